Context: an optimization exercise on an open-source flow, tuned for small area, a short achievable clock period and few clock cycles per item. The choices shown serve that exercise and are no tape-out recipe.
Where RTL was checked, it was by simulation tests only, not by an equivalence proof against the original.
Order is by start time. A run may have started before the one above it ended, and the first run may already hold edits.
The series may have gaps, and a smaller design here may also do less where the tests do not look.
Function not checked in runs 1, 4, 6 to 16, 22 to 25, 29 to 33, 42, 43, 57 and 58: the RTL went through the layout flow alone.
Power is estimated from default activity; no workload was simulated.

`design/flow/run.sh`:
```
#!/bin/bash
# synth_recipe.tcl (not shown) runs the flow's synth.tcl, then flattens the netlist and writes it again
# the make line also repeats each setting of config.mk as NAME=value (left out here)
make -C /OpenROAD-flow-scripts/flow DESIGN_CONFIG=/design/flow/config.mk WORK_HOME=/design/flow/orfs CLKGATE_MAP_FILE= SYNTH_SCRIPT=/design/flow/synth_recipe.tcl finish
```
`design/flow/config.mk`:
```
export PLATFORM = sky130hd
export DESIGN_NAME = FP16_div
export DESIGN_NICKNAME = FP16_div
export VERILOG_FILES = /design/flow/design.v
export SDC_FILE = /design/flow/constraint.sdc
export NUM_CORES = 4
export LEC_CHECK = 0
export CAP_MARGIN = 20
export CORE_MARGIN = 2
export CORE_UTILIZATION = 40
export SLEW_MARGIN = 20
```
`design/flow/constraint.sdc`:
```
create_clock -name core_clock -period 5.0 [get_ports {clk}]
set_input_delay 1.0000 -clock core_clock [delete_from_list [all_inputs] [get_ports {clk}]]
set_output_delay 1.0000 -clock core_clock [all_outputs]
set_load 0.01 [all_outputs]
```
`design/flow/design.v`:
```
`timescale 1ns / 1ps
module FP16_div(
    input [15:0]data_dividend,
    input [15:0]data_divisor,
    input input_valid,
    input clk,
    input rst,
    output reg [15:0]data_q,
    output reg output_update,
    output reg idle
    );
    reg [2:0]state;
    reg overflow;
    reg sign_x;
    reg sign_d;
    reg sign_q;
    reg signed [6:0]exp_x;
    reg signed [6:0]exp_d;
    reg signed [6:0]exp_q;
    reg [44:0]rm_x;
    wire [44:0]rm_x_cache1;
    wire [44:0]rm_x_cache2;
    reg [43:0]rm_d;
    reg [11:0]rm_q;
    reg [11:0]rm_q_cache;
    reg round_flag;
    reg [5:0]n;
    reg debug;
    assign rm_x_cache1 = rm_x << 1;
    assign rm_x_cache2 = rm_x[44] ? rm_x_cache1 + rm_d : rm_x_cache1 - rm_d;
    always@(posedge clk or posedge rst) begin        
        if(rst) begin
            state <= 3'd0;
        end
        else    begin
            case (state)
                3'd0 : begin                
                    if(input_valid)
                        state <= 1;
                    else
                        state <= 0;
                end
                3'd1 : begin                
                    if(overflow)
                        state <= 6;
                    else
                        state <= 2;
                end
                3'd2 : begin                
                    if(n == 0)
                        state <= 3;
                    else
                        state <= 2;
                end
                3'd3 : state <= 4;          
                3'd4 : state <= 5;          
                3'd5 : state <= 6;          
                3'd6 : state <= 0;          
            endcase
        end
    end
    always@(posedge clk)    begin
      if(rst)   begin
        output_update <= 1'b0;
        idle <= 1'b0;
        data_q <= 16'h0000;
        overflow <= 1'b0;
        sign_x <= 1'b0;
        sign_d <= 1'b0;
        exp_x <= 0;
        exp_d <= 0;
        rm_d <= 44'd0;
        rm_x <= 45'd0;
        round_flag <= 1'b0;
        n <= 6'd32;
      end
      else  begin
        case(state)
            3'd0 : begin
                output_update <= 1'b0;
                if(input_valid) begin
                    idle <= 1'b0;
                    sign_x <= data_dividend[15];
                    rm_x <= data_dividend[9:0];
                    if(data_dividend[14:10] == 5'd0)    begin
                        if(data_dividend[9:0] == 10'd0) begin    
                            exp_x <= data_dividend[14:10];
                            rm_x[10] <= 1'b0;
                        end
                        else    begin                            
                            exp_x <= 7'd1;
                            rm_x[10] <= 1'b0;
                        end
                    end
                    else    begin                                
                        exp_x <= data_dividend[14:10];
                        rm_x[10] <= 1'b1;
                    end
                    sign_d <= data_divisor[15];
                    rm_d  <= data_divisor[9:0];
                    if(data_divisor[14:10] == 5'd0)    begin
                        if(data_divisor[9:0] == 10'd0) begin    
                            exp_d <= data_divisor[14:10];
                            rm_d[10] <= 1'b0;
                            overflow <= 1'b1;
                        end
                        else    begin                            
                            exp_d <= 7'd1;
                            rm_d[10] <= 1'b0;
                            overflow <= 1'b0;
                        end
                    end
                    else    begin                                
                        exp_d <= data_divisor[14:10];
                        rm_d[10] <= 1'b1;
                        overflow <= 1'b0;
                    end
                end
                else    begin
                    idle <= 1'b1;
                    sign_x <= sign_x;
                    exp_x <= exp_x;
                    rm_x <= rm_x;
                    sign_d <= sign_d;
                    exp_d <= exp_d;
                    rm_d <= rm_d;
                    overflow <= overflow;
                end
            end
            3'd1 : begin
                exp_q <= exp_x - exp_d + 15;
                sign_q <= sign_x ^ sign_d;
                rm_x <= rm_x << 22;
                rm_d <= rm_d << 33;
                n <= 6'd32;
            end
            3'd2 : begin
                rm_x[44:1] <= rm_x_cache2[44:1];
                rm_x[0] <= ~rm_x_cache2[44];
                n <= n - 1;
            end
            3'd3 : begin
                casex(rm_x[32:0])
                    33'b1_xxxx_xxxx_xxxx_xxxx_xxxx_xxxx_xxxx_xxxx :begin
                        rm_q <= rm_x[32:22];
                        round_flag <= rm_x[21];
                        exp_q <= exp_q + 10;
                    end
                    33'b0_1xxx_xxxx_xxxx_xxxx_xxxx_xxxx_xxxx_xxxx :begin
                        rm_q <= rm_x[31:21];
                        round_flag <= rm_x[20];
                        exp_q <= exp_q + 9;
                    end
                    33'b0_01xx_xxxx_xxxx_xxxx_xxxx_xxxx_xxxx_xxxx :begin
                        rm_q <= rm_x[30:20];
                        round_flag <= rm_x[19];
                        exp_q <= exp_q + 8;
                    end
                    33'b0_001x_xxxx_xxxx_xxxx_xxxx_xxxx_xxxx_xxxx :begin
                        rm_q <= rm_x[29:19];
                        round_flag <= rm_x[18];
                        exp_q <= exp_q + 7;
                    end
                    33'b0_0001_xxxx_xxxx_xxxx_xxxx_xxxx_xxxx_xxxx :begin
                        rm_q <= rm_x[28:18];
                        round_flag <= rm_x[17];
                        exp_q <= exp_q + 6;
                    end
                    33'b0_0000_1xxx_xxxx_xxxx_xxxx_xxxx_xxxx_xxxx :begin
                        rm_q <= rm_x[27:17];
                        round_flag <= rm_x[16];
                        exp_q <= exp_q + 5;
                    end
                    33'b0_0000_01xx_xxxx_xxxx_xxxx_xxxx_xxxx_xxxx :begin
                        rm_q <= rm_x[26:16];
                        round_flag <= rm_x[15];
                        exp_q <= exp_q + 4;
                    end
                    33'b0_0000_001x_xxxx_xxxx_xxxx_xxxx_xxxx_xxxx :begin
                        rm_q <= rm_x[25:15];
                        round_flag <= rm_x[14];
                        exp_q <= exp_q + 3;
                    end
                    33'b0_0000_0001_xxxx_xxxx_xxxx_xxxx_xxxx_xxxx :begin
                        rm_q <= rm_x[24:14];
                        round_flag <= rm_x[13];
                        exp_q <= exp_q + 2;
                    end
                    33'b0_0000_0000_1xxx_xxxx_xxxx_xxxx_xxxx_xxxx :begin
                        rm_q <= rm_x[23:13];
                        round_flag <= rm_x[12];
                        exp_q <= exp_q + 1;
                    end
                    33'b0_0000_0000_01xx_xxxx_xxxx_xxxx_xxxx_xxxx :begin
                        rm_q <= rm_x[22:12];
                        round_flag <= rm_x[11];
                        exp_q <= exp_q;
                    end
                    33'b0_0000_0000_001x_xxxx_xxxx_xxxx_xxxx_xxxx :begin
                        rm_q <= rm_x[21:11];
                        round_flag <= rm_x[10];
                        exp_q <= exp_q - 1;
                    end
                    33'b0_0000_0000_0001_xxxx_xxxx_xxxx_xxxx_xxxx :begin
                        rm_q <= rm_x[20:10];
                        round_flag <= rm_x[9];
                        exp_q <= exp_q - 2;
                    end
                    33'b0_0000_0000_0000_1xxx_xxxx_xxxx_xxxx_xxxx :begin
                        rm_q <= rm_x[19:9];
                        round_flag <= rm_x[8];
                        exp_q <= exp_q - 3;
                    end
                    33'b0_0000_0000_0000_01xx_xxxx_xxxx_xxxx_xxxx :begin
                        rm_q <= rm_x[18:8];
                        round_flag <= rm_x[7];
                        exp_q <= exp_q - 4;
                    end
                    33'b0_0000_0000_0000_001x_xxxx_xxxx_xxxx_xxxx :begin
                        rm_q <= rm_x[17:7];
                        round_flag <= rm_x[6];
                        exp_q <= exp_q - 5;
                    end
                    33'b0_0000_0000_0000_0001_xxxx_xxxx_xxxx_xxxx :begin
                        rm_q <= rm_x[16:6];
                        round_flag <= rm_x[5];
                        exp_q <= exp_q - 6;
                    end
                    33'b0_0000_0000_0000_0000_1xxx_xxxx_xxxx_xxxx :begin
                        rm_q <= rm_x[15:5];
                        round_flag <= rm_x[4];
                        exp_q <= exp_q - 7;
                    end
                    33'b0_0000_0000_0000_0000_01xx_xxxx_xxxx_xxxx :begin
                        rm_q <= rm_x[14:4];
                        round_flag <= rm_x[3];
                        exp_q <= exp_q - 8;
                    end
                    33'b0_0000_0000_0000_0000_001x_xxxx_xxxx_xxxx :begin
                        rm_q <= rm_x[13:3];
                        round_flag <= rm_x[2];
                        exp_q <= exp_q - 9;
                    end
                    33'b0_0000_0000_0000_0000_0001_xxxx_xxxx_xxxx :begin
                        rm_q <= rm_x[12:2];
                        round_flag <= rm_x[1];
                        exp_q <= exp_q - 10;
                    end
                    33'b0_0000_0000_0000_0000_0000_1xxx_xxxx_xxxx :begin
                        rm_q <= rm_x[11:1];
                        round_flag <= rm_x[0];
                        exp_q <= exp_q - 11;
                    end
                    default : begin
                        rm_q <= 12'd0;
                        round_flag <= 1'b0;
                        exp_q <= 0;
                    end
                endcase
            end
            3'd4 : begin
                if(exp_q < 1)   begin
                    case(exp_q) 
                        0 : begin
                            round_flag <= rm_q[0];
                            rm_q <= rm_q >> 1;
                        end
                        -1 : begin
                            round_flag <= rm_q[1];
                            rm_q <= rm_q >> 2;
                        end
                        -2 : begin
                            round_flag <= rm_q[2];
                            rm_q <= rm_q >> 3;
                        end
                        -3 : begin
                            round_flag <= rm_q[3];
                            rm_q <= rm_q >> 4;
                        end
                        -4 : begin
                            round_flag <= rm_q[4];
                            rm_q <= rm_q >> 5;
                        end
                        -5 : begin
                            round_flag <= rm_q[5];
                            rm_q <= rm_q >> 6;
                        end
                        -6 : begin
                            round_flag <= rm_q[6];
                            rm_q <= rm_q >> 7;
                        end
                        -7 : begin
                            round_flag <= rm_q[7];
                            rm_q <= rm_q >> 8;
                        end
                        -8 : begin
                            round_flag <= rm_q[8];
                            rm_q <= rm_q >> 9;
                        end
                        -9 : begin
                            round_flag <= rm_q[9];
                            rm_q <= rm_q >> 10;
                        end
                        -10 : begin
                            round_flag <= rm_q[10];
                            rm_q <= rm_q >> 11;
                        end
                        default : begin
                            round_flag <= 1'b0;
                            rm_q <= 12'd0;
                        end
                    endcase
                    exp_q <= 0;
                end
                else    begin
                    exp_q <= exp_q;
                    rm_q <= rm_q;
                    round_flag <= round_flag;
                end
            end
            3'd5 : begin
                rm_q_cache = rm_q + round_flag;
                if(exp_q == 0)  begin
                    rm_q <= rm_q_cache;
                    if(rm_q_cache[10])    
                        exp_q <= 1;
                    else
                        exp_q <= exp_q;
                end
                else    begin
                    if(rm_q_cache[11])  begin    
                        exp_q <= exp_q + 1;
                        rm_q <= rm_q_cache >> 1;
                    end
                    else    begin
                        exp_q <= exp_q;
                        rm_q <= rm_q_cache;
                    end
                end
            end
            3'd6 : begin
                if((exp_q > 30) || overflow)
                    data_q <= {sign_q,15'h7bff};
                else if(rm_q == 12'd0)
                    data_q <= 16'h0000;
                else
                    data_q <= {sign_q,exp_q[4:0],rm_q[9:0]};
                output_update <= 1'b1;
                idle <= 1'b1;
            end
        endcase
      end
    end
endmodule
```
==> results.txt, run 1 <==
Hold path
The worst hold path belongs to the class reg -> reg. The hold path startpoint is exp_d[3].

Worst setup path
STA classifies the critical path startpoint as a register. STA classifies the critical path endpoint as a register. Data on the critical path arrives at its endpoint at 4770 ps. The startpoint of the worst setup timing path is rm_x[17].

The critical path is of the reg -> reg type. The required time of the critical path is roughly 5200 ps. The critical register-to-register path startpoint is rm_x[17].

The largest fanout on the critical path is 14.

Placed design
The HPWL reported at the end of detailed placement is around 33000 um. Timing analysis after detailed placement gives a worst setup slack of approximately 90 ps. The number of buffer cells added on primary ports is 52. Routability-driven placement finished with a final weighted congestion of between 0.9 and 1.

Timing
The count of final max-slew check failures is 0. The post-route clock period utilization is just over 90%. Headroom to the max-slew limit came out at 39.4%. The final-report hold violation count came to 0. The transition time at the pin with the least slew margin is 909 ps.

The worst-case clock skew is roughly 32 ps. The highest attainable clock frequency is 0.219 GHz. Setup repair after global routing left no endpoint under its margin. The final period demand of the worst path is 4570 ps. Setup slack closes at between 400 and 500 ps. Setup violations remaining at the end of the flow were counted as 0. The setup total negative slack is 0 ps.

Logic synthesis
After synthesis the netlist holds a flip-flop and latch count of between 100 and 150. The proportion of synthesized chip area in sequential cells is between 20% and 30%. The number of nets handed over by synthesis was 1755. The most common flop cell mapped by yosys is dfxtp_1. The combined area of all synthesized cells is between 10000 and 15000 um2. The count of flip-flops with a built-in enable after synthesis is 20. The count of distinct cell types in the synthesized netlist is 90. The average cell area after synthesis is between 7 and 8 um2. The synthesized instance count is around 1600. The total number of yosys warnings is 1. In the synthesized netlist the async set-or-reset flop fraction comes to ~2.3%.

Clock network
The tree is rooted in a clkbuf_16. Clock tree synthesis inserted a total of 17 buffers. The clock edge transition at the registers on the reported setup and hold paths is ~70 ps.

The clock reaches the later pin of the worst-skew pair after about 450 ps. The deepest level of the CTS H-tree is 4. TritonCTS built the clock tree.

The longest clock path from root to sink contains 2 buffers. CTS saw 128 sinks.

Drt
The first TritonRoute pass finished after 9 iterations. The number of vias after detailed routing is between 10000 and 15000. Dividing the detail-routed wire length by the instance count gives about 23 um. After detailed routing, the number of remaining DRC violations is 0. Using the TritonRoute via totals, the vias-per-cell ratio works out to about 6.6. The final antenna-violating net count is 0. The routed design has about 46000 um of wire.

The count of routing violations after the opening detailed-route iteration is 1808.

Finish
The library cell used most frequently in the layout, excluding fill and tap cells, is nand2_1. In the final layout, the share of cells above drive strength 1 is roughly 8.7%. The library cells used most frequently in the layout, excluding fill and tap cells, are nand2_1 (170), nor2_1 (134), a21oi_1 (119). The utilization of the core after routing is a little under half.

For this run, the post-layout net count is about 1700. Compared with the post-synthesis result, the final layout area differs by 12.0%.

Job
The count of maximum capacitance violations is 0.

Global routing
The global router's overall resource usage is between 20% and 30%. The maximum number of pins on one net before global-route repair is 76. The via count of the first global-routing pass is approximately 12000. The first global-routing pass estimated between 70000 and 80000 um of wire. The initial antenna violation count is 1.

The total congestion overflow after global routing is 0.

Floorplanning
The area of the die is approximately 32000 um2. The die span in x is 179 um. The number of ports placed on the die boundary is 53.

The height of the chip is ~180 um. The core footprint is between 20000 and 30000 um2. The floorplan has between 60 and 70 rows. For this configuration, the core starts out at a cell density of 40.9%.

Status
The run finished with no timing, DRC or antenna violations.
## stage by stage
step / hold slack (ps) / cells / area, um2
after CTS: 463 / 2017 / 13600
after global routing: 489 / 2020 / 13700
final: 461 / 2021 / 13700
after detailed placement: 454 / 1985 / 13000
after global placement: 445 / 1985 / 13000
after floorplan: 436 / 1645 / 12200
## per-layer routing
| metal | wire length (um) | part of all wire (%) | global-route usage (%) | vias to the layer above |
|---|---|---|---|---|
| li1 | - | - | - | 6119 |
| met1 | 19900 | 44 | 40.2 | 6340 |
| met4 | 1070 | 2.3 | 9.25 | 0 |
| met5 | 0 | 0 | 0 | - |
| met2 | 20500 | 45 | 43.6 | 760 |
| met3 | 4190 | 9.2 | 5.69 | 83 |
## cell usage after synthesis, drive strengths merged (18+ instances only)
master | number | share of area [%]
nand2 | 171 | 5.3
nor2 | 137 | 4.2
clkbuf | 126 | 3.9
a21oi | 120 | 5.0
dfxtp | 105 | 17
o21ai | 87 | 3.6
inv | 71 | 2.2
ha | 68 | 7.0
a22oi | 61 | 3.8
nand3 | 53 | 2.2
xnor2 | 50 | 3.6
nor3 | 40 | 1.8
a221oi | 35 | 2.5
o22ai | 34 | 1.7
a222oi | 33 | 2.7
nor4 | 33 | 1.9
buf | 31 | 1.2
xor2 | 24 | 1.7
nand2b | 21 | 1.1
edfxtp | 20 | 4.9
a21o | 19 | 1.2
nand4 | 18 | 0.92
## worst max-delay path, cell delays in order (launching register included)
cell and delay [ps]:
dfxtp_1 310, buf_4 190, nor4_1 560, nand2_1 260, nor4_2 360, nand2b_1 220, nor4_1 120, nor4_1 560
ha_1 350, a21o_1 150, a21oi_1 230, o21bai_1 150, nor3_2 200, inv_1 100, a311oi_1 290, nor2_1 90
a31o_1 210
## sequential cells by signal, indices dropped and copies added (netlist names), 3 cells and up
name	cells
rm_x	45
exp_d	5
exp_q	7
data_q	16
exp_x	5
n	6
rm_d	22
state	3
rm_q	12
## cell families (layout without fill, tap and decap cells)
kind of cell | after synthesis | after routing | synth area share, %
AND/OR/NAND/NOR | 579 | 579 | 23.7
AO/OA/AOI/OAI | 549 | 549 | 31.9
buffers and inverters | 229 | 214 | 7.31
flip-flops | 128 | 128 | 22.8
adder cells (fa/ha/maj) | 75 | 75 | 8.13
XOR/XNOR | 74 | 74 | 5.31
multiplexers | 11 | 11 | 0.913
other | 0 | 1 | 0
## timing repair
item / 4_1_cts / 5_1_grt
buffers inserted: 0 / 3
hold buffers: 0 / 0
setup endpoints to repair: 0 / 2
gates resized for setup: 0 / 1
## area by class of cell
class / instances / area, um2
Multi-Input combinational cell: 1288 / 8550
Clock inverter: 12 / 129
Timing Repair Buffer: 110 / 951
Fill cell: 3022 / 16100
Antenna cell: 1 / 2.50
Clock buffer: 20 / 489
Inverter: 72 / 270
Sequential cell: 128 / 2780
Tap cell: 390 / 488
## final timing paths
| kind | end | slack [ps] | depth (start not counted) |
|---|---|---|---|
| worst max-delay path | exp_q[5] | 430 | 16 |
| worst min-delay path | exp_d[3] | 460 | 2 |
| worst max register to register | exp_q[5] | 430 | 16 |
| worst min register to register | exp_d[3] | 460 | 2 |
| max in group asynchronous | state[1] | 4100 | 3 |
| min in group asynchronous | state[0] | 660 | 3 |
Power of run 1 is not shown: the default activity estimate is doubtful for this run.
==> run 2, diff against run 1 <==
==> design/flow/design.v (replaced) <==
`timescale 1ns / 1ps
module FP16_div(
    input [15:0]data_dividend,
    input [15:0]data_divisor,
    input input_valid,
    input clk,
    input rst,
    output [15:0]data_q,
    output reg output_update,
    output idle
    );
    reg busy;
    reg first;
    reg s;
    reg rnd;
    reg [11:0] X;            
    reg [10:0] D;            
    reg [6:0] E;             
    reg [9:0] M;             
    reg [3:0] K;             
    assign idle = ~busy;
    wire load = input_valid & ~busy;
    wire [4:0] ea = data_dividend[14:10];
    wire [4:0] eb = data_divisor[14:10];
    wire ea_nz = |ea;
    wire eb_nz = |eb;
    wire [6:0] E_in = {2'b00, ea[4:1], ea[0] | ~ea_nz} - {2'b00, eb[4:1], eb[0] | ~eb_nz} + 7'd15;
    wire [12:0] A = {1'b0, X} - {2'b00, D};                    
    wire [13:0] B = {1'b0, X, 1'b0} - {3'b000, D};             
    wire [13:0] C = {1'b0, X, 1'b0} - {3'b000, D} - {2'b00, D, 1'b0};  
    wire h = ~A[12];
    wire l = h ? ~C[13] : ~B[13];
    reg [10:0] P;            
    always @(*) begin
        case ({h, l})
            2'b00: P = {X[9:0], 1'b0};
            2'b01: P = B[10:0];
            2'b10: P = {A[9:0], 1'b0};
            default: P = C[10:0];
        endcase
    end
    wire Xz = ~|X;
    wire Dz = ~|D;
    wire norm = X[10] & D[10];
    wire signed [6:0] Es = E;
    wire e_ge2 = Es >= 2;
    wire e_eq1 = E == 7'd1;
    wire ovf = (Es >= 32) | ((E == 7'd31) & h);
    wire [6:0] t = E + 7'd10;                         
    wire [3:0] K0 = e_ge2 ? (4'd12 - {3'b000, h}) : t[3:0];
    wire K0_last = Es <= -9;                          
    wire K0_neg = Es <= -11;                          
    wire [6:0] Em1 = E - 7'd1;
    wire [4:0] Ef = e_ge2 ? (h ? E[4:0] : Em1[4:0]) : {4'b0000, e_eq1 & h};
    wire [3:0] Kc = first ? K0 : K;
    wire last = first ? K0_last : (K[3:1] == 3'd0);
    always @(posedge clk) begin
        if (rst) begin
            busy <= 1'b0;
            output_update <= 1'b0;
        end else if (load) begin
            busy <= 1'b1;
            output_update <= 1'b0;
        end else if (busy) begin
            if (first ? (Dz | Xz | (norm & (ovf | last))) : last) begin
                busy <= 1'b0;
                output_update <= 1'b1;
            end
        end else begin
            output_update <= 1'b0;
        end
    end
    always @(posedge clk) begin
        if (load) begin
            first <= 1'b1;
            s <= data_dividend[15] ^ data_divisor[15];
            X <= {1'b0, ea_nz, data_dividend[9:0]};
            D <= {eb_nz, data_divisor[9:0]};
            E <= E_in;
            M <= 10'd0;
            rnd <= 1'b0;
        end else if (busy) begin
            if (first & Dz) begin
                E <= 7'd30;
                M <= 10'h3ff;
            end else if (first & Xz) begin
                E <= 7'd0;
            end else if (first & ~norm) begin
                if (~X[10]) X <= {X[10:0], 1'b0};
                if (~D[10]) D <= {D[9:0], 1'b0};
                E <= E + {{6{~X[10] & D[10]}}, X[10] ^ D[10]};
            end else begin
                first <= 1'b0;
                if (first) E <= {2'b00, Ef};
                if (first & ovf) begin
                    E <= 7'd30;
                    M <= 10'h3ff;
                end else if (~last) begin
                    X <= {P, 1'b0};
                    M <= {M[7:0], h, l};
                    K <= Kc - 4'd2;
                end else if (~K0_neg | ~first) begin
                    if (Kc[0]) begin
                        M <= {M[8:0], h};
                        rnd <= l;
                    end else begin
                        rnd <= h;
                    end
                end
            end
        end
    end
    wire [14:0] EM = {E[4:0], M};
    wire sat = &{~E[0], E[4:1], M};                   
    wire [14:0] V = EM + {14'd0, rnd & ~sat};
    wire zero = ~|{E[4:0], M, rnd};
    assign data_q = {s & ~zero, V};
endmodule
--- a/design/flow/config.mk
+++ b/design/flow/config.mk
@@ -6,4 +6,5 @@
 export NUM_CORES = 4
 export LEC_CHECK = 0
+export ABC_CLOCK_PERIOD_IN_PS = 1500
 export CAP_MARGIN = 20
 export CORE_MARGIN = 2
==> results.txt, run 2 <==
Timing
The post-route clock period utilization came to 88.2% (-3.2 points). The final-report hold violation count is 0 (unchanged). The count of final max-slew check failures came to 0 (unchanged). The highest attainable clock frequency is 0.227 GHz (+3.7%). The remaining max-slew budget at the tightest pin was 46.1% (+6.7 points). The final period demand of the worst path is 4410 ps (-161 ps).

Placed design
The number of placed cells counting well taps is 857 (-57%). The routability congestion estimate came to 0.871 (-9.4%). The number of buffer cells added on primary ports is 52 (unchanged). The HPWL reported at the end of detailed placement is 12200 um (-63%).

Floorplanning
The die span in x is 121 um (-32%). The total number of placement rows came to 42 (-33%). The area of the die is 14800 um2 (-54%). The number of ports placed on the die boundary is 53 (unchanged). The core footprint is 13300 um2 (-55%).

The height of the chip came to 121 um (-32%). The initial core utilization is 41.3% (+0.42 points).

Logic synthesis
The total number of yosys warnings came to 1 (unchanged). The synthesized instance count is 648 (-61%). The synthesized flop and latch total was 49 (-62%). The count of distinct cell types in the synthesized netlist is 83 (-7.8%).

The count of flip-flops with a built-in enable after synthesis is 34 (+70%). The async set or reset register ratio after synthesis is 0% (-2.3 points). The most used flip-flop cell after synthesis is edfxtp_1. The net count of the mapped netlist came to 746 (-57%). The most common cell in the netlist is nand2_1.

The share of the synthesized area in the top cell type is 18.5% (+1.3 points). The proportion of synthesized chip area in sequential cells is 23.9% (+1.2 points). Ranked by instance count, the synthesized netlist is headed by nand2_1 (62), ha_1 (58), nor2_1 (52).

Worst setup path
The data arrival time of the worst path is 4630 ps (-140 ps). Traced cell by cell, the critical path runs through inv_1 -> fa_1 -> a211oi_2 -> o21ai_2 -> a211oi_1 -> o31ai_1 -> xnor2_1 -> ha_1 -> a21o_1 -> a21oi_1 -> nand2_1 -> nand4bb_1 -> nand2_4 -> xor2_4 -> or4b_1 -> a32oi_1. The critical path launch point type is a register. The kind of cell with the highest combined delay along the critical path is compound AO/OA/AOI/OAI gates. The required time of the critical path is 5220 ps (+20 ps). The delay of the slowest critical-path stage is 550 ps (about the same). The type of the worst setup path is reg -> reg. The number of buffers and inverters on the critical path was 1 (-1).

Clock network
The buffer count from post-CTS setup fixing is 0 (unchanged). The deepest level of the CTS H-tree is 2 (-2). The CTS tree is built. The clock edge transition at the registers on the reported setup and hold paths is 80 ps (about the same). The root buffer selected by CTS is clkbuf_16. The number of buffers inserted for hold repair after clock tree synthesis is 0 (unchanged). The CTS buffer count is 5 (-12). The clock latency at the later pin of the worst-skew pair was 300 ps (-150 ps).

Drt
The routed via count divided by cell count is 5.89 (-11%). The wire length on met1 is 7180 um (-64%). The post-route DRC violation count came to 0 (unchanged). The number of vias after detailed routing is 5091 (-62%). The sum of met3 wire segment lengths after detailed routing is 702 um (-83%). The final antenna-violating net count is 0 (unchanged). The routed wire length is 15600 um (-66%). The average detailed-routed wire length per instance is 18.0 um (-20%). The number of iterations in the first detailed-routing pass is 4 (-5).

Finish
Counting flops per register, the top entry is X. The count of filler cells inserted in the layout is 1298 (-57%). The number of nets at the end of the flow is 786 (-54%). The number of flip-flops under the largest register name is 12 (-73%). The number of antenna repair diodes is 0 (-1). The post-layout instance count excluding filler cells came to 865 (-57%).

The layout-stage area growth over the synthesis result is 14.6%. Leaving out fill and tap cells, the most frequent cell in the layout is nand2_1. The library cells used most frequently in the layout, excluding fill and tap cells, are nand2_1 (62), ha_1 (58), nor2_1 (52), clkdlybuf4s50_1 (52), a21oi_1 (43).

The fraction of final layout cells with drive strength greater than 1 is 7.26% (-1.4 points).

Hold path
The min-delay analysis places its worst path in the category reg -> reg.

Global routing
The maximum number of pins on one net before global-route repair is 46 (-39%). The initial antenna violation count is 0 (-1). The first-pass GRT wire length came to 25700 um (-64%). The total congestion overflow after global routing was 0 (unchanged).

Status
The flow ran to the end and the layout has no timing, DRC or antenna violations.

Job
The count of maximum capacitance violations is 0 (unchanged).
-- run 2: cell types whose count changed in the layout (fill, tap and decap cells not counted), sizes merged, moves of 34 or more --
| cell | before | now |
|---|---|---|
| dfxtp | 105 | 15 |
| a21oi | 120 | 45 |
| nand3 | 53 | 17 |
| buf | 59 | 6 |
| nand2 | 171 | 63 |
| inv | 80 | 43 |
| a22oi | 61 | 2 |
| a221oi | 35 | 1 |
| nor2 | 137 | 53 |
| o21ai | 87 | 37 |
-- run 2: routing by layer --
layer | up-vias | global-route usage (%)
met5 | - | 0
met4 | 0 | 5.75
met3 | 21 | 2.21
met2 | 146 | 36.4
met1 | 2454 | 29.9
li1 | 2470 | -
-- run 2: cell families after synthesis --
family,Yosys count,share of synthesized area (%)
AOI/OAI and AO/OA,187,24.9
xor gates and xnor gates,53,9.09
adders and majority gates,63,15.0
buffers and inverters,66,5.24
DFF,49,23.9
muxes,10,1.93
and+or+nand+nor,220,19.9
-- run 2: layout make-up --
cell class                 count  area, um2  area share [%]
multi-input combinational    533       3910            61.8
tap                          176        220            3.48
clock inverter                 3       28.8           0.455
inverter                      41        154            2.43
timing repair buffer          58        566            8.94
sequential                    49       1320            20.9
clock buffer                   5        125            1.98
-- run 2: per-stage QoR --
stage / area (um2) / hold WS [ps] / util, % / worst slack, ps
3_3_place_gp: 6170 / 551 / 46.2 / 746
3_5_place_dp: 6170 / 558 / 46.2 / 626
5_1_grt: 6320 / 600 / 47.4 / 197
6_report: 6320 / 577 / 47.4 / 590
4_1_cts: 6320 / 571 / 47.4 / 600
2_1_floorplan: 5520 / 478 / - / 1080
-- run 2: worst paths after layout --
kind / from / to / slack (ps) / cells after the start
min reg2reg: X[11] / X[11] / 580 / 2
max reg2reg: D[0] / X[11] / 590 / 16
max: D[0] / X[11] / 590 / 16
min: X[11] / X[11] / 580 / 2
Testbench counts for the RTL of run 2, summed over its fixed seeds: cycles 51,532, items 8,000.
Power of run 2 is not shown: the default activity estimate is doubtful for this run.
==> run 3, diff against run 2 <==
--- a/design/flow/config.mk
+++ b/design/flow/config.mk
@@ -10,3 +10,4 @@
 export CORE_MARGIN = 2
 export CORE_UTILIZATION = 40
+export SETUP_SLACK_MARGIN = 2.8
 export SLEW_MARGIN = 20
==> results.txt, run 3 <==
Global routing
The via count of the first global-routing pass came to 5570. The first-pass GRT wire length was 28300 um (+10%). The met1 usage is 30.0% (+0.12 points). The initial antenna violation count is 0 (unchanged). The met2 usage in global routing was 44.6% (+8.1 points).

The total congestion overflow after global routing is 0 (unchanged). The maximum number of pins on one net before global-route repair is 46 (unchanged). The met3 usage in global routing is 2.40% (+0.19 points).

Finish
The number of flip-flops under the largest register name is 12 (unchanged). The utilization of the core after routing is 59.4% (+12 points). The fraction of final layout cells with drive strength greater than 1 is 36.0% (+29 points). The number of nets at the end of the flow is 870 (+11%). Relative to the synthesized area, the layout overhead comes to 43.6%. The number of antenna repair diodes is 0 (unchanged). The top cell types in the final layout, fill and taps aside, are buf_4 (61), nand2_1 (55), nor2_1 (48). The leading cell type in the layout, fill and taps excluded is buf_4.

The register with the most flip-flops is X.

Floorplanning
The height of the chip is 121 um (unchanged). The initial core utilization is 41.3% (unchanged). The die span in x is 121 um (unchanged). The total number of placement rows is 42 (unchanged).

The core footprint came to 13300 um2 (unchanged). The area of the die was 14800 um2 (unchanged). The number of ports placed on the die boundary came to 53 (unchanged).

Timing
The worst hold-check slack is 555 ps (-22.7 ps). The count of final max-slew check failures was 0 (unchanged). The final period demand of the worst path is 4040 ps (-368 ps). The post-route clock period utilization was 80.8% (-7.4 points).

The worst-case clock skew is 8.90 ps. The remaining max-slew budget at the tightest pin is 42.5% (-3.5 points). The final-report hold violation count is 0 (unchanged). The highest attainable clock frequency is 0.247 GHz (+9.1%).

Drt
The post-route DRC violation count came to 0 (unchanged). The final antenna-violating net count came to 0 (unchanged). The routed via count divided by cell count is 5.84 (-0.85%). The sum of met3 wire segment lengths after detailed routing was 886 um (+26%). The wire length on met1 was 7440 um (+3.6%). The routed wire length is 18200 um (+17%). The number of iterations in the first detailed-routing pass is 4 (unchanged).

The highest metal layer carrying signal wires in the routed design is met4. The average detailed-routed wire length per instance is 19.2 um (+6.4%). The number of vias after detailed routing was 5538 (+8.8%).

Logic synthesis
The synthesized flop and latch total was 49 (unchanged). The most common flop cell mapped by yosys is edfxtp_1. The total number of yosys warnings is 1 (unchanged). The proportion of synthesized chip area in sequential cells was 23.9% (unchanged).

The count of flip-flops with a built-in enable after synthesis came to 34 (unchanged). The share of the synthesized area in the top cell type was 18.5% (unchanged). The most common cell in the netlist is nand2_1.

The count of distinct cell types in the synthesized netlist is 83 (unchanged). By count the netlist is led by nand2_1 (62), ha_1 (58), nor2_1 (52). The net count of the mapped netlist is 746 (unchanged). The async set or reset register ratio after synthesis is 0% (unchanged). The synthesized instance count was 648 (unchanged).

Clock network
The CTS buffer count is 5 (unchanged). The deepest level of the CTS H-tree is 2 (unchanged). The CTS tree is built. The number of buffers inserted for hold repair after clock tree synthesis is 0 (unchanged). The clock latency at the later pin of the worst-skew pair was 300 ps (about the same). The clock edge transition at the registers on the reported setup and hold paths is 80 ps (about the same). The root buffer selected by CTS is clkbuf_16.

Worst setup path
The type of the worst setup path is reg -> reg. The data arrival time of the worst path is 4200 ps (-430 ps). The worst setup path is launched from a register. The required time of the critical path is 5160 ps (-60 ps).

Placed design
The routability congestion estimate is 0.851 (-2.3%). The number of buffer cells added on primary ports is 52 (unchanged). The HPWL reported at the end of detailed placement is 12200 um (+0.31%).

Job
The count of maximum capacitance violations is 0 (unchanged).

Hold path
In this run the worst hold path is classified as reg -> reg.

Status
The flow ran to the end and the layout has no timing, DRC or antenna violations.
==> run 3: changes by cell type in the layout (fill, tap and decap cells not counted), moves of 11 or more <==
cell and delta:
clkdlybuf4s50_1 -28, dfxtp_1 -11, xnor2_1 -13, buf_4 +55
ha_1 -12, xnor2_2 +12, buf_2 +15, inv_1 -11
buf_6 +21
==> run 3: logic make-up (layout without fill, tap and decap cells) <==
group	after synthesis	in the layout	synth area share, %
buffers and inverters	66	188	5.24
adders and majority gates	63	63	15.0
xor gates and xnor gates	53	54	9.09
AOI/OAI and AO/OA	187	188	24.9
and+or+nand+nor	220	221	19.9
DFF	49	49	23.9
muxes	10	10	1.93
==> run 3: worst max-delay path: stages (launching register included) <==
cell,delay [ps]
edfxtp_1,480
fa_2,450
a211oi_4,260
o21ai_2,100
a211oi_2,240
o31ai_2,120
xnor2_1,170
ha_1,330
buf_6,110
o2111ai_2,140
nor2_2,160
o21ai_4,100
o2111ai_4,130
nand2_8,120
xnor2_4,350
buf_4,190
mux2_4,290
o21ai_1,130
==> run 3: what timing repair did <==
action / 4_1_cts / 5_1_grt
pin swaps: 49 / 44
buffers inserted: 61 / 20
cloned: 3 / 1
gates resized for setup: 177 / 41
endpoints found under the setup margin: 98 / 88
==> run 3: worst paths after layout <==
| path | start | to | slack [ps] | depth (start not counted) |
|---|---|---|---|---|
| max | X[0] | X[3] | 960 | 17 |
| max reg2reg | X[0] | X[3] | 960 | 17 |
| min reg2reg | M[9] | M[9] | 550 | 2 |
| min | M[9] | M[9] | 550 | 2 |
==> run 3: layout make-up <==
cell class / count / area (um2)
inverters: 41 / 176
clock inverters: 2 / 17.5
repair buffers: 139 / 1270
multi-input cells: 536 / 4740
clock buffers: 6 / 150
well taps: 176 / 220
fillers: 1127 / 5420
flip-flops and latches: 49 / 1350
==> run 3: stage by stage <==
step | setup WS, ps | instances | instance area, um2
detailed placement | 917 | 856 | 6550
global route | 851 | 949 | 7920
floorplan | 1350 | 648 | 5960
finish | 958 | 949 | 7920
CTS | 1150 | 928 | 7580
global placement | 964 | 856 | 6550
Power of run 3 is not shown: the default activity estimate is doubtful for this run.
==> run 4, diff against run 3 <==
--- a/design/flow/design.v
+++ b/design/flow/design.v
@@ -27,17 +27,6 @@
     wire [6:0] E_in = {2'b00, ea[4:1], ea[0] | ~ea_nz} - {2'b00, eb[4:1], eb[0] | ~eb_nz} + 7'd15;
     wire [12:0] A = {1'b0, X} - {2'b00, D};                    
-    wire [13:0] B = {1'b0, X, 1'b0} - {3'b000, D};             
-    wire [13:0] C = {1'b0, X, 1'b0} - {3'b000, D} - {2'b00, D, 1'b0};  
-    wire h = ~A[12];
-    wire l = h ? ~C[13] : ~B[13];
-    reg [10:0] P;            
-    always @(*) begin
-        case ({h, l})
-            2'b00: P = {X[9:0], 1'b0};
-            2'b01: P = B[10:0];
-            2'b10: P = {A[9:0], 1'b0};
-            default: P = C[10:0];
-        endcase
-    end
+    wire h = ~A[12];                                           
+    wire [10:0] P = h ? A[10:0] : X[10:0];                     
     wire Xz = ~|X;
     wire Dz = ~|D;
@@ -49,10 +38,10 @@
     wire [6:0] t = E + 7'd10;                         
     wire [3:0] K0 = e_ge2 ? (4'd12 - {3'b000, h}) : t[3:0];
-    wire K0_last = Es <= -9;                          
+    wire K0_last = Es <= -10;                         
     wire K0_neg = Es <= -11;                          
     wire [6:0] Em1 = E - 7'd1;
     wire [4:0] Ef = e_ge2 ? (h ? E[4:0] : Em1[4:0]) : {4'b0000, e_eq1 & h};
     wire [3:0] Kc = first ? K0 : K;
-    wire last = first ? K0_last : (K[3:1] == 3'd0);
+    wire last = first ? K0_last : (K == 4'd0);
     always @(posedge clk) begin
         if (rst) begin
@@ -98,13 +87,8 @@
                 end else if (~last) begin
                     X <= {P, 1'b0};
-                    M <= {M[7:0], h, l};
-                    K <= Kc - 4'd2;
+                    M <= {M[8:0], h};
+                    K <= Kc - 4'd1;
                 end else if (~K0_neg | ~first) begin
-                    if (Kc[0]) begin
-                        M <= {M[8:0], h};
-                        rnd <= l;
-                    end else begin
-                        rnd <= h;
-                    end
+                    rnd <= h;
                 end
             end
--- a/design/flow/config.mk
+++ b/design/flow/config.mk
@@ -6,8 +6,6 @@
 export NUM_CORES = 4
 export LEC_CHECK = 0
-export ABC_CLOCK_PERIOD_IN_PS = 1500
 export CAP_MARGIN = 20
 export CORE_MARGIN = 2
 export CORE_UTILIZATION = 40
-export SETUP_SLACK_MARGIN = 2.8
 export SLEW_MARGIN = 20
==> results.txt, run 4 <==
Status
The run finished with no timing, DRC or antenna violations.

Finish
The register with the most flip-flops is X. Relative to the synthesized area, the layout overhead comes to 17.2%. The post-layout instance count excluding filler cells is 641 (-32%).

The number of antenna repair diodes is 0 (unchanged). The library cell used most frequently in the layout, excluding fill and tap cells, is clkdlybuf4s50_1.

Clock network
The clock latency at the later pin of the worst-skew pair was 320 ps (+20 ps). The number of buffers inserted for hold repair after clock tree synthesis came to 0 (unchanged). The buffer count from post-CTS setup fixing is 0 (-100%). The number of gates resized after cts came to 0 (-100%). The CTS buffer count is 5 (unchanged).

TritonCTS built the clock tree. The root buffer selected by CTS is clkbuf_8.

Logic synthesis
The net count of the mapped netlist came to 535 (-28%). The share of the synthesized area in the top cell type is 24.3% (+5.8 points). The fraction of synthesized area in multiplexers is 0.238% (-1.7 points). The simple-gate area share of the yosys netlist is 21.6% (+1.7 points). The xor and xnor fraction of the mapped netlist area came to 6.88% (-2.2 points). The async set or reset register ratio after synthesis is 0% (unchanged). The most common flop cell mapped by yosys is edfxtp_1. The synthesized instance count is 460 (-29%).

The total number of yosys warnings is 1 (unchanged). The proportion of synthesized chip area in sequential cells is 31.4% (+7.5 points). The post-synthesis adder-cell area fraction is 12.4% (-2.5 points).

The count of distinct cell types in the synthesized netlist came to 72 (-13%). The synthesized flop and latch total is 49 (unchanged). The count of flip-flops with a built-in enable after synthesis was 34 (unchanged). The fraction of the mapped netlist area in compound gates is 21.9% (-3.0 points).

The commonest cells after synthesis are ha_1 (37), nand2_1 (37), edfxtp_1 (34).

Floorplanning
The die span in x is 106 um (-12%). The total number of placement rows was 37 (-12%). The core footprint was 10300 um2 (-23%). The height of the chip was 106 um (-12%).

Drt
The routed via count divided by cell count was 5.80 (-0.63%). The final antenna-violating net count was 0 (unchanged). The number of iterations in the first detailed-routing pass was 5 (+1).

The number of vias after detailed routing came to 3717 (-33%). The average detailed-routed wire length per instance is 17.1 um (-11%). The routed wire length is 11000 um (-40%). The post-route DRC violation count is 0 (unchanged).

Worst setup path
The required time of the critical path came to 4000 ps (-1160 ps). Walking the worst path, the cells encountered are inv_1 -> ha_1 -> nand3_1 -> o31a_1 -> ha_1 -> ha_1 -> nand2_1 -> nor2_1 -> nand4_1 -> xnor2_1 -> clkdlybuf4s50_1. The count of cells along the worst register-to-register path is 8 (-9). The data arrival time of the worst path is 3240 ps (-960 ps). The master of the slowest instance on the critical path is edfxtp_1. The worst setup path is launched from a register.

The setup slack of the most critical reg-to-reg path is 1780 ps (+820 ps). The type of the worst setup path is reg -> out. The delay of the slowest critical-path stage is 600 ps (+120 ps). The endpoint identified for the worst register-to-register timing path is E[0].

The kind of cell adding the most delay to the critical path is buffers and inverters. Tracing the worst setup path back leads to its startpoint at E[0]. The termination of the worst setup path is data_q[14]. The number of cells on the critical path was 11 (-6).

The critical register-to-register path startpoint is D[0].

Global routing
The maximum number of pins on one net before global-route repair is 31 (-33%). The first-pass GRT wire length is 17900 um (-37%). The initial antenna violation count was 0 (unchanged).

The total congestion overflow after global routing was 0 (unchanged).

Placed design
The routability congestion estimate is 0.882 (+3.7%). The HPWL reported at the end of detailed placement is 8360 um (-32%). The number of buffer cells added on primary ports is 52 (unchanged).

Job
The count of maximum capacitance violations came to 0 (unchanged).

Timing
The final period demand of the worst path came to 4240 ps (+199 ps). The final-report hold violation count was 0 (unchanged). The remaining max-slew budget at the tightest pin was 50.1% (+7.6 points).

The post-route clock period utilization is 84.8% (+4.0 points). The count of final max-slew check failures came to 0 (unchanged). The highest attainable clock frequency is 0.236 GHz (-4.7%). The worst-case clock skew is 7.64 ps (-1.26 ps).

Hold path
In this run the worst hold path is classified as reg -> reg.
-- run 4: worst min-delay path by stage --
stage | endpoint | slack (ps) | cells after the start
after floorplan | rnd | 490 | 2
after global placement | rnd | 520 | 2
after detailed placement | rnd | 520 | 2
after CTS | rnd | 540 | 2
after global routing | rnd | 560 | 2
final | rnd | 540 | 2
-- run 4: power by group --
| part | switching, mW | internal (mW) |
|---|---|---|
| clock network | 0.168 | 0.105 |
| registers | 0.236 | 0.628 |
| logic | 0.919 | 0.757 |
-- run 4: metal layers --
layer | part of all wire [%] | up-vias | wire, um | global-route usage (%)
li1 | - | 1818 | - | -
met1 | 47 | 1779 | 5190 | 26.8
met2 | 47 | 115 | 5160 | 33.2
met3 | 5.1 | 5 | 554 | 2.70
met4 | 0.52 | 0 | 57 | 3.90
met5 | 0 | - | 0 | 0
-- run 4: logic make-up after synthesis --
kind of cell / count (synthesis)
compound gates: 122
buf+inv: 53
xor+xnor: 33
mux: 1
flops: 49
fa+ha+maj: 40
simple gates: 162
-- run 4: per-stage QoR --
| step | utilization [%] | hold WS, ps | setup slack (ps) |
|---|---|---|---|
| global route | 47.9 | 564 | 543 |
| finish | 47.9 | 535 | 759 |
| CTS | 47.8 | 537 | 756 |
| floorplan | - | 491 | 1760 |
| global placement | 46.9 | 521 | 1210 |
| detailed placement | 46.9 | 520 | 1110 |
-- run 4: final cells by class --
cell class | instances | area (um2)
Clock buffer | 5 | 68.8
Clock inverter | 3 | 28.8
Fill cell | 990 | 5350
Inverter | 33 | 124
Multi-Input combinational cell | 358 | 2650
Sequential cell | 49 | 1320
Tap cell | 136 | 170
Timing Repair Buffer | 57 | 558
-- run 4: tightest hold or removal path, stage by stage (launching register included) --
cell	delay, ps
dfxtp_1	350
nor2_1	100
a211oi_1	50
==> run 5, diff against run 4 <==
--- a/design/flow/design.v
+++ b/design/flow/design.v
@@ -27,6 +27,17 @@
     wire [6:0] E_in = {2'b00, ea[4:1], ea[0] | ~ea_nz} - {2'b00, eb[4:1], eb[0] | ~eb_nz} + 7'd15;
     wire [12:0] A = {1'b0, X} - {2'b00, D};                    
-    wire h = ~A[12];                                           
-    wire [10:0] P = h ? A[10:0] : X[10:0];                     
+    wire [13:0] B = {1'b0, X, 1'b0} - {3'b000, D};             
+    wire [13:0] C = {1'b0, X, 1'b0} - {3'b000, D} - {2'b00, D, 1'b0};  
+    wire h = ~A[12];
+    wire l = h ? ~C[13] : ~B[13];
+    reg [10:0] P;            
+    always @(*) begin
+        case ({h, l})
+            2'b00: P = {X[9:0], 1'b0};
+            2'b01: P = B[10:0];
+            2'b10: P = {A[9:0], 1'b0};
+            default: P = C[10:0];
+        endcase
+    end
     wire Xz = ~|X;
     wire Dz = ~|D;
@@ -38,10 +49,10 @@
     wire [6:0] t = E + 7'd10;                         
     wire [3:0] K0 = e_ge2 ? (4'd12 - {3'b000, h}) : t[3:0];
-    wire K0_last = Es <= -10;                         
+    wire K0_last = Es <= -9;                          
     wire K0_neg = Es <= -11;                          
     wire [6:0] Em1 = E - 7'd1;
     wire [4:0] Ef = e_ge2 ? (h ? E[4:0] : Em1[4:0]) : {4'b0000, e_eq1 & h};
     wire [3:0] Kc = first ? K0 : K;
-    wire last = first ? K0_last : (K == 4'd0);
+    wire last = first ? K0_last : (K[3:1] == 3'd0);
     always @(posedge clk) begin
         if (rst) begin
@@ -87,8 +98,13 @@
                 end else if (~last) begin
                     X <= {P, 1'b0};
-                    M <= {M[8:0], h};
-                    K <= Kc - 4'd1;
+                    M <= {M[7:0], h, l};
+                    K <= Kc - 4'd2;
                 end else if (~K0_neg | ~first) begin
-                    rnd <= h;
+                    if (Kc[0]) begin
+                        M <= {M[8:0], h};
+                        rnd <= l;
+                    end else begin
+                        rnd <= h;
+                    end
                 end
             end
==> results.txt, run 5 <==
Worst setup path
The required time of the critical path is 5220 ps (+1220 ps). The data arrival time of the worst path is 4630 ps (+1390 ps). The type of the worst setup path is reg -> reg.

The master of the slowest instance on the critical path is or4b_1. The signal on the critical path passes through inv_1 -> fa_1 -> a211oi_2 -> o21ai_2 -> a211oi_1 -> o31ai_1 -> xnor2_1 -> ha_1 -> a21o_1 -> a21oi_1 -> nand2_1 -> nand4bb_1 -> nand2_4 -> xor2_4 -> or4b_1 -> a32oi_1. The worst setup path is launched from a register. Grouping stages by cell kind, the critical path spends the most delay in compound AO/OA/AOI/OAI gates. The delay of the slowest critical-path stage is 550 ps (-50 ps).

Logic synthesis
The proportion of synthesized chip area in sequential cells is 23.9% (-7.5 points). The net count of the mapped netlist is 746 (+39%). Among all cell types in the netlist, the one instantiated most often is nand2_1. Among all flip-flop cells after synthesis, the most frequent one is edfxtp_1.

The count of distinct cell types in the synthesized netlist came to 83 (+15%). The synthesized flop and latch total is 49 (unchanged). The async set or reset register ratio after synthesis is 0% (unchanged). Dividing the synthesized area by the synthesized cell count gives 8.52 um2.

The total number of yosys warnings came to 1 (unchanged). The share of the synthesized area in the top cell type was 18.5% (-5.8 points). The library cell occupying the most area in the post-synthesis netlist is edfxtp_1. The cell area that synthesis handed to floorplanning was 5520 um2.

The synthesized instance count is 648 (+41%). The count of flip-flops with a built-in enable after synthesis is 34 (unchanged). The commonest cells after synthesis are nand2_1 (62), ha_1 (58), nor2_1 (52).

Global routing
The first-pass GRT wire length is 25700 um (+43%). The maximum number of pins on one net before global-route repair is 46 (+48%). The initial antenna violation count came to 0 (unchanged). The total congestion overflow after global routing is 0 (unchanged).

Finish
The post-route netlist has around 7.3% of its cells at a drive strength greater than 1. From synthesis to final layout, the design area changed by 14.6%. The register with the most flip-flops is X. In the layout the commonest cells are nand2_1 (62), ha_1 (58), nor2_1 (52), clkdlybuf4s50_1 (52), a21oi_1 (43). The leading cell type in the layout, fill and taps excluded is nand2_1. The number of antenna repair diodes was 0 (unchanged). The post-layout instance count excluding filler cells was 865 (+35%).

Floorplanning
The die span in x is 121 um (+14%). 53 I/O pins were placed. The height of the chip is 121 um (+14%). The core footprint came to 13300 um2 (+30%). The area of the die is 14800 um2. The total number of placement rows came to 42 (+14%).

Hold path
The path class of the tightest hold or removal check is reg -> reg.

Placed design
The HPWL reported at the end of detailed placement is 12200 um (+46%). The number of buffer cells added on primary ports was 52 (unchanged). The setup slack at placement is 626 ps (-480 ps). The routability congestion estimate is 0.871 (-1.3%).

Timing
The final-report hold violation count is 0 (unchanged). The final period demand of the worst path is 4410 ps (+169 ps). The highest attainable clock frequency was 0.227 GHz (-3.8%).

The post-route clock period utilization came to 88.2% (+3.4 points). The remaining max-slew budget at the tightest pin is 46.1% (-4.0 points). The setup slack of the critical path after layout is 590 ps (-169 ps). The transition time at the pin with the least slew margin is approximately 800 ps. Setup repair after global routing left no endpoint under its margin. The worst-case clock skew is 12.0 ps (+4.36 ps). The count of final max-slew check failures is 0 (unchanged).

Clock network
The number of buffers inserted for hold repair after clock tree synthesis came to 0 (unchanged). The clock latency at the later pin of the worst-skew pair was 300 ps (-20 ps). The CTS tree is built. In this run the clock root is driven by a clkbuf_16.

The number of gates resized after cts came to 0 (unchanged). The CTS buffer count came to 5 (unchanged). The buffer count from post-CTS setup fixing is 0 (unchanged).

Drt
The routed wire length is 15600 um (+42%). The number of iterations in the first detailed-routing pass is 4 (-1). The post-route DRC violation count is 0 (unchanged). The routed via count divided by cell count came to 5.89 (+1.5%). The average detailed-routed wire length per instance was 18.0 um (+5.4%).

The number of vias after detailed routing is 5091 (+37%). The final antenna-violating net count is 0 (unchanged).

Job
The count of maximum capacitance violations is 0 (unchanged).

Status
The flow ran to the end and the layout has no timing, DRC or antenna violations.
run 5: cell types whose count changed in the layout (fill, tap and decap cells not counted), sizes merged, moves of 10 or more:
| cell | delta |
|---|---|
| ha | +21 |
| o221a | -10 |
| a21o | +12 |
| o21ai | +17 |
| xnor2 | +12 |
| a21oi | +20 |
| nand2 | +25 |
| nor2 | +22 |
| and3 | +12 |
run 5: logic make-up after synthesis:
kind of cell / Yosys count / share of synthesized area (%)
AOI/OAI and AO/OA: 187 / 24.9
xor gates and xnor gates: 53 / 9.09
adders and majority gates: 63 / 15.0
buffers and inverters: 66 / 5.24
DFF: 49 / 23.9
muxes: 10 / 1.93
and+or+nand+nor: 220 / 19.9
run 5: area by class of cell:
| cell class | instances | area [um2] |
|---|---|---|
| clock inverters | 3 | 28.8 |
| fillers | 1298 | 7020 |
| repair buffers | 58 | 566 |
| clock buffers | 5 | 125 |
| flip-flops and latches | 49 | 1320 |
| multi-input cells | 533 | 3910 |
| inverters | 41 | 154 |
| well taps | 176 | 220 |
run 5: path summary, 6_finish.rpt:
| path | depth (start not counted) | slack (ps) | from | to |
|---|---|---|---|---|
| setup / recovery | 16 | 590 | D[0] | X[11] |
| hold / removal | 2 | 580 | X[11] | X[11] |
| hold reg to reg | 2 | 580 | X[11] | X[11] |
| setup reg to reg | 16 | 590 | D[0] | X[11] |
run 5: routing by layer:
metal | track usage, % | up-vias | routed length, um
met5 | 0 | - | 0
met4 | 5.75 | 0 | 276
met3 | 2.21 | 21 | 702
met2 | 36.4 | 146 | 7430
met1 | 29.9 | 2454 | 7180
li1 | - | 2470 | -
run 5: stage by stage:
step           area [um2]  utilization [%]  hold WS, ps
2_1_floorplan        5520                -          478
5_1_grt              6320             47.4          600
3_3_place_gp         6170             46.2          551
3_5_place_dp         6170             46.2          558
4_1_cts              6320             47.4          571
6_report             6320             47.4          577
Testbench counts for the RTL of run 5, summed over its fixed seeds: cycles 51,532, items 8,000.
Power of run 5 is not shown: the default activity estimate is doubtful for this run.
==> run 6, diff against run 5 <==
==> design/flow/design.v (replaced) <==
`timescale 1ns / 1ps
module FP16_div(
    input [15:0]data_dividend,
    input [15:0]data_divisor,
    input input_valid,
    input clk,
    input rst,
    output [15:0]data_q,
    output reg output_update,
    output reg idle
    );
    reg found;               
    reg s;                   
    reg [12:0] X;            
    reg [10:0] D;            
    reg [6:0] E;             
    reg [10:0] M;            
    assign data_q = {s, E[4:0], M[9:0]};
    wire busy = ~idle;
    wire load = input_valid & idle;
    wire [4:0] ea = data_dividend[14:10];
    wire [4:0] eb = data_divisor[14:10];
    wire ea_nz = |ea;
    wire eb_nz = |eb;
    wire [12:0] X_in = ea_nz ? {2'b00, 1'b1, data_dividend[9:0]} : {2'b00, data_dividend[9:0], 1'b0};
    wire [10:0] D_in = eb_nz ? {1'b1, data_divisor[9:0]} : {data_divisor[9:0], 1'b0};
    wire [6:0] E_in = {2'b00, ea} + {2'b11, ~eb} + 7'd16;    
    wire sub = ~X[12];
    wire [12:0] T = X + ({2'b00, D} ^ {13{sub}}) + {12'd0, sub};
    wire q = ~T[12];
    wire Dz = ~|D;
    wire dn = ~D[10];
    wire last = found & M[10];
    wire e_ovf = ~E[6] & E[5];                            
    wire e_m10 = E == 7'b1110110;                         
    wire e_zero = E[6] & ~(E[5] & E[4] & (E[3] | (E[2] & E[1])));   
    wire e_den = (E[6] | (E == 7'd0)) & ~e_zero;          
    wire e_one = E == 7'd1;
    wire e_31 = E == 7'd31;
    wire [3:0] mk = 4'd1 - E[3:0];                        
    wire [10:0] marker = (~found & e_den & ~e_m10) ? (11'd1 << mk) : 11'd0;
    wire ovf = Dz | (~dn & ~found & (e_ovf | (e_31 & q)));
    wire done = ovf | (~dn & (found ? M[10] : (e_zero | e_m10)));
    wire dec = ~dn & ~found;
    wire [6:0] Epm = E + (dec ? 7'h7f : 7'h01);
    wire m_ones = &M[9:0];
    wire sat = m_ones & (E[4:0] == 5'd30);
    wire rnd = q & ~sat;
    wire [9:0] M_inc = M[9:0] + 10'd1;
    wire em_zero = ~|{E[4:0], M[9:0]};
    always @(posedge clk) begin
        if (rst) begin
            idle <= 1'b1;
            output_update <= 1'b0;
        end else if (load) begin
            idle <= 1'b0;
            output_update <= 1'b0;
        end else begin
            idle <= idle | done;
            output_update <= busy & done;
        end
    end
    always @(posedge clk) begin
        if (load) begin
            s <= data_dividend[15] ^ data_divisor[15];
            X <= X_in;
            D <= D_in;
            E <= E_in;
            M <= 11'd0;
            found <= 1'b0;
        end else if (ovf) begin
            E <= 7'd30;
            M <= 11'h3ff;
        end else if (dn) begin
            D <= {D[9:0], 1'b0};
            E <= Epm;
        end else begin
            X <= {T[11:0], 1'b0};
            if (last) begin
                if (rnd) begin
                    M[9:0] <= M_inc;
                    if (m_ones) E <= Epm;
                end
                if (em_zero & ~q) s <= 1'b0;
            end else begin
                M <= {M[9:0], found ? q : ((q | e_one) & ~e_zero)} | marker;
            end
            if (~found) begin
                found <= 1'b1;
                if (e_zero) begin
                    s <= 1'b0;
                    E <= 7'd0;
                end else if (e_den) begin
                    E <= 7'd0;
                    if (e_m10) s <= s & q;
                end else if (e_one) begin
                    E <= {6'd0, q};
                end else if (~q) begin
                    found <= 1'b0;
                    E <= Epm;
                end
            end
        end
    end
endmodule
==> results.txt, run 6 <==
Status
The flow ran to the end and the layout has no timing, DRC or antenna violations.

Job
The count of maximum capacitance violations is 0 (unchanged).

Logic synthesis
The count of distinct cell types in the synthesized netlist came to 64 (-23%). The async set or reset register ratio after synthesis is 0% (unchanged). The total number of yosys warnings is 1 (unchanged).

The average cell area after synthesis was 8.32 um2 (-2.3%). The fraction of synthesized area in multiplexers was 3.81% (+1.9 points). The xor and xnor fraction of the mapped netlist area is 6.40% (-2.7 points). The synthesized instance count came to 477 (-26%). The commonest cells after synthesis are nand2_1 (41), a21oi_1 (34), nor2_1 (33).

The share of the synthesized area in the top cell type came to 18.9% (+0.41 points). Yosys instantiated no cell more often than nand2_1. The count of flip-flops with a built-in enable after synthesis was 25 (-26%).

The post-synthesis adder-cell area fraction is 8.57% (-6.4 points). The proportion of synthesized chip area in sequential cells is 29.5% (+5.6 points). The synthesized flop and latch total is 46 (-6.1%). The library cell occupying the most area in the post-synthesis netlist is edfxtp_1. The simple-gate area share of the yosys netlist was 19.9% (+0.045 points).

The main combinational cell family by area after synthesis is compound AO/OA/AOI/OAI gates. The fraction of the mapped netlist area in compound gates is 24.4% (-0.54 points). The net count of the mapped netlist came to 538 (-28%).

Drt
The routed wire length came to 10300 um (-34%). The average detailed-routed wire length per instance was 16.3 um (-9.3%). The number of iterations in the first detailed-routing pass is 5 (+1).

The post-route DRC violation count was 0 (unchanged). The final antenna-violating net count is 0 (unchanged). The number of vias after detailed routing came to 3599 (-29%). The routed via count divided by cell count was 5.69 (-3.2%).

Finish
The layout-stage area growth over the synthesis result is 15.3%. The leading cell type in the layout, fill and taps excluded is clkdlybuf4s50_1. The register with the most flip-flops is X. The fraction of final layout cells with drive strength greater than 1 was 4.81% (-2.4 points).

In the layout the commonest cells are clkdlybuf4s50_1 (52), nand2_1 (41), a21oi_1 (34). The number of antenna repair diodes was 0 (unchanged).

Placed design
The number of buffer cells added on primary ports came to 52 (unchanged). The setup slack at placement was 1510 ps (+881 ps). The routability congestion estimate is 0.837 (-3.9%).

Worst setup path
In this run the critical register-to-register path is launched from X[12]. The capturing point of the worst reg2reg path is M[4]. The setup slack of the most critical reg-to-reg path is 1680 ps (+1090 ps).

The count of cells along the worst register-to-register path was 10 (-6). By startpoint and endpoint, the worst setup path is classified as reg -> reg. STA classifies the critical path startpoint as a register.

The data arrival time of the worst path is 3540 ps (-1090 ps).

Clock network
The tree is rooted in a clkbuf_8. The number of gates resized after cts is 0 (unchanged). The CTS tree is built. The buffer count from post-CTS setup fixing is 0 (unchanged). The number of buffers inserted for hold repair after clock tree synthesis is 0 (unchanged).

Timing
The post-route clock period utilization is 66.4% (-22 points). The final period demand of the worst path is 3320 ps (-1090 ps). The final-report hold violation count is 0 (unchanged). The setup slack of the critical path after layout is 1680 ps (+1090 ps). The remaining max-slew budget at the tightest pin came to 27.6% (-19 points). The highest attainable clock frequency is 0.301 GHz (+33%).

The transition time at the pin with the least slew margin came to 1090 ps (+281 ps). The worst-case clock skew was 6.94 ps (-5.06 ps). The count of final max-slew check failures was 0 (unchanged). Setup repair after global routing left no endpoint under its margin.

Hold path
The tightest min-delay check is of the reg -> reg type. In this run the most critical hold path is launched from M[8]. The end point of the most critical hold path is M[8]. The instance count along the most critical hold path is 2 (unchanged).

Floorplanning
The core footprint is 9680 um2 (-27%). The number of ports placed on the die boundary is 53 (unchanged). The total number of placement rows is 36 (-14%).

The height of the chip is 104 um (-15%).

Global routing
The first-pass GRT wire length was 17200 um (-33%). The total congestion overflow after global routing is 0 (unchanged). The initial antenna violation count is 0 (unchanged). The maximum number of pins on one net before global-route repair is 35 (-24%).
==> run 6: area by class of cell <==
type / count / area [um2]
fill: 970 / 5100
multi-input combinational: 371 / 2510
tap: 133 / 166
clock inverter: 2 / 37.5
sequential: 46 / 1170
timing repair buffer: 58 / 566
inverter: 16 / 60.1
clock buffer: 6 / 72.6
==> run 6: worst max-delay path by stage <==
stage                           start  endpoint  slack (ps)  depth (start not counted)
floorplan                       X[12]      X[0]        1220                          9
global placement    data_dividend[11]      X[2]        1540                          6
detailed placement  data_dividend[11]      X[2]        1510                          6
CTS                             X[12]      M[4]        1660                         10
global route                    X[12]      M[0]        1280                         10
finish                          X[12]      M[4]        1680                         10
==> run 6: power groups by stage <==
stage / registers, mW / clock network [mW] / logic, mW
2_1_floorplan: 0.684 / 0 / 1.54
3_3_place_gp: 0.837 / 0 / 1.78
3_5_place_dp: 0.839 / 0 / 1.80
4_1_cts: 0.833 / 0.296 / 1.81
5_1_grt: 0.865 / 0.309 / 2.02
6_report: 0.832 / 0.282 / 1.82
==> run 6: worst max-delay path, stage by stage, from the launching register on <==
cell	delay, ps
edfxtp_1	620
xnor2_1	300
inv_1	80
fa_1	400
nand2b_1	190
a21o_1	200
a211o_1	340
nand2_2	180
o21bai_1	320
or3_1	460
a31oi_1	150
==> run 6: per-layer routing <==
layer | part of all wire (%) | global-route usage, % | wire length, um | vias to the layer above
met5 | 0 | 0 | 0 | -
li1 | - | - | - | 1813
met1 | 47 | 26.2 | 4820 | 1666
met4 | 1.5 | 5.31 | 153 | 0
met3 | 4.5 | 3.08 | 460 | 19
met2 | 47 | 32.6 | 4890 | 101
==> run 6: through the flow <==
step / total power, mW / area [um2] / hold slack, ps / cells / util [%]
6_report: 2.93 / 4580 / 582 / 632 / 47.3
5_1_grt: 3.19 / 4580 / 619 / 632 / 47.3
4_1_cts: 2.94 / 4580 / 582 / 632 / 47.3
3_5_place_dp: 2.64 / 4470 / 566 / 624 / 46.1
3_3_place_gp: 2.62 / 4470 / 555 / 624 / 46.1
2_1_floorplan: 2.22 / 3970 / 507 / 477 / -
==> run 7, diff against run 6 <==
--- a/design/flow/config.mk
+++ b/design/flow/config.mk
@@ -9,3 +9,4 @@
 export CORE_MARGIN = 2
 export CORE_UTILIZATION = 40
+export SETUP_SLACK_MARGIN = 2.5
 export SLEW_MARGIN = 20
==> results.txt, run 7 <==
Status
The run finished with no timing, DRC or antenna violations.

Logic synthesis
The synthesized flop and latch total was 46 (unchanged). The proportion of synthesized chip area in sequential cells is 29.5% (unchanged). The most common flop cell mapped by yosys is edfxtp_1. The most common cell in the netlist is nand2_1. The share of the synthesized area in the top cell type is 18.9% (unchanged). By count the netlist is led by nand2_1 (41), a21oi_1 (34), nor2_1 (33). The total number of yosys warnings was 1 (unchanged). The count of flip-flops with a built-in enable after synthesis was 25 (unchanged). The synthesized instance count is 477 (unchanged).

The library cell occupying the most area in the post-synthesis netlist is edfxtp_1. The count of distinct cell types in the synthesized netlist is 64 (unchanged). The average cell area after synthesis is 8.32 um2 (unchanged).

Timing
The highest attainable clock frequency is 0.337 GHz (+12%). The count of final max-slew check failures came to 0 (unchanged). The final-report hold violation count is 0 (unchanged). The remaining max-slew budget at the tightest pin came to 46.1% (+19 points).

The worst hold-check slack is 555 ps (-26.7 ps). The transition time at the pin with the least slew margin is 802 ps (-285 ps). The setup slack of the critical path after layout is 2030 ps (+349 ps).

The post-route clock period utilization is 59.4% (-7.0 points). The setup total negative slack is 0 ps. Setup repair after global routing could not meet its margin everywhere. The final period demand of the worst path is 2970 ps (-349 ps). The worst-case clock skew is 6.92 ps (-0.0207 ps).

Job
The count of maximum capacitance violations is 0 (unchanged).

Worst setup path
The count of cells along the worst register-to-register path is 11 (+1). The worst register-to-register path ends at E[6]. The critical path launch point type is a register. The data arrival time of the worst path is 3230 ps (-310 ps).

The type of the worst setup path is reg -> reg. The critical register-to-register path startpoint is X[12]. The setup slack of the most critical reg-to-reg path is 2030 ps (+350 ps).

Drt
The routed via count divided by cell count is 5.85 (+2.7%). The average detailed-routed wire length per instance is 17.2 um (+5.3%). The final antenna-violating net count was 0 (unchanged). The number of vias after detailed routing is 3937 (+9.4%).

The routed wire length is 11600 um (+12%). The post-route DRC violation count came to 0 (unchanged). The number of iterations in the first detailed-routing pass is 4 (-1).

Global routing
The initial antenna violation count is 0 (unchanged). The global router's overall resource usage is between 20% and 30%. The maximum number of pins on one net before global-route repair was 37 (+5.7%). The total congestion overflow after global routing is 0 (unchanged). The first-pass GRT wire length was 19100 um (+11%).

Placed design
The area after detailed placement is 4520 um2 (+1.1%). The number of placed cells counting well taps is 622 (-0.32%). The number of buffer cells added on primary ports is 52 (unchanged). The routability congestion estimate came to 0.867 (+3.6%). The setup slack at placement was 1410 ps (-99.3 ps).

Finish
The final standard cell area without fillers is 5380 um2 (+17%). The library cells used most frequently in the layout, excluding fill and tap cells, are clkdlybuf4s50_1 (44), nand2_1 (39), buf_4 (31). X holds more flip-flops than any other register. Leaving out fill and tap cells, the most frequent cell in the layout is clkdlybuf4s50_1. The utilization of the core after routing is 55.6% (+8.3 points). The fraction of final layout cells with drive strength greater than 1 is 22.4% (+18 points). Compared with the post-synthesis result, the final layout area differs by 35.5%. The number of antenna repair diodes is 0 (unchanged). The post-layout instance count excluding filler cells is 673 (+6.5%).

Hold path
The path class of the lowest-slack min-delay path is reg -> reg. The end point of the most critical hold path is M[1]. The instance count along the most critical hold path came to 2 (unchanged). The startpoint identified for the worst hold timing path is M[1].

Clock network
TritonCTS built the clock tree. The tree built by TritonCTS fans out to 46 sinks. The root buffer selected by CTS is clkbuf_8.

Floorplanning
The number of ports placed on the die boundary is 53 (unchanged). The total number of placement rows is 36 (unchanged). The core footprint is 9680 um2 (unchanged).

Power
VDD sags by at most about 0.25 mV. The power consumption is 3.67 mW (+25%).
==> run 7: kinds of logic after synthesis <==
kind of cell    share of synthesized area, %
xor+xnor                                6.40
mux                                     3.81
flops                                   29.5
buf+inv                                 7.37
compound gates                          24.4
simple gates                            19.9
fa+ha+maj                               8.57
==> run 7: layer usage <==
| metal | global-route usage [%] | up-vias | routed length, um |
|---|---|---|---|
| li1 | - | 1899 | - |
| met2 | 36.5 | 126 | 5610 |
| met4 | 5.60 | 0 | 166 |
| met5 | 0 | - | 0 |
| met3 | 2.45 | 13 | 499 |
| met1 | 29.2 | 1899 | 5300 |
==> run 7: worst max path at each step <==
| stage | start | endpoint | cells after the start |
|---|---|---|---|
| 3_3_place_gp | data_dividend[11] | X[6] | 6 |
| 4_1_cts | X[12] | E[6] | 11 |
| 5_1_grt | X[12] | E[5] | 12 |
| 3_5_place_dp | data_dividend[11] | X[6] | 6 |
| 2_1_floorplan | X[12] | X[0] | 9 |
| 6_report | X[12] | E[6] | 11 |
==> run 7: what timing repair did <==
action                     CTS  global route
hold buffers                 0             0
gates resized for setup     69            20
pin swaps                   32            20
setup buffers               37             4
cloned                       2             0
setup endpoints to repair   74            54
==> run 7: area by class of cell <==
class | instances | area [um2]
clock buffer | 5 | 68.8
clock inverter | 3 | 47.5
fill | 877 | 4300
inverter | 16 | 60.1
multi-input combinational | 371 | 2880
sequential | 46 | 1180
tap | 133 | 166
timing repair buffer | 99 | 977
==> run 7: worst max-delay path, cell delays in order (launching register included) <==
cell and delay [ps]:
edfxtp_1 470, buf_4 170, nor2_2 120, a21oi_2 80, fa_2 370, nand2b_4 150
a21o_1 180, a211o_4 360, a21oi_4 250, a211oi_4 130, or4_1 550, nand3_1 80
==> run 7: report_power, final <==
group	internal, mW	switching, mW	leakage, nW
clock network	0.153	0.152	0.0591
logic	1.25	1.29	1.52
registers	0.593	0.237	0.431
total	1.99	1.68	2.01
==> run 8, diff against run 7 <==
--- a/design/flow/config.mk
+++ b/design/flow/config.mk
@@ -9,4 +9,4 @@
 export CORE_MARGIN = 2
 export CORE_UTILIZATION = 40
-export SETUP_SLACK_MARGIN = 2.5
+export SETUP_SLACK_MARGIN = 1.5
 export SLEW_MARGIN = 20
==> results.txt, run 8 <==
Global routing
The maximum number of pins on one net before global-route repair is 50 (+35%). The first-pass GRT wire length was 18000 um (-5.9%). The global router's overall resource usage came to 20.0% (-1.5 points). The initial antenna violation count is 0 (unchanged).

Worst setup path
The critical path launch point type is a register. The critical path in this run is classified as reg -> reg. The critical register-to-register path startpoint is X[12]. The data arrival time of the worst path came to 3400 ps (+170 ps). STA classifies the critical path endpoint as a register.

The startpoint of the worst setup timing path is X[12].

Logic synthesis
The most common flop cell mapped by yosys is edfxtp_1. By instance count, the leading cell after synthesis is nand2_1. In the synthesized netlist, the cells that appear most often are nand2_1 (41), a21oi_1 (34), nor2_1 (33).

The fraction of synthesized area in multiplexers came to 3.81% (unchanged). The synthesized flop and latch total is 46 (unchanged). The total number of yosys warnings came to 1 (unchanged). The fraction of the mapped netlist area in compound gates is 24.4% (unchanged). The average cell area after synthesis is 8.32 um2 (unchanged). The synthesized instance count is 477 (unchanged). The count of distinct cell types in the synthesized netlist was 64 (unchanged). The share of the synthesized area in the top cell type is 18.9% (unchanged). By area, the combinational part of the netlist is dominated by compound AO/OA/AOI/OAI gates. The post-synthesis adder-cell area fraction came to 8.57% (unchanged). The proportion of synthesized chip area in sequential cells came to 29.5% (unchanged).

Clock network
The number of gates resized after cts is 0 (-100%). The root buffer selected by CTS is clkbuf_8. The clock sink count is 46 (unchanged).

Drt
The final antenna-violating net count is 0 (unchanged). The routed via count divided by cell count is 5.82 (-0.45%). The post-route DRC violation count was 0 (unchanged). The average detailed-routed wire length per instance is 16.8 um (-2.1%). The number of vias after detailed routing is 3692 (-6.2%).

Timing
Setup repair after global routing left no endpoint under its margin. The final-report hold violation count is 0 (unchanged). The transition time at the pin with the least slew margin was 966 ps (+165 ps).

The highest attainable clock frequency is 0.313 GHz (-7.2%). The setup slack of the critical path after layout was 1800 ps (-229 ps). The worst hold-check slack was 522 ps (-33.3 ps). The remaining max-slew budget at the tightest pin came to 35.3% (-11 points).

The worst-case clock skew came to 8.01 ps (+1.09 ps). The post-route clock period utilization is 64.0% (+4.6 points). The setup total negative slack was 0 ps (unchanged).

The count of final max-slew check failures is 0 (unchanged).

Placed design
Detailed placement ended at an HPWL of around 7800 um. The routability congestion estimate was 0.828 (-4.5%). The setup slack at placement is 1550 ps (+143 ps). The number of placed cells counting well taps is 625 (+0.48%). The number of buffer cells added on primary ports was 52 (unchanged).

Finish
The sequential standard cell area came to 1170 um2 (-0.85%). The fraction of final layout cells with drive strength greater than 1 is 5.19% (-17 points). The register with the most flip-flops is X. The library cell used most frequently in the layout, excluding fill and tap cells, is clkdlybuf4s50_1. The post-layout instance count excluding filler cells was 634 (-5.8%).

In the layout the commonest cells are clkdlybuf4s50_1 (52), nand2_1 (41), a21oi_1 (34). The count of filler cells inserted in the layout is 970 (+11%). The number of antenna repair diodes is 0 (unchanged). Relative to the synthesized area, the layout overhead comes to 15.4%.

Status
The run finished with no timing, DRC or antenna violations.

Power
The cell-internal power was 1.54 mW (-23%). The power consumption is 2.94 mW (-20%). The share of power burned in registers came to 28.1% (+5.5 points).

The share of total power in the clock network is 8.2% (about the same). The worst IR drop on VDD is 0.245 mV (-2.9%). The fraction of power consumed by combinational cells is 63.7% (-5.4 points). The net switching fraction of the power came to 47.7% (+2.0 points).

Hold path
In this run the most critical hold path is launched from idle. The path class of the lowest-slack min-delay path is reg -> reg.

Job
The count of maximum capacitance violations is 0 (unchanged).

Floorplanning
The core footprint is 9680 um2 (unchanged). The total number of placement rows is 36 (unchanged). The number of ports placed on the die boundary came to 53 (unchanged).
[run 8: cell type report]
type,count,area share [%]
tap,133,3.63
sequential,46,25.6
clock buffer,6,1.58
inverter,16,1.31
timing repair buffer,60,12.9
clock inverter,2,0.300
multi-input combinational,371,54.7
[run 8: timing repair]
action / CTS / global route
endpoints found under the setup margin: 0 / 25
hold buffers: 0 / 0
buffers inserted: 0 / 1
[run 8: path summary, 6_finish.rpt]
check | endpoint | slack (ps) | cells after the start
max | E[1] | 1800 | 11
min | output_update | 520 | 1
max reg2reg | E[1] | 1800 | 11
min reg2reg | output_update | 520 | 1
[run 8: critical path: stages, from the launching register on]
cell      delay, ps
edfxtp_1        480
buf_12          190
xnor2_1         200
ha_1            310
a21o_1          220
o21ai_1         220
a211o_1         250
nand2_2         150
a221oi_2        240
buf_4           260
nand2_1         180
o32a_1          390
[run 8: metrics by stage]
stage	cell area, um2	utilization, %
3_3_place_gp	4480	46.2
2_1_floorplan	3970	-
3_5_place_dp	4480	46.2
5_1_grt	4580	47.3
6_report	4580	47.3
4_1_cts	4560	47.1
[run 8: power by group through the flow]
stage	logic (mW)	registers, mW	clock network [mW]
6_report	1.87	0.827	0.240
5_1_grt	2.08	0.854	0.256
4_1_cts	1.84	0.837	0.241
3_5_place_dp	1.83	0.843	0
3_3_place_gp	1.81	0.841	0
2_1_floorplan	1.54	0.683	0
[run 8: kinds of logic (layout without fill, tap and decap cells)]
kind of cell             Yosys count  after routing
AO/OA/AOI/OAI                    144            144
XOR/XNOR                          29             29
adder cells (fa/ha/maj)           26             26
buffers and inverters             60             84
flip-flops                        46             46
multiplexers                      15             15
AND/OR/NAND/NOR                  157            157
[run 8: per-layer routing]
layer / track usage, % / wire length [um]
met2: 34.9 / 5430
met1: 27.2 / 4810
met4: 3.38 / 34
met3: 2.27 / 397
met5: 0 / 0
==> run 9, diff against run 8 <==
==> design/flow/design.v (replaced) <==
`timescale 1ns / 1ps
module FP16_div(
    input [15:0]data_dividend,
    input [15:0]data_divisor,
    input input_valid,
    input clk,
    input rst,
    output [15:0]data_q,
    output reg output_update,
    output reg idle
    );
    reg found;               
    reg s;                   
    reg [12:0] X;            
    reg [10:0] D;            
    reg [6:0] F;             
    reg [10:0] M;            
    assign data_q = {s, F[4:0], M[9:0]};
    wire busy = ~idle;
    wire load = input_valid & idle;
    wire [4:0] ea = data_dividend[14:10];
    wire [4:0] eb = data_divisor[14:10];
    wire ea_nz = |ea;
    wire eb_nz = |eb;
    wire [12:0] X_in = ea_nz ? {2'b00, 1'b1, data_dividend[9:0]} : {2'b00, data_dividend[9:0], 1'b0};
    wire [10:0] D_in = eb_nz ? {1'b1, data_divisor[9:0]} : {data_divisor[9:0], 1'b0};
    wire [6:0] F_in = {2'b00, ea} + {2'b00, ~eb} + 7'b1110001;    
    wire sub = ~X[12];
    wire [11:0] T = X[11:0] + ({1'b0, D} ^ {12{sub}}) + {11'd0, sub};
    wire q = ~T[11];
    wire Dz = ~|D;
    wire dn = ~D[10];
    wire last = found & M[10];
    wire f_ovf = ~F[6] & F[5] & (|F[4:0]);                
    wire f_32 = F == 7'd32;                               
    wire f_zero = $signed(F) <= -10;
    wire f_m9 = F == 7'b1110111;                          
    wire f_den = ($signed(F) >= -8) & ($signed(F) <= 1);
    wire f_two = F == 7'd2;
    wire [3:0] mk = 4'd2 - F[3:0];                        
    wire [10:0] marker = (~found & f_den) ? (11'd1 << mk) : 11'd0;
    wire ovf = Dz | (~dn & ~found & (f_ovf | (f_32 & q)));
    wire done = ovf | (~dn & (found ? M[10] : (f_zero | f_m9)));
    wire [6:0] Fpm = F + ((found | dn) ? 7'h01 : 7'h7f);
    wire m_ones = &M[9:0];
    wire sat = m_ones & (F[4:0] == 5'd30);
    wire [9:0] M_inc = M[9:0] + 10'd1;
    wire em_zero = ~|{F[4:0], M[9:0]};
    always @(posedge clk) begin
        if (rst) begin
            idle <= 1'b1;
            output_update <= 1'b0;
        end else if (load) begin
            idle <= 1'b0;
            output_update <= 1'b0;
        end else begin
            idle <= idle | done;
            output_update <= busy & done;
        end
    end
    always @(posedge clk) begin
        if (load) begin
            s <= data_dividend[15] ^ data_divisor[15];
            X <= X_in;
            D <= D_in;
            F <= F_in;
            M <= 11'd0;
            found <= 1'b0;
        end else if (ovf) begin
            F <= 7'd30;
            M <= 11'h3ff;
        end else if (dn) begin
            D <= {D[9:0], 1'b0};
            F <= Fpm;
        end else begin
            X <= {T, 1'b0};
            if (found) begin
                if (M[10]) begin
                    if (q & ~sat) begin
                        M[9:0] <= M_inc;
                        if (m_ones) F <= Fpm;
                    end
                    if (em_zero & ~q) s <= 1'b0;
                end else begin
                    M <= {M[9:0], q};
                end
            end else begin
                M <= {10'd0, (q | f_two) & ~f_zero} | marker;
                found <= q | f_two | f_den | f_zero | f_m9;      
                if (f_zero) s <= 1'b0;
                if (f_m9) s <= s & q;
                if (f_zero | f_m9 | f_den) F <= 7'd0;
                else if (f_two) F <= {6'd0, q};
                else F <= Fpm;
            end
        end
    end
endmodule
==> results.txt, run 9 <==
Finish
The register with the most flip-flops is X. The post-layout instance count excluding filler cells is 611 (-3.6%). The count of filler cells inserted in the layout is 997 (+2.8%). The library cell used most frequently in the layout, excluding fill and tap cells, is clkdlybuf4s50_1.

The sequential standard cell area is 1240 um2 (+6.0%). The number of antenna repair diodes is 0 (unchanged). The utilization of the core after routing is 47.5% (+0.14 points). The fraction of final layout cells with drive strength greater than 1 is 6.28% (+1.1 points). In the layout the commonest cells are clkdlybuf4s50_1 (52), nand2_1 (38), o21ai_0 (36). The final standard cell area without fillers was 4580 um2 (-0.16%). The layout-stage area growth over the synthesis result is 17.0%.

Drt
The number of vias after detailed routing is 3329 (-9.8%). The routed via count divided by cell count is 5.45 (-6.4%). The average detailed-routed wire length per instance is 16.1 um (-4.4%). The routed wire length is between 9000 and 10000 um. The final antenna-violating net count came to 0 (unchanged). The post-route DRC violation count is 0 (unchanged).

Timing
The final-report hold violation count is 0 (unchanged). The transition time at the pin with the least slew margin is 878 ps (-88.4 ps). The setup total negative slack is 0 ps (unchanged). Setup repair after global routing left no endpoint under its margin. The post-route clock period utilization came to 64.0% (about the same).

The count of final max-slew check failures was 0 (unchanged). The remaining max-slew budget at the tightest pin is 41.2% (+5.9 points). The worst-case clock skew was 13.7 ps (+5.68 ps). The setup slack of the critical path after layout is 1800 ps (-2.69 ps). The worst hold-check slack came to 618 ps (+95.6 ps). The highest attainable clock frequency was 0.312 GHz (about the same).

Logic synthesis
The synthesized instance count is 449 (-5.9%). The share of the synthesized area in the top cell type is 24.6% (+5.7 points). The total number of yosys warnings is 1 (unchanged).

After synthesis, the share of flip-flops with an asynchronous set or reset is 0%. The average cell area after synthesis is 8.71 um2 (+4.6%). The count of distinct cell types in the synthesized netlist was 56 (-13%). The most common flop cell mapped by yosys is edfxtp_1.

nand2_1 is the most common cell in the netlist. The synthesized flop and latch total is 46 (unchanged). The proportion of synthesized chip area in sequential cells is 31.7% (+2.2 points). Ranked by total cell area, the synthesized netlist is headed by edfxtp_1 (25%), ha_1 (8.0%), dfxtp_1 (7.2%), mux2i_1 (6.4%), o21ai_0 (4.6%). The commonest cells after synthesis are nand2_1 (39), o21ai_0 (36), a21oi_1 (33).

Placed design
The number of buffer cells added on primary ports is 52 (unchanged). The area after detailed placement is 4420 um2 (-1.3%). The setup slack at placement came to 1410 ps (-142 ps). The number of placed cells counting well taps is 598 (-4.3%). The routability congestion estimate came to 0.812 (-2.0%). The HPWL reported at the end of detailed placement is 7320 um (-6.2%).

Hold path
The path class of the lowest-slack min-delay path is reg -> reg. In this run the most critical hold path is launched from idle.

Job
The count of maximum capacitance violations was 0 (unchanged).

Status
The run finished with no timing, DRC or antenna violations.

Worst setup path
The setup slack of the most critical reg-to-reg path is 1800 ps (about the same). The critical path starts at X[12]. In this run the critical register-to-register path is launched from X[12]. The type of the worst setup path is reg -> reg. The kind of end point of the critical path is a register.

The critical path launch point type is a register. The data arrival time of the worst path is 3270 ps (-130 ps).

Global routing
The initial antenna violation count is 0 (unchanged). The first-pass GRT wire length is 16100 um (-10%). The global router's overall resource usage was 19.2% (-0.83 points). The maximum number of pins on one net before global-route repair is 27 (-46%).

Power
The worst IR drop on VDD is 0.358 mV (+46%). The power consumption was 2.95 mW (+0.40%).

Floorplanning
The total number of placement rows is 36 (unchanged). The number of ports placed on the die boundary came to 53 (unchanged). The floorplan step set the die height to between 100 and 150 um.

The core footprint was 9640 um2 (-0.47%). The initial core utilization is between 40 and 50%.

Clock network
The number of buffers inserted for hold repair after clock tree synthesis is 0 (unchanged). The clock sink count was 46 (unchanged). The root buffer selected by CTS is clkbuf_8.
-- run 9: cell types whose count changed in the layout (fill, tap and decap cells not counted), moves of 7 or more --
cell,before,now
nand3b_1,0,11
mux2i_1,14,25
nor2_1,33,24
o21ai_0,26,36
dfxtp_1,21,14
edfxtp_1,25,32
a31oi_1,16,7
nand3_1,22,12
-- run 9: power breakdown --
| group | total, mW | internal [mW] | switching [mW] |
|---|---|---|---|
| logic | 1.81 | 0.849 | 0.958 |
| registers | 0.860 | 0.627 | 0.233 |
| clock network | 0.283 | 0.149 | 0.133 |
-- run 9: routing by layer --
metal	wire [um]	part of all wire, %	GRT usage (%)	vias to the layer above
li1	-	-	-	1688
met1	4540	46	24.7	1555
met2	4840	49	34.4	80
met3	387	3.9	2.92	6
met4	64	0.65	3.64	0
met5	0	0	0	-
-- run 9: kinds of logic after synthesis --
group	Yosys count	share of synthesized area, %
AND/OR/NAND/NOR	139	18.2
multiplexers	25	6.40
buffers and inverters	61	7.58
AO/OA/AOI/OAI	125	20.7
XOR/XNOR	25	5.79
flip-flops	46	31.7
adder cells (fa/ha/maj)	28	9.54
-- run 9: critical path, cell delays in order (launching register included) --
cell and delay (ps):
edfxtp_1 370, buf_4 190, buf_4 140, xnor2_1 200, ha_1 300, a21oi_1 140
o21ai_0 120, a21oi_1 170, o41ai_2 110, xnor2_2 440, o22ai_4 240, buf_4 250
or2_2 290
-- run 9: layout make-up --
| type | instances | share of cell area, % |
|---|---|---|
| multi-input cells | 342 | 52.1 |
| flip-flops and latches | 46 | 27.1 |
| repair buffers | 63 | 13.2 |
| well taps | 133 | 3.64 |
| clock buffers | 6 | 1.59 |
| inverters | 19 | 1.56 |
| clock inverters | 2 | 0.820 |
-- run 9: what timing repair did --
item	CTS	global route
setup buffers	0	5
resized for setup	1	2
endpoints found under the setup margin	13	35
-- run 9: worst paths after layout --
kind / cells after the start / endpoint
setup reg to reg: 12 / D[10]
hold reg to reg: 2 / output_update
hold / removal: 2 / output_update
setup / recovery: 12 / D[10]
==> run 10, diff against run 9 <==
--- a/design/flow/config.mk
+++ b/design/flow/config.mk
@@ -9,4 +9,4 @@
 export CORE_MARGIN = 2
 export CORE_UTILIZATION = 40
-export SETUP_SLACK_MARGIN = 1.5
+export SETUP_SLACK_MARGIN = 2.5
 export SLEW_MARGIN = 20
==> results.txt, run 10 <==
Status
The run finished with no timing, DRC or antenna violations.

Worst setup path
The critical path launch point type is a register. In this run the worst setup path begins at X[12]. The kind of end point of the critical path is a register.

The largest individual stage delay along the critical path comes from the cell edfxtp_1. The critical register-to-register path startpoint is X[12]. The setup path with the least slack is of type reg -> reg. The number of buffers and inverters on the critical path was 2 (-1).

Broken down by cell family, the worst path's largest delay share belongs to compound AO/OA/AOI/OAI gates. The signal on the critical path passes through buf_6 -> xnor2_4 -> ha_1 -> nand2_2 -> o31ai_4 -> nand3_2 -> o41ai_4 -> xnor2_4 -> o22ai_4 -> buf_8 -> nand2_8 -> nand2_8. The data arrival time of the worst path is 2960 ps (-310 ps).

The delay of the slowest critical-path stage came to 530 ps (+90 ps).

Floorplanning
The height of the chip is 103 um (unchanged). The total number of placement rows is 36 (unchanged). The core footprint is 9640 um2 (unchanged). The initial core utilization is 40.6% (unchanged). The number of ports placed on the die boundary is 53 (unchanged). The area of the die is between 10000 and 15000 um2.

Global routing
The maximum number of pins on one net before global-route repair was 39 (+44%). The first-pass GRT wire length is 17200 um (+6.3%). The initial antenna violation count is 0 (unchanged).

The global router's overall resource usage is 20.7% (+1.5 points).

Power
The total net switching power is 1.66 mW (+25%). The share of total power in the clock network is 9.0% (-0.6 points). The power consumption is 3.80 mW (+29%). The share of power burned in registers was 22.6% (-6.5 points). The net switching fraction of the power is 43.7% (-1.2 points). The worst IR drop on VDD is 0.319 mV (-11%). The fraction of power consumed by combinational cells is 68.5% (+7.2 points).

Drt
The number of vias after detailed routing is 3562 (+7.0%). The average detailed-routed wire length per instance is 16.9 um (+5.0%). The routed via count divided by cell count is 5.54 (+1.7%). The post-route DRC violation count is 0 (unchanged). The routed wire length is 10900 um (+10%).

Finish
The utilization of the core after routing is 56.0% (+8.6 points). Relative to the synthesized area, the layout overhead comes to 38.1%. The fraction of final layout cells with drive strength greater than 1 was 24.9% (+19 points).

The final standard cell area without fillers is 5400 um2 (+18%). The top cell types in the final layout, fill and taps aside, are clkdlybuf4s50_1 (45), edfxtp_1 (32), nand2_1 (31). The number of antenna repair diodes is 0 (unchanged).

The register with the most flip-flops in the final layout is X. The post-layout instance count excluding filler cells is 643 (+5.2%).

Timing
The count of final max-slew check failures is 0 (unchanged). The setup slack of the critical path after layout is 2070 ps (+268 ps). The worst hold-check slack is 626 ps (+8.52 ps). The final-report hold violation count was 0 (unchanged). The highest attainable clock frequency came to 0.341 GHz (+9.1%). The remaining max-slew budget at the tightest pin is 43.3% (+2.0 points).

The post-route clock period utilization was 58.7% (-5.4 points). The transition time at the pin with the least slew margin is 851 ps (-27.0 ps). The worst-case clock skew is 13.6 ps (-0.129 ps). The setup total negative slack was 0 ps (unchanged).

Logic synthesis
The total number of yosys warnings came to 1 (unchanged). Sorting the synthesized cells by area gives the leading types as edfxtp_1 (25%), ha_1 (8.0%), dfxtp_1 (7.2%), mux2i_1 (6.4%), o21ai_0 (4.6%). The average cell area after synthesis is 8.71 um2 (unchanged). The count of distinct cell types in the synthesized netlist was 56 (unchanged). The async set or reset register ratio after synthesis is 0% (unchanged). The most common cell in the synthesized netlist is nand2_1.

The synthesized instance count is 449 (unchanged). The proportion of synthesized chip area in sequential cells is 31.7% (unchanged). The commonest cells after synthesis are nand2_1 (39), o21ai_0 (36), a21oi_1 (33).

Placed design
The routability congestion estimate came to 0.859 (+5.8%). The setup slack at placement is 1450 ps (+43.0 ps). The area after detailed placement was 4470 um2 (+1.1%). The HPWL reported at the end of detailed placement was 7290 um (-0.44%).

Hold path
The hold path startpoint is idle. The path class of the tightest hold or removal check is reg -> reg.

Job
The count of maximum capacitance violations is 0 (unchanged).

Clock network
The root buffer selected by CTS is clkbuf_8. The clock sink count is 46 (unchanged). The number of buffers inserted for hold repair after clock tree synthesis came to 0 (unchanged).
run 10: cell families after synthesis:
group	Yosys count	share of synthesized area (%)
AND/OR/NAND/NOR	139	18.2
flip-flops	46	31.7
AO/OA/AOI/OAI	125	20.7
buffers and inverters	61	7.58
adder cells (fa/ha/maj)	28	9.54
XOR/XNOR	25	5.79
multiplexers	25	6.40
run 10: what timing repair did:
action / in CTS / in global routing
resized for setup: 67 / 41
endpoints found under the setup margin: 70 / 70
cloned: 2 / 1
pin swaps: 30 / 19
setup buffers: 23 / 11
run 10: area by class of cell:
cell class | instances | area, um2 | area share [%]
clock buffer | 5 | 68.8 | 1.27
clock inverter | 3 | 68.8 | 1.27
inverter | 19 | 75.1 | 1.39
multi-input combinational | 343 | 2850 | 52.8
sequential | 46 | 1250 | 23.1
tap | 133 | 166 | 3.08
timing repair buffer | 94 | 926 | 17.1
run 10: power by group through the flow:
stage,Combinational [mW],Clock (mW),Sequential (mW)
floorplan,1.55,0,0.734
global placement,1.78,0,0.883
detailed placement,1.81,0,0.883
CTS,2.24,0.347,0.841
global route,2.84,0.357,0.883
finish,2.60,0.341,0.858
run 10: per-layer routing:
metal / wire length [um] / vias to the layer above / GRT usage (%)
li1: - / 1757 / -
met1: 4950 / 1715 / 29.4
met2: 5420 / 80 / 33.9
met3: 392 / 10 / 2.51
met4: 105 / 0 / 4.96
met5: 0 / - / 0
run 10: final timing paths:
path | endpoint | slack, ps | depth (start not counted)
max | X[11] | 2070 | 12
min | idle | 630 | 2
max reg2reg | X[11] | 2070 | 12
min reg2reg | idle | 630 | 2
run 10: worst register-to-register path, delay by kind of cell, from the launching register on:
family                   cells  cell delay [ps]
buffers and inverters        2              370
adder cells (fa/ha/maj)      1              300
AO/OA/AOI/OAI                3              760
XOR/XNOR                     2              280
flip-flops                   1              530
AND/OR/NAND/NOR              4              400
==> run 11, diff against run 10 <==
--- a/design/flow/design.v
+++ b/design/flow/design.v
@@ -61,7 +61,15 @@
     always @(posedge clk) begin
         if (load) begin
-            s <= data_dividend[15] ^ data_divisor[15];
             X <= X_in;
             D <= D_in;
+        end else if (dn) begin
+            D <= {D[9:0], 1'b0};
+        end else begin
+            X <= {T, 1'b0};
+        end
+    end
+    always @(posedge clk) begin
+        if (load) begin
+            s <= data_dividend[15] ^ data_divisor[15];
             F <= F_in;
             M <= 11'd0;
@@ -71,27 +79,23 @@
             M <= 11'h3ff;
         end else if (dn) begin
-            D <= {D[9:0], 1'b0};
             F <= Fpm;
+        end else if (found) begin
+            if (M[10]) begin
+                if (q & ~sat) begin
+                    M[9:0] <= M_inc;
+                    if (m_ones) F <= Fpm;
+                end
+                if (em_zero & ~q) s <= 1'b0;
+            end else begin
+                M <= {M[9:0], q};
+            end
         end else begin
-            X <= {T, 1'b0};
-            if (found) begin
-                if (M[10]) begin
-                    if (q & ~sat) begin
-                        M[9:0] <= M_inc;
-                        if (m_ones) F <= Fpm;
-                    end
-                    if (em_zero & ~q) s <= 1'b0;
-                end else begin
-                    M <= {M[9:0], q};
-                end
-            end else begin
-                M <= {10'd0, (q | f_two) & ~f_zero} | marker;
-                found <= q | f_two | f_den | f_zero | f_m9;      
-                if (f_zero) s <= 1'b0;
-                if (f_m9) s <= s & q;
-                if (f_zero | f_m9 | f_den) F <= 7'd0;
-                else if (f_two) F <= {6'd0, q};
-                else F <= Fpm;
-            end
+            M <= {10'd0, (q | f_two) & ~f_zero} | marker;
+            found <= q | f_two | f_den | f_zero | f_m9;      
+            if (f_zero) s <= 1'b0;
+            if (f_m9) s <= s & q;
+            if (f_zero | f_m9 | f_den) F <= 7'd0;
+            else if (f_two) F <= {6'd0, q};
+            else F <= Fpm;
         end
     end
==> design/flow/flow/run.sh (new file) <==
#!/bin/bash
# Standard layout, with the port buffers made from buf_2 cells.
set -euo pipefail
export BUFFER_PORTS_ARGS="-buffer_cell sky130_fd_sc_hd__buf_2"
bash standard.sh > standard.log 2>&1
==> design/flow/standard.sh (new file) <==
#!/bin/bash
# synth_recipe.tcl (not shown) runs the flow's synth.tcl, then flattens the netlist and writes it again
# the make line also repeats each setting of config.mk as NAME=value (left out here)
make -C /OpenROAD-flow-scripts/flow DESIGN_CONFIG=/design/flow/config.mk WORK_HOME=/design/flow/orfs CLKGATE_MAP_FILE= SYNTH_SCRIPT=/design/flow/synth_recipe.tcl "${@:-finish}"
--- a/design/flow/config.mk
+++ b/design/flow/config.mk
@@ -9,4 +9,4 @@
 export CORE_MARGIN = 2
 export CORE_UTILIZATION = 40
-export SETUP_SLACK_MARGIN = 2.5
+export SETUP_SLACK_MARGIN = 1.5
 export SLEW_MARGIN = 20
removed: design/flow/run.sh
==> results.txt, run 11 <==
Timing
The highest attainable clock frequency was 0.306 GHz (-10%). The worst-case clock skew came to 11.0 ps (-2.52 ps). The count of final max-slew check failures is 0 (unchanged). The remaining max-slew budget at the tightest pin is 34.0% (-9.3 points). The setup slack of the critical path after layout is 1740 ps (-330 ps). The setup total negative slack was 0 ps (unchanged). The worst hold-check slack is 503 ps (-123 ps). The final-report hold violation count is 0 (unchanged). The transition time at the pin with the least slew margin is 986 ps (+135 ps). The post-route clock period utilization is 65.3% (+6.6 points).

Clock network
TritonCTS built the clock tree. The later pin in the worst-skew pair is clocked with a latency of 310 ps. Clock tree synthesis inserted a total of 5 buffers. The clock sink count was 46 (unchanged).

Logic synthesis
The async set or reset register ratio after synthesis is 0% (unchanged). The average cell area after synthesis came to 8.75 um2 (+0.48%). The commonest cells after synthesis are a21oi_1 (32), nor2_1 (32), o21ai_0 (32). In the post-synthesis netlist, the biggest area contributors are edfxtp_1 (24%), ha_1 (7.9%), dfxtp_1 (7.6%), xnor2_1 (4.7%), mux2i_1 (4.6%). The count of distinct cell types in the synthesized netlist was 59 (+5.4%). The synthesized instance count is 452 (+0.67%). The proportion of synthesized chip area in sequential cells is 31.1% (-0.61 points). After synthesis, the largest area contributor takes up a little under a quarter of total cell area.

Floorplanning
The total number of placement rows was 36 (unchanged). The area of the die came to 10700 um2 (+1.1%). The initial core utilization is 40.8% (+0.28 points). The height of the chip is 103 um (+0.55%). The number of ports placed on the die boundary is 53 (unchanged).

The core footprint came to 9680 um2 (+0.47%).

Power
The fraction of power consumed by combinational cells came to 61.6% (-6.9 points). The net switching fraction of the power is 46.7% (+3.1 points). The share of total power in the clock network is 8.5% (-0.5 points). The worst IR drop on VDD was 0.223 mV (-30%).

The share of power burned in registers is 29.9% (+7.3 points).

Worst setup path
The type of the worst setup path is reg -> reg. The data arrival time of the worst path is 3470 ps (+510 ps). The delay of the slowest critical-path stage is 500 ps (-30 ps).

STA classifies the critical path endpoint as a register. The setup slack of the most critical reg-to-reg path was 1740 ps (-330 ps). The startpoint identified for the worst register-to-register timing path is X[12]. STA classifies the critical path startpoint as a register. The slowest stage of the critical path belongs to the cell a31oi_2. In this run the critical register-to-register path is captured at M[2]. Traced cell by cell, the critical path runs through buf_12 -> xnor2_1 -> ha_1 -> a21o_1 -> a21oi_1 -> a21bo_1 -> a31oi_1 -> or4_1 -> a31oi_2 -> o2111ai_1 -> o311a_1. The count of cells along the worst register-to-register path came to 11 (-1).

Job
The count of maximum capacitance violations is 0 (unchanged).

Finish
After the last flow step, the layout net total stands at around 540. The number of antenna repair diodes is 0 (unchanged). The layout-stage area growth over the synthesis result is 9.05%.

The utilization of the core after routing is 44.5% (-11 points). In the layout the commonest cells are buf_2 (52), nor2_1 (32), o21ai_0 (32), a21oi_1 (32), edfxtp_1 (31). The final standard cell area without fillers is 4310 um2 (-20%). The fraction of final layout cells with drive strength greater than 1 is 16.9% (-8.0 points). X holds more flip-flops than any other register.

Hold path
The instance count along the most critical hold path is 1 (-1). The worst hold path terminates at output_update. In this run the most critical hold path is launched from idle. The path class of the lowest-slack min-delay path is reg -> reg.

Placed design
The HPWL reported at the end of detailed placement came to 7000 um (-4.0%). The routability congestion estimate is 0.837 (-2.5%). The area after detailed placement is 4180 um2 (-6.3%). The setup slack at placement came to 1220 ps (-235 ps).

Status
The run finished with no timing, DRC or antenna violations.

Drt
The average detailed-routed wire length per instance was 15.8 um (-6.6%). The post-route DRC violation count is 0 (unchanged). The routed via count divided by cell count came to 5.68 (+2.5%).

The routed wire length is 9580 um (-12%). The number of vias after detailed routing is 3448 (-3.2%).

Global routing
The global router's overall resource usage came to 18.8% (-2.0 points). The initial antenna violation count is 0 (unchanged). The first-pass GRT wire length is 15900 um (-7.2%). The maximum number of pins on one net before global-route repair is 39 (unchanged).
-- run 11: how the worst max path moves through the flow --
stage / start / to / slack, ps
floorplan: X[12] / F[3] / 1640
global placement: X[12] / M[2] / 1330
detailed placement: X[12] / M[2] / 1220
CTS: X[12] / F[1] / 1690
global route: X[12] / M[2] / 1550
finish: X[12] / M[2] / 1740
-- run 11: per-layer routing --
layer  global-route usage, %  part of all wire (%)  up-vias
met4                    6.07                   1.6        0
met1                    26.8                    47     1612
li1                        -                     -     1708
met5                       0                     0        -
met3                    2.08                   5.4       11
met2                    29.7                    46      117
-- run 11: repair_timing --
action / CTS / global route
hold buffers: 0 / 0
buffers inserted: 2 / 0
gates resized for setup: 1 / 1
gates cloned: 0 / 0
setup endpoints to repair: 18 / 7
-- run 11: per-stage QoR --
stage          std cells  power, mW
6_report             607       2.82
5_1_grt              607       3.08
4_1_cts              607       2.80
3_5_place_dp         597       2.52
3_3_place_gp         597       2.48
2_1_floorplan        452       2.19
-- run 11: kinds of logic after synthesis --
family	Yosys count	share of synthesized area, %
AOI/OAI and AO/OA	124	21.0
xor gates and xnor gates	32	7.09
adders and majority gates	28	9.43
buffers and inverters	62	7.66
DFF	46	31.1
muxes	18	4.56
and+or+nand+nor	142	19.1
-- run 11: final cells by class --
type,instances,area (um2)
clock buffer,6,73.8
clock inverter,2,13.8
fill,970,5370
inverter,16,60.1
multi-input combinational,344,2430
sequential,46,1230
tap,133,166
timing repair buffer,60,333
-- run 11: power groups by stage --
stage | combinational (mW) | clock (mW) | sequential [mW]
2_1_floorplan | 1.48 | 0 | 0.712
3_3_place_gp | 1.62 | 0 | 0.866
3_5_place_dp | 1.65 | 0 | 0.871
4_1_cts | 1.71 | 0.244 | 0.844
5_1_grt | 1.95 | 0.255 | 0.874
6_report | 1.74 | 0.239 | 0.845
-- run 11: critical path, delay by kind of cell (launching register included) --
kind / cells / cell delay [ps]
DFF: 1 / 430
xor gates and xnor gates: 1 / 170
and+or+nand+nor: 1 / 490
AOI/OAI and AO/OA: 7 / 1600
adders and majority gates: 1 / 300
buffers and inverters: 1 / 170
==> run 12, diff against run 11 <==
==> design/flow/run.sh (new file) <==
#!/bin/bash
# synth_recipe.tcl (not shown) runs the flow's synth.tcl, then flattens the netlist and writes it again
# the make line also repeats each setting of config.mk as NAME=value (left out here)
make -C /OpenROAD-flow-scripts/flow DESIGN_CONFIG=/design/flow/config.mk WORK_HOME=/design/flow/orfs CLKGATE_MAP_FILE= SYNTH_SCRIPT=/design/flow/synth_recipe.tcl finish
removed: design/flow/flow/run.sh
removed: design/flow/standard.sh
==> results.txt, run 12 <==
Clock network
The clock sink count was 46 (unchanged). The CTS tree is built. The clock latency at the later pin of the worst-skew pair was 310 ps (about the same).

The CTS buffer count is 5 (unchanged). The number of buffers between clock root and the deepest sink is 2.

Finish
The multi-input logic area is 2430 um2 (unchanged). The sequential standard cell area came to 1230 um2 (unchanged). The count of filler cells inserted in the layout is 965 (-0.52%). The number of antenna repair diodes is 0 (unchanged). The fraction of final layout cells with drive strength greater than 1 came to 5.08% (-12 points).

The layout-stage area growth over the synthesis result is 15.1%. In the layout the commonest cells are clkdlybuf4s50_1 (52), nor2_1 (32), o21ai_0 (32), a21oi_1 (32), edfxtp_1 (31). The register with the most flip-flops is X. The number of nets at the end of the flow is 534 (-0.37%). The utilization of the core after routing came to 47.0% (+2.5 points). The post-layout instance count excluding filler cells was 605 (-0.33%).

Worst setup path
The delay of the slowest critical-path stage is 810 ps (+310 ps). Traced cell by cell, the critical path runs through clkdlybuf4s50_1 -> or4_1 -> nor2_1 -> inv_1 -> o211ai_1 -> o31ai_1. Grouping stages by cell kind, the critical path spends the most delay in simple AND/OR/NAND/NOR gates. The master of the slowest instance on the critical path is nor2_1. The type of the worst setup path is in -> reg. The worst setup path is captured at a register. STA classifies the critical path startpoint as an input pin.

The count of cells along the worst register-to-register path is 11 (unchanged). The data arrival time of the worst path was 3330 ps (-140 ps). The setup slack of the most critical reg-to-reg path is 1730 ps (about the same). At the worst endpoint, the required time is a little over 5000 ps. The startpoint identified for the worst register-to-register timing path is X[12].

The capturing point of the worst reg2reg path is M[2]. The number of buffers and inverters on the critical path was 2 (+1).

Floorplanning
The total number of placement rows is 36 (unchanged). The initial core utilization came to 40.8% (unchanged). The core footprint is 9680 um2 (unchanged). The area of the die is 10700 um2 (unchanged).

The height of the chip is 103 um (unchanged). The number of ports placed on the die boundary is 53 (unchanged).

Drt
The routed via count divided by cell count was 5.57 (-1.9%). The post-route DRC violation count came to 0 (unchanged). The routed wire length is 9480 um (-1.1%). The number of vias after detailed routing was 3370 (-2.3%).

The average detailed-routed wire length per instance was 15.7 um (-0.74%).

Timing
The worst-case clock skew is 7.66 ps (-3.39 ps). The count of final max-slew check failures was 0 (unchanged). The setup total negative slack is 0 ps (unchanged). The final-report hold violation count is 0 (unchanged). The highest attainable clock frequency is 0.306 GHz (-0.18%). The post-route clock period utilization is 65.4% (+0.12 points). The remaining max-slew budget at the tightest pin is 28.8% (-5.2 points). The transition time at the pin with the least slew margin was 1060 ps (+77.2 ps).

Placed design
The routability congestion estimate is 0.887 (+6.0%). The number of placed cells counting well taps was 596 (-0.17%). The HPWL reported at the end of detailed placement was 6990 um (-0.14%).

Logic synthesis
The share of the synthesized area in the top cell type came to 23.5% (unchanged). The average cell area after synthesis is 8.75 um2 (unchanged). The async set or reset register ratio after synthesis is 0% (unchanged).

The proportion of synthesized chip area in sequential cells is 31.1% (unchanged). The commonest cells after synthesis are a21oi_1 (32), nor2_1 (32), o21ai_0 (32). After synthesis, the cell types taking the most area are edfxtp_1 (24%), ha_1 (7.9%), dfxtp_1 (7.6%), xnor2_1 (4.7%), mux2i_1 (4.6%).

The count of distinct cell types in the synthesized netlist is 59 (unchanged). The synthesized instance count is 452 (unchanged).

Hold path
The end point of the most critical hold path is output_update. The tightest min-delay check is of the reg -> reg type. The hold path startpoint is idle.

The instance count along the most critical hold path is 1 (unchanged).

Global routing
The initial antenna violation count is 0 (unchanged). The first-pass GRT wire length came to 16000 um (+0.43%). The maximum number of pins on one net before global-route repair is 30 (-23%). The global router's overall resource usage is 18.8% (+0.080 points).

Status
The flow ran to the end and the layout has no timing, DRC or antenna violations.

Job
The count of maximum capacitance violations is 0 (unchanged).

Power
The worst IR drop on VDD was 0.184 mV (-17%).
[run 12: cell counts after synthesis]
No cell type changed its count.
[run 12: cell families (layout without fill, tap and decap cells)]
kind of cell | count (synthesis) | in the layout | share of synthesized area [%]
AOI/OAI and AO/OA | 124 | 124 | 21.0
xor gates and xnor gates | 32 | 32 | 7.09
adders and majority gates | 28 | 28 | 9.43
buffers and inverters | 62 | 82 | 7.66
DFF | 46 | 46 | 31.1
muxes | 18 | 18 | 4.56
and+or+nand+nor | 142 | 142 | 19.1
[run 12: cell type report]
cell class	count	area share (%)
clock buffers	6	1.59
clock inverters	2	0.192
inverters	16	1.32
multi-input cells	344	53.5
flip-flops and latches	46	27.0
well taps	133	3.66
repair buffers	58	12.7
[run 12: worst max path at each step]
stage	cells after the start	start	to	slack (ps)
after global placement	10	X[12]	M[2]	1340
after global routing	11	X[12]	found	1510
final	6	data_dividend[11]	X[5]	1730
after floorplan	13	X[12]	F[3]	1640
after CTS	11	X[12]	F[1]	1560
after detailed placement	10	X[12]	M[2]	1240
[run 12: per-stage QoR]
stage               cell area [um2]  power [mW]  hold slack, ps  worst slack, ps
floorplan                      3960        2.19             518             1640
global placement               4440        2.55             498             1340
detailed placement             4440        2.58             499             1240
CTS                            4540        2.84             523             1560
global route                   4550        3.13             558             1510
finish                         4550        2.85             521             1730
[run 12: per-layer routing]
layer	track usage (%)	vias to the layer above	part of all wire, %
met5	0	-	0
met4	5.26	0	1.3
met3	2.42	10	4.6
met2	29.4	92	46
met1	27.5	1561	48
li1	-	1707	-
[run 12: repair_timing]
item,in CTS,in global routing
buffers inserted,1,0
pin swaps,0,0
endpoints found under the setup margin,18,7
gates resized for setup,1,1
hold buffers,0,0
cloned,0,0
[run 12: report_power, final]
part	leakage, nW	switching (mW)	internal [mW]	total (mW)
registers	0.442	0.227	0.612	0.839
clock network	0.0426	0.136	0.0966	0.233
logic	1.16	0.928	0.850	1.78
total	1.64	1.29	1.56	2.85
==> run 13, diff against run 12 <==
==> design/flow/flow/run.sh (new file) <==
#!/bin/bash
# Standard layout, with the port buffers made from buf_2 cells.
set -euo pipefail
export BUFFER_PORTS_ARGS="-buffer_cell sky130_fd_sc_hd__buf_2"
bash standard.sh > standard.log 2>&1
==> design/flow/standard.sh (new file) <==
#!/bin/bash
# synth_recipe.tcl (not shown) runs the flow's synth.tcl, then flattens the netlist and writes it again
# the make line also repeats each setting of config.mk as NAME=value (left out here)
make -C /OpenROAD-flow-scripts/flow DESIGN_CONFIG=/design/flow/config.mk WORK_HOME=/design/flow/orfs CLKGATE_MAP_FILE= SYNTH_SCRIPT=/design/flow/synth_recipe.tcl "${@:-finish}"
--- a/design/flow/config.mk
+++ b/design/flow/config.mk
@@ -9,4 +9,4 @@
 export CORE_MARGIN = 2
 export CORE_UTILIZATION = 40
-export SETUP_SLACK_MARGIN = 1.5
+export SETUP_SLACK_MARGIN = 2.0
 export SLEW_MARGIN = 20
removed: design/flow/run.sh
==> results.txt, run 13 <==
Clock network
The clock latency at the later pin of the worst-skew pair is 300 ps (about the same). The CTS buffer count is 5 (unchanged). The number of buffers between clock root and the deepest sink was 2 (unchanged). The number of buffers inserted for hold repair after clock tree synthesis is 0 (unchanged). The clock edge transition at the registers on the reported setup and hold paths is roughly 90 ps. The CTS tree is built.

Finish
The count of filler cells inserted in the layout is 918 (-4.9%). The register with the most flip-flops in the final layout is X. The number of antenna repair diodes is 0 (unchanged). The layout-stage area growth over the synthesis result is 17.2%.

The number of nets at the end of the flow is 556 (+4.1%). The top cell types in the final layout, fill and taps aside, are buf_2 (52), edfxtp_1 (31), nor2_1 (31), o21ai_0 (31), a21oi_1 (29). The fraction of final layout cells with drive strength greater than 1 is 24.1% (+19 points).

Floorplanning
The initial core utilization came to 40.8% (unchanged). The area of the die was 10700 um2 (unchanged).

Power
The power in combinational cells came to 2.13 mW (+20%). The power consumption was 3.22 mW (+13%). The power group with the highest consumption is combinational logic. The cell-internal power is 1.77 mW (+14%). The sequential cell power is 853 uW (+2%). The total net switching power is 1.45 mW (+12%). The share of total power in the clock network came to 7.2% (-1.0 points).

The share of power burned in registers is 26.5% (-2.9 points). The fraction of power consumed by combinational cells is 66.3% (+3.9 points). The worst IR drop on VDD is 0.231 mV (+25%). The clock-net power was 233 uW (about the same).

Logic synthesis
The share of the synthesized area in the top cell type is 23.5% (unchanged). The count of distinct cell types in the synthesized netlist is 59 (unchanged). The proportion of synthesized chip area in sequential cells is 31.1% (unchanged). The commonest cells after synthesis are a21oi_1 (32), nor2_1 (32), o21ai_0 (32). The async set or reset register ratio after synthesis is 0% (unchanged).

Timing
The worst hold-check slack is 496 ps (-25.3 ps). The count of final max-slew check failures is 0 (unchanged). The worst-case clock skew is 14.4 ps (+6.70 ps). The highest attainable clock frequency is 0.323 GHz (+5.7%).

The transition time at the pin with the least slew margin came to 1070 ps (+8.23 ps). The post-route clock period utilization was 61.9% (-3.5 points). The remaining max-slew budget at the tightest pin came to 28.3% (-0.55 points).

Placed design
During placement, the flow inserted port buffers numbering 52. The routability congestion estimate was 0.867 (-2.3%). The HPWL reported at the end of detailed placement is 7090 um (+1.5%).

Worst setup path
The critical path goes through buf_12 -> xnor2_1 -> ha_1 -> o21a_1 -> o211a_1 -> o21ai_2 -> a31oi_2 -> or4_4 -> a31o_4 -> or3_1 -> o22ai_1. The data arrival time of the worst path is 3230 ps (-100 ps). The count of cells along the worst register-to-register path was 11 (unchanged). The setup slack of the most critical reg-to-reg path is 1910 ps (+180 ps). The type of the worst setup path is reg -> reg. In this run the worst path has a maximum fanout of 11. The worst setup path is launched from a register.

The required time of the critical path is 5140 ps (+80 ps).

Drt
In this run the top signal layer used is met4. The routed via count divided by cell count is 5.62 (+0.84%). The wire length on met1 is 4580 um (-0.37%).

The average detailed-routed wire length per instance was 16.3 um (+3.8%). The sum of met3 wire segment lengths after detailed routing came to 624 um (+44%). The routed length on met2 is 4840 um (+12%). The number of vias after detailed routing is 3522 (+4.5%). The routed wire length is 10200 um (+7.6%). The post-route DRC violation count is 0 (unchanged).

Global routing
The met1 usage is 27.4% (-0.065 points). The routing layer with the top usage in global route is met2. The first-pass GRT wire length is 16900 um (+5.6%). The maximum number of pins on one net before global-route repair is 31 (+3.3%). The via count of the first global-routing pass is 3414. The met3 usage in global routing is 2.76% (+0.34 points). The met2 usage in global routing came to 32.4% (+3.0 points). The initial antenna violation count is 0 (unchanged).

The global router's overall resource usage is 19.9% (+1.1 points).

Hold path
The path class of the lowest-slack min-delay path is reg -> reg. The instance count along the most critical hold path is 1 (unchanged).

Job
The count of maximum capacitance violations is 0 (unchanged).

Status
The flow ran to the end and the layout has no timing, DRC or antenna violations.
[run 13: changes by cell type in the layout (fill, tap and decap cells not counted), moves of 3 or more]
cell	change
buf_2	+52
clkdlybuf4s50_1	-52
buf_4	+20
nor3_1	-4
nor3_2	+4
xnor2_1	-4
a21oi_1	-3
ha_1	-3
ha_4	+3
[run 13: layout make-up]
cell class / count / area (um2) / share of cell area, %
multi-input combinational: 345 / 2610 / 56.4
tap: 133 / 166 / 3.59
sequential: 46 / 1230 / 26.6
inverter: 16 / 60.1 / 1.30
timing repair buffer: 79 / 479 / 10.3
clock buffer: 7 / 76.3 / 1.65
clock inverter: 1 / 7.51 / 0.162
[run 13: through the flow]
step	util (%)	std cells	cell area (um2)	worst slack, ps
detailed placement	43.2	597	4180	1170
global route	47.9	627	4630	1780
floorplan	-	452	3960	2000
global placement	43.2	597	4180	1340
finish	47.9	627	4630	1910
CTS	45.8	616	4430	1960
[run 13: logic make-up (layout without fill, tap and decap cells)]
logic type               count (synthesis)  count (layout)  share of synthesized area, %
multiplexers                            18              18                          4.56
adder cells (fa/ha/maj)                 28              28                          9.43
flip-flops                              46              46                          31.1
buffers and inverters                   62             103                          7.66
XOR/XNOR                                32              32                          7.09
AND/OR/NAND/NOR                        142             142                          19.1
AO/OA/AOI/OAI                          124             125                          21.0
[run 13: repair_timing]
item | in CTS | in global routing
buffers inserted | 10 | 11
pin swaps | 5 | 14
resized for setup | 12 | 18
endpoints found under the setup margin | 31 | 29
gates cloned | 1 | 0
[run 13: path summary, 6_finish.rpt]
| kind | startpoint | end |
|---|---|---|
| setup / recovery | X[12] | F[0] |
| hold / removal | idle | output_update |
| setup reg to reg | X[12] | F[0] |
| hold reg to reg | idle | output_update |
[run 13: worst max-delay path: cells and delay by family (launching register included)]
| family | cells | cell delay, ps |
|---|---|---|
| AND/OR/NAND/NOR | 2 | 890 |
| XOR/XNOR | 1 | 130 |
| AO/OA/AOI/OAI | 6 | 1010 |
| adder cells (fa/ha/maj) | 1 | 310 |
| buffers and inverters | 1 | 180 |
| flip-flops | 1 | 420 |
==> run 14, diff against run 13 <==
==> design/flow/design.v (replaced) <==
`timescale 1ns / 1ps
module FP16_div(
    input [15:0]data_dividend,
    input [15:0]data_divisor,
    input input_valid,
    input clk,
    input rst,
    output [15:0]data_q,
    output reg output_update,
    output reg idle
    );
    reg found;               
    reg s;                   
    reg [12:0] X;            
    reg [10:0] D;            
    reg [6:0] E;             
    reg [10:0] M;            
    assign data_q = {s, E[4:0], M[9:0]};
    wire busy = ~idle;
    wire load = input_valid & idle;
    wire [4:0] ea = data_dividend[14:10];
    wire [4:0] eb = data_divisor[14:10];
    wire ea_nz = |ea;
    wire eb_nz = |eb;
    wire [12:0] X_in = ea_nz ? {2'b00, 1'b1, data_dividend[9:0]} : {2'b00, data_dividend[9:0], 1'b0};
    wire [10:0] D_in = eb_nz ? {1'b1, data_divisor[9:0]} : {data_divisor[9:0], 1'b0};
    wire [6:0] E_in = {2'b00, ea} + {2'b00, ~eb} + 7'b1110000;    
    wire sub = ~X[12];
    wire [11:0] Dm = {1'b0, D} ^ {12{sub}};                    
    wire [11:0] D2m = {D, 1'b0} ^ {12{sub}};                   
    wire [11:0] T1 = X[11:0] + Dm + {11'd0, sub};              
    wire [11:0] A = {X[10:0], 1'b0} + Dm + {11'd0, sub};       
    wire [11:0] B = {X[10:0], 1'b0} + Dm + D2m + {10'd0, sub, 1'b0};   
    wire q1 = ~T1[11];
    wire [11:0] T2 = (q1 == sub) ? B : A;
    wire q2 = ~T2[11];
    wire Dz = ~|D;
    wire dn = ~D[10];
    wire signed [6:0] Es = E;
    wire e_ovf = Es >= 32;
    wire e31 = E == 7'd31;
    wire e_big = (Es >= 3) & (Es <= 31);
    wire e2 = E == 7'd2;
    wire e1 = E == 7'd1;
    wire e_den = (Es >= -8) & (Es <= 0);
    wire e_m9 = Es == -9;
    wire e_m10 = Es == -10;
    wire e_zero = Es <= -11;
    wire [3:0] mk = 4'd2 - E[3:0];                       
    wire [10:0] marker = 11'd1 << mk;
    wire [6:0] Ep1 = E + 7'd1;
    wire [6:0] Em1 = E - 7'd1;
    wire [6:0] Em2 = E - 7'd2;
    wire [9:0] M_inc = M[9:0] + 10'd1;
    wire ones9 = &M[8:0];
    wire ones10 = ones9 & M[9];
    wire e30 = E[4:0] == 5'd30;
    wire zero9 = ~|{E[4:0], M[8:0]};
    wire inc9 = q1 & q2 & ~(e30 & ones9);                 
    wire inc10 = q1 & ~(e30 & ones10);                    
    wire ovf = Dz | (~dn & ~found & (e_ovf | (e31 & q1)));
    wire done = ovf | (~dn & (found ? (M[10] | M[9]) : (e_zero | e_m10 | e_m9)));
    always @(posedge clk) begin
        if (rst) begin
            idle <= 1'b1;
            output_update <= 1'b0;
        end else if (load) begin
            idle <= 1'b0;
            output_update <= 1'b0;
        end else begin
            idle <= idle | done;
            output_update <= busy & done;
        end
    end
    always @(posedge clk) begin
        if (load) begin
            X <= X_in;
            D <= D_in;
        end else if (dn) begin
            D <= {D[9:0], 1'b0};
        end else begin
            X <= {T2, 1'b0};
        end
    end
    always @(posedge clk) begin
        if (load) begin
            s <= data_dividend[15] ^ data_divisor[15];
            E <= E_in;
            M <= 11'd0;
            found <= 1'b0;
        end else if (ovf) begin
            E <= 7'd30;
            M <= 11'h3ff;
        end else if (dn) begin
            E <= Ep1;
        end else if (found) begin
            if (M[10]) begin
                if (inc10) begin
                    M[9:0] <= M_inc;
                    if (ones10) E <= Ep1;
                end
                if (zero9 & ~M[9] & ~q1) s <= 1'b0;
            end else if (M[9]) begin
                M[9:0] <= inc9 ? {M_inc[8:0], 1'b0} : {M[8:0], q1 | q2};
                if (inc9 & ones9) E <= Ep1;
                if (zero9 & ~q1 & ~q2) s <= 1'b0;
            end else begin
                M <= {M[8:0], q1, q2};
            end
        end else begin
            found <= 1'b1;
            if (e_zero) begin
                s <= 1'b0;
                E <= 7'd0;
            end else if (e_m10) begin
                s <= s & q1;
                E <= 7'd0;
                M <= {10'd0, q1};
            end else if (e_m9) begin
                s <= s & (q1 | q2);
                E <= 7'd0;
                M <= {9'd0, q1 & q2, q1 ^ q2};
            end else if (e_den) begin
                E <= 7'd0;
                M <= marker | {9'd0, q1, q2};
            end else if (e1) begin
                E <= {6'd0, q1};
                M <= {9'd0, 1'b1, q2};
            end else if (e2) begin
                E <= q1 ? 7'd2 : {6'd0, q2};
                M <= {9'd0, q1, q1 ? q2 : 1'b1};
            end else begin
                if (q1) begin
                    M <= {9'd0, 1'b1, q2};
                end else if (q2) begin
                    E <= Em1;
                    M <= 11'd1;
                end else begin
                    E <= Em2;
                    found <= 1'b0;
                end
            end
        end
    end
endmodule
--- a/design/flow/config.mk
+++ b/design/flow/config.mk
@@ -9,4 +9,4 @@
 export CORE_MARGIN = 2
 export CORE_UTILIZATION = 40
-export SETUP_SLACK_MARGIN = 2.0
+export SETUP_SLACK_MARGIN = 1.5
 export SLEW_MARGIN = 20
==> results.txt, run 14 <==
Status
The flow ran to the end and the layout has no timing, DRC or antenna violations.

Logic synthesis
After synthesis, the mean cell area works out to around 8.4 um2. Yosys attributes the largest share of cell area to edfxtp_1 (16%), ha_1 (15%), dfxtp_1 (5.2%), mux2i_1 (5.2%), xnor2_1 (4.5%). The async set or reset register ratio after synthesis is 0% (unchanged). The net count of the mapped netlist is 804. The commonest cells after synthesis are ha_1 (69), nand2_1 (56), a21oi_1 (48). The count of distinct cell types in the synthesized netlist is 78 (+32%).

The share of the synthesized area in the top cell type is 16.0% (-7.6 points). The most common flop cell mapped by yosys is edfxtp_1. The most common cell in the netlist is ha_1. The proportion of synthesized chip area in sequential cells was 21.1% (-10 points). The synthesized flop and latch total is between 40 and 50.

Hold path
In this run the most critical hold path is launched from idle. The tightest min-delay check is of the reg -> reg type. The instance count along the most critical hold path is 2 (+1).

Placed design
The number of placed cells counting well taps was 904 (+51%). The setup slack at placement came to -63.4 ps (-1240 ps). The HPWL reported at the end of detailed placement is 13000 um (+83%). The routability congestion estimate is 0.863 (-0.45%). The number of buffer cells added on primary ports was 52 (unchanged).

Finish
Relative to the synthesized area, the layout overhead comes to 32.1%. More flip-flops sit in one register than any other, and that register is X. The number of antenna repair diodes came to 0 (unchanged). The number of nets at the end of the flow came to 886 (+59%).

The utilization of the core after routing was 53.6% (+5.7 points). The fraction of final layout cells with drive strength greater than 1 is 31.7% (+7.6 points). The post-layout instance count excluding filler cells is 964 (+54%). The top cell types in the final layout, fill and taps aside, are buf_4 (56), nand2_1 (55), buf_2 (52).

Drt
The sum of met3 wire segment lengths after detailed routing was 808 um (+29%). The post-route DRC violation count was 0 (unchanged). The routed via count divided by cell count is 5.99 (+6.7%).

The wire length on met1 is 7960 um (+74%). The routed wire length was 18300 um (+79%). The routed length on met2 is 9020 um (+87%). The average detailed-routed wire length per instance is 18.9 um (+16%). The number of vias after detailed routing is 5779 (+64%). The topmost layer with routed signal wires is met4.

Floorplanning
The die is ~120 um tall. The initial core utilization came to 40.6% (-0.27 points). The area of the die came to 15600 um2 (+45%).

Global routing
The global router's overall resource usage was 23.1% (+3.1 points). The maximum number of pins on one net before global-route repair is 42 (+35%). The met1 usage is 29.4% (+2.0 points). The initial antenna violation count was 0 (unchanged). The via count of the first global-routing pass was 5791 (+70%). The first-pass GRT wire length is 29400 um (+74%). The routing layer with the top usage in global route is met2.

The met3 usage in global routing was 2.96% (+0.21 points). The met2 usage in global routing was 40.4% (+8.1 points).

Clock network
The CTS buffer count came to 5 (unchanged). The clock edge transition at the registers on the reported setup and hold paths is 70 ps (-20 ps). TritonCTS built the clock tree. The clock latency at the later pin of the worst-skew pair is 300 ps (about the same).

Worst setup path
In this run the critical register-to-register path is captured at E[6]. The worst setup path is launched from a register. The data arrival time of the worst path is 4730 ps (+1500 ps).

The startpoint of the worst setup timing path is X[12]. The critical register-to-register path startpoint is X[12]. The setup slack of the most critical reg-to-reg path is 320 ps (-1590 ps).

The required time of the critical path is 5050 ps (-90 ps). The count of cells along the worst register-to-register path was 21 (+10). The largest fanout on the critical path is 7 (-4).

The worst setup path is of the reg -> reg kind.

Timing
The transition time at the pin with the least slew margin is 1100 ps (+31.5 ps). The remaining max-slew budget at the tightest pin was 26.2% (-2.1 points). The highest attainable clock frequency is 0.214 GHz (-34%).

The setup slack of the critical path after layout was 317 ps (-1590 ps). The post-route clock period utilization is 93.7% (+32 points). The worst-case clock skew came to 8.45 ps (-5.91 ps). The count of final max-slew check failures is 0 (unchanged).

Job
The count of maximum capacitance violations came to 0 (unchanged).
[run 14: changes by cell type after synthesis, sizes merged, moves of 12 or more]
cell | before | now
o21ai | 33 | 47
nand2 | 26 | 56
nand3 | 10 | 23
ha | 25 | 69
mux2i | 18 | 30
inv | 16 | 28
a21oi | 32 | 48
[run 14: how the worst max path moves through the flow]
stage | endpoint | slack, ps | cells after the start
6_report | E[6] | 320 | 21
5_1_grt | E[1] | 150 | 20
4_1_cts | E[6] | 330 | 23
3_5_place_dp | E[6] | -60 | 22
3_3_place_gp | E[6] | 40 | 22
2_1_floorplan | E[6] | 230 | 22
[run 14: repair_timing]
action	CTS	global route
hold buffers	0	0
gates resized for setup	93	35
pin swaps	37	19
buffers inserted	35	16
endpoints found under the setup margin	39	38
cloned	1	0
[run 14: cells by family after synthesis]
kind of cell	share of synthesized area (%)
flops	21.1
simple gates	20.0
mux	5.54
xor+xnor	7.90
fa+ha+maj	15.8
buf+inv	6.72
compound gates	22.9
[run 14: metrics by stage]
stage | area [um2] | hold WS, ps | TNS (ps)
after global routing | 7700 | 619 | 0
after detailed placement | 6370 | 568 | -169
after floorplan | 6010 | 539 | 0
final | 7700 | 566 | 0
after CTS | 7350 | 585 | 0
after global placement | 6370 | 542 | 0
[run 14: area by class of cell]
cell class / instances / area [um2]
clock buffer: 7 / 133
clock inverter: 1 / 7.51
fill: 1266 / 6670
inverter: 28 / 108
multi-input combinational: 572 / 5060
sequential: 46 / 1230
tap: 184 / 230
timing repair buffer: 126 / 936
[run 14: worst max-delay path: stages (launching register included)]
cell and delay [ps]:
edfxtp_1 460, buf_12 190, xnor2_4 230, ha_4 240, a21o_1 170, a31o_1 230
a221o_1 360, nor3_4 160, inv_2 70, ha_4 240, ha_4 230, a21oi_2 150
o21ai_2 80, a31oi_4 150, a21o_1 150, nand2_1 60, mux2i_2 200, xor2_2 230
buf_12 170, mux2_4 310, a311oi_2 240, o21ai_1 80
Power of run 14 is not shown: default switching activity piles up to over one toggle a cycle in this logic, so the estimate is an artifact.
==> run 15, diff against run 14 <==
==> design/flow/design.v (replaced) <==
`timescale 1ns / 1ps
module FP16_div(
    input [15:0]data_dividend,
    input [15:0]data_divisor,
    input input_valid,
    input clk,
    input rst,
    output [15:0]data_q,
    output reg output_update,
    output reg idle
    );
    reg found;               
    reg st;                  
    reg qr;                  
    reg s;                   
    reg [12:0] X;            
    reg [10:0] D;            
    reg [6:0] E;             
    reg [9:0] M;             
    assign data_q = {s, E[4:0], M[9:0]};
    wire busy = ~idle;
    wire load = input_valid & idle;
    wire [4:0] ea = data_dividend[14:10];
    wire [4:0] eb = data_divisor[14:10];
    wire ea_nz = |ea;
    wire eb_nz = |eb;
    wire [12:0] X_in = ea_nz ? {2'b00, 1'b1, data_dividend[9:0]} : {2'b00, data_dividend[9:0], 1'b0};
    wire [10:0] D_in = eb_nz ? {1'b1, data_divisor[9:0]} : {data_divisor[9:0], 1'b0};
    wire [6:0] E_in = {2'b00, ea} + {2'b00, ~eb} + 7'b1110000;    
    wire sub = ~X[12];
    wire [11:0] T = X[11:0] + ({1'b0, D} ^ {12{sub}}) + {11'd0, sub};
    wire q = ~T[11];
    wire Dz = ~|D;
    wire dn = ~D[10];
    wire signed [6:0] Es = E;
    wire e_ovf = Es >= 32;
    wire e31 = E == 7'd31;
    wire e_zero = Es <= -11;
    wire e_m10 = Es == -10;
    wire e_m9 = Es == -9;
    wire e_den = (Es >= -8) & (Es <= 0);
    wire e1 = E == 7'd1;
    wire [3:0] mk = 4'd1 - E[3:0];                    
    wire [9:0] marker = 10'd1 << mk;
    wire [6:0] Ep1 = E + 7'd1;
    wire [6:0] Em1 = E - 7'd1;
    wire [13:0] EM9 = {E[4:0], M[8:0]};
    wire [13:0] EM9_inc = EM9 + 14'd1;
    wire sat = (EM9 == {5'd30, 9'h1ff}) & qr;
    wire [14:0] rounded = (q & ~sat) ? (qr ? {EM9_inc, 1'b0} : {EM9, 1'b1}) : {EM9, qr};
    wire em_zero = ~|{EM9, qr};
    wire rnd_now = st & found & M[9];
    wire ovf = Dz | (~dn & ((~st & e_ovf) | (st & ~found & e31 & qr)));
    wire done = ovf | (~dn & (st ? (found ? M[9] : e_m9) : (e_zero | e_m10)));
    always @(posedge clk) begin
        if (rst) begin
            idle <= 1'b1;
            output_update <= 1'b0;
        end else if (load) begin
            idle <= 1'b0;
            output_update <= 1'b0;
        end else begin
            idle <= idle | done;
            output_update <= busy & done;
        end
    end
    always @(posedge clk) begin
        if (load) begin
            X <= X_in;
            D <= D_in;
            st <= 1'b0;
        end else if (dn) begin
            D <= {D[9:0], 1'b0};
        end else begin
            X <= {T, 1'b0};
            st <= 1'b1;
        end
        qr <= q;
    end
    always @(posedge clk) begin
        if (load) begin
            s <= data_dividend[15] ^ data_divisor[15];
            E <= E_in;
            M <= 10'd0;
            found <= 1'b0;
        end else if (ovf) begin
            E <= 7'd30;
            M <= 10'h3ff;
        end else if (dn) begin
            E <= Ep1;
        end else if (~st) begin
            if (e_zero) begin
                E <= 7'd0;
                s <= 1'b0;
            end else if (e_m10) begin
                E <= 7'd0;
                M <= {9'd0, q};
                s <= s & q;
            end
        end else if (found) begin
            if (M[9]) begin
                {E[4:0], M} <= rounded;
                if (em_zero & ~q) s <= 1'b0;
            end else begin
                M <= {M[8:0], qr};
            end
        end else begin
            found <= 1'b1;
            if (e_m9) begin
                E <= 7'd0;
                M <= {8'd0, qr & q, qr ^ q};
                s <= s & (qr | q);
            end else if (e_den) begin
                E <= 7'd0;
                M <= marker | {9'd0, qr};
            end else if (e1) begin
                E <= {6'd0, qr};
                M <= 10'd1;
            end else if (qr) begin
                M <= 10'd1;
            end else begin
                found <= 1'b0;
                E <= Em1;
            end
        end
    end
endmodule
==> results.txt, run 15 <==
Status
The flow ran to the end and the layout has no timing, DRC or antenna violations.

Drt
The first routing iteration left around 360 violations. The routed via count divided by cell count came to 6.03 (+0.54%). The post-route DRC violation count is 0 (unchanged). The average detailed-routed wire length per instance was 18.2 um (-3.8%). The number of vias after detailed routing is 4237 (-27%). The routed wire length is 12800 um (-30%).

Logic synthesis
For this run, the number of Yosys warnings is 1. The proportion of synthesized chip area in sequential cells came to 28.8% (+7.7 points). The most common cell in the netlist is nor2_1. The average cell area after synthesis is 8.22 um2 (-1.7%). The synthesized flop and latch total is 47 (+2.2%).

The async set or reset register ratio after synthesis is 0% (unchanged). Synthesis handed over a netlist of around 530 instances. The most common flop cell mapped by yosys is edfxtp_1.

The net count of the mapped netlist is 595 (-26%). After synthesis, the most frequently instantiated cells are nor2_1 (45), nand2_1 (43), o21ai_0 (38). By area the synthesized netlist is led by edfxtp_1 (21%), ha_1 (8.7%), dfxtp_1 (7.4%), xnor2_1 (5.4%), o21ai_0 (4.4%).

The share of the synthesized area in the top cell type is 21.5% (+5.5 points). The count of distinct cell types in the synthesized netlist is 68 (-13%).

Worst setup path
The critical path launch point type is a register. The number of buffers and inverters on the critical path is 3 (unchanged). The largest fanout on the critical path is 12 (+5). The slowest stage of the critical path belongs to the cell edfxtp_1. The kind of cell adding the most delay to the critical path is compound AO/OA/AOI/OAI gates. The worst setup path is of the reg -> reg kind.

The data arrival time of the worst path is 3320 ps (-1410 ps). Walking the worst path, the cells encountered are buf_4 -> xnor2_1 -> ha_1 -> a21oi_1 -> o21ai_0 -> or3_1 -> o21a_4 -> xnor2_4 -> inv_4 -> nor2_4 -> nor3_1 -> a211oi_2 -> buf_4. The dominant cell type by count on the critical path is buf_4.

The required time of the critical path was 5010 ps (-40 ps). STA classifies the critical path endpoint as a register. The delay of the slowest critical-path stage is 480 ps (+20 ps).

Finish
The number of antenna repair diodes came to 0 (unchanged). The fraction of final layout cells with drive strength greater than 1 was 14.7% (-17 points). The largest registers in the layout are X (13), D (11), M (10). Leaving out fill and tap cells, the most frequent cells in the layout are buf_2 (52), nor2_1 (44), nand2_1 (43). The register with the most flip-flops is X. The number of nets at the end of the flow is 629 (-29%). The count of filler cells inserted in the layout is 1099 (-13%).

The layout-stage area growth over the synthesis result is 11.7%.

Timing
The transition time at the pin with the least slew margin is 1110 ps (+5.04 ps). The count of final max-slew check failures is 0 (unchanged). The post-route clock period utilization is 66.2% (-27 points). The setup total negative slack came to 0 ps (unchanged).

The setup slack of the critical path after layout is 1690 ps (+1370 ps). The remaining max-slew budget at the tightest pin is 25.9% (-0.34 points). The worst-case clock skew is 12.3 ps (+3.81 ps).

Setup repair after global routing left no endpoint under its margin. The highest attainable clock frequency came to 0.302 GHz (+41%).

Placed design
The number of buffer cells added on primary ports is 52 (unchanged). The setup slack at placement is 1190 ps (+1260 ps). The HPWL reported at the end of detailed placement is 9570 um (-26%). The routability congestion estimate is 0.949 (+10%).

Clock network
CTS placed an instance of clkbuf_8 at the clock tree root. The CTS buffer count came to 5 (unchanged). TritonCTS built the clock tree. The number of buffers inserted for hold repair after clock tree synthesis is 0 (unchanged). The clock latency at the later pin of the worst-skew pair came to 300 ps (about the same). In this run the deepest clock path goes through 2 buffers. The clock edge transition at the registers on the reported setup and hold paths is 100 ps (+30 ps).

Job
The count of maximum capacitance violations is 0 (unchanged).

Global routing
The via count of the first global-routing pass is 4032 (-30%). The initial antenna violation count is 0 (unchanged). The maximum number of pins on one net before global-route repair is 25 (-40%). The global router's overall resource usage is 22.0% (-1.0 points). The first-pass GRT wire length is 20300 um (-31%).

Floorplanning
The height of the chip came to 108 um (-13%). The area of the die is 11700 um2 (-25%). The initial core utilization is 40.6% (about the same).

Hold path
The worst hold path belongs to the class reg -> reg.

Power
The share of total power in the clock network is roughly 10%.
==> run 15: logic make-up (layout without fill, tap and decap cells) <==
| kind of cell | Yosys count | count (layout) | synth area share, % |
|---|---|---|---|
| xor gates and xnor gates | 39 | 39 | 8.30 |
| adders and majority gates | 32 | 32 | 9.57 |
| and+or+nand+nor | 195 | 195 | 22.3 |
| AOI/OAI and AO/OA | 139 | 139 | 20.8 |
| DFF | 47 | 47 | 28.8 |
| buffers and inverters | 57 | 92 | 5.77 |
| muxes | 19 | 19 | 4.41 |
==> run 15: final timing paths <==
| check | startpoint | to | slack, ps | depth (start not counted) |
|---|---|---|---|---|
| worst max-delay path | X[12] | E[0] | 1690 | 13 |
| worst min-delay path | idle | output_update | 540 | 1 |
| worst max register to register | X[12] | E[0] | 1690 | 13 |
| worst min register to register | idle | output_update | 540 | 1 |
==> run 15: stage by stage <==
step | power (mW) | hold slack, ps | instance area (um2) | instances | utilization [%]
6_report | 3.31 | 537 | 4850 | 703 | 45.3
5_1_grt | 3.57 | 572 | 4850 | 703 | 45.3
4_1_cts | 3.18 | 532 | 4800 | 700 | 44.9
3_5_place_dp | 2.79 | 516 | 4640 | 688 | 43.4
3_3_place_gp | 2.74 | 497 | 4640 | 688 | 43.4
2_1_floorplan | 2.37 | 510 | 4350 | 528 | -
==> run 15: what timing repair did <==
action / in CTS / in global routing
gates resized for setup: 1 / 5
setup endpoints to repair: 7 / 10
pin swaps: 1 / 4
buffers inserted: 4 / 3
==> run 15: layout make-up <==
cell class	count	area, um2	area share [%]
multi-input cells	424	2870	59.1
flip-flops and latches	47	1250	25.8
repair buffers	63	343	7.07
well taps	140	175	3.61
inverters	21	81.3	1.68
clock buffers	6	72.6	1.50
clock inverters	2	60.1	1.24
==> run 15: layer usage <==
metal / track usage, % / vias to the layer above / routed length, um
met5: 0 / - / 0
met4: 7.88 / 0 / 295
met3: 2.95 / 38 / 844
met2: 37.2 / 166 / 6140
met1: 28.8 / 2023 / 5530
li1: - / 2010 / -
==> run 16, diff against run 15 <==
==> design/flow/design.v: back to that of run 11 <==
--- a/design/flow/config.mk
+++ b/design/flow/config.mk
@@ -8,5 +8,5 @@
 export CAP_MARGIN = 20
 export CORE_MARGIN = 2
-export CORE_UTILIZATION = 40
+export CORE_UTILIZATION = 65
 export SETUP_SLACK_MARGIN = 1.5
 export SLEW_MARGIN = 20
==> results.txt, run 16 <==
Status
The run finished with no timing, DRC or antenna violations.

Clock network
The number of buffers inserted for hold repair after clock tree synthesis came to 0 (unchanged). The clock latency at the later pin of the worst-skew pair was 310 ps (about the same). The clock edge transition at the registers on the reported setup and hold paths is 100 ps (about the same). The CTS tree is built. The CTS buffer count is 5 (unchanged). The number of buffers between clock root and the deepest sink is 2 (unchanged). The root buffer cell chosen for the clock tree is clkbuf_8.

Finish
The library cell used most frequently in the layout, excluding fill and tap cells, is buf_2. Ranked by flip-flop count, first place goes to X. The count of filler cells inserted in the layout is 478 (-57%). The number of nets at the end of the flow is 537 (-15%). The multi-input logic area is 2440 um2 (-15%). The layout-stage area growth over the synthesis result is 7.28%. The fraction of final layout cells with drive strength greater than 1 was 16.8% (+2.1 points).

The library cells used most frequently in the layout, excluding fill and tap cells, are buf_2 (52), nor2_1 (32), o21ai_0 (32), a21oi_1 (32), edfxtp_1 (31). The sequential standard cell area came to 1230 um2 (-1.6%). In the final layout, the registers with the most flip-flops are X (13), D (11), M (11).

Logic synthesis
The synthesized flop and latch total is 46 (-2.1%). The total number of yosys warnings is 1 (unchanged). The average cell area after synthesis is 8.75 um2 (+6.5%).

The async set or reset register ratio after synthesis came to 0% (unchanged). The net count of the mapped netlist came to 515 (-13%). The synthesized instance count is 452 (-14%).

The share of the synthesized area in the top cell type is 23.5% (+2.1 points). The count of distinct cell types in the synthesized netlist was 59 (-13%). The most common flop cell mapped by yosys is edfxtp_1. The proportion of synthesized chip area in sequential cells was 31.1% (+2.3 points).

Drt
The routed wire length is 9140 um (-29%). The post-route DRC violation count is 0 (unchanged). The average detailed-routed wire length per instance is 16.6 um (-8.9%). The routed via count divided by cell count came to 6.25 (+3.7%). The number of vias after detailed routing is 3437 (-19%).

The count of routing violations after the opening detailed-route iteration came to 253 (-30%).

Timing
Setup violations remaining at the end of the flow were counted as 0. The setup slack of the critical path after layout is 1670 ps (-22.0 ps). The highest attainable clock frequency is 0.300 GHz (-0.66%).

The setup total negative slack was 0 ps (unchanged). Setup repair after global routing left no endpoint under its margin. The worst-case clock skew is 15.5 ps (+3.24 ps). The count of final max-slew check failures is 0 (unchanged). The transition time at the pin with the least slew margin is 1060 ps (-52.3 ps). The post-route clock period utilization is 66.7% (+0.44 points). The remaining max-slew budget at the tightest pin came to 29.4% (+3.5 points).

Worst setup path
The type of the worst setup path is reg -> reg. The number of buffers and inverters on the critical path is 1 (-2). On the critical path the largest part of the delay comes from compound AO/OA/AOI/OAI gates.

The worst setup path is launched from a register. The data arrival time of the worst path is 3480 ps (+160 ps). The largest fanout on the critical path came to 17 (+5).

The required time of the critical path was 5140 ps (+130 ps). The signal on the critical path passes through buf_4 -> xnor2_1 -> ha_1 -> o21a_1 -> o211a_1 -> o21ai_0 -> a31oi_1 -> or4_1 -> a31o_4 -> or3_1 -> o22ai_1. The kind of end point of the critical path is a register. The master of the slowest instance on the critical path is or4_1.

Floorplanning
The initial core utilization is 67.2% (+27 points). The area of the die is 6720 um2 (-43%). The height of the chip is 82.0 um (-24%).

Placed design
The setup slack at placement came to 1210 ps (+16.8 ps). The HPWL reported at the end of detailed placement is 6630 um (-31%). The routability congestion estimate is 0.888 (-6.5%). The number of buffer cells added on primary ports is 52 (unchanged).

Global routing
The total congestion overflow after global routing is 0. The via count of the first global-routing pass is 3058 (-24%). The initial antenna violation count is 0 (unchanged). The maximum number of pins on one net before global-route repair was 35 (+40%). The first-pass GRT wire length is 14400 um (-29%).

Power
The share of total power in the clock network came to 8.4% (-1.8 points). The power consumption is 2.81 mW (-15%). The fraction of power consumed by combinational cells is between 60% and 70%.

Hold path
The tightest min-delay check is of the reg -> reg type.

Job
The count of maximum capacitance violations is 0 (unchanged).
==> run 16: cell types whose count changed in the layout (fill, tap and decap cells not counted), moves of 7 or more <==
cell,previous run,this run
nand2_1,43,26
nor2_1,44,32
nand3_1,25,10
nor4_1,13,6
nand3b_1,1,10
==> run 16: timing repair <==
| action | CTS | global route |
|---|---|---|
| gates cloned | 0 | 0 |
| setup endpoints to repair | 18 | 9 |
| buffers inserted | 3 | 0 |
| gates resized for setup | 1 | 2 |
| pin swaps | 0 | 0 |
==> run 16: final timing paths <==
| kind | cells after the start | startpoint | slack [ps] | end |
|---|---|---|---|---|
| setup / recovery | 11 | X[12] | 1670 | F[0] |
| hold reg to reg | 1 | idle | 510 | output_update |
| hold / removal | 1 | idle | 510 | output_update |
| setup reg to reg | 11 | X[12] | 1670 | F[0] |
==> run 16: layout make-up <==
| cell class | count | share of cell area [%] |
|---|---|---|
| timing repair buffer | 61 | 7.73 |
| multi-input combinational | 344 | 57.6 |
| clock buffer | 6 | 1.71 |
| inverter | 16 | 1.42 |
| tap | 75 | 2.21 |
| sequential | 46 | 29.0 |
| clock inverter | 2 | 0.324 |
==> run 16: logic make-up (layout without fill, tap and decap cells) <==
logic type      Yosys count  count (layout)  share of synthesized area [%]
fa+ha+maj                28              28                           9.43
flops                    46              46                           31.1
mux                      18              18                           4.56
buf+inv                  62              85                           7.66
compound gates          124             124                           21.0
simple gates            142             142                           19.1
xor+xnor                 32              32                           7.09
==> run 16: routing by layer <==
metal	track usage (%)	wire length (um)
met5	0	0
met4	3.83	58
met3	3.96	506
met2	45.0	4220
met1	39.2	4350
==> run 16: per-stage QoR <==
step / std cells / hold slack [ps] / cell area (um2) / utilization [%]
after floorplan: 452 / 518 / 3960 / -
after global routing: 550 / 528 / 4240 / 72.1
after global placement: 539 / 488 / 4110 / 69.9
final: 550 / 510 / 4240 / 72.1
after CTS: 550 / 511 / 4230 / 71.8
after detailed placement: 539 / 495 / 4110 / 69.9
==> run 17, diff against run 16 <==
==> design/flow/design.v (replaced) <==
`timescale 1ns / 1ps
module FP16_div(
    input [15:0]data_dividend,
    input [15:0]data_divisor,
    input input_valid,
    input clk,
    input rst,
    output [15:0]data_q,
    output reg output_update,
    output reg idle
    );
    reg found;               
    reg st;                  
    reg qr1, qr2;            
    reg s;                   
    reg rnd;                 
    reg [12:0] X;            
    reg [10:0] D;            
    reg [12:0] D3;           
    reg [6:0] E;             
    reg [9:0] M;             
    wire busy = ~idle;
    wire load = input_valid & idle;
    wire [4:0] ea = data_dividend[14:10];
    wire [4:0] eb = data_divisor[14:10];
    wire ea_nz = |ea;
    wire eb_nz = |eb;
    wire [12:0] X_in = {2'b00, ea_nz, data_dividend[9:0]};
    wire [10:0] D_in = {eb_nz, data_divisor[9:0]};
    wire [12:0] D3_in = {2'b00, D_in} + {1'b0, D_in, 1'b0};
    wire [6:0] E_in = {2'b00, ea} + {2'b00, ~eb} + {6'd0, ~ea_nz} + {6'd0, eb_nz} + 7'b1101111;    
    wire sub = ~X[12];
    wire [11:0] Dm = {1'b0, D} ^ {12{sub}};                    
    wire [11:0] D3m = D3[11:0] ^ {12{sub}};                    
    wire [11:0] T1 = X[11:0] + Dm + {11'd0, sub};              
    wire [11:0] A = {X[10:0], 1'b0} + Dm + {11'd0, sub};       
    wire [11:0] B = {X[10:0], 1'b0} + D3m + {11'd0, sub};      
    wire q1 = ~T1[11];
    wire [11:0] T2 = (q1 == sub) ? B : A;
    wire q2 = ~T2[11];
    wire Dz = ~|D;
    wire dn = ~D[10];
    wire signed [6:0] Es = E;
    wire e_ovf = Es >= 32;
    wire e31 = E == 7'd31;
    wire e_zero = Es <= -11;
    wire e_m10 = Es == -10;
    wire e_m9 = Es == -9;
    wire e_den = (Es >= -8) & (Es <= 0);
    wire e1 = E == 7'd1;
    wire e2 = E == 7'd2;
    wire [3:0] mk = 4'd2 - E[3:0];                    
    wire [10:0] marker = 11'd1 << mk;
    wire [6:0] Ep1 = E + 7'd1;
    wire [6:0] Em1 = E - 7'd1;
    wire [6:0] Em2 = E - 7'd2;
    reg f2;
    reg [6:0] E2;
    reg [10:0] M2;
    always @(*) begin
        f2 = 1'b1;
        E2 = E;
        M2 = {M[8:0], qr1, qr2};
        if (~found) begin
            if (e_den) begin
                E2 = 7'd0;
                M2 = marker | {9'd0, qr1, qr2};
            end else if (e1) begin
                E2 = {6'd0, qr1};
                M2 = {9'd0, 1'b1, qr2};
            end else if (e2) begin
                E2 = qr1 ? 7'd2 : {6'd0, qr2};
                M2 = {9'd0, qr1, qr1 ? qr2 : 1'b1};
            end else if (qr1) begin
                M2 = {9'd0, 1'b1, qr2};
            end else if (qr2) begin
                E2 = Em1;
                M2 = 11'd1;
            end else begin
                E2 = Em2;
                M2 = 11'd0;
                f2 = 1'b0;
            end
        end
    end
    wire ovf = Dz | (~dn & (st ? (~found & e31 & qr1) : e_ovf));
    wire zero = ~dn & ~st & e_zero;
    wire fin_b = ~dn & (st ? M2[10] : e_m10);         
    wire fin_a = ~dn & (st ? (M2[9] & ~M2[10]) : e_m9);          
    wire done = ovf | zero | fin_a | fin_b;
    always @(posedge clk) begin
        if (rst) begin
            idle <= 1'b1;
            output_update <= 1'b0;
        end else if (load) begin
            idle <= 1'b0;
            output_update <= 1'b0;
        end else begin
            idle <= idle | done;
            output_update <= busy & done;
        end
    end
    always @(posedge clk) begin
        if (load) begin
            X <= X_in;
            D <= D_in;
            D3 <= D3_in;
            st <= 1'b0;
        end else if (dn) begin
            D <= {D[9:0], 1'b0};
            D3 <= {D3[11:0], 1'b0};
        end else begin
            X <= {T2, 1'b0};
            st <= 1'b1;
        end
        qr1 <= q1;
        qr2 <= q2;
        rnd <= (fin_b & q1) | (fin_a & q2);
    end
    always @(posedge clk) begin
        if (load) begin
            s <= data_dividend[15] ^ data_divisor[15];
            E <= E_in;
            M <= 10'd0;
            found <= 1'b0;
        end else if (ovf) begin
            E <= 7'd30;
            M <= 10'h3ff;
        end else if (dn) begin
            E <= Ep1;
        end else if (~st) begin
            if (zero | fin_a | fin_b) begin
                E <= 7'd0;
                M <= {9'd0, fin_a & q1};
            end
        end else begin
            E <= E2;
            found <= f2;
            M <= fin_a ? {M2[8:0], q1} : M2[9:0];
        end
    end
    wire [14:0] EM = {E[4:0], M};
    wire sat = EM == 15'h7bff;
    wire [14:0] V = EM + {14'd0, rnd & ~sat};
    wire rzero = ~|{EM, rnd};
    assign data_q = {s & ~rzero, V};
endmodule
--- a/design/flow/config.mk
+++ b/design/flow/config.mk
@@ -8,5 +8,5 @@
 export CAP_MARGIN = 20
 export CORE_MARGIN = 2
-export CORE_UTILIZATION = 65
-export SETUP_SLACK_MARGIN = 1.5
+export CORE_UTILIZATION = 40
+export SETUP_SLACK_MARGIN = 2.5
 export SLEW_MARGIN = 20
==> results.txt, run 17 <==
Floorplanning
The initial core utilization came to 40.9% (-26 points). The area of the die was 16500 um2 (+150%). The height of the chip was 128 um (+57%).

Finish
The number of nets at the end of the flow is 943 (+76%). The fraction of final layout cells with drive strength greater than 1 was 35.3% (+18 points). The post-layout instance count excluding filler cells was 1029 (+87%). The layout-stage area growth over the synthesis result is 37.0%. Leaving out fill and tap cells, the most frequent cells in the layout are nand2_1 (72), buf_4 (59), ha_1 (50). The register with the most flip-flops in the layout has 13 of them. Leaving out fill and tap cells, the most frequent cell in the layout is nand2_1. The register with the most flip-flops is X.

In the final layout, the registers with the most flip-flops are X (13), D3 (12), D (11).

Logic synthesis
In the synthesized netlist the dominant register cell turns out to be edfxtp_1. The async set or reset register ratio after synthesis was 0% (unchanged). After synthesis the cells add up to slightly above 6000 um2. The synthesized instance count is 732 (+62%). The share of the synthesized area in the top cell type is 19.9% (-3.7 points). The count of distinct cell types in the synthesized netlist is 77 (+31%).

The net count of the mapped netlist is 839 (+63%). The synthesized flop and latch total was 61 (+33%). The total number of yosys warnings is 1 (unchanged).

Worst setup path
On the critical path, the stage with the largest delay is an instance of or3_4. The type of the worst setup path is reg -> out. STA classifies the critical path startpoint as a register. Traced cell by cell, the critical path runs through and3_4 -> and3_4 -> nand2_2 -> o31a_1 -> ha_4 -> ha_4 -> nand3_4 -> or3_4 -> xnor2_2 -> buf_2. The kind of cell adding the most delay to the critical path is simple AND/OR/NAND/NOR gates. The required time of the critical path came to 4000 ps (-1140 ps). The kind of end point of the critical path is an output port. The largest fanout on the critical path is 4 (-13). The data arrival time of the worst path is 2360 ps (-1120 ps).

The number of buffers and inverters on the critical path is 1 (unchanged).

Job
The count of maximum capacitance violations is 0 (unchanged).

Timing
The worst hold-check slack was 551 ps (+40.5 ps). The number of failing setup endpoints in the final timing report is 0 (unchanged). The setup slack of the critical path after layout came to 1640 ps (-30.1 ps). The highest attainable clock frequency is 0.297 GHz (-0.90%). The setup total negative slack is 0 ps (unchanged). The post-route clock period utilization is 67.3% (+0.60 points). The transition time at the pin with the least slew margin came to 728 ps (-328 ps). The count of final max-slew check failures is 0 (unchanged). The worst-case clock skew came to 7.52 ps (-7.98 ps). The remaining max-slew budget at the tightest pin is 51.4% (+22 points). Setup repair after global routing could not meet its margin everywhere.

Drt
The routed length on met2 came to 8560 um (+100%). The post-route DRC violation count is 0 (unchanged). The number of vias after detailed routing came to 5977 (+74%). The routed via count divided by cell count was 5.81 (-7.0%).

The sum of met3 wire segment lengths after detailed routing is 1320 um (+160%). The count of nets left with antenna violations once routing finished came out at 0. The topmost layer with routed signal wires is met5. The wire length on met1 is 8170 um (+88%). The count of routing violations after the opening detailed-route iteration is 486 (+92%).

The average detailed-routed wire length per instance was 17.8 um (+7.3%). The routed wire length is 18300 um (+100%).

Placed design
The number of buffer cells added on primary ports was 52 (unchanged). The setup slack at placement was 1490 ps (+284 ps). The HPWL reported at the end of detailed placement came to 12500 um (+89%). The routability congestion estimate is 0.954 (+7.5%).

Global routing
The via count of the first global-routing pass is 5663 (+85%). The maximum number of pins on one net before global-route repair is 42 (+20%). The first-pass GRT wire length is 28700 um (+100%).

The total congestion overflow after global routing is 0 (unchanged). The initial antenna violation count is 1 (+1).

Clock network
The root buffer selected by CTS is clkbuf_16. The number of buffers between clock root and the deepest sink came to 2 (unchanged). The clock latency at the later pin of the worst-skew pair came to 330 ps (+20 ps). The CTS buffer count is 9 (+4).

The clock edge transition at the registers on the reported setup and hold paths is 60 ps (-40 ps).

Status
The run finished with no timing, DRC or antenna violations.

Hold path
The tightest min-delay check is of the reg -> reg type.

Power
The power consumption is 5.81 mW (+110%).
-- run 17: cell types whose count changed after synthesis, sizes merged, moves of 11 or more --
cell | previous run | this run
a21oi | 32 | 43
xnor2 | 21 | 57
o21ai | 33 | 46
inv | 16 | 37
nand2 | 26 | 83
nor2 | 33 | 49
nand3 | 10 | 30
buf | 23 | 11
ha | 25 | 66
-- run 17: layout make-up --
class | count | area, um2
sequential | 61 | 1650
tap | 188 | 235
clock buffer | 10 | 239
fill | 1282 | 6650
inverter | 37 | 154
timing repair buffer | 123 | 933
clock inverter | 6 | 70.1
multi-input combinational | 604 | 5210
-- run 17: cells by family after synthesis --
kind of cell             count (synthesis)  synth area share [%]
buffers and inverters                   67                  4.42
AND/OR/NAND/NOR                        268                  22.0
flip-flops                              61                  26.3
AO/OA/AOI/OAI                          177                  19.1
multiplexers                            17                  2.99
adder cells (fa/ha/maj)                 72                  15.3
XOR/XNOR                                70                  9.89
-- run 17: path summary, 6_finish.rpt --
kind | startpoint | end | slack (ps) | cells past startpoint
min reg2reg | X[11] | X[11] | 550 | 2
min | X[11] | X[11] | 550 | 2
max reg2reg | E[1] | M[5] | 2100 | 14
max | M[4] | data_q[14] | 1640 | 10
-- run 17: repair_timing --
item / CTS / global route
gates resized for setup: 89 / 86
hold buffers: 0 / 0
setup buffers: 30 / 36
cloned: 0 / 1
pin swaps: 36 / 48
setup endpoints to repair: 61 / 63
-- run 17: per-layer routing --
layer	global-route usage, %	vias to the layer above
li1	-	2874
met1	30.4	2843
met5	0	-
met2	35.0	225
met4	4.91	2
met3	3.45	33
-- run 17: power breakdown --
part | switching [mW] | internal, mW | total (mW)
Sequential | 0.275 | 0.769 | 1.04
Combinational | 2.18 | 1.93 | 4.11
Clock | 0.258 | 0.404 | 0.662
Total | 2.71 | 3.10 | 5.81
-- run 17: stage by stage --
stage	cell area (um2)	util, %
finish	8490	56.1
global route	8490	56.1
CTS	7760	51.2
detailed placement	6840	45.2
global placement	6840	45.2
floorplan	6500	-
Testbench counts for the RTL of run 17, summed over its fixed seeds: cycles 51,570, items 8,000.
==> run 18, diff against run 17 <==
--- a/design/flow/config.mk
+++ b/design/flow/config.mk
@@ -9,4 +9,4 @@
 export CORE_MARGIN = 2
 export CORE_UTILIZATION = 40
-export SETUP_SLACK_MARGIN = 2.5
+export SETUP_SLACK_MARGIN = 2.0
 export SLEW_MARGIN = 20
==> results.txt, run 18 <==
Global routing
The first-pass GRT wire length was 27500 um (-4.1%). The via count of the first global-routing pass came to 5485 (-3.1%). The total congestion overflow after global routing is 0 (unchanged). The initial antenna violation count was 0 (-1). The maximum number of pins on one net before global-route repair is 59 (+40%).

Logic synthesis
The async set or reset register ratio after synthesis is 0% (unchanged). The share of the synthesized area in the top cell type is 19.9% (unchanged). The most common flop cell mapped by yosys is edfxtp_1. The net count of the mapped netlist is 839 (unchanged).

The total number of yosys warnings is 1 (unchanged). The synthesized flop and latch total is 61 (unchanged). The count of distinct cell types in the synthesized netlist is 77 (unchanged). The combined area of all synthesized cells came to 6200 um2 (unchanged). The synthesized instance count came to 732 (unchanged).

Drt
The number of vias after detailed routing was 5680 (-5.0%). The count of routing violations after the opening detailed-route iteration is 477 (-1.9%). The post-route DRC violation count was 0 (unchanged). The routed wire length is 16800 um (-8.2%).

The routed via count divided by cell count is 5.78 (-0.42%). The average detailed-routed wire length per instance is 17.1 um (-3.8%). The final antenna-violating net count is 0 (unchanged).

Worst setup path
The largest fanout on the critical path is 3 (-1). The required time of the critical path is 4000 ps (about the same). The signal on the critical path passes through inv_4 -> ha_4 -> nand4_1 -> o31a_1 -> ha_2 -> and4_4 -> and3_4 -> nand2_2 -> xnor2_1 -> buf_2.

The type of the worst setup path is reg -> out. The data arrival time of the worst path is 2350 ps (about the same). For this design, the slowest cell found on the critical path is edfxtp_1. The worst setup path is captured at an output port.

The critical path launch point type is a register.

Placed design
The area after detailed placement is 6640 um2 (-2.9%). The number of buffer cells added on primary ports is 52 (unchanged). The setup slack at placement is 1250 ps (-242 ps). The routability congestion estimate is 0.918 (-3.7%). The HPWL reported at the end of detailed placement is 12300 um (-1.4%).

Finish
The final standard cell area without fillers is 7360 um2 (-13%). Counting flops per register, the top entry is X. In the layout the commonest cells are nand2_1 (75), ha_1 (61), xnor2_1 (50). The post-layout instance count excluding filler cells is 982 (-4.6%). The number of nets at the end of the flow came to 896 (-5.0%). Relative to the synthesized area, the layout overhead comes to 18.7%.

The count of filler cells inserted in the layout is 1416 (+10%). The leading cell type in the layout, fill and taps excluded is nand2_1. The utilization of the core after routing is 48.6% (-7.5 points). The fraction of final layout cells with drive strength greater than 1 is 20.4% (-15 points). In the final layout, the registers with the most flip-flops are X (13), D3 (12), D (11).

The number of flip-flops under the largest register name is 13 (unchanged).

Status
The run finished with no timing, DRC or antenna violations.

Timing
The highest attainable clock frequency was 0.299 GHz (+0.45%). The transition time at the pin with the least slew margin came to 690 ps (-37.8 ps). The remaining max-slew budget at the tightest pin was 53.9% (+2.5 points). The count of final max-slew check failures was 0 (unchanged). The setup total negative slack came to 0 ps (unchanged).

The worst hold-check slack is 496 ps (-55.0 ps). The number of failing setup endpoints in the final timing report came to 0 (unchanged). Setup repair after global routing could not meet its margin everywhere. The setup slack of the critical path after layout was 1650 ps (+15.0 ps). The worst-case clock skew was 12.3 ps (+4.80 ps). The post-route clock period utilization was 67.0% (-0.30 points).

Clock network
The root buffer selected by CTS is clkbuf_16. The CTS buffer count is 9 (unchanged). The clock latency at the later pin of the worst-skew pair is 340 ps (about the same). The clock sink count is between 60 and 70. The number of buffers between clock root and the deepest sink is 2 (unchanged). The clock edge transition at the registers on the reported setup and hold paths is 50 ps (about the same).

Floorplanning
The height of the chip is 128 um (unchanged). The initial core utilization is 40.9% (unchanged). The area of the die is 16500 um2 (unchanged).

Job
The count of maximum capacitance violations was 0 (unchanged).

Power
The power consumption is 4.92 mW (-15%). The analysis attributes to cell leakage a power of between 3 and 4 nW.

Hold path
The path class of the tightest hold or removal check is reg -> reg.
## run 18: repair_timing
item | in CTS | in global routing
setup buffers | 18 | 2
resized for setup | 31 | 36
hold buffers | 0 | 0
endpoints found under the setup margin | 50 | 47
pin swaps | 12 | 14
## run 18: cell type report
class / count / area (um2) / area share, %
Clock buffer: 9 / 225 / 3.06
Sequential cell: 61 / 1650 / 22.4
Tap cell: 188 / 235 / 3.20
Timing Repair Buffer: 76 / 474 / 6.45
Inverter: 37 / 145 / 1.97
Clock inverter: 7 / 66.3 / 0.901
Multi-Input combinational cell: 604 / 4560 / 62.0
## run 18: path summary, 6_finish.rpt
kind	start	endpoint	slack (ps)	cells past startpoint
worst max-delay path	E[0]	data_q[11]	1650	10
worst min-delay path	X[11]	X[11]	500	2
worst max register to register	E[2]	M[8]	2090	11
worst min register to register	X[11]	X[11]	500	2
## run 18: logic make-up (layout without fill, tap and decap cells)
group                      Yosys count  in the layout  synth area share [%]
AOI/OAI and AO/OA                  177            177                  19.1
xor gates and xnor gates            70             70                  9.89
adders and majority gates           72             72                  15.3
buffers and inverters               67            129                  4.42
DFF                                 61             61                  26.3
muxes                               17             17                  2.99
and+or+nand+nor                    268            268                  22.0
## run 18: layer usage
| metal | track usage, % | wire length, um | share of wire, % | vias to the layer above |
|---|---|---|---|---|
| met5 | 0 | 0 | 0 | - |
| met4 | 6.33 | 249 | 1.5 | 0 |
| met3 | 2.41 | 843 | 5.0 | 21 |
| met2 | 33.3 | 7650 | 45 | 170 |
| met1 | 29.2 | 8090 | 48 | 2719 |
| li1 | - | - | - | 2770 |
## run 18: worst max-delay path, delay by kind of cell, from the launching register on
kind / cells / cell delay (ps)
AOI/OAI and AO/OA: 1 / 310
xor gates and xnor gates: 1 / 130
adders and majority gates: 2 / 330
buffers and inverters: 2 / 260
DFF: 1 / 460
and+or+nand+nor: 4 / 540
## run 18: power breakdown
group / internal [mW] / switching (mW)
clock: 0.383 / 0.241
sequential: 0.769 / 0.261
combinational: 1.44 / 1.83
total: 2.59 / 2.33
==> run 19, diff against run 18 <==
--- a/design/flow/config.mk
+++ b/design/flow/config.mk
@@ -9,4 +9,4 @@
 export CORE_MARGIN = 2
 export CORE_UTILIZATION = 40
-export SETUP_SLACK_MARGIN = 2.0
+export SETUP_SLACK_MARGIN = 1.0
 export SLEW_MARGIN = 20
==> results.txt, run 19 <==
Status
The flow ran to the end and the layout has no timing, DRC or antenna violations.

Floorplanning
The floorplan has 45 rows. The area of the die is 16500 um2 (unchanged). The height of the chip was 128 um (unchanged). The initial core utilization came to 40.9% (unchanged).

Drt
The routed via count divided by cell count is 5.67 (-1.9%). The average detailed-routed wire length per instance came to 16.8 um (-2.0%). The post-route DRC violation count is 0 (unchanged). The number of vias after detailed routing is 5497 (-3.2%).

The routed wire length is 16300 um (-3.3%).

Timing
Setup repair after global routing could not meet its margin everywhere. The worst-case clock skew was 8.91 ps (-3.42 ps). The worst hold-check slack is 498 ps (+1.77 ps). The number of failing setup endpoints in the final timing report is 0 (unchanged). The setup total negative slack is 0 ps (unchanged).

The transition time at the pin with the least slew margin is 983 ps (+293 ps). The setup slack of the critical path after layout came to 1160 ps (-491 ps). The remaining max-slew budget at the tightest pin is 34.1% (-20 points). The count of final max-slew check failures was 0 (unchanged). The highest attainable clock frequency is 0.260 GHz (-13%).

Worst setup path
The worst setup path is launched from a register. The critical register-to-register path startpoint is X[12]. The count of cells along the worst register-to-register path is 11 (unchanged).

The capturing point of the worst reg2reg path is X[11]. The setup slack of the most critical reg-to-reg path is 1620 ps (-470 ps). The data arrival time of the worst path is 2840 ps (+490 ps). The largest fanout on the critical path came to 10 (+7). The termination of the worst setup path is data_q[14]. The kind of end point of the critical path is an output port. The worst setup path is of the reg -> out kind.

Clock network
The number of buffers inserted for hold repair after clock tree synthesis is 0 (unchanged). The clock edge transition at the registers on the reported setup and hold paths is 50 ps (about the same). The clock sink count is 61 (unchanged). The tree is rooted in a clkbuf_16. The number of buffers between clock root and the deepest sink came to 2 (unchanged).

The CTS buffer count is 9 (unchanged).

Global routing
The maximum number of pins on one net before global-route repair is 42 (-29%). The met1 usage is 29.1% (-0.10 points). The initial antenna violation count is 0 (unchanged). The total congestion overflow after global routing is 0 (unchanged). The met3 usage in global routing came to 2.99% (+0.58 points). The routing layer with the top usage in global route is met2. The via count of the first global-routing pass is 5354 (-2.4%). The met2 usage in global routing is 31.2% (-2.1 points). The first-pass GRT wire length came to 26700 um (-3.0%).

Finish
The final standard cell area without fillers was 6900 um2 (-6.2%). The fraction of final layout cells with drive strength greater than 1 is 12.0% (-8.4 points). The number of flip-flops under the largest register name was 13 (unchanged). In the final layout, the registers with the most flip-flops are X (13), D3 (12), D (11). The count of filler cells inserted in the layout is 1475 (+4.2%). Leaving out fill and tap cells, the most frequent cell in the layout is nand2_1. The number of nets at the end of the flow is 883 (-1.5%).

The sequential standard cell area is 1630 um2 (-1.1%).

Hold path
The instance count along the most critical hold path is 2 (unchanged). The path class of the lowest-slack min-delay path is reg -> reg.

Logic synthesis
The async set or reset register ratio after synthesis came to 0% (unchanged). The synthesized instance count is 732 (unchanged). The count of distinct cell types in the synthesized netlist is 77 (unchanged).

The total number of yosys warnings was 1 (unchanged). The most common flop cell mapped by yosys is edfxtp_1. The net count of the mapped netlist is 839 (unchanged). The synthesized flop and latch total is 61 (unchanged). The share of the synthesized area in the top cell type is 19.9% (unchanged). The combined area of all synthesized cells is 6200 um2 (unchanged).

Power
The leakage dissipation is 2.98 nW (-5.7%). The power consumption is 4.67 mW (-5.2%).

Placed design
The setup slack at placement is 1250 ps (-3.38 ps). The area after detailed placement came to 6590 um2 (-0.79%). The routability congestion estimate is 0.886 (-3.5%). The number of buffer cells added on primary ports is 52 (unchanged). The HPWL reported at the end of detailed placement is 12500 um (+1.5%).
==> run 19: cell type report <==
| class | instances | share of cell area [%] |
|---|---|---|
| clock buffers | 10 | 3.32 |
| multi-input cells | 604 | 62.2 |
| inverters | 37 | 2.01 |
| well taps | 188 | 3.41 |
| repair buffers | 63 | 4.97 |
| flip-flops and latches | 61 | 23.6 |
| clock inverters | 6 | 0.435 |
==> run 19: metal layers <==
layer  wire length (um)  part of all wire (%)
met1               7950                    49
met2               7360                    45
met3                708                   4.3
met4                258                   1.6
met5                  0                     0
==> run 19: worst min-delay path by stage <==
stage / slack (ps) / from / end
finish: 500 / X[11] / X[11]
global route: 510 / X[11] / X[11]
CTS: 500 / X[11] / X[11]
detailed placement: 490 / X[11] / X[11]
global placement: 470 / X[11] / X[11]
floorplan: 460 / X[11] / X[11]
==> run 19: timing repair <==
| action | CTS | global route |
|---|---|---|
| setup endpoints to repair | 0 | 7 |
| buffers inserted | 0 | 7 |
| resized for setup | 0 | 0 |
==> run 19: stage by stage <==
step                      std cells  utilization (%)
final                           969             45.6
after global placement          946             43.5
after detailed placement        946             43.5
after floorplan                 732                -
after CTS                       962             45.2
after global routing            969             45.6
==> run 19: worst max-delay path: stages (launching register included) <==
cell and delay [ps]:
edfxtp_1 540, inv_1 180, ha_1 260, nand4_1 100
o31a_1 150, ha_1 180, ha_1 190, nand3_1 200
or3_1 390, xnor2_1 160, buf_2 150
==> run 19: kinds of logic (layout without fill, tap and decap cells) <==
kind of cell	count (synthesis)	after routing	synth area share [%]
compound gates	177	177	19.1
xor+xnor	70	70	9.89
fa+ha+maj	72	72	15.3
buf+inv	67	116	4.42
flops	61	61	26.3
mux	17	17	2.99
simple gates	268	268	22.0
==> run 19: power by group <==
group | switching, mW | leakage, nW | internal, mW
Sequential | 0.317 | 0.580 | 0.764
Combinational | 1.67 | 2.27 | 1.36
Clock | 0.229 | 0.127 | 0.329
Total | 2.22 | 2.98 | 2.45
==> run 20, diff against run 19 <==
--- a/design/flow/config.mk
+++ b/design/flow/config.mk
@@ -9,4 +9,4 @@
 export CORE_MARGIN = 2
 export CORE_UTILIZATION = 40
-export SETUP_SLACK_MARGIN = 1.0
+export SETUP_SLACK_MARGIN = 1.5
 export SLEW_MARGIN = 20
==> results.txt, run 20 <==
Status
The flow ran to the end and the layout has no timing, DRC or antenna violations.

Hold path
The path class of the tightest hold or removal check is reg -> reg. The end point of the most critical hold path is X[11]. The worst hold path begins at X[11].

The instance count along the most critical hold path is 2 (unchanged).

Timing
The number of failing setup endpoints in the final timing report is 0 (unchanged). The highest attainable clock frequency came to 0.287 GHz (+10%). The worst hold-check slack is 498 ps (+0.210 ps). The remaining max-slew budget at the tightest pin came to 33.4% (-0.69 points). The count of final max-slew check failures came to 0 (unchanged).

The worst-case clock skew is 10.2 ps (+1.30 ps). The transition time at the pin with the least slew margin is 993 ps (+10.3 ps). The setup slack of the critical path after layout was 1510 ps (+352 ps). Setup repair after global routing could not meet its margin everywhere.

Worst setup path
The worst setup path is captured at an output port. The critical path launch point type is a register. The largest fanout on the critical path is 5 (-5). The count of cells along the worst register-to-register path is 9 (-2). Data on the critical path is required at its endpoint by ~4000 ps. The type of the worst setup path is reg -> out. In this run the critical register-to-register path is captured at M[5]. In this run the critical register-to-register path is launched from E[0]. The data arrival time of the worst path came to 2490 ps (-350 ps). The setup slack of the most critical reg-to-reg path is 1720 ps (+100 ps).

Clock network
The root buffer selected by CTS is clkbuf_16. CTS built an H-tree with a depth of 3. The number of buffers between clock root and the deepest sink is 2 (unchanged). The CTS buffer count came to 9 (unchanged). The clock edge transition at the registers on the reported setup and hold paths was 60 ps (about the same).

Finish
Leaving out fill and tap cells, the most frequent cell in the layout is nand2_1. The count of filler cells inserted in the layout came to 1459 (-1.1%). The number of flip-flops under the largest register name is 13 (unchanged). The fraction of final layout cells with drive strength greater than 1 is 15.3% (+3.3 points).

The utilization of the core after routing came to 46.5% (+0.88 points). In the final layout, the registers with the most flip-flops are X (13), D3 (12), D (11). The number of nets at the end of the flow is 893 (+1.1%). The post-layout instance count excluding filler cells was 979 (+1.0%).

The final standard cell area without fillers is 7040 um2 (+1.9%). The number of antenna repair diodes is 0.

Drt
The number of vias after detailed routing is 5574 (+1.4%). The average detailed-routed wire length per instance is 16.9 um (+0.88%). The routed wire length is 16600 um (+1.9%). The post-route DRC violation count is 0 (unchanged). The routed via count divided by cell count is 5.69 (+0.37%).

Floorplanning
The height of the chip is 128 um (unchanged). Pin placement for this block handled between 50 and 60 I/O pins. The initial core utilization is 40.9% (unchanged).

The total number of placement rows was 45 (unchanged). The area of the die is 16500 um2 (unchanged).

Logic synthesis
The count of distinct cell types in the synthesized netlist is 77 (unchanged). The async set or reset register ratio after synthesis was 0% (unchanged). The most common flop cell mapped by yosys is edfxtp_1. The total number of yosys warnings was 1 (unchanged).

The share of the synthesized area in the top cell type is 19.9% (unchanged). The net count of the mapped netlist is 839 (unchanged). The synthesized instance count is 732 (unchanged).

The synthesized flop and latch total is 61 (unchanged). The combined area of all synthesized cells is 6200 um2 (unchanged).

Placed design
The number of placed cells counting well taps is 946 (unchanged). The setup slack at placement is 1250 ps (unchanged). The number of buffer cells added on primary ports is 52 (unchanged). The routability congestion estimate is 0.886 (unchanged). The HPWL reported at the end of detailed placement is 12500 um (unchanged). The area after detailed placement is 6590 um2 (unchanged).

Global routing
The total congestion overflow after global routing came to 0 (unchanged). The first-pass GRT wire length is 27000 um (+1.1%). The via count of the first global-routing pass is 5402 (+0.90%). The maximum number of pins on one net before global-route repair came to 42 (unchanged).

The initial antenna violation count is 0 (unchanged).

Power
The leakage dissipation came to 3.02 nW (+1.4%). The power consumption was 4.72 mW (+1.1%).
==> run 20: cell counts after synthesis <==
Identical to the previous run, type by type.
==> run 20: final cells by class <==
cell class,instances,area [um2],share of cell area (%)
Clock buffer,10,229,3.25
Clock inverter,6,30.0,0.427
Inverter,37,139,1.97
Multi-Input combinational cell,604,4340,61.7
Sequential cell,61,1650,23.4
Tap cell,188,235,3.34
Timing Repair Buffer,73,418,5.94
==> run 20: timing repair <==
item	CTS	global route
setup buffers	6	11
hold buffers	0	0
endpoints found under the setup margin	27	10
pin swaps	0	1
resized for setup	11	10
==> run 20: worst max-delay path, stage by stage (launching register included) <==
cell and delay [ps]:
dfxtp_4 350, and3_4 180, and3_4 190, nand2_2 90
o31a_1 150, ha_2 190, ha_2 220, nand3_4 110
or3_1 360, xnor2_1 170, buf_2 150
==> run 20: layer usage <==
metal	wire [um]	up-vias	GRT usage (%)	share of wire, %
met5	0	-	0	0
met4	198	0	6.59	1.2
met3	807	12	3.08	4.9
met2	7530	154	31.8	45
met1	8050	2642	29.3	49
li1	-	2766	-	-
==> run 20: worst max path at each step <==
stage,start,endpoint,slack [ps],cells after the start
finish,M[6],data_q[14],1510,10
global route,M[6],data_q[14],1390,10
CTS,M[6],data_q[14],1470,10
detailed placement,X[12],X[11],1250,10
global placement,X[12],X[11],1520,10
floorplan,E[0],data_q[14],1800,10
==> run 20: logic make-up after synthesis <==
logic type | Yosys count | synth area share, %
adder cells (fa/ha/maj) | 72 | 15.3
AO/OA/AOI/OAI | 177 | 19.1
AND/OR/NAND/NOR | 268 | 22.0
flip-flops | 61 | 26.3
XOR/XNOR | 70 | 9.89
multiplexers | 17 | 2.99
buffers and inverters | 67 | 4.42
==> run 20: where the power goes <==
| part | switching, mW | internal [mW] | total [mW] |
|---|---|---|---|
| clock network | 0.231 | 0.329 | 0.560 |
| logic | 1.74 | 1.38 | 3.13 |
| registers | 0.265 | 0.769 | 1.03 |
| total | 2.24 | 2.48 | 4.72 |
==> run 21, diff against run 20 <==
--- a/design/flow/config.mk
+++ b/design/flow/config.mk
@@ -6,7 +6,7 @@
 export NUM_CORES = 4
 export LEC_CHECK = 0
-export CAP_MARGIN = 20
+export CAP_MARGIN = 0
 export CORE_MARGIN = 2
 export CORE_UTILIZATION = 40
 export SETUP_SLACK_MARGIN = 1.5
-export SLEW_MARGIN = 20
+export SLEW_MARGIN = 0
==> results.txt, run 21 <==
Logic synthesis
The total number of yosys warnings was 1 (unchanged). The most common flop cell mapped by yosys is edfxtp_1. The synthesized instance count is 732 (unchanged).

The synthesized flop and latch total came to 61 (unchanged). The most common cell in the netlist is nand2_1. The net count of the mapped netlist came to 839 (unchanged). The async set or reset register ratio after synthesis is 0% (unchanged). The share of the synthesized area in the top cell type is 19.9% (unchanged).

Yosys attributes the largest share of cell area to edfxtp_1 (20%), ha_1 (13%), xnor2_1 (8.1%), dfxtp_1 (6.5%), nand2_1 (5.0%). The count of distinct cell types in the synthesized netlist was 77 (unchanged).

Clock network
The tree built by TritonCTS fans out to slightly above 60 sinks. The number of buffers inserted for hold repair after clock tree synthesis was 0 (unchanged). The clock edge transition at the registers on the reported setup and hold paths is 60 ps (about the same).

The deepest level of the CTS H-tree came to 3 (unchanged). The CTS buffer count is 9 (unchanged). The root buffer selected by CTS is clkbuf_16. The number of buffers between clock root and the deepest sink is 2 (unchanged).

Floorplanning
The area of the die was 16500 um2 (unchanged). The initial core utilization is 40.9% (unchanged). The total number of placement rows is 45 (unchanged). The number of ports placed on the die boundary came to 53 (unchanged).

Timing
The transition time at the pin with the least slew margin was 993 ps (unchanged). The count of final max-slew check failures is 0 (unchanged). Setup repair after global routing could not meet its margin everywhere. The worst hold-check slack came to 498 ps (unchanged). The setup slack of the critical path after layout is 1510 ps (unchanged). The remaining max-slew budget at the tightest pin is 33.4% (unchanged). The number of failing setup endpoints in the final timing report is 0 (unchanged). The worst-case clock skew is 10.2 ps (unchanged). The highest attainable clock frequency was 0.287 GHz (unchanged).

Hold path
The instance count along the most critical hold path is 2 (unchanged). The path class of the lowest-slack min-delay path is reg -> reg.

Drt
The routed wire length is 16600 um (unchanged). The routed via count divided by cell count came to 5.69 (unchanged). The average detailed-routed wire length per instance is 16.9 um (unchanged). The post-route DRC violation count was 0 (unchanged).

Power
The leakage dissipation is 3.02 nW (unchanged). The power consumption is 4.72 mW (unchanged). The power per cell area is 671 nW/um2.

Status
The run finished with no timing, DRC or antenna violations.

Finish
The fraction of final layout cells with drive strength greater than 1 was 15.3% (unchanged). The library cell used most frequently in the layout, excluding fill and tap cells, is nand2_1. The utilization of the core after routing was 46.5% (unchanged). The count of filler cells inserted in the layout is 1459 (unchanged). The number of nets at the end of the flow is 893 (unchanged). The final standard cell area without fillers is 7040 um2 (unchanged).

The largest registers in the layout are X (13), D3 (12), D (11). The post-layout instance count excluding filler cells is 979 (unchanged). The number of flip-flops under the largest register name was 13 (unchanged).

Worst setup path
The critical path goes through and3_4 -> and3_4 -> nand2_2 -> o31a_1 -> ha_2 -> ha_2 -> nand3_4 -> or3_1 -> xnor2_1 -> buf_2. The kind of end point of the critical path is an output port. The required time of the critical path is 4000 ps (about the same).

The type of the worst setup path is reg -> out. The delay of the slowest critical-path stage came to 360 ps (about the same). The master of the slowest instance on the critical path is or3_1. The number of cells on the critical path is 10 (unchanged).

The cell family contributing the most delay on the critical path is simple AND/OR/NAND/NOR gates. The number of buffers and inverters on the critical path is 1 (unchanged). The critical path launch point type is a register. The data arrival time of the worst path came to 2490 ps (about the same).

Global routing
The via count of the first global-routing pass is 5402 (unchanged). The first-pass GRT wire length is 27000 um (unchanged). The total congestion overflow after global routing was 0 (unchanged). The maximum number of pins on one net before global-route repair is 42 (unchanged). The initial antenna violation count is 0 (unchanged).

Placed design
The number of placed cells counting well taps is 946 (unchanged). The setup slack at placement came to 1250 ps (unchanged). The area after detailed placement came to 6590 um2 (unchanged). The number of buffer cells added on primary ports is 52 (unchanged). The routability congestion estimate is 0.886 (unchanged).

The HPWL reported at the end of detailed placement was 12500 um (unchanged).
-- run 21: timing repair --
item,4_1_cts,5_1_grt
resized for setup,11,10
pin swaps,0,1
endpoints found under the setup margin,27,10
setup buffers,6,11
-- run 21: final timing paths --
check             startpoint         end  slack (ps)
hold / removal         X[11]       X[11]         500
hold reg to reg        X[11]       X[11]         500
setup / recovery        M[6]  data_q[14]        1510
setup reg to reg        E[0]        M[5]        1720
-- run 21: worst register-to-register path, delay by kind of cell (launching register included) --
kind                     cells  cell delay (ps)
flip-flops                   1              380
adder cells (fa/ha/maj)      1              380
AO/OA/AOI/OAI                5             1810
AND/OR/NAND/NOR              2              420
buffers and inverters        1              220
-- run 21: logic make-up after synthesis --
logic type,Yosys count,synth area share [%]
muxes,17,2.99
xor gates and xnor gates,70,9.89
AOI/OAI and AO/OA,177,19.1
DFF,61,26.3
buffers and inverters,67,4.42
adders and majority gates,72,15.3
and+or+nand+nor,268,22.0
-- run 21: cell type report --
class | count | area [um2] | share of cell area [%]
Clock inverter | 6 | 30.0 | 0.427
Tap cell | 188 | 235 | 3.34
Inverter | 37 | 139 | 1.97
Multi-Input combinational cell | 604 | 4340 | 61.7
Clock buffer | 10 | 229 | 3.25
Sequential cell | 61 | 1650 | 23.4
Timing Repair Buffer | 73 | 418 | 5.94
-- run 21: report_power, final --
part           switching [mW]  total (mW)  internal, mW
logic                    1.74        3.13          1.38
clock network           0.231       0.560         0.329
registers               0.265        1.03         0.769
-- run 21: per-layer routing --
metal	vias up	part of all wire, %	global-route usage (%)
met3	12	4.9	3.08
met5	-	0	0
li1	2766	-	-
met4	0	1.2	6.59
met1	2642	49	29.3
met2	154	45	31.8
==> run 22, diff against run 21 <==
--- a/design/flow/design.v
+++ b/design/flow/design.v
@@ -17,5 +17,4 @@
     reg [12:0] X;            
     reg [10:0] D;            
-    reg [12:0] D3;           
     reg [6:0] E;             
     reg [9:0] M;             
@@ -28,12 +27,14 @@
     wire [12:0] X_in = {2'b00, ea_nz, data_dividend[9:0]};
     wire [10:0] D_in = {eb_nz, data_divisor[9:0]};
-    wire [12:0] D3_in = {2'b00, D_in} + {1'b0, D_in, 1'b0};
     wire [6:0] E_in = {2'b00, ea} + {2'b00, ~eb} + {6'd0, ~ea_nz} + {6'd0, eb_nz} + 7'b1101111;    
     wire sub = ~X[12];
     wire [11:0] Dm = {1'b0, D} ^ {12{sub}};                    
-    wire [11:0] D3m = D3[11:0] ^ {12{sub}};                    
+    wire [11:0] D2m = {D, 1'b0} ^ {12{sub}};                   
+    wire [11:0] X2 = {X[10:0], 1'b0};
+    wire [11:0] cs_s = X2 ^ Dm ^ D2m;
+    wire [11:0] cs_c = (X2 & Dm) | (X2 & D2m) | (Dm & D2m);
     wire [11:0] T1 = X[11:0] + Dm + {11'd0, sub};              
     wire [11:0] A = {X[10:0], 1'b0} + Dm + {11'd0, sub};       
-    wire [11:0] B = {X[10:0], 1'b0} + D3m + {11'd0, sub};      
+    wire [11:0] B = cs_s + {cs_c[10:0], 1'b0} + {10'd0, sub, 1'b0};   
     wire q1 = ~T1[11];
     wire [11:0] T2 = (q1 == sub) ? B : A;
@@ -105,9 +106,7 @@
             X <= X_in;
             D <= D_in;
-            D3 <= D3_in;
             st <= 1'b0;
         end else if (dn) begin
             D <= {D[9:0], 1'b0};
-            D3 <= {D3[11:0], 1'b0};
         end else begin
             X <= {T2, 1'b0};
--- a/design/flow/config.mk
+++ b/design/flow/config.mk
@@ -6,7 +6,7 @@
 export NUM_CORES = 4
 export LEC_CHECK = 0
-export CAP_MARGIN = 0
+export CAP_MARGIN = 20
 export CORE_MARGIN = 2
 export CORE_UTILIZATION = 40
 export SETUP_SLACK_MARGIN = 1.5
-export SLEW_MARGIN = 0
+export SLEW_MARGIN = 20
==> results.txt, run 22 <==
Status
The flow ran to the end and the layout has no timing, DRC or antenna violations.

Clock network
Clock tree synthesis selected as its root buffer the cell clkbuf_16. The CTS buffer count was 5 (-4). The clock edge transition at the registers on the reported setup and hold paths was 80 ps (+20 ps).

The clock sink count is 49 (-20%). The later pin in the worst-skew pair is clocked with a latency of approximately 310 ps. The number of buffers inserted for hold repair after clock tree synthesis is 0 (unchanged). The number of buffers between clock root and the deepest sink is 2 (unchanged). The deepest level of the CTS H-tree is 2 (-1).

Finish
Leaving out fill and tap cells, the most frequent cell in the layout is nand2_1. From synthesis to final layout, the design area changed by 18.6%. 0 antenna diodes ended up in the layout. In the layout the commonest cells are nand2_1 (66), ha_1 (54), buf_2 (52). The number of nets at the end of the flow is 824 (-7.7%). The final standard cell area without fillers is 6450 um2 (-8.3%). The number of flip-flops under the largest register name was 13 (unchanged). The fraction of final layout cells with drive strength greater than 1 is 19.1% (+3.8 points).

The largest registers in the layout are X (13), D (11), M (10).

Timing
Setup repair after global routing could not meet its margin everywhere. The number of failing setup endpoints in the final timing report came to 0 (unchanged). The worst-case clock skew is 12.6 ps (+2.42 ps).

The transition time at the pin with the least slew margin is 887 ps (-106 ps). The highest attainable clock frequency was 0.290 GHz (+1.3%). The remaining max-slew budget at the tightest pin is 40.3% (+7.0 points). The final period demand of the worst path is about 3400 ps.

The count of final max-slew check failures was 0 (unchanged).

Drt
In this run the remaining antenna-violating nets after routing total 0. The number of iterations in the first detailed-routing pass is 5. The average detailed-routed wire length per instance was 16.7 um (-1.3%). The routed wire length is 14900 um (-10%).

The routed via count divided by cell count came to 5.66 (-0.64%). The post-route DRC violation count is 0 (unchanged).

Logic synthesis
The count of distinct cell types in the synthesized netlist is 69 (-10%). The most common flop cell mapped by yosys is edfxtp_1. The async set or reset register ratio after synthesis is 0% (unchanged). The share of the synthesized area in the top cell type came to 16.0% (-3.9 points). Among all cell types in the netlist, the one instantiated most often is nand2_1.

Each instance of the synthesized netlist takes up on average 8.23 um2. The synthesized flop and latch total is 49 (-20%). The net count of the mapped netlist is 770 (-8.2%).

The synthesized instance count is 661 (-9.7%). The total number of yosys warnings is 1 (unchanged). By area the synthesized netlist is led by edfxtp_1 (16%), ha_1 (14%), dfxtp_1 (7.4%), xnor2_1 (6.8%), nand2_1 (4.7%).

Floorplanning
The initial core utilization was 41.1% (+0.17 points). The total number of placement rows is 42 (-6.7%). The core region is ~13000 um2.

The number of ports placed on the die boundary was 53 (unchanged). The area of the die is 14600 um2 (-12%).

Global routing
The via count of the first global-routing pass is 4792 (-11%). The first-pass GRT wire length came to 24100 um (-11%). The total congestion overflow after global routing is 0 (unchanged).

The maximum number of pins on one net before global-route repair is 27 (-36%). The initial antenna violation count was 0 (unchanged).

Worst setup path
The delay of the slowest critical-path stage is 410 ps (+50 ps). The setup path with the least slack is of type reg -> reg. Tracing the worst setup path back leads to its startpoint at X[12].

The worst register-to-register path begins at X[12]. The critical path launch point type is a register. The kind of end point of the critical path is a register. The master of the slowest instance on the critical path is dfxtp_4. The setup slack of the most critical reg-to-reg path was 1560 ps (-160 ps). The data arrival time of the worst path is 3580 ps (+1090 ps). The required time of the critical path came to 5140 ps (+1140 ps). Walking the worst path, the cells encountered are buf_6 -> xor2_4 -> inv_1 -> ha_1 -> inv_1 -> xnor2_1 -> ha_1 -> ha_4 -> a211oi_2 -> o21ai_1 -> a2111o_1 -> o211ai_1 -> o22a_1 -> o211ai_1.

Placed design
The number of buffer cells added on primary ports is 52 (unchanged). The HPWL reported at the end of detailed placement was 11000 um (-12%). The routability congestion estimate is 0.942 (+6.3%). The area after detailed placement is 5860 um2 (-11%).

Hold path
The worst hold path begins at idle. In this run the worst hold path is classified as reg -> reg.

Job
Across the run, the number of max-cap violations was 0.
[run 22: changes by cell type after synthesis, moves of 11 or more]
| cell | change |
|---|---|
| xnor2_1 | -15 |
| nand2_1 | -14 |
| edfxtp_1 | -12 |
| a31oi_1 | +11 |
| inv_1 | +18 |
| o21ai_0 | -15 |
[run 22: per-layer routing]
| metal | GRT usage [%] | vias up | part of all wire, % |
|---|---|---|---|
| met4 | 4.43 | 0 | 0.97 |
| li1 | - | 2479 | - |
| met5 | 0 | - | 0 |
| met3 | 3.07 | 15 | 5.2 |
| met2 | 33.1 | 151 | 47 |
| met1 | 29.4 | 2401 | 47 |
[run 22: worst max-delay path, delay by kind of cell (launching register included)]
family | cells | cell delay (ps)
compound gates | 6 | 1290
flops | 1 | 410
buf+inv | 3 | 350
xor+xnor | 2 | 320
fa+ha+maj | 3 | 920
[run 22: cell type report]
cell class                      instances  area (um2)
Tap cell                              176         220
Inverter                               55         210
Clock buffer                            5         125
Fill cell                            1322        6790
Sequential cell                        49        1280
Timing Repair Buffer                   78         459
Clock inverter                          3        28.8
Multi-Input combinational cell        526        4130
[run 22: path summary, 6_finish.rpt]
path | endpoint | cells past startpoint
max | rnd | 14
min | output_update | 1
max reg2reg | rnd | 14
min reg2reg | output_update | 1
[run 22: logic make-up (layout without fill, tap and decap cells)]
family	Yosys count	count (layout)	synth area share, %
fa+ha+maj	76	76	19.0
buf+inv	86	141	6.11
simple gates	225	225	20.3
xor+xnor	62	62	10.2
flops	49	49	23.4
mux	8	8	1.47
compound gates	155	155	19.5
[run 22: what timing repair did]
action	CTS	global route
endpoints found under the setup margin	35	28
buffers inserted	10	8
endpoints found under the hold margin	0	0
pin swaps	3	11
resized for setup	17	38
[run 22: stage by stage]
step	hold WS (ps)	util (%)	std cells	setup slack (ps)
floorplan	519	-	661	1500
global route	567	48.7	892	1400
global placement	496	44.3	866	793
finish	520	48.7	892	1560
CTS	519	46.7	884	1420
detailed placement	509	44.3	866	852
Power of run 22 is not shown: default switching activity piles up to over one toggle a cycle in this logic, so the estimate is an artifact.
==> run 23, diff against run 22 <==
--- a/design/flow/config.mk
+++ b/design/flow/config.mk
@@ -9,4 +9,4 @@
 export CORE_MARGIN = 2
 export CORE_UTILIZATION = 40
-export SETUP_SLACK_MARGIN = 1.5
+export SETUP_SLACK_MARGIN = 2.0
 export SLEW_MARGIN = 20
==> results.txt, run 23 <==
Timing
The transition time at the pin with the least slew margin came to 927 ps (+39.9 ps). The highest attainable clock frequency was 0.294 GHz (+1.1%). Setup repair after global routing could not meet its margin everywhere. The final period demand of the worst path was 3410 ps (-35.8 ps). The number of failing setup endpoints in the final timing report is 0 (unchanged). The worst-case clock skew came to 13.1 ps (+0.512 ps). The remaining max-slew budget at the tightest pin was 38.1% (-2.2 points). The count of final max-slew check failures is 0 (unchanged).

Hold path
The instance count along the most critical hold path came to 1 (unchanged). The worst hold path begins at idle. In this run the worst hold path is classified as reg -> reg.

The end point of the most critical hold path is output_update.

Worst setup path
The capturing point of the worst reg2reg path is X[12]. The slowest stage of the critical path is the edfxtp_1 cell. The critical path launch point type is a register. The worst register-to-register path begins at X[12]. The kind of end point of the critical path is an output port. The delay of the slowest critical-path stage is 510 ps (+100 ps).

The setup slack of the most critical reg-to-reg path is 1650 ps (+90 ps). The data arrival time of the worst path is 2410 ps (-1170 ps). Traced cell by cell, the critical path runs through inv_8 -> ha_4 -> nand2_2 -> nor2_2 -> nand3_1 -> o31a_1 -> ha_4 -> ha_4 -> buf_4 -> nand3_2 -> xnor2_1 -> buf_2.

The startpoint of the worst setup timing path is E[0]. The count of cells along the worst register-to-register path is 15 (+1).

Logic synthesis
The main combinational cell family by area after synthesis is simple AND/OR/NAND/NOR gates. After synthesis, the cell types taking the most area are edfxtp_1 (16%), ha_1 (14%), dfxtp_1 (7.4%), xnor2_1 (6.8%), nand2_1 (4.7%). The most used flip-flop cell after synthesis is edfxtp_1. The synthesized flop and latch total was 49 (unchanged). The count of distinct cell types in the synthesized netlist is 69 (unchanged). The fraction of the mapped netlist area in compound gates is 19.5% (unchanged). The xor and xnor fraction of the mapped netlist area is 10.2% (unchanged). The average cell area after synthesis is 8.23 um2 (unchanged). The post-synthesis adder-cell area fraction is 19.0% (unchanged). The combined area of all synthesized cells is ~5400 um2. The fraction of synthesized area in multiplexers came to 1.47% (unchanged).

The share of the synthesized area in the top cell type is 16.0% (unchanged). nand2_1 is the most common cell in the netlist. The simple-gate area share of the yosys netlist is 20.3% (unchanged). The total number of yosys warnings came to 1 (unchanged).

The async set or reset register ratio after synthesis is 0% (unchanged).

Drt
The routed wire length is 17000 um (+14%). The number of iterations in the first detailed-routing pass is 6 (+1). The final antenna-violating net count came to 0 (unchanged). The post-route DRC violation count is 0 (unchanged). The average detailed-routed wire length per instance was 17.8 um (+6.7%).

Clock network
The clock edge transition at the registers on the reported setup and hold paths is 70 ps (about the same). The deepest level of the CTS H-tree is 2 (unchanged). The tree is rooted in a clkbuf_16. The CTS buffer count is 5 (unchanged). The clock sink count came to 49 (unchanged).

The number of buffers between clock root and the deepest sink is 2 (unchanged).

Finish
The fraction of final layout cells with drive strength greater than 1 is 35.4% (+16 points). The sequential standard cell area is 1280 um2 (about the same). The count of filler cells inserted in the layout is 1189 (-10%). The number of antenna repair diodes is 0 (unchanged). The number of flip-flops under the largest register name is 13 (unchanged). The multi-input logic area is 4650 um2 (+12%). The top cell types in the final layout, fill and taps aside, are buf_4 (72), nand2_1 (60), buf_2 (50).

The number of nets at the end of the flow is 883 (+7.2%). The area growth from synthesis to layout is 38.0%.

Global routing
The total congestion overflow after global routing is 0 (unchanged). The first-pass GRT wire length is 26400 um (+9.6%). The via count of the first global-routing pass came to 5125 (+6.9%).

Floorplanning
The number of ports placed on the die boundary came to 53 (unchanged). The initial core utilization is 41.1% (unchanged). The area of the die is 14600 um2 (unchanged). The total number of placement rows is 42 (unchanged). The core footprint is 13200 um2 (unchanged).

Placed design
The number of buffer cells added on primary ports is 52 (unchanged). The routability congestion estimate is 0.908 (-3.5%).

Status
The run finished with no timing, DRC or antenna violations.

Job
The count of maximum capacitance violations is 0 (unchanged).
-- run 23: cell types whose count changed in the layout (fill, tap and decap cells not counted), moves of 7 or more --
cell     before  now
buf_4        25   72
buf_6         1   11
ha_1         54   41
ha_4          6   19
inv_1        50   38
inv_2         4   12
xnor2_1      33   26
-- run 23: cell families after synthesis --
| logic type | after synthesis |
|---|---|
| AO/OA/AOI/OAI | 155 |
| XOR/XNOR | 62 |
| adder cells (fa/ha/maj) | 76 |
| buffers and inverters | 86 |
| flip-flops | 49 |
| multiplexers | 8 |
| AND/OR/NAND/NOR | 225 |
-- run 23: repair_timing --
action / 4_1_cts / 5_1_grt
hold buffers: 0 / 0
endpoints found under the hold margin: 0 / 0
setup buffers: 54 / 27
pin swaps: 44 / 44
resized for setup: 99 / 46
endpoints found under the setup margin: 48 / 39
-- run 23: cell type report --
class                   count  area share (%)
multi-input cells         526            61.9
flip-flops and latches     49            17.0
repair buffers            137            13.1
inverters                  55            3.11
well taps                 176            2.93
clock buffers               5            1.67
clock inverters             3           0.283
-- run 23: through the flow --
step	worst slack, ps	utilization (%)	instance area, um2	std cells	hold slack [ps]
after floorplan	1740	-	5710	661	521
after global placement	1370	45.7	6050	862	551
after detailed placement	1260	45.7	6050	862	533
after CTS	1620	53.4	7080	924	552
after global routing	1500	56.7	7510	951	601
final	1590	56.7	7510	951	577
-- run 23: metal layers --
layer  part of all wire [%]  vias up  track usage (%)
met1                     45     2606             32.4
met4                    2.3        0             5.45
li1                       -     2602                -
met3                    6.0       38             3.07
met2                     46      197             36.4
met5                      0        -                0
-- run 23: worst max path at each step --
stage                            to  slack [ps]  cells past startpoint
final                     data_q[4]        1590                     12
after global routing      data_q[8]        1500                     13
after CTS                 data_q[8]        1620                     13
after detailed placement        rnd        1260                     13
after global placement         X[9]        1370                     14
after floorplan               X[12]        1740                     13
Power of run 23 is left out for the same reason.
==> run 24, diff against run 23 <==
--- a/design/flow/design.v
+++ b/design/flow/design.v
@@ -30,8 +30,12 @@
     wire sub = ~X[12];
     wire [11:0] Dm = {1'b0, D} ^ {12{sub}};                    
-    wire [11:0] D2m = {D, 1'b0} ^ {12{sub}};                   
     wire [11:0] X2 = {X[10:0], 1'b0};
-    wire [11:0] cs_s = X2 ^ Dm ^ D2m;
-    wire [11:0] cs_c = (X2 & Dm) | (X2 & D2m) | (Dm & D2m);
+    wire [11:0] Dd = {1'b0, D};
+    wire [11:0] D2 = {D, 1'b0};
+    wire [11:0] K = Dd ^ D2;
+    wire [11:0] Pp = sub ? ~(Dd & D2) : (Dd | D2);
+    wire [11:0] Gg = sub ? ~(Dd | D2) : (Dd & D2);
+    wire [11:0] cs_s = X2 ^ K;
+    wire [11:0] cs_c = (X2 & Pp) | Gg;
     wire [11:0] T1 = X[11:0] + Dm + {11'd0, sub};              
     wire [11:0] A = {X[10:0], 1'b0} + Dm + {11'd0, sub};       
--- a/design/flow/config.mk
+++ b/design/flow/config.mk
@@ -9,4 +9,4 @@
 export CORE_MARGIN = 2
 export CORE_UTILIZATION = 40
-export SETUP_SLACK_MARGIN = 2.0
+export SETUP_SLACK_MARGIN = 1.5
 export SLEW_MARGIN = 20
==> results.txt, run 24 <==
Status
The run finished with no timing, DRC or antenna violations.

Global routing
The met2 usage in global routing came to 33.5% (-2.9 points). The met1 usage is 28.6% (-3.8 points). The via count of the first global-routing pass came to 4959 (-3.2%). The total congestion overflow after global routing is 0 (unchanged). The first-pass GRT wire length is 24600 um (-7.0%). Entering global routing, the biggest net connects 35 pins.

The routing layer with the top usage in global route is met2.

Logic synthesis
The synthesized design contains 29 enable-type register cells. The share of the synthesized area in the top cell type is 19.1% (+3.1 points). The synthesized flop and latch total is 49 (unchanged).

The combined area of all synthesized cells is 5700 um2 (+4.8%). The total number of yosys warnings is 1 (unchanged). The count of distinct cell types in the synthesized netlist is 65 (-5.8%). The most common cell in the synthesized netlist is ha_1. Yosys attributes the largest share of cell area to ha_1 (19%), edfxtp_1 (15%), dfxtp_1 (7.0%), xnor2_1 (6.6%), xor2_1 (4.3%). The async set or reset register ratio after synthesis is 0% (unchanged). The average cell area after synthesis is 8.44 um2 (+2.5%).

The synthesized design spends more area on one cell type than any other, namely ha_1.

Drt
The average detailed-routed wire length per instance is 17.1 um (-4.0%). The sum of met3 wire segment lengths after detailed routing came to 710 um (-30%). The post-route DRC violation count is 0 (unchanged). The routed length on met2 is 7320 um (-7.2%). The final antenna-violating net count came to 0 (unchanged). The number of iterations in the first detailed-routing pass is 6 (unchanged).

The routed wire length is 15600 um (-8.1%). The wire length on met1 is 7380 um (-4.0%). The number of vias after detailed routing is 5216.

Hold path
The startpoint identified for the worst hold timing path is X[11]. The worst hold path belongs to the class reg -> reg.

Finish
The post-layout instance count excluding filler cells is 911 (-4.2%). The fraction of final layout cells with drive strength greater than 1 is 15.9% (-19 points). The area growth from synthesis to layout is 14.5%. The number of antenna repair diodes is 0 (unchanged). The library cells used most frequently in the layout, excluding fill and tap cells, are ha_1 (84), buf_2 (52), inv_1 (49). The count of filler cells inserted in the layout came to 1351 (+14%). The number of nets at the end of the flow is 857 (-2.9%). The number of flip-flops under the largest register name is 13 (unchanged). The utilization of the core after routing is 47.1% (-9.7 points). The largest registers in the layout are X (13), D (11), M (10).

Worst setup path
The critical path launch point type is a register. The delay of the slowest critical-path stage was 500 ps (about the same). The signal on the critical path passes through ha_4 -> nand4_1 -> o41a_1 -> ha_2 -> and3_1 -> nand3_4 -> or3_1 -> xnor2_1 -> buf_2. The critical register-to-register path startpoint is E[1].

The worst setup path is captured at an output port. The data arrival time of the worst path is 2440 ps (+30 ps). The critical path starts at E[1]. For this design, the slowest cell found on the critical path is edfxtp_1.

Clock network
The number of buffers inserted for hold repair after clock tree synthesis is 0 (unchanged). The number of buffers between clock root and the deepest sink is 2 (unchanged). The clock edge transition at the registers on the reported setup and hold paths is 70 ps (about the same). The clock sink count is 49 (unchanged). The CTS buffer count is 5 (unchanged). The deepest level of the CTS H-tree is 2 (unchanged).

Timing
The final period demand of the worst path is 3440 ps (+35.4 ps). The highest attainable clock frequency came to 0.291 GHz (-1.0%). The count of final max-slew check failures came to 0 (unchanged). The number of failing setup endpoints in the final timing report is 0 (unchanged). The remaining max-slew budget at the tightest pin is 52.5% (+14 points). The transition time at the pin with the least slew margin is 711 ps (-216 ps). The worst-case clock skew is 6.37 ps (-6.78 ps). The worst hold-check slack came to 567 ps (-9.98 ps).

Placed design
The number of placed cells counting well taps was 883 (+2.4%). The number of buffer cells added on primary ports came to 52 (unchanged). The routability congestion estimate is 0.900 (-0.88%).

Floorplanning
The initial core utilization is 41.1% (about the same). The area of the die is 15200 um2 (+4.6%). The number of ports placed on the die boundary was 53 (unchanged). The total number of placement rows is 43 (+2.4%). The core footprint came to 13900 um2 (+4.8%).

Job
The count of maximum capacitance violations is 0 (unchanged).
[run 24: cell count changes after synthesis, sizes merged, moves of 9 or more]
| cell | previous run | this run |
|---|---|---|
| ha | 62 | 87 |
| nand2 | 68 | 45 |
| nand3 | 32 | 15 |
| nor2 | 43 | 34 |
| o31ai | 2 | 14 |
| xor2 | 19 | 28 |
[run 24: layout make-up]
cell class                      count  area, um2  share of cell area, %
Tap cell                          180        225                   3.45
Clock inverter                      1       6.26                 0.0957
Timing Repair Buffer               75        437                   6.68
Clock buffer                        7        164                   2.51
Inverter                           54        206                   3.16
Timing Repair inverter              2       12.5                  0.191
Multi-Input combinational cell    543       4200                   64.3
Sequential cell                    49       1280                   19.6
[run 24: final timing paths]
path                endpoint  slack (ps)  depth (start not counted)
setup / recovery  data_q[11]        1560                          9
hold / removal         X[11]         570                          2
setup reg to reg        E[3]        1630                          8
hold reg to reg        X[11]         570                          2
[run 24: what timing repair did]
action	in CTS	in global routing
pin swaps	1	2
gates cloned	1	1
endpoints found under the setup margin	25	22
resized for setup	9	16
buffers inserted	7	11
[run 24: critical path: cells and delay by family, from the launching register on]
family / cells / cell delay [ps]
AND/OR/NAND/NOR: 4 / 830
flip-flops: 1 / 500
adder cells (fa/ha/maj): 2 / 410
buffers and inverters: 1 / 140
AO/OA/AOI/OAI: 1 / 130
XOR/XNOR: 1 / 130
[run 24: per-stage QoR]
stage | setup slack, ps | cell area (um2)
6_report | 1560 | 6530
5_1_grt | 1410 | 6530
4_1_cts | 1500 | 6360
3_5_place_dp | 1190 | 6110
3_3_place_gp | 1270 | 6110
2_1_floorplan | 1560 | 5700
[run 24: cell families (layout without fill, tap and decap cells)]
| family | after synthesis | count (layout) | share of synthesized area [%] |
|---|---|---|---|
| flops | 49 | 49 | 22.3 |
| compound gates | 173 | 173 | 20.3 |
| xor+xnor | 71 | 71 | 10.9 |
| mux | 12 | 12 | 2.13 |
| simple gates | 195 | 195 | 17.9 |
| buf+inv | 84 | 139 | 5.68 |
| fa+ha+maj | 92 | 92 | 20.8 |
Power of run 24 is not shown: the default activity estimate is doubtful for this run.
==> run 25, diff against run 24 <==
--- a/design/flow/config.mk
+++ b/design/flow/config.mk
@@ -9,4 +9,4 @@
 export CORE_MARGIN = 2
 export CORE_UTILIZATION = 40
-export SETUP_SLACK_MARGIN = 1.5
+export SETUP_SLACK_MARGIN = 2.0
 export SLEW_MARGIN = 20
==> results.txt, run 25 <==
Drt
The post-route DRC violation count is 0 (unchanged). The average detailed-routed wire length per instance is 18.2 um (+6.3%). The number of iterations in the first detailed-routing pass is 4 (-2). After detailed routing, the number of vias per cell comes to around 5.7.

The routed wire length is 17700 um (+13%). The final antenna-violating net count is 0 (unchanged). The number of vias after detailed routing is 5531 (+6.0%).

Timing
The transition time at the pin with the least slew margin is 759 ps (+48.1 ps). The final period demand of the worst path was 3410 ps (-30.4 ps). The worst-case clock skew was 10.8 ps (+4.40 ps). The remaining max-slew budget at the tightest pin came to 49.3% (-3.2 points).

The number of failing setup endpoints in the final timing report is 0 (unchanged). The count of final max-slew check failures is 0 (unchanged). Setup repair after global routing could not meet its margin everywhere. The highest attainable clock frequency is 0.293 GHz (+0.89%).

Clock network
The cell sitting at the root of the clock tree is a clkbuf_16. The deepest level of the CTS H-tree came to 2 (unchanged). The number of buffers between clock root and the deepest sink came to 2 (unchanged). The clock edge transition at the registers on the reported setup and hold paths is 70 ps (about the same). The number of buffers inserted for hold repair after clock tree synthesis is 0 (unchanged). The CTS buffer count is 5 (unchanged). The clock sink count came to 49 (unchanged).

Global routing
The maximum number of pins on one net before global-route repair came to 34 (-2.9%). For this run, the total global-route usage over all layers was measured as approximately 22%. The via count of the first global-routing pass is 5280 (+6.5%).

The first-pass GRT wire length is 26700 um (+8.9%). The total congestion overflow after global routing is 0 (unchanged).

Worst setup path
The critical path launch point type is a register. The kind of end point of the critical path is an output port. The setup slack of the most critical reg-to-reg path was 1650 ps (+20 ps). The master of the slowest instance on the critical path is edfxtp_1. The data arrival time of the worst path is 2410 ps (-30 ps). The type of the worst setup path is reg -> out. The count of cells along the worst register-to-register path was 11 (+3). The delay of the slowest critical-path stage is 490 ps (about the same). The critical path goes through ha_4 -> nand4_1 -> o41a_1 -> ha_2 -> and3_4 -> nand3_4 -> or3_4 -> xnor2_2 -> buf_2. The required time of the critical path is around 4000 ps.

Finish
The top cell types in the final layout, fill and taps aside, are ha_1 (71), buf_4 (64), buf_2 (52). The multi-input logic area is 4760 um2 (+13%). The number of antenna repair diodes is 0 (unchanged). The number of flip-flops under the largest register name is 13 (unchanged). The count of filler cells inserted in the layout is 1217 (-9.9%).

The sequential standard cell area is 1290 um2 (+0.78%). The fraction of final layout cells with drive strength greater than 1 is 34.3% (+18 points). The layout-stage area growth over the synthesis result is 33.7%.

The number of nets at the end of the flow was 916 (+6.9%). The largest registers in the layout are X (13), D (11), M (10).

Logic synthesis
In the synthesized netlist, the cells that appear most often are ha_1 (87), inv_1 (52), nand2_1 (45). The net count of the mapped netlist is approximately 800. The count of distinct cell types in the synthesized netlist was 65 (unchanged). The combined area of all synthesized cells was 5700 um2 (unchanged). By area the synthesized netlist is led by ha_1 (19%), edfxtp_1 (15%), dfxtp_1 (7.0%), xnor2_1 (6.6%), xor2_1 (4.3%). The share of the synthesized area in the top cell type is 19.1% (unchanged). Yosys instantiated no cell more often than ha_1. The library cell occupying the most area in the post-synthesis netlist is ha_1.

The count of flip-flops with a built-in enable after synthesis came to 29 (unchanged). The total number of yosys warnings was 1 (unchanged). The average cell area after synthesis is 8.44 um2 (unchanged). The async set or reset register ratio after synthesis is 0% (unchanged). The synthesized flop and latch total was 49 (unchanged).

Job
The count of maximum capacitance violations was 0 (unchanged).

Floorplanning
The number of ports placed on the die boundary was 53 (unchanged). The initial core utilization is 41.1% (unchanged). The total number of placement rows is 43 (unchanged).

The core footprint came to 13900 um2 (unchanged). The area of the die is 15200 um2 (unchanged).

Status
The flow ran to the end and the layout has no timing, DRC or antenna violations.

Hold path
The instance count along the most critical hold path came to 1 (-1). The path class of the lowest-slack min-delay path is reg -> reg.

Placed design
The number of buffer cells added on primary ports came to 52 (unchanged). The routability congestion estimate came to 0.910 (+1.0%).
-- run 25: final timing paths --
path	from	endpoint
setup / recovery	E[1]	data_q[11]
hold / removal	idle	output_update
setup reg to reg	E[1]	E[1]
hold reg to reg	idle	output_update
-- run 25: cell families after synthesis --
kind of cell	share of synthesized area, %
flip-flops	22.3
AO/OA/AOI/OAI	20.3
XOR/XNOR	10.9
adder cells (fa/ha/maj)	20.8
buffers and inverters	5.68
AND/OR/NAND/NOR	17.9
multiplexers	2.13
-- run 25: metal layers --
metal	vias to the layer above	global-route usage, %	routed length (um)
li1	2684	-	-
met5	-	0	0
met3	19	3.37	866
met1	2693	31.5	8130
met2	135	36.1	8370
met4	0	5.61	284
-- run 25: worst max-delay path, delay by kind of cell, from the launching register on --
kind,cells,cell delay [ps]
buffers and inverters,1,130
DFF,1,490
xor gates and xnor gates,1,130
AOI/OAI and AO/OA,1,140
adders and majority gates,2,410
and+or+nand+nor,4,810
-- run 25: repair_timing --
item                                    4_1_cts  5_1_grt
setup buffers                                58       19
cloned                                        2        0
endpoints found under the setup margin       47       49
pin swaps                                    42       49
gates resized for setup                      95       65
-- run 25: layout make-up --
type,instances,share of cell area [%]
Clock inverter,3,0.213
Clock buffer,5,1.64
Sequential cell,49,16.9
Tap cell,180,2.95
Inverter,54,2.87
Timing Repair Buffer,135,12.9
Multi-Input combinational cell,543,62.4
Timing Repair inverter,1,0.0656
-- run 25: through the flow --
stage / util, % / hold WS (ps) / cell area, um2 / cells / setup slack (ps)
6_report: 55.0 / 553 / 7630 / 970 / 1590
5_1_grt: 55.0 / 596 / 7630 / 970 / 1510
4_1_cts: 51.7 / 561 / 7170 / 951 / 1640
3_5_place_dp: 44.8 / 524 / 6210 / 883 / 1410
3_3_place_gp: 44.8 / 534 / 6210 / 883 / 1440
2_1_floorplan: - / 513 / 5820 / 676 / 1890
Power of run 25 is not shown: the default activity estimate is doubtful for this run.
==> run 26, diff against run 25 <==
--- a/design/flow/design.v
+++ b/design/flow/design.v
@@ -57,7 +57,5 @@
     wire [3:0] mk = 4'd2 - E[3:0];                    
     wire [10:0] marker = 11'd1 << mk;
-    wire [6:0] Ep1 = E + 7'd1;
-    wire [6:0] Em1 = E - 7'd1;
-    wire [6:0] Em2 = E - 7'd2;
+    wire [6:0] Eadj = E + (dn ? 7'd1 : {6'b111111, qr2});
     reg f2;
     reg [6:0] E2;
@@ -80,8 +78,8 @@
                 M2 = {9'd0, 1'b1, qr2};
             end else if (qr2) begin
-                E2 = Em1;
+                E2 = Eadj;
                 M2 = 11'd1;
             end else begin
-                E2 = Em2;
+                E2 = Eadj;
                 M2 = 11'd0;
                 f2 = 1'b0;
@@ -131,5 +129,5 @@
             M <= 10'h3ff;
         end else if (dn) begin
-            E <= Ep1;
+            E <= Eadj;
         end else if (~st) begin
             if (zero | fin_a | fin_b) begin
--- a/design/flow/config.mk
+++ b/design/flow/config.mk
@@ -9,4 +9,4 @@
 export CORE_MARGIN = 2
 export CORE_UTILIZATION = 40
-export SETUP_SLACK_MARGIN = 2.0
+export SETUP_SLACK_MARGIN = 1.25
 export SLEW_MARGIN = 20
==> results.txt, run 26 <==
Worst setup path
The required time of the critical path was 5170 ps (+1170 ps). The worst setup path is of the reg -> reg kind. The data arrival time of the worst path was 3760 ps (+1350 ps). The kind of end point of the critical path is a register. The critical path launch point type is a register.

Global routing
The met3 usage in global routing is 3.09% (-0.28 points). The total congestion overflow after global routing came to 0 (unchanged). The maximum number of pins on one net before global-route repair is 34 (unchanged). The via count of the first global-routing pass is 4534 (-14%). The global router's overall resource usage came to 19.4% (-3.1 points). met2 is the most crowded layer. The met2 usage in global routing is 33.0% (-3.1 points). The met1 usage is 25.1% (-6.4 points).

The first-pass GRT wire length is 22700 um (-15%).

Timing
The transition time at the pin with the least slew margin is 861 ps (+102 ps). The final period demand of the worst path is 3590 ps (+182 ps). The highest attainable clock frequency was 0.278 GHz (-5.1%). The count of final max-slew check failures is 0 (unchanged).

The worst-case clock skew came to 11.3 ps (+0.556 ps). Setup repair after global routing could not meet its margin everywhere. Adding up every negative setup slack in the final design gives 0 ps. The number of failing setup endpoints in the final timing report is 0 (unchanged). The remaining max-slew budget at the tightest pin came to 42.6% (-6.7 points).

Drt
The routed wire length is 14400 um (-18%). The wire length on met1 is 6660 um (-18%). The number of vias after detailed routing is 4910 (-11%). The post-route DRC violation count is 0 (unchanged). The number of iterations in the first detailed-routing pass is 5 (+1). The final antenna-violating net count is 0 (unchanged). The average detailed-routed wire length per instance came to 16.5 um (-9.6%).

The sum of met3 wire segment lengths after detailed routing is 483 um (-44%). The topmost layer with routed signal wires is met4. The routed length on met2 is 6910 um (-17%). The routed via count divided by cell count came to 5.61 (-1.6%).

Logic synthesis
The share of the synthesized area in the top cell type was 18.0% (-1.1 points). The count of flip-flops with a built-in enable after synthesis is 29 (unchanged). The most common cell in the netlist is ha_1. The synthesized flop and latch total is 49 (unchanged). The commonest cells after synthesis are ha_1 (80), nand2_1 (55), inv_1 (49). The biggest area contributor in the post-synthesis netlist is ha_1.

The combined area of all synthesized cells is 5560 um2 (-2.6%). The total number of yosys warnings is 1 (unchanged). The async set or reset register ratio after synthesis is 0% (unchanged). After synthesis, the cell types taking the most area are ha_1 (18%), edfxtp_1 (16%), dfxtp_1 (7.2%), xnor2_1 (6.5%), xor2_1 (3.8%). The net count of the mapped netlist is 775 (-3.5%). The count of distinct cell types in the synthesized netlist is 73 (+12%).

Floorplanning
The initial core utilization is 40.5% (-0.59 points). The total number of placement rows is 43 (unchanged). The core footprint is 13700 um2 (-1.2%). The area of the die is 14800 um2 (-2.5%).

The number of ports placed on the die boundary is 53 (unchanged).

Hold path
The path class of the tightest hold or removal check is reg -> reg.

Clock network
The number of buffers between clock root and the deepest sink is 2 (unchanged). The clock sink count is 49 (unchanged). The number of buffers inserted for hold repair after clock tree synthesis is 0 (unchanged). The clock edge transition at the registers on the reported setup and hold paths is 80 ps (about the same). The cell sitting at the root of the clock tree is a clkbuf_16. The deepest level of the CTS H-tree is 2 (unchanged).

The CTS buffer count is 5 (unchanged).

Placed design
The number of buffer cells added on primary ports is 52 (unchanged). The routability congestion estimate was 0.896 (-1.4%).

Finish
The number of nets at the end of the flow was 815 (-11%). The layout-stage area growth over the synthesis result is 10.3%. The top cell types in the final layout, fill and taps aside, are ha_1 (80), nand2_1 (55), buf_2 (52).

The leading cell type in the layout, fill and taps excluded is ha_1. The count of filler cells inserted in the layout is 1369 (+12%). The largest registers in the layout are X (13), D (11), M (10). The number of antenna repair diodes is 0 (unchanged).

The fraction of final layout cells with drive strength greater than 1 was 12.4% (-22 points).

Job
The count of maximum capacitance violations is 0 (unchanged).

Status
The flow ran to the end and the layout has no timing, DRC or antenna violations.
-- run 26: changes by cell type after synthesis, sizes merged, moves of 4 or more --
cell	change
or3	-8
clkbuf	-7
nor3	-7
nand2	+10
a211oi	+6
ha	-7
or4	+4
xor2	-4
a31oi	+7
a221oi	-4
inv	-4
o21ai	-4
nor2b	-4
buf	+5
-- run 26: metrics by stage --
step           utilization (%)  worst slack (ps)  instances  instance area [um2]  hold WS [ps]
2_1_floorplan                -              1700        654                 5560           529
3_3_place_gp              43.5              1070        865                 5960           496
3_5_place_dp              43.5               964        865                 5960           506
4_1_cts                   44.6              1330        873                 6110           522
5_1_grt                   44.7              1220        875                 6130           577
6_report                  44.7              1410        875                 6130           520
-- run 26: area by class of cell --
type                       count  area [um2]  share of cell area (%)
timing repair buffer          60         320                    5.23
inverter                      50         191                    3.12
clock inverter                 3        20.0                   0.327
tap                          180         225                    3.67
timing repair inverter         1        5.00                  0.0817
multi-input combinational    527        3970                    64.8
clock buffer                   5         125                    2.04
sequential                    49        1270                    20.8
-- run 26: logic make-up (layout without fill, tap and decap cells) --
family                   count (synthesis)  count (layout)  synth area share, %
AO/OA/AOI/OAI                          178             178                 21.9
XOR/XNOR                                65              65                 10.2
adder cells (fa/ha/maj)                 86              86                 20.2
buffers and inverters                   78             119                 5.74
flip-flops                              49              49                 22.9
multiplexers                            11              11                 2.09
AND/OR/NAND/NOR                        187             187                 17.0
-- run 26: path summary, 6_finish.rpt --
path,start,endpoint,slack (ps),cells after the start
setup / recovery,X[12],X[4],1410,10
hold / removal,idle,output_update,520,1
setup reg to reg,X[12],X[4],1410,10
hold reg to reg,idle,output_update,520,1
-- run 26: what timing repair did --
item	CTS	global route
cloned	0	1
gates resized for setup	2	1
setup endpoints to repair	10	5
buffers inserted	0	1
-- run 26: worst max-delay path, cell delays in order (launching register included) --
cell and delay (ps):
dfxtp_2 640, xnor2_1 190, ha_1 320, a21o_1 190, a21oi_1 170, o21ai_0 160
o211a_1 280, a2111oi_4 620, buf_4 340, mux2_2 360, a21oi_1 150
Testbench counts for the RTL of run 26, summed over its fixed seeds: cycles 51,570, items 8,000.
Power of run 26 is not shown: the default activity estimate is doubtful for this run.
==> run 27, diff against run 26 <==
--- a/design/flow/config.mk
+++ b/design/flow/config.mk
@@ -9,4 +9,4 @@
 export CORE_MARGIN = 2
 export CORE_UTILIZATION = 40
-export SETUP_SLACK_MARGIN = 1.25
+export SETUP_SLACK_MARGIN = 1.5
 export SLEW_MARGIN = 20
==> results.txt, run 27 <==
Status
The run finished with no timing, DRC or antenna violations.

Finish
The register with the most flip-flops in the layout has 13 of them. Leaving out fill and tap cells, the most frequent cells in the layout are ha_1 (79), nand2_1 (55), buf_2 (52). From synthesis to final layout, the design area changed by 11.1%.

The count of filler cells inserted in the layout is 1370 (+0.073%). Leaving out fill and tap cells, the most frequent cell in the layout is ha_1. The number of antenna repair diodes was 0 (unchanged). The fraction of final layout cells with drive strength greater than 1 is 13.9% (+1.5 points).

The register with the most flip-flops is X. In the final layout, the registers with the most flip-flops are X (13), D (11), M (10). The multi-input logic area is 3980 um2 (+0.32%). The number of nets at the end of the flow is 818 (+0.37%). The sequential standard cell area was 1280 um2 (+0.98%).

Logic synthesis
The net count of the mapped netlist is 775 (unchanged). The count of distinct cell types in the synthesized netlist came to 73 (unchanged). The share of the synthesized area in the top cell type is 18.0% (unchanged).

The combined area of all synthesized cells came to 5560 um2 (unchanged). The most common flop cell mapped by yosys is edfxtp_1. The share of the Yosys chip area taken by registers is between 20% and 30%. The async set or reset register ratio after synthesis is 0% (unchanged). Each instance of the synthesized netlist takes up on average 8.50 um2.

ha_1 is the most common cell in the netlist. The library cell occupying the most area in the post-synthesis netlist is ha_1. By area the synthesized netlist is led by ha_1 (18%), edfxtp_1 (16%), dfxtp_1 (7.2%), xnor2_1 (6.5%), xor2_1 (3.8%).

The synthesized instance count is ~650. The commonest cells after synthesis are ha_1 (80), nand2_1 (55), inv_1 (49). The count of flip-flops with a built-in enable after synthesis is 29 (unchanged). The synthesized flop and latch total is 49 (unchanged). The total number of yosys warnings came to 1 (unchanged).

Global routing
The first-pass GRT wire length is 22900 um (+0.64%). The maximum number of pins on one net before global-route repair is 34 (unchanged). The total congestion overflow after global routing is 0 (unchanged). The initial antenna violation count is 0. The via count of the first global-routing pass is 4563 (+0.64%). The global router's overall resource usage was 19.5% (+0.14 points).

Hold path
The path class of the lowest-slack min-delay path is reg -> reg.

Timing
The remaining max-slew budget at the tightest pin was 43.8% (+1.2 points). The final period demand of the worst path was 3340 ps (-253 ps). The final-report hold violation count came to 0. The worst-case clock skew came to 11.0 ps (-0.312 ps). The transition time at the pin with the least slew margin is 844 ps (-17.3 ps).

The setup slack of the critical path after layout is 1660 ps (+253 ps). The count of final max-slew check failures came to 0 (unchanged). The setup total negative slack is 0 ps (unchanged).

The number of failing setup endpoints in the final timing report came to 0 (unchanged). The highest attainable clock frequency is 0.299 GHz (+7.6%). In the finished design, the share of the clock period the worst path needs comes to about two thirds.

Setup repair after global routing could not meet its margin everywhere.

Worst setup path
STA classifies the critical path endpoint as a register. The worst setup path is launched from a register. The largest fanout on the critical path is 4. The critical path is of the reg -> reg type.

The required time of the critical path is 5070 ps (-100 ps). The data arrival time of the worst path is 3410 ps (-350 ps).

Floorplanning
The core footprint is 13700 um2 (unchanged). The area of the die is 14800 um2 (unchanged). From left edge to right edge, the die measures approximately 120 um. The total number of placement rows is 43 (unchanged). The die is roughly 120 um tall. The number of ports placed on the die boundary is 53 (unchanged). The initial core utilization is 40.5% (unchanged).

Clock network
The deepest level of the CTS H-tree is 2 (unchanged). The clock edge transition at the registers on the reported setup and hold paths was 80 ps (about the same). The clock latency at the later pin of the worst-skew pair is approximately 310 ps. The number of buffers between clock root and the deepest sink was 2 (unchanged).

The clock sink count is 49 (unchanged). The CTS tree is built. The CTS buffer count is 5 (unchanged).

The tree is rooted in a clkbuf_16.

Drt
The number of iterations in the first detailed-routing pass is 5 (unchanged). The count of routing violations after the opening detailed-route iteration is between 300 and 400. The post-route DRC violation count is 0 (unchanged). The number of vias after detailed routing is 4917 (+0.14%). The routed wire length is 14400 um (about the same). The topmost layer with routed signal wires is met4. The sum of met3 wire segment lengths after detailed routing is 469 um (-2.9%). The routed length on met2 came to 6940 um (+0.36%).

The average detailed-routed wire length per instance is 16.4 um (-0.40%). The final antenna-violating net count is 0 (unchanged). The wire length on met1 was 6640 um (-0.39%). The routed via count divided by cell count is 5.60 (-0.20%).

Placed design
The setup slack at placement is 964 ps (unchanged). The number of buffer cells added on primary ports was 52 (unchanged). The HPWL reported at the end of detailed placement is around 11000 um. The routability congestion estimate is 0.896 (unchanged).

Job
The count of maximum capacitance violations is 0 (unchanged).
## run 27: cell counts after synthesis
No cell type changed its count.
## run 27: kinds of logic after synthesis
group                    count (synthesis)  share of synthesized area [%]
multiplexers                            11                           2.09
AO/OA/AOI/OAI                          178                           21.9
AND/OR/NAND/NOR                        187                           17.0
adder cells (fa/ha/maj)                 86                           20.2
XOR/XNOR                                65                           10.2
flip-flops                              49                           22.9
buffers and inverters                   78                           5.74
## run 27: layout make-up
class / instances / area share [%]
inverter: 50 / 3.10
timing repair buffer: 63 / 5.55
sequential: 49 / 20.8
multi-input combinational: 527 / 64.5
timing repair inverter: 1 / 0.0810
tap: 180 / 3.65
clock buffer: 5 / 2.03
clock inverter: 3 / 0.324
## run 27: final timing paths
path,start,endpoint,slack (ps),cells after the start
setup reg to reg,D[1],X[9],1660,16
setup / recovery,D[1],X[9],1660,16
hold reg to reg,idle,output_update,520,1
hold / removal,idle,output_update,520,1
## run 27: metrics by stage
step	std cells	hold WS, ps	area (um2)	util, %
6_report	878	521	6180	45.0
3_5_place_dp	865	506	5960	43.5
5_1_grt	878	577	6180	45.0
4_1_cts	876	522	6140	44.8
3_3_place_gp	865	496	5960	43.5
2_1_floorplan	654	529	5560	-
## run 27: layer usage
metal	up-vias	track usage (%)
li1	2473	-
met1	2318	25.3
met2	99	33.1
met3	27	3.09
met4	0	6.39
met5	-	0
## run 27: what timing repair did
action / 4_1_cts / 5_1_grt
pin swaps: 0 / 2
hold buffers: 0 / 0
endpoints found under the setup margin: 25 / 8
setup buffers: 2 / 2
gates cloned: 1 / 0
resized for setup: 7 / 8
## run 27: critical path, cell delays in order, from the launching register on
cell	delay [ps]
edfxtp_1	460
inv_1	170
ha_1	230
inv_1	70
a211oi_1	230
a31oi_1	70
ha_1	280
ha_1	190
inv_1	60
fa_1	410
nor2b_1	120
o21ai_0	100
a21boi_1	220
o21a_1	170
o21a_1	110
nor3_1	50
o22a_1	170
Power of run 27 is not shown: the default activity estimate is doubtful for this run.
==> run 28, diff against run 27 <==
--- a/design/flow/config.mk
+++ b/design/flow/config.mk
@@ -9,4 +9,4 @@
 export CORE_MARGIN = 2
 export CORE_UTILIZATION = 40
-export SETUP_SLACK_MARGIN = 1.5
+export SETUP_SLACK_MARGIN = 1.75
 export SLEW_MARGIN = 20
==> results.txt, run 28 <==
Status
The run finished with no timing, DRC or antenna violations.

Timing
The worst hold-check slack is 523 ps (+1.91 ps). The setup total negative slack is 0 ps (unchanged). The post-route clock period utilization is 65.0% (-1.8 points). The number of failing setup endpoints in the final timing report is 0 (unchanged). Setup repair after global routing could not meet its margin everywhere. The transition time at the pin with the least slew margin is 685 ps (-159 ps). The worst-case clock skew is 14.8 ps (+3.82 ps). The remaining max-slew budget at the tightest pin came to 54.0% (+10 points). The count of final max-slew check failures was 0 (unchanged).

Worst setup path
The worst setup path is captured at a register. The number of buffers and inverters on the critical path is 2 (-1). The worst setup path is of the reg -> reg kind.

The delay of the slowest critical-path stage was 420 ps (-40 ps). STA classifies the critical path startpoint as a register. The critical path goes through buf_4 -> ha_1 -> a211oi_2 -> a31oi_1 -> ha_1 -> ha_2 -> inv_1 -> fa_2 -> nor2b_1 -> o21ai_1 -> a21boi_2 -> o21a_1 -> o21a_1 -> nor3_1 -> o22a_1. The required time of the critical path was 5050 ps (-20 ps). The largest fanout on the critical path is 5 (+1).

Broken down by cell family, the worst path's largest delay share belongs to compound AO/OA/AOI/OAI gates.

Floorplanning
The area of the die is 14800 um2 (unchanged). The height of the chip is 122 um (unchanged). The number of ports placed on the die boundary was 53 (unchanged). The core footprint is 13700 um2 (unchanged).

The total number of placement rows is 43 (unchanged). The initial core utilization is 40.5% (unchanged). The die span in x is 122 um (unchanged).

Placed design
The routability congestion estimate was 0.895 (-0.11%). The number of buffer cells added on primary ports came to 52 (unchanged). The area after detailed placement was 5970 um2 (+0.13%). The HPWL reported at the end of detailed placement is 11300 um (+1.4%).

The number of placed cells counting well taps is 866 (+0.12%).

Logic synthesis
The net count of the mapped netlist was 775 (unchanged). Of all cell types, the one taking the most synthesized area is ha_1. Sorting the synthesized cells by how often they occur yields ha_1 (80), nand2_1 (55), inv_1 (49). The proportion of synthesized chip area in sequential cells is 22.9% (unchanged). The total number of yosys warnings is 1 (unchanged). The count of flip-flops with a built-in enable after synthesis is 29 (unchanged). For this run, the leading register cell type out of synthesis is edfxtp_1. The count of distinct cell types in the synthesized netlist is 73 (unchanged). The combined area of all synthesized cells came to 5560 um2 (unchanged). The synthesized instance count was 654 (unchanged). Yosys attributes the largest share of cell area to ha_1 (18%), edfxtp_1 (16%), dfxtp_1 (7.2%), xnor2_1 (6.5%), xor2_1 (3.8%). The async set or reset register ratio after synthesis came to 0% (unchanged). The share of the synthesized area in the top cell type is 18.0% (unchanged).

Drt
The average detailed-routed wire length per instance is 16.7 um (+2.1%). The post-route DRC violation count is 0 (unchanged). The routed wire length is 15200 um (+5.9%). The routed via count divided by cell count is 5.59 (-0.26%). The number of iterations in the first detailed-routing pass is 5 (unchanged). The count of routing violations after the opening detailed-route iteration is 257 (-34%).

Clock network
The clock latency at the later pin of the worst-skew pair is 310 ps (about the same). TritonCTS built the clock tree. The clock edge transition at the registers on the reported setup and hold paths is 70 ps (about the same).

The root buffer selected by CTS is clkbuf_16. The deepest level of the CTS H-tree is 2 (unchanged). The CTS buffer count is 5 (unchanged).

The number of buffers between clock root and the deepest sink came to 2 (unchanged).

Finish
Leaving out fill and tap cells, the most frequent cell in the layout is ha_1. The layout-stage area growth over the synthesis result is 17.0%. The number of flip-flops under the largest register name is 13 (unchanged).

In the layout the commonest cells are ha_1 (76), nand2_1 (54), buf_2 (52). The final standard cell area without fillers is 6500 um2 (+5.3%). X holds more flip-flops than any other register.

The largest registers in the layout are X (13), D (11), M (10). The number of antenna repair diodes is 0 (unchanged).

Hold path
The path class of the lowest-slack min-delay path is reg -> reg.

Global routing
The maximum number of pins on one net before global-route repair is 34 (unchanged). The via count of the first global-routing pass is 4646 (+1.8%). The total congestion overflow after global routing was 0 (unchanged). The first-pass GRT wire length is 23600 um (+3.5%).

Job
The count of maximum capacitance violations is 0 (unchanged).
==> run 28: cell counts after synthesis <==
No cell type changed its count.
==> run 28: per-layer routing <==
| metal | vias up | wire length, um | GRT usage, % |
|---|---|---|---|
| li1 | 2532 | - | - |
| met1 | 2400 | 6940 | 26.7 |
| met2 | 134 | 7450 | 34.1 |
| met3 | 17 | 603 | 3.09 |
| met4 | 0 | 249 | 5.32 |
| met5 | - | 0 | 0 |
==> run 28: cell families after synthesis <==
kind of cell | Yosys count | share of synthesized area (%)
simple gates | 187 | 17.0
compound gates | 178 | 21.9
fa+ha+maj | 86 | 20.2
buf+inv | 78 | 5.74
xor+xnor | 65 | 10.2
flops | 49 | 22.9
mux | 11 | 2.09
==> run 28: worst paths after layout <==
path / endpoint / slack [ps] / startpoint / depth (start not counted)
setup / recovery: X[9] / 1750 / D[0] / 15
hold / removal: output_update / 520 / idle / 1
setup reg to reg: X[9] / 1750 / D[0] / 15
hold reg to reg: output_update / 520 / idle / 1
==> run 28: per-stage QoR <==
step | utilization [%] | setup slack, ps
after global placement | 43.5 | 1060
after CTS | 45.5 | 1680
after floorplan | - | 1830
after detailed placement | 43.5 | 976
after global routing | 47.4 | 1600
final | 47.4 | 1750
==> run 28: layout make-up <==
cell class,instances,area [um2]
Fill cell,1338,7220
Multi-Input combinational cell,527,4060
Sequential cell,49,1290
Timing Repair Buffer,95,583
Tap cell,180,225
Inverter,50,191
Clock buffer,6,129
Clock inverter,2,13.8
Timing Repair inverter,1,7.51
==> run 28: repair_timing <==
item,4_1_cts,5_1_grt
gates cloned,1,0
resized for setup,21,24
setup endpoints to repair,29,29
buffers inserted,9,26
hold buffers,0,0
hold endpoints to repair,0,0
pin swaps,2,3
Power of run 28 is not shown: the default activity estimate is doubtful for this run.
==> run 29, diff against run 28 <==
--- a/design/flow/design.v
+++ b/design/flow/design.v
@@ -28,7 +28,30 @@
     wire [10:0] D_in = {eb_nz, data_divisor[9:0]};
     wire [6:0] E_in = {2'b00, ea} + {2'b00, ~eb} + {6'd0, ~ea_nz} + {6'd0, eb_nz} + 7'b1101111;    
+    function [11:0] add12;
+        input [11:0] a, b;
+        input c;
+        reg [11:0] g, p, G, P;
+        reg [12:0] cy;
+        integer i;
+        begin
+            g = a & b;
+            p = a ^ b;
+            G = g; P = p;
+            G[0] = g[0] | (p[0] & c);
+            P[0] = 1'b0;
+            for (i = 1; i < 12; i = i + 2) begin G[i] = G[i] | (P[i] & G[i-1]); P[i] = P[i] & P[i-1]; end
+            for (i = 3; i < 12; i = i + 4) begin G[i] = G[i] | (P[i] & G[i-2]); P[i] = P[i] & P[i-2]; end
+            G[7] = G[7] | (P[7] & G[3]); P[7] = P[7] & P[3];
+            G[11] = G[11] | (P[11] & G[7]);
+            G[5] = G[5] | (P[5] & G[3]);
+            G[9] = G[9] | (P[9] & G[7]);
+            for (i = 2; i < 12; i = i + 2) begin G[i] = G[i] | (P[i] & G[i-1]); end
+            cy = {G, c};
+            add12 = p ^ cy[11:0];
+        end
+    endfunction
     wire sub = ~X[12];
     wire [11:0] Dm = {1'b0, D} ^ {12{sub}};                    
-    wire [11:0] X2 = {X[10:0], 1'b0};
+    wire [11:0] X2 = {X[10:0], sub};                   
     wire [11:0] Dd = {1'b0, D};
     wire [11:0] D2 = {D, 1'b0};
@@ -38,7 +61,7 @@
     wire [11:0] cs_s = X2 ^ K;
     wire [11:0] cs_c = (X2 & Pp) | Gg;
-    wire [11:0] T1 = X[11:0] + Dm + {11'd0, sub};              
-    wire [11:0] A = {X[10:0], 1'b0} + Dm + {11'd0, sub};       
-    wire [11:0] B = cs_s + {cs_c[10:0], 1'b0} + {10'd0, sub, 1'b0};   
+    wire [11:0] T1 = add12(X[11:0], Dm, sub);              
+    wire [11:0] A = add12({X[10:0], 1'b0}, Dm, sub);       
+    wire [11:0] B = add12(cs_s, {cs_c[10:0], 1'b0}, sub);   
     wire q1 = ~T1[11];
     wire [11:0] T2 = (q1 == sub) ? B : A;
--- a/design/flow/config.mk
+++ b/design/flow/config.mk
@@ -9,4 +9,4 @@
 export CORE_MARGIN = 2
 export CORE_UTILIZATION = 40
-export SETUP_SLACK_MARGIN = 1.75
+export SETUP_SLACK_MARGIN = 1.5
 export SLEW_MARGIN = 20
==> results.txt, run 29 <==
Status
The flow ran to the end and the layout has no timing, DRC or antenna violations.

Worst setup path
The critical path launch point type is a register. STA classifies the critical path endpoint as a register. The required time of the critical path is 5200 ps (+150 ps).

The largest fanout on the critical path was 3 (-2). In this run the worst setup path begins at D[1]. The type of the worst setup path is reg -> reg. The delay of the slowest critical-path stage was 430 ps (about the same). The critical path goes through buf_4 -> ha_1 -> a211oi_1 -> a31oi_1 -> ha_1 -> o21ai_1 -> nand2b_1 -> a21o_1 -> a21oi_4 -> o21ai_2 -> a31o_2 -> fa_2 -> xnor2_2 -> xnor2_2 -> xnor2_2 -> o22ai_1 -> a21o_1.

Timing
Setup repair after global routing could not meet its margin everywhere. The remaining max-slew budget at the tightest pin came to 44.3% (-9.7 points). The count of final max-slew check failures is 0 (unchanged).

The setup total negative slack is 0 ps (unchanged). The worst-case clock skew is 7.88 ps (-6.95 ps). The post-route clock period utilization is 71.8% (+6.8 points). The transition time at the pin with the least slew margin is 834 ps (+149 ps).

Global routing
The total congestion overflow after global routing came to 0 (unchanged). The maximum number of pins on one net before global-route repair came to 31 (-8.8%). The met1 usage was 26.5% (-0.20 points). The via count of the first global-routing pass was 4673 (+0.58%). In this run the most used layer during global routing was met2. The met2 usage in global routing is 35.3% (+1.1 points).

Global routing used 20.8% of the available tracks across all layers. The first-pass GRT wire length is 23600 um (-0.20%).

Clock network
The clock edge transition at the registers on the reported setup and hold paths is 80 ps (about the same). The CTS buffer count is 5 (unchanged). The number of buffers between clock root and the deepest sink came to 2 (unchanged). The root buffer cell chosen for the clock tree is clkbuf_16.

The deepest level of the CTS H-tree was 2 (unchanged). The clock latency at the later pin of the worst-skew pair came to 310 ps (about the same).

Drt
The number of iterations in the first detailed-routing pass is 5 (unchanged). The wire length on met1 was 6650 um (-4.2%). The count of routing violations after the opening detailed-route iteration is 290 (+13%). The sum of met3 wire segment lengths after detailed routing is 528 um (-12%). The routed length on met2 is 7070 um (-5.1%). The routed wire length is 14600 um (-4.1%).

The routed via count divided by cell count was 5.51 (-1.3%). The post-route DRC violation count is 0 (unchanged). The topmost layer with routed signal wires is met4.

Floorplanning
The area of the die came to 14300 um2 (-3.6%). The total number of placement rows came to 42 (-2.3%). The height of the chip is 120 um (-1.8%).

The die span in x was 120 um (-1.8%). The initial core utilization was 40.7% (+0.21 points). The core footprint is 13100 um2 (-4.2%).

Logic synthesis
The synthesized instance count is 627 (-4.1%). The share of the synthesized area in the top cell type was 16.3% (-1.7 points). The async set or reset register ratio after synthesis is 0% (unchanged). The combined area of all synthesized cells is 5350 um2 (-3.7%). The count of flip-flops with a built-in enable after synthesis is 29 (unchanged).

The most used flip-flop cell after synthesis is edfxtp_1. The total number of yosys warnings is 1 (unchanged). Of all cell types, the one taking the most synthesized area is edfxtp_1. The count of distinct cell types in the synthesized netlist was 66 (-9.6%). By area the synthesized netlist is led by edfxtp_1 (16%), ha_1 (15%), dfxtp_1 (7.5%), xnor2_1 (6.2%), fa_1 (6.0%). By count the netlist is led by ha_1 (66), inv_1 (60), nand2_1 (51). The net count of the mapped netlist is 744 (-4.0%).

Hold path
The path class of the lowest-slack min-delay path is reg -> reg. The startpoint identified for the worst hold timing path is X[11].

Finish
The library cell used most frequently in the layout, excluding fill and tap cells, is ha_1. Ranked by flip-flop count, first place goes to X. The layout-stage area growth over the synthesis result is 16.7%. The number of flip-flops under the largest register name came to 13 (unchanged). The count of filler cells inserted in the layout was 1295 (-3.2%).

The number of antenna repair diodes was 0 (unchanged). In the final layout, the registers with the most flip-flops are X (13), D (11), M (10). The top cell types in the final layout, fill and taps aside, are ha_1 (61), inv_1 (56), buf_2 (52). The multi-input logic area is 3850 um2 (-5.1%).

Placed design
The routability congestion estimate is 0.883 (-1.4%). The number of buffer cells added on primary ports is 52 (unchanged).

Job
The count of maximum capacitance violations is 0 (unchanged).
-- run 29: cell count changes after synthesis, moves of 7 or more --
| cell | delta |
|---|---|
| ha_1 | -14 |
| nand3_1 | -7 |
| fa_1 | +10 |
| o21ai_0 | -11 |
| clkbuf_1 | +7 |
| inv_1 | +11 |
| a21oi_1 | +9 |
-- run 29: logic make-up (layout without fill, tap and decap cells) --
logic type,after synthesis,after routing,share of synthesized area (%)
flip-flops,49,49,23.8
AO/OA/AOI/OAI,170,170,21.4
adder cells (fa/ha/maj),82,82,21.4
buffers and inverters,94,155,7.09
XOR/XNOR,60,60,9.82
AND/OR/NAND/NOR,165,165,15.1
multiplexers,7,7,1.38
-- run 29: path summary, 6_finish.rpt --
| check | to | slack, ps | depth (start not counted) |
|---|---|---|---|
| setup reg to reg | rnd | 1410 | 17 |
| hold reg to reg | X[11] | 580 | 2 |
| setup / recovery | rnd | 1410 | 17 |
| hold / removal | X[11] | 580 | 2 |
-- run 29: worst max-delay path: cells and delay by family, from the launching register on --
kind | cells | cell delay (ps)
flip-flops | 1 | 430
adder cells (fa/ha/maj) | 3 | 870
XOR/XNOR | 3 | 560
AO/OA/AOI/OAI | 9 | 1360
buffers and inverters | 1 | 170
AND/OR/NAND/NOR | 1 | 90
-- run 29: layout make-up --
cell class / instances / share of cell area, %
clock buffers: 6 / 2.06
clock inverters: 2 / 0.200
inverters: 62 / 3.81
multi-input cells: 484 / 61.7
flip-flops and latches: 49 / 20.4
well taps: 176 / 3.53
repair buffers: 85 / 8.26
-- run 29: what timing repair did --
action                     CTS  global route
buffers inserted            18            10
hold buffers                 0             0
pin swaps                   10            19
resized for setup           14            23
setup endpoints to repair   17            20
-- run 29: stage by stage --
step	worst slack (ps)	util, %	instances	hold WS, ps	instance area, um2
finish	1410	47.5	864	579	6240
global route	1180	47.5	864	593	6240
global placement	1270	43.6	828	539	5730
floorplan	1510	-	627	515	5370
CTS	1400	46.2	854	579	6060
detailed placement	1150	43.6	828	567	5730
Power of run 29 is not shown: the default activity estimate is doubtful for this run.
==> run 30, diff against run 29 <==
--- a/design/flow/design.v
+++ b/design/flow/design.v
@@ -15,5 +15,5 @@
     reg s;                   
     reg rnd;                 
-    reg [12:0] X;            
+    reg [11:0] X;            
     reg [10:0] D;            
     reg [6:0] E;             
@@ -25,46 +25,28 @@
     wire ea_nz = |ea;
     wire eb_nz = |eb;
-    wire [12:0] X_in = {2'b00, ea_nz, data_dividend[9:0]};
+    wire [11:0] X_in = {1'b0, ea_nz, data_dividend[9:0]};
     wire [10:0] D_in = {eb_nz, data_divisor[9:0]};
     wire [6:0] E_in = {2'b00, ea} + {2'b00, ~eb} + {6'd0, ~ea_nz} + {6'd0, eb_nz} + 7'b1101111;    
-    function [11:0] add12;
-        input [11:0] a, b;
-        input c;
-        reg [11:0] g, p, G, P;
-        reg [12:0] cy;
-        integer i;
-        begin
-            g = a & b;
-            p = a ^ b;
-            G = g; P = p;
-            G[0] = g[0] | (p[0] & c);
-            P[0] = 1'b0;
-            for (i = 1; i < 12; i = i + 2) begin G[i] = G[i] | (P[i] & G[i-1]); P[i] = P[i] & P[i-1]; end
-            for (i = 3; i < 12; i = i + 4) begin G[i] = G[i] | (P[i] & G[i-2]); P[i] = P[i] & P[i-2]; end
-            G[7] = G[7] | (P[7] & G[3]); P[7] = P[7] & P[3];
-            G[11] = G[11] | (P[11] & G[7]);
-            G[5] = G[5] | (P[5] & G[3]);
-            G[9] = G[9] | (P[9] & G[7]);
-            for (i = 2; i < 12; i = i + 2) begin G[i] = G[i] | (P[i] & G[i-1]); end
-            cy = {G, c};
-            add12 = p ^ cy[11:0];
-        end
-    endfunction
-    wire sub = ~X[12];
-    wire [11:0] Dm = {1'b0, D} ^ {12{sub}};                    
-    wire [11:0] X2 = {X[10:0], sub};                   
+    wire [11:0] nD = ~{1'b0, D};
+    wire [11:0] X2 = {X[10:0], 1'b0};
+    wire [11:0] A = X[11:0] + nD + 12'd1;                      
+    wire [11:0] B = X2 + nD + 12'd1;                           
+    wire [11:0] D2 = {D, 1'b0};
     wire [11:0] Dd = {1'b0, D};
-    wire [11:0] D2 = {D, 1'b0};
-    wire [11:0] K = Dd ^ D2;
-    wire [11:0] Pp = sub ? ~(Dd & D2) : (Dd | D2);
-    wire [11:0] Gg = sub ? ~(Dd | D2) : (Dd & D2);
-    wire [11:0] cs_s = X2 ^ K;
-    wire [11:0] cs_c = (X2 & Pp) | Gg;
-    wire [11:0] T1 = add12(X[11:0], Dm, sub);              
-    wire [11:0] A = add12({X[10:0], 1'b0}, Dm, sub);       
-    wire [11:0] B = add12(cs_s, {cs_c[10:0], 1'b0}, sub);   
-    wire q1 = ~T1[11];
-    wire [11:0] T2 = (q1 == sub) ? B : A;
-    wire q2 = ~T2[11];
+    wire [11:0] X2c = {X[10:0], 1'b1};
+    wire [11:0] cs_s = X2c ^ Dd ^ D2;
+    wire [11:0] cs_c = (X2c & ~(Dd & D2)) | ~(Dd | D2);
+    wire [11:0] C = cs_s + {cs_c[10:0], 1'b0} + 12'd1;         
+    wire q1 = ~A[11];
+    wire q2 = q1 ? ~C[11] : ~B[11];
+    reg [10:0] P;            
+    always @(*) begin
+        case ({q1, q2})
+            2'b00: P = {X[9:0], 1'b0};
+            2'b01: P = B[10:0];
+            2'b10: P = {A[9:0], 1'b0};
+            default: P = C[10:0];
+        endcase
+    end
     wire Dz = ~|D;
     wire dn = ~D[10];
@@ -135,5 +117,5 @@
             D <= {D[9:0], 1'b0};
         end else begin
-            X <= {T2, 1'b0};
+            X <= {P, 1'b0};
             st <= 1'b1;
         end
--- a/design/flow/config.mk
+++ b/design/flow/config.mk
@@ -9,4 +9,4 @@
 export CORE_MARGIN = 2
 export CORE_UTILIZATION = 40
-export SETUP_SLACK_MARGIN = 1.5
+export SETUP_SLACK_MARGIN = 1.75
 export SLEW_MARGIN = 20
==> results.txt, run 30 <==
Floorplanning
The height of the chip is 118 um (-1.1%). The core footprint is 12700 um2 (-3.6%). The total number of placement rows is 41 (-2.4%).

The area of the die is 14000 um2 (-2.1%). The die span in x is 118 um (-1.1%).

Finish
The area growth from synthesis to layout is 19.7%. The fraction of final layout cells with drive strength greater than 1 is between 20% and 30%. The largest registers in the layout are X (12), D (11), M (10).

The number of antenna repair diodes was 0 (unchanged). More flip-flops sit in one register than any other, and that register is X. The number of flip-flops under the largest register name is 12 (-1).

In the layout the commonest cells are nand2_1 (66), buf_2 (52), nor2_1 (46). The utilization of the core after routing is 49.4% (+1.9 points). The library cell used most frequently in the layout, excluding fill and tap cells, is nand2_1.

Hold path
The instance count along the most critical hold path came to 1 (-1). The path class of the lowest-slack min-delay path is reg -> reg.

Job
The count of maximum capacitance violations is 0 (unchanged).

Worst setup path
The critical path launch point type is a register. The required time of the critical path is 5060 ps (-140 ps). The kind of end point of the critical path is a register. The critical path is of the reg -> reg type. The signal on the critical path passes through inv_2 -> fa_1 -> ha_4 -> a21bo_4 -> a211oi_4 -> o2111ai_2 -> a31oi_4 -> xnor2_4 -> buf_12 -> buf_6 -> mux2_4 -> nand3_2 -> nand2_1. The largest fanout on the critical path is 6 (+3). The count of cells along the worst register-to-register path is 13 (-4). The delay of the slowest critical-path stage is 470 ps (+40 ps).

Logic synthesis
The total number of yosys warnings was 1 (unchanged). The synthesized instance count came to 621 (-0.96%). The share of the synthesized area in the top cell type is 16.6% (+0.37 points). The combined area of all synthesized cells is 5230 um2 (-2.2%). The async set or reset register ratio after synthesis is 0% (unchanged). The synthesized design spends more area on one cell type than any other, namely edfxtp_1. The most common flop cell mapped by yosys is edfxtp_1. After synthesis, the most frequently instantiated cells are nand2_1 (66), ha_1 (48), nor2_1 (46). The count of flip-flops with a built-in enable after synthesis is 29 (unchanged). The count of distinct cell types in the synthesized netlist is 75 (+14%). The net count of the mapped netlist came to 719 (-3.4%). By area the synthesized netlist is led by edfxtp_1 (17%), ha_1 (11%), dfxtp_1 (7.3%), fa_1 (5.7%), xnor2_1 (5.4%). The average cell area after synthesis is about 8.4 um2.

Timing
The transition time at the pin with the least slew margin is 948 ps (+114 ps). The setup total negative slack came to 0 ps (unchanged). Setup repair after global routing could not meet its margin everywhere.

The setup slack of the critical path after layout came to 1750 ps (+341 ps). The remaining max-slew budget at the tightest pin is 36.7% (-7.7 points). The post-route clock period utilization is 65.0% (-6.8 points). The count of final max-slew check failures is 0 (unchanged). The worst-case clock skew is 8.92 ps (+1.03 ps).

Drt
The routed length on met2 is 7370 um (+4.1%). The count of routing violations after the opening detailed-route iteration is 338 (+17%). The post-route DRC violation count was 0 (unchanged).

The wire length on met1 is 6830 um (+2.7%). The topmost layer with routed signal wires is met4. The routed wire length came to 15300 um (+4.7%). The routed via count divided by cell count was 5.85 (+6.2%). The number of iterations in the first detailed-routing pass is 5 (unchanged). The sum of met3 wire segment lengths after detailed routing is 726 um (+38%).

Clock network
The clock latency at the later pin of the worst-skew pair is 300 ps (about the same). The number of buffers inserted for hold repair after clock tree synthesis is 0 (unchanged). The CTS buffer count is 5 (unchanged). The number of buffers between clock root and the deepest sink is 2 (unchanged).

The root buffer selected by CTS is clkbuf_16. The deepest level of the CTS H-tree is 2 (unchanged). The clock edge transition at the registers on the reported setup and hold paths is 80 ps (about the same).

Global routing
The first-pass GRT wire length was 24400 um (+3.4%). The maximum number of pins on one net before global-route repair is 47 (+52%). The via count of the first global-routing pass is 4865 (+4.1%). The total congestion overflow after global routing is 0 (unchanged). The global router's overall resource usage is 21.4% (+0.63 points).

Placed design
The setup slack at placement was 1100 ps (-48.1 ps). The number of buffer cells added on primary ports was 52 (unchanged). The routability congestion estimate was 0.884 (+0.20%).

Status
The flow ran to the end and the layout has no timing, DRC or antenna violations.
## run 30: final cells by class
cell class / instances / area (um2)
inverter: 35 / 134
sequential: 48 / 1260
fill: 1236 / 6410
timing repair buffer: 85 / 528
tap: 172 / 215
multi-input combinational: 513 / 3970
clock inverter: 3 / 26.3
clock buffer: 5 / 125
## run 30: kinds of logic after synthesis
| family | share of synthesized area, % |
|---|---|
| DFF | 23.9 |
| adders and majority gates | 17.2 |
| muxes | 2.15 |
| AOI/OAI and AO/OA | 22.8 |
| buffers and inverters | 5.07 |
| and+or+nand+nor | 20.2 |
| xor gates and xnor gates | 8.68 |
## run 30: worst max-delay path, delay by kind of cell (launching register included)
kind	cells	cell delay [ps]
adders and majority gates	2	770
AOI/OAI and AO/OA	4	930
and+or+nand+nor	2	130
xor gates and xnor gates	1	100
buffers and inverters	3	400
DFF	1	410
muxes	1	270
## run 30: worst paths after layout
kind                                      end  start  slack (ps)
worst max-delay path                     X[1]   D[2]        1750
worst min-delay path            output_update   idle         510
worst max register to register           X[1]   D[2]        1750
worst min register to register  output_update   idle         510
## run 30: per-layer routing
layer,track usage [%],vias to the layer above
met3,2.41,32
met5,0,-
met1,28.2,2427
met4,7.98,0
li1,-,2409
met2,35.9,169
## run 30: what timing repair did
action	CTS	global route
cloned	1	2
pin swaps	14	12
buffers inserted	24	5
endpoints found under the setup margin	27	17
endpoints found under the hold margin	0	0
gates resized for setup	33	27
## run 30: per-stage QoR
stage          area [um2]  cells  hold WS [ps]
2_1_floorplan        5230    621           495
3_3_place_gp         5600    821           486
3_5_place_dp         5600    821           505
4_1_cts              6080    854           510
5_1_grt              6260    861           547
6_report             6260    861           506
Power of run 30 is not shown: the default activity estimate is doubtful for this run.
==> run 31, diff against run 30 <==
--- a/design/flow/config.mk
+++ b/design/flow/config.mk
@@ -9,4 +9,4 @@
 export CORE_MARGIN = 2
 export CORE_UTILIZATION = 40
-export SETUP_SLACK_MARGIN = 1.75
+export SETUP_SLACK_MARGIN = 1.5
 export SLEW_MARGIN = 20
==> results.txt, run 31 <==
Global routing
The via count of the first global-routing pass is 4773 (-1.9%). The total congestion overflow after global routing is 0 (unchanged). The global router's overall resource usage was 21.0% (-0.44 points). The maximum number of pins on one net before global-route repair was 47 (unchanged).

The first-pass GRT wire length came to 23700 um (-2.7%).

Clock network
The number of buffers inserted for hold repair after clock tree synthesis is 0 (unchanged). The root buffer selected by CTS is clkbuf_16. The number of buffers between clock root and the deepest sink is 2 (unchanged). The CTS buffer count is 5 (unchanged). The clock latency at the later pin of the worst-skew pair was 300 ps (about the same). The clock edge transition at the registers on the reported setup and hold paths came to 70 ps (about the same). The deepest level of the CTS H-tree is 2 (unchanged).

Logic synthesis
The count of distinct cell types in the synthesized netlist is 75 (unchanged). The average cell area after synthesis is 8.42 um2 (unchanged). The biggest area contributor in the post-synthesis netlist is edfxtp_1. The main combinational cell family by area after synthesis is compound AO/OA/AOI/OAI gates. In the synthesized netlist, the cells that appear most often are nand2_1 (66), ha_1 (48), nor2_1 (46). The fraction of synthesized area in multiplexers is 2.15% (unchanged). The post-synthesis adder-cell area fraction is 17.2% (unchanged). The fraction of the mapped netlist area in compound gates is 22.8% (unchanged). The share of the synthesized area in the top cell type is 16.6% (unchanged). The xor and xnor fraction of the mapped netlist area came to 8.68% (unchanged). The async set or reset register ratio after synthesis came to 0% (unchanged). The total number of yosys warnings was 1 (unchanged).

The net count of the mapped netlist is 719 (unchanged). Summing the sequential cell areas from Yosys gives a little under a quarter of the chip area. The simple-gate area share of the yosys netlist came to 20.2% (unchanged). The count of flip-flops with a built-in enable after synthesis was 29 (unchanged). By area the synthesized netlist is led by edfxtp_1 (17%), ha_1 (11%), dfxtp_1 (7.3%), fa_1 (5.7%), xnor2_1 (5.4%). nand2_1 is the most common cell in the netlist.

The synthesized instance count is 621 (unchanged). The most used flip-flop cell after synthesis is edfxtp_1.

Placed design
The number of buffer cells added on primary ports is 52 (unchanged). The routability congestion estimate is 0.890 (+0.67%). The number of placed cells counting well taps was 821 (unchanged).

Timing
Setup repair after global routing left no endpoint under its margin. The post-route clock period utilization is 68.1% (+3.1 points). The remaining max-slew budget at the tightest pin is 37.1% (+0.40 points). The worst-case clock skew is 5.23 ps (-3.69 ps). The transition time at the pin with the least slew margin was 937 ps (-10.4 ps). The setup total negative slack is 0 ps (unchanged).

The count of final max-slew check failures is 0 (unchanged).

Hold path
The path class of the lowest-slack min-delay path is reg -> reg.

Finish
The layout-stage area growth over the synthesis result is 14.9%. In the final layout, the registers with the most flip-flops are X (12), D (11), M (10). The number of antenna repair diodes came to 0 (unchanged). The number of flip-flops under the largest register name is 12 (unchanged). The fraction of final layout cells with drive strength greater than 1 is 17.3% (-4.5 points).

The leading cell type in the layout, fill and taps excluded is nand2_1. In the layout the commonest cells are nand2_1 (66), buf_2 (52), ha_1 (48). The utilization of the core after routing is 47.4% (-2.0 points). The post-layout instance count excluding filler cells is 849 (-1.4%). Ranked by flip-flop count, first place goes to X.

Floorplanning
The die span in x is 118 um (unchanged). The initial core utilization is roughly two fifths. The core footprint is 12700 um2 (unchanged). The height of the chip is 118 um (unchanged). The area of the die is 14000 um2 (unchanged). The total number of placement rows is 41 (unchanged).

Worst setup path
The type of the worst setup path is reg -> reg. The delay of the slowest critical-path stage is 450 ps (-20 ps). The worst setup path is launched from a register. Walking the worst path, the cells encountered are inv_4 -> fa_1 -> ha_1 -> a21bo_1 -> a211oi_4 -> o2111ai_2 -> a31oi_4 -> buf_12 -> xnor2_4 -> buf_12 -> mux2i_1 -> and2_0 -> o31ai_1.

The dominant cell type by count on the critical path is buf_12. The largest fanout on the critical path is 5 (-1).

Drt
The routed via count divided by cell count came to 5.72 (-2.3%). The routed wire length is 15000 um (-2.1%). The count of routing violations after the opening detailed-route iteration came to 297 (-12%). The post-route DRC violation count is 0 (unchanged).

Status
The run finished with no timing, DRC or antenna violations.

Job
The count of maximum capacitance violations was 0 (unchanged).
-- run 31: cell types whose count changed in the layout (fill, tap and decap cells not counted), sizes merged --
cell / change
clkinvlp: +2
inv: -2
or3: -2
buf: -10
-- run 31: worst paths after layout --
path                         to  depth (start not counted)  start  slack (ps)
setup / recovery           X[3]                         13   D[2]        1600
hold / removal    output_update                          1   idle         510
setup reg to reg           X[3]                         13   D[2]        1600
hold reg to reg   output_update                          1   idle         510
-- run 31: what timing repair did --
| action | 4_1_cts | 5_1_grt |
|---|---|---|
| pin swaps | 2 | 2 |
| cloned | 1 | 0 |
| resized for setup | 7 | 16 |
| setup buffers | 8 | 11 |
| setup endpoints to repair | 23 | 17 |
-- run 31: cells by family (layout without fill, tap and decap cells) --
| group | after synthesis | count (layout) |
|---|---|---|
| compound gates | 168 | 168 |
| xor+xnor | 51 | 52 |
| fa+ha+maj | 63 | 63 |
| buf+inv | 63 | 118 |
| flops | 48 | 48 |
| mux | 11 | 11 |
| simple gates | 217 | 217 |
-- run 31: area by class of cell --
type	count	area [um2]
flip-flops and latches	48	1260
inverters	35	134
fillers	1269	6660
repair buffers	75	458
multi-input cells	511	3800
well taps	172	215
clock inverters	3	18.8
clock buffers	5	125
-- run 31: routing by layer --
metal	part of all wire [%]	track usage, %
met5	0	0
met4	1.5	5.95
met3	5.3	2.32
met2	49	37.5
met1	44	26.5
-- run 31: per-stage QoR --
step | cell area (um2) | hold slack, ps | setup WS (ps)
after global routing | 6010 | 549 | 1470
after detailed placement | 5600 | 504 | 1110
after global placement | 5600 | 486 | 1260
after CTS | 5870 | 511 | 1500
after floorplan | 5230 | 495 | 1740
final | 6010 | 505 | 1600
-- run 31: worst max-delay path: cells and delay by family (launching register included) --
family                     cells  cell delay, ps
AOI/OAI and AO/OA              5             990
adders and majority gates      2             780
DFF                            1             450
buffers and inverters          3             430
xor gates and xnor gates       1             170
muxes                          1             170
and+or+nand+nor                1             140
Power of run 31 is not shown: the default activity estimate is doubtful for this run.
==> run 32, diff against run 31 <==
--- a/design/flow/design.v
+++ b/design/flow/design.v
@@ -57,7 +57,8 @@
     wire e_m10 = Es == -10;
     wire e_m9 = Es == -9;
-    wire e_den = (Es >= -8) & (Es <= 0);
+    wire e_den = (Es >= -8) & (Es <= 1);
     wire e1 = E == 7'd1;
-    wire e2 = E == 7'd2;
+    wire e_m8 = Es == -8;
+    wire e_m7 = Es == -7;
     wire [3:0] mk = 4'd2 - E[3:0];                    
     wire [10:0] marker = 11'd1 << mk;
@@ -72,12 +73,6 @@
         if (~found) begin
             if (e_den) begin
-                E2 = 7'd0;
+                E2 = {6'd0, e1 & qr1};
                 M2 = marker | {9'd0, qr1, qr2};
-            end else if (e1) begin
-                E2 = {6'd0, qr1};
-                M2 = {9'd0, 1'b1, qr2};
-            end else if (e2) begin
-                E2 = qr1 ? 7'd2 : {6'd0, qr2};
-                M2 = {9'd0, qr1, qr1 ? qr2 : 1'b1};
             end else if (qr1) begin
                 M2 = {9'd0, 1'b1, qr2};
@@ -94,6 +89,6 @@
     wire ovf = Dz | (~dn & (st ? (~found & e31 & qr1) : e_ovf));
     wire zero = ~dn & ~st & e_zero;
-    wire fin_b = ~dn & (st ? M2[10] : e_m10);         
-    wire fin_a = ~dn & (st ? (M2[9] & ~M2[10]) : e_m9);          
+    wire fin_b = ~dn & (st ? (found ? M[8] : e_m8) : e_m10);               
+    wire fin_a = ~dn & (st ? (found ? (M[7] & ~M[8]) : e_m7) : e_m9);     
     wire done = ovf | zero | fin_a | fin_b;
     always @(posedge clk) begin
==> results.txt, run 32 <==
Status
The flow ran to the end and the layout has no timing, DRC or antenna violations.

Worst setup path
The kind of end point of the critical path is a register. The count of cells along the worst register-to-register path is 11 (-2). The capturing point of the worst reg2reg path is X[6]. The setup slack of the most critical reg-to-reg path is 1640 ps (+50 ps). STA classifies the critical path startpoint as a register. The critical register-to-register path startpoint is D[3]. At the worst endpoint, the required time is 5050 ps. The largest fanout on the critical path came to 5 (unchanged).

The type of the worst setup path is reg -> reg. The data arrival time of the worst path is about 3400 ps.

Hold path
The hold path startpoint is idle. The instance count along the most critical hold path came to 1 (unchanged). For hold timing, the worst endpoint is output_update. The path class of the tightest hold or removal check is reg -> reg.

Drt
The post-route DRC violation count was 0 (unchanged). The routed wire length is 14700 um (-1.7%). The routed via count divided by cell count was 5.82 (+1.9%). The average detailed-routed wire length per instance is approximately 18 um.

The count of routing violations after the opening detailed-route iteration came to 364 (+23%). The detail route stage leaves a number of antenna-violating nets equal to 0. Summing over every cut layer, the via total after detailed routing is a little under 5000. The number of iterations in the first detailed-routing pass is 5.

Clock network
The clock sink count is 48. The clock edge transition at the registers on the reported setup and hold paths is 70 ps (about the same). The number of buffers between clock root and the deepest sink is 2 (unchanged). The root buffer selected by CTS is clkbuf_16. The CTS buffer count is 5 (unchanged). TritonCTS built the clock tree. The deepest level of the CTS H-tree is 2 (unchanged). The clock latency at the later pin of the worst-skew pair is 300 ps (about the same).

Finish
The number of flip-flops under the largest register name came to 12 (unchanged). In the layout the commonest cells are nand2_1 (56), nor2_1 (54), buf_2 (52). The fraction of final layout cells with drive strength greater than 1 is 16.8% (-0.44 points).

In the final layout, the registers with the most flip-flops are X (12), D (11), M (10). The final standard cell area without fillers was 5790 um2 (-3.6%). The area growth from synthesis to layout is 12.3%. The number of antenna repair diodes came to 0 (unchanged). The library cell used most frequently in the layout, excluding fill and tap cells, is nand2_1. Ranked by flip-flop count, first place goes to X. After the last flow step, the layout net total stands at between 700 and 800.

Logic synthesis
Ranked by total cell area, the synthesized netlist is headed by edfxtp_1 (17%), ha_1 (12%), dfxtp_1 (7.4%), xnor2_1 (5.9%), fa_1 (5.8%). The commonest cells after synthesis are nand2_1 (56), nor2_1 (54), ha_1 (48). The average cell area after synthesis was 8.50 um2 (+0.86%). The combined area of all synthesized cells is around 5200 um2. The most common cell in the synthesized netlist is nand2_1.

The async set or reset register ratio after synthesis is 0% (unchanged). The total number of yosys warnings is 1 (unchanged). The net count of the mapped netlist is 705 (-1.9%). The share of the synthesized area in the top cell type is 16.9% (+0.24 points). The proportion of synthesized chip area in sequential cells is 24.3% (+0.34 points).

Of all cell types, the one taking the most synthesized area is edfxtp_1. The synthesized design contains between 40 and 50 register bits. The synthesized instance count is 607 (-2.3%). The count of flip-flops with a built-in enable after synthesis is 29 (unchanged).

The count of distinct cell types in the synthesized netlist was 72 (-4.0%). For this run, the leading register cell type out of synthesis is edfxtp_1.

Timing
The post-route clock period utilization is 67.1% (-0.93 points). The transition time at the pin with the least slew margin is 862 ps (-75.2 ps). The count of final max-slew check failures is 0 (unchanged). The remaining max-slew budget at the tightest pin was 42.5% (+5.4 points).

Setup repair after global routing left no endpoint under its margin. The worst-case clock skew is 9.86 ps (+4.63 ps). Derived from the worst setup path, the maximum achievable clock frequency is slightly below 0.3 GHz. The final-report hold violation count is 0. The setup total negative slack is 0 ps (unchanged). The number of failing setup endpoints in the final timing report is 0. The final period demand of the worst path is 3360 ps.

Floorplanning
The die span in x is 118 um (-0.68%). The area of the die is 13800 um2 (-1.4%). For this design the top-level I/O count stands at between 50 and 60. The core footprint is 12600 um2 (-0.40%). The total number of placement rows is 41 (unchanged). The height of the chip is 118 um (-0.68%). The initial core utilization came to 40.9% (-0.42 points).

Global routing
The initial antenna violation count is 0. The maximum number of pins on one net before global-route repair was 26 (-45%). The via count of the first global-routing pass was 4717 (-1.2%). The first-pass GRT wire length is 24300 um (+2.2%). The total congestion overflow after global routing is 0 (unchanged). The global router's overall resource usage is 21.4% (+0.41 points).

Job
The count of maximum capacitance violations is 0 (unchanged).

Placed design
The number of buffer cells added on primary ports was 52 (unchanged). Detailed placement ended at an HPWL of around 11000 um. The area after detailed placement is 5540 um2 (-1.2%).

The routability congestion estimate was 1.01 (+13%).
==> run 32: logic make-up after synthesis <==
| logic type | share of synthesized area, % |
|---|---|
| compound gates | 23.9 |
| xor+xnor | 8.85 |
| fa+ha+maj | 17.5 |
| buf+inv | 5.39 |
| flops | 24.3 |
| mux | 0.801 |
| simple gates | 19.3 |
==> run 32: area by class of cell <==
| class | count | area, um2 |
|---|---|---|
| fill | 1264 | 6830 |
| sequential | 48 | 1260 |
| clock buffer | 5 | 125 |
| multi-input combinational | 492 | 3670 |
| clock inverter | 3 | 22.5 |
| inverter | 42 | 158 |
| timing repair buffer | 63 | 343 |
| tap | 172 | 215 |
==> run 32: repair_timing <==
item,in CTS,in global routing
pin swaps,1,2
buffers inserted,6,2
gates resized for setup,6,14
setup endpoints to repair,16,12
hold buffers,0,0
==> run 32: routing by layer <==
layer	GRT usage, %	wire length [um]	vias to the layer above
met3	4.12	1000	19
met2	34.7	6830	182
li1	-	-	2338
met4	5.05	227	0
met1	29.4	6660	2265
met5	0	0	-
==> run 32: worst max path at each step <==
| stage | slack (ps) | to | startpoint |
|---|---|---|---|
| floorplan | 1830 | X[2] | D[3] |
| global placement | 1060 | X[6] | D[3] |
| detailed placement | 950 | X[6] | D[3] |
| CTS | 1530 | X[6] | D[1] |
| global route | 1500 | X[6] | D[3] |
| finish | 1640 | X[6] | D[3] |
==> run 32: worst max-delay path: stages (launching register included) <==
cell	delay, ps
edfxtp_1	420
inv_2	160
fa_1	440
ha_1	360
a21o_1	180
a31o_2	230
o211ai_1	240
o21ai_1	150
xnor2_2	180
and3_2	280
a22o_1	220
a221o_1	260
==> run 32: stage by stage <==
stage	hold WS (ps)	setup slack, ps	cells	utilization [%]
2_1_floorplan	514	1830	607	-
3_3_place_gp	502	1060	809	43.9
3_5_place_dp	519	946	809	43.9
4_1_cts	531	1530	823	45.5
5_1_grt	576	1500	825	45.9
6_report	531	1640	825	45.9
Power of run 32 is not shown: the default activity estimate is doubtful for this run.
==> run 33, diff against run 32 <==
--- a/design/flow/config.mk
+++ b/design/flow/config.mk
@@ -9,4 +9,4 @@
 export CORE_MARGIN = 2
 export CORE_UTILIZATION = 40
-export SETUP_SLACK_MARGIN = 1.5
+export SETUP_SLACK_MARGIN = 1.75
 export SLEW_MARGIN = 20
==> results.txt, run 33 <==
Worst setup path
The largest fanout on the critical path was 5 (unchanged). The critical path launch point type is a register. The critical path is of the reg -> reg type. The master of the slowest instance on the critical path is fa_1. In this run the critical register-to-register path is captured at X[6]. The delay of the slowest critical-path stage is 480 ps (+40 ps).

The signal on the critical path passes through inv_2 -> fa_1 -> ha_4 -> a21o_1 -> a31o_4 -> o211ai_1 -> o21ai_2 -> xnor2_2 -> and3_4 -> a22o_1 -> a221o_1. The most critical setup path has its startpoint at D[2]. The critical register-to-register path startpoint is D[2].

Global routing
The maximum number of pins on one net before global-route repair was 26 (unchanged). The via count of the first global-routing pass is 4761 (+0.93%). The total congestion overflow after global routing is 0 (unchanged). The met1 usage is 30.0% (+0.54 points). The routing layer with the top usage in global route is met2. The met2 usage in global routing is 35.6% (+0.95 points). The initial antenna violation count is 0 (unchanged). The first-pass GRT wire length came to 24600 um (+1.6%). The global router's overall resource usage is 21.7% (+0.36 points).

Timing
The worst-case clock skew is 12.9 ps (+3.00 ps). The final period demand of the worst path was 3220 ps (-140 ps). The worst hold-check slack came to 534 ps (+2.63 ps). Setup repair after global routing could not meet its margin everywhere.

The number of failing setup endpoints in the final timing report was 0 (unchanged). The remaining max-slew budget at the tightest pin is 36.6% (-5.8 points). The final-report hold violation count is 0 (unchanged).

Logic synthesis
The proportion of synthesized chip area in sequential cells is 24.3% (unchanged). In the synthesized netlist the dominant register cell turns out to be edfxtp_1. The async set or reset register ratio after synthesis was 0% (unchanged). The synthesized instance count was 607 (unchanged).

Sorting the synthesized cells by area gives the leading types as edfxtp_1 (17%), ha_1 (12%), dfxtp_1 (7.4%), xnor2_1 (5.9%), fa_1 (5.8%). The synthesized flop and latch total was 48 (unchanged). The count of flip-flops with a built-in enable after synthesis came to 29 (unchanged).

The net count of the mapped netlist is 705 (unchanged). The share of the synthesized area in the top cell type was 16.9% (unchanged). In the synthesized netlist, the cells that appear most often are nand2_1 (56), nor2_1 (54), ha_1 (48).

The most common cell in the netlist is nand2_1. The combined area of all synthesized cells was 5160 um2 (unchanged).

Finish
In the final layout, the registers with the most flip-flops are X (12), D (11), M (10). The number of nets at the end of the flow came to 772 (+2.9%). The fraction of final layout cells with drive strength greater than 1 is 23.4% (+6.6 points). The register with the most flip-flops is X.

Leaving out fill and tap cells, the most frequent cells in the layout are nand2_1 (54), buf_2 (52), nor2_1 (50). The count of filler cells inserted in the layout is 1238 (-2.1%). The number of antenna repair diodes is 0 (unchanged). Leaving out fill and tap cells, the most frequent cell in the layout is nand2_1.

Placed design
The routability congestion estimate is 1.01 (unchanged). The area after detailed placement is 5540 um2 (unchanged). The number of buffer cells added on primary ports was 52 (unchanged).

Drt
The routed wire length is 15100 um (+2.9%). The count of routing violations after the opening detailed-route iteration is 385 (+5.8%). The number of iterations in the first detailed-routing pass came to 5 (unchanged). The post-route DRC violation count is 0 (unchanged). The routed via count divided by cell count is 5.77 (-0.87%).

Hold path
The instance count along the most critical hold path came to 1 (unchanged). The hold path startpoint is idle.

Floorplanning
The number of ports placed on the die boundary came to 53 (unchanged). The die span in x is 118 um (unchanged). The area of the die is 13800 um2 (unchanged). The height of the chip came to 118 um (unchanged). The core footprint was 12600 um2 (unchanged). The total number of placement rows is 41 (unchanged).

Clock network
The clock sink count is 48 (unchanged). The root buffer selected by CTS is clkbuf_16. The number of buffers inserted for hold repair after clock tree synthesis came to 0 (unchanged).

The number of buffers between clock root and the deepest sink is 2 (unchanged). The CTS buffer count came to 5 (unchanged). The clock latency at the later pin of the worst-skew pair is 300 ps (about the same).

The clock edge transition at the registers on the reported setup and hold paths is 80 ps (about the same). The deepest level of the CTS H-tree is 2 (unchanged).

Job
The count of maximum capacitance violations is 0 (unchanged).

Status
The flow ran to the end and the layout has no timing, DRC or antenna violations.
-- run 33: cell counts after synthesis --
No cell type changed its count.
-- run 33: worst max-delay path by stage --
stage,end,cells past startpoint
floorplan,X[2],12
global placement,X[6],11
detailed placement,X[6],11
CTS,data_q[14],10
global route,X[8],12
finish,X[6],11
-- run 33: cell type report --
type	instances	area, um2	area share [%]
Clock buffer	5	125	2.04
Tap cell	172	215	3.51
Inverter	42	158	2.57
Multi-Input combinational cell	492	3820	62.4
Clock inverter	3	22.5	0.367
Sequential cell	48	1270	20.8
Timing Repair Buffer	85	512	8.35
-- run 33: critical path, delay by kind of cell, from the launching register on --
family	cells	cell delay, ps
adder cells (fa/ha/maj)	2	770
AND/OR/NAND/NOR	1	230
XOR/XNOR	1	190
flip-flops	1	410
buffers and inverters	1	140
AO/OA/AOI/OAI	6	1240
-- run 33: kinds of logic after synthesis --
group / count (synthesis) / share of synthesized area [%]
adder cells (fa/ha/maj): 63 / 17.5
AND/OR/NAND/NOR: 203 / 19.3
AO/OA/AOI/OAI: 172 / 23.9
buffers and inverters: 67 / 5.39
flip-flops: 48 / 24.3
XOR/XNOR: 50 / 8.85
multiplexers: 4 / 0.801
-- run 33: metal layers --
metal  share of wire [%]  up-vias  wire (um)
li1                    -     2373          -
met1                  45     2309       6760
met2                  47      186       7060
met3                 7.0       21       1060
met4                 1.8        0        272
met5                   0        -          0
-- run 33: what timing repair did --
action	in CTS	in global routing
resized for setup	23	40
endpoints found under the setup margin	26	15
pin swaps	4	25
buffers inserted	12	18
-- run 33: per-stage QoR --
stage | setup WS [ps] | std cells
floorplan | 1830 | 607
global placement | 1060 | 809
detailed placement | 946 | 809
CTS | 1760 | 829
global route | 1640 | 847
finish | 1780 | 847
Power of run 33 is not shown: the default activity estimate is doubtful for this run.
==> run 34, diff against run 33 <==
--- a/design/flow/design.v
+++ b/design/flow/design.v
@@ -123,21 +123,27 @@
             s <= data_dividend[15] ^ data_divisor[15];
             E <= E_in;
-            M <= 10'd0;
             found <= 1'b0;
         end else if (ovf) begin
             E <= 7'd30;
-            M <= 10'h3ff;
         end else if (dn) begin
             E <= Eadj;
         end else if (~st) begin
-            if (zero | fin_a | fin_b) begin
-                E <= 7'd0;
-                M <= {9'd0, fin_a & q1};
-            end
+            if (zero | fin_a | fin_b) E <= 7'd0;
         end else begin
             E <= E2;
             found <= f2;
+        end
+    end
+    always @(posedge clk) begin
+        if (load)
+            M <= 10'd0;
+        else if (ovf)
+            M <= 10'h3ff;
+        else if (dn)
+            M <= 10'd0;
+        else if (~st)
+            M <= {9'd0, fin_a & q1};
+        else
             M <= fin_a ? {M2[8:0], q1} : M2[9:0];
-        end
     end
     wire [14:0] EM = {E[4:0], M};
==> results.txt, run 34 <==
Clock network
The number of buffers inserted for hold repair after clock tree synthesis is 0 (unchanged). The deepest level of the CTS H-tree is 2 (unchanged). The number of buffers between clock root and the deepest sink is 2 (unchanged). The clock latency at the later pin of the worst-skew pair is 290 ps (about the same).

The root buffer selected by CTS is clkbuf_16. The CTS buffer count came to 5 (unchanged). The clock edge transition at the registers on the reported setup and hold paths is 60 ps (-20 ps). The number of gates resized after cts came to 17 (-26%). The buffer count from post-CTS setup fixing is 18 (+6).

The clock sink count is 48 (unchanged).

Global routing
The via count of the first global-routing pass is 4392 (-7.8%). The routing layer with the top usage in global route is met2. The initial antenna violation count is 0 (unchanged). The total congestion overflow after global routing is 0 (unchanged).

The met1 usage is 31.0% (+1.0 points). The first-pass GRT wire length is 22100 um (-10%). The global router's overall resource usage is 20.9% (-0.87 points).

The maximum number of pins on one net before global-route repair is 32 (+23%). The met2 usage in global routing is 31.3% (-4.4 points).

Job
The count of maximum capacitance violations was 0 (unchanged).

Hold path
In this run the most critical hold path is launched from st.

Logic synthesis
The most common flop cell mapped by yosys is edfxtp_1. A synthesized cell averages roughly 8.8 um2. The synthesized instance count was 570 (-6.1%).

Sorting the synthesized cells by how often they occur yields ha_1 (48), nand2_1 (47), nor2_1 (39). The share of the synthesized area in the top cell type is 17.5% (+0.57 points). The net count of the mapped netlist came to 668 (-5.2%). The count of flip-flops with a built-in enable after synthesis was 29 (unchanged).

The synthesized flop and latch total is 48 (unchanged). The async set or reset register ratio after synthesis is 0% (unchanged). In the post-synthesis netlist, the cell with the most instances is ha_1. The proportion of synthesized chip area in sequential cells was 25.1% (+0.82 points).

Worst setup path
The worst setup path is launched from a register. The type of the worst setup path is reg -> reg. The startpoint of the worst setup timing path is D[2]. The critical register-to-register path startpoint is D[2].

Finish
The number of flip-flops under the largest register name is 12. The number of antenna repair diodes is 0 (unchanged). The leading cell type in the layout, fill and taps excluded is buf_2.

The fraction of final layout cells with drive strength greater than 1 is 22.2% (-1.2 points). X holds more flip-flops than any other register. The number of nets at the end of the flow is 741 (-4.0%).

Leaving out fill and tap cells, the most frequent cells in the layout are buf_2 (52), nand2_1 (46), ha_1 (42). In the final layout, the registers with the most flip-flops are X (12), D (11), M (10).

Status
The flow ran to the end and the layout has no timing, DRC or antenna violations.

Timing
Setup repair after global routing could not meet its margin everywhere. The worst-case clock skew came to 5.18 ps (-7.67 ps). The count of final max-slew check failures is 0. The final-report hold violation count is 0 (unchanged). The final period demand of the worst path is 3230 ps (+12.7 ps). The worst path uses 64.6% of the clock period. The number of failing setup endpoints in the final timing report is 0 (unchanged).

Drt
The routed via count divided by cell count is 5.56 (-3.7%). The routed wire length was 13800 um (-9.1%). Signal routing reaches up to met4. The routed length on met2 is 6070 um (-14%). The number of iterations in the first detailed-routing pass was 4 (-1). The sum of met3 wire segment lengths after detailed routing came to 775 um (-27%).

Once detail routing completed, the nets flagged for antenna violations numbered 0. The post-route DRC violation count is 0 (unchanged). After detailed routing, the average wire length per cell comes to around 17 um. The count of routing violations after the opening detailed-route iteration is 288 (-25%). The wire length on met1 came to 6700 um (-0.83%).

Floorplanning
The number of ports placed on the die boundary came to 53 (unchanged). The core footprint was 12100 um2 (-4.0%). The total number of placement rows is 40 (-2.4%).

The area of the die was 13400 um2 (-3.1%). The die span in x came to 116 um (-1.6%). The height of the chip is 116 um (-1.6%).

Placed design
The routability congestion estimate was 0.884 (-12%). The number of buffer cells added on primary ports came to 52 (unchanged).
==> run 34: cell count changes in the layout (fill, tap and decap cells not counted), moves of 4 or more <==
cell      before  now
a211oi_1      12    5
a21boi_0       4    0
a221oi_1       5    0
dfxtp_1       11   15
dfxtp_4        5    0
inv_2         11    7
mux2i_1        3   17
nand2_1       54   46
nand2b_1       5   11
nor2_1        50   38
nor3_1        16   12
o211a_1        4    0
o21ai_0       15   26
==> run 34: layout make-up <==
cell class	instances	area, um2
Inverter	39	154
Clock buffer	7	133
Tap cell	168	210
Timing Repair Buffer	84	508
Clock inverter	1	5.00
Multi-Input combinational cell	465	3670
Sequential cell	48	1260
Fill cell	1206	6180
==> run 34: through the flow <==
step	cell area (um2)	util [%]	setup slack [ps]	hold slack, ps	cells
floorplan	4990	-	1780	516	570
global placement	5410	44.7	1490	557	777
detailed placement	5410	44.7	1440	563	777
CTS	5720	47.3	1730	576	803
global route	5930	49.0	1680	639	812
finish	5930	49.0	1770	582	812
==> run 34: worst max-delay path: stages, from the launching register on <==
cell	delay, ps
edfxtp_1	380
inv_2	80
fa_1	580
ha_4	230
a21o_1	170
a31o_4	220
a211oi_4	300
o31ai_4	100
xnor2_1	160
buf_4	210
buf_6	120
mux2i_1	210
o22ai_1	130
a21oi_1	180
==> run 34: kinds of logic (layout without fill, tap and decap cells) <==
| kind of cell | after synthesis | in the layout | share of synthesized area, % |
|---|---|---|---|
| and+or+nand+nor | 180 | 180 | 18.1 |
| AOI/OAI and AO/OA | 153 | 153 | 21.1 |
| adders and majority gates | 63 | 63 | 18.1 |
| buffers and inverters | 57 | 131 | 4.64 |
| xor gates and xnor gates | 49 | 49 | 8.98 |
| DFF | 48 | 48 | 25.1 |
| muxes | 20 | 20 | 4.06 |
==> run 34: path summary, 6_finish.rpt <==
| path | to | slack, ps | cells past startpoint |
|---|---|---|---|
| min reg2reg | st | 580 | 2 |
| min | st | 580 | 2 |
| max | X[4] | 1770 | 13 |
| max reg2reg | X[4] | 1770 | 13 |
Testbench counts for the RTL of run 34, summed over its fixed seeds: cycles 51,570, items 8,000.
Power of run 34 is not shown: the default activity estimate is doubtful for this run.
==> run 35, diff against run 34 <==
--- a/design/flow/config.mk
+++ b/design/flow/config.mk
@@ -9,4 +9,4 @@
 export CORE_MARGIN = 2
 export CORE_UTILIZATION = 40
-export SETUP_SLACK_MARGIN = 1.75
+export SETUP_SLACK_MARGIN = 1.5
 export SLEW_MARGIN = 20
==> results.txt, run 35 <==
Status
The flow ran to the end and the layout has no timing, DRC or antenna violations.

Logic synthesis
The share of the synthesized area in the top cell type is 17.5% (unchanged). The synthesized instance count is 570 (unchanged). The total number of yosys warnings is 1. The async set or reset register ratio after synthesis was 0% (unchanged). The most used flip-flop cell after synthesis is edfxtp_1.

The count of flip-flops with a built-in enable after synthesis is 29 (unchanged). The synthesized flop and latch total is 48 (unchanged). The combined area of all synthesized cells is about 5000 um2.

Sorting the synthesized cells by area gives the leading types as edfxtp_1 (17%), ha_1 (12%), dfxtp_1 (7.6%), fa_1 (6.0%), xnor2_1 (5.8%). The average cell area after synthesis is 8.75 um2 (unchanged). The proportion of synthesized chip area in sequential cells is 25.1% (unchanged). The library cell occupying the most area in the post-synthesis netlist is edfxtp_1. ha_1 is the most common cell in the netlist. The net count of the mapped netlist is 668 (unchanged). Counting instances in the post-synthesis netlist gives the leading cell types as ha_1 (48), nand2_1 (47), nor2_1 (39). The number of different library cells used by synthesis comes to just under 70.

Floorplanning
The die span in x is 116 um (unchanged). The core footprint is 12100 um2 (unchanged). The number of ports placed on the die boundary is 53 (unchanged). The total number of placement rows is 40 (unchanged). The height of the chip is 116 um (unchanged). Once the floorplan was initialized, standard cells occupied about two fifths of the core.

The area of the die came to 13400 um2 (unchanged).

Finish
The number of nets at the end of the flow is 723 (-2.4%). Leaving out fill and tap cells, the most frequent cells in the layout are buf_2 (52), nand2_1 (47), ha_1 (46). The number of antenna repair diodes is 0 (unchanged). The sequential standard cell area is 1250 um2 (-0.30%).

The fraction of final layout cells with drive strength greater than 1 was 16.3% (-5.9 points). In the final layout, the registers with the most flip-flops are X (12), D (11), M (10). The count of filler cells inserted in the layout is 1234 (+2.3%).

The leading cell type in the layout, fill and taps excluded is buf_2. The register with the most flip-flops is X. The multi-input logic area is 3540 um2 (-3.4%).

The number of flip-flops under the largest register name is 12 (unchanged). Compared with the post-synthesis result, the final layout area differs by 13.8%. The utilization of the core after routing is 46.9% (-2.1 points).

Placed design
The number of buffer cells added on primary ports was 52 (unchanged). The HPWL reported at the end of detailed placement is between 10000 and 15000 um. The routability congestion estimate is 0.897 (+1.5%).

Global routing
The total congestion overflow after global routing is 0 (unchanged). The via count of the first global-routing pass is 4301 (-2.1%). The global router's overall resource usage is 21.0% (+0.19 points). The initial antenna violation count was 0 (unchanged). The maximum number of pins on one net before global-route repair came to 34 (+6.3%).

The first-pass GRT wire length is 22400 um (+1.2%).

Clock network
The clock latency at the later pin of the worst-skew pair is 290 ps (about the same). The CTS buffer count was 5 (unchanged). The clock sink count is 48 (unchanged). The root buffer selected by CTS is clkbuf_16. The CTS tree is built. The clock edge transition at the registers on the reported setup and hold paths was 60 ps (about the same). The number of buffers between clock root and the deepest sink came to 2 (unchanged). The deepest level of the CTS H-tree is 2 (unchanged).

Timing
The transition time at the pin with the least slew margin is a little over 800 ps. Headroom to the max-slew limit came out at between 40 and 50%. The worst-case clock skew is 6.76 ps (+1.57 ps). The post-route clock period utilization was 67.9% (+3.3 points).

For this run, the top clock speed supported by timing is between 0.2 and 0.3 GHz. The number of failing setup endpoints in the final timing report is 0 (unchanged). The final-report hold violation count is 0 (unchanged). The count of final max-slew check failures is 0 (unchanged). Setup total negative slack on the finished layout was measured at 0 ps. Setup repair after global routing could not meet its margin everywhere. The final period demand of the worst path is 3400 ps (+166 ps).

Worst setup path
Of all nets on the critical path, the largest fanout is 7. The required time of the critical path is 4000 ps. The count of cells along the worst register-to-register path is 11 (-2). The worst setup path is launched from a register. STA classifies the critical path endpoint as an output port.

STA puts the critical path data arrival time at between 2000 and 2500 ps. The setup path with the least slack is of type reg -> out.

Hold path
The worst hold path belongs to the class reg -> reg. The instance count along the most critical hold path is 2 (unchanged).

Drt
The count of routing violations after the opening detailed-route iteration is 319 (+11%). The post-route DRC violation count is 0 (unchanged). The number of vias after detailed routing is approximately 4400.

The average detailed-routed wire length per instance came to 17.1 um (+0.69%). The routed via count divided by cell count is 5.59 (+0.57%). The number of iterations in the first detailed-routing pass was 4 (unchanged). The routed wire length was 13600 um (-1.5%). The final antenna-violating net count was 0 (unchanged).

Job
The count of maximum capacitance violations is 0 (unchanged).
## run 35: final timing paths
kind | slack (ps) | endpoint | from
worst max-delay path | 1600 | data_q[14] | E[3]
worst min-delay path | 570 | st | st
worst max register to register | 1650 | X[9] | X[1]
worst min register to register | 570 | st | st
## run 35: repair_timing
item | in CTS | in global routing
endpoints found under the setup margin | 11 | 12
setup buffers | 3 | 6
pin swaps | 0 | 2
resized for setup | 5 | 9
hold buffers | 0 | 0
## run 35: stage by stage
step	setup slack [ps]	instances	area [um2]	hold WS (ps)
CTS	1500	788	5610	568
detailed placement	1350	777	5410	554
floorplan	1670	570	4990	516
global route	1450	794	5680	599
global placement	1450	777	5410	554
finish	1600	794	5680	566
## run 35: worst max-delay path, cell delays in order (launching register included)
cell and delay [ps]:
edfxtp_1 490, and3_4 240, nand4_1 90, o31a_1 260, ha_1 220, ha_2 210
and2_1 170, nand2_1 100, nor2_1 50, xor2_1 130, buf_2 150
## run 35: cells by family after synthesis
family / after synthesis / synth area share [%]
compound gates: 153 / 21.1
xor+xnor: 49 / 8.98
fa+ha+maj: 63 / 18.1
buf+inv: 57 / 4.64
flops: 48 / 25.1
mux: 20 / 4.06
simple gates: 180 / 18.1
## run 35: cell type report
| type | instances | area share [%] |
|---|---|---|
| clock buffer | 7 | 2.58 |
| clock inverter | 1 | 0.110 |
| inverter | 39 | 2.62 |
| multi-input combinational | 465 | 62.4 |
| sequential | 48 | 22.1 |
| tap | 168 | 3.70 |
| timing repair buffer | 66 | 6.57 |
## run 35: per-layer routing
metal	wire length (um)	part of all wire (%)	track usage [%]
met1	6420	47	30.2
met2	6200	46	34.1
met3	842	6.2	3.56
met4	96	0.71	3.25
met5	0	0	0
Power of run 35 is not shown: the default activity estimate is doubtful for this run.
==> run 36, diff against run 35 <==
--- a/design/flow/config.mk
+++ b/design/flow/config.mk
@@ -9,4 +9,5 @@
 export CORE_MARGIN = 2
 export CORE_UTILIZATION = 40
+export CTS_BUF_LIST = sky130_fd_sc_hd__clkbuf_4 sky130_fd_sc_hd__clkbuf_8
 export SETUP_SLACK_MARGIN = 1.5
 export SLEW_MARGIN = 20
==> results.txt, run 36 <==
Logic synthesis
The share of the synthesized area in the top cell type is 17.5% (unchanged). The synthesized design spends more area on one cell type than any other, namely edfxtp_1. In the post-synthesis netlist, the cell with the most instances is ha_1. By count the netlist is led by ha_1 (48), nand2_1 (47), nor2_1 (39). The most used flip-flop cell after synthesis is edfxtp_1. The async set or reset register ratio after synthesis came to 0% (unchanged).

The synthesized instance count is 570 (unchanged). The net count of the mapped netlist was 668 (unchanged). In the post-synthesis netlist, the biggest area contributors are edfxtp_1 (17%), ha_1 (12%), dfxtp_1 (7.6%), fa_1 (6.0%), xnor2_1 (5.8%). The average cell area after synthesis was 8.75 um2 (unchanged). The count of flip-flops with a built-in enable after synthesis is 29 (unchanged). The count of distinct cell types in the synthesized netlist was 69 (unchanged).

The total number of yosys warnings is 1 (unchanged). The combined area of all synthesized cells came to 4990 um2 (unchanged).

Worst setup path
The number of cells on the critical path is 11 (+1). Following the worst setup path forward leads to its endpoint at X[9]. The kind of cell adding the most delay to the critical path is compound AO/OA/AOI/OAI gates. The setup slack of the most critical reg-to-reg path is 1640 ps (about the same). The data arrival time of the worst path is 3420 ps (+1020 ps). The worst setup path is launched from a register. The startpoint of the worst setup timing path is X[1]. The number of buffers and inverters on the critical path is 1 (unchanged). For this design, the slowest cell found on the critical path is edfxtp_1. The delay of the slowest critical-path stage is 540 ps (+50 ps). The worst register-to-register path begins at X[1]. The largest fanout on the critical path is 9 (+2).

The endpoint identified for the worst register-to-register timing path is X[9].

Drt
The routed wire length came to 13600 um (about the same). The number of vias after detailed routing is 4439 (unchanged). The number of iterations in the first detailed-routing pass is 5 (+1). The routed via count divided by cell count is 5.57 (-0.38%). The count of routing violations after the opening detailed-route iteration was 352 (+10%). The post-route DRC violation count is 0 (unchanged).

The average detailed-routed wire length per instance was 17.0 um (-0.31%).

Timing
The transition time at the pin with the least slew margin is 800 ps (-9.84 ps). The setup total negative slack is 0 ps (unchanged). The worst hold-check slack is 583 ps (+16.8 ps). The post-route clock period utilization is 67.2% (-0.69 points). The worst-case clock skew is 9.11 ps (+2.35 ps). Setup repair after global routing left no endpoint under its margin.

The final period demand of the worst path is 3360 ps (-34.6 ps). The final-report hold violation count is 0 (unchanged). The setup slack of the critical path after layout is 1640 ps (+34.6 ps). The count of final max-slew check failures was 0 (unchanged). The highest attainable clock frequency is 0.297 GHz (+1.0%).

Global routing
The total congestion overflow after global routing is 0 (unchanged). The initial antenna violation count came to 0 (unchanged). The maximum number of pins on one net before global-route repair was 34 (unchanged). The via count of the first global-routing pass is 4314 (+0.30%). The global router's overall resource usage came to 21.1% (+0.027 points).

Floorplanning
The area of the die was 13400 um2 (unchanged). The total number of placement rows came to 40 (unchanged). The number of ports placed on the die boundary is 53 (unchanged). The initial core utilization was 41.2% (unchanged).

Placed design
The routability congestion estimate was 0.897 (unchanged). The HPWL reported at the end of detailed placement is 10400 um (unchanged). The area after detailed placement is 5410 um2 (unchanged).

Finish
The number of flip-flops under the largest register name was 12 (unchanged). The number of nets at the end of the flow came to 726 (+0.41%). The leading cell type in the layout, fill and taps excluded is buf_2. The fraction of final layout cells with drive strength greater than 1 is 17.2% (+0.88 points). The register with the most flip-flops is X.

The final standard cell area without fillers is 5650 um2 (-0.48%).

Clock network
The deepest level of the CTS H-tree was 2 (unchanged). The clock edge transition at the registers on the reported setup and hold paths is 100 ps (+40 ps). The number of buffers between clock root and the deepest sink came to 2 (unchanged). The CTS buffer count is 5 (unchanged). CTS placed an instance of clkbuf_8 at the clock tree root.

Hold path
In this run the worst hold path is classified as reg -> reg.

Status
The run finished with no timing, DRC or antenna violations.

Job
The count of maximum capacitance violations is 0 (unchanged).
-- run 36: final cells by class --
class | instances | area, um2
Clock inverter | 1 | 6.26
Fill cell | 1240 | 6460
Clock buffer | 7 | 90.1
Inverter | 39 | 149
Tap cell | 168 | 210
Sequential cell | 48 | 1250
Timing Repair Buffer | 69 | 395
Multi-Input combinational cell | 465 | 3550
-- run 36: worst min path at each step --
| stage | slack, ps | from | endpoint | cells past startpoint |
|---|---|---|---|---|
| 4_1_cts | 570 | st | st | 2 |
| 3_3_place_gp | 550 | st | st | 2 |
| 3_5_place_dp | 550 | st | st | 2 |
| 6_report | 580 | st | st | 2 |
| 2_1_floorplan | 520 | st | st | 2 |
| 5_1_grt | 600 | st | st | 2 |
-- run 36: cells by family (layout without fill, tap and decap cells) --
| family | count (synthesis) | in the layout | synth area share [%] |
|---|---|---|---|
| AO/OA/AOI/OAI | 153 | 153 | 21.1 |
| XOR/XNOR | 49 | 49 | 8.98 |
| adder cells (fa/ha/maj) | 63 | 63 | 18.1 |
| buffers and inverters | 57 | 116 | 4.64 |
| flip-flops | 48 | 48 | 25.1 |
| multiplexers | 20 | 20 | 4.06 |
| AND/OR/NAND/NOR | 180 | 180 | 18.1 |
-- run 36: through the flow --
step	cells	utilization [%]
3_5_place_dp	777	44.7
3_3_place_gp	777	44.7
2_1_floorplan	570	-
4_1_cts	789	45.9
6_report	797	46.7
5_1_grt	797	46.7
-- run 36: per-layer routing --
layer / global-route usage [%] / wire length, um / up-vias
li1: - / - / 2200
met1: 30.4 / 6490 / 2124
met2: 33.9 / 6240 / 113
met3: 3.71 / 802 / 2
met4: 3.10 / 38 / 0
met5: 0 / 0 / -
-- run 36: what timing repair did --
item	in CTS	in global routing
hold buffers	0	0
setup endpoints to repair	13	10
pin swaps	0	4
buffers inserted	4	8
gates resized for setup	5	12
Power of run 36 is not shown: the default activity estimate is doubtful for this run.
==> run 37, diff against run 36 <==
==> design/flow/flow/run.sh (replaced) <==
#!/bin/bash
# Standard layout, with the port buffers made from buf_2 cells.
set -euo pipefail
export BUFFER_PORTS_ARGS="-buffer_cell sky130_fd_sc_hd__buf_1"
bash standard.sh > standard.log 2>&1
--- a/design/flow/config.mk
+++ b/design/flow/config.mk
@@ -9,5 +9,4 @@
 export CORE_MARGIN = 2
 export CORE_UTILIZATION = 40
-export CTS_BUF_LIST = sky130_fd_sc_hd__clkbuf_4 sky130_fd_sc_hd__clkbuf_8
 export SETUP_SLACK_MARGIN = 1.5
 export SLEW_MARGIN = 20
==> results.txt, run 37 <==
Status
The run finished with no timing, DRC or antenna violations.

Worst setup path
The master of the slowest instance on the critical path is edfxtp_1. The critical path launch point type is a register. The largest fanout on the critical path is 9 (unchanged). The setup slack of the most critical reg-to-reg path was 1590 ps (-50 ps). The data arrival time of the worst path is 3440 ps (+20 ps). The delay of the slowest critical-path stage was 520 ps (-20 ps).

Clock network
The number of buffers inserted for hold repair after clock tree synthesis is 0 (unchanged). The buffer count from post-CTS setup fixing is 9 (+5). The CTS buffer count is 5 (unchanged). The clock latency at the later pin of the worst-skew pair is 290 ps. The root buffer selected by CTS is clkbuf_16.

The number of gates resized after cts is 5 (unchanged). The deepest level of the CTS H-tree is 2 (unchanged). The clock edge transition at the registers on the reported setup and hold paths is 70 ps (-30 ps). The number of buffers between clock root and the deepest sink is 2 (unchanged).

Global routing
The initial antenna violation count is 0 (unchanged). The maximum number of pins on one net before global-route repair is 35 (+2.9%). The via count of the first global-routing pass is 4246 (-1.6%). The global router's overall resource usage came to 20.4% (-0.64 points). The total congestion overflow after global routing is 0 (unchanged). The first global-routing pass estimated approximately 22000 um of wire.

Logic synthesis
The count of distinct cell types in the synthesized netlist was 69 (unchanged). edfxtp_1 takes more of the synthesized area than any other cell. Yosys instantiated no cell more often than ha_1. The most common flop cell mapped by yosys is edfxtp_1. Sorting the synthesized cells by how often they occur yields ha_1 (48), nand2_1 (47), nor2_1 (39).

The average cell area after synthesis came to 8.75 um2 (unchanged). The total number of yosys warnings was 1 (unchanged). The async set or reset register ratio after synthesis is 0% (unchanged). The share of the synthesized area in the top cell type is 17.5% (unchanged). The count of flip-flops with a built-in enable after synthesis came to 29 (unchanged). In the post-synthesis netlist, the biggest area contributors are edfxtp_1 (17%), ha_1 (12%), dfxtp_1 (7.6%), fa_1 (6.0%), xnor2_1 (5.8%). The net count of the mapped netlist came to 668 (unchanged).

The combined area of all synthesized cells is 4990 um2 (unchanged). The synthesized instance count is 570 (unchanged).

Drt
The number of vias after detailed routing came to 4525 (+1.9%). The number of iterations in the first detailed-routing pass is 5 (unchanged). The average detailed-routed wire length per instance is 16.7 um (-2.2%).

The routed via count divided by cell count is 5.62 (+0.92%). The count of routing violations after the opening detailed-route iteration is 336 (-4.5%). The routed wire length is 13400 um (-1.2%). The post-route DRC violation count is 0 (unchanged).

Finish
The repair_antennas step left the layout with diodes totalling 0. Counting flops per register, the top entry is X. The number of flip-flops under the largest register name was 12 (unchanged).

In the final layout, the registers with the most flip-flops are X (12), D (11), M (10). The library cell used most frequently in the layout, excluding fill and tap cells, is buf_1. The number of nets at the end of the flow is 734 (+1.1%). The fraction of final layout cells with drive strength greater than 1 is 10.5% (-6.7 points).

Timing
The final period demand of the worst path is 3410 ps (+49.9 ps). The final-report hold violation count is 0 (unchanged). The worst-case clock skew is 7.11 ps (-2.00 ps). The post-route clock period utilization is 68.2% (+1.0 points). The count of final max-slew check failures came to 0 (unchanged). Setup repair after global routing left no endpoint under its margin. The worst hold-check slack is 570 ps (-12.6 ps).

The number of failing setup endpoints in the final timing report is 0. Headroom to the max-slew limit came out at 48.6%. The transition time at the pin with the least slew margin is 767 ps (-32.3 ps). The highest attainable clock frequency is 0.293 GHz (-1.5%).

The setup total negative slack is 0 ps (unchanged).

Placed design
The routability congestion estimate is 0.868 (-3.2%). The HPWL reported at the end of detailed placement came to 10400 um (-0.60%).

Floorplanning
The initial core utilization was 41.2% (unchanged). The number of ports placed on the die boundary is 53 (unchanged). The area of the die came to 13400 um2 (unchanged).

The total number of placement rows was 40 (unchanged). The floorplan step set the die height to 116 um.

Job
The count of maximum capacitance violations is 0 (unchanged).

Hold path
The worst hold path belongs to the class reg -> reg.
## run 37: changes by cell type in the layout (fill, tap and decap cells not counted), sizes merged
cell,delta
buf,+7
clkbuf,+1
clkinvlp,+1
inv,-2
clkinv,+1
## run 37: layout make-up
cell class / instances / area, um2
Fill cell: 1202 / 6390
Multi-Input combinational cell: 465 / 3540
Sequential cell: 48 / 1250
Timing Repair Buffer: 77 / 400
Tap cell: 168 / 210
Clock buffer: 7 / 158
Inverter: 39 / 150
Clock inverter: 1 / 5.00
## run 37: metrics by stage
step	setup WS (ps)	std cells	utilization, %	area [um2]
finish	1590	805	47.2	5720
global placement	1500	777	44.2	5350
detailed placement	1410	777	44.2	5350
global route	1500	805	47.2	5720
floorplan	1670	570	-	4990
CTS	1500	794	46.1	5590
## run 37: cells by family (layout without fill, tap and decap cells)
group / after synthesis / in the layout / synth area share [%]
adder cells (fa/ha/maj): 63 / 63 / 18.1
buffers and inverters: 57 / 124 / 4.64
XOR/XNOR: 49 / 49 / 8.98
multiplexers: 20 / 20 / 4.06
AO/OA/AOI/OAI: 153 / 153 / 21.1
AND/OR/NAND/NOR: 180 / 180 / 18.1
flip-flops: 48 / 48 / 25.1
## run 37: worst max-delay path, delay by kind of cell (launching register included)
| family | cells | cell delay, ps |
|---|---|---|
| AO/OA/AOI/OAI | 6 | 1180 |
| XOR/XNOR | 1 | 200 |
| adder cells (fa/ha/maj) | 2 | 730 |
| buffers and inverters | 1 | 180 |
| flip-flops | 1 | 520 |
| multiplexers | 1 | 330 |
## run 37: routing by layer
| layer | global-route usage [%] | wire length, um | vias up |
|---|---|---|---|
| met2 | 32.3 | 6010 | 134 |
| met5 | 0 | 0 | - |
| li1 | - | - | 2222 |
| met1 | 30.5 | 6620 | 2161 |
| met4 | 3.41 | 108 | 0 |
| met3 | 2.56 | 667 | 8 |
## run 37: path summary, 6_finish.rpt
path	startpoint	end	cells after the start
worst max-delay path	X[1]	X[9]	11
worst min-delay path	st	st	2
worst max register to register	X[1]	X[9]	11
worst min register to register	st	st	2
Power of run 37 is not shown: the default activity estimate is doubtful for this run.
==> run 38, diff against run 37 <==
==> design/flow/flow/run.sh (replaced) <==
#!/bin/bash
# Standard layout, with the port buffers made from buf_2 cells.
set -euo pipefail
export BUFFER_PORTS_ARGS="-buffer_cell sky130_fd_sc_hd__buf_2"
bash standard.sh > standard.log 2>&1
--- a/design/flow/config.mk
+++ b/design/flow/config.mk
@@ -9,4 +9,6 @@
 export CORE_MARGIN = 2
 export CORE_UTILIZATION = 40
+export CTS_BUF_LIST = sky130_fd_sc_hd__clkbuf_8
+export CTS_CLUSTER_SIZE = 30
 export SETUP_SLACK_MARGIN = 1.5
 export SLEW_MARGIN = 20
==> results.txt, run 38 <==
Status
The flow ran to the end and the layout has no timing, DRC or antenna violations.

Global routing
The maximum number of pins on one net before global-route repair is 34 (-2.9%). The global router's overall resource usage was 21.1% (+0.64 points). The first-pass GRT wire length is 22400 um (+2.2%).

The total congestion overflow after global routing is 0 (unchanged). The via count of the first global-routing pass is 4314 (+1.6%).

Worst setup path
The worst register-to-register path begins at X[1]. The setup slack of the most critical reg-to-reg path is 1640 ps (+50 ps). On the critical path, the stage with the largest delay is an instance of edfxtp_1. The number of buffers and inverters on the critical path was 1 (unchanged). The data arrival time of the worst path came to 3420 ps (-20 ps).

The delay of the slowest critical-path stage is 540 ps (+20 ps). The largest fanout on the critical path was 9 (unchanged).

Finish
The number of flip-flops under the largest register name was 12 (unchanged). The number of nets at the end of the flow is 726 (-1.1%). The sequential standard cell area is 1250 um2 (about the same). The multi-input logic area is 3550 um2 (+0.18%). The utilization of the core after routing is 46.6% (-0.57 points). The number of antenna repair diodes is 0 (unchanged). The final standard cell area without fillers came to 5650 um2 (-1.2%).

In the final layout, the registers with the most flip-flops are X (12), D (11), M (10). Leaving out fill and tap cells, the most frequent cell in the layout is buf_2. The fraction of final layout cells with drive strength greater than 1 is 17.0% (+6.5 points).

Hold path
The path class of the lowest-slack min-delay path is reg -> reg. The startpoint identified for the worst hold timing path is st. The end point of the most critical hold path is st.

Logic synthesis
The share of the synthesized area in the top cell type is 17.5% (unchanged). The synthesized design spends more area on one cell type than any other, namely edfxtp_1. The net count of the mapped netlist is 668 (unchanged). By area the synthesized netlist is led by edfxtp_1 (17%), ha_1 (12%), dfxtp_1 (7.6%), fa_1 (6.0%), xnor2_1 (5.8%).

The synthesized instance count is 570 (unchanged). By instance count, the leading cell after synthesis is ha_1. The total number of yosys warnings is 1 (unchanged).

The count of flip-flops with a built-in enable after synthesis came to 29 (unchanged). Among all flip-flop cells after synthesis, the most frequent one is edfxtp_1. The count of distinct cell types in the synthesized netlist is 69 (unchanged). The combined area of all synthesized cells is 4990 um2 (unchanged).

Floorplanning
The number of ports placed on the die boundary was 53 (unchanged). The height of the chip came to 116 um (unchanged). The initial core utilization is 41.2% (unchanged). The area of the die is 13400 um2 (unchanged).

Timing
The final period demand of the worst path is 3360 ps (-49.5 ps). The transition time at the pin with the least slew margin is 800 ps (+32.3 ps). The highest attainable clock frequency is 0.297 GHz (+1.5%). The remaining max-slew budget at the tightest pin is 46.5% (-2.2 points). The worst-case clock skew is 9.36 ps (+2.25 ps). The number of failing setup endpoints in the final timing report was 0 (unchanged). Setup repair after global routing left no endpoint under its margin.

The count of final max-slew check failures came to 0 (unchanged). The setup slack of the critical path after layout was 1640 ps (+49.5 ps). The setup total negative slack is 0 ps (unchanged).

Drt
The average detailed-routed wire length per instance is 17.0 um (+2.3%). The number of vias after detailed routing is 4442 (-1.8%). The routed length on met2 came to 6230 um (+3.7%). The routed wire length is 13600 um (+1.3%).

The topmost layer with routed signal wires is met4. The number of iterations in the first detailed-routing pass was 4 (-1). The post-route DRC violation count is 0 (unchanged). The wire length on met1 was 6500 um (-1.9%). The routed via count divided by cell count came to 5.57 (-0.85%). The count of routing violations after the opening detailed-route iteration is 352 (+4.8%).

Clock network
The deepest level of the CTS H-tree is 2 (unchanged). The number of buffers inserted for hold repair after clock tree synthesis is 0 (unchanged). The CTS buffer count is 5 (unchanged). The clock edge transition at the registers on the reported setup and hold paths came to 100 ps (+30 ps). The number of buffers between clock root and the deepest sink is 2 (unchanged). The root buffer selected by CTS is clkbuf_8.

Placed design
The area after detailed placement is 5410 um2 (+1.2%). The HPWL reported at the end of detailed placement came to 10400 um (+0.61%). The setup slack at placement came to 1350 ps (-59.0 ps).

Job
The count of maximum capacitance violations came to 0 (unchanged).
## run 38: cell counts after synthesis
No cell type changed its count.
## run 38: how the worst max path moves through the flow
| stage | startpoint | endpoint | slack [ps] | cells after the start |
|---|---|---|---|---|
| floorplan | D[10] | X[3] | 1670 | 13 |
| global placement | D[3] | X[9] | 1450 | 12 |
| detailed placement | D[3] | X[3] | 1350 | 12 |
| CTS | D[1] | X[9] | 1510 | 12 |
| global route | E[4] | data_q[14] | 1500 | 10 |
| finish | X[1] | X[9] | 1640 | 11 |
## run 38: cells by family after synthesis
| family | after synthesis | share of synthesized area [%] |
|---|---|---|
| fa+ha+maj | 63 | 18.1 |
| xor+xnor | 49 | 8.98 |
| mux | 20 | 4.06 |
| compound gates | 153 | 21.1 |
| flops | 48 | 25.1 |
| buf+inv | 57 | 4.64 |
| simple gates | 180 | 18.1 |
## run 38: layout make-up
| cell class | count | share of cell area (%) |
|---|---|---|
| clock buffer | 6 | 1.46 |
| clock inverter | 2 | 0.177 |
| inverter | 39 | 2.64 |
| multi-input combinational | 465 | 62.8 |
| sequential | 48 | 22.2 |
| tap | 168 | 3.72 |
| timing repair buffer | 69 | 7.00 |
## run 38: worst min-delay path: stages (launching register included)
cell	delay, ps
dfxtp_1	400
nor2_1	110
nor2_1	40
## run 38: metrics by stage
step | hold slack (ps) | instances
floorplan | 516 | 570
CTS | 572 | 789
detailed placement | 554 | 777
finish | 583 | 797
global route | 603 | 797
global placement | 554 | 777
## run 38: repair_timing
action                                  CTS  global route
pin swaps                                 0             4
buffers inserted                          4             8
endpoints found under the setup margin   13            10
resized for setup                         5            12
hold endpoints to repair                  0             0
## run 38: routing by layer
layer / vias up / GRT usage (%)
met5: - / 0
met4: 0 / 3.10
met3: 2 / 3.71
met2: 115 / 33.9
met1: 2125 / 30.4
li1: 2200 / -
Power of run 38 is not shown: the default activity estimate is doubtful for this run.
==> run 39, diff against run 38 <==
--- a/design/flow/config.mk
+++ b/design/flow/config.mk
@@ -9,6 +9,6 @@
 export CORE_MARGIN = 2
 export CORE_UTILIZATION = 40
-export CTS_BUF_LIST = sky130_fd_sc_hd__clkbuf_8
-export CTS_CLUSTER_SIZE = 30
+export CTS_BUF_LIST = sky130_fd_sc_hd__clkbuf_4 sky130_fd_sc_hd__clkbuf_8
+export GPL_TIMING_DRIVEN = 1
 export SETUP_SLACK_MARGIN = 1.5
 export SLEW_MARGIN = 20
==> results.txt, run 39 <==
Global routing
The global router's overall resource usage is 21.1% (unchanged). The total congestion overflow after global routing is 0 (unchanged). The first-pass GRT wire length is 22400 um (unchanged). The via count of the first global-routing pass is 4314 (unchanged). The maximum number of pins on one net before global-route repair came to 34 (unchanged).

Logic synthesis
The count of distinct cell types in the synthesized netlist was 69 (unchanged). Among all cell types in the netlist, the one instantiated most often is ha_1. Yosys attributes the largest share of cell area to edfxtp_1 (17%), ha_1 (12%), dfxtp_1 (7.6%), fa_1 (6.0%), xnor2_1 (5.8%). The net count of the mapped netlist is 668 (unchanged). The fraction of the mapped netlist area in compound gates was 21.1% (unchanged). The fraction of synthesized area in multiplexers is 4.06% (unchanged).

The synthesized instance count is 570 (unchanged). The biggest area contributor in the post-synthesis netlist is edfxtp_1. The combined area of all synthesized cells was 4990 um2 (unchanged). The proportion of synthesized chip area in sequential cells is around a quarter.

The total number of yosys warnings is 1 (unchanged). The simple-gate area share of the yosys netlist is 18.1% (unchanged). By area, the combinational part of the netlist is dominated by compound AO/OA/AOI/OAI gates.

The most common flop cell mapped by yosys is edfxtp_1. The count of flip-flops with a built-in enable after synthesis came to 29 (unchanged). The share of the synthesized area in the top cell type was 17.5% (unchanged).

By count the netlist is led by ha_1 (48), nand2_1 (47), nor2_1 (39). The post-synthesis adder-cell area fraction came to 18.1% (unchanged). The xor and xnor fraction of the mapped netlist area is 8.98% (unchanged).

Drt
The routed via count divided by cell count is 5.57 (about the same). The count of routing violations after the opening detailed-route iteration is 352 (unchanged). The number of iterations in the first detailed-routing pass came to 5 (+1). The post-route DRC violation count is 0 (unchanged). The average detailed-routed wire length per instance is 17.0 um (about the same). The wire length on met1 is 6490 um (-0.14%).

The topmost layer with routed signal wires is met4. The routed wire length came to 13600 um (about the same). The routed length on met2 is 6240 um (about the same). The number of vias after detailed routing came to 4439 (-0.068%).

Timing
The count of final max-slew check failures is 0 (unchanged). The transition time at the pin with the least slew margin is 800 ps (+0.00238 ps). The worst hold-check slack is 583 ps (unchanged). The highest attainable clock frequency is 0.297 GHz (about the same). The number of failing setup endpoints in the final timing report is 0 (unchanged).

The final period demand of the worst path came to 3360 ps (-0.370 ps). The worst-case clock skew is 9.11 ps (-0.252 ps). Setup repair after global routing left no endpoint under its margin.

The final-report hold violation count came to 0. The remaining max-slew budget at the tightest pin is 46.5% (about the same).

Status
The run finished with no timing, DRC or antenna violations.

Finish
The leading cell type in the layout, fill and taps excluded is buf_2. The post-layout instance count excluding filler cells is 797 (unchanged). The number of antenna repair diodes is 0 (unchanged). In the final layout, the registers with the most flip-flops are X (12), D (11), M (10). In the layout the commonest cells are buf_2 (52), nand2_1 (47), ha_1 (45). The utilization of the core after routing came to 46.7% (about the same). The number of nets at the end of the flow is 726 (unchanged). The number of flip-flops under the largest register name is 12 (unchanged). The fraction of final layout cells with drive strength greater than 1 is 17.2% (+0.16 points).

Clock network
The deepest level of the CTS H-tree is 2 (unchanged). The CTS buffer count is 5 (unchanged). The cell sitting at the root of the clock tree is a clkbuf_8.

The number of buffers between clock root and the deepest sink came to 2 (unchanged). The clock edge transition at the registers on the reported setup and hold paths was 100 ps (about the same). The clock sink count is 48.

Floorplanning
The height of the chip is 116 um (unchanged). The initial core utilization came to 41.2% (unchanged). The area of the die is 13400 um2 (unchanged). The region available for standard cell placement spans about 12000 um2. The number of ports placed on the die boundary is 53 (unchanged).

Placed design
The number of placed cells counting well taps is 777 (unchanged). The HPWL reported at the end of detailed placement is 10400 um (unchanged).

Job
The count of maximum capacitance violations is 0 (unchanged).

Worst setup path
The data arrival time of the worst path is 3420 ps (about the same). The largest fanout on the critical path is 9 (unchanged).

Hold path
The path class of the tightest hold or removal check is reg -> reg.
-- run 39: cell counts after synthesis --
Identical to the previous run, type by type.
-- run 39: final cells by class --
type                       instances  area [um2]
clock inverter                     1        6.26
tap                              168         210
fill                            1240        6460
clock buffer                       7        90.1
inverter                          39         149
timing repair buffer              69         395
multi-input combinational        465        3550
sequential                        48        1250
-- run 39: through the flow --
| stage | setup WS [ps] | cell area [um2] |
|---|---|---|
| 2_1_floorplan | 1670 | 4990 |
| 3_3_place_gp | 1450 | 5410 |
| 3_5_place_dp | 1350 | 5410 |
| 4_1_cts | 1510 | 5560 |
| 5_1_grt | 1500 | 5650 |
| 6_report | 1640 | 5650 |
-- run 39: logic make-up after synthesis --
family	count (synthesis)
AOI/OAI and AO/OA	153
xor gates and xnor gates	49
adders and majority gates	63
buffers and inverters	57
DFF	48
muxes	20
and+or+nand+nor	180
-- run 39: worst paths after layout --
check / slack [ps] / endpoint / from / depth (start not counted)
worst max-delay path: 1640 / X[9] / X[1] / 11
worst min-delay path: 580 / st / st / 2
worst max register to register: 1640 / X[9] / X[1] / 11
worst min register to register: 580 / st / st / 2
-- run 39: worst max-delay path, cell delays in order, from the launching register on --
cell      delay, ps
edfxtp_1        540
fa_1            500
ha_1            240
a21o_1          190
a31o_2          240
a211oi_4        310
o31ai_2         140
xnor2_2         210
buf_6           180
mux2_2          340
o22ai_1         150
a21oi_1          60
-- run 39: per-layer routing --
| layer | global-route usage, % | vias to the layer above |
|---|---|---|
| met5 | 0 | - |
| met4 | 3.10 | 0 |
| met3 | 3.71 | 2 |
| met2 | 33.9 | 113 |
| met1 | 30.4 | 2124 |
| li1 | - | 2200 |
-- run 39: timing repair --
item	CTS	global route
setup endpoints to repair	13	10
endpoints found under the hold margin	0	0
hold buffers	0	0
pin swaps	0	4
cloned	0	0
gates resized for setup	5	12
buffers inserted	4	8
Power of run 39 is not shown: the default activity estimate is doubtful for this run.
==> run 40, diff against run 39 <==
--- a/design/flow/config.mk
+++ b/design/flow/config.mk
@@ -10,5 +10,5 @@
 export CORE_UTILIZATION = 40
 export CTS_BUF_LIST = sky130_fd_sc_hd__clkbuf_4 sky130_fd_sc_hd__clkbuf_8
-export GPL_TIMING_DRIVEN = 1
 export SETUP_SLACK_MARGIN = 1.5
 export SLEW_MARGIN = 20
+export TNS_END_PERCENT = 100
==> results.txt, run 40 <==
Global routing
The first-pass GRT wire length came to 22400 um (unchanged). The global router's overall resource usage is 21.1% (unchanged). The via count of the first global-routing pass is 4314 (unchanged). The maximum number of pins on one net before global-route repair was 34 (unchanged).

Clock network
The number of buffers between clock root and the deepest sink is 2 (unchanged). The clock edge transition at the registers on the reported setup and hold paths is 100 ps (about the same). The CTS buffer count was 5 (unchanged).

The deepest level of the CTS H-tree is 2 (unchanged). The root buffer selected by CTS is clkbuf_8. The clock sink count is 48 (unchanged).

Job
The count of maximum capacitance violations came to 0 (unchanged).

Worst setup path
The largest fanout on the critical path came to 9 (unchanged). The data arrival time of the worst path was 3420 ps (about the same). The count of cells along the worst register-to-register path came to 11 (unchanged).

Timing
The final period demand of the worst path was 3360 ps (unchanged). The count of final max-slew check failures is 0 (unchanged). The transition time at the pin with the least slew margin came to 800 ps (unchanged). The setup total negative slack is 0 ps. The number of failing setup endpoints in the final timing report was 0 (unchanged).

The highest attainable clock frequency is 0.297 GHz (unchanged). After layout, the worst path uses about 67% of the clock period. Setup repair after global routing left no endpoint under its margin. The remaining max-slew budget at the tightest pin is 46.5% (unchanged). The final-report hold violation count is 0 (unchanged).

The setup slack of the critical path after layout came to 1640 ps (unchanged). The worst-case clock skew is 9.11 ps (unchanged).

Finish
The library cell used most frequently in the layout, excluding fill and tap cells, is buf_2. The count of filler cells inserted in the layout was 1240 (unchanged). The top cell types in the final layout, fill and taps aside, are buf_2 (52), nand2_1 (47), ha_1 (45). The largest registers in the layout are X (12), D (11), M (10). The number of flip-flops under the largest register name is 12 (unchanged). The fraction of final layout cells with drive strength greater than 1 came to 17.2% (unchanged). The post-layout instance count excluding filler cells is 797 (unchanged).

The number of antenna repair diodes is 0 (unchanged). The number of nets at the end of the flow is 726 (unchanged). The final standard cell area without fillers came to 5650 um2 (unchanged).

Logic synthesis
The synthesized instance count is 570 (unchanged). The total number of yosys warnings was 1 (unchanged). The library cell occupying the most area in the post-synthesis netlist is edfxtp_1. The combined area of all synthesized cells was 4990 um2 (unchanged).

In the post-synthesis netlist, the cell with the most instances is ha_1. The share of the synthesized area in the top cell type is 17.5% (unchanged). In the synthesized netlist the dominant register cell turns out to be edfxtp_1. The count of flip-flops with a built-in enable after synthesis was 29 (unchanged). The proportion of synthesized chip area in sequential cells is 25.1% (unchanged). Yosys attributes the largest share of cell area to edfxtp_1 (17%), ha_1 (12%), dfxtp_1 (7.6%), fa_1 (6.0%), xnor2_1 (5.8%).

The count of distinct cell types in the synthesized netlist is 69 (unchanged). The net count of the mapped netlist came to 668 (unchanged). Sorting the synthesized cells by how often they occur yields ha_1 (48), nand2_1 (47), nor2_1 (39).

Drt
The routed via count divided by cell count came to 5.57 (unchanged). The detailed router used layers up to and including met4. The wire length on met1 is 6490 um (unchanged). The count of routing violations after the opening detailed-route iteration was 352 (unchanged). The number of vias after detailed routing is 4439 (unchanged). The routed length on met2 is 6240 um (unchanged). The routed wire length came to 13600 um (unchanged). The post-route DRC violation count is 0 (unchanged). The number of iterations in the first detailed-routing pass is 5 (unchanged). The average detailed-routed wire length per instance is 17.0 um (unchanged).

Status
The run finished with no timing, DRC or antenna violations.

Hold path
The instance count along the most critical hold path is 2 (unchanged). The worst hold path belongs to the class reg -> reg.

Floorplanning
The height of the chip is 116 um (unchanged). The area of the die is 13400 um2 (unchanged). The core footprint is 12100 um2 (unchanged).

The number of ports placed on the die boundary is 53 (unchanged). The initial core utilization is 41.2% (unchanged).

Placed design
The number of placed cells counting well taps is 777 (unchanged). The HPWL reported at the end of detailed placement was 10400 um (unchanged). The setup slack at placement is 1350 ps (unchanged). The area after detailed placement came to 5410 um2 (unchanged).
==> run 40: cell counts in the layout (fill, tap and decap cells not counted) <==
No cell type changed its count.
==> run 40: what timing repair did <==
action | in CTS | in global routing
hold buffers | 0 | 0
pin swaps | 0 | 4
setup buffers | 4 | 8
endpoints found under the setup margin | 13 | 10
gates resized for setup | 5 | 12
==> run 40: per-stage QoR <==
| stage | utilization [%] | hold WS, ps |
|---|---|---|
| 2_1_floorplan | - | 516 |
| 3_3_place_gp | 44.7 | 554 |
| 3_5_place_dp | 44.7 | 554 |
| 4_1_cts | 45.9 | 572 |
| 5_1_grt | 46.7 | 603 |
| 6_report | 46.7 | 583 |
==> run 40: cell families (layout without fill, tap and decap cells) <==
kind of cell,after synthesis,count (layout),share of synthesized area [%]
fa+ha+maj,63,63,18.1
flops,48,48,25.1
buf+inv,57,116,4.64
compound gates,153,153,21.1
simple gates,180,180,18.1
xor+xnor,49,49,8.98
mux,20,20,4.06
==> run 40: layer usage <==
metal / track usage [%] / up-vias
li1: - / 2200
met1: 30.4 / 2124
met2: 33.9 / 113
met3: 3.71 / 2
met4: 3.10 / 0
met5: 0 / -
==> run 40: final timing paths <==
path	from	endpoint	slack, ps
max	X[1]	X[9]	1640
max reg2reg	X[1]	X[9]	1640
min reg2reg	st	st	580
min	st	st	580
==> run 40: critical path: stages (launching register included) <==
cell and delay (ps):
edfxtp_1 540, fa_1 500, ha_1 240, a21o_1 190
a31o_2 240, a211oi_4 310, o31ai_2 140, xnor2_2 210
buf_6 180, mux2_2 340, o22ai_1 150, a21oi_1 60
==> run 40: final cells by class <==
| class | count | area [um2] | area share (%) |
|---|---|---|---|
| tap | 168 | 210 | 3.72 |
| multi-input combinational | 465 | 3550 | 62.8 |
| clock inverter | 1 | 6.26 | 0.111 |
| inverter | 39 | 149 | 2.63 |
| sequential | 48 | 1250 | 22.2 |
| timing repair buffer | 69 | 395 | 7.00 |
| clock buffer | 7 | 90.1 | 1.59 |
Power of run 40 is not shown: the default activity estimate is doubtful for this run.
==> run 41, diff against run 40 <==
--- a/design/flow/design.v
+++ b/design/flow/design.v
@@ -27,5 +27,7 @@
     wire [11:0] X_in = {1'b0, ea_nz, data_dividend[9:0]};
     wire [10:0] D_in = {eb_nz, data_divisor[9:0]};
-    wire [6:0] E_in = {2'b00, ea} + {2'b00, ~eb} + {6'd0, ~ea_nz} + {6'd0, eb_nz} + 7'b1101111;    
+    wire [4:0] ex = {ea[4:1], ea[0] | ~ea_nz};
+    wire [4:0] ed = {eb[4:1], eb[0] | ~eb_nz};
+    wire [6:0] E_in = {2'b00, ex} + {2'b00, ~ed} + 7'b1110000;    
     wire [11:0] nD = ~{1'b0, D};
     wire [11:0] X2 = {X[10:0], 1'b0};
@@ -40,13 +42,7 @@
     wire q1 = ~A[11];
     wire q2 = q1 ? ~C[11] : ~B[11];
-    reg [10:0] P;            
-    always @(*) begin
-        case ({q1, q2})
-            2'b00: P = {X[9:0], 1'b0};
-            2'b01: P = B[10:0];
-            2'b10: P = {A[9:0], 1'b0};
-            default: P = C[10:0];
-        endcase
-    end
+    wire [10:0] P_hi = C[11] ? {A[9:0], 1'b0} : C[10:0];      
+    wire [10:0] P_lo = B[11] ? {X[9:0], 1'b0} : B[10:0];      
+    wire [10:0] P = q1 ? P_hi : P_lo;
     wire Dz = ~|D;
     wire dn = ~D[10];
--- a/design/flow/config.mk
+++ b/design/flow/config.mk
@@ -12,3 +12,2 @@
 export SETUP_SLACK_MARGIN = 1.5
 export SLEW_MARGIN = 20
-export TNS_END_PERCENT = 100
==> results.txt, run 41 <==
Logic synthesis
The count of distinct cell types in the synthesized netlist is 66 (-4.3%). The proportion of synthesized chip area in sequential cells was 25.3% (+0.22 points). The commonest cells after synthesis are nand2_1 (55), ha_1 (48), nor2_1 (41). The share of the synthesized area in the top cell type is 17.6% (+0.15 points). The net count of the mapped netlist was 668 (unchanged). The total number of yosys warnings is 1 (unchanged).

The combined area of all synthesized cells is 4950 um2 (-0.85%). For this run, the leading register cell type out of synthesis is edfxtp_1. The synthesized instance count came to 571 (+0.18%).

The count of flip-flops with a built-in enable after synthesis is 29 (unchanged). After synthesis, the cell types taking the most area are edfxtp_1 (18%), ha_1 (12%), dfxtp_1 (7.7%), fa_1 (5.7%), xnor2_1 (5.1%). edfxtp_1 takes more of the synthesized area than any other cell. The most common cell in the netlist is nand2_1.

Worst setup path
The delay of the slowest critical-path stage is 400 ps (-140 ps). The signal on the critical path passes through and3_4 -> and3_4 -> and4_4 -> a21boi_2 -> ha_2 -> ha_4 -> and3_4 -> nand4_1 -> xnor2_1 -> buf_2. The count of cells along the worst register-to-register path is 12 (+1). The slowest stage of the critical path belongs to the cell dfxtp_2. The dominant cell type by count on the critical path is and3_4. The data arrival time of the worst path is 2370 ps (-1050 ps). The largest fanout on the critical path was 6 (-3).

Global routing
The global router's overall resource usage is 21.0% (-0.065 points). The via count of the first global-routing pass is 4381 (+1.6%). The maximum number of pins on one net before global-route repair is 41 (+21%). The first-pass GRT wire length is 22100 um (-1.4%).

Hold path
The path class of the lowest-slack min-delay path is reg -> reg. The instance count along the most critical hold path is 1 (-1).

Floorplanning
The initial core utilization is 41.0% (-0.18 points). The core footprint was 12100 um2 (-0.41%). The number of ports placed on the die boundary is 53 (unchanged).

The height of the chip is 115 um (-0.41%). The area of the die is 13300 um2 (-0.83%).

Timing
The count of final max-slew check failures is 0 (unchanged). The setup total negative slack was 0 ps (unchanged). Setup repair after global routing could not meet its margin everywhere. The remaining max-slew budget at the tightest pin came to 47.2% (+0.76 points). The highest attainable clock frequency is 0.297 GHz (-0.16%). The final period demand of the worst path came to 3370 ps (+5.50 ps). The transition time at the pin with the least slew margin is 781 ps (-18.2 ps). The number of failing setup endpoints in the final timing report was 0 (unchanged).

The worst-case clock skew was 11.5 ps (+2.35 ps). The post-route clock period utilization is 67.3% (+0.11 points).

Clock network
The deepest level of the CTS H-tree came to 2 (unchanged). The number of buffers between clock root and the deepest sink is 2 (unchanged). The root buffer cell chosen for the clock tree is clkbuf_8. The buffer count from post-CTS setup fixing was 6 (+2). The CTS buffer count is 5 (unchanged). The number of buffers inserted for hold repair after clock tree synthesis is 0 (unchanged). The clock sink count is 48 (unchanged).

The clock edge transition at the registers on the reported setup and hold paths is 90 ps (about the same).

Drt
The post-route DRC violation count is 0 (unchanged). The count of routing violations after the opening detailed-route iteration was 362 (+2.8%). The number of iterations in the first detailed-routing pass is 5 (unchanged).

The average detailed-routed wire length per instance is 16.9 um (-0.84%). The routed via count divided by cell count came to 5.56 (-0.19%). Once detail routing completed, the nets flagged for antenna violations numbered 0. The routed wire length is 13500 um (-0.71%). The number of vias after detailed routing is 4436 (-0.068%).

Job
The count of maximum capacitance violations is 0 (unchanged).

Finish
The number of nets at the end of the flow is 726 (unchanged). The library cell used most frequently in the layout, excluding fill and tap cells, is nand2_1. The largest registers in the layout are X (12), D (11), M (10).

The number of flip-flops under the largest register name is 12 (unchanged). The count of filler cells inserted in the layout is 1162 (-6.3%). The layout-stage area growth over the synthesis result is 14.4%. The sequential standard cell area came to 1260 um2 (+0.50%). The number of antenna repair diodes is 0 (unchanged).

The multi-input logic area is 3520 um2 (-0.81%). The fraction of final layout cells with drive strength greater than 1 is 19.4% (+2.2 points). In the layout the commonest cells are nand2_1 (55), buf_2 (52), ha_1 (46).

Placed design
The HPWL reported at the end of detailed placement is 10100 um (-3.2%).

Status
The run finished with no timing, DRC or antenna violations.
-- run 41: cell count changes after synthesis, moves of 6 or more --
cell / change
o21ai_0: +6
a21oi_1: -11
or3_1: +7
nor3_1: +6
nand2_1: +8
mux2i_1: -8
nand3_1: -9
-- run 41: through the flow --
step / hold slack (ps) / cell area, um2 / setup slack (ps) / std cells
finish: 498 / 5660 / 1630 / 798
global route: 548 / 5660 / 1460 / 798
CTS: 502 / 5530 / 1530 / 786
detailed placement: 488 / 5350 / 1160 / 772
global placement: 481 / 5350 / 1280 / 772
floorplan: 508 / 4950 / 1810 / 571
-- run 41: final cells by class --
| cell class | instances | area share [%] |
|---|---|---|
| timing repair buffer | 74 | 7.65 |
| inverter | 36 | 2.45 |
| sequential | 48 | 22.3 |
| clock buffer | 7 | 1.59 |
| multi-input combinational | 464 | 62.2 |
| clock inverter | 1 | 0.155 |
| tap | 168 | 3.71 |
-- run 41: per-layer routing --
metal  track usage [%]  vias to the layer above  share of wire [%]
met3              2.42                       15                4.4
met1              30.3                     2096                 48
met5                 0                        -                  0
met2              33.8                      125                 46
li1                  -                     2200                  -
met4              4.90                        0                1.3
-- run 41: kinds of logic (layout without fill, tap and decap cells) --
kind of cell / count (synthesis) / after routing / synth area share (%)
fa+ha+maj: 62 / 62 / 17.8
compound gates: 154 / 154 / 22.5
simple gates: 190 / 190 / 19.0
flops: 48 / 48 / 25.3
mux: 12 / 12 / 2.48
xor+xnor: 46 / 46 / 8.30
buf+inv: 59 / 118 / 4.68
-- run 41: critical path, delay by kind of cell, from the launching register on --
family	cells	cell delay (ps)
flip-flops	1	400
AND/OR/NAND/NOR	5	980
XOR/XNOR	1	120
AO/OA/AOI/OAI	1	60
buffers and inverters	1	150
adder cells (fa/ha/maj)	2	370
-- run 41: final timing paths --
kind / start / endpoint / slack, ps
worst max-delay path: M[2] / data_q[14] / 1630
worst max register to register: D[1] / X[5] / 1670
worst min-delay path: idle / output_update / 500
worst min register to register: idle / output_update / 500
Testbench counts for the RTL of run 41, summed over its fixed seeds: cycles 51,570, items 8,000.
Power of run 41 is not shown: the default activity estimate is doubtful for this run.
==> run 42, diff against run 41 <==
--- a/design/flow/design.v
+++ b/design/flow/design.v
@@ -25,9 +25,10 @@
     wire ea_nz = |ea;
     wire eb_nz = |eb;
-    wire [11:0] X_in = {1'b0, ea_nz, data_dividend[9:0]};
+    wire lt = ea_nz & eb_nz & (data_dividend[9:7] < data_divisor[9:7]);
+    wire [11:0] X_in = lt ? {1'b1, data_dividend[9:0], 1'b0} : {1'b0, ea_nz, data_dividend[9:0]};
     wire [10:0] D_in = {eb_nz, data_divisor[9:0]};
     wire [4:0] ex = {ea[4:1], ea[0] | ~ea_nz};
     wire [4:0] ed = {eb[4:1], eb[0] | ~eb_nz};
-    wire [6:0] E_in = {2'b00, ex} + {2'b00, ~ed} + 7'b1110000;    
+    wire [6:0] E_in = {2'b00, ex} + {2'b00, ~ed} + {6'd0, ~lt} + 7'b1101111;    
     wire [11:0] nD = ~{1'b0, D};
     wire [11:0] X2 = {X[10:0], 1'b0};
==> results.txt, run 42 <==
Logic synthesis
The combined area of all synthesized cells is 5100 um2 (+3.1%). The share of the synthesized area in the top cell type was 17.7% (+0.066 points). The average instance in the mapped netlist occupies 8.70 um2.

The simple-gate area share of the yosys netlist was 16.5% (-2.4 points). The xor and xnor fraction of the mapped netlist area is 8.39% (+0.097 points). The total number of yosys warnings was 1 (unchanged). The proportion of synthesized chip area in sequential cells is 24.7% (-0.55 points). The main combinational cell family by area after synthesis is compound AO/OA/AOI/OAI gates. By instance count, the leading cell after synthesis is ha_1. The post-synthesis adder-cell area fraction is 18.4% (+0.60 points). The net count of the mapped netlist is 687 (+2.8%).

The fraction of synthesized area in multiplexers is 6.28% (+3.8 points). The commonest cells after synthesis are ha_1 (51), nand2_1 (48), inv_1 (45). For this run, the leading register cell type out of synthesis is edfxtp_1.

The synthesized instance count is 586 (+2.6%). The count of distinct cell types in the synthesized netlist is 69 (+4.5%). After synthesis, the cell types taking the most area are edfxtp_1 (18%), ha_1 (13%), dfxtp_1 (7.1%), fa_1 (5.9%), mux2i_1 (5.5%). The fraction of the mapped netlist area in compound gates is 20.5% (-2.0 points).

Clock network
The CTS buffer count is 5 (unchanged). The clock edge transition at the registers on the reported setup and hold paths is 100 ps (about the same). The clock sink count is 48 (unchanged). The root buffer selected by CTS is clkbuf_8.

The deepest level of the CTS H-tree is 2 (unchanged). The number of buffers inserted for hold repair after clock tree synthesis came to 0 (unchanged). The number of buffers between clock root and the deepest sink is 2 (unchanged).

Global routing
The via count of the first global-routing pass was 4670 (+6.6%). The global router's overall resource usage is 20.6% (-0.44 points). The maximum number of pins on one net before global-route repair came to 32 (-22%). The first-pass GRT wire length is 22400 um (+1.2%).

Drt
The routed via count divided by cell count was 5.72 (+2.9%). The number of iterations in the first detailed-routing pass is 4 (-1). The number of vias after detailed routing was 4709 (+6.2%).

The final antenna-violating net count is 0 (unchanged). The average detailed-routed wire length per instance is 16.7 um (-1.3%). The count of routing violations after the opening detailed-route iteration is 283 (-22%). The routed wire length is 13700 um (+1.8%). The post-route DRC violation count is 0 (unchanged).

Status
The flow ran to the end and the layout has no timing, DRC or antenna violations.

Hold path
The instance count along the most critical hold path came to 1 (unchanged). The min-delay analysis places its worst path in the category reg -> reg. The worst hold path begins at idle.

The end point of the most critical hold path is output_update.

Floorplanning
The area of the die came to 13700 um2 (+3.0%). The core footprint was 12500 um2 (+3.8%). The initial core utilization is 40.7% (-0.28 points). The height of the chip came to 117 um (+1.5%).

The die is 117 um wide. The number of ports placed on the die boundary is 53 (unchanged).

Finish
The number of antenna repair diodes came to 0 (unchanged). The final standard cell area without fillers was 5950 um2 (+5.2%). The library cell used most frequently in the layout, excluding fill and tap cells, is buf_2.

The largest registers in the layout are X (12), D (11), M (10). The number of nets at the end of the flow was 751 (+3.4%). In the layout the commonest cells are buf_2 (52), nand2_1 (48), ha_1 (47).

Placed design
The HPWL reported at the end of detailed placement is 10700 um (+6.0%). The area after detailed placement was 5590 um2 (+4.4%).

Worst setup path
The data arrival time of the worst path was 3520 ps (+1150 ps). The critical register-to-register path startpoint is D[3]. The count of cells along the worst register-to-register path is 11 (-1). The setup slack of the most critical reg-to-reg path is 1610 ps (-60 ps). The capturing point of the worst reg2reg path is X[4].

Timing
The final period demand of the worst path came to 3410 ps (+40.3 ps). The post-route clock period utilization is 68.1% (+0.81 points). The number of failing setup endpoints in the final timing report is 0 (unchanged). The remaining max-slew budget at the tightest pin was 38.7% (-8.5 points). The highest attainable clock frequency is 0.293 GHz (-1.2%). The setup total negative slack is 0 ps (unchanged). The transition time at the pin with the least slew margin is 911 ps (+129 ps). The worst-case clock skew is 9.90 ps (-1.56 ps). Setup repair after global routing could not meet its margin everywhere.

Job
The count of maximum capacitance violations was 0 (unchanged).
run 42: cell types whose count changed in the layout (fill, tap and decap cells not counted), sizes merged, moves of 7 or more:
cell and change:
inv +10, nand2b -7, mux2i +19, a221oi +7, nand2 -7, a21oi +7, o21ai -14
run 42: critical path, cell delays in order:
cell and delay (ps):
buf_2 110, or4_4 540, nor2_4 140, nor3_1 50, nand2_1 80, buf_8 100
inv_2 30, ha_4 250, inv_2 40, ha_4 150, fa_2 340, a21o_1 200
a21oi_2 170, nor3b_1 70, o32ai_1 250
run 42: stage by stage:
stage                     util (%)  std cells  setup slack [ps]  hold WS [ps]
after CTS                     46.4        812              1500           568
after global placement        44.6        795              1170           539
after detailed placement      44.6        795              1110           544
final                         47.6        823              1590           565
after floorplan                  -        586              1320           480
after global routing          47.6        823              1430           587
run 42: area by class of cell:
| cell class | instances | area [um2] |
|---|---|---|
| Timing Repair Buffer | 78 | 467 |
| Multi-Input combinational cell | 471 | 3710 |
| Tap cell | 172 | 215 |
| Clock inverter | 2 | 35.0 |
| Inverter | 46 | 181 |
| Sequential cell | 48 | 1260 |
| Fill cell | 1252 | 6570 |
| Clock buffer | 6 | 76.3 |
run 42: what timing repair did:
action / CTS / global route
cloned: 1 / 0
pin swaps: 1 / 6
setup buffers: 8 / 11
setup endpoints to repair: 19 / 19
resized for setup: 9 / 22
run 42: worst max path at each step:
stage                       from    end  slack [ps]  cells past startpoint
2_1_floorplan   data_divisor[13]   E[4]        1320                     14
3_3_place_gp    data_divisor[13]   E[4]        1170                     15
3_5_place_dp    data_divisor[13]   E[4]        1110                     15
4_1_cts                    D[10]   X[4]        1500                     10
5_1_grt                     D[3]  X[11]        1430                     12
6_report       data_dividend[10]   E[6]        1590                     15
run 42: per-layer routing:
metal	routed length, um	GRT usage (%)
met1	5950	25.0
met2	7100	37.9
met3	431	1.96
met4	234	7.14
met5	0	0
Power of run 42 is not shown: the default activity estimate is doubtful for this run.
==> run 43, diff against run 42 <==
--- a/design/flow/config.mk
+++ b/design/flow/config.mk
@@ -10,4 +10,4 @@
 export CORE_UTILIZATION = 40
 export CTS_BUF_LIST = sky130_fd_sc_hd__clkbuf_4 sky130_fd_sc_hd__clkbuf_8
-export SETUP_SLACK_MARGIN = 1.5
+export SETUP_SLACK_MARGIN = 1.65
 export SLEW_MARGIN = 20
==> results.txt, run 43 <==
Clock network
The CTS buffer count is 5 (unchanged). The clock sink count is 48 (unchanged). The deepest level of the CTS H-tree came to 2 (unchanged). The clock latency at the later pin of the worst-skew pair is 320 ps.

The clock edge transition at the registers on the reported setup and hold paths is 100 ps (about the same). The number of buffers between clock root and the deepest sink was 2 (unchanged). The root buffer selected by CTS is clkbuf_8.

Logic synthesis
The most common cell in the netlist is ha_1. The combined area of all synthesized cells is 5100 um2 (unchanged). The count of flip-flops with a built-in enable after synthesis is 30. The net count of the mapped netlist was 687 (unchanged). After synthesis, the most frequently instantiated cells are ha_1 (51), nand2_1 (48), inv_1 (45). Yosys attributes the largest share of cell area to edfxtp_1 (18%), ha_1 (13%), dfxtp_1 (7.1%), fa_1 (5.9%), mux2i_1 (5.5%). The most used flip-flop cell after synthesis is edfxtp_1. The count of distinct cell types in the synthesized netlist is 69 (unchanged). The async set or reset register ratio after synthesis is 0%. The proportion of synthesized chip area in sequential cells was 24.7% (unchanged). The total number of yosys warnings came to 1 (unchanged). The share of the synthesized area in the top cell type was 17.7% (unchanged). The synthesized instance count is 586 (unchanged). The average cell area after synthesis came to 8.70 um2 (unchanged).

Floorplanning
The core footprint is 12500 um2 (unchanged). The initial core utilization is 40.7% (unchanged). The height of the chip was 117 um (unchanged). The number of ports placed on the die boundary is 53 (unchanged). The area of the die is 13700 um2 (unchanged). The die span in x is 117 um (unchanged).

Drt
The number of iterations in the first detailed-routing pass is 5 (+1). The final antenna-violating net count was 0 (unchanged). The average detailed-routed wire length per instance came to 16.7 um (about the same).

The number of vias after detailed routing is 4674 (-0.74%). The routed via count divided by cell count is 5.60 (-2.2%). The count of routing violations after the opening detailed-route iteration is 304 (+7.4%).

The routed wire length is 13900 um (+1.5%). The post-route DRC violation count is 0 (unchanged).

Timing
The worst hold-check slack is 552 ps (-12.6 ps). The transition time at the pin with the least slew margin is 887 ps (-23.4 ps). The setup slack of the critical path after layout is 1640 ps (+49.3 ps). The final period demand of the worst path is 3360 ps (-49.3 ps). The highest attainable clock frequency is 0.298 GHz (+1.5%). The remaining max-slew budget at the tightest pin came to 40.4% (+1.7 points). The post-route clock period utilization is 67.2% (-0.99 points). The worst-case clock skew was 11.2 ps (+1.33 ps). Setup repair after global routing could not meet its margin everywhere. The setup total negative slack is 0 ps (unchanged). The number of failing setup endpoints in the final timing report is 0 (unchanged).

Worst setup path
Traced cell by cell, the critical path runs through buf_6 -> or4_4 -> nor2_4 -> nor3_2 -> nand2_1 -> buf_8 -> inv_4 -> ha_4 -> inv_4 -> ha_4 -> fa_2 -> a21o_1 -> a21oi_2 -> xor2_1 -> a21oi_1. The startpoint identified for the worst register-to-register timing path is D[2]. The data arrival time of the worst path is 3410 ps (-110 ps). The delay of the slowest critical-path stage is 540 ps (about the same). The startpoint of the worst setup timing path is data_divisor[10]. Among all stages on the critical path, the largest delay is contributed by or4_4. The critical path launch point type is an input pin.

Global routing
The global router's overall resource usage is 20.9% (+0.34 points). The maximum number of pins on one net before global-route repair is 49 (+53%). The via count of the first global-routing pass is 4599 (-1.5%). The first-pass GRT wire length was 22600 um (+1.1%).

Placed design
During placement, the flow inserted port buffers numbering between 50 and 60. The HPWL reported at the end of detailed placement is 10500 um (-2.0%). The setup slack at placement was 1110 ps (+4.15 ps).

Finish
The leading cell type in the layout, fill and taps excluded is buf_2. Leaving out fill and tap cells, the most frequent cells in the layout are buf_2 (51), nand2_1 (48), ha_1 (44). The largest registers in the layout are X (12), D (11), M (10). The count of filler cells inserted in the layout is 1217 (-2.8%). The utilization of the core after routing is 49.2% (+1.6 points). The number of antenna repair diodes is 0 (unchanged). The number of nets at the end of the flow is 763 (+1.6%).

Hold path
The startpoint identified for the worst hold timing path is qr1. The path class of the lowest-slack min-delay path is reg -> reg.

Job
The count of maximum capacitance violations came to 0 (unchanged).

Status
The flow ran to the end and the layout has no timing, DRC or antenna violations.
==> run 43: changes by cell type in the layout (fill, tap and decap cells not counted), sizes merged <==
cell	change
buf	+12
clkinv	+1
inv	-1
==> run 43: layout make-up <==
| class | count | area [um2] | area share [%] |
|---|---|---|---|
| multi-input cells | 471 | 3790 | 61.6 |
| flip-flops and latches | 48 | 1270 | 20.6 |
| repair buffers | 90 | 579 | 9.41 |
| well taps | 172 | 215 | 3.49 |
| inverters | 46 | 190 | 3.09 |
| clock buffers | 6 | 76.3 | 1.24 |
| clock inverters | 2 | 35.0 | 0.569 |
==> run 43: logic make-up (layout without fill, tap and decap cells) <==
logic type	count (synthesis)	after routing	synth area share (%)
buffers and inverters	68	144	5.13
and+or+nand+nor	176	176	16.5
AOI/OAI and AO/OA	149	149	20.5
adders and majority gates	66	66	18.4
muxes	31	31	6.28
DFF	48	48	24.7
xor gates and xnor gates	48	49	8.39
==> run 43: worst max-delay path: cells and delay by family <==
family / cells / cell delay [ps]
simple gates: 4 / 820
xor+xnor: 1 / 150
buf+inv: 4 / 260
fa+ha+maj: 3 / 770
compound gates: 3 / 390
==> run 43: path summary, 6_finish.rpt <==
| check | endpoint | slack (ps) | cells past startpoint |
|---|---|---|---|
| worst max-delay path | E[4] | 1640 | 15 |
| worst min register to register | found | 550 | 2 |
| worst max register to register | X[2] | 1700 | 12 |
| worst min-delay path | found | 550 | 2 |
==> run 43: through the flow <==
step,area (um2),std cells
CTS,5910,820
detailed placement,5590,795
global placement,5590,795
global route,6160,835
finish,6160,835
floorplan,5160,586
==> run 43: metal layers <==
metal	up-vias	routed length (um)	global-route usage [%]
met5	-	0	0
met4	0	272	7.14
met3	21	446	2.16
met2	91	7180	37.5
met1	2253	6030	26.2
li1	2309	-	-
==> run 43: repair_timing <==
item,CTS,global route
hold buffers,0,0
resized for setup,24,35
setup endpoints to repair,26,23
pin swaps,6,18
setup buffers,16,15
gates cloned,1,0
Power of run 43 is not shown: the default activity estimate is doubtful for this run.
==> run 44, diff against run 43 <==
--- a/design/flow/design.v
+++ b/design/flow/design.v
@@ -25,10 +25,9 @@
     wire ea_nz = |ea;
     wire eb_nz = |eb;
-    wire lt = ea_nz & eb_nz & (data_dividend[9:7] < data_divisor[9:7]);
-    wire [11:0] X_in = lt ? {1'b1, data_dividend[9:0], 1'b0} : {1'b0, ea_nz, data_dividend[9:0]};
+    wire [11:0] X_in = {1'b0, ea_nz, data_dividend[9:0]};
     wire [10:0] D_in = {eb_nz, data_divisor[9:0]};
     wire [4:0] ex = {ea[4:1], ea[0] | ~ea_nz};
     wire [4:0] ed = {eb[4:1], eb[0] | ~eb_nz};
-    wire [6:0] E_in = {2'b00, ex} + {2'b00, ~ed} + {6'd0, ~lt} + 7'b1101111;    
+    wire [6:0] E_in = {2'b00, ex} + {2'b00, ~ed} + 7'b1110000;    
     wire [11:0] nD = ~{1'b0, D};
     wire [11:0] X2 = {X[10:0], 1'b0};
==> results.txt, run 44 <==
Finish
The final standard cell area without fillers came to 5780 um2 (-6.2%). The library cells used most frequently in the layout, excluding fill and tap cells, are nand2_1 (55), buf_2 (52), ha_1 (45). The number of nets at the end of the flow is 737 (-3.4%).

The largest registers in the layout are X (12), D (11), M (10). The leading cell type in the layout, fill and taps excluded is nand2_1. The post-layout instance count excluding filler cells came to 809 (-3.1%).

The number of antenna repair diodes was 0 (unchanged).

Worst setup path
The data arrival time of the worst path is 2280 ps (-1130 ps). STA classifies the critical path startpoint as a register. The startpoint of the worst setup timing path is M[4]. The critical register-to-register path startpoint is D[3].

Logic synthesis
The combined area of all synthesized cells is 4950 um2 (-3.0%). The async set or reset register ratio after synthesis is 0% (unchanged). The share of the synthesized area in the top cell type was 17.6% (-0.066 points). The count of flip-flops with a built-in enable after synthesis is 29 (-3.3%). Ranked by instance count, the synthesized netlist is headed by nand2_1 (55), ha_1 (48), nor2_1 (41). By instance count, the leading cell after synthesis is nand2_1. By area the synthesized netlist is led by edfxtp_1 (18%), ha_1 (12%), dfxtp_1 (7.7%), fa_1 (5.7%), xnor2_1 (5.1%). The count of distinct cell types in the synthesized netlist is 66 (-4.3%). The proportion of synthesized chip area in sequential cells is 25.3% (+0.55 points). The average cell area after synthesis was 8.66 um2 (-0.42%). The synthesized instance count was 571 (-2.6%). The synthesized flop and latch total is 48. The total number of yosys warnings is 1 (unchanged). The net count of the mapped netlist came to 668 (-2.8%).

Timing
The post-route clock period utilization is 65.6% (-1.6 points). The worst-case clock skew came to 12.4 ps (+1.12 ps). The count of final max-slew check failures is 0.

The remaining max-slew budget at the tightest pin came to 56.6% (+16 points). The transition time at the pin with the least slew margin was 642 ps (-245 ps). The final period demand of the worst path is 3280 ps (-79.2 ps). Setup repair after global routing could not meet its margin everywhere. The final-report hold violation count was 0. The setup slack of the critical path after layout is 1720 ps (+79.2 ps).

The setup total negative slack is 0 ps (unchanged). The highest attainable clock frequency is 0.305 GHz (+2.4%). The number of failing setup endpoints in the final timing report was 0 (unchanged).

Clock network
CTS placed an instance of clkbuf_8 at the clock tree root. The number of buffers between clock root and the deepest sink is 2 (unchanged). The clock edge transition at the registers on the reported setup and hold paths is 90 ps (about the same).

The CTS buffer count is 5 (unchanged). The deepest level of the CTS H-tree is 2 (unchanged). The clock latency at the later pin of the worst-skew pair came to 310 ps (about the same).

The number of buffers inserted for hold repair after clock tree synthesis came to 0 (unchanged).

Placed design
The number of buffer cells added on primary ports came to 52 (unchanged). The setup slack at placement is 1160 ps (+43.4 ps). The HPWL reported at the end of detailed placement was 10100 um (-3.8%).

The area after detailed placement is 5350 um2 (-4.2%).

Hold path
The hold path startpoint is idle. The worst hold path belongs to the class reg -> reg.

Global routing
The met2 usage in global routing came to 34.5% (-3.0 points). The global router's overall resource usage came to 21.2% (+0.31 points). The first-pass GRT wire length is 22300 um (-1.3%). The routing layer with the top usage in global route is met2. The met1 usage came to 30.4% (+4.2 points). The maximum number of pins on one net before global-route repair is 41 (-16%).

The via count of the first global-routing pass was 4436 (-3.5%).

Floorplanning
The height of the chip came to 115 um (-1.4%). The initial core utilization was 41.0% (+0.28 points). The core footprint came to 12100 um2 (-3.6%).

The die span in x is 115 um (-1.4%). The area of the die came to 13300 um2 (-2.9%).

Drt
The number of vias after detailed routing is 4482 (-4.1%). The count of routing violations after the opening detailed-route iteration came to 363 (+19%). The final antenna-violating net count is 0 (unchanged). The routed wire length is 13700 um (-1.7%).

The average detailed-routed wire length per instance is 16.9 um (+1.5%). The routed via count divided by cell count is 5.54 (-1.0%). The post-route DRC violation count is 0 (unchanged).

Job
The count of maximum capacitance violations is 0 (unchanged).

Status
The flow ran to the end and the layout has no timing, DRC or antenna violations.
run 44: cell types whose count changed after synthesis, sizes merged, moves of 5 or more:
cell / change
a21oi: -7
inv: -9
nand2b: +7
or3: +5
a31oi: +5
and2: +5
o21ai: +14
nor3: -5
mux2i: -19
nand2: +7
a221oi: -7
run 44: cell families after synthesis:
family / synth area share, %
simple gates: 19.0
compound gates: 22.5
fa+ha+maj: 17.8
buf+inv: 4.68
flops: 25.3
xor+xnor: 8.30
mux: 2.48
run 44: timing repair:
| item | in CTS | in global routing |
|---|---|---|
| buffers inserted | 11 | 18 |
| cloned | 0 | 0 |
| endpoints found under the hold margin | 0 | 0 |
| pin swaps | 2 | 6 |
| setup endpoints to repair | 26 | 29 |
| resized for setup | 19 | 19 |
run 44: worst max-delay path, stage by stage, from the launching register on:
cell	delay [ps]
dfxtp_4	350
and3_4	180
and3_4	180
and4_4	190
a21boi_2	140
ha_2	200
ha_4	140
and3_4	170
nand4_1	120
xnor2_1	160
buf_2	150
run 44: final cells by class:
type                       count  area (um2)
tap                          168         210
fill                        1151        6280
sequential                    48        1260
clock inverter                 1        8.76
inverter                      36         141
timing repair buffer          85         524
multi-input combinational    464        3540
clock buffer                   7        90.1
run 44: worst paths after layout:
| kind | to | slack, ps | cells after the start |
|---|---|---|---|
| setup reg to reg | X[5] | 1780 | 12 |
| hold / removal | output_update | 500 | 1 |
| hold reg to reg | output_update | 500 | 1 |
| setup / recovery | data_q[14] | 1720 | 10 |
run 44: metal layers:
metal  share of wire, %  up-vias
met4                1.3        0
met5                  0        -
li1                   -     2223
met1                 48     2107
met2                 46      137
met3                4.6       15
run 44: metrics by stage:
step                      hold WS (ps)  utilization, %
after global routing               548            47.9
final                              499            47.9
after floorplan                    508               -
after detailed placement           488            44.4
after global placement             481            44.4
after CTS                          502            46.3
Testbench counts for the RTL of run 44, summed over its fixed seeds: cycles 51,570, items 8,000.
Power of run 44 is not shown: the default activity estimate is doubtful for this run.
==> run 45, diff against run 44 <==
--- a/design/flow/config.mk
+++ b/design/flow/config.mk
@@ -8,5 +8,5 @@
 export CAP_MARGIN = 20
 export CORE_MARGIN = 2
-export CORE_UTILIZATION = 40
+export CORE_UTILIZATION = 60
 export CTS_BUF_LIST = sky130_fd_sc_hd__clkbuf_4 sky130_fd_sc_hd__clkbuf_8
 export SETUP_SLACK_MARGIN = 1.65
==> results.txt, run 45 <==
Status
The flow ran to the end and the layout has no timing, DRC or antenna violations.

Global routing
The via count of the first global-routing pass is 4237 (-4.5%). The first-pass GRT wire length was 20900 um (-6.5%). The total congestion overflow after global routing is 0.

The global router's overall resource usage is 29.5% (+8.3 points). The maximum number of pins on one net before global-route repair came to 26 (-37%).

Logic synthesis
The total number of yosys warnings was 1 (unchanged). The async set or reset register ratio after synthesis is 0% (unchanged). The synthesized flop and latch total came to 48 (unchanged). The net count of the mapped netlist is 668 (unchanged). The combined area of all synthesized cells is 4950 um2 (unchanged). By count the netlist is led by nand2_1 (55), ha_1 (48), nor2_1 (41). The most common cell in the netlist is nand2_1. The count of distinct cell types in the synthesized netlist is 66 (unchanged). The count of flip-flops with a built-in enable after synthesis was 29 (unchanged). In the post-synthesis netlist, the biggest area contributors are edfxtp_1 (18%), ha_1 (12%), dfxtp_1 (7.7%), fa_1 (5.7%), xnor2_1 (5.1%). The average cell area after synthesis is 8.66 um2 (unchanged). The proportion of synthesized chip area in sequential cells was 25.3% (unchanged). The synthesized instance count came to 571 (unchanged). The share of the synthesized area in the top cell type came to 17.6% (unchanged).

Floorplanning
The initial core utilization is 61.1% (+20 points). The floorplan has 33 rows. The height of the chip is 94.8 um (-18%). The area of the die is 8990 um2 (-32%). The core footprint was 8090 um2 (-33%). The die span in x is 94.8 um (-18%).

Worst setup path
The critical path launch point type is a register. The data arrival time of the worst path is 2330 ps (+50 ps). The slowest stage of the critical path is the dfxtp_4 cell.

The critical path goes through and3_4 -> and3_4 -> and4_4 -> a21boi_2 -> ha_2 -> ha_4 -> and3_4 -> nand4_1 -> xnor2_1 -> buf_2. The cell that appears most often on the critical path is and3_4. For the worst setup path, the data required time is approximately 4000 ps. The delay of the slowest critical-path stage is 360 ps (about the same).

Drt
The average detailed-routed wire length per instance came to 17.6 um (+3.9%). The routed via count divided by cell count is 6.14 (+11%). The number of vias after detailed routing is 4532 (+1.1%). The count of routing violations after the opening detailed-route iteration came to 306 (-16%). The routed wire length is 13000 um (-5.2%). The final antenna-violating net count is 0 (unchanged).

The post-route DRC violation count is 0 (unchanged).

Finish
The number of nets at the end of the flow came to 729 (-1.1%). The count of filler cells inserted in the layout came to 671 (-42%). The largest registers in the layout are X (12), D (11), M (10).

The number of antenna repair diodes came to 0 (unchanged). The leading cell type in the layout, fill and taps excluded is nand2_1. The register with the most flip-flops in the layout has 12 of them. The top cell types in the final layout, fill and taps aside, are nand2_1 (55), buf_2 (52), ha_1 (45). The utilization of the core after routing came to 70.3% (+22 points).

Timing
The count of final max-slew check failures is 0 (unchanged). The worst-case clock skew is 11.8 ps (-0.515 ps). The highest attainable clock frequency is 0.300 GHz (-1.6%). The transition time at the pin with the least slew margin came to 628 ps (-14.3 ps).

The number of failing setup endpoints in the final timing report is 0 (unchanged). Setup repair after global routing could not meet its margin everywhere. The setup total negative slack was 0 ps (unchanged). The post-route clock period utilization was 66.6% (+1.0 points).

The final period demand of the worst path was 3330 ps (+51.8 ps). The final-report hold violation count is 0 (unchanged). The worst hold-check slack is 524 ps (+25.2 ps).

The remaining max-slew budget at the tightest pin is 58.0% (+1.4 points).

Clock network
The number of buffers inserted for hold repair after clock tree synthesis came to 0 (unchanged). The number of buffers between clock root and the deepest sink is 2 (unchanged). The root buffer cell chosen for the clock tree is clkbuf_8.

The deepest level of the CTS H-tree is 2 (unchanged). The clock latency at the later pin of the worst-skew pair was 300 ps (about the same). The CTS buffer count was 5 (unchanged). The clock edge transition at the registers on the reported setup and hold paths came to 100 ps (about the same).

Hold path
The tightest min-delay check is of the reg -> reg type.

Job
The count of maximum capacitance violations was 0 (unchanged).

Placed design
The number of buffer cells added on primary ports is 52 (unchanged). The HPWL reported at the end of detailed placement was 9790 um (-3.2%).
run 45: cell counts after synthesis:
Identical to the previous run, type by type.
run 45: critical path, delay by kind of cell (launching register included):
kind / cells / cell delay, ps
adders and majority gates: 2 / 340
AOI/OAI and AO/OA: 1 / 140
buffers and inverters: 1 / 150
and+or+nand+nor: 5 / 870
xor gates and xnor gates: 1 / 170
DFF: 1 / 360
run 45: path summary, 6_finish.rpt:
path / from / endpoint / slack, ps / cells after the start
worst max-delay path: M[4] / data_q[14] / 1670 / 10
worst min-delay path: idle / output_update / 520 / 1
worst max register to register: D[3] / X[3] / 1740 / 12
worst min register to register: idle / output_update / 520 / 1
run 45: layer usage:
metal  wire [um]  vias to the layer above  GRT usage, %
met5           0                        -             0
met4          87                        0          5.56
met3         774                        8          4.55
met2        6090                      147          46.9
met1        6030                     2170          42.9
li1            -                     2207             -
run 45: per-stage QoR:
stage          setup slack [ps]  std cells  instance area (um2)
2_1_floorplan              1810        571                 4950
3_3_place_gp               1410        709                 5270
3_5_place_dp               1390        709                 5270
4_1_cts                    1640        727                 5510
5_1_grt                    1550        738                 5690
6_report                   1670        738                 5690
run 45: kinds of logic (layout without fill, tap and decap cells):
family / after synthesis / count (layout) / synth area share (%)
simple gates: 190 / 190 / 19.0
compound gates: 154 / 154 / 22.5
fa+ha+maj: 62 / 62 / 17.8
buf+inv: 59 / 121 / 4.68
flops: 48 / 48 / 25.3
xor+xnor: 46 / 46 / 8.30
mux: 12 / 12 / 2.48
run 45: final cells by class:
cell class,instances,area [um2],share of cell area [%]
clock buffer,6,82.6,1.45
clock inverter,2,12.5,0.220
inverter,36,144,2.53
multi-input combinational,464,3570,62.9
sequential,48,1260,22.2
tap,105,131,2.31
timing repair buffer,77,478,8.41
run 45: repair_timing:
action / CTS / global route
pin swaps: 4 / 7
gates cloned: 0 / 1
endpoints found under the setup margin: 25 / 29
endpoints found under the hold margin: 0 / 0
setup buffers: 10 / 10
gates resized for setup: 18 / 24
Power of run 45 is not shown: the default activity estimate is doubtful for this run.
==> run 46, diff against run 45 <==
==> design/flow/flow/run.sh (replaced) <==
#!/bin/bash
# Standard layout, with the port buffers made from buf_2 cells.
set -euo pipefail
export BUFFER_PORTS_ARGS="-buffer_cell sky130_fd_sc_hd__buf_2"
export SKIP_GATE_CLONING=1
bash standard.sh > standard.log 2>&1
--- a/design/flow/config.mk
+++ b/design/flow/config.mk
@@ -8,5 +8,5 @@
 export CAP_MARGIN = 20
 export CORE_MARGIN = 2
-export CORE_UTILIZATION = 60
+export CORE_UTILIZATION = 40
 export CTS_BUF_LIST = sky130_fd_sc_hd__clkbuf_4 sky130_fd_sc_hd__clkbuf_8
 export SETUP_SLACK_MARGIN = 1.65
==> results.txt, run 46 <==
Worst setup path
The data arrival time of the worst path was 2280 ps (-50 ps). The required time of the critical path is 4000 ps (about the same). The delay of the slowest critical-path stage is 350 ps (about the same).

The master of the slowest instance on the critical path is dfxtp_4. The dominant cell type by count on the critical path is and3_4. The critical path launch point type is a register. Traced cell by cell, the critical path runs through and3_4 -> and3_4 -> and4_4 -> a21boi_2 -> ha_2 -> ha_4 -> and3_4 -> nand4_1 -> xnor2_1 -> buf_2.

Logic synthesis
By area the synthesized netlist is led by edfxtp_1 (18%), ha_1 (12%), dfxtp_1 (7.7%), fa_1 (5.7%), xnor2_1 (5.1%). The proportion of synthesized chip area in sequential cells is 25.3% (unchanged). The combined area of all synthesized cells came to 4950 um2 (unchanged). The count of flip-flops with a built-in enable after synthesis is 29 (unchanged). The async set or reset register ratio after synthesis came to 0% (unchanged). The synthesized flop and latch total was 48 (unchanged).

Ranked by instance count, the synthesized netlist is headed by nand2_1 (55), ha_1 (48), nor2_1 (41). The average cell area after synthesis came to 8.66 um2 (unchanged). The share of the synthesized area in the top cell type is 17.6% (unchanged).

The total number of yosys warnings came to 1 (unchanged). The count of distinct cell types in the synthesized netlist is 66 (unchanged). The synthesized instance count came to 571 (unchanged). The most common cell in the netlist is nand2_1. The net count of the mapped netlist was 668 (unchanged).

Global routing
The global router's overall resource usage is 21.2% (-8.3 points). The first-pass GRT wire length is 22300 um (+7.0%). The via count of the first global-routing pass is 4436 (+4.7%). The total congestion overflow after global routing is 0 (unchanged).

The maximum number of pins on one net before global-route repair is 41 (+58%).

Status
The flow ran to the end and the layout has no timing, DRC or antenna violations.

Timing
The transition time at the pin with the least slew margin was 642 ps (+14.3 ps). The final period demand of the worst path is 3280 ps (-51.8 ps). The number of failing setup endpoints in the final timing report is 0 (unchanged).

The worst hold-check slack came to 499 ps (-25.2 ps). The worst-case clock skew was 12.4 ps (+0.515 ps). The final-report hold violation count was 0 (unchanged). The highest attainable clock frequency is 0.305 GHz (+1.6%).

The post-route clock period utilization was 65.6% (-1.0 points). The count of final max-slew check failures is 0 (unchanged). The setup total negative slack is 0 ps (unchanged). The remaining max-slew budget at the tightest pin is 56.6% (-1.4 points).

Drt
The number of vias after detailed routing was 4482 (-1.1%). The post-route DRC violation count was 0 (unchanged). The routed via count divided by cell count is 5.54 (-9.8%).

The routed wire length is 13700 um (+5.5%). The average detailed-routed wire length per instance was 16.9 um (-3.8%). The count of routing violations after the opening detailed-route iteration is 363 (+19%). The final antenna-violating net count came to 0 (unchanged).

Clock network
The deepest level of the CTS H-tree is 2 (unchanged). The CTS tree is built. The number of buffers inserted for hold repair after clock tree synthesis was 0 (unchanged). The root buffer selected by CTS is clkbuf_8.

The CTS buffer count came to 5 (unchanged). The number of buffers between clock root and the deepest sink came to 2 (unchanged). The clock latency at the later pin of the worst-skew pair is 310 ps (about the same).

Finish
The library cells used most frequently in the layout, excluding fill and tap cells, are nand2_1 (55), buf_2 (52), ha_1 (45). The sequential standard cell area is 1260 um2 (unchanged). The number of antenna repair diodes is 0 (unchanged). The number of flip-flops under the largest register name came to 12 (unchanged). The count of filler cells inserted in the layout is 1151 (+72%). The library cell used most frequently in the layout, excluding fill and tap cells, is nand2_1. The number of nets at the end of the flow was 737 (+1.1%).

The multi-input logic area is 3540 um2 (-0.98%). The final standard cell area without fillers is 5780 um2 (+1.6%).

Job
The count of maximum capacitance violations is 0 (unchanged).

Floorplanning
The initial core utilization is 41.0% (-20 points). The die span in x is 115 um (+22%). The total number of placement rows is 40 (+21%). The core footprint is 12100 um2 (+49%). The area of the die is 13300 um2 (+48%).

Placed design
The number of buffer cells added on primary ports is 52 (unchanged). The HPWL reported at the end of detailed placement was 10100 um (+3.3%). The area after detailed placement is 5350 um2 (+1.5%).

Hold path
The path class of the lowest-slack min-delay path is reg -> reg.
==> run 46: worst max-delay path, delay by kind of cell (launching register included) <==
kind | cells | cell delay [ps]
compound gates | 1 | 140
xor+xnor | 1 | 160
fa+ha+maj | 2 | 340
buf+inv | 1 | 150
flops | 1 | 350
simple gates | 5 | 840
==> run 46: through the flow <==
stage               worst slack, ps  util, %  cells
finish                         1720     47.9    809
global placement               1280     44.4    772
global route                   1570     47.9    809
detailed placement             1160     44.4    772
CTS                            1670     46.3    791
floorplan                      1810        -    571
==> run 46: kinds of logic (layout without fill, tap and decap cells) <==
group | count (synthesis) | count (layout) | synth area share [%]
xor gates and xnor gates | 46 | 46 | 8.30
adders and majority gates | 62 | 62 | 17.8
muxes | 12 | 12 | 2.48
and+or+nand+nor | 190 | 190 | 19.0
AOI/OAI and AO/OA | 154 | 154 | 22.5
DFF | 48 | 48 | 25.3
buffers and inverters | 59 | 129 | 4.68
==> run 46: area by class of cell <==
type	instances	area share, %
Timing Repair Buffer	85	9.08
Inverter	36	2.45
Clock inverter	1	0.152
Multi-Input combinational cell	464	61.3
Clock buffer	7	1.56
Sequential cell	48	21.9
Tap cell	168	3.64
==> run 46: timing repair <==
action                     CTS  global route
pin swaps                    2             6
setup endpoints to repair   26            29
setup buffers               11            18
resized for setup           19            19
==> run 46: final timing paths <==
| path | from | to | slack, ps | depth (start not counted) |
|---|---|---|---|---|
| worst max-delay path | M[4] | data_q[14] | 1720 | 10 |
| worst min-delay path | idle | output_update | 500 | 1 |
| worst max register to register | D[3] | X[5] | 1780 | 12 |
| worst min register to register | idle | output_update | 500 | 1 |
==> run 46: per-layer routing <==
metal	global-route usage [%]	up-vias	part of all wire, %
met5	0	-	0
met4	4.90	0	1.3
met2	34.5	137	46
met1	30.4	2107	48
li1	-	2223	-
met3	2.42	15	4.6
Power of run 46 is not shown: the default activity estimate is doubtful for this run.
==> run 47, diff against run 46 <==
==> design/flow/flow/run.sh (replaced) <==
#!/bin/bash
# Standard layout, with the port buffers made from buf_2 cells.
set -euo pipefail
export BUFFER_PORTS_ARGS="-buffer_cell sky130_fd_sc_hd__buf_2"
export SETUP_MOVE_SEQUENCE="unbuffer,sizeup,swap,buffer"
bash standard.sh > standard.log 2>&1
==> results.txt, run 47 <==
Timing
The remaining max-slew budget at the tightest pin is 56.6% (unchanged). The post-route clock period utilization was 65.6% (unchanged). The number of failing setup endpoints in the final timing report is 0 (unchanged). The highest attainable clock frequency is 0.305 GHz (unchanged). The worst hold-check slack is 499 ps (unchanged).

The final-report hold violation count is 0 (unchanged). The final period demand of the worst path is 3280 ps (unchanged). Setup repair after global routing could not meet its margin everywhere. The transition time at the pin with the least slew margin is 642 ps (unchanged).

The worst-case clock skew is 12.4 ps (unchanged). The setup total negative slack was 0 ps (unchanged). The count of final max-slew check failures came to 0 (unchanged).

Finish
The library cells used most frequently in the layout, excluding fill and tap cells, are nand2_1 (55), buf_2 (52), ha_1 (45). In the final layout, the registers with the most flip-flops are X (12), D (11), M (10). In the final layout, the share of cells above drive strength 1 is approximately 22%. The final standard cell area without fillers is 5780 um2 (unchanged). The number of antenna repair diodes was 0 (unchanged). The area growth from synthesis to layout is 16.8%. Leaving out fill and tap cells, the most frequent cell in the layout is nand2_1. The number of nets at the end of the flow is 737 (unchanged). The number of flip-flops under the largest register name is 12 (unchanged). The register with the most flip-flops is X.

Logic synthesis
By count the netlist is led by nand2_1 (55), ha_1 (48), nor2_1 (41). The count of distinct cell types in the synthesized netlist is 66 (unchanged). The proportion of synthesized chip area in sequential cells came to 25.3% (unchanged). The share of the synthesized area in the top cell type was 17.6% (unchanged). The total number of yosys warnings is 1 (unchanged). The async set or reset register ratio after synthesis is 0% (unchanged).

The synthesized instance count is 571 (unchanged). The most common cell in the netlist is nand2_1. The most common flop cell mapped by yosys is edfxtp_1. The average cell area after synthesis is 8.66 um2 (unchanged). The library cell occupying the most area in the post-synthesis netlist is edfxtp_1. The count of flip-flops with a built-in enable after synthesis is 29 (unchanged). By area the synthesized netlist is led by edfxtp_1 (18%), ha_1 (12%), dfxtp_1 (7.7%), fa_1 (5.7%), xnor2_1 (5.1%). The net count of the mapped netlist came to 668 (unchanged). The combined area of all synthesized cells is 4950 um2 (unchanged). The synthesized flop and latch total is 48 (unchanged).

Worst setup path
The dominant cell type by count on the critical path is and3_4. The critical path launch point type is a register. The signal on the critical path passes through and3_4 -> and3_4 -> and4_4 -> a21boi_2 -> ha_2 -> ha_4 -> and3_4 -> nand4_1 -> xnor2_1 -> buf_2. The delay of the slowest critical-path stage is 350 ps (about the same).

The required time of the critical path is 4000 ps (about the same). Along the worst path, the maximum fanout reaches 3. The master of the slowest instance on the critical path is dfxtp_4.

The type of the worst setup path is reg -> out. The kind of end point of the critical path is an output port. The data arrival time of the worst path is 2280 ps (about the same).

Hold path
The min-delay analysis places its worst path in the category reg -> reg.

Global routing
The maximum number of pins on one net before global-route repair is 41 (unchanged). The total congestion overflow after global routing came to 0 (unchanged). The first-pass GRT wire length is 22300 um (unchanged).

The initial antenna violation count came to 0. The via count of the first global-routing pass is 4436 (unchanged). The global router's overall resource usage is 21.2% (unchanged).

Drt
The average detailed-routed wire length per instance is 16.9 um (unchanged). The routed wire length is 13700 um (unchanged). The number of iterations in the first detailed-routing pass is 5. The final antenna-violating net count came to 0 (unchanged).

The post-route DRC violation count is 0 (unchanged). The count of routing violations after the opening detailed-route iteration is 363 (unchanged). The routed via count divided by cell count is 5.54 (unchanged). The number of vias after detailed routing is 4482 (unchanged).

Floorplanning
The area of the die was 13300 um2 (unchanged). The total number of placement rows is 40 (unchanged). For this design the top-level I/O count stands at between 50 and 60. The initial core utilization is 41.0% (unchanged).

The core footprint is 12100 um2 (unchanged). The height of the chip is between 100 and 150 um. The die span in x is 115 um (unchanged).

Placed design
The area after detailed placement was 5350 um2 (unchanged). The HPWL reported at the end of detailed placement is 10100 um (unchanged). The number of buffer cells added on primary ports is 52 (unchanged). Routability-driven placement finished with a final weighted congestion of ~0.88.

Clock network
TritonCTS built the clock tree. The number of buffers inserted for hold repair after clock tree synthesis is 0 (unchanged). The deepest level of the CTS H-tree was 2 (unchanged).

The clock sink count is 48. The CTS buffer count was 5 (unchanged). The root buffer cell chosen for the clock tree is clkbuf_8. Clock-pin slew was measured on the worst setup and hold paths at about 90 ps. The number of buffers between clock root and the deepest sink was 2 (unchanged). The clock latency at the later pin of the worst-skew pair is 310 ps (about the same).

Job
The count of maximum capacitance violations is 0 (unchanged).

Status
The run finished with no timing, DRC or antenna violations.
[run 47: cell counts after synthesis]
No cell type changed its count.
[run 47: worst max-delay path, delay by kind of cell, from the launching register on]
kind,cells,cell delay (ps)
simple gates,5,840
buf+inv,1,150
fa+ha+maj,2,340
xor+xnor,1,160
compound gates,1,140
flops,1,350
[run 47: worst paths after layout]
kind	slack (ps)	cells past startpoint	to	start
min reg2reg	500	1	output_update	idle
min	500	1	output_update	idle
max reg2reg	1780	12	X[5]	D[3]
max	1720	10	data_q[14]	M[4]
[run 47: final cells by class]
type | instances | area (um2)
clock buffer | 7 | 90.1
clock inverter | 1 | 8.76
inverter | 36 | 141
sequential | 48 | 1260
multi-input combinational | 464 | 3540
timing repair buffer | 85 | 524
fill | 1151 | 6280
tap | 168 | 210
[run 47: routing by layer]
metal	up-vias	track usage, %	share of wire (%)
met5	-	0	0
met4	0	4.90	1.3
met3	15	2.42	4.6
met2	137	34.5	46
met1	2107	30.4	48
li1	2223	-	-
[run 47: cells by family after synthesis]
family | share of synthesized area [%]
AND/OR/NAND/NOR | 19.0
AO/OA/AOI/OAI | 22.5
adder cells (fa/ha/maj) | 17.8
buffers and inverters | 4.68
flip-flops | 25.3
XOR/XNOR | 8.30
multiplexers | 2.48
[run 47: per-stage QoR]
| step | cells | worst slack, ps | utilization (%) |
|---|---|---|---|
| 6_report | 809 | 1720 | 47.9 |
| 5_1_grt | 809 | 1570 | 47.9 |
| 4_1_cts | 791 | 1670 | 46.3 |
| 3_5_place_dp | 772 | 1160 | 44.4 |
| 3_3_place_gp | 772 | 1280 | 44.4 |
| 2_1_floorplan | 571 | 1810 | - |
[run 47: what timing repair did]
action / 4_1_cts / 5_1_grt
setup endpoints to repair: 26 / 29
endpoints found under the hold margin: 0 / 0
buffers inserted: 11 / 18
pin swaps: 2 / 6
gates resized for setup: 19 / 19
Power of run 47 is not shown: the default activity estimate is doubtful for this run.
==> run 48, diff against run 47 <==
--- a/design/flow/design.v
+++ b/design/flow/design.v
@@ -15,4 +15,5 @@
     reg s;                   
     reg rnd;                 
+    reg ltr;                 
     reg [11:0] X;            
     reg [10:0] D;            
@@ -25,5 +26,6 @@
     wire ea_nz = |ea;
     wire eb_nz = |eb;
-    wire [11:0] X_in = {1'b0, ea_nz, data_dividend[9:0]};
+    wire lt = ea_nz & eb_nz & (data_dividend[9:6] < data_divisor[9:6]);
+    wire [11:0] X_in = lt ? {1'b1, data_dividend[9:0], 1'b0} : {1'b0, ea_nz, data_dividend[9:0]};
     wire [10:0] D_in = {eb_nz, data_divisor[9:0]};
     wire [4:0] ex = {ea[4:1], ea[0] | ~ea_nz};
@@ -48,9 +50,9 @@
     wire dn = ~D[10];
     wire signed [6:0] Es = E;
-    wire e_ovf = Es >= 32;
+    wire e_ovf = ltr ? (Es >= 33) : (Es >= 32);
     wire e31 = E == 7'd31;
-    wire e_zero = Es <= -11;
-    wire e_m10 = Es == -10;
-    wire e_m9 = Es == -9;
+    wire e_zero = ltr ? (Es <= -10) : (Es <= -11);
+    wire e_m10 = ltr ? (Es == -9) : (Es == -10);
+    wire e_m9 = ltr ? (Es == -8) : (Es == -9);
     wire e_den = (Es >= -8) & (Es <= 1);
     wire e1 = E == 7'd1;
@@ -59,5 +61,5 @@
     wire [3:0] mk = 4'd2 - E[3:0];                    
     wire [10:0] marker = 11'd1 << mk;
-    wire [6:0] Eadj = E + (dn ? 7'd1 : {6'b111111, qr2});
+    wire [6:0] Eadj = E + (dn ? 7'd1 : {6'b111111, qr2 | ~st});
     reg f2;
     reg [6:0] E2;
@@ -111,4 +113,5 @@
             st <= 1'b1;
         end
+        if (load) ltr <= lt;
         qr1 <= q1;
         qr2 <= q2;
@@ -126,4 +129,5 @@
         end else if (~st) begin
             if (zero | fin_a | fin_b) E <= 7'd0;
+            else if (ltr) E <= Eadj;
         end else begin
             E <= E2;
==> design/flow/flow/run.sh (replaced) <==
#!/bin/bash
# Standard layout, with the port buffers made from buf_2 cells.
set -euo pipefail
export BUFFER_PORTS_ARGS="-buffer_cell sky130_fd_sc_hd__buf_2"
bash standard.sh > standard.log 2>&1
--- a/design/flow/config.mk
+++ b/design/flow/config.mk
@@ -10,4 +10,4 @@
 export CORE_UTILIZATION = 40
 export CTS_BUF_LIST = sky130_fd_sc_hd__clkbuf_4 sky130_fd_sc_hd__clkbuf_8
-export SETUP_SLACK_MARGIN = 1.65
+export SETUP_SLACK_MARGIN = 1.5
 export SLEW_MARGIN = 20
==> results.txt, run 48 <==
Status
The flow ran to the end and the layout has no timing, DRC or antenna violations.

Logic synthesis
The most used flip-flop cell after synthesis is edfxtp_1. The combined area of all synthesized cells was 5130 um2 (+3.7%). The count of distinct cell types in the synthesized netlist came to 67 (+1.5%).

The synthesized flop and latch total is 49 (+2.1%). Among all cell types in the netlist, the one instantiated most often is nand2_1. The total number of yosys warnings was 1 (unchanged). The synthesized instance count came to 588 (+3.0%).

The commonest cells after synthesis are nand2_1 (52), ha_1 (51), nor2_1 (40). The share of the synthesized area in the top cell type is 18.2% (+0.55 points). The net count of the mapped netlist came to 687 (+2.8%).

Clock network
The number of buffers between clock root and the deepest sink came to 2 (unchanged). The number of buffers inserted for hold repair after clock tree synthesis is 0 (unchanged). The CTS buffer count came to 5 (unchanged). The clock latency at the later pin of the worst-skew pair is 310 ps (about the same). The clock sink count was 49 (+2.1%).

Finish
The largest registers in the layout are X (12), D (11), M (10). The post-layout instance count excluding filler cells was 825 (+2.0%). The fraction of final layout cells with drive strength greater than 1 is 18.4% (-3.3 points). The sequential standard cell area is 1300 um2 (+2.8%). In the layout the commonest cells are nand2_1 (52), buf_2 (52), ha_1 (49). X holds more flip-flops than any other register.

The final standard cell area without fillers is 5950 um2 (+3.0%). The number of nets at the end of the flow is 751 (+1.9%). The number of antenna repair diodes is 0 (unchanged). From synthesis to final layout, the design area changed by 16.0%. The number of flip-flops under the largest register name is 12 (unchanged).

Timing
Setup repair after global routing could not meet its margin everywhere. The highest attainable clock frequency is 0.301 GHz (-1.3%). The setup total negative slack was 0 ps (unchanged). The worst hold-check slack is 495 ps (-4.12 ps). The post-route clock period utilization is 66.5% (+0.87 points). The transition time at the pin with the least slew margin came to 817 ps (+174 ps). The number of failing setup endpoints in the final timing report is 0 (unchanged). The final period demand of the worst path came to 3320 ps (+43.6 ps). The final-report hold violation count is 0 (unchanged). The remaining max-slew budget at the tightest pin is 44.2% (-12 points).

Floorplanning
The total number of placement rows is 41 (+2.5%). The area of the die was 13700 um2 (+3.5%). The number of ports placed on the die boundary is 53 (unchanged).

The core footprint is 12600 um2 (+4.2%). The initial core utilization is 40.8% (-0.21 points). The height of the chip is 117 um (+1.8%).

The die span in x came to 117 um (+1.8%).

Placed design
The setup slack at placement is 1240 ps (+83.1 ps). The number of buffer cells added on primary ports was 52 (unchanged). The HPWL reported at the end of detailed placement is 10600 um (+5.1%).

The routability congestion estimate came to 0.893 (+1.3%). The area after detailed placement came to 5550 um2 (+3.7%).

Worst setup path
The critical path is of the reg -> reg type. The most critical setup path has its startpoint at D[5]. The data arrival time of the worst path is 3380 ps (+1100 ps). The count of cells along the worst register-to-register path is 12 (unchanged). The capturing point of the worst reg2reg path is X[5]. STA classifies the critical path endpoint as a register.

The worst setup path is launched from a register. The critical register-to-register path startpoint is D[5].

Global routing
The total congestion overflow after global routing was 0 (unchanged). The met1 usage is 24.4% (-5.9 points). The global router's overall resource usage is 20.4% (-0.83 points).

The met3 usage in global routing is 2.78% (+0.36 points). The routing layer with the top usage in global route is met2. The first-pass GRT wire length is 22000 um (-1.3%).

Drt
The number of iterations in the first detailed-routing pass is 5 (unchanged). The routed wire length is 13700 um (+0.12%). The post-route DRC violation count came to 0 (unchanged). The average detailed-routed wire length per instance was 16.6 um (-1.8%). The routed via count divided by cell count is 5.63 (+1.6%). The number of vias after detailed routing was 4646 (+3.7%).

Job
The count of maximum capacitance violations came to 0 (unchanged).

Hold path
The worst hold path belongs to the class reg -> reg.
run 48: cell types whose count changed in the layout (fill, tap and decap cells not counted), moves of 4 or more:
cell      before  now
mux2i_1       10   20
nand2b_1      14    8
nor4_1         5    9
ha_1          45   49
o211a_1        0    5
buf_4         31   24
nor3_1        18   10
nor2b_1        9   17
run 48: kinds of logic (layout without fill, tap and decap cells):
kind of cell	after synthesis	count (layout)	share of synthesized area (%)
and+or+nand+nor	191	191	18.8
AOI/OAI and AO/OA	154	154	20.9
adders and majority gates	64	64	17.5
buffers and inverters	58	122	4.51
DFF	49	49	25.2
xor gates and xnor gates	48	49	8.34
muxes	24	24	4.78
run 48: cell type report:
type | count | area share (%)
Tap cell | 172 | 3.62
Inverter | 35 | 2.27
Timing Repair Buffer | 79 | 8.16
Multi-Input combinational cell | 482 | 62.2
Sequential cell | 49 | 21.8
Clock inverter | 3 | 0.757
Clock buffer | 5 | 1.16
run 48: metal layers:
| metal | vias to the layer above | wire, um | part of all wire [%] |
|---|---|---|---|
| li1 | 2289 | - | - |
| met3 | 38 | 465 | 3.4 |
| met2 | 117 | 6930 | 51 |
| met5 | - | 0 | 0 |
| met4 | 0 | 463 | 3.4 |
| met1 | 2202 | 5860 | 43 |
run 48: what timing repair did:
item	CTS	global route
hold endpoints to repair	0	0
pin swaps	2	4
gates cloned	0	1
gates resized for setup	10	16
endpoints found under the setup margin	15	21
setup buffers	1	20
run 48: worst min-delay path by stage:
stage               start             to  slack [ps]  cells after the start
detailed placement   idle  output_update         480                      1
finish               idle  output_update         490                      1
floorplan            idle  output_update         520                      1
global placement     idle  output_update         480                      1
global route         idle  output_update         550                      1
CTS                  idle  output_update         500                      1
run 48: worst max-delay path: stages (launching register included):
cell	delay, ps
edfxtp_1	400
inv_1	220
fa_1	450
ha_1	350
a21o_1	210
and3_1	180
a221oi_2	220
a21oi_2	110
buf_4	160
xnor2_4	280
buf_12	150
mux2i_1	220
a211oi_1	110
Testbench counts for the RTL of run 48, summed over its fixed seeds: cycles 48,597, items 8,000.
Power of run 48 is not shown: the default activity estimate is doubtful for this run.
==> run 49, diff against run 48 <==
--- a/design/flow/config.mk
+++ b/design/flow/config.mk
@@ -10,4 +10,4 @@
 export CORE_UTILIZATION = 40
 export CTS_BUF_LIST = sky130_fd_sc_hd__clkbuf_4 sky130_fd_sc_hd__clkbuf_8
-export SETUP_SLACK_MARGIN = 1.5
+export SETUP_SLACK_MARGIN = 1.65
 export SLEW_MARGIN = 20
==> results.txt, run 49 <==
Finish
The fraction of final layout cells with drive strength greater than 1 is 21.0% (+2.6 points). The number of flip-flops under the largest register name is 12 (unchanged). In the final layout, the registers with the most flip-flops are X (12), D (11), M (10). The number of nets at the end of the flow is 756 (+0.67%). The number of antenna repair diodes is 0 (unchanged). The register with the most flip-flops is X. The final standard cell area without fillers came to 6030 um2 (+1.3%). Relative to the synthesized area, the layout overhead comes to 17.5%. The top cell types in the final layout, fill and taps aside, are nand2_1 (52), buf_2 (52), ha_1 (47).

Timing
The count of final max-slew check failures is 0. The worst-case clock skew is approximately 12 ps. The final-report hold violation count was 0 (unchanged). The post-route clock period utilization is 65.2% (-1.3 points).

The setup total negative slack was 0 ps (unchanged). Setup repair after global routing could not meet its margin everywhere. The highest attainable clock frequency is 0.307 GHz (+2.0%). The final period demand of the worst path was 3260 ps (-63.6 ps). The remaining max-slew budget at the tightest pin is 51.0% (+6.9 points). The number of failing setup endpoints in the final timing report is 0 (unchanged). The transition time at the pin with the least slew margin is 728 ps (-88.8 ps).

Logic synthesis
The combined area of all synthesized cells is 5130 um2 (unchanged). Among all cell types in the netlist, the one instantiated most often is nand2_1. The count of distinct cell types in the synthesized netlist is 67 (unchanged). The synthesized instance count is 588 (unchanged).

Averaged over all synthesized cells, the footprint is around 8.7 um2. The net count of the mapped netlist is 687 (unchanged). Yosys mapped a number of flops with a built-in enable equal to 31. The share of the Yosys chip area taken by registers is between 20% and 30%. The share of the synthesized area in the top cell type is 18.2% (unchanged). In the post-synthesis netlist, the biggest area contributors are edfxtp_1 (18%), ha_1 (12%), dfxtp_1 (7.0%), xnor2_1 (5.3%), fa_1 (5.1%). The largest total area in the synthesized netlist belongs to edfxtp_1.

In the synthesized netlist the async set-or-reset flop fraction comes to 0%. For this run, the leading register cell type out of synthesis is edfxtp_1. The commonest cells after synthesis are nand2_1 (52), ha_1 (51), nor2_1 (40). The total number of yosys warnings is 1 (unchanged). The synthesized flop and latch total is 49 (unchanged).

Drt
The detailed router finished its first iteration with approximately 350 violations. The routed wire length is 13800 um (+0.65%). The post-route DRC violation count came to 0 (unchanged). The number of iterations in the first detailed-routing pass came to 5 (unchanged). The number of vias after detailed routing is 4701 (+1.2%). The average detailed-routed wire length per instance is 16.6 um (about the same).

The routed via count divided by cell count was 5.66 (+0.57%). Once detail routing completed, the nets flagged for antenna violations numbered 0.

Floorplanning
The core footprint is 12600 um2 (unchanged). The height of the chip was 117 um (unchanged). The area of the die was 13700 um2 (unchanged). The number of ports placed on the die boundary came to 53 (unchanged).

The initial core utilization is 40.8% (unchanged). The die span in x is 117 um (unchanged). The total number of placement rows is 41 (unchanged).

Worst setup path
The kind of end point of the critical path is an output port. STA classifies the critical path startpoint as a register. The kind of cell adding the most delay to the critical path is simple AND/OR/NAND/NOR gates. The number of buffers and inverters on the critical path is 1 (-2). The master of the slowest instance on the critical path is dfxtp_4. By startpoint and endpoint, the worst setup path is classified as reg -> out. The signal on the critical path passes through and3_4 -> and3_4 -> and4_4 -> a21boi_2 -> ha_2 -> ha_4 -> nand4_1 -> nor2_1 -> xor2_1 -> buf_2. The largest fanout on the critical path is 5. The data arrival time of the worst path is 2260 ps (-1120 ps). The delay of the slowest critical-path stage was 370 ps (-80 ps). STA puts the critical path data required time at 4000 ps. Among the stages of the critical path, the cell type that occurs most often is and3_4.

Status
The flow ran to the end and the layout has no timing, DRC or antenna violations.

Global routing
The global router's overall resource usage is 20.9% (+0.50 points). The first-pass GRT wire length was 22500 um (+2.2%). The total congestion overflow after global routing is 0 (unchanged). The initial antenna violation count is 0.

The via count of the first global-routing pass is between 4000 and 5000. The maximum number of pins on one net before global-route repair is 29.

Clock network
The CTS tree is built. The number of buffers between clock root and the deepest sink is 2 (unchanged). The number of buffers inserted for hold repair after clock tree synthesis is 0 (unchanged). The clock sink count is 49 (unchanged).

The deepest level of the CTS H-tree is 2. The clock edge transition at the registers on the reported setup and hold paths is ~100 ps. The clock latency at the later pin of the worst-skew pair is 310 ps (about the same).

The root buffer selected by CTS is clkbuf_8. The CTS buffer count is 5 (unchanged).

Placed design
The number of buffer cells added on primary ports came to 52 (unchanged). The routability congestion estimate was 0.893 (unchanged). The HPWL reported at the end of detailed placement is 10600 um (unchanged). The area after detailed placement is 5550 um2 (unchanged).

Job
The count of maximum capacitance violations is 0 (unchanged).

Hold path
The path class of the lowest-slack min-delay path is reg -> reg.
[run 49: logic make-up after synthesis]
group | Yosys count | share of synthesized area (%)
AO/OA/AOI/OAI | 154 | 20.9
XOR/XNOR | 48 | 8.34
adder cells (fa/ha/maj) | 64 | 17.5
buffers and inverters | 58 | 4.51
flip-flops | 49 | 25.2
multiplexers | 24 | 4.78
AND/OR/NAND/NOR | 191 | 18.8
[run 49: final timing paths]
path	cells past startpoint	startpoint	slack (ps)	endpoint
hold reg to reg	1	idle	500	output_update
setup / recovery	10	M[3]	1740	data_q[14]
setup reg to reg	12	D[4]	1770	X[11]
hold / removal	1	idle	500	output_update
[run 49: what timing repair did]
item,CTS,global route
cloned,1,0
setup endpoints to repair,26,27
resized for setup,21,24
buffers inserted,11,15
pin swaps,4,7
endpoints found under the hold margin,0,0
[run 49: final cells by class]
cell class	instances	area [um2]
Clock buffer	5	68.8
Clock inverter	3	45.0
Inverter	35	135
Timing Repair Buffer	84	517
Multi-Input combinational cell	482	3750
Sequential cell	49	1300
Fill cell	1216	6540
Tap cell	172	215
[run 49: stage by stage]
stage	util, %	setup WS [ps]	cells	hold WS (ps)
2_1_floorplan	-	1730	588	517
3_3_place_gp	44.1	1220	794	476
3_5_place_dp	44.2	1240	795	485
4_1_cts	46.5	1650	815	501
5_1_grt	48.0	1580	830	551
6_report	48.0	1740	830	497
[run 49: metal layers]
| layer | track usage, % | part of all wire (%) | routed length (um) | vias to the layer above |
|---|---|---|---|---|
| met5 | 0 | 0 | 0 | - |
| li1 | - | - | - | 2309 |
| met3 | 2.94 | 3.4 | 471 | 35 |
| met4 | 9.25 | 3.2 | 447 | 0 |
| met1 | 24.7 | 42 | 5790 | 2234 |
| met2 | 37.5 | 51 | 7090 | 123 |
Power of run 49 is not shown: the default activity estimate is doubtful for this run.
==> run 50, diff against run 49 <==
--- a/design/flow/config.mk
+++ b/design/flow/config.mk
@@ -10,4 +10,4 @@
 export CORE_UTILIZATION = 40
 export CTS_BUF_LIST = sky130_fd_sc_hd__clkbuf_4 sky130_fd_sc_hd__clkbuf_8
-export SETUP_SLACK_MARGIN = 1.65
+export SETUP_SLACK_MARGIN = 1.8
 export SLEW_MARGIN = 20
==> results.txt, run 50 <==
Status
The run finished with no timing, DRC or antenna violations.

Logic synthesis
The synthesized flop and latch total is 49 (unchanged). The share of the synthesized area in the top cell type was 18.2% (unchanged). The post-synthesis adder-cell area fraction is 17.5% (unchanged). The synthesized design spends more area on one cell type than any other, namely edfxtp_1. The proportion of synthesized chip area in sequential cells is 25.2% (unchanged). The main combinational cell family by area after synthesis is compound AO/OA/AOI/OAI gates.

The average cell area after synthesis is 8.72 um2 (unchanged). The xor and xnor fraction of the mapped netlist area is 8.34% (unchanged). The simple-gate area share of the yosys netlist was 18.8% (unchanged). The fraction of synthesized area in multiplexers is 4.78% (unchanged).

The most common cell in the netlist is nand2_1. The net count of the mapped netlist is 687 (unchanged). The commonest cells after synthesis are nand2_1 (52), ha_1 (51), nor2_1 (40).

The synthesized instance count is 588 (unchanged). The count of distinct cell types in the synthesized netlist came to 67 (unchanged). The combined area of all synthesized cells was 5130 um2 (unchanged). The total number of yosys warnings came to 1 (unchanged). The async set or reset register ratio after synthesis came to 0% (unchanged). Yosys attributes the largest share of cell area to edfxtp_1 (18%), ha_1 (12%), dfxtp_1 (7.0%), xnor2_1 (5.3%), fa_1 (5.1%). The count of flip-flops with a built-in enable after synthesis is 31 (unchanged).

The fraction of the mapped netlist area in compound gates is 20.9% (unchanged).

Worst setup path
The required time of the critical path is 5040 ps (+1040 ps). The type of the worst setup path is reg -> reg. The largest fanout on the critical path is 9 (+4).

STA classifies the critical path endpoint as a register.

Clock network
The number of buffers between clock root and the deepest sink was 2 (unchanged). The clock latency at the later pin of the worst-skew pair is 300 ps (about the same). Clock tree synthesis selected as its root buffer the cell clkbuf_8. The CTS tree is built. The clock sink count is 49 (unchanged). The number of buffers inserted for hold repair after clock tree synthesis was 0 (unchanged).

The CTS buffer count is 5 (unchanged).

Timing
The transition time at the pin with the least slew margin is 704 ps (-23.9 ps). Setup repair after global routing could not meet its margin everywhere. The final-report hold violation count is 0 (unchanged).

The post-route clock period utilization is 65.3% (+0.079 points). The highest attainable clock frequency is 0.306 GHz (-0.12%). The count of final max-slew check failures is 0 (unchanged). The remaining max-slew budget at the tightest pin came to 52.7% (+1.7 points). The number of failing setup endpoints in the final timing report is 0 (unchanged).

The setup total negative slack is 0 ps (unchanged).

Finish
The largest registers in the layout are X (12), D (11), M (10). The number of flip-flops under the largest register name came to 12 (unchanged). The number of antenna repair diodes came to 0 (unchanged). The register with the most flip-flops is X. The library cells used most frequently in the layout, excluding fill and tap cells, are buf_2 (52), nand2_1 (50), ha_1 (45). The number of nets at the end of the flow is 763 (+0.93%). The final standard cell area without fillers came to 6250 um2 (+3.8%). The fraction of final layout cells with drive strength greater than 1 was 24.1% (+3.1 points). The utilization of the core after routing is 49.8% (+1.8 points). The area growth from synthesis to layout is 21.9%.

Global routing
The via count of the first global-routing pass is 4381 (-7.8%). The initial antenna violation count is 1 (+1). The maximum number of pins on one net before global-route repair is 30 (+3.4%). The first-pass GRT wire length was 22800 um (+1.5%). The total congestion overflow after global routing is 0 (unchanged). The global router's overall resource usage is 21.3% (+0.37 points).

Drt
The number of iterations in the first detailed-routing pass is 5 (unchanged). The post-route DRC violation count is 0 (unchanged). The final antenna-violating net count is 0 (unchanged).

Floorplanning
The number of ports placed on the die boundary is 53 (unchanged). The die span in x is 117 um (unchanged). The initial core utilization is 40.8% (unchanged).

The core footprint came to 12600 um2 (unchanged). The area of the die is 13700 um2 (unchanged).

Placed design
The HPWL reported at the end of detailed placement is 10800 um (+1.5%). The routability congestion estimate is 0.900 (+0.80%). The number of buffer cells added on primary ports was 52 (unchanged).

Job
The count of maximum capacitance violations was 0 (unchanged).

Hold path
The path class of the tightest hold or removal check is reg -> reg.
-- run 50: cell counts after synthesis --
Identical to the previous run, type by type.
-- run 50: logic make-up (layout without fill, tap and decap cells) --
family,after synthesis,in the layout
and+or+nand+nor,191,191
adders and majority gates,64,64
xor gates and xnor gates,48,48
muxes,24,24
buffers and inverters,58,135
AOI/OAI and AO/OA,154,154
DFF,49,49
-- run 50: through the flow --
step / worst slack, ps / hold slack [ps] / std cells
global placement: 1380 / 528 / 794
global route: 1670 / 584 / 837
detailed placement: 1190 / 528 / 794
floorplan: 1810 / 517 / 588
finish: 1740 / 530 / 837
CTS: 1790 / 543 / 825
-- run 50: final cells by class --
| cell class | instances | area (um2) |
|---|---|---|
| fillers | 1199 | 6310 |
| multi-input cells | 481 | 3860 |
| flip-flops and latches | 49 | 1300 |
| repair buffers | 92 | 648 |
| well taps | 172 | 215 |
| inverters | 35 | 136 |
| clock buffers | 7 | 83.8 |
| clock inverters | 1 | 5.00 |
-- run 50: repair_timing --
action                                 CTS  global route
pin swaps                                6            15
buffers inserted                        23            10
setup endpoints to repair               27            21
gates cloned                             0             2
resized for setup                       33            36
endpoints found under the hold margin    0             0
-- run 50: critical path, cell delays in order, from the launching register on --
cell       delay [ps]
edfxtp_1          510
fa_1              530
ha_4              300
a21bo_4           240
a211oi_4          310
a221oi_2          120
a21oi_2           260
xnor2_4           150
clkbuf_16         200
o21ai_0           250
a21oi_1           140
-- run 50: worst paths after layout --
check | start | to | slack (ps) | depth (start not counted)
setup / recovery | X[1] | X[8] | 1740 | 10
hold reg to reg | idle | output_update | 530 | 1
hold / removal | idle | output_update | 530 | 1
setup reg to reg | X[1] | X[8] | 1740 | 10
-- run 50: routing by layer --
layer	wire (um)	vias to the layer above	track usage (%)
met5	11	-	0
met4	92	2	4.47
met3	735	13	2.78
met2	6840	158	33.3
met1	7200	2251	31.4
li1	-	2305	-
Power of run 50 is not shown: the default activity estimate is doubtful for this run.
==> run 51, diff against run 50 <==
--- a/design/flow/config.mk
+++ b/design/flow/config.mk
@@ -10,4 +10,4 @@
 export CORE_UTILIZATION = 40
 export CTS_BUF_LIST = sky130_fd_sc_hd__clkbuf_4 sky130_fd_sc_hd__clkbuf_8
-export SETUP_SLACK_MARGIN = 1.8
+export SETUP_SLACK_MARGIN = 1.72
 export SLEW_MARGIN = 20
==> results.txt, run 51 <==
Timing
The final-report hold violation count is 0 (unchanged). The number of failing setup endpoints in the final timing report is 0 (unchanged). The setup slack of the critical path after layout is 1760 ps (+21.5 ps).

The setup total negative slack is 0 ps (unchanged). The post-route clock period utilization was 64.8% (-0.43 points). The remaining max-slew budget at the tightest pin is 50.9% (-1.8 points). The transition time at the pin with the least slew margin is 730 ps (+26.2 ps). The count of final max-slew check failures is 0 (unchanged).

Setup repair after global routing could not meet its margin everywhere. The highest attainable clock frequency is 0.309 GHz (+0.66%).

Global routing
The initial antenna violation count is 0 (-1). The via count of the first global-routing pass is 4799 (+9.5%). The first-pass GRT wire length came to 22800 um (-0.24%). The total congestion overflow after global routing came to 0 (unchanged). The maximum number of pins on one net before global-route repair is 29 (-3.3%).

The global router's overall resource usage came to 21.2% (-0.043 points).

Worst setup path
The largest fanout on the critical path came to 3 (-6). The count of cells along the worst register-to-register path came to 14 (+4). The setup slack of the most critical reg-to-reg path is 1790 ps (+50 ps).

The kind of end point of the critical path is an output port. The critical register-to-register path startpoint is D[2]. The type of the worst setup path is reg -> out.

The required time of the critical path was 4000 ps (-1040 ps). The worst register-to-register path ends at X[9].

Logic synthesis
The library cell occupying the most area in the post-synthesis netlist is edfxtp_1. The combined area of all synthesized cells came to 5130 um2 (unchanged). The post-synthesis adder-cell area fraction was 17.5% (unchanged). The fraction of the mapped netlist area in compound gates came to 20.9% (unchanged). The fraction of synthesized area in multiplexers was 4.78% (unchanged).

Ranked by total cell area, the synthesized netlist is headed by edfxtp_1 (18%), ha_1 (12%), dfxtp_1 (7.0%), xnor2_1 (5.3%), fa_1 (5.1%). The xor and xnor fraction of the mapped netlist area was 8.34% (unchanged). The net count of the mapped netlist is 687 (unchanged). The share of the synthesized area in the top cell type is 18.2% (unchanged). The most common cell in the netlist is nand2_1. The simple-gate area share of the yosys netlist is 18.8% (unchanged). The count of distinct cell types in the synthesized netlist is 67 (unchanged). After synthesis, the largest family of logic cells by area is compound AO/OA/AOI/OAI gates. The proportion of synthesized chip area in sequential cells is 25.2% (unchanged).

The total number of yosys warnings is 1 (unchanged). By count the netlist is led by nand2_1 (52), ha_1 (51), nor2_1 (40). The synthesized instance count is 588 (unchanged). The synthesized flop and latch total is 49 (unchanged).

The count of flip-flops with a built-in enable after synthesis came to 31 (unchanged). The async set or reset register ratio after synthesis is 0% (unchanged).

Drt
The post-route DRC violation count was 0 (unchanged). The number of iterations in the first detailed-routing pass is 5 (unchanged). The final antenna-violating net count is 0 (unchanged).

Finish
The post-layout instance count excluding filler cells is 843 (+0.72%). The number of antenna repair diodes came to 0 (unchanged). The number of flip-flops under the largest register name was 12 (unchanged).

The number of nets at the end of the flow is 769 (+0.79%). Ranked by flip-flop count, first place goes to X. In the final layout, the registers with the most flip-flops are X (12), D (11), M (10). The utilization of the core after routing was 49.5% (-0.23 points). The fraction of final layout cells with drive strength greater than 1 is 23.5% (-0.51 points).

Floorplanning
The area of the die is 13700 um2 (unchanged). The core footprint is 12600 um2 (unchanged). The initial core utilization is 40.8% (unchanged). The die span in x is 117 um (unchanged). The number of ports placed on the die boundary is 53 (unchanged).

Placed design
The routability congestion estimate was 0.893 (-0.79%). The number of placed cells counting well taps is 795 (+0.13%). The setup slack at placement is 1240 ps (+53.2 ps).

Hold path
The instance count along the most critical hold path was 1 (unchanged). For hold timing, the worst endpoint is output_update. The min-delay analysis places its worst path in the category reg -> reg.

Clock network
The clock latency at the later pin of the worst-skew pair was 310 ps (about the same). The CTS buffer count is 5 (unchanged). The number of buffers between clock root and the deepest sink is 2 (unchanged).

Job
The count of maximum capacitance violations is 0 (unchanged).

Status
The run finished with no timing, DRC or antenna violations.
==> run 51: cell counts after synthesis <==
Identical to the previous run, type by type.
==> run 51: timing repair <==
item,in CTS,in global routing
buffers inserted,18,21
pin swaps,5,21
resized for setup,31,32
hold buffers,0,0
gates cloned,1,0
setup endpoints to repair,27,26
==> run 51: logic make-up after synthesis <==
family / after synthesis
mux: 24
compound gates: 154
flops: 49
fa+ha+maj: 64
buf+inv: 58
xor+xnor: 48
simple gates: 191
==> run 51: layer usage <==
metal	GRT usage, %	vias to the layer above	share of wire, %
met3	3.04	39	4.2
met4	9.80	0	3.4
met2	38.1	135	51
met5	0	-	0
li1	-	2322	-
met1	24.9	2273	41
==> run 51: worst max-delay path by stage <==
stage                          start  cells past startpoint    endpoint  slack [ps]
finish                          M[3]                     10  data_q[14]        1760
global route                    M[3]                     10  data_q[14]        1610
CTS                             D[0]                     12       X[11]        1730
detailed placement              D[1]                     11       X[11]        1240
global placement    data_dividend[7]                      9        X[4]        1220
floorplan           data_divisor[13]                     12        E[5]        1730
==> run 51: critical path: stages, from the launching register on <==
cell and delay, ps:
dfxtp_4 360, and3_4 180, and3_4 180, and4_4 190, a21boi_2 140, ha_2 220
ha_4 150, nand4_1 90, nor2_1 130, xor2_1 140, buf_2 140
==> run 51: final cells by class <==
class                      count  area (um2)
tap                          172         215
fill                        1203        6340
inverter                      35         143
multi-input combinational    482        3790
clock buffer                   5        68.8
clock inverter                 3        45.0
sequential                    49        1310
timing repair buffer          97         656
==> run 51: through the flow <==
stage,area [um2],hold WS (ps)
finish,6220,494
global route,6220,551
CTS,5920,501
detailed placement,5550,485
global placement,5540,476
floorplan,5130,517
Power of run 51 is not shown: the default activity estimate is doubtful for this run.
==> run 52, diff against run 51 <==
--- a/design/flow/config.mk
+++ b/design/flow/config.mk
@@ -9,5 +9,6 @@
 export CORE_MARGIN = 2
 export CORE_UTILIZATION = 40
-export CTS_BUF_LIST = sky130_fd_sc_hd__clkbuf_4 sky130_fd_sc_hd__clkbuf_8
-export SETUP_SLACK_MARGIN = 1.72
+export CTS_BUF_LIST = sky130_fd_sc_hd__clkbuf_8
+export CTS_CLUSTER_SIZE = 30
+export SETUP_SLACK_MARGIN = 1.65
 export SLEW_MARGIN = 20
==> results.txt, run 52 <==
Status
The flow ran to the end and the layout has no timing, DRC or antenna violations.

Clock network
The deepest level of the CTS H-tree is 2. Clock tree synthesis found a total of 49 sinks. The number of buffers between clock root and the deepest sink is 2 (unchanged).

The clock latency at the later pin of the worst-skew pair is 310 ps (about the same). The CTS tree is built. The root buffer cell chosen for the clock tree is clkbuf_8. The CTS buffer count came to 5 (unchanged). Clock-pin slew was measured on the worst setup and hold paths at about 100 ps. The number of buffers inserted for hold repair after clock tree synthesis was 0 (unchanged).

Finish
The number of nets at the end of the flow is 756 (-1.7%). The final standard cell area without fillers is 6030 um2 (-3.2%). The layout-stage area growth over the synthesis result is 17.5%. In the layout the commonest cells are nand2_1 (52), buf_2 (52), ha_1 (47). The register with the most flip-flops is X. The largest registers in the layout are X (12), D (11), M (10). The fraction of final layout cells with drive strength greater than 1 came to 21.0% (-2.6 points). The number of antenna repair diodes is 0 (unchanged). The number of flip-flops under the largest register name was 12 (unchanged).

Timing
The clock period could shrink to 3260 ps. The number of failing setup endpoints in the final timing report was 0 (unchanged). The setup total negative slack is 0 ps (unchanged). The transition time at the pin with the least slew margin is 728 ps (-2.31 ps).

The remaining max-slew budget at the tightest pin is 51.0% (+0.16 points). The setup slack of the critical path after layout is 1740 ps (-17.6 ps). The highest attainable clock frequency is 0.307 GHz (-0.54%). The worst-case clock skew is approximately 12 ps. The final-report hold violation count is 0 (unchanged). The count of final max-slew check failures is 0 (unchanged). The post-route clock period utilization came to 65.2% (+0.35 points). Setup repair after global routing could not meet its margin everywhere.

Logic synthesis
The count of distinct cell types in the synthesized netlist is 67 (unchanged). The library cell occupying the most area in the post-synthesis netlist is edfxtp_1. The proportion of synthesized chip area in sequential cells is 25.2% (unchanged). nand2_1 is the most common cell in the netlist. The net count of the mapped netlist came to 687 (unchanged). The average cell area after synthesis is approximately 8.7 um2. The synthesized flop and latch total came to 49 (unchanged).

By count the netlist is led by nand2_1 (52), ha_1 (51), nor2_1 (40). The total number of yosys warnings is 1 (unchanged). The synthesized instance count is 588 (unchanged). In the post-synthesis netlist, the biggest area contributors are edfxtp_1 (18%), ha_1 (12%), dfxtp_1 (7.0%), xnor2_1 (5.3%), fa_1 (5.1%). The share of the synthesized area in the top cell type is 18.2% (unchanged).

The count of flip-flops with a built-in enable after synthesis is 31 (unchanged). The combined area of all synthesized cells is 5130 um2 (unchanged). The most common flop cell mapped by yosys is edfxtp_1.

The async set or reset register ratio after synthesis is 0% (unchanged).

Floorplanning
The area of the die was 13700 um2 (unchanged). The die span in x came to 117 um (unchanged). From bottom edge to top edge, the die measures about 120 um. The core footprint was 12600 um2 (unchanged). The initial core utilization came to 40.8% (unchanged). The total number of placement rows is 41. The number of ports placed on the die boundary is 53 (unchanged).

Placed design
The area after detailed placement is 5550 um2 (unchanged). The routability congestion estimate is 0.893 (unchanged). During placement, the flow inserted port buffers numbering 52. The setup slack at placement is 1240 ps (unchanged).

Summed over all nets, the half-perimeter wirelength after detailed placement is about 11000 um.

Drt
The routed via count divided by cell count is 5.66. The count of routing violations after the opening detailed-route iteration is roughly 350. The routed layout has 4701 vias. Wires add up to ~14000 um. In the final routed layout, each cell accounts on average for 16.6 um. The final antenna-violating net count is 0 (unchanged). The number of iterations in the first detailed-routing pass is 5 (unchanged). The post-route DRC violation count came to 0 (unchanged).

Global routing
The met2 usage in global routing is 37.5% (-0.57 points). The global routing stage identified its most utilized layer as met2. The met3 usage in global routing is 2.94% (-0.10 points). The initial antenna violation count is 0 (unchanged). The first-pass GRT wire length is 22500 um (-1.2%). The global router's overall resource usage came to 20.9% (-0.33 points). The via count of the first global-routing pass was 4751 (-1.0%).

The met1 usage is 24.7% (-0.19 points). The total congestion overflow after global routing is 0 (unchanged). The maximum number of pins on one net before global-route repair is 29 (unchanged).

Worst setup path
The type of the worst setup path is reg -> out. STA classifies the critical path endpoint as an output port. STA puts the critical path data arrival time at about 2300 ps. The setup slack of the most critical reg-to-reg path is 1770 ps (-20 ps). The critical path launch point type is a register. The required time of the critical path is 4000 ps (about the same). The largest fanout on the critical path came to 5 (+2).

Job
The count of maximum capacitance violations is 0 (unchanged).

Hold path
The path class of the lowest-slack min-delay path is reg -> reg.
## run 52: cell counts after synthesis
Identical to the previous run, type by type.
## run 52: final cells by class
cell class	count	area (um2)
inverter	35	135
clock inverter	3	45.0
timing repair buffer	84	517
tap	172	215
multi-input combinational	482	3750
sequential	49	1300
clock buffer	5	68.8
fill	1216	6540
## run 52: what timing repair did
item,4_1_cts,5_1_grt
cloned,1,0
gates resized for setup,21,24
pin swaps,4,7
setup endpoints to repair,26,27
buffers inserted,11,15
## run 52: stage by stage
stage	instances	utilization, %	hold slack, ps
2_1_floorplan	588	-	517
3_3_place_gp	794	44.1	476
3_5_place_dp	795	44.2	485
4_1_cts	815	46.5	501
5_1_grt	830	48.0	551
6_report	830	48.0	497
## run 52: worst max-delay path, stage by stage, from the launching register on
cell and delay (ps):
dfxtp_4 370, and3_4 170, and3_4 180, and4_4 190, a21boi_2 140, ha_2 220
ha_4 140, nand4_1 90, nor2_1 150, xor2_1 150, buf_2 140
## run 52: kinds of logic (layout without fill, tap and decap cells)
logic type | after synthesis | after routing | share of synthesized area [%]
DFF | 49 | 49 | 25.2
adders and majority gates | 64 | 64 | 17.5
AOI/OAI and AO/OA | 154 | 154 | 20.9
muxes | 24 | 24 | 4.78
buffers and inverters | 58 | 127 | 4.51
xor gates and xnor gates | 48 | 49 | 8.34
and+or+nand+nor | 191 | 191 | 18.8
## run 52: path summary, 6_finish.rpt
kind | to | startpoint | cells past startpoint
worst max-delay path | data_q[14] | M[3] | 10
worst min-delay path | output_update | idle | 1
worst max register to register | X[11] | D[4] | 12
worst min register to register | output_update | idle | 1
## run 52: routing by layer
layer  routed length (um)  vias to the layer above
li1                     -                     2309
met1                 5790                     2234
met2                 7090                      123
met3                  471                       35
met4                  447                        0
met5                    0                        -
Power of run 52 is not shown: the default activity estimate is doubtful for this run.
==> run 53, diff against run 52 <==
--- a/design/flow/config.mk
+++ b/design/flow/config.mk
@@ -10,5 +10,6 @@
 export CORE_UTILIZATION = 40
 export CTS_BUF_LIST = sky130_fd_sc_hd__clkbuf_8
-export CTS_CLUSTER_SIZE = 30
+export CTS_CLUSTER_DIAMETER = 200
+export CTS_CLUSTER_SIZE = 50
 export SETUP_SLACK_MARGIN = 1.65
 export SLEW_MARGIN = 20
==> results.txt, run 53 <==
Timing
Setup repair after global routing could not meet its margin everywhere. The remaining max-slew budget at the tightest pin is 51.0% (unchanged). The post-route clock period utilization came to 65.2% (unchanged). The transition time at the pin with the least slew margin came to 728 ps (unchanged).

The worst hold-check slack is 497 ps (unchanged). The final-report hold violation count came to 0 (unchanged). The highest attainable clock frequency is 0.307 GHz (unchanged). The number of failing setup endpoints in the final timing report is 0 (unchanged). The worst-case clock skew is 11.7 ps (unchanged). The setup total negative slack is 0 ps (unchanged).

The count of final max-slew check failures came to 0 (unchanged). The final period demand of the worst path is 3260 ps (unchanged).

Global routing
The initial antenna violation count was 0 (unchanged). The total congestion overflow after global routing is 0 (unchanged). The via count of the first global-routing pass is 4751 (unchanged). The maximum number of pins on one net before global-route repair is 29 (unchanged). The global router's overall resource usage is 20.9% (unchanged). The first-pass GRT wire length is 22500 um (unchanged).

Placed design
The routability congestion estimate is 0.893 (unchanged). The number of buffer cells added on primary ports was 52 (unchanged). The HPWL reported at the end of detailed placement is 10600 um (unchanged). The area after detailed placement is 5550 um2 (unchanged).

Finish
The number of antenna repair diodes is 0 (unchanged). Leaving out fill and tap cells, the most frequent cells in the layout are nand2_1 (52), buf_2 (52), ha_1 (47). The layout-stage area growth over the synthesis result is 17.5% (unchanged). More flip-flops sit in one register than any other, and that register is X.

The largest registers in the layout are X (12), D (11), M (10). The number of nets at the end of the flow is 756 (unchanged). The final standard cell area without fillers is 6030 um2 (unchanged).

The fraction of final layout cells with drive strength greater than 1 is 21.0% (unchanged). The number of flip-flops under the largest register name came to 12 (unchanged).

Worst setup path
The critical path launch point type is a register. The startpoint of the worst setup timing path is M[3]. The type of the worst setup path is reg -> out. The data arrival time of the worst path came to 2260 ps (about the same).

The largest fanout on the critical path was 5 (unchanged). The critical register-to-register path startpoint is D[4]. The kind of end point of the critical path is an output port. The required time of the critical path is 4000 ps (about the same).

Floorplanning
The die span in x came to 117 um (unchanged). The number of ports placed on the die boundary is 53 (unchanged). The area of the die is 13700 um2 (unchanged). The total number of placement rows is 41 (unchanged). The initial core utilization is 40.8% (unchanged). The height of the chip is 117 um (unchanged). The core footprint is 12600 um2 (unchanged).

Job
The count of maximum capacitance violations is 0 (unchanged).

Clock network
The clock latency at the later pin of the worst-skew pair is 310 ps (about the same). TritonCTS built the clock tree. The number of buffers inserted for hold repair after clock tree synthesis came to 0 (unchanged).

The number of buffers between clock root and the deepest sink is 2 (unchanged). The clock edge transition at the registers on the reported setup and hold paths came to 100 ps (about the same). The clock sink count is 49 (unchanged). The CTS buffer count came to 5 (unchanged). The root buffer selected by CTS is clkbuf_8. The deepest level of the CTS H-tree came to 2 (unchanged).

Drt
The average detailed-routed wire length per instance was 16.6 um (unchanged). The number of vias after detailed routing is 4701 (unchanged). The number of iterations in the first detailed-routing pass was 5 (unchanged).

The post-route DRC violation count is 0 (unchanged). The routed wire length is 13800 um (unchanged). The count of routing violations after the opening detailed-route iteration is 354 (unchanged).

The routed via count divided by cell count is 5.66 (unchanged). The final antenna-violating net count is 0 (unchanged).

Logic synthesis
The count of distinct cell types in the synthesized netlist came to 67 (unchanged). The synthesized instance count was 588 (unchanged). The biggest area contributor in the post-synthesis netlist is edfxtp_1. The total number of yosys warnings is 1 (unchanged). The most common cell in the netlist is nand2_1. The average cell area after synthesis is 8.72 um2 (unchanged). The proportion of synthesized chip area in sequential cells is 25.2% (unchanged). The combined area of all synthesized cells is 5130 um2 (unchanged). The share of the synthesized area in the top cell type is 18.2% (unchanged). The synthesized flop and latch total is 49 (unchanged). The net count of the mapped netlist is 687 (unchanged).

By area the synthesized netlist is led by edfxtp_1 (18%), ha_1 (12%), dfxtp_1 (7.0%), xnor2_1 (5.3%), fa_1 (5.1%). For this run, the leading register cell type out of synthesis is edfxtp_1. The async set or reset register ratio after synthesis was 0% (unchanged).

The count of flip-flops with a built-in enable after synthesis is 31 (unchanged). Ranked by instance count, the synthesized netlist is headed by nand2_1 (52), ha_1 (51), nor2_1 (40).

Hold path
The path class of the lowest-slack min-delay path is reg -> reg. The hold path startpoint is idle.

Status
The flow ran to the end and the layout has no timing, DRC or antenna violations.
==> run 53: cell counts after synthesis <==
No cell type changed its count.
==> run 53: cell families (layout without fill, tap and decap cells) <==
family / count (synthesis) / after routing / synth area share (%)
AOI/OAI and AO/OA: 154 / 154 / 20.9
xor gates and xnor gates: 48 / 49 / 8.34
muxes: 24 / 24 / 4.78
adders and majority gates: 64 / 64 / 17.5
buffers and inverters: 58 / 127 / 4.51
DFF: 49 / 49 / 25.2
and+or+nand+nor: 191 / 191 / 18.8
==> run 53: routing by layer <==
layer	part of all wire (%)	vias up	global-route usage, %
li1	-	2309	-
met1	42	2234	24.7
met3	3.4	35	2.94
met2	51	123	37.5
met4	3.2	0	9.25
met5	0	-	0
==> run 53: metrics by stage <==
stage / util [%] / std cells / setup slack [ps]
3_5_place_dp: 44.2 / 795 / 1240
4_1_cts: 46.5 / 815 / 1650
3_3_place_gp: 44.1 / 794 / 1220
5_1_grt: 48.0 / 830 / 1580
6_report: 48.0 / 830 / 1740
2_1_floorplan: - / 588 / 1730
==> run 53: worst paths after layout <==
path,to,slack [ps],cells after the start
min,output_update,500,1
min reg2reg,output_update,500,1
max reg2reg,X[11],1770,12
max,data_q[14],1740,10
==> run 53: critical path, stage by stage, from the launching register on <==
cell      delay [ps]
dfxtp_4          370
and3_4           170
and3_4           180
and4_4           190
a21boi_2         140
ha_2             220
ha_4             140
nand4_1           90
nor2_1           150
xor2_1           150
buf_2            140
==> run 53: final cells by class <==
class	instances	area, um2
Clock buffer	5	68.8
Multi-Input combinational cell	482	3750
Sequential cell	49	1300
Inverter	35	135
Clock inverter	3	45.0
Fill cell	1216	6540
Tap cell	172	215
Timing Repair Buffer	84	517
==> run 53: repair_timing <==
item | CTS | global route
resized for setup | 21 | 24
setup endpoints to repair | 26 | 27
pin swaps | 4 | 7
gates cloned | 1 | 0
buffers inserted | 11 | 15
Power of run 53 is not shown: the default activity estimate is doubtful for this run.
==> run 54, diff against run 53 <==
--- a/design/flow/config.mk
+++ b/design/flow/config.mk
@@ -9,5 +9,5 @@
 export CORE_MARGIN = 2
 export CORE_UTILIZATION = 40
-export CTS_BUF_LIST = sky130_fd_sc_hd__clkbuf_8
+export CTS_BUF_LIST = sky130_fd_sc_hd__clkbuf_16
 export CTS_CLUSTER_DIAMETER = 200
 export CTS_CLUSTER_SIZE = 50
==> results.txt, run 54 <==
Timing
Setup repair after global routing could not meet its margin everywhere. The setup total negative slack came to 0 ps (unchanged). The post-route clock period utilization came to 64.9% (-0.24 points). The count of final max-slew check failures is 0 (unchanged).

The remaining max-slew budget at the tightest pin is 50.5% (-0.54 points). The final-report hold violation count was 0 (unchanged). The final period demand of the worst path is 3250 ps (-11.9 ps). The worst-case clock skew is 6.76 ps (-4.89 ps). The highest attainable clock frequency came to 0.308 GHz (+0.37%). The worst hold-check slack is 501 ps (+4.50 ps). The number of failing setup endpoints in the final timing report is 0 (unchanged).

The transition time at the pin with the least slew margin came to 736 ps (+7.97 ps).

Logic synthesis
After synthesis, the most frequently instantiated cells are nand2_1 (52), ha_1 (51), nor2_1 (40). The most common cell in the netlist is nand2_1. The average cell area after synthesis is 8.72 um2 (unchanged). The net count of the mapped netlist is 687 (unchanged).

In the post-synthesis netlist, the biggest area contributors are edfxtp_1 (18%), ha_1 (12%), dfxtp_1 (7.0%), xnor2_1 (5.3%), fa_1 (5.1%). The total number of yosys warnings was 1 (unchanged). The async set or reset register ratio after synthesis is 0% (unchanged). The proportion of synthesized chip area in sequential cells is 25.2% (unchanged). The share of the synthesized area in the top cell type came to 18.2% (unchanged). The synthesized flop and latch total came to 49 (unchanged). The combined area of all synthesized cells is 5130 um2 (unchanged). The most common flop cell mapped by yosys is edfxtp_1.

The count of distinct cell types in the synthesized netlist is 67 (unchanged). The count of flip-flops with a built-in enable after synthesis is 31 (unchanged). The largest total area in the synthesized netlist belongs to edfxtp_1. The synthesized instance count was 588 (unchanged).

Drt
The routed length on met2 is 7090 um (about the same). The routed wire length came to 13800 um (+0.28%). The average detailed-routed wire length per instance is 16.6 um (about the same). The count of routing violations after the opening detailed-route iteration came to 339 (-4.2%). The routed via count divided by cell count is 5.65 (-0.30%). The number of iterations in the first detailed-routing pass is 5 (unchanged).

The number of vias after detailed routing came to 4704 (+0.064%). The final antenna-violating net count is 0 (unchanged). The wire length on met1 came to 5770 um (-0.35%). The sum of met3 wire segment lengths after detailed routing came to 544 um (+15%). The topmost layer with routed signal wires is met4. The post-route DRC violation count was 0 (unchanged).

Floorplanning
The area of the die was 13700 um2 (unchanged). The initial core utilization came to 40.8% (unchanged). The core footprint is 12600 um2 (unchanged). The number of ports placed on the die boundary is 53 (unchanged). The total number of placement rows is 41 (unchanged). The die span in x was 117 um (unchanged). The height of the chip is 117 um (unchanged).

Clock network
The CTS buffer count is 5 (unchanged). In this run the clock root is driven by a clkbuf_16. The number of buffers between clock root and the deepest sink is 2 (unchanged). The clock sink count came to 49 (unchanged). The clock latency at the later pin of the worst-skew pair is 290 ps (-20 ps). The deepest level of the CTS H-tree is 2 (unchanged). The number of buffers inserted for hold repair after clock tree synthesis is 0 (unchanged).

The clock edge transition at the registers on the reported setup and hold paths was 70 ps (-30 ps). TritonCTS built the clock tree.

Finish
Leaving out fill and tap cells, the most frequent cells in the layout are nand2_1 (52), buf_2 (52), ha_1 (47). The utilization of the core after routing is 48.6% (+0.68 points). The number of flip-flops under the largest register name is 12 (unchanged). The fraction of final layout cells with drive strength greater than 1 is 21.3% (+0.36 points).

The number of nets at the end of the flow is 759 (+0.40%). Counting flops per register, the top entry is X. The layout-stage area growth over the synthesis result is 19.2%. The largest registers in the layout are X (12), D (11), M (10). The number of antenna repair diodes is 0 (unchanged).

Worst setup path
The largest fanout on the critical path was 5 (unchanged). The required time of the critical path is 4000 ps (about the same). By startpoint and endpoint, the worst setup path is classified as reg -> out.

The data arrival time of the worst path is 2250 ps (about the same). The kind of end point of the critical path is an output port. The worst setup path is launched from a register.

Global routing
The initial antenna violation count is 0 (unchanged). The first-pass GRT wire length is 22500 um (about the same). The global router's overall resource usage came to 20.9% (about the same). The via count of the first global-routing pass is 4740 (-0.23%).

The maximum number of pins on one net before global-route repair is 29 (unchanged). The total congestion overflow after global routing is 0 (unchanged).

Status
The run finished with no timing, DRC or antenna violations.

Job
The count of maximum capacitance violations came to 0 (unchanged).

Placed design
The routability congestion estimate was 0.893 (unchanged). The HPWL reported at the end of detailed placement is 10600 um (unchanged). The number of buffer cells added on primary ports is 52 (unchanged).

Hold path
The path class of the lowest-slack min-delay path is reg -> reg.
run 54: logic make-up (layout without fill, tap and decap cells):
| group | Yosys count | after routing | share of synthesized area, % |
|---|---|---|---|
| flops | 49 | 49 | 25.2 |
| buf+inv | 58 | 130 | 4.51 |
| compound gates | 154 | 154 | 20.9 |
| fa+ha+maj | 64 | 64 | 17.5 |
| xor+xnor | 48 | 49 | 8.34 |
| mux | 24 | 24 | 4.78 |
| simple gates | 191 | 191 | 18.8 |
run 54: timing repair:
action	in CTS	in global routing
endpoints found under the hold margin	0	0
pin swaps	4	7
buffers inserted	10	19
cloned	1	0
gates resized for setup	18	26
setup endpoints to repair	26	27
run 54: worst max-delay path, stage by stage, from the launching register on:
cell and delay, ps:
dfxtp_4 360, and3_4 180, and3_4 180, and4_4 190
a21boi_2 140, ha_2 210, ha_4 150, nand4_1 100
nor2_1 150, xor2_1 150, buf_2 140
run 54: final timing paths:
kind	from	endpoint	slack, ps	depth (start not counted)
worst max-delay path	M[2]	data_q[14]	1750	10
worst min-delay path	idle	output_update	500	1
worst max register to register	D[4]	X[11]	1760	12
worst min register to register	idle	output_update	500	1
run 54: per-layer routing:
layer	GRT usage, %	vias up
met5	0	-
met4	9.18	0
met3	2.52	41
met2	37.8	142
met1	24.7	2210
li1	-	2311
run 54: layout make-up:
class	count	area, um2
Tap cell	172	215
Inverter	35	135
Clock buffer	6	150
Multi-Input combinational cell	482	3750
Clock inverter	2	15.0
Sequential cell	49	1300
Timing Repair Buffer	87	549
Fill cell	1213	6460
run 54: through the flow:
stage	instance area, um2	setup slack, ps	instances
floorplan	5130	1730	588
CTS	5890	1650	814
global placement	5540	1220	794
finish	6110	1750	833
detailed placement	5550	1240	795
global route	6110	1590	833
Power of run 54 is not shown: the default activity estimate is doubtful for this run.
==> run 55, diff against run 54 <==
==> design/flow/config.mk (replaced) <==
export PLATFORM = sky130hd
export DESIGN_NAME = FP16_div
export DESIGN_NICKNAME = FP16_div
export VERILOG_FILES = /design/flow/design.v
export SDC_FILE = /design/flow/constraint.sdc
export NUM_CORES = 4
export LEC_CHECK = 0
export ABC_AREA = 1
export CAP_MARGIN = 20
export CORE_MARGIN = 2
export CORE_UTILIZATION = 40
export CTS_BUF_LIST = sky130_fd_sc_hd__clkbuf_4 sky130_fd_sc_hd__clkbuf_8
export SETUP_SLACK_MARGIN = 2.0
export SLEW_MARGIN = 20
==> results.txt, run 55 <==
Status
The flow ran to the end and the layout has no timing, DRC or antenna violations.

Global routing
The global router's overall resource usage is 22.3% (+1.5 points). The total congestion overflow after global routing was 0 (unchanged). The via count of the first global-routing pass is 5212 (+10%). The initial antenna violation count came to 0 (unchanged). The first-pass GRT wire length was 26600 um (+18%).

Logic synthesis
The most common cell in the synthesized netlist is nand2_1. The most common flop cell mapped by yosys is edfxtp_1. The async set or reset register ratio after synthesis is 0% (unchanged).

The total number of yosys warnings was 1 (unchanged). The combined area of all synthesized cells is 5760 um2 (+12%). The proportion of synthesized chip area in sequential cells came to 22.4% (-2.8 points). The synthesized instance count is 870 (+48%). The library cell occupying the most area in the post-synthesis netlist is nand2_1.

The count of flip-flops with a built-in enable after synthesis is 31 (unchanged). The average cell area after synthesis is 6.63 um2 (-24%).

Worst setup path
The type of the worst setup path is reg -> out. The count of cells along the worst register-to-register path is 15 (+3). The critical path launch point type is a register. The largest fanout on the critical path came to 4 (-1). The critical path starts at M[3]. The kind of cell adding the most delay to the critical path is flip-flops.

The number of buffers and inverters on the critical path is 2 (+1). The data arrival time of the worst path is 2070 ps (-180 ps). The required time of the critical path was 4000 ps (about the same). The delay of the slowest critical-path stage is 370 ps (about the same). The worst setup path is captured at an output port.

Drt
The average detailed-routed wire length per instance was 15.0 um (-9.9%). The post-route DRC violation count was 0 (unchanged). The count of routing violations after the opening detailed-route iteration is 463 (+37%). The routed wire length is 16700 um (+21%). The final antenna-violating net count is 0 (unchanged).

The routed via count divided by cell count was 5.18 (-8.3%). The number of iterations in the first detailed-routing pass is 5 (unchanged).

Floorplanning
The die span in x is 124 um (+5.8%). The area of the die is 15400 um2 (+12%). The number of ports placed on the die boundary is 53 (unchanged). The initial core utilization is 41.2% (+0.40 points).

The height of the chip is 124 um (+5.8%). The total number of placement rows is 43 (+4.9%). The core footprint was 14000 um2 (+11%).

Hold path
In this run the worst hold path is classified as reg -> reg. The instance count along the most critical hold path is 3 (+2). In this run the most critical hold path is launched from idle.

Placed design
The HPWL reported at the end of detailed placement is 13200 um (+24%). The routability congestion estimate is 0.930 (+4.2%).

Timing
The setup total negative slack is 0 ps (unchanged). The worst hold-check slack is 542 ps (+40.8 ps). The count of final max-slew check failures is 0 (unchanged). The transition time at the pin with the least slew margin came to 773 ps (+37.3 ps).

The final-report hold violation count is 0 (unchanged). The worst-case clock skew is 5.98 ps (-0.785 ps). The post-route clock period utilization is 61.4% (-3.5 points). The remaining max-slew budget at the tightest pin is 48.3% (-2.2 points).

Finish
The library cells used most frequently in the layout, excluding fill and tap cells, are nand2_1 (251), inv_1 (131), nand3_1 (92). The number of antenna repair diodes is 0 (unchanged). The count of filler cells inserted in the layout is 1429 (+18%). The number of flip-flops under the largest register name is 12 (unchanged).

The utilization of the core after routing is 47.4% (-1.2 points). The register with the most flip-flops is X. The largest registers in the layout are X (12), D (11), M (10). The number of nets at the end of the flow is 1036 (+36%). The fraction of final layout cells with drive strength greater than 1 is 17.1% (-4.3 points).

Clock network
The clock latency at the later pin of the worst-skew pair was 310 ps (+20 ps). The CTS buffer count came to 5 (unchanged). The clock sink count was 49 (unchanged).

TritonCTS built the clock tree. The number of buffers between clock root and the deepest sink is 2 (unchanged). The root buffer selected by CTS is clkbuf_8. The number of buffers inserted for hold repair after clock tree synthesis is 0 (unchanged).

Job
The count of maximum capacitance violations is 0 (unchanged).
-- run 55: cell count changes after synthesis, sizes merged, moves of 10 or more --
cell	before	now
nor2	40	62
clkbuf	16	5
inv	33	142
xnor2	32	16
nand2	52	270
mux2i	20	0
o31ai	12	0
o21ai	36	22
nand4	4	19
a22oi	2	12
a21o	13	2
nand3	14	100
nor2b	17	0
-- run 55: worst min-delay path, cell delays in order, from the launching register on --
cell	delay (ps)
dfxtp_1	340
inv_1	80
nand2_1	50
nand3_1	50
-- run 55: worst max-delay path by stage --
| stage | endpoint | cells past startpoint |
|---|---|---|
| 6_report | data_q[10] | 10 |
| 5_1_grt | data_q[14] | 11 |
| 4_1_cts | data_q[14] | 11 |
| 3_5_place_dp | data_q[14] | 11 |
| 3_3_place_gp | data_q[14] | 11 |
| 2_1_floorplan | data_q[14] | 10 |
-- run 55: repair_timing --
item                                    4_1_cts  5_1_grt
pin swaps                                     8        3
cloned                                        0        0
setup buffers                                14       10
endpoints found under the setup margin       26       32
gates resized for setup                      28       32
-- run 55: metal layers --
metal  track usage (%)  share of wire, %  vias up
met2              34.2                43      191
met5                 0                 0        -
met3              3.30               6.0       15
met1              33.8                49     2610
met4              3.30               1.1        0
li1                  -                 -     2972
-- run 55: logic make-up (layout without fill, tap and decap cells) --
group	after synthesis	count (layout)	share of synthesized area (%)
compound gates	89	89	9.72
xor+xnor	35	35	5.32
fa+ha+maj	64	64	15.6
buf+inv	159	227	11.1
flops	49	49	22.4
simple gates	474	474	35.9
-- run 55: area by class of cell --
type                            count  area (um2)  share of cell area, %
Clock buffer                        5        68.8                   1.04
Clock inverter                      3        20.0                  0.302
Inverter                          142         552                   8.32
Multi-Input combinational cell    662        3990                   60.2
Sequential cell                    49        1310                   19.8
Tap cell                          180         225                   3.40
Timing Repair Buffer               77         460                   6.94
-- run 55: metrics by stage --
stage                     instances  setup WS (ps)  instance area, um2
after floorplan                 870           2100                5760
after global placement         1086           1730                6150
after detailed placement       1086           1710                6150
after CTS                      1108           1920                6420
after global routing           1118           1820                6630
final                          1118           1930                6630
Power of run 55 is not shown: the default activity estimate is doubtful for this run.
==> run 56, diff against run 55 <==
--- a/design/flow/config.mk
+++ b/design/flow/config.mk
@@ -11,4 +11,4 @@
 export CORE_UTILIZATION = 40
 export CTS_BUF_LIST = sky130_fd_sc_hd__clkbuf_4 sky130_fd_sc_hd__clkbuf_8
-export SETUP_SLACK_MARGIN = 2.0
+export SETUP_SLACK_MARGIN = 1.65
 export SLEW_MARGIN = 20
==> results.txt, run 56 <==
Logic synthesis
The proportion of synthesized chip area in sequential cells was 22.4% (unchanged). The net count of the mapped netlist is approximately 970. The average cell area after synthesis is 6.63 um2 (unchanged). Yosys instantiated no cell more often than nand2_1. The total number of yosys warnings is 1 (unchanged). The synthesized design spends more area on one cell type than any other, namely nand2_1. The synthesized instance count was 870 (unchanged). The count of flip-flops with a built-in enable after synthesis is 31 (unchanged). The async set or reset register ratio after synthesis is 0% (unchanged). For this run, the leading register cell type out of synthesis is edfxtp_1. The combined area of all synthesized cells is 5760 um2 (unchanged). After synthesis, the largest area contributor takes up between 15 and 20% of total cell area.

Timing
The worst-case clock skew was 7.34 ps (+1.37 ps). The setup total negative slack is 0 ps (unchanged). Setup repair after global routing could not meet its margin everywhere. The remaining max-slew budget at the tightest pin is 46.5% (-1.8 points).

The post-route clock period utilization was 65.1% (+3.7 points). The count of final max-slew check failures came to 0 (unchanged). The final-report hold violation count is 0 (unchanged).

The transition time at the pin with the least slew margin is 801 ps (+27.6 ps).

Finish
The number of antenna repair diodes is 0 (unchanged). The top cell types in the final layout, fill and taps aside, are nand2_1 (260), inv_1 (139), nand3_1 (95). Leaving out fill and tap cells, the most frequent cell in the layout is nand2_1.

The register with the most flip-flops is X. In the final layout, the registers with the most flip-flops are X (12), D (11), M (10). The number of nets at the end of the flow is 1017 (-1.8%). The fraction of final layout cells with drive strength greater than 1 was 11.6% (-5.4 points).

The number of flip-flops under the largest register name is 12 (unchanged).

Clock network
TritonCTS built the clock tree. The clock latency at the later pin of the worst-skew pair is 310 ps (about the same). The number of buffers between clock root and the deepest sink was 2 (unchanged). The CTS buffer count is 5 (unchanged). CTS placed an instance of clkbuf_8 at the clock tree root. Clock-pin slew was measured on the worst setup and hold paths at approximately 100 ps. The clock sink count came to 49 (unchanged).

Hold path
The instance count along the most critical hold path is 3 (unchanged). The hold path startpoint is idle. The path class of the lowest-slack min-delay path is reg -> reg.

Floorplanning
The number of ports placed on the die boundary came to 53 (unchanged). The height of the chip is 124 um (unchanged). The initial core utilization came to 41.2% (unchanged). The area of the die is 15400 um2 (unchanged). The die span in x is 124 um (unchanged). The core footprint is 14000 um2 (unchanged). The total number of placement rows came to 43 (unchanged).

Drt
The post-route DRC violation count is 0 (unchanged). The routed wire length is 16300 um (-2.7%). The number of iterations in the first detailed-routing pass is 5 (unchanged). The average detailed-routed wire length per instance is 14.8 um (-1.0%).

The count of routing violations after the opening detailed-route iteration came to 511 (+10%). The routed via count divided by cell count is 5.18 (+0.11%).

Global routing
The first-pass GRT wire length is 26400 um (-0.80%). The met2 usage in global routing is 33.8% (-0.31 points). The met3 usage in global routing is 3.57% (+0.27 points). The initial antenna violation count is 0 (unchanged).

The global router's overall resource usage is 22.1% (-0.23 points). The via count of the first global-routing pass came to 5172 (-0.77%). The routing layer with the top usage in global route is met2.

The met1 usage is 33.2% (-0.60 points).

Placed design
The HPWL reported at the end of detailed placement is 13200 um (unchanged). The routability congestion estimate is 0.930 (unchanged). Port buffering added 52 buffers.

Worst setup path
The kind of end point of the critical path is an output port. The count of cells along the worst register-to-register path is 14 (-1). The type of the worst setup path is reg -> out. The largest fanout on the critical path is 5 (+1). The data arrival time of the worst path is 2260 ps (+190 ps). The required time of the critical path is 4000 ps (about the same). The critical path launch point type is a register.

Job
The count of maximum capacitance violations is 0 (unchanged).

Status
The run finished with no timing, DRC or antenna violations.
-- run 56: worst max-delay path, stage by stage, from the launching register on --
cell and delay (ps):
edfxtp_1 400, inv_2 100, nor2_4 160, nand2_1 90
o31a_1 300, ha_1 190, ha_2 210, nand2_2 100
nor2_1 60, nand2_1 70, xor2_1 130, buf_2 140
-- run 56: worst max-delay path by stage --
stage,cells past startpoint,slack (ps),endpoint,startpoint
after floorplan,10,2100,data_q[14],E[1]
after global placement,11,1730,data_q[14],E[1]
after detailed placement,11,1710,data_q[14],E[1]
after CTS,11,1660,data_q[14],E[1]
after global routing,11,1580,data_q[14],E[1]
final,11,1740,data_q[14],E[1]
-- run 56: metal layers --
metal  routed length (um)  part of all wire, %
met5                    0                    0
met4                  140                 0.86
met3                 1210                  7.4
met2                 6900                   42
met1                 8030                   49
-- run 56: through the flow --
stage	hold WS, ps	instances	setup slack [ps]	instance area [um2]	util, %
floorplan	488	870	2100	5760	-
global placement	528	1086	1730	6150	44.0
detailed placement	523	1086	1710	6150	44.0
CTS	546	1098	1660	6290	44.9
global route	575	1099	1580	6320	45.2
finish	542	1099	1740	6320	45.2
-- run 56: area by class of cell --
type,instances,area (um2)
multi-input combinational,662,3860
fill,1460,7670
clock inverter,3,20.0
inverter,142,533
sequential,49,1300
tap,180,225
timing repair buffer,58,305
clock buffer,5,68.8
-- run 56: cell families (layout without fill, tap and decap cells) --
kind of cell | count (synthesis) | in the layout | share of synthesized area, %
AOI/OAI and AO/OA | 89 | 89 | 9.72
adders and majority gates | 64 | 64 | 15.6
buffers and inverters | 159 | 208 | 11.1
DFF | 49 | 49 | 22.4
xor gates and xnor gates | 35 | 35 | 5.32
and+or+nand+nor | 474 | 474 | 35.9
-- run 56: repair_timing --
item | 4_1_cts | 5_1_grt
hold buffers | 0 | 0
gates resized for setup | 7 | 7
setup buffers | 4 | 1
endpoints found under the hold margin | 0 | 0
endpoints found under the setup margin | 10 | 12
pin swaps | 1 | 0
Power of run 56 is not shown: the default activity estimate is doubtful for this run.
==> run 57, diff against run 56 <==
--- a/design/flow/design.v
+++ b/design/flow/design.v
@@ -15,4 +15,5 @@
     reg s;                   
     reg rnd;                 
+    reg cm;                  
     reg ltr;                 
     reg [11:0] X;            
@@ -117,4 +118,5 @@
         qr2 <= q2;
         rnd <= (fin_b & q1) | (fin_a & q2);
+        cm <= st & ((fin_b & (&M2[9:0])) | (fin_a & (&M2[8:0]) & q1));
     end
     always @(posedge clk) begin
@@ -147,8 +149,9 @@
             M <= fin_a ? {M2[8:0], q1} : M2[9:0];
     end
-    wire [14:0] EM = {E[4:0], M};
-    wire sat = EM == 15'h7bff;
-    wire [14:0] V = EM + {14'd0, rnd & ~sat};
-    wire rzero = ~|{EM, rnd};
-    assign data_q = {s & ~rzero, V};
+    wire sat = cm & (E[4:0] == 5'd30);
+    wire r = rnd & ~sat;
+    wire [9:0] Mr = M + {9'd0, r};
+    wire [4:0] Er = E[4:0] + {4'd0, r & cm};
+    wire rzero = ~|{E[4:0], M, rnd};
+    assign data_q = {s & ~rzero, Er, Mr};
 endmodule
--- a/design/flow/config.mk
+++ b/design/flow/config.mk
@@ -6,9 +6,8 @@
 export NUM_CORES = 4
 export LEC_CHECK = 0
-export ABC_AREA = 1
 export CAP_MARGIN = 20
 export CORE_MARGIN = 2
 export CORE_UTILIZATION = 40
 export CTS_BUF_LIST = sky130_fd_sc_hd__clkbuf_4 sky130_fd_sc_hd__clkbuf_8
-export SETUP_SLACK_MARGIN = 1.65
+export SETUP_SLACK_MARGIN = 2.0
 export SLEW_MARGIN = 20
==> results.txt, run 57 <==
Drt
The number of iterations in the first detailed-routing pass is 6 (+1). The post-route DRC violation count is 0 (unchanged). The routed wire length is 17500 um (+7.4%).

The average detailed-routed wire length per instance is 19.2 um (+30%). The final antenna-violating net count is 0. The routed via count divided by cell count is 5.91 (+14%). The count of routing violations after the opening detailed-route iteration is 434 (-15%).

Finish
The post-layout instance count excluding filler cells came to 910 (-17%). The multi-input logic area is 4410 um2 (+14%). The utilization of the core after routing came to 53.5% (+8.4 points). The final standard cell area without fillers was 7140 um2 (+13%). The number of nets at the end of the flow was 834 (-18%). The fraction of final layout cells with drive strength greater than 1 is 33.7% (+22 points).

The count of filler cells inserted in the layout is 1212 (-17%). The sequential standard cell area came to 1320 um2 (+1.2%). The number of antenna repair diodes is 0 (unchanged).

The library cell used most frequently in the layout, excluding fill and tap cells, is buf_4.

Clock network
The clock latency at the later pin of the worst-skew pair was 330 ps (+20 ps). The CTS buffer count is 5 (unchanged). The cell sitting at the root of the clock tree is a clkbuf_8. The clock sink count is 50 (+2.0%).

TritonCTS built the clock tree. The number of buffers between clock root and the deepest sink is 2 (unchanged). The clock edge transition at the registers on the reported setup and hold paths is 110 ps (about the same).

Global routing
The initial antenna violation count was 0 (unchanged). The first-pass GRT wire length came to 26800 um (+1.4%). The via count of the first global-routing pass is 5236 (+1.2%). The global router's overall resource usage is 23.1% (+1.0 points).

Worst setup path
The number of buffers and inverters on the critical path was 3 (+1). The data arrival time of the worst path is 3190 ps (+930 ps). The largest fanout on the critical path is 6 (+1).

The critical path is of the reg -> reg type. The delay of the slowest critical-path stage came to 560 ps (+160 ps). The count of cells along the worst register-to-register path came to 11 (-3).

The slowest stage of the critical path is the a2111oi_1 cell. The kind of cell adding the most delay to the critical path is compound AO/OA/AOI/OAI gates. The kind of end point of the critical path is a register. Traced cell by cell, the critical path runs through inv_4 -> buf_4 -> ha_1 -> a21o_1 -> a21o_1 -> a21o_2 -> nor3_4 -> buf_4 -> a311oi_1 -> a2111oi_1 -> a311oi_1. The required time of the critical path is 5060 ps (+1060 ps).

Placed design
The number of placed cells counting well taps is 823 (-24%). The setup slack at placement is 1340 ps (-375 ps). The HPWL reported at the end of detailed placement is 11800 um (-10%). The number of buffer cells added on primary ports is 52 (unchanged). The routability congestion estimate is 0.928 (-0.20%).

Hold path
In this run the most critical hold path is launched from idle.

Timing
The count of final max-slew check failures is 0 (unchanged). The worst hold-check slack is 521 ps (-21.1 ps). The remaining max-slew budget at the tightest pin is 48.1% (+1.6 points). The transition time at the pin with the least slew margin was 771 ps (-29.7 ps).

The setup total negative slack came to 0 ps (unchanged). The post-route clock period utilization is 62.6% (-2.5 points). Setup repair after global routing could not meet its margin everywhere. The worst-case clock skew came to 10.7 ps (+3.33 ps).

Logic synthesis
The average cell area after synthesis was 8.93 um2 (+35%). Summed over all instances, the cell type with the most area after synthesis is edfxtp_1. The total number of yosys warnings is 1 (unchanged). The proportion of synthesized chip area in sequential cells is 23.9% (+1.5 points). The share of the synthesized area in the top cell type is 17.0% (-0.10 points). In the synthesized netlist the dominant register cell turns out to be edfxtp_1.

The async set or reset register ratio after synthesis is 0% (unchanged). The count of flip-flops with a built-in enable after synthesis is 31 (unchanged). The synthesized instance count is 615 (-29%).

Floorplanning
The area of the die is 14700 um2 (-4.6%). The total number of placement rows is 42 (-2.3%). The core footprint is 13300 um2 (-4.6%). The die span in x is 121 um (-2.3%). The height of the chip is 121 um (-2.3%). The number of ports placed on the die boundary is 53 (unchanged). The initial core utilization was 41.1% (-0.085 points).

Status
The flow ran to the end and the layout has no timing, DRC or antenna violations.

Job
The count of maximum capacitance violations is 0 (unchanged).
-- run 57: cell types whose count changed after synthesis, moves of 9 or more --
| cell | delta |
|---|---|
| nand2b_1 | +10 |
| a21o_1 | +9 |
| xnor2_1 | +13 |
| mux2i_1 | +15 |
| inv_1 | -101 |
| a31oi_1 | +10 |
| nor2_1 | -28 |
| nand2_1 | -219 |
| a22oi_1 | -11 |
| nand4_1 | -12 |
| o21ai_0 | +20 |
| nand3_1 | -75 |
| o31ai_1 | +13 |
-- run 57: kinds of logic (layout without fill, tap and decap cells) --
kind of cell	after synthesis	count (layout)	share of synthesized area [%]
compound gates	187	188	25.1
xor+xnor	44	44	7.16
fa+ha+maj	66	66	16.8
buf+inv	63	181	4.67
flops	50	50	23.9
mux	19	19	3.62
simple gates	186	186	18.7
-- run 57: worst max path at each step --
stage / from / end / slack, ps / cells past startpoint
after detailed placement: data_dividend[7] / X[1] / 1340 / 7
after global routing: D[8] / X[11] / 1820 / 11
final: D[8] / X[11] / 1870 / 11
after global placement: data_dividend[7] / X[1] / 1400 / 7
after floorplan: data_divisor[13] / E[5] / 1660 / 11
after CTS: data_divisor[14] / E[5] / 1910 / 12
-- run 57: final cells by class --
| class | count | area share (%) |
|---|---|---|
| clock buffers | 5 | 0.963 |
| well taps | 176 | 3.08 |
| repair buffers | 132 | 12.6 |
| inverters | 41 | 2.50 |
| clock inverters | 3 | 0.666 |
| multi-input cells | 503 | 61.8 |
| flip-flops and latches | 50 | 18.4 |
-- run 57: timing repair --
action / CTS / global route
gates resized for setup: 45 / 61
cloned: 0 / 1
endpoints found under the setup margin: 29 / 25
buffers inserted: 47 / 31
pin swaps: 18 / 43
-- run 57: metal layers --
metal	GRT usage [%]	share of wire, %	up-vias
met5	0	0	-
met4	9.05	3.2	0
met3	3.43	4.7	40
met2	39.5	50	187
met1	29.3	42	2580
li1	-	-	2574
Power of run 57 is not shown: the default activity estimate is doubtful for this run.
==> run 58, diff against run 57 <==
--- a/design/flow/config.mk
+++ b/design/flow/config.mk
@@ -10,4 +10,4 @@
 export CORE_UTILIZATION = 40
 export CTS_BUF_LIST = sky130_fd_sc_hd__clkbuf_4 sky130_fd_sc_hd__clkbuf_8
-export SETUP_SLACK_MARGIN = 2.0
+export SETUP_SLACK_MARGIN = 1.65
 export SLEW_MARGIN = 20
==> results.txt, run 58 <==
Drt
The routed wire length came to 15900 um (-9.3%). The post-route DRC violation count came to 0 (unchanged). The routed via count divided by cell count was 5.96 (+0.80%). The final antenna-violating net count was 0 (unchanged). The average detailed-routed wire length per instance is 18.4 um (-4.0%).

The count of routing violations after the opening detailed-route iteration was 372 (-14%). The number of iterations in the first detailed-routing pass is 5 (-1).

Timing
The count of final max-slew check failures is 0 (unchanged). Setup repair after global routing left no endpoint under its margin. The remaining max-slew budget at the tightest pin came to 42.7% (-5.4 points).

The worst hold-check slack is 521 ps (+0.704 ps). The transition time at the pin with the least slew margin is 852 ps (+80.9 ps). The setup total negative slack is 0 ps (unchanged).

The post-route clock period utilization was 65.0% (+2.4 points). The worst-case clock skew came to 14.3 ps (+3.58 ps).

Logic synthesis
The most common flop cell mapped by yosys is edfxtp_1. The average cell area after synthesis came to 8.93 um2 (unchanged). The share of the synthesized area in the top cell type is 17.0% (unchanged). Ranked by total cell area, the synthesized netlist is headed by edfxtp_1 (17%), ha_1 (12%), dfxtp_1 (6.9%), fa_1 (4.7%), xnor2_1 (4.6%).

The async set or reset register ratio after synthesis came to 0% (unchanged). The total number of yosys warnings came to 1 (unchanged). The synthesized instance count is 615 (unchanged). Of all cell types, the one taking the most synthesized area is edfxtp_1. The count of flip-flops with a built-in enable after synthesis was 31 (unchanged). The proportion of synthesized chip area in sequential cells is 23.9% (unchanged).

Floorplanning
The area of the die is 14700 um2 (unchanged). The number of ports placed on the die boundary is 53 (unchanged). The total number of placement rows is 42 (unchanged).

The core footprint was 13300 um2 (unchanged). The initial core utilization is 41.1% (unchanged). The height of the chip came to 121 um (unchanged). The die span in x is 121 um (unchanged).

Clock network
The CTS tree is built. The clock sink count is 50 (unchanged). The root buffer cell chosen for the clock tree is clkbuf_8. The clock latency at the later pin of the worst-skew pair came to 330 ps (about the same). The number of buffers between clock root and the deepest sink is 2 (unchanged). The CTS buffer count is 5 (unchanged). The clock edge transition at the registers on the reported setup and hold paths is 120 ps (about the same). The number of hold buffers added after CTS was 0.

Worst setup path
The critical register-to-register path startpoint is D[7]. The kind of end point of the critical path is a register. The count of cells along the worst register-to-register path was 10 (-1). The number of buffers and inverters on the critical path is 1 (-2). The signal on the critical path passes through inv_4 -> fa_1 -> ha_1 -> and4_2 -> and2_2 -> a22o_4 -> a21o_2 -> or3_1 -> a31oi_2 -> o2bb2ai_1. The data arrival time of the worst path came to 3430 ps (+240 ps). The kind of cell adding the most delay to the critical path is simple AND/OR/NAND/NOR gates. The type of the worst setup path is reg -> reg. The delay of the slowest critical-path stage is 450 ps (-110 ps). On the critical path, the stage with the largest delay is an instance of edfxtp_1.

The largest fanout on the critical path is 5 (-1). The required time of the critical path was 5180 ps (+120 ps).

Placed design
The routability congestion estimate is 0.867 (-6.6%). The number of placed cells counting well taps is 825 (+0.24%). The number of buffer cells added on primary ports is 52 (unchanged). The HPWL reported at the end of detailed placement is 11800 um (about the same).

Finish
The number of antenna repair diodes is 0 (unchanged). The post-layout instance count excluding filler cells is 860 (-5.5%). The final standard cell area without fillers came to 6370 um2 (-11%). Leaving out fill and tap cells, the most frequent cell in the layout is buf_2. The fraction of final layout cells with drive strength greater than 1 is 21.6% (-12 points). The count of filler cells inserted in the layout is 1312 (+8.3%). The number of nets at the end of the flow came to 784 (-6.0%).

Status
The run finished with no timing, DRC or antenna violations.

Global routing
The total overflow left after global routing is 0. The via count of the first global-routing pass is 5063 (-3.3%). The global router's overall resource usage came to 21.5% (-1.6 points). The initial antenna violation count is 0 (unchanged). The first-pass GRT wire length came to 25300 um (-5.5%).

Hold path
The hold path startpoint is idle.

Job
The count of maximum capacitance violations is 0 (unchanged).
==> run 58: cell counts after synthesis <==
Identical to the previous run, type by type.
==> run 58: per-layer routing <==
| layer | wire (um) | up-vias | share of wire (%) | track usage [%] |
|---|---|---|---|---|
| met5 | 0 | - | 0 | 0 |
| met2 | 7500 | 180 | 47 | 36.4 |
| met1 | 6980 | 2442 | 44 | 27.5 |
| met3 | 736 | 44 | 4.6 | 2.73 |
| li1 | - | 2460 | - | - |
| met4 | 654 | 0 | 4.1 | 9.34 |
==> run 58: worst max path at each step <==
stage	startpoint	endpoint	slack, ps	cells after the start
3_3_place_gp	data_divisor[13]	E[5]	1370	12
2_1_floorplan	data_divisor[13]	E[5]	1570	11
6_report	D[7]	X[3]	1750	10
4_1_cts	E[0]	data_q[14]	1640	8
5_1_grt	D[2]	X[9]	1640	10
3_5_place_dp	data_divisor[13]	E[5]	1330	12
==> run 58: cell families after synthesis <==
group                      count (synthesis)  share of synthesized area, %
muxes                                     19                          3.62
and+or+nand+nor                          186                          18.7
buffers and inverters                     63                          4.67
adders and majority gates                 66                          16.8
DFF                                       50                          23.9
xor gates and xnor gates                  44                          7.16
AOI/OAI and AO/OA                        187                          25.1
==> run 58: final cells by class <==
cell class	instances	area (um2)	area share, %
Multi-Input combinational cell	503	4060	63.8
Sequential cell	50	1310	20.6
Timing Repair Buffer	82	489	7.68
Tap cell	176	220	3.46
Inverter	41	170	2.67
Clock buffer	5	68.8	1.08
Clock inverter	3	47.5	0.746
==> run 58: what timing repair did <==
item                       in CTS  in global routing
setup endpoints to repair      15                 20
pin swaps                       1                  7
buffers inserted                6                 20
gates cloned                    0                  1
gates resized for setup         8                 28
hold endpoints to repair        0                  0
==> run 58: through the flow <==
step | setup slack [ps] | utilization, %
floorplan | 1570 | -
global placement | 1370 | 44.3
detailed placement | 1330 | 44.3
CTS | 1640 | 45.6
global route | 1640 | 47.7
finish | 1750 | 47.7
Power of run 58 is not shown: the default activity estimate is doubtful for this run.
==> run 59, diff against run 58 <==
--- a/design/flow/design.v
+++ b/design/flow/design.v
@@ -15,5 +15,4 @@
     reg s;                   
     reg rnd;                 
-    reg cm;                  
     reg ltr;                 
     reg [11:0] X;            
@@ -118,5 +117,4 @@
         qr2 <= q2;
         rnd <= (fin_b & q1) | (fin_a & q2);
-        cm <= st & ((fin_b & (&M2[9:0])) | (fin_a & (&M2[8:0]) & q1));
     end
     always @(posedge clk) begin
@@ -149,9 +147,8 @@
             M <= fin_a ? {M2[8:0], q1} : M2[9:0];
     end
-    wire sat = cm & (E[4:0] == 5'd30);
-    wire r = rnd & ~sat;
-    wire [9:0] Mr = M + {9'd0, r};
-    wire [4:0] Er = E[4:0] + {4'd0, r & cm};
-    wire rzero = ~|{E[4:0], M, rnd};
-    assign data_q = {s & ~rzero, Er, Mr};
+    wire [14:0] EM = {E[4:0], M};
+    wire sat = EM == 15'h7bff;
+    wire [14:0] V = EM + {14'd0, rnd & ~sat};
+    wire rzero = ~|{EM, rnd};
+    assign data_q = {s & ~rzero, V};
 endmodule
==> design/flow/flow/run.sh (replaced) <==
#!/bin/bash
# Standard layout; the port buffers are placed by flow/bufports.tcl (buf_1 on
# inputs, buf_2 on outputs) instead of by the standard global-placement step.
set -euo pipefail
export DONT_BUFFER_PORTS=1
export PRE_GLOBAL_PLACE_TCL="$PWD/flow/bufports.tcl"
bash standard.sh > standard.log 2>&1
==> design/flow/flow/bufports.tcl (new file) <==
# Port buffers: buf_1 on the inputs, buf_2 on the outputs.
buffer_ports -inputs -buffer_cell sky130_fd_sc_hd__buf_1
buffer_ports -outputs -buffer_cell sky130_fd_sc_hd__buf_2
==> results.txt, run 59 <==
Drt
Summing over every cut layer, the via total after detailed routing is approximately 4500. The number of iterations in the first detailed-routing pass was 4 (-1). The post-route DRC violation count came to 0 (unchanged). The sum of met3 wire segment lengths after detailed routing is 474 um (-36%).

The average detailed-routed wire length per instance is 17.7 um (-4.2%). The topmost layer with routed signal wires is met4. The routed via count divided by cell count is 5.83 (-2.1%). The final antenna-violating net count is 0 (unchanged). The wire length on met1 came to 5850 um (-16%). The routed wire length is 13600 um (-14%). The count of routing violations after the opening detailed-route iteration is 328 (-12%).

The routed length on met2 is 6880 um (-8.3%).

Clock network
The CTS buffer count was 5 (unchanged). The clock sink count is 49 (-2.0%). The number of buffers between clock root and the deepest sink was 2 (unchanged). Clock tree synthesis selected as its root buffer the cell clkbuf_8. The clock edge transition at the registers on the reported setup and hold paths is 100 ps (-20 ps). The clock latency at the later pin of the worst-skew pair is 310 ps (-20 ps). The deepest level of the CTS H-tree is 2.

The CTS tree is built.

Timing
The worst-case clock skew was 8.45 ps (-5.80 ps). The count of final max-slew check failures was 0 (unchanged). The number of failing setup endpoints in the final timing report is 0. The transition time at the pin with the least slew margin is 861 ps (+8.92 ps). The routed design could run at a clock period as short as between 3000 and 4000 ps. Setup repair after global routing could not meet its margin everywhere. Static timing analysis puts the maximum clock frequency at between 0.3 and 0.4 GHz. The post-route clock period utilization is 65.0% (about the same).

The final-report hold violation count was 0. The setup slack of the critical path after layout is 1750 ps (+0.120 ps). The remaining max-slew budget at the tightest pin is 42.6% (-0.13 points). The setup total negative slack is 0 ps (unchanged).

Worst setup path
The critical path launch point type is a register. The largest fanout on the critical path was 6 (+1). The kind of end point of the critical path is an output port. The required time of the critical path is 4000 ps (-1180 ps). The data arrival time of the worst path is 2250 ps (-1180 ps). The type of the worst setup path is reg -> out.

Placed design
The HPWL reported at the end of detailed placement is 10400 um (-12%). The routability congestion estimate was 0.928 (+7.0%). The number of buffer cells added on primary ports is 52 (unchanged).

The setup slack at placement is 1230 ps (-102 ps). The area after detailed placement is 5280 um2.

Finish
The multi-input logic area came to 3700 um2 (-8.8%). The number of antenna repair diodes is 0 (unchanged). The number of nets at the end of the flow is 698 (-11%). The library cells used most frequently in the layout, excluding fill and tap cells, are nand2_1 (52), ha_1 (49), nor2_1 (40).

The fraction of final layout cells with drive strength greater than 1 is 12.0% (-9.6 points). The leading cell type in the layout, fill and taps excluded is nand2_1. The largest registers in the layout are X (12), D (11), M (10). The final standard cell area without fillers is 5690 um2 (-11%). The count of filler cells inserted in the layout is 1224 (-6.7%). The sequential standard cell area came to 1300 um2 (-1.1%). The number of flip-flops under the largest register name is 12. The register with the most flip-flops is X. Compared with the post-synthesis result, the final layout area differs by 10.9%.

Logic synthesis
The synthesized flop and latch total is between 40 and 50. The most common cell in the netlist is nand2_1. The synthesized instance count is 588 (-4.4%). The library cell occupying the most area in the post-synthesis netlist is edfxtp_1. The total number of yosys warnings is 1 (unchanged). The count of flip-flops with a built-in enable after synthesis is 31 (unchanged). The share of the synthesized area in the top cell type came to 18.2% (+1.2 points).

The count of distinct cell types in the synthesized netlist is 67. The cell area that synthesis handed to floorplanning was roughly 5100 um2. By count the netlist is led by nand2_1 (52), ha_1 (51), nor2_1 (40). In the post-synthesis netlist, the biggest area contributors are edfxtp_1 (18%), ha_1 (12%), dfxtp_1 (7.0%), xnor2_1 (5.3%), fa_1 (5.1%). The average cell area after synthesis is 8.72 um2 (-2.3%). The number of nets handed over by synthesis was roughly 700. The proportion of synthesized chip area in sequential cells is 25.2% (+1.3 points). The async set or reset register ratio after synthesis is 0% (unchanged). In the synthesized netlist the dominant register cell turns out to be edfxtp_1.

Global routing
The global router's overall resource usage is 20.4% (-1.1 points). The first-pass GRT wire length came to 21700 um (-14%). The total congestion overflow after global routing came to 0 (unchanged). The initial antenna violation count was 0 (unchanged). The via count of the first global-routing pass came to 4422 (-13%). Entering global routing, the biggest net connects 29 pins.

Floorplanning
The area of the die is 13700 um2 (-6.4%). The die span in x is 117 um (-3.2%). The height of the chip came to 117 um (-3.2%).

The initial core utilization is 40.8% (-0.32 points). The total number of placement rows is 41 (-2.4%). The number of ports placed on the die boundary is 53 (unchanged). The core footprint came to 12600 um2 (-5.8%).

Job
The count of maximum capacitance violations was 0 (unchanged).

Status
The run finished with no timing, DRC or antenna violations.

Hold path
The path class of the lowest-slack min-delay path is reg -> reg.
run 59: routing by layer:
metal / GRT usage, % / vias up
li1: - / 2174
met1: 24.8 / 2185
met2: 36.2 / 116
met3: 2.57 / 28
met4: 8.63 / 0
met5: 0 / -
run 59: area by class of cell:
type | count | area share (%)
Sequential cell | 49 | 22.8
Tap cell | 172 | 3.79
Clock buffer | 5 | 1.21
Inverter | 35 | 2.33
Timing Repair Buffer | 27 | 3.92
Clock inverter | 3 | 0.792
Multi-Input combinational cell | 481 | 65.2
run 59: critical path, cell delays in order, from the launching register on:
cell	delay, ps
dfxtp_4	380
and3_4	180
and3_4	180
and4_4	200
a21boi_2	130
ha_2	210
and2_2	210
nand2_1	70
nor2_1	120
xor2_1	270
run 59: per-stage QoR:
step / hold WS (ps) / util, % / cells
after detailed placement: 558 / 42.0 / 742
final: 567 / 45.2 / 772
after global routing: 624 / 45.2 / 772
after CTS: 575 / 43.7 / 754
after global placement: 549 / 42.0 / 742
after floorplan: 517 / - / 588
run 59: worst paths after layout:
check,start,endpoint,slack [ps],cells after the start
hold reg to reg,idle,output_update,570,1
hold / removal,idle,output_update,570,1
setup reg to reg,D[2],X[5],1760,11
setup / recovery,M[2],data_q[13],1750,9
run 59: kinds of logic after synthesis:
family | share of synthesized area [%]
DFF | 25.2
AOI/OAI and AO/OA | 20.9
and+or+nand+nor | 18.8
adders and majority gates | 17.5
xor gates and xnor gates | 8.34
buffers and inverters | 4.51
muxes | 4.78
run 59: timing repair:
item	4_1_cts	5_1_grt
setup endpoints to repair	26	23
hold buffers	0	0
gates cloned	0	0
pin swaps	4	6
resized for setup	18	15
setup buffers	4	17
Testbench counts for the RTL of run 59, summed over its fixed seeds: cycles 48,597, items 8,000.
Power of run 59 is not shown: the default activity estimate is doubtful for this run.
==> run 60, diff against run 59 <==
--- a/design/flow/flow/run.sh
+++ b/design/flow/flow/run.sh
@@ -5,3 +5,4 @@
 export DONT_BUFFER_PORTS=1
 export PRE_GLOBAL_PLACE_TCL="$PWD/flow/bufports.tcl"
+export POST_GLOBAL_PLACE_TCL="$PWD/flow/bufports_post.tcl"
 bash standard.sh > standard.log 2>&1
==> design/flow/flow/bufports.tcl (replaced) <==
# Port buffers: buf_1 on the inputs, buf_2 on the outputs.  They are kept
# through the timing-driven placement's remove_buffers, and released again
# after global placement (flow/bufports_post.tcl).
buffer_ports -inputs -buffer_cell sky130_fd_sc_hd__buf_1
buffer_ports -outputs -buffer_cell sky130_fd_sc_hd__buf_2
set_dont_touch [get_cells {input* output*}]
==> design/flow/flow/bufports_post.tcl (new file) <==
unset_dont_touch [get_cells {input* output*}]
==> results.txt, run 60 <==
Hold path
In this run the worst hold path is classified as reg -> reg. The instance count along the most critical hold path is 1 (unchanged).

Logic synthesis
The synthesized flop and latch total came to 49 (unchanged). The proportion of synthesized chip area in sequential cells is 25.2% (unchanged). The async set or reset register ratio after synthesis is 0% (unchanged). The most common flop cell mapped by yosys is edfxtp_1. After synthesis, the cell types taking the most area are edfxtp_1 (18%), ha_1 (12%), dfxtp_1 (7.0%), xnor2_1 (5.3%), fa_1 (5.1%). The combined area of all synthesized cells is 5130 um2 (unchanged). The count of distinct cell types in the synthesized netlist is 67 (unchanged). The count of flip-flops with a built-in enable after synthesis is 31 (unchanged).

The share of the synthesized area in the top cell type came to 18.2% (unchanged). The average cell area after synthesis is 8.72 um2 (unchanged). The net count of the mapped netlist is 687 (unchanged). By instance count, the leading cell after synthesis is nand2_1. The synthesized instance count was 588 (unchanged). Of all cell types, the one taking the most synthesized area is edfxtp_1.

Clock network
The CTS tree is built. The CTS buffer count is 5 (unchanged). The clock sink count is 49 (unchanged). In this run the clock root is driven by a clkbuf_8.

The clock latency at the later pin of the worst-skew pair is 320 ps (about the same). The deepest level of the CTS H-tree is 2 (unchanged).

Finish
The post-layout instance count excluding filler cells is 838 (+8.5%). The final standard cell area without fillers is 6010 um2 (+5.6%). In the final layout, the registers with the most flip-flops are X (12), D (11), M (10).

Ranked by flip-flop count, first place goes to X. Relative to the synthesized area, the layout overhead comes to 17.1%. The number of nets at the end of the flow was 764 (+9.5%). The number of antenna repair diodes was 0 (unchanged).

The count of filler cells inserted in the layout is 1243 (+1.6%). Leaving out fill and tap cells, the most frequent cells in the layout are nand2_1 (51), ha_1 (49), nor2_1 (40). The multi-input logic area is 3710 um2 (about the same).

Floorplanning
The number of ports placed on the die boundary is 53 (unchanged). The initial core utilization is 40.8% (unchanged). The core footprint is 12600 um2 (unchanged). The area of the die is 13700 um2 (unchanged). The die span in x came to 117 um (unchanged).

The total number of placement rows came to 41 (unchanged).

Global routing
The via count of the first global-routing pass is 4548 (+2.8%). The maximum number of pins on one net before global-route repair is 34 (+17%). The total congestion overflow after global routing was 0 (unchanged). The initial antenna violation count was 0 (unchanged). The global router's overall resource usage came to 20.7% (+0.32 points).

The first-pass GRT wire length is 22300 um (+2.3%).

Timing
The post-route clock period utilization is 65.6% (+0.52 points). The number of failing setup endpoints in the final timing report is 0 (unchanged). The final period demand of the worst path is 3280 ps (+26.2 ps). The transition time at the pin with the least slew margin is 741 ps (-120 ps).

Setup repair after global routing could not meet its margin everywhere. The count of final max-slew check failures is 0 (unchanged). The setup total negative slack is 0 ps (unchanged).

The remaining max-slew budget at the tightest pin is 50.2% (+7.6 points). The highest attainable clock frequency is 0.305 GHz (-0.80%).

Drt
The final antenna-violating net count is 0 (unchanged). The routed via count divided by cell count is 5.59 (-4.1%). The average detailed-routed wire length per instance came to 16.7 um (-5.7%). The number of iterations in the first detailed-routing pass is 5 (+1). The count of routing violations after the opening detailed-route iteration came to 395 (+20%). The post-route DRC violation count is 0 (unchanged).

The number of vias after detailed routing came to 4686 (+4.1%).

Worst setup path
The largest fanout on the critical path is 3 (-3). The required time of the critical path was 4000 ps (about the same). The dominant cell type by count on the critical path is and3_4.

The type of the worst setup path is reg -> out. The kind of end point of the critical path is an output port. The signal on the critical path passes through and3_4 -> and3_4 -> and4_4 -> a21boi_2 -> ha_2 -> ha_4 -> nand4_1 -> nor2_1 -> xor2_1 -> buf_2. The worst setup path is launched from a register.

Placed design
The area after detailed placement is 5500 um2 (+4.1%). The number of buffer cells added on primary ports is 52 (unchanged). The number of placed cells counting well taps is 794 (+7.0%).

Status
The flow ran to the end and the layout has no timing, DRC or antenna violations.
-- run 60: worst paths after layout --
check | start | slack, ps | end
setup reg to reg | D[2] | 1750 | X[11]
hold / removal | idle | 510 | output_update
setup / recovery | M[2] | 1720 | data_q[14]
hold reg to reg | idle | 510 | output_update
-- run 60: layout make-up --
type | instances | area share, %
Clock inverter | 3 | 0.479
Clock buffer | 5 | 1.15
Sequential cell | 49 | 21.6
Inverter | 35 | 2.25
Tap cell | 172 | 3.58
Timing Repair Buffer | 93 | 9.17
Multi-Input combinational cell | 481 | 61.7
-- run 60: cells by family (layout without fill, tap and decap cells) --
group                    Yosys count  in the layout  synth area share (%)
AND/OR/NAND/NOR                  191            191                  18.8
AO/OA/AOI/OAI                    154            154                  20.9
buffers and inverters             58            136                  4.51
multiplexers                      24             24                  4.78
adder cells (fa/ha/maj)           64             64                  17.5
XOR/XNOR                          48             48                  8.34
flip-flops                        49             49                  25.2
-- run 60: what timing repair did --
item	CTS	global route
buffers inserted	14	22
gates resized for setup	21	16
hold buffers	0	0
setup endpoints to repair	26	25
cloned	0	0
pin swaps	4	9
endpoints found under the hold margin	0	0
-- run 60: critical path, delay by kind of cell (launching register included) --
kind,cells,cell delay [ps]
and+or+nand+nor,5,790
adders and majority gates,2,380
DFF,1,370
xor gates and xnor gates,1,150
AOI/OAI and AO/OA,1,140
buffers and inverters,1,140
-- run 60: metrics by stage --
step / hold WS [ps] / setup slack, ps
after global routing: 539 / 1580
after CTS: 519 / 1660
after global placement: 476 / 1230
after floorplan: 517 / 1730
final: 514 / 1720
after detailed placement: 495 / 1180
-- run 60: layer usage --
layer | up-vias | wire (um) | part of all wire [%] | global-route usage (%)
li1 | 2311 | - | - | -
met1 | 2273 | 6050 | 43 | 25.6
met4 | 0 | 277 | 2.0 | 6.51
met3 | 16 | 358 | 2.6 | 1.85
met2 | 86 | 7290 | 52 | 37.9
met5 | - | 0 | 0 | 0
Power of run 60 is not shown: the default activity estimate is doubtful for this run.

-- static timing again, ports no longer ideal --
In the flow no input, the clock included, has a driving cell. The finished layouts below were timed again as built, in two steps.
Step 1 sets driving cells, clkbuf_16 on the clock port and buf_2 on the other inputs (assumed; they add their load-dependent delay and slew).
Step 2, shift: input delay + t, output delay - t, t = (earliest + latest rising clock arrival at the registers) / 2. This alone moves slack from input paths to output paths.
Slacks: no drivers / after step 1 / after step 2; pairs: no drivers / after step 1.
| run | t (ns) | setup WS [ns] | worst register clock-pin slew, ns | worst slew at a driven data input, ns |
|---|---|---|---|---|
| run 1 | 0.487 | 0.429 / 0.429 / 0.429 | 0.07 / 0.07 | 0.06 |
| run 2 | 0.337 | 0.590 / 0.590 / 0.590 | 0.08 / 0.08 | 0.04 |
| run 3 | 0.336 | 0.958 / 0.958 / 0.958 | 0.08 / 0.08 | 0.04 |
| run 4 | 0.347 | 0.759 / 0.729 / 1.075 | 0.11 / 0.11 | 0.04 |
| run 5 | 0.337 | 0.590 / 0.590 / 0.590 | 0.08 / 0.08 | 0.04 |
| run 6 | 0.331 | 1.681 / 1.681 / 1.514 | 0.09 / 0.09 | 0.04 |
| run 7 | 0.339 | 2.030 / 2.030 / 1.894 | 0.10 / 0.10 | 0.04 |
| run 8 | 0.334 | 1.800 / 1.800 / 1.572 | 0.10 / 0.10 | 0.04 |
| run 9 | 0.331 | 1.798 / 1.798 / 1.574 | 0.10 / 0.10 | 0.04 |
| run 10 | 0.337 | 2.066 / 2.066 / 1.949 | 0.10 / 0.10 | 0.04 |
| run 11 | 0.332 | 1.736 / 1.736 / 1.736 | 0.10 / 0.10 | 0.03 |
| run 12 | 0.336 | 1.730 / 1.733 / 1.402 | 0.09 / 0.09 | 0.03 |
| run 13 | 0.323 | 1.907 / 1.907 / 1.861 | 0.10 / 0.10 | 0.03 |
| run 14 | 0.346 | 0.317 / 0.317 / 0.317 | 0.07 / 0.07 | 0.04 |
| run 15 | 0.327 | 1.689 / 1.689 / 1.689 | 0.10 / 0.10 | 0.03 |
| run 16 | 0.332 | 1.667 / 1.667 / 1.667 | 0.10 / 0.10 | 0.04 |
| run 17 | 0.367 | 1.637 / 1.599 / 1.827 | 0.06 / 0.06 | 0.05 |
| run 18 | 0.371 | 1.652 / 1.610 / 1.722 | 0.06 / 0.06 | 0.04 |
| run 19 | 0.369 | 1.161 / 1.122 / 1.491 | 0.06 / 0.06 | 0.03 |
| run 20 | 0.371 | 1.513 / 1.474 / 1.552 | 0.06 / 0.06 | 0.03 |
| run 21 | 0.371 | 1.513 / 1.474 / 1.552 | 0.06 / 0.06 | 0.03 |
| run 22 | 0.338 | 1.557 / 1.534 / 1.511 | 0.08 / 0.08 | 0.03 |
| run 23 | 0.341 | 1.593 / 1.556 / 1.650 | 0.08 / 0.08 | 0.04 |
| run 24 | 0.345 | 1.558 / 1.515 / 1.605 | 0.07 / 0.07 | 0.05 |
| run 25 | 0.342 | 1.588 / 1.546 / 1.651 | 0.08 / 0.08 | 0.04 |
| run 26 | 0.345 | 1.406 / 1.394 / 1.406 | 0.08 / 0.08 | 0.04 |
| run 27 | 0.346 | 1.659 / 1.628 / 1.635 | 0.08 / 0.08 | 0.04 |
| run 28 | 0.342 | 1.749 / 1.749 / 1.604 | 0.08 / 0.08 | 0.03 |
| run 29 | 0.345 | 1.411 / 1.411 / 1.411 | 0.08 / 0.08 | 0.05 |
| run 30 | 0.339 | 1.752 / 1.727 / 1.576 | 0.08 / 0.08 | 0.03 |
| run 31 | 0.340 | 1.597 / 1.560 / 1.557 | 0.07 / 0.07 | 0.03 |
| run 32 | 0.335 | 1.643 / 1.643 / 1.601 | 0.07 / 0.07 | 0.04 |
| run 33 | 0.338 | 1.783 / 1.783 / 1.602 | 0.08 / 0.08 | 0.04 |
| run 34 | 0.325 | 1.770 / 1.753 / 1.628 | 0.07 / 0.07 | 0.04 |
| run 35 | 0.327 | 1.604 / 1.564 / 1.524 | 0.07 / 0.07 | 0.03 |
| run 36 | 0.339 | 1.638 / 1.618 / 1.529 | 0.10 / 0.10 | 0.03 |
| run 37 | 0.318 | 1.588 / 1.588 / 1.553 | 0.07 / 0.07 | 0.04 |
| run 38 | 0.339 | 1.638 / 1.618 / 1.529 | 0.10 / 0.10 | 0.03 |
| run 39 | 0.339 | 1.638 / 1.618 / 1.529 | 0.10 / 0.10 | 0.03 |
| run 40 | 0.339 | 1.638 / 1.618 / 1.529 | 0.10 / 0.10 | 0.03 |
| run 41 | 0.335 | 1.633 / 1.601 / 1.491 | 0.10 / 0.10 | 0.03 |
| run 42 | 0.328 | 1.593 / 1.603 / 1.275 | 0.10 / 0.10 | 0.04 |
| run 43 | 0.346 | 1.642 / 1.639 / 1.293 | 0.10 / 0.10 | 0.04 |
| run 44 | 0.338 | 1.721 / 1.689 / 1.647 | 0.10 / 0.10 | 0.03 |
| run 45 | 0.332 | 1.669 / 1.636 / 1.625 | 0.10 / 0.10 | 0.03 |
| run 46 | 0.338 | 1.721 / 1.689 / 1.647 | 0.10 / 0.10 | 0.03 |
| run 47 | 0.338 | 1.721 / 1.689 / 1.647 | 0.10 / 0.10 | 0.03 |
| run 48 | 0.338 | 1.677 / 1.659 / 1.384 | 0.10 / 0.10 | 0.03 |
| run 49 | 0.339 | 1.741 / 1.710 / 1.428 | 0.10 / 0.10 | 0.04 |
| run 50 | 0.329 | 1.737 / 1.737 / 1.607 | 0.09 / 0.09 | 0.05 |
| run 51 | 0.339 | 1.759 / 1.727 / 1.495 | 0.10 / 0.10 | 0.03 |
| run 52 | 0.339 | 1.741 / 1.710 / 1.428 | 0.10 / 0.10 | 0.04 |
| run 53 | 0.339 | 1.741 / 1.710 / 1.428 | 0.10 / 0.10 | 0.04 |
| run 54 | 0.322 | 1.753 / 1.719 / 1.452 | 0.07 / 0.07 | 0.04 |
| run 55 | 0.338 | 1.928 / 1.898 / 1.865 | 0.10 / 0.10 | 0.04 |
| run 56 | 0.338 | 1.743 / 1.712 / 1.798 | 0.10 / 0.10 | 0.04 |
| run 57 | 0.360 | 1.870 / 1.870 / 1.570 | 0.11 / 0.11 | 0.05 |
| run 58 | 0.359 | 1.748 / 1.748 / 1.477 | 0.12 / 0.12 | 0.04 |
| run 59 | 0.345 | 1.748 / 1.715 / 1.545 | 0.10 / 0.10 | 0.12 |
| run 60 | 0.347 | 1.722 / 1.688 / 1.478 | 0.11 / 0.11 | 0.03 |
After both steps every run listed still meets setup and hold. For run 43, which loses most, drivers alone change the setup slack by -0.003 ns; drivers and shift together by -0.349 ns.
